This is an optimization exercise on Yosys and OpenROAD, whose aim is small area and a short achievable clock period, not a production implementation. RTL that was checked went through simulation tests only; none was proved equivalent to the original. Runs are listed by start time; runs that overlapped did not see each other's results, and the first one shown may already differ from the original design. Not every run is shown, and edits may drop behaviour that the tests do not exercise. For runs 1 to 13, 21 to 23, 25, 32 to 34, 36, 38, 40, 42 and 46, only the layout was checked, not whether the RTL still works.

==> flow/design.v <==
module pe (
    input clk,
    input [31:0] x,       
    input [31:0] w,       
    input clr,            
    output [31:0] sum     
);
  wire neg0 = x[1];
  wire one0 = x[0] ^ 1'b0;
  wire two0 = (x[1] & ~x[0] & ~1'b0) | (~x[1] & x[0] & 1'b0);
  wire neg1 = x[3];
  wire one1 = x[2] ^ x[1];
  wire two1 = (x[3] & ~x[2] & ~x[1]) | (~x[3] & x[2] & x[1]);
  wire neg2 = x[5];
  wire one2 = x[4] ^ x[3];
  wire two2 = (x[5] & ~x[4] & ~x[3]) | (~x[5] & x[4] & x[3]);
  wire neg3 = x[7];
  wire one3 = x[6] ^ x[5];
  wire two3 = (x[7] & ~x[6] & ~x[5]) | (~x[7] & x[6] & x[5]);
  wire neg4 = x[9];
  wire one4 = x[8] ^ x[7];
  wire two4 = (x[9] & ~x[8] & ~x[7]) | (~x[9] & x[8] & x[7]);
  wire neg5 = x[11];
  wire one5 = x[10] ^ x[9];
  wire two5 = (x[11] & ~x[10] & ~x[9]) | (~x[11] & x[10] & x[9]);
  wire neg6 = x[13];
  wire one6 = x[12] ^ x[11];
  wire two6 = (x[13] & ~x[12] & ~x[11]) | (~x[13] & x[12] & x[11]);
  wire neg7 = x[15];
  wire one7 = x[14] ^ x[13];
  wire two7 = (x[15] & ~x[14] & ~x[13]) | (~x[15] & x[14] & x[13]);
  wire neg8 = x[17];
  wire one8 = x[16] ^ x[15];
  wire two8 = (x[17] & ~x[16] & ~x[15]) | (~x[17] & x[16] & x[15]);
  wire neg9 = x[19];
  wire one9 = x[18] ^ x[17];
  wire two9 = (x[19] & ~x[18] & ~x[17]) | (~x[19] & x[18] & x[17]);
  wire neg10 = x[21];
  wire one10 = x[20] ^ x[19];
  wire two10 = (x[21] & ~x[20] & ~x[19]) | (~x[21] & x[20] & x[19]);
  wire neg11 = x[23];
  wire one11 = x[22] ^ x[21];
  wire two11 = (x[23] & ~x[22] & ~x[21]) | (~x[23] & x[22] & x[21]);
  wire neg12 = x[25];
  wire one12 = x[24] ^ x[23];
  wire two12 = (x[25] & ~x[24] & ~x[23]) | (~x[25] & x[24] & x[23]);
  wire neg13 = x[27];
  wire one13 = x[26] ^ x[25];
  wire two13 = (x[27] & ~x[26] & ~x[25]) | (~x[27] & x[26] & x[25]);
  wire neg14 = x[29];
  wire one14 = x[28] ^ x[27];
  wire two14 = (x[29] & ~x[28] & ~x[27]) | (~x[29] & x[28] & x[27]);
  wire neg15 = x[31];
  wire one15 = x[30] ^ x[29];
  wire two15 = (x[31] & ~x[30] & ~x[29]) | (~x[31] & x[30] & x[29]);
  wire pp0_0 = (one0 & w[0]) ^ neg0;
  wire pp0_1 = ((one0 & w[1]) | (two0 & w[0])) ^ neg0;
  wire pp0_2 = ((one0 & w[2]) | (two0 & w[1])) ^ neg0;
  wire pp0_3 = ((one0 & w[3]) | (two0 & w[2])) ^ neg0;
  wire pp0_4 = ((one0 & w[4]) | (two0 & w[3])) ^ neg0;
  wire pp0_5 = ((one0 & w[5]) | (two0 & w[4])) ^ neg0;
  wire pp0_6 = ((one0 & w[6]) | (two0 & w[5])) ^ neg0;
  wire pp0_7 = ((one0 & w[7]) | (two0 & w[6])) ^ neg0;
  wire pp0_8 = ((one0 & w[8]) | (two0 & w[7])) ^ neg0;
  wire pp0_9 = ((one0 & w[9]) | (two0 & w[8])) ^ neg0;
  wire pp0_10 = ((one0 & w[10]) | (two0 & w[9])) ^ neg0;
  wire pp0_11 = ((one0 & w[11]) | (two0 & w[10])) ^ neg0;
  wire pp0_12 = ((one0 & w[12]) | (two0 & w[11])) ^ neg0;
  wire pp0_13 = ((one0 & w[13]) | (two0 & w[12])) ^ neg0;
  wire pp0_14 = ((one0 & w[14]) | (two0 & w[13])) ^ neg0;
  wire pp0_15 = ((one0 & w[15]) | (two0 & w[14])) ^ neg0;
  wire pp0_16 = ((one0 & w[16]) | (two0 & w[15])) ^ neg0;
  wire pp0_17 = ((one0 & w[17]) | (two0 & w[16])) ^ neg0;
  wire pp0_18 = ((one0 & w[18]) | (two0 & w[17])) ^ neg0;
  wire pp0_19 = ((one0 & w[19]) | (two0 & w[18])) ^ neg0;
  wire pp0_20 = ((one0 & w[20]) | (two0 & w[19])) ^ neg0;
  wire pp0_21 = ((one0 & w[21]) | (two0 & w[20])) ^ neg0;
  wire pp0_22 = ((one0 & w[22]) | (two0 & w[21])) ^ neg0;
  wire pp0_23 = ((one0 & w[23]) | (two0 & w[22])) ^ neg0;
  wire pp0_24 = ((one0 & w[24]) | (two0 & w[23])) ^ neg0;
  wire pp0_25 = ((one0 & w[25]) | (two0 & w[24])) ^ neg0;
  wire pp0_26 = ((one0 & w[26]) | (two0 & w[25])) ^ neg0;
  wire pp0_27 = ((one0 & w[27]) | (two0 & w[26])) ^ neg0;
  wire pp0_28 = ((one0 & w[28]) | (two0 & w[27])) ^ neg0;
  wire pp0_29 = ((one0 & w[29]) | (two0 & w[28])) ^ neg0;
  wire pp0_30 = ((one0 & w[30]) | (two0 & w[29])) ^ neg0;
  wire pp0_31 = ((one0 & w[31]) | (two0 & w[30])) ^ neg0;
  wire pp1_2 = (one1 & w[0]) ^ neg1;
  wire pp1_3 = ((one1 & w[1]) | (two1 & w[0])) ^ neg1;
  wire pp1_4 = ((one1 & w[2]) | (two1 & w[1])) ^ neg1;
  wire pp1_5 = ((one1 & w[3]) | (two1 & w[2])) ^ neg1;
  wire pp1_6 = ((one1 & w[4]) | (two1 & w[3])) ^ neg1;
  wire pp1_7 = ((one1 & w[5]) | (two1 & w[4])) ^ neg1;
  wire pp1_8 = ((one1 & w[6]) | (two1 & w[5])) ^ neg1;
  wire pp1_9 = ((one1 & w[7]) | (two1 & w[6])) ^ neg1;
  wire pp1_10 = ((one1 & w[8]) | (two1 & w[7])) ^ neg1;
  wire pp1_11 = ((one1 & w[9]) | (two1 & w[8])) ^ neg1;
  wire pp1_12 = ((one1 & w[10]) | (two1 & w[9])) ^ neg1;
  wire pp1_13 = ((one1 & w[11]) | (two1 & w[10])) ^ neg1;
  wire pp1_14 = ((one1 & w[12]) | (two1 & w[11])) ^ neg1;
  wire pp1_15 = ((one1 & w[13]) | (two1 & w[12])) ^ neg1;
  wire pp1_16 = ((one1 & w[14]) | (two1 & w[13])) ^ neg1;
  wire pp1_17 = ((one1 & w[15]) | (two1 & w[14])) ^ neg1;
  wire pp1_18 = ((one1 & w[16]) | (two1 & w[15])) ^ neg1;
  wire pp1_19 = ((one1 & w[17]) | (two1 & w[16])) ^ neg1;
  wire pp1_20 = ((one1 & w[18]) | (two1 & w[17])) ^ neg1;
  wire pp1_21 = ((one1 & w[19]) | (two1 & w[18])) ^ neg1;
  wire pp1_22 = ((one1 & w[20]) | (two1 & w[19])) ^ neg1;
  wire pp1_23 = ((one1 & w[21]) | (two1 & w[20])) ^ neg1;
  wire pp1_24 = ((one1 & w[22]) | (two1 & w[21])) ^ neg1;
  wire pp1_25 = ((one1 & w[23]) | (two1 & w[22])) ^ neg1;
  wire pp1_26 = ((one1 & w[24]) | (two1 & w[23])) ^ neg1;
  wire pp1_27 = ((one1 & w[25]) | (two1 & w[24])) ^ neg1;
  wire pp1_28 = ((one1 & w[26]) | (two1 & w[25])) ^ neg1;
  wire pp1_29 = ((one1 & w[27]) | (two1 & w[26])) ^ neg1;
  wire pp1_30 = ((one1 & w[28]) | (two1 & w[27])) ^ neg1;
  wire pp1_31 = ((one1 & w[29]) | (two1 & w[28])) ^ neg1;
  wire pp2_4 = (one2 & w[0]) ^ neg2;
  wire pp2_5 = ((one2 & w[1]) | (two2 & w[0])) ^ neg2;
  wire pp2_6 = ((one2 & w[2]) | (two2 & w[1])) ^ neg2;
  wire pp2_7 = ((one2 & w[3]) | (two2 & w[2])) ^ neg2;
  wire pp2_8 = ((one2 & w[4]) | (two2 & w[3])) ^ neg2;
  wire pp2_9 = ((one2 & w[5]) | (two2 & w[4])) ^ neg2;
  wire pp2_10 = ((one2 & w[6]) | (two2 & w[5])) ^ neg2;
  wire pp2_11 = ((one2 & w[7]) | (two2 & w[6])) ^ neg2;
  wire pp2_12 = ((one2 & w[8]) | (two2 & w[7])) ^ neg2;
  wire pp2_13 = ((one2 & w[9]) | (two2 & w[8])) ^ neg2;
  wire pp2_14 = ((one2 & w[10]) | (two2 & w[9])) ^ neg2;
  wire pp2_15 = ((one2 & w[11]) | (two2 & w[10])) ^ neg2;
  wire pp2_16 = ((one2 & w[12]) | (two2 & w[11])) ^ neg2;
  wire pp2_17 = ((one2 & w[13]) | (two2 & w[12])) ^ neg2;
  wire pp2_18 = ((one2 & w[14]) | (two2 & w[13])) ^ neg2;
  wire pp2_19 = ((one2 & w[15]) | (two2 & w[14])) ^ neg2;
  wire pp2_20 = ((one2 & w[16]) | (two2 & w[15])) ^ neg2;
  wire pp2_21 = ((one2 & w[17]) | (two2 & w[16])) ^ neg2;
  wire pp2_22 = ((one2 & w[18]) | (two2 & w[17])) ^ neg2;
  wire pp2_23 = ((one2 & w[19]) | (two2 & w[18])) ^ neg2;
  wire pp2_24 = ((one2 & w[20]) | (two2 & w[19])) ^ neg2;
  wire pp2_25 = ((one2 & w[21]) | (two2 & w[20])) ^ neg2;
  wire pp2_26 = ((one2 & w[22]) | (two2 & w[21])) ^ neg2;
  wire pp2_27 = ((one2 & w[23]) | (two2 & w[22])) ^ neg2;
  wire pp2_28 = ((one2 & w[24]) | (two2 & w[23])) ^ neg2;
  wire pp2_29 = ((one2 & w[25]) | (two2 & w[24])) ^ neg2;
  wire pp2_30 = ((one2 & w[26]) | (two2 & w[25])) ^ neg2;
  wire pp2_31 = ((one2 & w[27]) | (two2 & w[26])) ^ neg2;
  wire pp3_6 = (one3 & w[0]) ^ neg3;
  wire pp3_7 = ((one3 & w[1]) | (two3 & w[0])) ^ neg3;
  wire pp3_8 = ((one3 & w[2]) | (two3 & w[1])) ^ neg3;
  wire pp3_9 = ((one3 & w[3]) | (two3 & w[2])) ^ neg3;
  wire pp3_10 = ((one3 & w[4]) | (two3 & w[3])) ^ neg3;
  wire pp3_11 = ((one3 & w[5]) | (two3 & w[4])) ^ neg3;
  wire pp3_12 = ((one3 & w[6]) | (two3 & w[5])) ^ neg3;
  wire pp3_13 = ((one3 & w[7]) | (two3 & w[6])) ^ neg3;
  wire pp3_14 = ((one3 & w[8]) | (two3 & w[7])) ^ neg3;
  wire pp3_15 = ((one3 & w[9]) | (two3 & w[8])) ^ neg3;
  wire pp3_16 = ((one3 & w[10]) | (two3 & w[9])) ^ neg3;
  wire pp3_17 = ((one3 & w[11]) | (two3 & w[10])) ^ neg3;
  wire pp3_18 = ((one3 & w[12]) | (two3 & w[11])) ^ neg3;
  wire pp3_19 = ((one3 & w[13]) | (two3 & w[12])) ^ neg3;
  wire pp3_20 = ((one3 & w[14]) | (two3 & w[13])) ^ neg3;
  wire pp3_21 = ((one3 & w[15]) | (two3 & w[14])) ^ neg3;
  wire pp3_22 = ((one3 & w[16]) | (two3 & w[15])) ^ neg3;
  wire pp3_23 = ((one3 & w[17]) | (two3 & w[16])) ^ neg3;
  wire pp3_24 = ((one3 & w[18]) | (two3 & w[17])) ^ neg3;
  wire pp3_25 = ((one3 & w[19]) | (two3 & w[18])) ^ neg3;
  wire pp3_26 = ((one3 & w[20]) | (two3 & w[19])) ^ neg3;
  wire pp3_27 = ((one3 & w[21]) | (two3 & w[20])) ^ neg3;
  wire pp3_28 = ((one3 & w[22]) | (two3 & w[21])) ^ neg3;
  wire pp3_29 = ((one3 & w[23]) | (two3 & w[22])) ^ neg3;
  wire pp3_30 = ((one3 & w[24]) | (two3 & w[23])) ^ neg3;
  wire pp3_31 = ((one3 & w[25]) | (two3 & w[24])) ^ neg3;
  wire pp4_8 = (one4 & w[0]) ^ neg4;
  wire pp4_9 = ((one4 & w[1]) | (two4 & w[0])) ^ neg4;
  wire pp4_10 = ((one4 & w[2]) | (two4 & w[1])) ^ neg4;
  wire pp4_11 = ((one4 & w[3]) | (two4 & w[2])) ^ neg4;
  wire pp4_12 = ((one4 & w[4]) | (two4 & w[3])) ^ neg4;
  wire pp4_13 = ((one4 & w[5]) | (two4 & w[4])) ^ neg4;
  wire pp4_14 = ((one4 & w[6]) | (two4 & w[5])) ^ neg4;
  wire pp4_15 = ((one4 & w[7]) | (two4 & w[6])) ^ neg4;
  wire pp4_16 = ((one4 & w[8]) | (two4 & w[7])) ^ neg4;
  wire pp4_17 = ((one4 & w[9]) | (two4 & w[8])) ^ neg4;
  wire pp4_18 = ((one4 & w[10]) | (two4 & w[9])) ^ neg4;
  wire pp4_19 = ((one4 & w[11]) | (two4 & w[10])) ^ neg4;
  wire pp4_20 = ((one4 & w[12]) | (two4 & w[11])) ^ neg4;
  wire pp4_21 = ((one4 & w[13]) | (two4 & w[12])) ^ neg4;
  wire pp4_22 = ((one4 & w[14]) | (two4 & w[13])) ^ neg4;
  wire pp4_23 = ((one4 & w[15]) | (two4 & w[14])) ^ neg4;
  wire pp4_24 = ((one4 & w[16]) | (two4 & w[15])) ^ neg4;
  wire pp4_25 = ((one4 & w[17]) | (two4 & w[16])) ^ neg4;
  wire pp4_26 = ((one4 & w[18]) | (two4 & w[17])) ^ neg4;
  wire pp4_27 = ((one4 & w[19]) | (two4 & w[18])) ^ neg4;
  wire pp4_28 = ((one4 & w[20]) | (two4 & w[19])) ^ neg4;
  wire pp4_29 = ((one4 & w[21]) | (two4 & w[20])) ^ neg4;
  wire pp4_30 = ((one4 & w[22]) | (two4 & w[21])) ^ neg4;
  wire pp4_31 = ((one4 & w[23]) | (two4 & w[22])) ^ neg4;
  wire pp5_10 = (one5 & w[0]) ^ neg5;
  wire pp5_11 = ((one5 & w[1]) | (two5 & w[0])) ^ neg5;
  wire pp5_12 = ((one5 & w[2]) | (two5 & w[1])) ^ neg5;
  wire pp5_13 = ((one5 & w[3]) | (two5 & w[2])) ^ neg5;
  wire pp5_14 = ((one5 & w[4]) | (two5 & w[3])) ^ neg5;
  wire pp5_15 = ((one5 & w[5]) | (two5 & w[4])) ^ neg5;
  wire pp5_16 = ((one5 & w[6]) | (two5 & w[5])) ^ neg5;
  wire pp5_17 = ((one5 & w[7]) | (two5 & w[6])) ^ neg5;
  wire pp5_18 = ((one5 & w[8]) | (two5 & w[7])) ^ neg5;
  wire pp5_19 = ((one5 & w[9]) | (two5 & w[8])) ^ neg5;
  wire pp5_20 = ((one5 & w[10]) | (two5 & w[9])) ^ neg5;
  wire pp5_21 = ((one5 & w[11]) | (two5 & w[10])) ^ neg5;
  wire pp5_22 = ((one5 & w[12]) | (two5 & w[11])) ^ neg5;
  wire pp5_23 = ((one5 & w[13]) | (two5 & w[12])) ^ neg5;
  wire pp5_24 = ((one5 & w[14]) | (two5 & w[13])) ^ neg5;
  wire pp5_25 = ((one5 & w[15]) | (two5 & w[14])) ^ neg5;
  wire pp5_26 = ((one5 & w[16]) | (two5 & w[15])) ^ neg5;
  wire pp5_27 = ((one5 & w[17]) | (two5 & w[16])) ^ neg5;
  wire pp5_28 = ((one5 & w[18]) | (two5 & w[17])) ^ neg5;
  wire pp5_29 = ((one5 & w[19]) | (two5 & w[18])) ^ neg5;
  wire pp5_30 = ((one5 & w[20]) | (two5 & w[19])) ^ neg5;
  wire pp5_31 = ((one5 & w[21]) | (two5 & w[20])) ^ neg5;
  wire pp6_12 = (one6 & w[0]) ^ neg6;
  wire pp6_13 = ((one6 & w[1]) | (two6 & w[0])) ^ neg6;
  wire pp6_14 = ((one6 & w[2]) | (two6 & w[1])) ^ neg6;
  wire pp6_15 = ((one6 & w[3]) | (two6 & w[2])) ^ neg6;
  wire pp6_16 = ((one6 & w[4]) | (two6 & w[3])) ^ neg6;
  wire pp6_17 = ((one6 & w[5]) | (two6 & w[4])) ^ neg6;
  wire pp6_18 = ((one6 & w[6]) | (two6 & w[5])) ^ neg6;
  wire pp6_19 = ((one6 & w[7]) | (two6 & w[6])) ^ neg6;
  wire pp6_20 = ((one6 & w[8]) | (two6 & w[7])) ^ neg6;
  wire pp6_21 = ((one6 & w[9]) | (two6 & w[8])) ^ neg6;
  wire pp6_22 = ((one6 & w[10]) | (two6 & w[9])) ^ neg6;
  wire pp6_23 = ((one6 & w[11]) | (two6 & w[10])) ^ neg6;
  wire pp6_24 = ((one6 & w[12]) | (two6 & w[11])) ^ neg6;
  wire pp6_25 = ((one6 & w[13]) | (two6 & w[12])) ^ neg6;
  wire pp6_26 = ((one6 & w[14]) | (two6 & w[13])) ^ neg6;
  wire pp6_27 = ((one6 & w[15]) | (two6 & w[14])) ^ neg6;
  wire pp6_28 = ((one6 & w[16]) | (two6 & w[15])) ^ neg6;
  wire pp6_29 = ((one6 & w[17]) | (two6 & w[16])) ^ neg6;
  wire pp6_30 = ((one6 & w[18]) | (two6 & w[17])) ^ neg6;
  wire pp6_31 = ((one6 & w[19]) | (two6 & w[18])) ^ neg6;
  wire pp7_14 = (one7 & w[0]) ^ neg7;
  wire pp7_15 = ((one7 & w[1]) | (two7 & w[0])) ^ neg7;
  wire pp7_16 = ((one7 & w[2]) | (two7 & w[1])) ^ neg7;
  wire pp7_17 = ((one7 & w[3]) | (two7 & w[2])) ^ neg7;
  wire pp7_18 = ((one7 & w[4]) | (two7 & w[3])) ^ neg7;
  wire pp7_19 = ((one7 & w[5]) | (two7 & w[4])) ^ neg7;
  wire pp7_20 = ((one7 & w[6]) | (two7 & w[5])) ^ neg7;
  wire pp7_21 = ((one7 & w[7]) | (two7 & w[6])) ^ neg7;
  wire pp7_22 = ((one7 & w[8]) | (two7 & w[7])) ^ neg7;
  wire pp7_23 = ((one7 & w[9]) | (two7 & w[8])) ^ neg7;
  wire pp7_24 = ((one7 & w[10]) | (two7 & w[9])) ^ neg7;
  wire pp7_25 = ((one7 & w[11]) | (two7 & w[10])) ^ neg7;
  wire pp7_26 = ((one7 & w[12]) | (two7 & w[11])) ^ neg7;
  wire pp7_27 = ((one7 & w[13]) | (two7 & w[12])) ^ neg7;
  wire pp7_28 = ((one7 & w[14]) | (two7 & w[13])) ^ neg7;
  wire pp7_29 = ((one7 & w[15]) | (two7 & w[14])) ^ neg7;
  wire pp7_30 = ((one7 & w[16]) | (two7 & w[15])) ^ neg7;
  wire pp7_31 = ((one7 & w[17]) | (two7 & w[16])) ^ neg7;
  wire pp8_16 = (one8 & w[0]) ^ neg8;
  wire pp8_17 = ((one8 & w[1]) | (two8 & w[0])) ^ neg8;
  wire pp8_18 = ((one8 & w[2]) | (two8 & w[1])) ^ neg8;
  wire pp8_19 = ((one8 & w[3]) | (two8 & w[2])) ^ neg8;
  wire pp8_20 = ((one8 & w[4]) | (two8 & w[3])) ^ neg8;
  wire pp8_21 = ((one8 & w[5]) | (two8 & w[4])) ^ neg8;
  wire pp8_22 = ((one8 & w[6]) | (two8 & w[5])) ^ neg8;
  wire pp8_23 = ((one8 & w[7]) | (two8 & w[6])) ^ neg8;
  wire pp8_24 = ((one8 & w[8]) | (two8 & w[7])) ^ neg8;
  wire pp8_25 = ((one8 & w[9]) | (two8 & w[8])) ^ neg8;
  wire pp8_26 = ((one8 & w[10]) | (two8 & w[9])) ^ neg8;
  wire pp8_27 = ((one8 & w[11]) | (two8 & w[10])) ^ neg8;
  wire pp8_28 = ((one8 & w[12]) | (two8 & w[11])) ^ neg8;
  wire pp8_29 = ((one8 & w[13]) | (two8 & w[12])) ^ neg8;
  wire pp8_30 = ((one8 & w[14]) | (two8 & w[13])) ^ neg8;
  wire pp8_31 = ((one8 & w[15]) | (two8 & w[14])) ^ neg8;
  wire pp9_18 = (one9 & w[0]) ^ neg9;
  wire pp9_19 = ((one9 & w[1]) | (two9 & w[0])) ^ neg9;
  wire pp9_20 = ((one9 & w[2]) | (two9 & w[1])) ^ neg9;
  wire pp9_21 = ((one9 & w[3]) | (two9 & w[2])) ^ neg9;
  wire pp9_22 = ((one9 & w[4]) | (two9 & w[3])) ^ neg9;
  wire pp9_23 = ((one9 & w[5]) | (two9 & w[4])) ^ neg9;
  wire pp9_24 = ((one9 & w[6]) | (two9 & w[5])) ^ neg9;
  wire pp9_25 = ((one9 & w[7]) | (two9 & w[6])) ^ neg9;
  wire pp9_26 = ((one9 & w[8]) | (two9 & w[7])) ^ neg9;
  wire pp9_27 = ((one9 & w[9]) | (two9 & w[8])) ^ neg9;
  wire pp9_28 = ((one9 & w[10]) | (two9 & w[9])) ^ neg9;
  wire pp9_29 = ((one9 & w[11]) | (two9 & w[10])) ^ neg9;
  wire pp9_30 = ((one9 & w[12]) | (two9 & w[11])) ^ neg9;
  wire pp9_31 = ((one9 & w[13]) | (two9 & w[12])) ^ neg9;
  wire pp10_20 = (one10 & w[0]) ^ neg10;
  wire pp10_21 = ((one10 & w[1]) | (two10 & w[0])) ^ neg10;
  wire pp10_22 = ((one10 & w[2]) | (two10 & w[1])) ^ neg10;
  wire pp10_23 = ((one10 & w[3]) | (two10 & w[2])) ^ neg10;
  wire pp10_24 = ((one10 & w[4]) | (two10 & w[3])) ^ neg10;
  wire pp10_25 = ((one10 & w[5]) | (two10 & w[4])) ^ neg10;
  wire pp10_26 = ((one10 & w[6]) | (two10 & w[5])) ^ neg10;
  wire pp10_27 = ((one10 & w[7]) | (two10 & w[6])) ^ neg10;
  wire pp10_28 = ((one10 & w[8]) | (two10 & w[7])) ^ neg10;
  wire pp10_29 = ((one10 & w[9]) | (two10 & w[8])) ^ neg10;
  wire pp10_30 = ((one10 & w[10]) | (two10 & w[9])) ^ neg10;
  wire pp10_31 = ((one10 & w[11]) | (two10 & w[10])) ^ neg10;
  wire pp11_22 = (one11 & w[0]) ^ neg11;
  wire pp11_23 = ((one11 & w[1]) | (two11 & w[0])) ^ neg11;
  wire pp11_24 = ((one11 & w[2]) | (two11 & w[1])) ^ neg11;
  wire pp11_25 = ((one11 & w[3]) | (two11 & w[2])) ^ neg11;
  wire pp11_26 = ((one11 & w[4]) | (two11 & w[3])) ^ neg11;
  wire pp11_27 = ((one11 & w[5]) | (two11 & w[4])) ^ neg11;
  wire pp11_28 = ((one11 & w[6]) | (two11 & w[5])) ^ neg11;
  wire pp11_29 = ((one11 & w[7]) | (two11 & w[6])) ^ neg11;
  wire pp11_30 = ((one11 & w[8]) | (two11 & w[7])) ^ neg11;
  wire pp11_31 = ((one11 & w[9]) | (two11 & w[8])) ^ neg11;
  wire pp12_24 = (one12 & w[0]) ^ neg12;
  wire pp12_25 = ((one12 & w[1]) | (two12 & w[0])) ^ neg12;
  wire pp12_26 = ((one12 & w[2]) | (two12 & w[1])) ^ neg12;
  wire pp12_27 = ((one12 & w[3]) | (two12 & w[2])) ^ neg12;
  wire pp12_28 = ((one12 & w[4]) | (two12 & w[3])) ^ neg12;
  wire pp12_29 = ((one12 & w[5]) | (two12 & w[4])) ^ neg12;
  wire pp12_30 = ((one12 & w[6]) | (two12 & w[5])) ^ neg12;
  wire pp12_31 = ((one12 & w[7]) | (two12 & w[6])) ^ neg12;
  wire pp13_26 = (one13 & w[0]) ^ neg13;
  wire pp13_27 = ((one13 & w[1]) | (two13 & w[0])) ^ neg13;
  wire pp13_28 = ((one13 & w[2]) | (two13 & w[1])) ^ neg13;
  wire pp13_29 = ((one13 & w[3]) | (two13 & w[2])) ^ neg13;
  wire pp13_30 = ((one13 & w[4]) | (two13 & w[3])) ^ neg13;
  wire pp13_31 = ((one13 & w[5]) | (two13 & w[4])) ^ neg13;
  wire pp14_28 = (one14 & w[0]) ^ neg14;
  wire pp14_29 = ((one14 & w[1]) | (two14 & w[0])) ^ neg14;
  wire pp14_30 = ((one14 & w[2]) | (two14 & w[1])) ^ neg14;
  wire pp14_31 = ((one14 & w[3]) | (two14 & w[2])) ^ neg14;
  wire pp15_30 = (one15 & w[0]) ^ neg15;
  wire pp15_31 = ((one15 & w[1]) | (two15 & w[0])) ^ neg15;
  wire as1 = neg12 ^ pp0_24;
  wire ac2 = neg12 & pp0_24;
  wire as3 = pp0_25 ^ pp1_25;
  wire ac4 = pp0_25 & pp1_25;
  wire as5 = neg13 ^ pp0_26 ^ pp1_26;
  wire ac6 = (neg13 & pp0_26) | (neg13 & pp1_26) | (pp0_26 & pp1_26);
  wire as7 = pp2_26 ^ pp3_26;
  wire ac8 = pp2_26 & pp3_26;
  wire as9 = pp0_27 ^ pp1_27 ^ pp2_27;
  wire ac10 = (pp0_27 & pp1_27) | (pp0_27 & pp2_27) | (pp1_27 & pp2_27);
  wire as11 = pp3_27 ^ pp4_27;
  wire ac12 = pp3_27 & pp4_27;
  wire as13 = neg14 ^ pp0_28 ^ pp1_28;
  wire ac14 = (neg14 & pp0_28) | (neg14 & pp1_28) | (pp0_28 & pp1_28);
  wire as15 = pp2_28 ^ pp3_28 ^ pp4_28;
  wire ac16 = (pp2_28 & pp3_28) | (pp2_28 & pp4_28) | (pp3_28 & pp4_28);
  wire as17 = pp5_28 ^ pp6_28;
  wire ac18 = pp5_28 & pp6_28;
  wire as19 = pp0_29 ^ pp1_29 ^ pp2_29;
  wire ac20 = (pp0_29 & pp1_29) | (pp0_29 & pp2_29) | (pp1_29 & pp2_29);
  wire as21 = pp3_29 ^ pp4_29 ^ pp5_29;
  wire ac22 = (pp3_29 & pp4_29) | (pp3_29 & pp5_29) | (pp4_29 & pp5_29);
  wire as23 = pp6_29 ^ pp7_29;
  wire ac24 = pp6_29 & pp7_29;
  wire as25 = neg15 ^ pp0_30 ^ pp1_30;
  wire ac26 = (neg15 & pp0_30) | (neg15 & pp1_30) | (pp0_30 & pp1_30);
  wire as27 = pp2_30 ^ pp3_30 ^ pp4_30;
  wire ac28 = (pp2_30 & pp3_30) | (pp2_30 & pp4_30) | (pp3_30 & pp4_30);
  wire as29 = pp5_30 ^ pp6_30 ^ pp7_30;
  wire ac30 = (pp5_30 & pp6_30) | (pp5_30 & pp7_30) | (pp6_30 & pp7_30);
  wire as31 = pp8_30 ^ pp9_30;
  wire ac32 = pp8_30 & pp9_30;
  wire as33 = pp0_31 ^ pp1_31 ^ pp2_31;
  wire ac34 = (pp0_31 & pp1_31) | (pp0_31 & pp2_31) | (pp1_31 & pp2_31);
  wire as35 = pp3_31 ^ pp4_31 ^ pp5_31;
  wire ac36 = (pp3_31 & pp4_31) | (pp3_31 & pp5_31) | (pp4_31 & pp5_31);
  wire as37 = pp6_31 ^ pp7_31 ^ pp8_31;
  wire ac38 = (pp6_31 & pp7_31) | (pp6_31 & pp8_31) | (pp7_31 & pp8_31);
  wire as39 = pp9_31 ^ pp10_31;
  wire ac40 = pp9_31 & pp10_31;
  wire as41 = neg8 ^ pp0_16;
  wire ac42 = neg8 & pp0_16;
  wire as43 = pp0_17 ^ pp1_17;
  wire ac44 = pp0_17 & pp1_17;
  wire as45 = neg9 ^ pp0_18 ^ pp1_18;
  wire ac46 = (neg9 & pp0_18) | (neg9 & pp1_18) | (pp0_18 & pp1_18);
  wire as47 = pp2_18 ^ pp3_18;
  wire ac48 = pp2_18 & pp3_18;
  wire as49 = pp0_19 ^ pp1_19 ^ pp2_19;
  wire ac50 = (pp0_19 & pp1_19) | (pp0_19 & pp2_19) | (pp1_19 & pp2_19);
  wire as51 = pp3_19 ^ pp4_19;
  wire ac52 = pp3_19 & pp4_19;
  wire as53 = neg10 ^ pp0_20 ^ pp1_20;
  wire ac54 = (neg10 & pp0_20) | (neg10 & pp1_20) | (pp0_20 & pp1_20);
  wire as55 = pp2_20 ^ pp3_20 ^ pp4_20;
  wire ac56 = (pp2_20 & pp3_20) | (pp2_20 & pp4_20) | (pp3_20 & pp4_20);
  wire as57 = pp5_20 ^ pp6_20;
  wire ac58 = pp5_20 & pp6_20;
  wire as59 = pp0_21 ^ pp1_21 ^ pp2_21;
  wire ac60 = (pp0_21 & pp1_21) | (pp0_21 & pp2_21) | (pp1_21 & pp2_21);
  wire as61 = pp3_21 ^ pp4_21 ^ pp5_21;
  wire ac62 = (pp3_21 & pp4_21) | (pp3_21 & pp5_21) | (pp4_21 & pp5_21);
  wire as63 = pp6_21 ^ pp7_21;
  wire ac64 = pp6_21 & pp7_21;
  wire as65 = neg11 ^ pp0_22 ^ pp1_22;
  wire ac66 = (neg11 & pp0_22) | (neg11 & pp1_22) | (pp0_22 & pp1_22);
  wire as67 = pp2_22 ^ pp3_22 ^ pp4_22;
  wire ac68 = (pp2_22 & pp3_22) | (pp2_22 & pp4_22) | (pp3_22 & pp4_22);
  wire as69 = pp5_22 ^ pp6_22 ^ pp7_22;
  wire ac70 = (pp5_22 & pp6_22) | (pp5_22 & pp7_22) | (pp6_22 & pp7_22);
  wire as71 = pp8_22 ^ pp9_22;
  wire ac72 = pp8_22 & pp9_22;
  wire as73 = pp0_23 ^ pp1_23 ^ pp2_23;
  wire ac74 = (pp0_23 & pp1_23) | (pp0_23 & pp2_23) | (pp1_23 & pp2_23);
  wire as75 = pp3_23 ^ pp4_23 ^ pp5_23;
  wire ac76 = (pp3_23 & pp4_23) | (pp3_23 & pp5_23) | (pp4_23 & pp5_23);
  wire as77 = pp6_23 ^ pp7_23 ^ pp8_23;
  wire ac78 = (pp6_23 & pp7_23) | (pp6_23 & pp8_23) | (pp7_23 & pp8_23);
  wire as79 = pp9_23 ^ pp10_23;
  wire ac80 = pp9_23 & pp10_23;
  wire as81 = pp1_24 ^ pp2_24 ^ pp3_24;
  wire ac82 = (pp1_24 & pp2_24) | (pp1_24 & pp3_24) | (pp2_24 & pp3_24);
  wire as83 = pp4_24 ^ pp5_24 ^ pp6_24;
  wire ac84 = (pp4_24 & pp5_24) | (pp4_24 & pp6_24) | (pp5_24 & pp6_24);
  wire as85 = pp7_24 ^ pp8_24 ^ pp9_24;
  wire ac86 = (pp7_24 & pp8_24) | (pp7_24 & pp9_24) | (pp8_24 & pp9_24);
  wire as87 = pp10_24 ^ pp11_24 ^ pp12_24;
  wire ac88 = (pp10_24 & pp11_24) | (pp10_24 & pp12_24) | (pp11_24 & pp12_24);
  wire as89 = pp2_25 ^ pp3_25 ^ pp4_25;
  wire ac90 = (pp2_25 & pp3_25) | (pp2_25 & pp4_25) | (pp3_25 & pp4_25);
  wire as91 = pp5_25 ^ pp6_25 ^ pp7_25;
  wire ac92 = (pp5_25 & pp6_25) | (pp5_25 & pp7_25) | (pp6_25 & pp7_25);
  wire as93 = pp8_25 ^ pp9_25 ^ pp10_25;
  wire ac94 = (pp8_25 & pp9_25) | (pp8_25 & pp10_25) | (pp9_25 & pp10_25);
  wire as95 = pp11_25 ^ pp12_25 ^ ac2;
  wire ac96 = (pp11_25 & pp12_25) | (pp11_25 & ac2) | (pp12_25 & ac2);
  wire as97 = pp4_26 ^ pp5_26 ^ pp6_26;
  wire ac98 = (pp4_26 & pp5_26) | (pp4_26 & pp6_26) | (pp5_26 & pp6_26);
  wire as99 = pp7_26 ^ pp8_26 ^ pp9_26;
  wire ac100 = (pp7_26 & pp8_26) | (pp7_26 & pp9_26) | (pp8_26 & pp9_26);
  wire as101 = pp10_26 ^ pp11_26 ^ pp12_26;
  wire ac102 = (pp10_26 & pp11_26) | (pp10_26 & pp12_26) | (pp11_26 & pp12_26);
  wire as103 = pp13_26 ^ ac4 ^ as5;
  wire ac104 = (pp13_26 & ac4) | (pp13_26 & as5) | (ac4 & as5);
  wire as105 = pp5_27 ^ pp6_27 ^ pp7_27;
  wire ac106 = (pp5_27 & pp6_27) | (pp5_27 & pp7_27) | (pp6_27 & pp7_27);
  wire as107 = pp8_27 ^ pp9_27 ^ pp10_27;
  wire ac108 = (pp8_27 & pp9_27) | (pp8_27 & pp10_27) | (pp9_27 & pp10_27);
  wire as109 = pp11_27 ^ pp12_27 ^ pp13_27;
  wire ac110 = (pp11_27 & pp12_27) | (pp11_27 & pp13_27) | (pp12_27 & pp13_27);
  wire as111 = ac6 ^ ac8 ^ as9;
  wire ac112 = (ac6 & ac8) | (ac6 & as9) | (ac8 & as9);
  wire as113 = pp7_28 ^ pp8_28 ^ pp9_28;
  wire ac114 = (pp7_28 & pp8_28) | (pp7_28 & pp9_28) | (pp8_28 & pp9_28);
  wire as115 = pp10_28 ^ pp11_28 ^ pp12_28;
  wire ac116 = (pp10_28 & pp11_28) | (pp10_28 & pp12_28) | (pp11_28 & pp12_28);
  wire as117 = pp13_28 ^ pp14_28 ^ ac10;
  wire ac118 = (pp13_28 & pp14_28) | (pp13_28 & ac10) | (pp14_28 & ac10);
  wire as119 = ac12 ^ as13 ^ as15;
  wire ac120 = (ac12 & as13) | (ac12 & as15) | (as13 & as15);
  wire as121 = pp8_29 ^ pp9_29 ^ pp10_29;
  wire ac122 = (pp8_29 & pp9_29) | (pp8_29 & pp10_29) | (pp9_29 & pp10_29);
  wire as123 = pp11_29 ^ pp12_29 ^ pp13_29;
  wire ac124 = (pp11_29 & pp12_29) | (pp11_29 & pp13_29) | (pp12_29 & pp13_29);
  wire as125 = pp14_29 ^ ac14 ^ ac16;
  wire ac126 = (pp14_29 & ac14) | (pp14_29 & ac16) | (ac14 & ac16);
  wire as127 = ac18 ^ as19 ^ as21;
  wire ac128 = (ac18 & as19) | (ac18 & as21) | (as19 & as21);
  wire as129 = pp10_30 ^ pp11_30 ^ pp12_30;
  wire ac130 = (pp10_30 & pp11_30) | (pp10_30 & pp12_30) | (pp11_30 & pp12_30);
  wire as131 = pp13_30 ^ pp14_30 ^ pp15_30;
  wire ac132 = (pp13_30 & pp14_30) | (pp13_30 & pp15_30) | (pp14_30 & pp15_30);
  wire as133 = ac20 ^ ac22 ^ ac24;
  wire ac134 = (ac20 & ac22) | (ac20 & ac24) | (ac22 & ac24);
  wire as135 = as25 ^ as27 ^ as29;
  wire ac136 = (as25 & as27) | (as25 & as29) | (as27 & as29);
  wire as137 = pp11_31 ^ pp12_31 ^ pp13_31;
  wire ac138 = (pp11_31 & pp12_31) | (pp11_31 & pp13_31) | (pp12_31 & pp13_31);
  wire as139 = pp14_31 ^ pp15_31 ^ ac26;
  wire ac140 = (pp14_31 & pp15_31) | (pp14_31 & ac26) | (pp15_31 & ac26);
  wire as141 = ac28 ^ ac30 ^ ac32;
  wire ac142 = (ac28 & ac30) | (ac28 & ac32) | (ac30 & ac32);
  wire as143 = as33 ^ as35 ^ as37;
  wire ac144 = (as33 & as35) | (as33 & as37) | (as35 & as37);
  wire as145 = neg5 ^ pp0_10;
  wire ac146 = neg5 & pp0_10;
  wire as147 = pp0_11 ^ pp1_11;
  wire ac148 = pp0_11 & pp1_11;
  wire as149 = neg6 ^ pp0_12 ^ pp1_12;
  wire ac150 = (neg6 & pp0_12) | (neg6 & pp1_12) | (pp0_12 & pp1_12);
  wire as151 = pp2_12 ^ pp3_12;
  wire ac152 = pp2_12 & pp3_12;
  wire as153 = pp0_13 ^ pp1_13 ^ pp2_13;
  wire ac154 = (pp0_13 & pp1_13) | (pp0_13 & pp2_13) | (pp1_13 & pp2_13);
  wire as155 = pp3_13 ^ pp4_13;
  wire ac156 = pp3_13 & pp4_13;
  wire as157 = neg7 ^ pp0_14 ^ pp1_14;
  wire ac158 = (neg7 & pp0_14) | (neg7 & pp1_14) | (pp0_14 & pp1_14);
  wire as159 = pp2_14 ^ pp3_14 ^ pp4_14;
  wire ac160 = (pp2_14 & pp3_14) | (pp2_14 & pp4_14) | (pp3_14 & pp4_14);
  wire as161 = pp5_14 ^ pp6_14;
  wire ac162 = pp5_14 & pp6_14;
  wire as163 = pp0_15 ^ pp1_15 ^ pp2_15;
  wire ac164 = (pp0_15 & pp1_15) | (pp0_15 & pp2_15) | (pp1_15 & pp2_15);
  wire as165 = pp3_15 ^ pp4_15 ^ pp5_15;
  wire ac166 = (pp3_15 & pp4_15) | (pp3_15 & pp5_15) | (pp4_15 & pp5_15);
  wire as167 = pp6_15 ^ pp7_15;
  wire ac168 = pp6_15 & pp7_15;
  wire as169 = pp1_16 ^ pp2_16 ^ pp3_16;
  wire ac170 = (pp1_16 & pp2_16) | (pp1_16 & pp3_16) | (pp2_16 & pp3_16);
  wire as171 = pp4_16 ^ pp5_16 ^ pp6_16;
  wire ac172 = (pp4_16 & pp5_16) | (pp4_16 & pp6_16) | (pp5_16 & pp6_16);
  wire as173 = pp7_16 ^ pp8_16 ^ as41;
  wire ac174 = (pp7_16 & pp8_16) | (pp7_16 & as41) | (pp8_16 & as41);
  wire as175 = pp2_17 ^ pp3_17 ^ pp4_17;
  wire ac176 = (pp2_17 & pp3_17) | (pp2_17 & pp4_17) | (pp3_17 & pp4_17);
  wire as177 = pp5_17 ^ pp6_17 ^ pp7_17;
  wire ac178 = (pp5_17 & pp6_17) | (pp5_17 & pp7_17) | (pp6_17 & pp7_17);
  wire as179 = pp8_17 ^ ac42 ^ as43;
  wire ac180 = (pp8_17 & ac42) | (pp8_17 & as43) | (ac42 & as43);
  wire as181 = pp4_18 ^ pp5_18 ^ pp6_18;
  wire ac182 = (pp4_18 & pp5_18) | (pp4_18 & pp6_18) | (pp5_18 & pp6_18);
  wire as183 = pp7_18 ^ pp8_18 ^ pp9_18;
  wire ac184 = (pp7_18 & pp8_18) | (pp7_18 & pp9_18) | (pp8_18 & pp9_18);
  wire as185 = ac44 ^ as45 ^ as47;
  wire ac186 = (ac44 & as45) | (ac44 & as47) | (as45 & as47);
  wire as187 = pp5_19 ^ pp6_19 ^ pp7_19;
  wire ac188 = (pp5_19 & pp6_19) | (pp5_19 & pp7_19) | (pp6_19 & pp7_19);
  wire as189 = pp8_19 ^ pp9_19 ^ ac46;
  wire ac190 = (pp8_19 & pp9_19) | (pp8_19 & ac46) | (pp9_19 & ac46);
  wire as191 = ac48 ^ as49 ^ as51;
  wire ac192 = (ac48 & as49) | (ac48 & as51) | (as49 & as51);
  wire as193 = pp7_20 ^ pp8_20 ^ pp9_20;
  wire ac194 = (pp7_20 & pp8_20) | (pp7_20 & pp9_20) | (pp8_20 & pp9_20);
  wire as195 = pp10_20 ^ ac50 ^ ac52;
  wire ac196 = (pp10_20 & ac50) | (pp10_20 & ac52) | (ac50 & ac52);
  wire as197 = as53 ^ as55 ^ as57;
  wire ac198 = (as53 & as55) | (as53 & as57) | (as55 & as57);
  wire as199 = pp8_21 ^ pp9_21 ^ pp10_21;
  wire ac200 = (pp8_21 & pp9_21) | (pp8_21 & pp10_21) | (pp9_21 & pp10_21);
  wire as201 = ac54 ^ ac56 ^ ac58;
  wire ac202 = (ac54 & ac56) | (ac54 & ac58) | (ac56 & ac58);
  wire as203 = as59 ^ as61 ^ as63;
  wire ac204 = (as59 & as61) | (as59 & as63) | (as61 & as63);
  wire as205 = pp10_22 ^ pp11_22 ^ ac60;
  wire ac206 = (pp10_22 & pp11_22) | (pp10_22 & ac60) | (pp11_22 & ac60);
  wire as207 = ac62 ^ ac64 ^ as65;
  wire ac208 = (ac62 & ac64) | (ac62 & as65) | (ac64 & as65);
  wire as209 = as67 ^ as69 ^ as71;
  wire ac210 = (as67 & as69) | (as67 & as71) | (as69 & as71);
  wire as211 = pp11_23 ^ ac66 ^ ac68;
  wire ac212 = (pp11_23 & ac66) | (pp11_23 & ac68) | (ac66 & ac68);
  wire as213 = ac70 ^ ac72 ^ as73;
  wire ac214 = (ac70 & ac72) | (ac70 & as73) | (ac72 & as73);
  wire as215 = as75 ^ as77 ^ as79;
  wire ac216 = (as75 & as77) | (as75 & as79) | (as77 & as79);
  wire as217 = as1 ^ ac74 ^ ac76;
  wire ac218 = (as1 & ac74) | (as1 & ac76) | (ac74 & ac76);
  wire as219 = ac78 ^ ac80 ^ as81;
  wire ac220 = (ac78 & ac80) | (ac78 & as81) | (ac80 & as81);
  wire as221 = as83 ^ as85 ^ as87;
  wire ac222 = (as83 & as85) | (as83 & as87) | (as85 & as87);
  wire as223 = as3 ^ ac82 ^ ac84;
  wire ac224 = (as3 & ac82) | (as3 & ac84) | (ac82 & ac84);
  wire as225 = ac86 ^ ac88 ^ as89;
  wire ac226 = (ac86 & ac88) | (ac86 & as89) | (ac88 & as89);
  wire as227 = as91 ^ as93 ^ as95;
  wire ac228 = (as91 & as93) | (as91 & as95) | (as93 & as95);
  wire as229 = as7 ^ ac90 ^ ac92;
  wire ac230 = (as7 & ac90) | (as7 & ac92) | (ac90 & ac92);
  wire as231 = ac94 ^ ac96 ^ as97;
  wire ac232 = (ac94 & ac96) | (ac94 & as97) | (ac96 & as97);
  wire as233 = as99 ^ as101 ^ as103;
  wire ac234 = (as99 & as101) | (as99 & as103) | (as101 & as103);
  wire as235 = as11 ^ ac98 ^ ac100;
  wire ac236 = (as11 & ac98) | (as11 & ac100) | (ac98 & ac100);
  wire as237 = ac102 ^ as105 ^ as107;
  wire ac238 = (ac102 & as105) | (ac102 & as107) | (as105 & as107);
  wire as239 = as109 ^ ac104 ^ as111;
  wire ac240 = (as109 & ac104) | (as109 & as111) | (ac104 & as111);
  wire as241 = as17 ^ ac106 ^ ac108;
  wire ac242 = (as17 & ac106) | (as17 & ac108) | (ac106 & ac108);
  wire as243 = ac110 ^ as113 ^ as115;
  wire ac244 = (ac110 & as113) | (ac110 & as115) | (as113 & as115);
  wire as245 = as117 ^ ac112 ^ as119;
  wire ac246 = (as117 & ac112) | (as117 & as119) | (ac112 & as119);
  wire as247 = as23 ^ ac114 ^ ac116;
  wire ac248 = (as23 & ac114) | (as23 & ac116) | (ac114 & ac116);
  wire as249 = ac118 ^ as121 ^ as123;
  wire ac250 = (ac118 & as121) | (ac118 & as123) | (as121 & as123);
  wire as251 = ac120 ^ as125 ^ as127;
  wire ac252 = (ac120 & as125) | (ac120 & as127) | (as125 & as127);
  wire as253 = as31 ^ ac122 ^ ac124;
  wire ac254 = (as31 & ac122) | (as31 & ac124) | (ac122 & ac124);
  wire as255 = as129 ^ as131 ^ ac126;
  wire ac256 = (as129 & as131) | (as129 & ac126) | (as131 & ac126);
  wire as257 = ac128 ^ as133 ^ as135;
  wire ac258 = (ac128 & as133) | (ac128 & as135) | (as133 & as135);
  wire as259 = as39 ^ ac130 ^ ac132;
  wire ac260 = (as39 & ac130) | (as39 & ac132) | (ac130 & ac132);
  wire as261 = as137 ^ as139 ^ ac134;
  wire ac262 = (as137 & as139) | (as137 & ac134) | (as139 & ac134);
  wire as263 = ac136 ^ as141 ^ as143;
  wire ac264 = (ac136 & as141) | (ac136 & as143) | (as141 & as143);
  wire as265 = neg3 ^ pp0_6;
  wire ac266 = neg3 & pp0_6;
  wire as267 = pp0_7 ^ pp1_7;
  wire ac268 = pp0_7 & pp1_7;
  wire as269 = neg4 ^ pp0_8 ^ pp1_8;
  wire ac270 = (neg4 & pp0_8) | (neg4 & pp1_8) | (pp0_8 & pp1_8);
  wire as271 = pp2_8 ^ pp3_8;
  wire ac272 = pp2_8 & pp3_8;
  wire as273 = pp0_9 ^ pp1_9 ^ pp2_9;
  wire ac274 = (pp0_9 & pp1_9) | (pp0_9 & pp2_9) | (pp1_9 & pp2_9);
  wire as275 = pp3_9 ^ pp4_9;
  wire ac276 = pp3_9 & pp4_9;
  wire as277 = pp1_10 ^ pp2_10 ^ pp3_10;
  wire ac278 = (pp1_10 & pp2_10) | (pp1_10 & pp3_10) | (pp2_10 & pp3_10);
  wire as279 = pp4_10 ^ pp5_10 ^ as145;
  wire ac280 = (pp4_10 & pp5_10) | (pp4_10 & as145) | (pp5_10 & as145);
  wire as281 = pp2_11 ^ pp3_11 ^ pp4_11;
  wire ac282 = (pp2_11 & pp3_11) | (pp2_11 & pp4_11) | (pp3_11 & pp4_11);
  wire as283 = pp5_11 ^ ac146 ^ as147;
  wire ac284 = (pp5_11 & ac146) | (pp5_11 & as147) | (ac146 & as147);
  wire as285 = pp4_12 ^ pp5_12 ^ pp6_12;
  wire ac286 = (pp4_12 & pp5_12) | (pp4_12 & pp6_12) | (pp5_12 & pp6_12);
  wire as287 = ac148 ^ as149 ^ as151;
  wire ac288 = (ac148 & as149) | (ac148 & as151) | (as149 & as151);
  wire as289 = pp5_13 ^ pp6_13 ^ ac150;
  wire ac290 = (pp5_13 & pp6_13) | (pp5_13 & ac150) | (pp6_13 & ac150);
  wire as291 = ac152 ^ as153 ^ as155;
  wire ac292 = (ac152 & as153) | (ac152 & as155) | (as153 & as155);
  wire as293 = pp7_14 ^ ac154 ^ ac156;
  wire ac294 = (pp7_14 & ac154) | (pp7_14 & ac156) | (ac154 & ac156);
  wire as295 = as157 ^ as159 ^ as161;
  wire ac296 = (as157 & as159) | (as157 & as161) | (as159 & as161);
  wire as297 = ac158 ^ ac160 ^ ac162;
  wire ac298 = (ac158 & ac160) | (ac158 & ac162) | (ac160 & ac162);
  wire as299 = as163 ^ as165 ^ as167;
  wire ac300 = (as163 & as165) | (as163 & as167) | (as165 & as167);
  wire as301 = ac164 ^ ac166 ^ ac168;
  wire ac302 = (ac164 & ac166) | (ac164 & ac168) | (ac166 & ac168);
  wire as303 = as169 ^ as171 ^ as173;
  wire ac304 = (as169 & as171) | (as169 & as173) | (as171 & as173);
  wire as305 = ac170 ^ ac172 ^ ac174;
  wire ac306 = (ac170 & ac172) | (ac170 & ac174) | (ac172 & ac174);
  wire as307 = as175 ^ as177 ^ as179;
  wire ac308 = (as175 & as177) | (as175 & as179) | (as177 & as179);
  wire as309 = ac176 ^ ac178 ^ as181;
  wire ac310 = (ac176 & ac178) | (ac176 & as181) | (ac178 & as181);
  wire as311 = as183 ^ ac180 ^ as185;
  wire ac312 = (as183 & ac180) | (as183 & as185) | (ac180 & as185);
  wire as313 = ac182 ^ ac184 ^ as187;
  wire ac314 = (ac182 & ac184) | (ac182 & as187) | (ac184 & as187);
  wire as315 = as189 ^ ac186 ^ as191;
  wire ac316 = (as189 & ac186) | (as189 & as191) | (ac186 & as191);
  wire as317 = ac188 ^ ac190 ^ as193;
  wire ac318 = (ac188 & ac190) | (ac188 & as193) | (ac190 & as193);
  wire as319 = ac192 ^ as195 ^ as197;
  wire ac320 = (ac192 & as195) | (ac192 & as197) | (as195 & as197);
  wire as321 = ac194 ^ as199 ^ ac196;
  wire ac322 = (ac194 & as199) | (ac194 & ac196) | (as199 & ac196);
  wire as323 = ac198 ^ as201 ^ as203;
  wire ac324 = (ac198 & as201) | (ac198 & as203) | (as201 & as203);
  wire as325 = ac200 ^ as205 ^ ac202;
  wire ac326 = (ac200 & as205) | (ac200 & ac202) | (as205 & ac202);
  wire as327 = ac204 ^ as207 ^ as209;
  wire ac328 = (ac204 & as207) | (ac204 & as209) | (as207 & as209);
  wire as329 = ac206 ^ ac208 ^ ac210;
  wire ac330 = (ac206 & ac208) | (ac206 & ac210) | (ac208 & ac210);
  wire as331 = as211 ^ as213 ^ as215;
  wire ac332 = (as211 & as213) | (as211 & as215) | (as213 & as215);
  wire as333 = ac212 ^ ac214 ^ ac216;
  wire ac334 = (ac212 & ac214) | (ac212 & ac216) | (ac214 & ac216);
  wire as335 = as217 ^ as219 ^ as221;
  wire ac336 = (as217 & as219) | (as217 & as221) | (as219 & as221);
  wire as337 = ac218 ^ ac220 ^ ac222;
  wire ac338 = (ac218 & ac220) | (ac218 & ac222) | (ac220 & ac222);
  wire as339 = as223 ^ as225 ^ as227;
  wire ac340 = (as223 & as225) | (as223 & as227) | (as225 & as227);
  wire as341 = ac224 ^ ac226 ^ ac228;
  wire ac342 = (ac224 & ac226) | (ac224 & ac228) | (ac226 & ac228);
  wire as343 = as229 ^ as231 ^ as233;
  wire ac344 = (as229 & as231) | (as229 & as233) | (as231 & as233);
  wire as345 = ac230 ^ ac232 ^ ac234;
  wire ac346 = (ac230 & ac232) | (ac230 & ac234) | (ac232 & ac234);
  wire as347 = as235 ^ as237 ^ as239;
  wire ac348 = (as235 & as237) | (as235 & as239) | (as237 & as239);
  wire as349 = ac236 ^ ac238 ^ as241;
  wire ac350 = (ac236 & ac238) | (ac236 & as241) | (ac238 & as241);
  wire as351 = as243 ^ ac240 ^ as245;
  wire ac352 = (as243 & ac240) | (as243 & as245) | (ac240 & as245);
  wire as353 = ac242 ^ ac244 ^ as247;
  wire ac354 = (ac242 & ac244) | (ac242 & as247) | (ac244 & as247);
  wire as355 = as249 ^ ac246 ^ as251;
  wire ac356 = (as249 & ac246) | (as249 & as251) | (ac246 & as251);
  wire as357 = ac248 ^ ac250 ^ as253;
  wire ac358 = (ac248 & ac250) | (ac248 & as253) | (ac250 & as253);
  wire as359 = as255 ^ ac252 ^ as257;
  wire ac360 = (as255 & ac252) | (as255 & as257) | (ac252 & as257);
  wire as361 = ac254 ^ ac256 ^ as259;
  wire ac362 = (ac254 & ac256) | (ac254 & as259) | (ac256 & as259);
  wire as363 = as261 ^ ac258 ^ as263;
  wire ac364 = (as261 & ac258) | (as261 & as263) | (ac258 & as263);
  reg ra_0_0;
  reg ra_0_1;
  reg ra_1_0;
  reg ra_2_0;
  reg ra_2_1;
  reg ra_2_2;
  reg ra_3_0;
  reg ra_3_1;
  reg ra_4_0;
  reg ra_4_1;
  reg ra_4_2;
  reg ra_4_3;
  reg ra_5_0;
  reg ra_5_1;
  reg ra_5_2;
  reg ra_6_0;
  reg ra_6_1;
  reg ra_6_2;
  reg ra_6_3;
  reg ra_7_0;
  reg ra_7_1;
  reg ra_7_2;
  reg ra_7_3;
  reg ra_8_0;
  reg ra_8_1;
  reg ra_8_2;
  reg ra_8_3;
  reg ra_9_0;
  reg ra_9_1;
  reg ra_9_2;
  reg ra_9_3;
  reg ra_10_0;
  reg ra_10_1;
  reg ra_10_2;
  reg ra_10_3;
  reg ra_11_0;
  reg ra_11_1;
  reg ra_11_2;
  reg ra_11_3;
  reg ra_12_0;
  reg ra_12_1;
  reg ra_12_2;
  reg ra_12_3;
  reg ra_13_0;
  reg ra_13_1;
  reg ra_13_2;
  reg ra_13_3;
  reg ra_14_0;
  reg ra_14_1;
  reg ra_14_2;
  reg ra_14_3;
  reg ra_15_0;
  reg ra_15_1;
  reg ra_15_2;
  reg ra_15_3;
  reg ra_16_0;
  reg ra_16_1;
  reg ra_16_2;
  reg ra_16_3;
  reg ra_17_0;
  reg ra_17_1;
  reg ra_17_2;
  reg ra_17_3;
  reg ra_18_0;
  reg ra_18_1;
  reg ra_18_2;
  reg ra_18_3;
  reg ra_19_0;
  reg ra_19_1;
  reg ra_19_2;
  reg ra_19_3;
  reg ra_20_0;
  reg ra_20_1;
  reg ra_20_2;
  reg ra_20_3;
  reg ra_21_0;
  reg ra_21_1;
  reg ra_21_2;
  reg ra_21_3;
  reg ra_22_0;
  reg ra_22_1;
  reg ra_22_2;
  reg ra_22_3;
  reg ra_23_0;
  reg ra_23_1;
  reg ra_23_2;
  reg ra_23_3;
  reg ra_24_0;
  reg ra_24_1;
  reg ra_24_2;
  reg ra_24_3;
  reg ra_25_0;
  reg ra_25_1;
  reg ra_25_2;
  reg ra_25_3;
  reg ra_26_0;
  reg ra_26_1;
  reg ra_26_2;
  reg ra_26_3;
  reg ra_27_0;
  reg ra_27_1;
  reg ra_27_2;
  reg ra_27_3;
  reg ra_28_0;
  reg ra_28_1;
  reg ra_28_2;
  reg ra_28_3;
  reg ra_29_0;
  reg ra_29_1;
  reg ra_29_2;
  reg ra_29_3;
  reg ra_30_0;
  reg ra_30_1;
  reg ra_30_2;
  reg ra_30_3;
  reg ra_31_0;
  reg ra_31_1;
  reg ra_31_2;
  reg ra_31_3;
  always @(posedge clk) begin
    ra_0_0 <= neg0;
    ra_0_1 <= pp0_0;
    ra_1_0 <= pp0_1;
    ra_2_0 <= neg1;
    ra_2_1 <= pp0_2;
    ra_2_2 <= pp1_2;
    ra_3_0 <= pp0_3;
    ra_3_1 <= pp1_3;
    ra_4_0 <= neg2;
    ra_4_1 <= pp0_4;
    ra_4_2 <= pp1_4;
    ra_4_3 <= pp2_4;
    ra_5_0 <= pp0_5;
    ra_5_1 <= pp1_5;
    ra_5_2 <= pp2_5;
    ra_6_0 <= pp1_6;
    ra_6_1 <= pp2_6;
    ra_6_2 <= pp3_6;
    ra_6_3 <= as265;
    ra_7_0 <= pp2_7;
    ra_7_1 <= pp3_7;
    ra_7_2 <= ac266;
    ra_7_3 <= as267;
    ra_8_0 <= pp4_8;
    ra_8_1 <= ac268;
    ra_8_2 <= as269;
    ra_8_3 <= as271;
    ra_9_0 <= ac270;
    ra_9_1 <= ac272;
    ra_9_2 <= as273;
    ra_9_3 <= as275;
    ra_10_0 <= ac274;
    ra_10_1 <= ac276;
    ra_10_2 <= as277;
    ra_10_3 <= as279;
    ra_11_0 <= ac278;
    ra_11_1 <= ac280;
    ra_11_2 <= as281;
    ra_11_3 <= as283;
    ra_12_0 <= ac282;
    ra_12_1 <= ac284;
    ra_12_2 <= as285;
    ra_12_3 <= as287;
    ra_13_0 <= ac286;
    ra_13_1 <= ac288;
    ra_13_2 <= as289;
    ra_13_3 <= as291;
    ra_14_0 <= ac290;
    ra_14_1 <= ac292;
    ra_14_2 <= as293;
    ra_14_3 <= as295;
    ra_15_0 <= ac294;
    ra_15_1 <= ac296;
    ra_15_2 <= as297;
    ra_15_3 <= as299;
    ra_16_0 <= ac298;
    ra_16_1 <= ac300;
    ra_16_2 <= as301;
    ra_16_3 <= as303;
    ra_17_0 <= ac302;
    ra_17_1 <= ac304;
    ra_17_2 <= as305;
    ra_17_3 <= as307;
    ra_18_0 <= ac306;
    ra_18_1 <= ac308;
    ra_18_2 <= as309;
    ra_18_3 <= as311;
    ra_19_0 <= ac310;
    ra_19_1 <= ac312;
    ra_19_2 <= as313;
    ra_19_3 <= as315;
    ra_20_0 <= ac314;
    ra_20_1 <= ac316;
    ra_20_2 <= as317;
    ra_20_3 <= as319;
    ra_21_0 <= ac318;
    ra_21_1 <= ac320;
    ra_21_2 <= as321;
    ra_21_3 <= as323;
    ra_22_0 <= ac322;
    ra_22_1 <= ac324;
    ra_22_2 <= as325;
    ra_22_3 <= as327;
    ra_23_0 <= ac326;
    ra_23_1 <= ac328;
    ra_23_2 <= as329;
    ra_23_3 <= as331;
    ra_24_0 <= ac330;
    ra_24_1 <= ac332;
    ra_24_2 <= as333;
    ra_24_3 <= as335;
    ra_25_0 <= ac334;
    ra_25_1 <= ac336;
    ra_25_2 <= as337;
    ra_25_3 <= as339;
    ra_26_0 <= ac338;
    ra_26_1 <= ac340;
    ra_26_2 <= as341;
    ra_26_3 <= as343;
    ra_27_0 <= ac342;
    ra_27_1 <= ac344;
    ra_27_2 <= as345;
    ra_27_3 <= as347;
    ra_28_0 <= ac346;
    ra_28_1 <= ac348;
    ra_28_2 <= as349;
    ra_28_3 <= as351;
    ra_29_0 <= ac350;
    ra_29_1 <= ac352;
    ra_29_2 <= as353;
    ra_29_3 <= as355;
    ra_30_0 <= ac354;
    ra_30_1 <= ac356;
    ra_30_2 <= as357;
    ra_30_3 <= as359;
    ra_31_0 <= ac358;
    ra_31_1 <= ac360;
    ra_31_2 <= as361;
    ra_31_3 <= as363;
  end
  reg [31:0] acc;
  wire [31:0] accm = clr ? 32'd0 : acc;
  wire bs1 = ra_4_0 ^ ra_4_1;
  wire bc2 = ra_4_0 & ra_4_1;
  wire bs3 = ra_5_0 ^ ra_5_1;
  wire bc4 = ra_5_0 & ra_5_1;
  wire bs5 = ra_6_0 ^ ra_6_1 ^ ra_6_2;
  wire bc6 = (ra_6_0 & ra_6_1) | (ra_6_0 & ra_6_2) | (ra_6_1 & ra_6_2);
  wire bs7 = ra_7_0 ^ ra_7_1 ^ ra_7_2;
  wire bc8 = (ra_7_0 & ra_7_1) | (ra_7_0 & ra_7_2) | (ra_7_1 & ra_7_2);
  wire bs9 = ra_8_0 ^ ra_8_1 ^ ra_8_2;
  wire bc10 = (ra_8_0 & ra_8_1) | (ra_8_0 & ra_8_2) | (ra_8_1 & ra_8_2);
  wire bs11 = ra_9_0 ^ ra_9_1 ^ ra_9_2;
  wire bc12 = (ra_9_0 & ra_9_1) | (ra_9_0 & ra_9_2) | (ra_9_1 & ra_9_2);
  wire bs13 = ra_10_0 ^ ra_10_1 ^ ra_10_2;
  wire bc14 = (ra_10_0 & ra_10_1) | (ra_10_0 & ra_10_2) | (ra_10_1 & ra_10_2);
  wire bs15 = ra_11_0 ^ ra_11_1 ^ ra_11_2;
  wire bc16 = (ra_11_0 & ra_11_1) | (ra_11_0 & ra_11_2) | (ra_11_1 & ra_11_2);
  wire bs17 = ra_12_0 ^ ra_12_1 ^ ra_12_2;
  wire bc18 = (ra_12_0 & ra_12_1) | (ra_12_0 & ra_12_2) | (ra_12_1 & ra_12_2);
  wire bs19 = ra_13_0 ^ ra_13_1 ^ ra_13_2;
  wire bc20 = (ra_13_0 & ra_13_1) | (ra_13_0 & ra_13_2) | (ra_13_1 & ra_13_2);
  wire bs21 = ra_14_0 ^ ra_14_1 ^ ra_14_2;
  wire bc22 = (ra_14_0 & ra_14_1) | (ra_14_0 & ra_14_2) | (ra_14_1 & ra_14_2);
  wire bs23 = ra_15_0 ^ ra_15_1 ^ ra_15_2;
  wire bc24 = (ra_15_0 & ra_15_1) | (ra_15_0 & ra_15_2) | (ra_15_1 & ra_15_2);
  wire bs25 = ra_16_0 ^ ra_16_1 ^ ra_16_2;
  wire bc26 = (ra_16_0 & ra_16_1) | (ra_16_0 & ra_16_2) | (ra_16_1 & ra_16_2);
  wire bs27 = ra_17_0 ^ ra_17_1 ^ ra_17_2;
  wire bc28 = (ra_17_0 & ra_17_1) | (ra_17_0 & ra_17_2) | (ra_17_1 & ra_17_2);
  wire bs29 = ra_18_0 ^ ra_18_1 ^ ra_18_2;
  wire bc30 = (ra_18_0 & ra_18_1) | (ra_18_0 & ra_18_2) | (ra_18_1 & ra_18_2);
  wire bs31 = ra_19_0 ^ ra_19_1 ^ ra_19_2;
  wire bc32 = (ra_19_0 & ra_19_1) | (ra_19_0 & ra_19_2) | (ra_19_1 & ra_19_2);
  wire bs33 = ra_20_0 ^ ra_20_1 ^ ra_20_2;
  wire bc34 = (ra_20_0 & ra_20_1) | (ra_20_0 & ra_20_2) | (ra_20_1 & ra_20_2);
  wire bs35 = ra_21_0 ^ ra_21_1 ^ ra_21_2;
  wire bc36 = (ra_21_0 & ra_21_1) | (ra_21_0 & ra_21_2) | (ra_21_1 & ra_21_2);
  wire bs37 = ra_22_0 ^ ra_22_1 ^ ra_22_2;
  wire bc38 = (ra_22_0 & ra_22_1) | (ra_22_0 & ra_22_2) | (ra_22_1 & ra_22_2);
  wire bs39 = ra_23_0 ^ ra_23_1 ^ ra_23_2;
  wire bc40 = (ra_23_0 & ra_23_1) | (ra_23_0 & ra_23_2) | (ra_23_1 & ra_23_2);
  wire bs41 = ra_24_0 ^ ra_24_1 ^ ra_24_2;
  wire bc42 = (ra_24_0 & ra_24_1) | (ra_24_0 & ra_24_2) | (ra_24_1 & ra_24_2);
  wire bs43 = ra_25_0 ^ ra_25_1 ^ ra_25_2;
  wire bc44 = (ra_25_0 & ra_25_1) | (ra_25_0 & ra_25_2) | (ra_25_1 & ra_25_2);
  wire bs45 = ra_26_0 ^ ra_26_1 ^ ra_26_2;
  wire bc46 = (ra_26_0 & ra_26_1) | (ra_26_0 & ra_26_2) | (ra_26_1 & ra_26_2);
  wire bs47 = ra_27_0 ^ ra_27_1 ^ ra_27_2;
  wire bc48 = (ra_27_0 & ra_27_1) | (ra_27_0 & ra_27_2) | (ra_27_1 & ra_27_2);
  wire bs49 = ra_28_0 ^ ra_28_1 ^ ra_28_2;
  wire bc50 = (ra_28_0 & ra_28_1) | (ra_28_0 & ra_28_2) | (ra_28_1 & ra_28_2);
  wire bs51 = ra_29_0 ^ ra_29_1 ^ ra_29_2;
  wire bc52 = (ra_29_0 & ra_29_1) | (ra_29_0 & ra_29_2) | (ra_29_1 & ra_29_2);
  wire bs53 = ra_30_0 ^ ra_30_1 ^ ra_30_2;
  wire bc54 = (ra_30_0 & ra_30_1) | (ra_30_0 & ra_30_2) | (ra_30_1 & ra_30_2);
  wire bs55 = ra_31_0 ^ ra_31_1 ^ ra_31_2;
  wire bc56 = (ra_31_0 & ra_31_1) | (ra_31_0 & ra_31_2) | (ra_31_1 & ra_31_2);
  wire bs57 = ra_2_0 ^ ra_2_1;
  wire bc58 = ra_2_0 & ra_2_1;
  wire bs59 = ra_3_0 ^ ra_3_1;
  wire bc60 = ra_3_0 & ra_3_1;
  wire bs61 = ra_4_2 ^ ra_4_3 ^ accm[4];
  wire bc62 = (ra_4_2 & ra_4_3) | (ra_4_2 & accm[4]) | (ra_4_3 & accm[4]);
  wire bs63 = ra_5_2 ^ accm[5] ^ bc2;
  wire bc64 = (ra_5_2 & accm[5]) | (ra_5_2 & bc2) | (accm[5] & bc2);
  wire bs65 = ra_6_3 ^ accm[6] ^ bc4;
  wire bc66 = (ra_6_3 & accm[6]) | (ra_6_3 & bc4) | (accm[6] & bc4);
  wire bs67 = ra_7_3 ^ accm[7] ^ bc6;
  wire bc68 = (ra_7_3 & accm[7]) | (ra_7_3 & bc6) | (accm[7] & bc6);
  wire bs69 = ra_8_3 ^ accm[8] ^ bc8;
  wire bc70 = (ra_8_3 & accm[8]) | (ra_8_3 & bc8) | (accm[8] & bc8);
  wire bs71 = ra_9_3 ^ accm[9] ^ bc10;
  wire bc72 = (ra_9_3 & accm[9]) | (ra_9_3 & bc10) | (accm[9] & bc10);
  wire bs73 = ra_10_3 ^ accm[10] ^ bc12;
  wire bc74 = (ra_10_3 & accm[10]) | (ra_10_3 & bc12) | (accm[10] & bc12);
  wire bs75 = ra_11_3 ^ accm[11] ^ bc14;
  wire bc76 = (ra_11_3 & accm[11]) | (ra_11_3 & bc14) | (accm[11] & bc14);
  wire bs77 = ra_12_3 ^ accm[12] ^ bc16;
  wire bc78 = (ra_12_3 & accm[12]) | (ra_12_3 & bc16) | (accm[12] & bc16);
  wire bs79 = ra_13_3 ^ accm[13] ^ bc18;
  wire bc80 = (ra_13_3 & accm[13]) | (ra_13_3 & bc18) | (accm[13] & bc18);
  wire bs81 = ra_14_3 ^ accm[14] ^ bc20;
  wire bc82 = (ra_14_3 & accm[14]) | (ra_14_3 & bc20) | (accm[14] & bc20);
  wire bs83 = ra_15_3 ^ accm[15] ^ bc22;
  wire bc84 = (ra_15_3 & accm[15]) | (ra_15_3 & bc22) | (accm[15] & bc22);
  wire bs85 = ra_16_3 ^ accm[16] ^ bc24;
  wire bc86 = (ra_16_3 & accm[16]) | (ra_16_3 & bc24) | (accm[16] & bc24);
  wire bs87 = ra_17_3 ^ accm[17] ^ bc26;
  wire bc88 = (ra_17_3 & accm[17]) | (ra_17_3 & bc26) | (accm[17] & bc26);
  wire bs89 = ra_18_3 ^ accm[18] ^ bc28;
  wire bc90 = (ra_18_3 & accm[18]) | (ra_18_3 & bc28) | (accm[18] & bc28);
  wire bs91 = ra_19_3 ^ accm[19] ^ bc30;
  wire bc92 = (ra_19_3 & accm[19]) | (ra_19_3 & bc30) | (accm[19] & bc30);
  wire bs93 = ra_20_3 ^ accm[20] ^ bc32;
  wire bc94 = (ra_20_3 & accm[20]) | (ra_20_3 & bc32) | (accm[20] & bc32);
  wire bs95 = ra_21_3 ^ accm[21] ^ bc34;
  wire bc96 = (ra_21_3 & accm[21]) | (ra_21_3 & bc34) | (accm[21] & bc34);
  wire bs97 = ra_22_3 ^ accm[22] ^ bc36;
  wire bc98 = (ra_22_3 & accm[22]) | (ra_22_3 & bc36) | (accm[22] & bc36);
  wire bs99 = ra_23_3 ^ accm[23] ^ bc38;
  wire bc100 = (ra_23_3 & accm[23]) | (ra_23_3 & bc38) | (accm[23] & bc38);
  wire bs101 = ra_24_3 ^ accm[24] ^ bc40;
  wire bc102 = (ra_24_3 & accm[24]) | (ra_24_3 & bc40) | (accm[24] & bc40);
  wire bs103 = ra_25_3 ^ accm[25] ^ bc42;
  wire bc104 = (ra_25_3 & accm[25]) | (ra_25_3 & bc42) | (accm[25] & bc42);
  wire bs105 = ra_26_3 ^ accm[26] ^ bc44;
  wire bc106 = (ra_26_3 & accm[26]) | (ra_26_3 & bc44) | (accm[26] & bc44);
  wire bs107 = ra_27_3 ^ accm[27] ^ bc46;
  wire bc108 = (ra_27_3 & accm[27]) | (ra_27_3 & bc46) | (accm[27] & bc46);
  wire bs109 = ra_28_3 ^ accm[28] ^ bc48;
  wire bc110 = (ra_28_3 & accm[28]) | (ra_28_3 & bc48) | (accm[28] & bc48);
  wire bs111 = ra_29_3 ^ accm[29] ^ bc50;
  wire bc112 = (ra_29_3 & accm[29]) | (ra_29_3 & bc50) | (accm[29] & bc50);
  wire bs113 = ra_30_3 ^ accm[30] ^ bc52;
  wire bc114 = (ra_30_3 & accm[30]) | (ra_30_3 & bc52) | (accm[30] & bc52);
  wire bs115 = ra_31_3 ^ accm[31] ^ bc54;
  wire bc116 = (ra_31_3 & accm[31]) | (ra_31_3 & bc54) | (accm[31] & bc54);
  wire bs117 = ra_0_0 ^ ra_0_1;
  wire bc118 = ra_0_0 & ra_0_1;
  wire bs119 = ra_1_0 ^ accm[1];
  wire bc120 = ra_1_0 & accm[1];
  wire bs121 = ra_2_2 ^ accm[2] ^ bs57;
  wire bc122 = (ra_2_2 & accm[2]) | (ra_2_2 & bs57) | (accm[2] & bs57);
  wire bs123 = accm[3] ^ bc58 ^ bs59;
  wire bc124 = (accm[3] & bc58) | (accm[3] & bs59) | (bc58 & bs59);
  wire bs125 = bs1 ^ bc60 ^ bs61;
  wire bc126 = (bs1 & bc60) | (bs1 & bs61) | (bc60 & bs61);
  wire bs127 = bs3 ^ bc62 ^ bs63;
  wire bc128 = (bs3 & bc62) | (bs3 & bs63) | (bc62 & bs63);
  wire bs129 = bs5 ^ bc64 ^ bs65;
  wire bc130 = (bs5 & bc64) | (bs5 & bs65) | (bc64 & bs65);
  wire bs131 = bs7 ^ bc66 ^ bs67;
  wire bc132 = (bs7 & bc66) | (bs7 & bs67) | (bc66 & bs67);
  wire bs133 = bs9 ^ bc68 ^ bs69;
  wire bc134 = (bs9 & bc68) | (bs9 & bs69) | (bc68 & bs69);
  wire bs135 = bs11 ^ bc70 ^ bs71;
  wire bc136 = (bs11 & bc70) | (bs11 & bs71) | (bc70 & bs71);
  wire bs137 = bs13 ^ bc72 ^ bs73;
  wire bc138 = (bs13 & bc72) | (bs13 & bs73) | (bc72 & bs73);
  wire bs139 = bs15 ^ bc74 ^ bs75;
  wire bc140 = (bs15 & bc74) | (bs15 & bs75) | (bc74 & bs75);
  wire bs141 = bs17 ^ bc76 ^ bs77;
  wire bc142 = (bs17 & bc76) | (bs17 & bs77) | (bc76 & bs77);
  wire bs143 = bs19 ^ bc78 ^ bs79;
  wire bc144 = (bs19 & bc78) | (bs19 & bs79) | (bc78 & bs79);
  wire bs145 = bs21 ^ bc80 ^ bs81;
  wire bc146 = (bs21 & bc80) | (bs21 & bs81) | (bc80 & bs81);
  wire bs147 = bs23 ^ bc82 ^ bs83;
  wire bc148 = (bs23 & bc82) | (bs23 & bs83) | (bc82 & bs83);
  wire bs149 = bs25 ^ bc84 ^ bs85;
  wire bc150 = (bs25 & bc84) | (bs25 & bs85) | (bc84 & bs85);
  wire bs151 = bs27 ^ bc86 ^ bs87;
  wire bc152 = (bs27 & bc86) | (bs27 & bs87) | (bc86 & bs87);
  wire bs153 = bs29 ^ bc88 ^ bs89;
  wire bc154 = (bs29 & bc88) | (bs29 & bs89) | (bc88 & bs89);
  wire bs155 = bs31 ^ bc90 ^ bs91;
  wire bc156 = (bs31 & bc90) | (bs31 & bs91) | (bc90 & bs91);
  wire bs157 = bs33 ^ bc92 ^ bs93;
  wire bc158 = (bs33 & bc92) | (bs33 & bs93) | (bc92 & bs93);
  wire bs159 = bs35 ^ bc94 ^ bs95;
  wire bc160 = (bs35 & bc94) | (bs35 & bs95) | (bc94 & bs95);
  wire bs161 = bs37 ^ bc96 ^ bs97;
  wire bc162 = (bs37 & bc96) | (bs37 & bs97) | (bc96 & bs97);
  wire bs163 = bs39 ^ bc98 ^ bs99;
  wire bc164 = (bs39 & bc98) | (bs39 & bs99) | (bc98 & bs99);
  wire bs165 = bs41 ^ bc100 ^ bs101;
  wire bc166 = (bs41 & bc100) | (bs41 & bs101) | (bc100 & bs101);
  wire bs167 = bs43 ^ bc102 ^ bs103;
  wire bc168 = (bs43 & bc102) | (bs43 & bs103) | (bc102 & bs103);
  wire bs169 = bs45 ^ bc104 ^ bs105;
  wire bc170 = (bs45 & bc104) | (bs45 & bs105) | (bc104 & bs105);
  wire bs171 = bs47 ^ bc106 ^ bs107;
  wire bc172 = (bs47 & bc106) | (bs47 & bs107) | (bc106 & bs107);
  wire bs173 = bs49 ^ bc108 ^ bs109;
  wire bc174 = (bs49 & bc108) | (bs49 & bs109) | (bc108 & bs109);
  wire bs175 = bs51 ^ bc110 ^ bs111;
  wire bc176 = (bs51 & bc110) | (bs51 & bs111) | (bc110 & bs111);
  wire bs177 = bs53 ^ bc112 ^ bs113;
  wire bc178 = (bs53 & bc112) | (bs53 & bs113) | (bc112 & bs113);
  wire bs179 = bs55 ^ bc114 ^ bs115;
  wire bc180 = (bs55 & bc114) | (bs55 & bs115) | (bc114 & bs115);
  wire [31:0] r0 = {bc178, bc176, bc174, bc172, bc170, bc168, bc166, bc164, bc162, bc160, bc158, bc156, bc154, bc152, bc150, bc148, bc146, bc144, bc142, bc140, bc138, bc136, bc134, bc132, bc130, bc128, bc126, bc124, bc122, bc120, bc118, accm[0]};
  wire [31:0] r1 = {bs179, bs177, bs175, bs173, bs171, bs169, bs167, bs165, bs163, bs161, bs159, bs157, bs155, bs153, bs151, bs149, bs147, bs145, bs143, bs141, bs139, bs137, bs135, bs133, bs131, bs129, bs127, bs125, bs123, bs121, bs119, bs117};
  assign sum = r0 + r1;
  always @(posedge clk) acc <= sum;
endmodule
module systolic_array #(
    parameter M           = 5,
    parameter N           = 3,
    parameter K           = 4,
    parameter DATA_WIDTH  = 32
) (
    input clk,
    input rst_n,
    input [DATA_WIDTH*M-1:0] X,
    input [DATA_WIDTH*K-1:0] W,
    output reg [DATA_WIDTH*M*K-1:0] Y,
    output done
);
reg [3:0] cnt;
reg done_q;
always @(posedge clk or negedge rst_n) begin
    if (!rst_n) begin
        cnt <= 4'd0;
        done_q <= 1'b0;
    end else begin
        if (cnt != 4'd15) cnt <= cnt + 4'd1;
        if (cnt == 4'd13) done_q <= 1'b1;
    end
end
assign done = done_q;
wire ld  = (cnt <= 4'd2);                        
wire clr = (cnt == 4'd2) | (cnt == 4'd5) | (cnt == 4'd8) | (cnt == 4'd11);
wire [3:0] wy;                                   
assign wy[0] = (cnt == 4'd4);
assign wy[1] = (cnt == 4'd7);
assign wy[2] = (cnt == 4'd10);
assign wy[3] = (cnt == 4'd13);
reg [31:0] wq [0:9];
integer p;
always @(posedge clk) begin
    for (p = 0; p < 9; p = p + 1) begin
        if (p % 3 == 0 && ld) wq[p] <= W[32*(p/3) +: 32];
        else wq[p] <= wq[p+1];
    end
    wq[9] <= W[96 +: 32];
end
genvar i;
generate
    for (i = 0; i < M; i = i + 1) begin : row
        reg [31:0] xr0, xr1, xr2;
        always @(posedge clk) begin
            xr0 <= ld ? X[32*i +: 32] : xr1;
            xr1 <= xr2;
            xr2 <= xr0;
        end
        wire [31:0] sum;
        pe u (.clk(clk), .x(xr0), .w(wq[0]), .clr(clr), .sum(sum));
        always @(posedge clk) begin
            if (wy[0]) Y[32*(4*i+0) +: 32] <= sum;
            if (wy[1]) Y[32*(4*i+1) +: 32] <= sum;
            if (wy[2]) Y[32*(4*i+2) +: 32] <= sum;
            if (wy[3]) Y[32*(4*i+3) +: 32] <= sum;
        end
    end
endgenerate
endmodule
==> flow/run.sh <==
#!/bin/bash
# synth_recipe.tcl (not shown) runs the flow's synth.tcl, then flattens the netlist and writes it again
# the make line also repeats each setting of config.mk as NAME=value (left out here)
make -C /OpenROAD-flow-scripts/flow DESIGN_CONFIG=/design/flow/config.mk WORK_HOME=/design/flow/orfs CLKGATE_MAP_FILE= SYNTH_SCRIPT=/design/flow/synth_recipe.tcl finish
==> flow/config.mk <==
export PLATFORM = sky130hd
export DESIGN_NAME = systolic_array
export DESIGN_NICKNAME = systolic_array
export VERILOG_FILES = /design/flow/design.v
export SDC_FILE = /design/flow/constraint.sdc
export NUM_CORES = 8
export LEC_CHECK = 0
export ABC_CLOCK_PERIOD_IN_PS = 3000
export CAP_MARGIN = 20
export CORE_MARGIN = 2
export CORE_UTILIZATION = 40
export SETUP_SLACK_MARGIN = 5
export SLEW_MARGIN = 20
==> flow/constraint.sdc <==
create_clock -name core_clock -period 8.5 [get_ports {clk}]
set_input_delay 1.7000 -clock core_clock [delete_from_list [all_inputs] [get_ports {clk}]]
set_output_delay 1.7000 -clock core_clock [all_outputs]
set_load 0.01 [all_outputs]
==> impl_metrics.toml, run 1 <==
[sta]
max_clock_freq_mhz = 183
relSlewSlack = 0.384
fin_skew_ns = 0.0923
finalSetupTns_ns = 0
slew_viol_final = 0
finalCritPeriodShare = 0.643
finalSetupViolCount = 0
rsz0062_at_grt = "true"
hold_violations = 0
finalCriticalPeriod_ns = 5.46
worst_pin_slew_ns = 0.924

[synth]
synth.largest_area_cell = "dfxtp_1"
syn_nets = 15400
synth-adder-area-share = 0.206
yosysMostFrequentCell = "nor2_1"
synth_area_leaders = "dfxtp_1 (23%), fa_1 (17%), edfxtp_1 (15%)"
ys_top_cells_by_count = "nor2_1 (1823), dfxtp_1 (1540), inv_1 (1265)"
synth_top_area_frac = 0.233
synth-xor-area-share = 0.0451
synth_top_family_by_area = "adder cells"
yosys_register_bits = 2185
ys_types = 85
async_flop_share = 0.00229
syn_inst = 13700
ys_seq_area_frac = 0.379
synthMuxAreaShare = 0.0222
syn_avg_cell_area_um2 = 9.66
synth_compound_area_frac = 0.182
ys.flop_type = "dfxtp_1"
synth-simple-area-share = 0.0906
synth_warnings = 4
synth_edf_count = 640
synth.cell_area_mm2 = 0.132

[cells_and_area]
fin_nets = 16200
area.sequential_mm2 = 0.0505
area_delta_synth_final_pct = 27.7
fillCellCount = 29300
multi_input_area_mm2 = 0.0784
drive_above_1_share = 0.189

[min_path]
min_path_type = "register to register"
min_from = "row[2].xr2[4]$_DFF_P_"
holdPathEnd = "row[2].xr1[4]$_DFF_P_"
min_path_cells = 0

[place]
gp_congestion = 0.888
io_buffers = 930
dp_hpwl_um = 300000

[job]
max_cap_violations = 0

[global_routing]
gr-total-overflow = 0
grt_usage = 0.284
grt_first_pass_wirelength_um = 709000
grt_pass1_vias = 104000
antenna_found_initial = 59
grt_max_degree = 106

[drt]
routedWlPerCell_um = 26.5
vias = 110000
drtAntennaViolNets = 0
drt-total-wl_um = 504000
drc = 0
drt_iter0_markers = 13600
first_pass_iters = 7
via_per_inst = 5.77

[critical_path]
worst_r2r_startpoint = "cnt[0]$_DFFE_PN0P_"
r2r_slack_ns = 3.04
rr_endpoint = "Y[319]$_DFFE_PN_"
cp.required_ns = 9.13
cp_max_fo = 7
r2r_cells = 25
cp-start-kind = "register"
critPathArrivalTime_ns = 6.09
critical_path_class = "register to register"
cp-end-kind = "register"

[floorplan]
core_area_mm2 = 0.330
die_w_um = 579
die_h_um = 579
dieArea_mm2 = 0.335
placementRows = 211
start_util = 0.401
io-pin-count = 931

[clocking]
cts.reportedPaths.clkPinSlew_ns = 0.06
cts_buffers = 226
tritoncts = "built"
clockBufferDepth = 4
clock_latency_ns = 0.98
cts.sinks = 2185
hold_buffers = 0
root_buffer = "clkbuf_16"
h-tree-depth = 4

[run_status]
status = "timing/DRC/antenna clean"
## placed cells by master, fill, tap and decap left out, types with 420 or more instances in the layout
cell	netlist	routed
nor2_1	1823	1738
dfxtp_1	1540	1440
inv_1	1265	1161
fa_1	1130	1052
a211oi_1	933	864
o21ai_0	766	649
edfxtp_1	640	640
nand2_1	699	640
dlygate4sd2_1	0	623
a221oi_1	557	483
buf_4	0	420
## critical path, stage by stage, from the launching register on
cell       delay, ns
dfrtp_2         0.47
inv_4           0.11
ha_4            0.15
nor2_4          0.03
o21ai_2         0.17
o21ai_4         0.09
buf_6           0.15
buf_16          0.17
buf_6           0.16
and2_4          0.13
fa_1            0.48
inv_1           0.05
fa_1            0.53
inv_2           0.05
ha_4            0.25
nand4_1         0.14
a31oi_4         0.12
a2111oi_4       0.46
o31ai_4         0.14
a21o_1          0.22
a21oi_2         0.20
o211ai_1        0.12
buf_4           0.17
a31o_1          0.19
a21oi_2         0.17
xnor2_2         0.13
## metal layers
metal  track usage  up-vias  part of all wire
met5       0.00227        -            0.0011
met4         0.136       72             0.061
met3        0.0750     1659              0.11
met2         0.437     6639              0.44
met1         0.371    53300              0.39
li1              -    48300                 -
## final cells by class
cell class,instances,area share
Sequential cell,2185,0.299
Timing Repair Buffer,1892,0.128
Multi-Input combinational cell,8879,0.464
Tap cell,4366,0.0323
Antenna cell,14,0.000207
Inverter,1280,0.0297
Clock buffer,299,0.0376
Clock inverter,125,0.00962
## per-stage QoR
step	cells	util	hold slack, ns	setup WS (ns)	instance area (µm²)
floorplan	13700	-	0.310	3.33	133000
global placement	17900	0.440	0.310	2.47	145000
detailed placement	17900	0.440	0.312	2.41	145000
CTS	18800	0.497	0.243	3.10	164000
global route	19000	0.513	0.253	2.87	169000
finish	19000	0.513	0.262	3.04	169000
## logic make-up after synthesis
logic type / after synthesis
AOI/OAI and AO/OA: 3497
xor gates and xnor gates: 682
adders and majority gates: 1518
buffers and inverters: 2640
DFF: 2185
muxes: 261
and+or+nand+nor: 2919
## flip-flops by register name, summed over array words and instances (netlist names), 160 cells and up
name       cells
Y            640
wq           320
row.u.acc    160
row.xr0      160
row.xr1      160
row.xr2      160
## how the worst max path moves through the flow
stage | start | to | cells after the start
floorplan | cnt[0]$_DFFE_PN0P_ | Y[192]$_DFFE_PN_ | 4
global placement | cnt[1]$_DFFE_PN0P_ | Y[573]$_DFFE_PN_ | 22
detailed placement | cnt[1]$_DFFE_PN0P_ | Y[573]$_DFFE_PN_ | 22
CTS | cnt[0]$_DFFE_PN0P_ | Y[573]$_DFFE_PN_ | 24
global route | cnt[0]$_DFFE_PN0P_ | Y[573]$_DFFE_PN_ | 24
finish | cnt[0]$_DFFE_PN0P_ | Y[319]$_DFFE_PN_ | 25
## repair_timing
item	CTS	global route
buffers inserted	399	173
pin swaps	332	311
setup endpoints to repair	1688	907
endpoints found under the hold margin	0	0
resized for setup	2147	715
gates cloned	57	28
Power of run 1 is not shown: the default activity estimate is doubtful for this run.
==> inputs of run 2 (changes only) <==
--- a/flow/config.mk
+++ b/flow/config.mk
@@ -5,9 +5,7 @@
 export SDC_FILE = /design/flow/constraint.sdc
 export NUM_CORES = 8
 export LEC_CHECK = 0
-export ABC_CLOCK_PERIOD_IN_PS = 3000
 export CAP_MARGIN = 20
 export CORE_MARGIN = 2
 export CORE_UTILIZATION = 40
-export SETUP_SLACK_MARGIN = 5
 export SLEW_MARGIN = 20
==> run 2 against run 1 <==
Effect of this change: register-to-register slack got worse by 0.71 ns; core utilization decreased by 4.9 points; count of clock-buffer cells in the layout increased by 21; hold slack got worse by 0.0032 ns; first-iteration DRC count decreased by 13%; maximum frequency decreased by 12%; worst setup slack got worse by 0.71 ns; largest cell class unchanged; final cell count decreased by 3.4%; sequential share of layout area increased by 3.0 points; non-clock buffer count decreased by 645; highest routed layer unchanged; via count decreased by 6.2%; area after synthesis unchanged; still clean; critical path type unchanged.
==> impl_metrics.toml, run 2 <==
[drt]
routedWlPerCell_um = 23.6
drtAntennaViolNets = 0
drt-total-wl_um = 434000
vias = 103000
drc = 0
drt_iter0_markers = 11800
via_per_inst = 5.60
first_pass_iters = 7

[cells_and_area]
fin_nets = 15600
multi_input_area_share = 0.474
num_antenna_cells = 12
regMostFlops = "Y"
largestClassByArea = "multi-input combinational cells"
buffers = 1247
multi_input_gates = 8877
clock_buffers = 320
multi_input_area_mm2 = 0.0724
seq_area_frac = 0.329
seq_cell_count = 2185
n_all_inverters = 1280
final-clk-cell-share = 0.0520
largest_reg_flops = 640
layout_commonest_cell = "nor2_1"
bufAreaShareNonClock = 0.0780
fillCellCount = 30800
drive_above_1_share = 0.0783
top_regs = "Y x640, wq x320"
area.sequential_mm2 = 0.0503
mostFrequentLayoutCells = "nor2_1 (1791), dfxtp_1 (1493), inv_1 (1258)"
area_delta_synth_final_pct = 15.6

[clocking]
h-tree-depth = 4
cts.sinks = 2185
cts.reportedPaths.clkPinSlew_ns = 0.07
hold_buffers = 0
tritoncts = "built"
cts_setup_buffers = 0
cts_buffers = 230
clock_latency_ns = 0.97
clockBufferDepth = 4
root_buffer = "clkbuf_16"
cts_resized = 0

[sta]
relSlewSlack = 0.289
worst_pin_slew_ns = 1.06
finalCritPeriodShare = 0.727
fin_skew_ns = 0.0890
slew_viol_final = 0
finalSetupTns_ns = 0
hold_violations = 0
rsz0062_at_grt = "false"
max_clock_freq_mhz = 162
finalSetupViolCount = 0
finalCriticalPeriod_ns = 6.18

[global_routing]
grt_usage = 0.253
antenna_found_initial = 45
gr-total-overflow = 0
grt_max_degree = 118
grt_pass1_vias = 98200
grt_first_pass_wirelength_um = 646000

[floorplan]
start_util = 0.401
taps = 4366
die_w_um = 579
placementRows = 211
core_area_mm2 = 0.330
die_h_um = 579
io-pin-count = 931
dieArea_mm2 = 0.335

[critical_path]
cp_max_fo = 100
critical_path_class = "register to register"
cp.required_ns = 9.18
cpMaxStageDelayCell = "fa_1"
worst_path_largest_cell_delay_ns = 0.53
cp-end-kind = "register"
cp-start-kind = "register"
critPathArrivalTime_ns = 6.86
cp_common_cell = "inv_1"
crit_path_cell_trace = "inv_1 -> ha_1 -> inv_1 -> o21ai_0 -> o21ai_4 -> buf_12 -> and2_1 -> fa_1 -> inv_1 -> fa_1 -> inv_1 -> ha_1 -> o21a_1 -> o21ai_1 -> a21bo_2 -> nor4_1 -> o211ai_1 -> a21oi_2 -> a211o_1 -> a31o_1 -> a21oi_2 -> xnor2_1"

[synth]
syn_avg_cell_area_um2 = 9.66
synth_area_leaders = "dfxtp_1 (23%), fa_1 (17%), edfxtp_1 (15%)"
yosysMostFrequentCell = "nor2_1"
synth.largest_area_cell = "dfxtp_1"
yosys_register_bits = 2185
synth_edf_count = 640
ys_types = 85
syn_nets = 15400
ys.flop_type = "dfxtp_1"
ys_seq_area_frac = 0.379
async_flop_share = 0.00229
synth_warnings = 4
synth_top_area_frac = 0.233
ys_top_cells_by_count = "nor2_1 (1823), dfxtp_1 (1540), inv_1 (1265)"
synth.cell_area_mm2 = 0.132
syn_inst = 13700

[run_status]
status = "timing/DRC/antenna clean"

[job]
max_cap_violations = 0

[min_path]
min_path_type = "register to register"

[place]
gp_congestion = 0.890
dp_hpwl_um = 303000
io_buffers = 930
-- run 2: cell counts after synthesis --
No cell type changed its count.
-- run 2: worst paths after layout --
kind                                    startpoint                  to  slack, ns  cells after the start
worst max register to register  cnt[0]$_DFFE_PN0P_    Y[189]$_DFFE_PN_       2.32                     22
worst min register to register   wq[6][24]$_DFF_P_   wq[5][24]$_DFF_P_       0.26                      0
worst min-delay path             wq[6][24]$_DFF_P_   wq[5][24]$_DFF_P_       0.26                      0
worst max-delay path            cnt[0]$_DFFE_PN0P_    Y[189]$_DFFE_PN_       2.32                     22
max in group asynchronous                    rst_n  cnt[1]$_DFFE_PN0P_       6.77                      1
min in group asynchronous                    rst_n  done_q$_DFFE_PN0N_       1.23                      1
-- run 2: metrics by stage --
| step | hold WS [ns] | area [µm²] | std cells | worst slack, ns | utilization |
|---|---|---|---|---|---|
| 2_1_floorplan | 0.310 | 132000 | 13700 | 1.05 | - |
| 3_3_place_gp | 0.310 | 145000 | 18000 | 2.52 | 0.439 |
| 3_5_place_dp | 0.312 | 145000 | 18000 | 2.35 | 0.439 |
| 4_1_cts | 0.266 | 153000 | 18400 | 2.34 | 0.464 |
| 5_1_grt | 0.283 | 153000 | 18400 | 1.94 | 0.464 |
| 6_report | 0.259 | 153000 | 18400 | 2.32 | 0.464 |
-- run 2: logic make-up (layout without fill, tap and decap cells) --
group	count (synthesis)	after routing	synth area share
AOI/OAI and AO/OA	3497	3497	0.182
and+or+nand+nor	2919	2919	0.0906
buffers and inverters	2640	2960	0.0749
DFF	2185	2185	0.379
adders and majority gates	1518	1518	0.206
xor gates and xnor gates	682	682	0.0451
muxes	261	261	0.0222
other	0	12	0
-- run 2: metal layers --
layer,GRT usage,vias to the layer above,share of wire
li1,-,46900,-
met1,0.334,49900,0.40
met2,0.399,5102,0.45
met3,0.0595,1039,0.097
met4,0.105,64,0.044
met5,0,-,0.00097
-- run 2: critical path, delay by kind of cell (launching register included) --
family	cells	cell delay, ns
compound gates	10	1.99
buf+inv	5	0.51
simple gates	2	0.91
flops	1	0.41
fa+ha+maj	4	1.50
xor+xnor	1	0.36
Power of run 2 is not shown: the default activity estimate is doubtful for this run.
==> inputs of run 3 (changes only) <==
--- a/flow/design.v
+++ b/flow/design.v
@@ -1141,13 +1141,23 @@
     end
 end
 assign done = done_q;
-wire ld  = (cnt <= 4'd2);                        
-wire clr = (cnt == 4'd2) | (cnt == 4'd5) | (cnt == 4'd8) | (cnt == 4'd11);
-wire [3:0] wy;                                   
-assign wy[0] = (cnt == 4'd4);
-assign wy[1] = (cnt == 4'd7);
-assign wy[2] = (cnt == 4'd10);
-assign wy[3] = (cnt == 4'd13);
+reg ld;          
+reg [M-1:0] clr;  
+reg [3:0] wy;    
+always @(posedge clk or negedge rst_n) begin
+    if (!rst_n) begin
+        ld <= 1'b1;
+        clr <= {M{1'b0}};
+        wy <= 4'd0;
+    end else begin
+        ld <= (cnt <= 4'd1);
+        clr <= {M{(cnt == 4'd1) | (cnt == 4'd4) | (cnt == 4'd7) | (cnt == 4'd10)}};
+        wy[0] <= (cnt == 4'd3);
+        wy[1] <= (cnt == 4'd6);
+        wy[2] <= (cnt == 4'd9);
+        wy[3] <= (cnt == 4'd12);
+    end
+end
 reg [31:0] wq [0:9];
 integer p;
 always @(posedge clk) begin
@@ -1167,7 +1177,7 @@
             xr2 <= xr0;
         end
         wire [31:0] sum;
-        pe u (.clk(clk), .x(xr0), .w(wq[0]), .clr(clr), .sum(sum));
+        pe u (.clk(clk), .x(xr0), .w(wq[0]), .clr(clr[i]), .sum(sum));
         always @(posedge clk) begin
             if (wy[0]) Y[32*(4*i+0) +: 32] <= sum;
             if (wy[1]) Y[32*(4*i+1) +: 32] <= sum;
==> run 3 against run 2 <==
Effect of this change: worst setup slack better by 0.13 ns; cell area up 0.79%; maximum frequency up 2.2%; routed wire length up 1.9%; critical path depth down 6; via count up 1.4%; still clean; count of clock-buffer cells in the layout up 3; register-to-register slack better by 0.13 ns; area after synthesis up 0.97%; sequential share of layout area down 0.14 points.
==> impl_metrics.toml, run 3 <==
[run_status]
status = "timing/DRC/antenna clean"

[floorplan]
die_h_um = 582
placementRows = 212
io-pin-count = 931
start_util = 0.401
core_area_mm2 = 0.333
die_w_um = 582
dieArea_mm2 = 0.339

[cells_and_area]
fillCellCount = 31300
area.sequential_mm2 = 0.0505
mostFrequentLayoutCells = "nor2_1 (1774), dfxtp_1 (1492), inv_1 (1390)"
fin_util = 0.463
largest_reg_flops = 640
layout_commonest_cell = "nor2_1"
area_delta_synth_final_pct = 15.4
regMostFlops = "Y"
multi_input_area_mm2 = 0.0730
drive_above_1_share = 0.0771
top_regs = "Y x640, wq x320"
fin_nets = 15800

[clocking]
clockBufferDepth = 4
cts_setup_buffers = 0
cts.sinks = 2191
root_buffer = "clkbuf_16"
tritoncts = "built"
cts_resized = 0
cts_buffers = 232
h-tree-depth = 4
cts.reportedPaths.clkPinSlew_ns = 0.06
hold_buffers = 0
clock_latency_ns = 0.99

[sta]
finalCritPeriodShare = 0.711
fin_skew_ns = 0.111
worst_pin_slew_ns = 1.12
rsz0062_at_grt = "false"
hold_violations = 0
finalSetupTns_ns = 0
finalCriticalPeriod_ns = 6.04
slew_viol_final = 0
max_clock_freq_mhz = 165
relSlewSlack = 0.252
finalSetupViolCount = 0

[synth]
async_flop_share = 0.00502
ys_seq_area_frac = 0.377
yosysMostFrequentCell = "nor2_1"
ys_types = 85
ys_top_cells_by_count = "nor2_1 (1804), dfxtp_1 (1540), inv_1 (1399)"
yosys_register_bits = 2191
syn_avg_cell_area_um2 = 9.61
synth.largest_area_cell = "dfxtp_1"
synth_area_leaders = "dfxtp_1 (23%), fa_1 (17%), edfxtp_1 (14%)"
synth_top_area_frac = 0.231
syn_nets = 15600
synth_edf_count = 640
syn_inst = 13900
synth.cell_area_mm2 = 0.134
ys.flop_type = "dfxtp_1"
synth_warnings = 4

[drt]
via_per_inst = 5.61
drc = 0
drt-total-wl_um = 443000
first_pass_iters = 6
drt_iter0_markers = 11000
vias = 104000
routedWlPerCell_um = 23.8
drtAntennaViolNets = 0

[critical_path]
cpMaxStageDelayCell = "dfrtp_4"
cp_max_fo = 54
cp-end-kind = "register"
cp.required_ns = 9.13
crit_family = "compound AO/OA/AOI/OAI gates"
worst_path_largest_cell_delay_ns = 0.77
worst_r2r_startpoint = "clr[0]$_DFF_PN0_"
path_buf_inv = 3
cp-start-kind = "register"
crit_path_cell_trace = "buf_4 -> nor2b_1 -> fa_1 -> inv_1 -> fa_1 -> inv_1 -> ha_1 -> nand3_1 -> nor2_1 -> nand2_1 -> a2111o_1 -> a31oi_1 -> a21oi_1 -> o21ai_1 -> a221oi_1 -> xnor2_1"
crit_start = "clr[0]$_DFF_PN0_"
critPathArrivalTime_ns = 6.67
critical_path_class = "register to register"

[global_routing]
grt_first_pass_wirelength_um = 660000
grt_pass1_vias = 100000
antenna_found_initial = 38
grt_max_degree = 141
gr-total-overflow = 0
grt_usage = 0.255

[place]
dp_hpwl_um = 307000
gp_congestion = 0.892
io_buffers = 930

[min_path]
min_path_type = "register to register"
min_from = "row[1].xr2[23]$_DFF_P_"

[job]
max_cap_violations = 0
==> run 3: cell types whose count changed in the layout (fill, tap and decap cells not counted), sizes merged, moves of 7 or more <==
cell,before,now
inv,1295,1423
nand2b,43,135
nand2,699,620
nor2b,21,93
and2,164,110
nor2,1824,1804
xnor2,400,387
a31oi,12,23
mux2i,5,15
a21oi,425,434
xor2,282,291
o31ai,7,15
a221oi,561,554
==> run 3: kinds of logic after synthesis <==
logic type               Yosys count  share of synthesized area
AND/OR/NAND/NOR                 2952                     0.0933
XOR/XNOR                         678                     0.0444
multiplexers                     271                     0.0227
adder cells (fa/ha/maj)         1518                      0.204
AO/OA/AOI/OAI                   3517                      0.181
buffers and inverters           2775                     0.0780
flip-flops                      2191                      0.377
==> run 3: through the flow <==
step	hold WS (ns)	cells	area, µm²	setup WS [ns]
floorplan	0.310	13900	134000	4.18
global placement	0.310	18200	146000	2.46
detailed placement	0.312	18200	146000	2.46
CTS	0.305	18600	154000	2.43
global route	0.313	18600	154000	2.12
finish	0.313	18600	154000	2.46
==> run 3: path summary, 6_finish.rpt <==
check                                         end  slack [ns]  depth (start not counted)
setup reg to reg                 Y[223]$_DFFE_PP_        2.46                         16
hold / removal             row[1].xr1[23]$_DFF_P_        0.31                          0
hold reg to reg            row[1].xr1[23]$_DFF_P_        0.31                          0
min in group asynchronous      done_q$_DFFE_PN0N_        1.23                          1
max in group asynchronous         wy[2]$_DFF_PN0_        6.76                          1
setup / recovery                 Y[223]$_DFFE_PP_        2.46                         16
==> run 3: layer usage <==
metal  wire [µm]  up-vias  part of all wire  GRT usage
met5         277        -           0.00063          0
li1            -    47400                 -          -
met4       19600       42             0.044      0.104
met2      194000     5361              0.44      0.390
met3       43600     1054             0.099     0.0581
met1      185000    50600              0.42      0.347
==> run 3: final cells by class <==
cell class                      instances  share of cell area
Antenna cell                           12            0.000195
Inverter                             1412              0.0345
Clock buffer                          323              0.0434
Tap cell                             4387              0.0356
Multi-Input combinational cell       8936               0.474
Sequential cell                      2191               0.328
Timing Repair Buffer                 1243              0.0768
Clock inverter                        110             0.00833
Power of run 3 is not shown: the default activity estimate is doubtful for this run.
--- run 4: outline of the changes from run 3 ---
flow/design.v: 1189 -> 1205 lines; modules unchanged: 0
  pe: edited, 1118 -> 1128 lines, shown in part
  systolic_array: edited, 71 -> 77 lines, not shown
==> module pe as of run 4, first 50 of 1128 lines <==
module pe (
    input clk,
    input [31:0] x,       
    input [31:0] w,       
    input clr,            
    output [31:0] sum     
);
  reg [31:0] acc;        
  wire [31:0] accm = clr ? 32'd0 : acc;
  wire neg0 = x[1];
  wire one0 = x[0] ^ 1'b0;
  wire two0 = (x[1] & ~x[0] & ~1'b0) | (~x[1] & x[0] & 1'b0);
  wire neg1 = x[3];
  wire one1 = x[2] ^ x[1];
  wire two1 = (x[3] & ~x[2] & ~x[1]) | (~x[3] & x[2] & x[1]);
  wire neg2 = x[5];
  wire one2 = x[4] ^ x[3];
  wire two2 = (x[5] & ~x[4] & ~x[3]) | (~x[5] & x[4] & x[3]);
  wire neg3 = x[7];
  wire one3 = x[6] ^ x[5];
  wire two3 = (x[7] & ~x[6] & ~x[5]) | (~x[7] & x[6] & x[5]);
  wire neg4 = x[9];
  wire one4 = x[8] ^ x[7];
  wire two4 = (x[9] & ~x[8] & ~x[7]) | (~x[9] & x[8] & x[7]);
  wire neg5 = x[11];
  wire one5 = x[10] ^ x[9];
  wire two5 = (x[11] & ~x[10] & ~x[9]) | (~x[11] & x[10] & x[9]);
  wire neg6 = x[13];
  wire one6 = x[12] ^ x[11];
  wire two6 = (x[13] & ~x[12] & ~x[11]) | (~x[13] & x[12] & x[11]);
  wire neg7 = x[15];
  wire one7 = x[14] ^ x[13];
  wire two7 = (x[15] & ~x[14] & ~x[13]) | (~x[15] & x[14] & x[13]);
  wire neg8 = x[17];
  wire one8 = x[16] ^ x[15];
  wire two8 = (x[17] & ~x[16] & ~x[15]) | (~x[17] & x[16] & x[15]);
  wire neg9 = x[19];
  wire one9 = x[18] ^ x[17];
  wire two9 = (x[19] & ~x[18] & ~x[17]) | (~x[19] & x[18] & x[17]);
  wire neg10 = x[21];
  wire one10 = x[20] ^ x[19];
  wire two10 = (x[21] & ~x[20] & ~x[19]) | (~x[21] & x[20] & x[19]);
  wire neg11 = x[23];
  wire one11 = x[22] ^ x[21];
  wire two11 = (x[23] & ~x[22] & ~x[21]) | (~x[23] & x[22] & x[21]);
  wire neg12 = x[25];
  wire one12 = x[24] ^ x[23];
  wire two12 = (x[25] & ~x[24] & ~x[23]) | (~x[25] & x[24] & x[23]);
  wire neg13 = x[27];
  wire one13 = x[26] ^ x[25];
--- a/flow/config.mk
+++ b/flow/config.mk
@@ -5,7 +5,10 @@
 export SDC_FILE = /design/flow/constraint.sdc
 export NUM_CORES = 8
 export LEC_CHECK = 0
+export ABC_AREA = 1
 export CAP_MARGIN = 20
 export CORE_MARGIN = 2
-export CORE_UTILIZATION = 40
+export CORE_UTILIZATION = 60
+export PLACE_DENSITY = 0.7
+export SETUP_SLACK_MARGIN = 4
 export SLEW_MARGIN = 20
==> run 4 against run 3 <==
Effect of this change: final cell count fell by 17%; critical path type unchanged; non-clock buffer count fell by 99; core utilization rose by 24 points.
==> impl_metrics.toml, run 4 <==
[run_status]
status = "timing/DRC/antenna clean"

[synth]
yosysMostFrequentCell = "inv_1"
ys_types = 66
synth_edf_count = 640
ys_top_cells_by_count = "inv_1 (1958), dfxtp_1 (1570), xor2_1 (1444)"
syn_avg_cell_area_um2 = 10.3
ys_seq_area_frac = 0.415
synth_area_leaders = "dfxtp_1 (26%), fa_1 (18%), edfxtp_1 (16%)"
syn_nets = 13600
synth.cell_area_mm2 = 0.123
yosys_register_bits = 2223
ys.flop_type = "dfxtp_1"
async_flop_share = 0.00585
synth_warnings = 4
synth.largest_area_cell = "dfxtp_1"
synth_top_area_frac = 0.256
syn_inst = 11900

[cells_and_area]
fin_util = 0.700
drive_above_1_share = 0.0832
regMostFlops = "Y"
layout_commonest_cell = "inv_1"
postLayoutCellArea_mm2 = 0.143
area_delta_synth_final_pct = 16.3
fin_nets = 14300
largest_reg_flops = 640
mostFrequentLayoutCells = "inv_1 (1924), dfxtp_1 (1547), xor2_1 (1444)"
top_regs = "Y x640, wq x320"

[clocking]
cts_buffers = 217
hold_buffers = 0
tritoncts = "built"
cts.reportedPaths.clkPinSlew_ns = 0.07
clock_latency_ns = 0.89
h-tree-depth = 4
root_buffer = "clkbuf_16"
cts.sinks = 2223
clockBufferDepth = 3

[global_routing]
grt.busiest_layer = "met2"
grt_pass1_vias = 90600
grt_use_met2 = 0.558
use_met1 = 0.480
gr-total-overflow = 0
met3_usage = 0.0941
grt_max_degree = 116
antenna_found_initial = 26
grt_first_pass_wirelength_um = 568000
grt_usage = 0.361

[sta]
relSlewSlack = 0.306
max_clock_freq_mhz = 227
finalCriticalPeriod_ns = 4.41
finalSetupViolCount = 0
fin_skew_ns = 0.0544
slew_viol_final = 0
finalCritPeriodShare = 0.519
finalSetupTns_ns = 0
worst_pin_slew_ns = 1.04
hold_violations = 0
whs_ns = 0.294
rsz0062_at_grt = "true"

[floorplan]
start_util = 0.602
dieArea_mm2 = 0.208
placementRows = 166
die_h_um = 456
core_area_mm2 = 0.204
io-pin-count = 931
die_w_um = 456

[job]
max_cap_violations = 0

[drt]
highest_layer = "met5"
drt-total-wl_um = 382000
via_per_inst = 5.77
vias = 89400
wl_met1_um = 151000
first_pass_iters = 9
drt_iter0_markers = 10500
drc = 0
dr_wl_met2_um = 171000
met3WireLength_um = 40200
drtAntennaViolNets = 0
routedWlPerCell_um = 24.7

[critical_path]
cp_max_fo = 63
cp.required_ns = 9.31
critical_path_class = "register to register"
cp-start-kind = "register"
critPathArrivalTime_ns = 5.22
cp-end-kind = "register"

[place]
dp_hpwl_um = 277000
placed_area_mm2 = 0.134
gp_congestion = 0.976
io_buffers = 930

[min_path]
min_path_type = "register to register"
[run 4: path summary, 6_finish.rpt]
path	start	endpoint	slack, ns	cells past startpoint
setup reg to reg	wq[0][0]$_DFF_P_	row[3].u.ra_31_2$_DFF_P_	4.09	12
setup / recovery	wq[0][0]$_DFF_P_	row[3].u.ra_31_2$_DFF_P_	4.09	12
min in group asynchronous	rst_n	cnt[3]$_DFFE_PN0P_	1.24	1
max in group asynchronous	rst_n	wy[1]$_DFF_PN0_	6.74	1
hold / removal	row[2].xr2[15]$_DFF_P_	row[2].xr1[15]$_DFF_P_	0.29	0
hold reg to reg	row[2].xr2[15]$_DFF_P_	row[2].xr1[15]$_DFF_P_	0.29	0
[run 4: what timing repair did]
action                     in CTS  in global routing
resized for setup              77                200
gates cloned                    3                 13
buffers inserted                6                 64
pin swaps                       0                  4
setup endpoints to repair      58                 15
[run 4: cell type report]
type	count	area [µm²]
Multi-Input combinational cell	6936	61500
Fill cell	15200	61100
Clock buffer	288	6150
Antenna cell	11	27.5
Timing Repair Buffer	1144	11200
Clock inverter	125	1470
Inverter	2064	8030
Sequential cell	2223	51100
Timing Repair inverter	14	70.1
Tap cell	2688	3360
[run 4: kinds of logic after synthesis]
group	Yosys count	synth area share
AND/OR/NAND/NOR	1839	0.0608
adder cells (fa/ha/maj)	1444	0.216
XOR/XNOR	1540	0.110
AO/OA/AOI/OAI	1921	0.0937
other	1	0.0000305
buffers and inverters	2743	0.0865
flip-flops	2223	0.415
multiplexers	191	0.0175
[run 4: through the flow]
| step | worst slack, ns | instances |
|---|---|---|
| finish | 4.09 | 15500 |
| global route | 3.93 | 15500 |
| CTS | 3.95 | 15400 |
| detailed placement | 3.34 | 15000 |
| global placement | 3.29 | 15000 |
| floorplan | 4.45 | 11900 |
[run 4: critical path: stages (launching register included)]
cell and delay (ns):
dfxtp_4 0.51, inv_4 0.73, buf_6 0.65, nor2_1 0.13
xor2_1 0.19, fa_1 0.56, inv_1 0.06, fa_1 0.41
xnor2_1 0.22, xnor2_1 0.17, xnor2_1 0.16, xor2_1 0.20
xor2_1 0.17
Power of run 4 is left out: the tool's default activity adds up to more than one toggle a clock period on the data nets, which glitch-free logic cannot reach.
==> inputs of run 5 (changes only) <==
--- a/flow/design.v
+++ b/flow/design.v
@@ -1,60 +1,60 @@
 module pe (
     input clk,
-    input [31:0] x,       
+    input [47:0] xe,      
     input [31:0] w,       
     input clr,            
     output [31:0] sum     
 );
   reg [31:0] acc;        
   wire [31:0] accm = clr ? 32'd0 : acc;
-  wire neg0 = x[1];
-  wire one0 = x[0] ^ 1'b0;
-  wire two0 = (x[1] & ~x[0] & ~1'b0) | (~x[1] & x[0] & 1'b0);
-  wire neg1 = x[3];
-  wire one1 = x[2] ^ x[1];
-  wire two1 = (x[3] & ~x[2] & ~x[1]) | (~x[3] & x[2] & x[1]);
-  wire neg2 = x[5];
-  wire one2 = x[4] ^ x[3];
-  wire two2 = (x[5] & ~x[4] & ~x[3]) | (~x[5] & x[4] & x[3]);
-  wire neg3 = x[7];
-  wire one3 = x[6] ^ x[5];
-  wire two3 = (x[7] & ~x[6] & ~x[5]) | (~x[7] & x[6] & x[5]);
-  wire neg4 = x[9];
-  wire one4 = x[8] ^ x[7];
-  wire two4 = (x[9] & ~x[8] & ~x[7]) | (~x[9] & x[8] & x[7]);
-  wire neg5 = x[11];
-  wire one5 = x[10] ^ x[9];
-  wire two5 = (x[11] & ~x[10] & ~x[9]) | (~x[11] & x[10] & x[9]);
-  wire neg6 = x[13];
-  wire one6 = x[12] ^ x[11];
-  wire two6 = (x[13] & ~x[12] & ~x[11]) | (~x[13] & x[12] & x[11]);
-  wire neg7 = x[15];
-  wire one7 = x[14] ^ x[13];
-  wire two7 = (x[15] & ~x[14] & ~x[13]) | (~x[15] & x[14] & x[13]);
-  wire neg8 = x[17];
-  wire one8 = x[16] ^ x[15];
-  wire two8 = (x[17] & ~x[16] & ~x[15]) | (~x[17] & x[16] & x[15]);
-  wire neg9 = x[19];
-  wire one9 = x[18] ^ x[17];
-  wire two9 = (x[19] & ~x[18] & ~x[17]) | (~x[19] & x[18] & x[17]);
-  wire neg10 = x[21];
-  wire one10 = x[20] ^ x[19];
-  wire two10 = (x[21] & ~x[20] & ~x[19]) | (~x[21] & x[20] & x[19]);
-  wire neg11 = x[23];
-  wire one11 = x[22] ^ x[21];
-  wire two11 = (x[23] & ~x[22] & ~x[21]) | (~x[23] & x[22] & x[21]);
-  wire neg12 = x[25];
-  wire one12 = x[24] ^ x[23];
-  wire two12 = (x[25] & ~x[24] & ~x[23]) | (~x[25] & x[24] & x[23]);
-  wire neg13 = x[27];
-  wire one13 = x[26] ^ x[25];
-  wire two13 = (x[27] & ~x[26] & ~x[25]) | (~x[27] & x[26] & x[25]);
-  wire neg14 = x[29];
-  wire one14 = x[28] ^ x[27];
-  wire two14 = (x[29] & ~x[28] & ~x[27]) | (~x[29] & x[28] & x[27]);
-  wire neg15 = x[31];
-  wire one15 = x[30] ^ x[29];
-  wire two15 = (x[31] & ~x[30] & ~x[29]) | (~x[31] & x[30] & x[29]);
+  wire one0 = xe[0];
+  wire two0 = xe[1];
+  wire neg0 = xe[2];
+  wire one1 = xe[3];
+  wire two1 = xe[4];
+  wire neg1 = xe[5];
+  wire one2 = xe[6];
+  wire two2 = xe[7];
+  wire neg2 = xe[8];
+  wire one3 = xe[9];
+  wire two3 = xe[10];
+  wire neg3 = xe[11];
+  wire one4 = xe[12];
+  wire two4 = xe[13];
+  wire neg4 = xe[14];
+  wire one5 = xe[15];
+  wire two5 = xe[16];
+  wire neg5 = xe[17];
+  wire one6 = xe[18];
+  wire two6 = xe[19];
+  wire neg6 = xe[20];
+  wire one7 = xe[21];
+  wire two7 = xe[22];
+  wire neg7 = xe[23];
+  wire one8 = xe[24];
+  wire two8 = xe[25];
+  wire neg8 = xe[26];
+  wire one9 = xe[27];
+  wire two9 = xe[28];
+  wire neg9 = xe[29];
+  wire one10 = xe[30];
+  wire two10 = xe[31];
+  wire neg10 = xe[32];
+  wire one11 = xe[33];
+  wire two11 = xe[34];
+  wire neg11 = xe[35];
+  wire one12 = xe[36];
+  wire two12 = xe[37];
+  wire neg12 = xe[38];
+  wire one13 = xe[39];
+  wire two13 = xe[40];
+  wire neg13 = xe[41];
+  wire one14 = xe[42];
+  wire two14 = xe[43];
+  wire neg14 = xe[44];
+  wire one15 = xe[45];
+  wire two15 = xe[46];
+  wire neg15 = xe[47];
   wire pp0_0 = (one0 & w[0]) ^ neg0;
   wire pp0_1 = ((one0 & w[1]) | (two0 & w[0])) ^ neg0;
   wire pp0_2 = ((one0 & w[2]) | (two0 & w[1])) ^ neg0;
@@ -1183,17 +1183,31 @@
         wq[9] <= W[64 +: 32];
     end
 end
+function [47:0] benc(input [31:0] x);
+    integer k;
+    reg b2, b1, b0;
+    begin
+        for (k = 0; k < 16; k = k + 1) begin
+            b2 = x[2*k+1];
+            b1 = x[2*k];
+            b0 = (k == 0) ? 1'b0 : x[(k == 0) ? 0 : 2*k-1];
+            benc[3*k]   = b1 ^ b0;
+            benc[3*k+1] = (b2 & ~b1 & ~b0) | (~b2 & b1 & b0);
+            benc[3*k+2] = b2;
+        end
+    end
+endfunction
 genvar i;
 generate
     for (i = 0; i < M; i = i + 1) begin : row
-        reg [31:0] xr0, xr1, xr2;
+        reg [47:0] xr0, xr1, xr2;
         always @(posedge clk) begin
-            xr0 <= ldany ? X[32*i +: 32] : xr1;
+            xr0 <= ldany ? benc(X[32*i +: 32]) : xr1;
             xr1 <= xr2;
             xr2 <= xr0;
         end
         wire [31:0] sum;
-        pe u (.clk(clk), .x(xr0), .w(wq[0]), .clr(clr[i]), .sum(sum));
+        pe u (.clk(clk), .xe(xr0), .w(wq[0]), .clr(clr[i]), .sum(sum));
         always @(posedge clk) begin
             if (wy[0]) Y[32*(4*i+0) +: 32] <= sum;
             if (wy[1]) Y[32*(4*i+1) +: 32] <= sum;
==> run 5 against run 4 <==
Effect of this change: worst setup slack worse by 0.0033 ns; hold slack better by 0.011 ns; non-clock buffer count is 63 lower; clock skew is 0.0050 ns higher; global-route usage is 2.0 points higher; critical path depth is 2 lower; sequential share of layout area is 1.7 points higher; count of clock-buffer cells in the layout is 35 higher; first-iteration DRC count is 5.5% higher; die area is 5.3% higher; sequential cell count is 240 higher; critical endpoint is now row[1].u.ra_25_3$_DFF_P_.
==> impl_metrics.toml, run 5 <==
[run_status]
status = "timing/DRC/antenna clean"

[cells_and_area]
area_delta_synth_final_pct = 15.4
mostFrequentLayoutCells = "inv_1 (2071), dfxtp_1 (1805), xor2_1 (1422)"
top_regs = "Y x640, wq x320"
regMostFlops = "Y"
fillCellCount = 16100
largest_reg_flops = 640
drive_above_1_share = 0.0589
postLayoutCellArea_mm2 = 0.149
layout_commonest_cell = "inv_1"
fin_nets = 15100

[place]
dp_hpwl_um = 302000
gp_congestion = 1.01
dp_slack_ns = 3.83
placed_area_mm2 = 0.141
io_buffers = 930

[synth]
syn_avg_cell_area_um2 = 10.1
synth_top_area_frac = 0.280
ys_seq_area_frac = 0.431
synth.cell_area_mm2 = 0.129
ys_types = 51
synth_area_leaders = "dfxtp_1 (28%), fa_1 (17%), edfxtp_1 (15%)"
yosys_register_bits = 2463
async_flop_share = 0.00528
syn_nets = 14500
synth_warnings = 4
ys_top_cells_by_count = "inv_1 (2082), dfxtp_1 (1810), xor2_1 (1422)"
ys.flop_type = "dfxtp_1"
synth.largest_area_cell = "dfxtp_1"
synth_edf_count = 640
syn_inst = 12700
yosysMostFrequentCell = "inv_1"

[clocking]
hold_buffers = 0
cts.reportedPaths.clkPinSlew_ns = 0.06
tritoncts = "built"
cts_buffers = 240
clock_latency_ns = 0.95
root_buffer = "clkbuf_16"
cts.sinks = 2463
clockBufferDepth = 3
h-tree-depth = 4

[global_routing]
met3_usage = 0.113
use_met1 = 0.501
grt_usage = 0.381
grt_pass1_vias = 98200
grt_max_degree = 184
gr-total-overflow = 0
grt.busiest_layer = "met2"
grt_use_met2 = 0.573
grt_first_pass_wirelength_um = 622000
antenna_found_initial = 43

[drt]
drt-total-wl_um = 423000
drt_iter0_markers = 11100
highest_layer = "met5"
dr_wl_met2_um = 185000
met3WireLength_um = 49300
first_pass_iters = 7
routedWlPerCell_um = 25.7
via_per_inst = 5.90
drtAntennaViolNets = 0
drc = 0
wl_met1_um = 164000
vias = 97100

[critical_path]
endpoint = "row[1].u.ra_25_3$_DFF_P_"
worst_r2r_startpoint = "clr[0]$_DFF_PN0_"
critical_path_class = "register to register"
rr_endpoint = "row[1].u.ra_25_3$_DFF_P_"
cp-start-kind = "register"
cp-end-kind = "register"
r2r_slack_ns = 4.09
cp_max_fo = 38
critPathArrivalTime_ns = 5.21
cp.required_ns = 9.30
crit_start = "clr[0]$_DFF_PN0_"
r2r_cells = 10

[sta]
slew_viol_final = 0
rsz0062_at_grt = "true"
hold_violations = 0
max_clock_freq_mhz = 227
worst_slack_ns = 4.09
finalCriticalPeriod_ns = 4.41
finalCritPeriodShare = 0.519
relSlewSlack = 0.167
finalSetupTns_ns = 0
fin_skew_ns = 0.0594
finalSetupViolCount = 0
worst_pin_slew_ns = 1.25

[floorplan]
dieArea_mm2 = 0.219
io-pin-count = 931
die_h_um = 468
core_area_mm2 = 0.214
start_util = 0.603
die_w_um = 468
placementRows = 170

[job]
max_cap_violations = 0

[min_path]
min_from = "row[0].xr2[23]$_DFF_P_"
min_path_cells = 0
holdPathEnd = "row[0].xr1[23]$_DFF_P_"
min_path_type = "register to register"
run 5: cell count changes in the layout (fill, tap and decap cells not counted), moves of 25 or more:
cell and delta:
dfxtp_1 +258, nand2_1 +189, mux2_2 -150, inv_1 +147, o21ai_0 +131, a31oi_1 +115, a21oi_1 +88, nor2_1 +80
or2_2 +70, clkinv_1 +45, nand3_1 +43, buf_4 -41, nand2_2 -26, inv_4 -25
run 5: critical path, cell delays in order (launching register included):
cell and delay (ns):
dfrtp_4 0.68, inv_6 0.51, buf_4 0.61, nand2_1 0.14, fa_1 0.51, inv_1 0.06, fa_1 0.55, inv_1 0.07
fa_1 0.54, inv_1 0.06, fa_1 0.47
run 5: layout make-up:
| cell class | count | area, µm² | area share |
|---|---|---|---|
| repair buffers | 1081 | 10600 | 0.0713 |
| multi-input cells | 7392 | 62300 | 0.418 |
| flip-flops and latches | 2463 | 55800 | 0.374 |
| repair inverters | 1 | 5.00 | 0.0000335 |
| clock buffers | 323 | 6770 | 0.0454 |
| well taps | 2838 | 3550 | 0.0238 |
| clock inverters | 133 | 1690 | 0.0113 |
| diodes | 17 | 42.5 | 0.000285 |
| inverters | 2198 | 8360 | 0.0560 |
run 5: cells by family (layout without fill, tap and decap cells):
family / after synthesis / in the layout / synth area share
and+or+nand+nor: 2171 / 2171 / 0.0691
DFF: 2463 / 2463 / 0.431
muxes: 41 / 41 / 0.00357
buffers and inverters: 2894 / 3736 / 0.0869
AOI/OAI and AO/OA: 2237 / 2237 / 0.102
xor gates and xnor gates: 1498 / 1498 / 0.101
other: 1 / 18 / 0.0000290
adders and majority gates: 1444 / 1444 / 0.205
run 5: repair_timing:
action | 4_1_cts | 5_1_grt
setup buffers | 0 | 7
cloned | 0 | 1
gates resized for setup | 7 | 34
endpoints found under the setup margin | 14 | 6
run 5: stage by stage:
| stage | hold WS (ns) | std cells | util |
|---|---|---|---|
| floorplan | 0.310 | 12700 | - |
| global placement | 0.310 | 16000 | 0.655 |
| detailed placement | 0.312 | 16000 | 0.655 |
| CTS | 0.297 | 16400 | 0.695 |
| global route | 0.302 | 16400 | 0.696 |
| finish | 0.305 | 16400 | 0.696 |
Power of run 5 is left out for the same reason.
==> run 6: too many edits to list; what changed since run 5 <==
flow/design.v: 1219 -> 1204 lines; modules unchanged: 0
  pe: edited, 1128 -> 1127 lines, shown in part
  systolic_array: edited, 91 -> 77 lines
==> module pe, changes in run 6, first 58 of 1221 lines <==
@@ -1,60 +1,60 @@
 module pe (
     input clk,
-    input [47:0] xe,      
+    input [31:0] x,       
     input [31:0] w,       
     input clr,            
     output [31:0] sum     
 );
   reg [31:0] acc;        
   wire [31:0] accm = clr ? 32'd0 : acc;
-  wire one0 = xe[0];
-  wire two0 = xe[1];
-  wire neg0 = xe[2];
-  wire one1 = xe[3];
-  wire two1 = xe[4];
-  wire neg1 = xe[5];
-  wire one2 = xe[6];
-  wire two2 = xe[7];
-  wire neg2 = xe[8];
-  wire one3 = xe[9];
-  wire two3 = xe[10];
-  wire neg3 = xe[11];
-  wire one4 = xe[12];
-  wire two4 = xe[13];
-  wire neg4 = xe[14];
-  wire one5 = xe[15];
-  wire two5 = xe[16];
-  wire neg5 = xe[17];
-  wire one6 = xe[18];
-  wire two6 = xe[19];
-  wire neg6 = xe[20];
-  wire one7 = xe[21];
-  wire two7 = xe[22];
-  wire neg7 = xe[23];
-  wire one8 = xe[24];
-  wire two8 = xe[25];
-  wire neg8 = xe[26];
-  wire one9 = xe[27];
-  wire two9 = xe[28];
-  wire neg9 = xe[29];
-  wire one10 = xe[30];
-  wire two10 = xe[31];
-  wire neg10 = xe[32];
-  wire one11 = xe[33];
-  wire two11 = xe[34];
-  wire neg11 = xe[35];
-  wire one12 = xe[36];
-  wire two12 = xe[37];
-  wire neg12 = xe[38];
-  wire one13 = xe[39];
-  wire two13 = xe[40];
-  wire neg13 = xe[41];
-  wire one14 = xe[42];
-  wire two14 = xe[43];
-  wire neg14 = xe[44];
-  wire one15 = xe[45];
-  wire two15 = xe[46];
==> module systolic_array, changes in run 6 <==
@@ -55,31 +55,17 @@
         wq[9] <= W[64 +: 32];
     end
 end
-function [47:0] benc(input [31:0] x);
-    integer k;
-    reg b2, b1, b0;
-    begin
-        for (k = 0; k < 16; k = k + 1) begin
-            b2 = x[2*k+1];
-            b1 = x[2*k];
-            b0 = (k == 0) ? 1'b0 : x[(k == 0) ? 0 : 2*k-1];
-            benc[3*k]   = b1 ^ b0;
-            benc[3*k+1] = (b2 & ~b1 & ~b0) | (~b2 & b1 & b0);
-            benc[3*k+2] = b2;
-        end
-    end
-endfunction
 genvar i;
 generate
     for (i = 0; i < M; i = i + 1) begin : row
-        reg [47:0] xr0, xr1, xr2;
+        reg [31:0] xr0, xr1, xr2;
         always @(posedge clk) begin
-            xr0 <= ldany ? benc(X[32*i +: 32]) : xr1;
+            xr0 <= ldany ? X[32*i +: 32] : xr1;
             xr1 <= xr2;
             xr2 <= xr0;
         end
         wire [31:0] sum;
-        pe u (.clk(clk), .xe(xr0), .w(wq[0]), .clr(clr[i]), .sum(sum));
+        pe u (.clk(clk), .x(xr0), .w(wq[0]), .clr(clr[i]), .sum(sum));
         always @(posedge clk) begin
             if (wy[0]) Y[32*(4*i+0) +: 32] <= sum;
             if (wy[1]) Y[32*(4*i+1) +: 32] <= sum;
==> run 6 against run 5 <==
Effect of this change: first-iteration DRC count down 10%; cell area decreased by 4.8%; still clean; sequential cell count is 240 lower; hold slack better by 0.014 ns; clock skew fell by 0.020 ns.
==> impl_metrics.toml, run 6 <==
[synth]
yosysMostFrequentCell = "inv_1"
syn_inst = 11900
synth.cell_area_mm2 = 0.123
syn_nets = 13600
ys_types = 60
synth_warnings = 4
synth_area_leaders = "dfxtp_1 (26%), fa_1 (18%), edfxtp_1 (16%)"
yosys_register_bits = 2223
async_flop_share = 0.00585
synth-xor-area-share = 0.110
synth_compound_area_frac = 0.0928
synth.largest_area_cell = "dfxtp_1"
synthMuxAreaShare = 0.0175
synth_top_family_by_area = "adder cells"
synth_top_area_frac = 0.256
synth_edf_count = 640
syn_avg_cell_area_um2 = 10.3
ys_top_cells_by_count = "inv_1 (1870), dfxtp_1 (1570), xor2_1 (1434)"
ys.flop_type = "dfxtp_1"
synth-adder-area-share = 0.216
synth-simple-area-share = 0.0633
ys_seq_area_frac = 0.415

[place]
gp_congestion = 0.948
dp_hpwl_um = 275000
placed_area_mm2 = 0.134
io_buffers = 930
dp_slack_ns = 3.49

[cells_and_area]
mostFrequentLayoutCells = "inv_1 (1838), dfxtp_1 (1558), xor2_1 (1434)"
multi_input_area_mm2 = 0.0615
multi_input_gates = 7004
num_antenna_cells = 2
clock_buffers = 300
fillCellCount = 15400
drive_above_1_share = 0.0769
area.sequential_mm2 = 0.0510
multi_input_area_share = 0.433
area_delta_synth_final_pct = 15.6
final-clk-cell-share = 0.0549
top_regs = "Y x640, wq x320"
seq_cell_count = 2223
postLayoutCellArea_mm2 = 0.142
seq_area_frac = 0.359
buffers = 1102
layout_commonest_cell = "inv_1"
largest_reg_flops = 640
fin_nets = 14300
regMostFlops = "Y"
largestClassByArea = "multi-input combinational cells"
n_all_inverters = 1988
bufAreaShareNonClock = 0.0753

[drt]
drtAntennaViolNets = 0
dr_wl_met2_um = 172000
drc = 0
met3WireLength_um = 41100
drt_iter0_markers = 9918
first_pass_iters = 11
via_per_inst = 5.81
routedWlPerCell_um = 24.6
drt-total-wl_um = 380000
wl_met1_um = 146000
highest_layer = "met5"
vias = 89600

[sta]
finalCriticalPeriod_ns = 4.50
worst_pin_slew_ns = 1.16
slew_viol_final = 0
whs_ns = 0.319
relSlewSlack = 0.224
finalSetupTns_ns = 0
finalCritPeriodShare = 0.530
finalSetupViolCount = 0
worst_slack_ns = 4.00
hold_violations = 0
rsz0062_at_grt = "true"
fin_skew_ns = 0.0395
max_clock_freq_mhz = 222

[global_routing]
gr-total-overflow = 0
grt_usage = 0.360
antenna_found_initial = 28
grt_use_met2 = 0.561
grt_pass1_vias = 91300
use_met1 = 0.465
grt_max_degree = 115
met3_usage = 0.100
grt.busiest_layer = "met2"
grt_first_pass_wirelength_um = 566000

[floorplan]
dieArea_mm2 = 0.208
taps = 2688
die_h_um = 457
io-pin-count = 931
core_area_mm2 = 0.204
placementRows = 166
die_w_um = 457
start_util = 0.602

[critical_path]
cp.required_ns = 9.27
r2r_cells = 10
critPathArrivalTime_ns = 5.28
cp-end-kind = "register"
cp_max_fo = 42
critical_path_class = "register to register"
cp-start-kind = "register"

[min_path]
min_path_cells = 0
min_path_type = "register to register"

[clocking]
tritoncts = "built"
clockBufferDepth = 3
cts.sinks = 2223
cts.reportedPaths.clkPinSlew_ns = 0.07
root_buffer = "clkbuf_16"
h-tree-depth = 4
cts_buffers = 220
clock_latency_ns = 0.92

[job]
max_cap_violations = 0

[run_status]
status = "timing/DRC/antenna clean"
==> run 6: cell types whose count changed after synthesis, sizes merged, moves of 35 or more <==
cell / before / now
o21ai: 499 / 362
a31oi: 148 / 8
clkbuf: 360 / 408
xnor2: 76 / 111
nand2: 1222 / 1147
nand3: 240 / 184
nor2: 531 / 485
dfxtp: 1810 / 1570
a21oi: 276 / 216
or2: 79 / 14
buf: 336 / 268
mux2: 41 / 191
inv: 2142 / 1947
==> run 6: cell families (layout without fill, tap and decap cells) <==
group           count (synthesis)  in the layout
buf+inv                      2657           3512
flops                        2223           2223
simple gates                 1917           1917
compound gates               1906           1906
xor+xnor                     1545           1545
fa+ha+maj                    1444           1444
mux                           191            191
other cells                     1              3
==> run 6: worst max-delay path: stages, from the launching register on <==
cell	delay, ns
dfxtp_1	0.97
clkinv_4	0.56
buf_4	0.47
o22ai_1	0.29
xor2_1	0.10
ha_1	0.26
fa_1	0.55
inv_1	0.05
fa_1	0.51
inv_1	0.06
fa_1	0.46
==> run 6: path summary, 6_finish.rpt <==
check                                        from                  endpoint  slack, ns
setup / recovery                wq[0][10]$_DFF_P_  row[0].u.ra_30_3$_DFF_P_       4.00
hold / removal             row[2].xr2[31]$_DFF_P_    row[2].xr1[31]$_DFF_P_       0.32
setup reg to reg                wq[0][10]$_DFF_P_  row[0].u.ra_30_3$_DFF_P_       4.00
hold reg to reg            row[2].xr2[31]$_DFF_P_    row[2].xr1[31]$_DFF_P_       0.32
max in group asynchronous                   rst_n          clr[0]$_DFF_PN0_       6.85
min in group asynchronous                   rst_n        cnt[2]$_DFFE_PN0P_       1.19
==> run 6: repair_timing <==
item,CTS,global route
hold endpoints to repair,0,0
setup endpoints to repair,97,58
gates resized for setup,36,66
hold buffers,0,0
buffers inserted,0,26
gates cloned,1,6
==> run 6: per-stage QoR <==
step            util  std cells
6_report       0.696      15400
5_1_grt        0.696      15400
4_1_cts        0.694      15400
3_5_place_dp   0.655      15000
3_3_place_gp   0.655      15000
2_1_floorplan      -      11900
Power of run 6 is left out for the same reason.
==> inputs of run 7 (changes only) <==
--- a/flow/design.v
+++ b/flow/design.v
@@ -1169,6 +1169,7 @@
 end
 wire ldany = |ld;
 reg [31:0] wq [0:9];
+wire [31:0] wq0_d = (ld[0] | ld[2]) ? W[0 +: 32] : ld[1] ? W[32 +: 32] : wq[1];
 integer q;
 always @(posedge clk) begin
     for (q = 0; q < 9; q = q + 1) wq[q] <= wq[q+1];
@@ -1191,8 +1192,10 @@
             xr1 <= xr2;
             xr2 <= xr0;
         end
+        reg [31:0] wl;
+        always @(posedge clk) wl <= wq0_d;
         wire [31:0] sum;
-        pe u (.clk(clk), .x(xr0), .w(wq[0]), .clr(clr[i]), .sum(sum));
+        pe u (.clk(clk), .x(xr0), .w(wl), .clr(clr[i]), .sum(sum));
         always @(posedge clk) begin
             if (wy[0]) Y[32*(4*i+0) +: 32] <= sum;
             if (wy[1]) Y[32*(4*i+1) +: 32] <= sum;
==> run 7 against run 6 <==
Effect of this change: highest routed layer unchanged; critical path depth decreased by 2; routed wire length increased by 0.78%; core utilization decreased by 0.055 points; first-iteration DRC count increased by 1.8%; maximum frequency increased by 0.14%; sequential share of layout area increased by 0.060 points.
==> impl_metrics.toml, run 7 <==
[cells_and_area]
fin_nets = 14200
fin_util = 0.695
regMostFlops = "Y"
area_delta_synth_final_pct = 15.5
top_regs = "Y x640, wq x288"
postLayoutCellArea_mm2 = 0.142
layout_commonest_cell = "inv_1"
drive_above_1_share = 0.0768
instances_no_fill = 15400
mostFrequentLayoutCells = "inv_1 (1854), dfxtp_1 (1564), xor2_1 (1437)"
largest_reg_flops = 640

[clocking]
root_buffer = "clkbuf_16"
cts_buffers = 220
clock_latency_ns = 0.92
cts.sinks = 2223
cts.reportedPaths.clkPinSlew_ns = 0.06
clockBufferDepth = 3
tritoncts = "built"
h-tree-depth = 4
hold_buffers = 0

[sta]
relSlewSlack = 0.197
rsz0062_at_grt = "true"
worst_pin_slew_ns = 1.20
fin_skew_ns = 0.0470
finalSetupTns_ns = 0
slew_viol_final = 0
finalCritPeriodShare = 0.529
hold_violations = 0
finalCriticalPeriod_ns = 4.50
worst_slack_ns = 4.00
finalSetupViolCount = 0
whs_ns = 0.312
max_clock_freq_mhz = 222

[global_routing]
grt_max_degree = 103
use_met1 = 0.479
met3_usage = 0.101
grt.busiest_layer = "met2"
gr-total-overflow = 0
grt_usage = 0.362
grt_use_met2 = 0.554
antenna_found_initial = 34
grt_first_pass_wirelength_um = 568000
grt_pass1_vias = 90500

[synth]
syn_inst = 11900
ys_top_cells_by_count = "inv_1 (1880), dfxtp_1 (1570), xor2_1 (1438)"
synth_warnings = 3
synthMuxAreaShare = 0.0175
synth_top_family_by_area = "adder cells"
synth_compound_area_frac = 0.0936
synth-simple-area-share = 0.0619
synth_top_area_frac = 0.256
synth_area_leaders = "dfxtp_1 (26%), fa_1 (18%), edfxtp_1 (16%)"
ys_seq_area_frac = 0.415
synth.cell_area_mm2 = 0.123
ys_types = 61
synth_edf_count = 640
synth.largest_area_cell = "dfxtp_1"
ys.flop_type = "dfxtp_1"
synth-xor-area-share = 0.110
yosys_register_bits = 2223
syn_nets = 13600
yosysMostFrequentCell = "inv_1"
syn_avg_cell_area_um2 = 10.4
async_flop_share = 0.00585
synth-adder-area-share = 0.216

[floorplan]
dieArea_mm2 = 0.208
die_h_um = 456
die_w_um = 456
io-pin-count = 931
placementRows = 166
start_util = 0.602
core_area_mm2 = 0.204

[place]
dp_hpwl_um = 279000
gp_congestion = 0.970
dp.cells = 14900
placed_area_mm2 = 0.134
io_buffers = 930
dp_slack_ns = 3.50

[critical_path]
critical_path_class = "register to register"
cp.required_ns = 9.27
cp-start-kind = "register"
cp-end-kind = "register"
critPathArrivalTime_ns = 5.27
cp_max_fo = 60

[drt]
dr_wl_met2_um = 170000
via_per_inst = 5.81
first_pass_iters = 7
met3WireLength_um = 41600
routedWlPerCell_um = 24.8
vias = 89400
drc = 0
drt-total-wl_um = 382000
wl_met1_um = 150000
highest_layer = "met5"
drtAntennaViolNets = 0
drt_iter0_markers = 10100

[min_path]
min_path_type = "register to register"

[run_status]
status = "timing/DRC/antenna clean"

[job]
max_cap_violations = 0
## run 7: changes by cell type after synthesis, moves of 6 or more
cell,delta
nand2_1,-48
buf_1,+27
clkbuf_1,-26
o21ai_2,+15
xnor2_1,-13
and2_1,-11
o21ai_0,+11
inv_1,+10
clkinv_1,-9
o21bai_1,-9
buf_6,+8
nand2_2,+7
buf_2,-6
## run 7: area by class of cell
| type | instances | area, µm² |
|---|---|---|
| Timing Repair Buffer | 1105 | 10700 |
| Timing Repair inverter | 5 | 25.0 |
| Sequential cell | 2223 | 51000 |
| Multi-Input combinational cell | 6971 | 61400 |
| Tap cell | 2688 | 3360 |
| Inverter | 1986 | 7640 |
| Antenna cell | 6 | 15.0 |
| Clock inverter | 119 | 1420 |
| Clock buffer | 301 | 6290 |
| Fill cell | 15500 | 62100 |
## run 7: cells by family after synthesis
kind of cell | Yosys count
AOI/OAI and AO/OA | 1926
xor gates and xnor gates | 1538
adders and majority gates | 1444
buffers and inverters | 2663
DFF | 2223
muxes | 191
other | 1
and+or+nand+nor | 1871
## run 7: worst max-delay path, stage by stage (launching register included)
cell and delay, ns:
dfxtp_4 0.47, inv_4 0.81, buf_4 0.87, o22ai_1 0.23, xor2_1 0.30, fa_1 0.58
fa_1 0.56, inv_1 0.05, fa_1 0.45
## run 7: final timing paths
| check | start | end | slack (ns) | depth (start not counted) |
|---|---|---|---|---|
| max | row[0].wl[0]$_DFF_P_ | row[4].u.ra_25_3$_DFF_P_ | 4.00 | 8 |
| min | wq[2][5]$_DFF_P_ | wq[1][5]$_DFF_P_ | 0.31 | 0 |
| max reg2reg | row[0].wl[0]$_DFF_P_ | row[4].u.ra_25_3$_DFF_P_ | 4.00 | 8 |
| min reg2reg | wq[2][5]$_DFF_P_ | wq[1][5]$_DFF_P_ | 0.31 | 0 |
| max in group asynchronous | rst_n | wy[3]$_DFF_PN0_ | 6.87 | 1 |
| min in group asynchronous | rst_n | cnt[0]$_DFFE_PN0P_ | 1.16 | 1 |
## run 7: timing repair
action / CTS / global route
cloned: 0 / 5
setup endpoints to repair: 35 / 49
buffers inserted: 0 / 24
gates resized for setup: 8 / 50
pin swaps: 0 / 0
Power of run 7 is left out for the same reason.
==> inputs of run 8 (changes only) <==
--- a/flow/config.mk
+++ b/flow/config.mk
@@ -10,5 +10,5 @@
 export CORE_MARGIN = 2
 export CORE_UTILIZATION = 60
 export PLACE_DENSITY = 0.7
-export SETUP_SLACK_MARGIN = 4
+export SETUP_SLACK_MARGIN = 5
 export SLEW_MARGIN = 20
==> run 8 against run 7 <==
Effect of this change: routed wire length increased by 10%; sequential share of layout area fell by 2.5 points; global-route usage grew 3.0 points; final cell count up 3.3%; sequential cell count stayed put; critical path depth up 8; maximum frequency is 19% higher; worst setup slack improved by 0.72 ns; critical endpoint is now row[0].u.ra_28_3$_DFF_P_.
==> impl_metrics.toml, run 8 <==
[global_routing]
gr-total-overflow = 0
grt_usage = 0.392
use_met1 = 0.502
grt_first_pass_wirelength_um = 609000
grt_use_met2 = 0.589
grt_max_degree = 106
grt_pass1_vias = 94800
antenna_found_initial = 38
grt.busiest_layer = "met2"
met3_usage = 0.129

[drt]
wl_met1_um = 156000
highest_layer = "met5"
met3WireLength_um = 52700
dr_wl_met2_um = 183000
first_pass_iters = 8
drt_iter0_markers = 11800
drc = 0
drt-total-wl_um = 421000
drtAntennaViolNets = 0
routedWlPerCell_um = 26.5
vias = 95000
via_per_inst = 5.97

[synth]
yosysMostFrequentCell = "inv_1"
async_flop_share = 0.00585
synth_edf_count = 640
syn_avg_cell_area_um2 = 10.4
syn_inst = 11900
ys_seq_area_frac = 0.415
ys_top_cells_by_count = "inv_1 (1880), dfxtp_1 (1570), xor2_1 (1438)"
ys_types = 61
ys.flop_type = "dfxtp_1"
synth_warnings = 3
synth.cell_area_mm2 = 0.123
syn_nets = 13600
yosys_register_bits = 2223
synth.largest_area_cell = "dfxtp_1"
synth_area_leaders = "dfxtp_1 (26%), fa_1 (18%), edfxtp_1 (16%)"
synth_top_area_frac = 0.256

[sta]
relSlewSlack = 0.209
slew_viol_final = 0
fin_skew_ns = 0.0348
finalSetupViolCount = 0
finalCritPeriodShare = 0.445
worst_pin_slew_ns = 1.19
hold_violations = 0
finalCriticalPeriod_ns = 3.78
whs_ns = 0.321
rsz0062_at_grt = "true"
max_clock_freq_mhz = 265
finalSetupTns_ns = 0

[floorplan]
io-pin-count = 931
dieArea_mm2 = 0.208
placementRows = 166
die_w_um = 456
start_util = 0.602
die_h_um = 456
core_area_mm2 = 0.204

[clocking]
hold_buffers = 0
clockBufferDepth = 3
clock_latency_ns = 0.91
tritoncts = "built"
h-tree-depth = 4
cts_buffers = 220
cts.sinks = 2223
cts.reportedPaths.clkPinSlew_ns = 0.07
root_buffer = "clkbuf_16"

[cells_and_area]
postLayoutCellArea_mm2 = 0.153
top_regs = "Y x640, wq x288"
mostFrequentLayoutCells = "inv_1 (1787), dfxtp_1 (1488), xor2_1 (1344)"
fin_util = 0.751
drive_above_1_share = 0.167
layout_commonest_cell = "inv_1"
area.sequential_mm2 = 0.0512
fin_nets = 14800
regMostFlops = "Y"
fillCellCount = 13900
multi_input_area_mm2 = 0.0655
largest_reg_flops = 640
area_delta_synth_final_pct = 24.7

[min_path]
min_from = "row[2].xr2[15]$_DFF_P_"
min_path_type = "register to register"

[critical_path]
worst_r2r_startpoint = "row[0].xr0[7]$_DFF_P_"
cp_max_fo = 4
crit_start = "row[0].xr0[7]$_DFF_P_"
cp-start-kind = "register"
critical_path_class = "register to register"
cp-end-kind = "register"
critPathArrivalTime_ns = 4.60
cp.required_ns = 9.32

[place]
dp_hpwl_um = 277000
io_buffers = 930
placed_area_mm2 = 0.134
gp_congestion = 0.967

[run_status]
status = "timing/DRC/antenna clean"

[job]
max_cap_violations = 0
run 8: changes by cell type in the layout (fill, tap and decap cells not counted), sizes merged, moves of 13 or more:
cell           previous run  this run
dlygate4sd2               0       467
clkdlybuf4s50           930       435
inv                    1967      1954
bufbuf                    0        50
buf                     175       587
dlymetal6s2s              0        28
clkinvlp                 39        71
run 8: layout make-up:
cell class              count  area share
inverters                1986      0.0552
flip-flops and latches   2223       0.334
well taps                2688      0.0220
clock buffers             291      0.0402
repair inverters           30     0.00154
diodes                     18    0.000294
repair buffers           1574       0.110
clock inverters           126     0.00897
multi-input cells        6982       0.428
run 8: worst paths after layout:
path,to,slack [ns],cells past startpoint
min,row[2].xr1[15]$_DFF_P_,0.32,0
max,row[0].u.ra_28_3$_DFF_P_,4.72,16
max reg2reg,row[0].u.ra_28_3$_DFF_P_,4.72,16
min reg2reg,row[2].xr1[15]$_DFF_P_,0.32,0
min in group asynchronous,done_q$_DFFE_PN0N_,1.16,1
max in group asynchronous,clr[0]$_DFF_PN0_,6.91,1
run 8: metrics by stage:
step	std cells	worst slack (ns)
final	15900	4.72
after global routing	15900	4.71
after CTS	15700	4.91
after detailed placement	15000	3.52
after global placement	15000	3.55
after floorplan	11900	5.00
run 8: repair_timing:
| action | 4_1_cts | 5_1_grt |
|---|---|---|
| gates cloned | 92 | 9 |
| pin swaps | 207 | 245 |
| resized for setup | 1549 | 596 |
| setup buffers | 273 | 154 |
| setup endpoints to repair | 1043 | 511 |
run 8: logic make-up (layout without fill, tap and decap cells):
group	after synthesis	in the layout	share of synthesized area
xor gates and xnor gates	1538	1538	0.110
other	1	19	0.0000305
and+or+nand+nor	1871	1881	0.0619
AOI/OAI and AO/OA	1926	1927	0.0936
adders and majority gates	1444	1444	0.216
muxes	191	191	0.0175
DFF	2223	2223	0.415
buffers and inverters	2663	4007	0.0859
run 8: critical path: stages (launching register included):
cell and delay (ns):
dfxtp_2 0.33, buf_12 0.14, nor2_4 0.16, nand2_2 0.09, o21ai_4 0.09, clkinvlp_4 0.19
buf_6 0.15, buf_6 0.11, o22ai_4 0.11, xor2_2 0.09, fa_2 0.53, inv_2 0.04
fa_1 0.52, inv_2 0.07, fa_1 0.50, inv_2 0.04, fa_2 0.52
Power of run 8 is left out for the same reason.
==> inputs of run 9 (changes only) <==
--- a/flow/design.v
+++ b/flow/design.v
@@ -1,10 +1,12 @@
 module pe (
     input clk,
     input [31:0] x,       
-    input [31:0] w,       
+    input [31:0] wd,      
     input clr,            
     output [31:0] sum     
 );
+  reg [31:0] w;
+  always @(posedge clk) w <= wd;
   reg [31:0] acc;        
   wire [31:0] accm = clr ? 32'd0 : acc;
   wire neg0 = x[1];
@@ -1192,10 +1194,8 @@
             xr1 <= xr2;
             xr2 <= xr0;
         end
-        reg [31:0] wl;
-        always @(posedge clk) wl <= wq0_d;
         wire [31:0] sum;
-        pe u (.clk(clk), .x(xr0), .w(wl), .clr(clr[i]), .sum(sum));
+        pe u (.clk(clk), .x(xr0), .wd(wq0_d), .clr(clr[i]), .sum(sum));
         always @(posedge clk) begin
             if (wy[0]) Y[32*(4*i+0) +: 32] <= sum;
             if (wy[1]) Y[32*(4*i+1) +: 32] <= sum;
--- a/flow/config.mk
+++ b/flow/config.mk
@@ -10,5 +10,6 @@
 export CORE_MARGIN = 2
 export CORE_UTILIZATION = 60
 export PLACE_DENSITY = 0.7
-export SETUP_SLACK_MARGIN = 5
+export SETUP_SLACK_MARGIN = 4
 export SLEW_MARGIN = 20
+export SYNTH_HIERARCHICAL = 1
==> run 9 against run 8 <==
Effect of this change: count of clock-buffer cells in the layout up 27; die area grew 3.8%; via count fell by 1.7%; first-iteration DRC count fell by 17%.
==> impl_metrics.toml, run 9 <==
[drt]
via_per_inst = 5.65
drt_iter0_markers = 9730
drc = 0
vias = 93400
drt-total-wl_um = 387000
highest_layer = "met5"
first_pass_iters = 14
routedWlPerCell_um = 23.4
wl_met1_um = 155000
drtAntennaViolNets = 0
met3WireLength_um = 36600
dr_wl_met2_um = 176000

[cells_and_area]
layout_commonest_cell = "inv_1"
area_delta_synth_final_pct = 14.8
area.sequential_mm2 = 0.0538
largest_reg_flops = 640
regMostFlops = "Y"
top_regs = "Y x640, wq x288"
fillCellCount = 15900
mostFrequentLayoutCells = "inv_1 (2163), nand2_1 (1818), dfxtp_1 (1707)"
instances_no_fill = 16500
multi_input_area_mm2 = 0.0620
fin_nets = 15200
drive_above_1_share = 0.0561

[floorplan]
die_h_um = 465
dieArea_mm2 = 0.216
core_area_mm2 = 0.212
io-pin-count = 931
placementRows = 169
start_util = 0.602
die_w_um = 465

[synth]
yosysMostFrequentCell = "inv_1"
syn_nets = 14500
yosys_register_bits = 2361
ys_seq_area_frac = 0.422
ys_top_cells_by_count = "inv_1 (2171), nand2_1 (1828), dfxtp_1 (1708)"
synth.largest_area_cell = "dfxtp_1"
synth_warnings = 9
synth_edf_count = 640
synth_area_leaders = "dfxtp_1 (27%), fa_1 (18%), edfxtp_1 (15%)"
synth_top_area_frac = 0.268
synth.cell_area_mm2 = 0.127
async_flop_share = 0.00551
syn_avg_cell_area_um2 = 9.98
ys.flop_type = "dfxtp_1"
ys_types = 49
syn_inst = 12800

[global_routing]
grt_first_pass_wirelength_um = 578000
antenna_found_initial = 54
grt_usage = 0.353
grt_max_degree = 180
grt_pass1_vias = 93800
gr-total-overflow = 0

[place]
dp_slack_ns = 3.31
dp.cells = 16000
gp_congestion = 0.970
io_buffers = 930
dp_hpwl_um = 283000

[sta]
max_clock_freq_mhz = 227
finalCritPeriodShare = 0.517
worst_pin_slew_ns = 1.29
slew_viol_final = 0
hold_violations = 0
finalCriticalPeriod_ns = 4.40
worst_slack_ns = 4.10
fin_skew_ns = 0.0591
finalSetupViolCount = 0
finalSetupTns_ns = 0
whs_ns = 0.290
rsz0062_at_grt = "false"
relSlewSlack = 0.137

[clocking]
tritoncts = "built"
clock_latency_ns = 0.91
root_buffer = "clkbuf_16"
cts.sinks = 2361
clockBufferDepth = 3
h-tree-depth = 4
cts_buffers = 230
cts.reportedPaths.clkPinSlew_ns = 0.07

[critical_path]
rr_endpoint = "row[2].u.ra_29_3$_DFF_P_"
cp.required_ns = 9.23
cp-end-kind = "register"
crit_start = "row[2].xr0[15]$_DFF_P_"
worst_r2r_startpoint = "row[2].xr0[15]$_DFF_P_"
cp-start-kind = "register"
critical_path_class = "register to register"
endpoint = "row[2].u.ra_29_3$_DFF_P_"
r2r_cells = 11
cp_max_fo = 19
critPathArrivalTime_ns = 5.13
r2r_slack_ns = 4.10

[run_status]
status = "timing/DRC/antenna clean"

[min_path]
min_path_type = "register to register"
holdPathEnd = "row[3].xr1[20]$_DFF_P_"
min_path_cells = 0
min_from = "row[3].xr2[20]$_DFF_P_"

[job]
max_cap_violations = 0
## run 9: cell types whose count changed after synthesis, sizes merged, moves of 94 or more
| cell | change |
|---|---|
| nand2 | +779 |
| nand3 | +274 |
| dfxtp | +138 |
| inv | +303 |
| mux2 | -191 |
| o21ai | -162 |
| nor2 | -94 |
## run 9: logic make-up (layout without fill, tap and decap cells)
kind of cell               count (synthesis)  after routing  share of synthesized area
AOI/OAI and AO/OA                       1686           1686                     0.0812
DFF                                     2361           2361                      0.422
other                                      1             58                  0.0000294
and+or+nand+nor                         2803           2803                     0.0906
buffers and inverters                   2946           3806                     0.0925
xor gates and xnor gates                1535           1535                      0.106
adders and majority gates               1444           1444                      0.208
## run 9: routing by layer
metal / vias up / track usage
li1: 41700 / -
met1: 45700 / 0.475
met2: 5017 / 0.545
met3: 978 / 0.0751
met4: 8 / 0.174
met5: - / 0
## run 9: layout make-up
| class | count | area share |
|---|---|---|
| diodes | 57 | 0.000975 |
| well taps | 2821 | 0.0241 |
| repair buffers | 1056 | 0.0708 |
| clock buffers | 318 | 0.0441 |
| inverters | 2313 | 0.0598 |
| multi-input cells | 7469 | 0.424 |
| flip-flops and latches | 2361 | 0.367 |
| clock inverters | 119 | 0.00910 |
## run 9: Yosys stat by module (local to each module, per instance)
module | times used | flip-flops and latches | cell area, µm² | cells inside
systolic_array | 1 | 1421 | 40600 | 2786
pe | 5 | 188 | 17400 | 1998
## run 9: timing repair
item | CTS | global route
gates cloned | 0 | 0
pin swaps | 0 | 0
endpoints found under the setup margin | 36 | 25
buffers inserted | 0 | 9
hold buffers | 0 | 0
gates resized for setup | 4 | 23
hold endpoints to repair | 0 | 0
## run 9: metrics by stage
step	utilization	cell area, µm²
final	0.691	146000
after global routing	0.691	146000
after CTS	0.689	146000
after detailed placement	0.653	138000
after global placement	0.653	138000
after floorplan	-	127000
## run 9: critical path: stages (launching register included)
cell and delay, ns:
dfxtp_1 0.32, buf_4 0.35, inv_2 0.26, nand2_1 0.15, nand2_1 0.55, o22ai_1 0.39, xor2_1 0.21, fa_1 0.49
fa_1 0.47, fa_1 0.52, inv_1 0.07, fa_1 0.44
Power of run 9 is left out for the same reason.
--- run 10: outline of the changes from run 9 ---
flow/design.v: 1207 -> 1149 lines; modules unchanged: 1
  pe: edited, 1129 -> 1071 lines, shown in part
==> module pe, changes in run 10, first 46 of 652 lines <==
@@ -721,33 +721,93 @@
   wire ac390 = (ac278 & ac280) | (ac278 & as283) | (ac280 & as283);
   wire as391 = as285 ^ ac282 ^ as287;
   wire ac392 = (as285 & ac282) | (as285 & as287) | (ac282 & as287);
-  wire ax393 = accm[31] ^ pp0_31;
-  wire ax394 = pp1_31 ^ pp2_31;
-  wire ax395 = pp3_31 ^ pp4_31;
-  wire ax396 = pp5_31 ^ pp6_31;
-  wire ax397 = pp7_31 ^ pp8_31;
-  wire ax398 = pp9_31 ^ pp10_31;
-  wire ax399 = pp11_31 ^ pp12_31;
-  wire ax400 = pp13_31 ^ pp14_31;
-  wire ax401 = pp15_31 ^ ac42;
-  wire ax402 = ax393 ^ ax394;
-  wire ax403 = ax395 ^ ax396;
-  wire ax404 = ax397 ^ ax398;
-  wire ax405 = ax399 ^ ax400;
-  wire ax406 = ax401 ^ ac44;
-  wire ax407 = ac46 ^ ac48;
-  wire ax408 = ac50 ^ ac156;
-  wire ax409 = ac158 ^ ax402;
-  wire ax410 = ax403 ^ ax404;
-  wire ax411 = ax405 ^ ax406;
-  wire ax412 = ax407 ^ ax408;
-  wire ax413 = ax409 ^ ax410;
-  wire ax414 = ac160 ^ ac162;
-  wire ax415 = ac284 ^ ac286;
-  wire ax416 = ax411 ^ ax412;
-  wire ax417 = ax413 ^ ax414;
-  wire ax418 = ax415 ^ ax416;
-  wire ax419 = ac288 ^ ac390;
+  wire as393 = neg1 ^ accm[2];
+  wire ac394 = neg1 & accm[2];
+  wire as395 = accm[3] ^ pp0_3;
+  wire ac396 = accm[3] & pp0_3;
+  wire as397 = pp0_4 ^ pp1_4 ^ pp2_4;
+  wire ac398 = (pp0_4 & pp1_4) | (pp0_4 & pp2_4) | (pp1_4 & pp2_4);
+  wire as399 = pp1_5 ^ pp2_5 ^ ac290;
+  wire ac400 = (pp1_5 & pp2_5) | (pp1_5 & ac290) | (pp2_5 & ac290);
+  wire as401 = pp3_6 ^ as293 ^ ac292;
+  wire ac402 = (pp3_6 & as293) | (pp3_6 & ac292) | (as293 & ac292);
+  wire as403 = ac294 ^ ac296 ^ as297;
+  wire ac404 = (ac294 & ac296) | (ac294 & as297) | (ac296 & as297);
+  wire as405 = ac298 ^ ac300 ^ as301;
+  wire ac406 = (ac298 & ac300) | (ac298 & as301) | (ac300 & as301);
+  wire as407 = ac302 ^ ac304 ^ as305;
--- a/flow/config.mk
+++ b/flow/config.mk
@@ -10,6 +10,6 @@
 export CORE_MARGIN = 2
 export CORE_UTILIZATION = 60
 export PLACE_DENSITY = 0.7
-export SETUP_SLACK_MARGIN = 4
+export SETUP_SLACK_MARGIN = 5
 export SLEW_MARGIN = 20
 export SYNTH_HIERARCHICAL = 1
==> run 10 against run 9 <==
Effect of this change: area after synthesis fell by 3.0%; hold slack improved by 0.0067 ns; still clean; cell area rose by 6.5%; final cell count rose by 1.3%.
==> impl_metrics.toml, run 10 <==
[cells_and_area]
area_delta_synth_final_pct = 26.0
drive_above_1_share = 0.182
top_regs = "Y x640, wq x288"
fin_nets = 15500
mostFrequentLayoutCells = "nand2_1 (1849), inv_1 (1641), dfxtp_1 (1460)"
layout_commonest_cell = "nand2_1"
fillCellCount = 13700
instances_no_fill = 16700
multi_input_area_mm2 = 0.0676
largest_reg_flops = 640
regMostFlops = "Y"
fin_util = 0.761
postLayoutCellArea_mm2 = 0.156
area.sequential_mm2 = 0.0511

[synth]
synth.largest_area_cell = "dfxtp_1"
yosysMostFrequentCell = "nand2_1"
synth_top_area_frac = 0.253
synth-adder-area-share = 0.215
synth_edf_count = 640
synth_compound_area_frac = 0.0838
synth_top_family_by_area = "adder cells"
synth_area_leaders = "dfxtp_1 (25%), fa_1 (18%), edfxtp_1 (16%)"
ys_top_cells_by_count = "nand2_1 (1998), inv_1 (1876), dfxtp_1 (1563)"
synth-xor-area-share = 0.105
ys_seq_area_frac = 0.411
syn_avg_cell_area_um2 = 9.92
synthMuxAreaShare = 0
synth-simple-area-share = 0.0991
async_flop_share = 0.00587
syn_inst = 12500
synth_warnings = 9
syn_nets = 14200
ys.flop_type = "dfxtp_1"
yosys_register_bits = 2216
ys_types = 52
synth.cell_area_mm2 = 0.124

[critical_path]
r2r_slack_ns = 4.41
critical_path_class = "register to register"
cp.required_ns = 9.25
rr_endpoint = "row[3].u.ra_31_2$_DFF_P_"
critPathArrivalTime_ns = 4.83
r2r_cells = 20
cp-end-kind = "register"
cp-start-kind = "register"
cp_max_fo = 16
worst_r2r_startpoint = "row[3].xr0[9]$_DFF_P_"

[sta]
rsz0062_at_grt = "true"
finalCritPeriodShare = 0.481
max_clock_freq_mhz = 245
worst_pin_slew_ns = 1.15
finalSetupViolCount = 0
slew_viol_final = 0
finalCriticalPeriod_ns = 4.09
relSlewSlack = 0.231
worst_slack_ns = 4.41
fin_skew_ns = 0.0609
finalSetupTns_ns = 0
hold_violations = 0
whs_ns = 0.297

[floorplan]
die_h_um = 458
dieArea_mm2 = 0.210
die_w_um = 458
placementRows = 166
io-pin-count = 931
start_util = 0.604
core_area_mm2 = 0.205

[drt]
drc = 0
routedWlPerCell_um = 25.9
drtAntennaViolNets = 0
first_pass_iters = 9
drt_iter0_markers = 13200
vias = 99200
drt-total-wl_um = 433000
via_per_inst = 5.93

[clocking]
cts_buffers = 220
cts.sinks = 2216
root_buffer = "clkbuf_16"
tritoncts = "built"
hold_buffers = 0
clock_latency_ns = 0.90
cts_setup_buffers = 459
h-tree-depth = 4
cts.reportedPaths.clkPinSlew_ns = 0.07
cts_resized = 1391
clockBufferDepth = 3

[global_routing]
grt_first_pass_wirelength_um = 625000
grt_pass1_vias = 97800
grt_usage = 0.399
gr-total-overflow = 0
grt_max_degree = 144
antenna_found_initial = 56

[min_path]
min_path_cells = 0
min_from = "row[4].xr2[2]$_DFF_P_"
holdPathEnd = "row[4].xr1[2]$_DFF_P_"
min_path_type = "register to register"

[place]
io_buffers = 930
dp.cells = 15500
dp_hpwl_um = 291000
dp_slack_ns = 3.34
placed_area_mm2 = 0.135
gp_congestion = 0.986

[run_status]
status = "timing/DRC/antenna clean"

[job]
max_cap_violations = 0
## run 10: changes by cell type in the layout (fill, tap and decap cells not counted), sizes merged, moves of 145 or more
cell / delta
nand2: +150
clkdlybuf4s50: -340
buf: +593
inv: -396
dfxtp: -145
dlygate4sd2: +254
## run 10: final cells by class
type,count,share of cell area
diodes,52,0.000835
repair inverters,41,0.00186
clock buffers,303,0.0402
inverters,2008,0.0542
repair buffers,1677,0.110
multi-input cells,7624,0.434
clock inverters,113,0.00954
well taps,2688,0.0216
flip-flops and latches,2216,0.328
## run 10: worst max-delay path: stages, from the launching register on
cell and delay, ns:
dfxtp_4 0.41, clkinv_8 0.15, o21ai_4 0.22, clkinvlp_4 0.20, buf_6 0.17, o22ai_4 0.25
xor2_2 0.21, fa_1 0.45, fa_1 0.51, inv_2 0.05, fa_2 0.36, xnor2_2 0.19
nand3_1 0.13, nand4_1 0.15, nand2_1 0.07, nand2_1 0.08, nand2_1 0.06, nand2_1 0.09
nand2_2 0.08, nand3_1 0.08, nand2_1 0.05
## run 10: Yosys stat by module (local to each module, per instance)
| module | cells | times used | flops+latches |
|---|---|---|---|
| pe | 1935 | 5 | 159 |
| systolic_array | 2786 | 1 | 1421 |
## run 10: routing by layer
metal	up-vias	routed length, µm	track usage
li1	42500	-	-
met1	48300	160000	0.519
met2	6770	191000	0.605
met3	1739	52600	0.110
met4	26	29700	0.222
met5	-	170	0
## run 10: worst max-delay path by stage
stage	startpoint	to	slack, ns	cells past startpoint
floorplan	row[0].xr0[1]$_DFF_P_	row[0].u.ra_30_2$_DFF_P_	4.77	15
global placement	row[0].xr0[11]$_DFF_P_	row[0].u.ra_30_2$_DFF_P_	3.41	13
detailed placement	row[0].xr0[11]$_DFF_P_	row[0].u.ra_30_2$_DFF_P_	3.34	13
CTS	row[1].xr0[7]$_DFF_P_	row[1].u.ra_29_2$_DFF_P_	4.56	14
global route	row[3].xr0[9]$_DFF_P_	row[3].u.ra_31_2$_DFF_P_	4.26	22
finish	row[3].xr0[9]$_DFF_P_	row[3].u.ra_31_2$_DFF_P_	4.41	20
Power of run 10 is not shown: the default activity estimate is doubtful for this run.
==> inputs of run 11 (changes only) <==
==> flow/design.v: back to that of run 9 <==
==> run 11 against run 10 <==
Effect of this change: still clean; via count is 0.45% lower; core utilization is 1.5 points lower; critical path depth is 7 lower; sequential share of layout area is 1.4 points higher; cell area is 1.3% higher; worst setup slack better by 0.40 ns; largest cell class unchanged.
==> impl_metrics.toml, run 11 <==
[drt]
first_pass_iters = 12
met3WireLength_um = 45200
dr_wl_met2_um = 190000
via_per_inst = 5.79
drt_iter0_markers = 11000
drc = 0
wl_met1_um = 161000
routedWlPerCell_um = 24.8
drtAntennaViolNets = 0
highest_layer = "met5"
vias = 98800
drt-total-wl_um = 424000

[cells_and_area]
seq_area_frac = 0.342
clock_buffers = 302
area_delta_synth_final_pct = 23.9
final-clk-cell-share = 0.0538
instances_no_fill = 17100
n_all_inverters = 2345
multi_input_area_share = 0.420
fin_util = 0.746
bufAreaShareNonClock = 0.0995
fillCellCount = 14700
area.sequential_mm2 = 0.0539
layout_commonest_cell = "inv_1"
fin_nets = 15700
multi_input_area_mm2 = 0.0664
largest_reg_flops = 640
mostFrequentLayoutCells = "inv_1 (2075), nand2_1 (1668), dfxtp_1 (1626)"
seq_cell_count = 2361
top_regs = "Y x640, wq x288"
regMostFlops = "Y"
multi_input_gates = 7477
num_antenna_cells = 70
drive_above_1_share = 0.152
buffers = 1546
largestClassByArea = "multi-input combinational cells"

[floorplan]
die_h_um = 465
core_area_mm2 = 0.212
start_util = 0.602
io-pin-count = 931
placementRows = 169
taps = 2821
die_w_um = 465
dieArea_mm2 = 0.216

[synth]
ys_seq_area_frac = 0.422
synth-simple-area-share = 0.0906
synth_top_area_frac = 0.268
ys_types = 49
synth_edf_count = 640
synthMuxAreaShare = 0
synth_compound_area_frac = 0.0812
syn_inst = 12800
synth_top_family_by_area = "adder cells"
syn_avg_cell_area_um2 = 9.98
synth-adder-area-share = 0.208
yosys_register_bits = 2361
yosysMostFrequentCell = "inv_1"
ys_top_cells_by_count = "inv_1 (2171), nand2_1 (1828), dfxtp_1 (1708)"
synth_area_leaders = "dfxtp_1 (27%), fa_1 (18%), edfxtp_1 (15%)"
synth.largest_area_cell = "dfxtp_1"
synth.cell_area_mm2 = 0.127
synth-xor-area-share = 0.106
async_flop_share = 0.00551
ys.flop_type = "dfxtp_1"
synth_warnings = 9
syn_nets = 14500

[critical_path]
cp_max_fo = 5
cp-end-kind = "register"
critical_path_class = "register to register"
cp.required_ns = 9.33
rr_endpoint = "row[4].u.ra_28_3$_DFF_P_"
worst_r2r_startpoint = "row[4].xr0[10]$_DFF_P_"
r2r_slack_ns = 4.81
crit_start = "row[4].xr0[10]$_DFF_P_"
r2r_cells = 13
critPathArrivalTime_ns = 4.51
cp-start-kind = "register"

[sta]
finalSetupTns_ns = 0
max_clock_freq_mhz = 271
hold_violations = 0
relSlewSlack = 0.203
rsz0062_at_grt = "true"
finalCriticalPeriod_ns = 3.69
fin_skew_ns = 0.0784
finalSetupViolCount = 0
worst_pin_slew_ns = 1.19
finalCritPeriodShare = 0.434
slew_viol_final = 0

[min_path]
holdPathEnd = "row[3].xr1[10]$_DFF_P_"
min_from = "row[3].xr2[10]$_DFF_P_"
min_path_cells = 0
min_path_type = "register to register"

[clocking]
cts.sinks = 2361
clock_latency_ns = 0.94
cts.reportedPaths.clkPinSlew_ns = 0.07
clockBufferDepth = 3
tritoncts = "built"
cts_buffers = 235
h-tree-depth = 4
root_buffer = "clkbuf_16"

[place]
gp_congestion = 0.966
dp_hpwl_um = 286000
io_buffers = 930
dp.cells = 16000

[global_routing]
antenna_found_initial = 59
use_met1 = 0.499
grt_max_degree = 135
met3_usage = 0.0944
grt_pass1_vias = 98700
grt_use_met2 = 0.582
gr-total-overflow = 0
grt_first_pass_wirelength_um = 617000
grt.busiest_layer = "met2"
grt_usage = 0.380

[job]
max_cap_violations = 0

[run_status]
status = "timing/DRC/antenna clean"
run 11: cell count changes in the layout (fill, tap and decap cells not counted), sizes merged, moves of 35 or more:
| cell | delta |
|---|---|
| clkdlybuf4s50 | -251 |
| inv | +347 |
| dlygate4sd2 | +322 |
| dlymetal6s2s | -71 |
| buf | -152 |
| dfxtp | +145 |
| a21oi | +35 |
| xor2 | +35 |
| clkinvlp | -39 |
| nand2 | -142 |
run 11: how the worst max path moves through the flow:
stage / slack (ns) / cells past startpoint / endpoint
5_1_grt: 4.77 / 19 / row[2].u.ra_31_1$_DFF_P_
3_5_place_dp: 3.75 / 12 / row[4].u.ra_28_3$_DFF_P_
4_1_cts: 4.87 / 13 / row[4].u.ra_30_3$_DFF_P_
3_3_place_gp: 3.91 / 12 / row[4].u.ra_28_3$_DFF_P_
2_1_floorplan: 5.03 / 19 / row[0].u.ra_31_1$_DFF_P_
6_report: 4.81 / 13 / row[4].u.ra_28_3$_DFF_P_
run 11: kinds of logic (layout without fill, tap and decap cells):
group | count (synthesis) | count (layout)
xor+xnor | 1535 | 1535
other cells | 1 | 71
flops | 2361 | 2361
fa+ha+maj | 1444 | 1444
compound gates | 1686 | 1686
simple gates | 2803 | 2811
buf+inv | 2946 | 4339
run 11: critical path: stages (launching register included):
cell and delay, ns:
dfxtp_1 0.50, nor2_1 0.13, nor2_4 0.14, clkinvlp_4 0.18, buf_4 0.17, buf_4 0.15, o22ai_1 0.18, xor2_1 0.11
ha_1 0.26, fa_1 0.60, inv_1 0.07, fa_1 0.52, inv_1 0.06, fa_2 0.51
run 11: per-module statistics from Yosys (local to each module, per instance):
module          copies in the design  cells  cell area (µm²)  flip-flops and latches
systolic_array                     1   2786            40600                    1421
pe                                 5   1998            17400                     188
run 11: through the flow:
step                hold WS (ns)  instance area (µm²)  setup slack, ns
finish                     0.291               158000             4.81
global route               0.297               158000             4.77
CTS                        0.281               153000             4.87
detailed placement         0.312               138000             3.75
global placement           0.310               138000             3.91
floorplan                  0.310               128000             5.03
run 11: timing repair:
action,in CTS,in global routing
gates resized for setup,1507,627
pin swaps,182,267
buffers inserted,247,200
hold buffers,0,0
gates cloned,80,10
endpoints found under the setup margin,1120,528
Power of run 11 is left out: the tool's default activity adds up to more than one toggle a clock period on the data nets, which glitch-free logic cannot reach.
==> inputs of run 12 (changes only) <==
--- a/flow/design.v
+++ b/flow/design.v
@@ -1,12 +1,10 @@
 module pe (
     input clk,
     input [31:0] x,       
-    input [31:0] wd,      
+    input [31:0] w,       
     input clr,            
     output [31:0] sum     
 );
-  reg [31:0] w;
-  always @(posedge clk) w <= wd;
   reg [31:0] acc;        
   wire [31:0] accm = clr ? 32'd0 : acc;
   wire neg0 = x[1];
@@ -1194,8 +1192,10 @@
             xr1 <= xr2;
             xr2 <= xr0;
         end
+        reg [31:0] wl;
+        always @(posedge clk) wl <= wq0_d;
         wire [31:0] sum;
-        pe u (.clk(clk), .x(xr0), .wd(wq0_d), .clr(clr[i]), .sum(sum));
+        pe u (.clk(clk), .x(xr0), .w(wl), .clr(clr[i]), .sum(sum));
         always @(posedge clk) begin
             if (wy[0]) Y[32*(4*i+0) +: 32] <= sum;
             if (wy[1]) Y[32*(4*i+1) +: 32] <= sum;
==> flow/flow/run.sh (new file) <==
#!/bin/bash
set -euo pipefail
export BUFFER_PORTS_ARGS="-buffer_cell sky130_fd_sc_hd__buf_2"
bash standard.sh > standard_make.log 2>&1
==> flow/standard.sh (new file) <==
#!/bin/bash
# synth_recipe.tcl (not shown) runs the flow's synth.tcl, then flattens the netlist and writes it again
# the make line also repeats each setting of config.mk as NAME=value (left out here)
make -C /OpenROAD-flow-scripts/flow DESIGN_CONFIG=/design/flow/config.mk WORK_HOME=/design/flow/orfs CLKGATE_MAP_FILE= SYNTH_SCRIPT=/design/flow/synth_recipe.tcl "${@:-finish}"
--- a/flow/config.mk
+++ b/flow/config.mk
@@ -12,4 +12,3 @@
 export PLACE_DENSITY = 0.7
 export SETUP_SLACK_MARGIN = 5
 export SLEW_MARGIN = 20
-export SYNTH_HIERARCHICAL = 1
removed: flow/run.sh
==> run 12 against run 11 <==
Effect of this change: core utilization shrank 1.6 points; still clean; first-iteration DRC count is 8.1% higher; critical path depth stayed put; synthesized cell count down 7.2%; critical path type unchanged; area after synthesis fell by 3.7%; sequential share of layout area increased by 0.21 points; worst setup slack better by 0.0075 ns.
==> impl_metrics.toml, run 12 <==
[sta]
fin_skew_ns = 0.0620
rsz0062_at_grt = "true"
finalSetupViolCount = 0
max_clock_freq_mhz = 272
hold_violations = 0
worst_pin_slew_ns = 1.22
finalCritPeriodShare = 0.433
whs_ns = 0.295
finalSetupTns_ns = 0
worst_slack_ns = 4.82
slew_viol_final = 0
relSlewSlack = 0.181
finalCriticalPeriod_ns = 3.68

[drt]
drtAntennaViolNets = 0
drt-total-wl_um = 422000
drc = 0
vias = 95000
via_per_inst = 5.99
first_pass_iters = 19
drt_iter0_markers = 11900
routedWlPerCell_um = 26.6

[floorplan]
placementRows = 166
io-pin-count = 931
core_area_mm2 = 0.204
dieArea_mm2 = 0.208
die_h_um = 456
start_util = 0.602
die_w_um = 456

[synth]
yosysMostFrequentCell = "inv_1"
syn_avg_cell_area_um2 = 10.4
ys_top_cells_by_count = "inv_1 (1880), dfxtp_1 (1570), xor2_1 (1438)"
syn_inst = 11900
synth_warnings = 3
ys.flop_type = "dfxtp_1"
async_flop_share = 0.00585
yosys_register_bits = 2223
synth_edf_count = 640
ys_seq_area_frac = 0.415
synth_top_area_frac = 0.256
synth_area_leaders = "dfxtp_1 (26%), fa_1 (18%), edfxtp_1 (16%)"
synth.cell_area_mm2 = 0.123
syn_nets = 13600
ys_types = 61
synth.largest_area_cell = "dfxtp_1"

[place]
dp.cells = 15000
gp_congestion = 0.955
dp_slack_ns = 3.62
io_buffers = 930
dp_hpwl_um = 275000

[cells_and_area]
regMostFlops = "Y"
instances_no_fill = 15900
fin_nets = 14700
largest_reg_flops = 640
layout_commonest_cell = "inv_1"
top_regs = "Y x640, wq x288"
drive_above_1_share = 0.238
mostFrequentLayoutCells = "inv_1 (1788), dfxtp_1 (1483), xor2_1 (1340)"
area_delta_synth_final_pct = 21.3

[critical_path]
critical_path_class = "register to register"
worst_path_largest_cell_delay_ns = 0.50
critPathArrivalTime_ns = 4.47
r2r_slack_ns = 4.82
cp.required_ns = 9.29
r2r_cells = 13
path_buf_inv = 4
worst_r2r_startpoint = "row[1].xr0[3]$_DFF_P_"
cp-end-kind = "register"
crit_family = "adder cells"
crit_path_cell_trace = "buf_12 -> nand2_8 -> nor2_4 -> a21oi_4 -> buf_12 -> o22ai_2 -> xor2_1 -> fa_1 -> inv_1 -> fa_2 -> fa_1 -> inv_1 -> fa_1"
cp-start-kind = "register"
cpMaxStageDelayCell = "fa_1"
rr_endpoint = "row[1].u.ra_29_3$_DFF_P_"
cp_max_fo = 7
cp_common_cell = "fa_1"

[clocking]
root_buffer = "clkbuf_16"
cts.sinks = 2223
h-tree-depth = 4
hold_buffers = 0
tritoncts = "built"
clockBufferDepth = 3
cts_buffers = 218
cts.reportedPaths.clkPinSlew_ns = 0.07
clock_latency_ns = 0.94

[global_routing]
gr-total-overflow = 0
grt_max_degree = 98
grt_usage = 0.394
antenna_found_initial = 50
grt_pass1_vias = 95900
grt_first_pass_wirelength_um = 612000

[min_path]
min_path_cells = 0
holdPathEnd = "row[2].xr1[31]$_DFF_P_"
min_from = "row[2].xr2[31]$_DFF_P_"
min_path_type = "register to register"

[run_status]
status = "timing/DRC/antenna clean"

[job]
max_cap_violations = 0
[run 12: cell count changes after synthesis, moves of 72 or more]
cell      change
o21ai_0     +172
mux2_2      +191
clkbuf_1     +72
dfxtp_1     -138
inv_1       -291
nor2_1       +92
nand3_1     -270
nand2_1     -756
[run 12: final cells by class]
class | instances | area [µm²]
fill | 14300 | 55000
timing repair inverter | 29 | 203
tap | 2688 | 3360
inverter | 1986 | 8390
antenna | 15 | 37.5
clock buffer | 279 | 6110
multi-input combinational | 6983 | 65600
timing repair buffer | 1535 | 12300
sequential | 2223 | 51200
clock inverter | 133 | 1740
[run 12: repair_timing]
item,in CTS,in global routing
cloned,90,11
pin swaps,215,235
setup buffers,268,122
gates resized for setup,1086,565
setup endpoints to repair,668,531
[run 12: per-layer routing]
metal  track usage  part of all wire
met1         0.506              0.37
met2         0.587              0.43
met3         0.131              0.13
met4         0.220             0.072
met5             0            0.0011
[run 12: worst max path at each step]
stage | from | to | slack, ns | cells past startpoint
2_1_floorplan | row[1].xr0[3]$_DFF_P_ | row[1].u.ra_27_3$_DFF_P_ | 5.00 | 14
3_3_place_gp | row[0].wl[12]$_DFF_P_ | row[0].u.ra_30_3$_DFF_P_ | 3.65 | 9
3_5_place_dp | row[0].wl[14]$_DFF_P_ | row[4].u.ra_29_3$_DFF_P_ | 3.62 | 9
4_1_cts | row[0].xr0[7]$_DFF_P_ | row[0].u.ra_28_3$_DFF_P_ | 4.83 | 15
5_1_grt | row[1].xr0[3]$_DFF_P_ | row[1].u.ra_29_3$_DFF_P_ | 4.72 | 13
6_report | row[1].xr0[3]$_DFF_P_ | row[1].u.ra_29_3$_DFF_P_ | 4.82 | 13
[run 12: cell families after synthesis]
family,Yosys count,share of synthesized area
buf+inv,2663,0.0859
flops,2223,0.415
compound gates,1926,0.0936
simple gates,1871,0.0619
xor+xnor,1538,0.110
fa+ha+maj,1444,0.216
mux,191,0.0175
other cells,1,0.0000305
[run 12: metrics by stage]
stage               utilization  cell area (µm²)
floorplan                     -           123000
global placement          0.633           129000
detailed placement        0.633           129000
CTS                       0.712           145000
global route              0.730           149000
finish                    0.731           149000
Power of run 12 is left out for the same reason.
==> inputs of run 13 (changes only) <==
--- a/flow/design.v
+++ b/flow/design.v
@@ -1,60 +1,64 @@
 module pe (
     input clk,
     input [31:0] x,       
-    input [31:0] w,       
+    input [15:0] eone,    
+    input [15:0] etwo,    
+    input [31:0] wd,      
     input clr,            
     output [31:0] sum     
 );
+  reg [31:0] w;
+  always @(posedge clk) w <= wd;
   reg [31:0] acc;        
   wire [31:0] accm = clr ? 32'd0 : acc;
+  wire one0 = eone[0];
+  wire two0 = etwo[0];
   wire neg0 = x[1];
-  wire one0 = x[0] ^ 1'b0;
-  wire two0 = (x[1] & ~x[0] & ~1'b0) | (~x[1] & x[0] & 1'b0);
+  wire one1 = eone[1];
+  wire two1 = etwo[1];
   wire neg1 = x[3];
-  wire one1 = x[2] ^ x[1];
-  wire two1 = (x[3] & ~x[2] & ~x[1]) | (~x[3] & x[2] & x[1]);
+  wire one2 = eone[2];
+  wire two2 = etwo[2];
   wire neg2 = x[5];
-  wire one2 = x[4] ^ x[3];
-  wire two2 = (x[5] & ~x[4] & ~x[3]) | (~x[5] & x[4] & x[3]);
+  wire one3 = eone[3];
+  wire two3 = etwo[3];
   wire neg3 = x[7];
-  wire one3 = x[6] ^ x[5];
-  wire two3 = (x[7] & ~x[6] & ~x[5]) | (~x[7] & x[6] & x[5]);
+  wire one4 = eone[4];
+  wire two4 = etwo[4];
   wire neg4 = x[9];
-  wire one4 = x[8] ^ x[7];
-  wire two4 = (x[9] & ~x[8] & ~x[7]) | (~x[9] & x[8] & x[7]);
+  wire one5 = eone[5];
+  wire two5 = etwo[5];
   wire neg5 = x[11];
-  wire one5 = x[10] ^ x[9];
-  wire two5 = (x[11] & ~x[10] & ~x[9]) | (~x[11] & x[10] & x[9]);
+  wire one6 = eone[6];
+  wire two6 = etwo[6];
   wire neg6 = x[13];
-  wire one6 = x[12] ^ x[11];
-  wire two6 = (x[13] & ~x[12] & ~x[11]) | (~x[13] & x[12] & x[11]);
+  wire one7 = eone[7];
+  wire two7 = etwo[7];
   wire neg7 = x[15];
-  wire one7 = x[14] ^ x[13];
-  wire two7 = (x[15] & ~x[14] & ~x[13]) | (~x[15] & x[14] & x[13]);
+  wire one8 = eone[8];
+  wire two8 = etwo[8];
   wire neg8 = x[17];
-  wire one8 = x[16] ^ x[15];
-  wire two8 = (x[17] & ~x[16] & ~x[15]) | (~x[17] & x[16] & x[15]);
+  wire one9 = eone[9];
+  wire two9 = etwo[9];
   wire neg9 = x[19];
-  wire one9 = x[18] ^ x[17];
-  wire two9 = (x[19] & ~x[18] & ~x[17]) | (~x[19] & x[18] & x[17]);
+  wire one10 = eone[10];
+  wire two10 = etwo[10];
   wire neg10 = x[21];
-  wire one10 = x[20] ^ x[19];
-  wire two10 = (x[21] & ~x[20] & ~x[19]) | (~x[21] & x[20] & x[19]);
+  wire one11 = eone[11];
+  wire two11 = etwo[11];
   wire neg11 = x[23];
-  wire one11 = x[22] ^ x[21];
-  wire two11 = (x[23] & ~x[22] & ~x[21]) | (~x[23] & x[22] & x[21]);
+  wire one12 = eone[12];
+  wire two12 = etwo[12];
   wire neg12 = x[25];
-  wire one12 = x[24] ^ x[23];
-  wire two12 = (x[25] & ~x[24] & ~x[23]) | (~x[25] & x[24] & x[23]);
+  wire one13 = eone[13];
+  wire two13 = etwo[13];
   wire neg13 = x[27];
-  wire one13 = x[26] ^ x[25];
-  wire two13 = (x[27] & ~x[26] & ~x[25]) | (~x[27] & x[26] & x[25]);
+  wire one14 = eone[14];
+  wire two14 = etwo[14];
   wire neg14 = x[29];
-  wire one14 = x[28] ^ x[27];
-  wire two14 = (x[29] & ~x[28] & ~x[27]) | (~x[29] & x[28] & x[27]);
+  wire one15 = eone[15];
+  wire two15 = etwo[15];
   wire neg15 = x[31];
-  wire one15 = x[30] ^ x[29];
-  wire two15 = (x[31] & ~x[30] & ~x[29]) | (~x[31] & x[30] & x[29]);
   wire pp0_0 = (one0 & w[0]) ^ neg0;
   wire pp0_1 = ((one0 & w[1]) | (two0 & w[0])) ^ neg0;
   wire pp0_2 = ((one0 & w[2]) | (two0 & w[1])) ^ neg0;
@@ -1183,19 +1187,40 @@
         wq[9] <= W[64 +: 32];
     end
 end
+function [15:0] bone(input [31:0] x);
+    integer k;
+    begin
+        for (k = 0; k < 16; k = k + 1)
+            bone[k] = x[2*k] ^ ((k == 0) ? 1'b0 : x[(k == 0) ? 0 : 2*k-1]);
+    end
+endfunction
+function [15:0] btwo(input [31:0] x);
+    integer k;
+    reg b2, b1, b0;
+    begin
+        for (k = 0; k < 16; k = k + 1) begin
+            b2 = x[2*k+1];
+            b1 = x[2*k];
+            b0 = (k == 0) ? 1'b0 : x[(k == 0) ? 0 : 2*k-1];
+            btwo[k] = (b2 & ~b1 & ~b0) | (~b2 & b1 & b0);
+        end
+    end
+endfunction
 genvar i;
 generate
     for (i = 0; i < M; i = i + 1) begin : row
         reg [31:0] xr0, xr1, xr2;
+        reg [15:0] eone, etwo;       
+        wire [31:0] xr0_d = ldany ? X[32*i +: 32] : xr1;
         always @(posedge clk) begin
-            xr0 <= ldany ? X[32*i +: 32] : xr1;
+            xr0 <= xr0_d;
+            eone <= bone(xr0_d);
+            etwo <= btwo(xr0_d);
             xr1 <= xr2;
             xr2 <= xr0;
         end
-        reg [31:0] wl;
-        always @(posedge clk) wl <= wq0_d;
         wire [31:0] sum;
-        pe u (.clk(clk), .x(xr0), .w(wl), .clr(clr[i]), .sum(sum));
+        pe u (.clk(clk), .x(xr0), .eone(eone), .etwo(etwo), .wd(wq0_d), .clr(clr[i]), .sum(sum));
         always @(posedge clk) begin
             if (wy[0]) Y[32*(4*i+0) +: 32] <= sum;
             if (wy[1]) Y[32*(4*i+1) +: 32] <= sum;
--- a/flow/config.mk
+++ b/flow/config.mk
@@ -12,3 +12,4 @@
 export PLACE_DENSITY = 0.7
 export SETUP_SLACK_MARGIN = 5
 export SLEW_MARGIN = 20
+export SYNTH_HIERARCHICAL = 1
==> run 13 against run 12 <==
Effect of this change: still clean; critical path depth fell by 5; clock skew fell by 0.00084 ns; count of clock-buffer cells in the layout rose by 95; final cell count rose by 15%; hold slack barely moved; maximum frequency rose by 3.4%; sequential share of layout area rose by 2.6 points; cell area rose by 3.4%; worst setup slack improved by 0.12 ns; area after synthesis rose by 10%; routed wire length rose by 3.7%; highest routed layer unchanged.
==> impl_metrics.toml, run 13 <==
[run_status]
status = "timing/DRC/antenna clean"

[floorplan]
die_h_um = 479
placementRows = 174
core_area_mm2 = 0.225
start_util = 0.603
taps = 2992
die_w_um = 479
io-pin-count = 931
dieArea_mm2 = 0.230

[critical_path]
critPathArrivalTime_ns = 4.34
cp-start-kind = "register"
rr_endpoint = "row[1].u.ra_30_3$_DFF_P_"
cp_common_cell = "fa_1"
cp_max_fo = 14
worst_r2r_startpoint = "row[1].eone[8]$_DFF_P_"
critical_path_class = "register to register"
worst_path_largest_cell_delay_ns = 0.53
cp-end-kind = "register"
crit_path_cell_trace = "inv_1 -> o22ai_1 -> xor2_1 -> fa_1 -> fa_1 -> fa_1 -> inv_1 -> fa_1"
cpMaxStageDelayCell = "dfxtp_1"
cp.required_ns = 9.29
endpoint = "row[1].u.ra_30_3$_DFF_P_"
r2r_cells = 8
r2r_slack_ns = 4.94
crit_start = "row[1].eone[8]$_DFF_P_"

[cells_and_area]
fillCellCount = 17500
multi_input_area_mm2 = 0.0668
final-clk-cell-share = 0.0591
fin_nets = 16800
fin_util = 0.686
num_antenna_cells = 77
buffers = 1173
clock_buffers = 374
regMostFlops = "Y"
largestClassByArea = "multi-input combinational cells"
drive_above_1_share = 0.144
seq_cell_count = 2516
layout_commonest_cell = "inv_1"
area.sequential_mm2 = 0.0569
mostFrequentLayoutCells = "inv_1 (2358), nand2_1 (2268), dfxtp_1 (1830)"
top_regs = "Y x640, wq x288"
multi_input_area_share = 0.434
bufAreaShareNonClock = 0.0448
n_all_inverters = 2630
seq_area_frac = 0.370
multi_input_gates = 8440
largest_reg_flops = 640
area_delta_synth_final_pct = 13.7

[min_path]
min_path_type = "register to register"
min_from = "row[4].xr0[24]$_DFF_P_"
holdPathEnd = "row[4].xr2[24]$_DFF_P_"
min_path_cells = 0

[synth]
yosysMostFrequentCell = "inv_1"
synth.cell_area_mm2 = 0.135
synth_edf_count = 640
async_flop_share = 0.00517
syn_avg_cell_area_um2 = 9.53
synth.largest_area_cell = "dfxtp_1"
ys_top_cells_by_count = "inv_1 (2437), nand2_1 (2297), dfxtp_1 (1863)"
syn_inst = 14200
ys.flop_type = "dfxtp_1"
synth_top_area_frac = 0.275
ys_seq_area_frac = 0.420
syn_nets = 15900
yosys_register_bits = 2516
ys_types = 43
synth_area_leaders = "dfxtp_1 (28%), fa_1 (17%), edfxtp_1 (14%)"
synth_warnings = 9

[sta]
worst_pin_slew_ns = 1.14
slew_viol_final = 0
relSlewSlack = 0.240
finalCritPeriodShare = 0.418
finalCriticalPeriod_ns = 3.56
finalSetupViolCount = 0
rsz0062_at_grt = "true"
hold_violations = 0
finalSetupTns_ns = 0
fin_skew_ns = 0.0612
max_clock_freq_mhz = 281

[clocking]
hold_buffers = 0
h-tree-depth = 5
cts_buffers = 278
tritoncts = "built"
cts.sinks = 2516
cts.reportedPaths.clkPinSlew_ns = 0.07
root_buffer = "clkbuf_16"
clockBufferDepth = 4
clock_latency_ns = 0.98

[drt]
drc = 0
via_per_inst = 5.74
drt_iter0_markers = 11500
routedWlPerCell_um = 23.9
drtAntennaViolNets = 0
first_pass_iters = 9
drt-total-wl_um = 438000
vias = 105000

[place]
io_buffers = 930
dp_hpwl_um = 314000
gp_congestion = 0.984

[global_routing]
grt_usage = 0.373
grt_first_pass_wirelength_um = 645000
gr-total-overflow = 0
antenna_found_initial = 97
grt_max_degree = 149
grt_pass1_vias = 105000

[job]
max_cap_violations = 0
run 13: cell count changes after synthesis, sizes merged, moves of 20 or more:
cell	change
buf	+56
nor3	+33
mux2	-160
a21oi	-20
nand2	+1258
xnor2	-34
clkbuf	-73
o21ai	-44
o22ai	-21
nor2	-23
inv	+558
clkinv	+49
nand3	+538
dfxtp	+293
run 13: layer usage:
layer | routed length, µm | GRT usage | share of wire
met1 | 170000 | 0.487 | 0.39
met2 | 192000 | 0.559 | 0.44
met3 | 48200 | 0.104 | 0.11
met4 | 27200 | 0.211 | 0.062
met5 | 453 | 0 | 0.0010
run 13: critical path, delay by kind of cell, from the launching register on:
family	cells	cell delay, ns
fa+ha+maj	4	1.97
compound gates	1	0.25
xor+xnor	1	0.22
flops	1	0.53
buf+inv	2	0.43
run 13: per-stage QoR:
| stage | instance area, µm² | setup WS (ns) | std cells | hold slack [ns] |
|---|---|---|---|---|
| after floorplan | 135000 | 5.28 | 14200 | 0.310 |
| after global placement | 142000 | 4.38 | 17600 | 0.310 |
| after detailed placement | 142000 | 4.20 | 17600 | 0.312 |
| after CTS | 152000 | 4.99 | 18200 | 0.296 |
| after global routing | 154000 | 4.90 | 18300 | 0.302 |
| final | 154000 | 4.94 | 18300 | 0.296 |
run 13: logic make-up (layout without fill, tap and decap cells):
kind of cell | count (synthesis) | count (layout) | synth area share
AND/OR/NAND/NOR | 3666 | 3666 | 0.112
buffers and inverters | 3253 | 4283 | 0.0939
flip-flops | 2516 | 2516 | 0.420
AO/OA/AOI/OAI | 1807 | 1807 | 0.0791
XOR/XNOR | 1491 | 1491 | 0.0964
adder cells (fa/ha/maj) | 1444 | 1444 | 0.196
multiplexers | 31 | 31 | 0.00258
other | 1 | 78 | 0.0000277
run 13: modules after synthesis, one instance, submodules excluded:
module	cells	cell area, µm²
pe	2064	17500
systolic_array	3889	48100
run 13: repair_timing:
action / 4_1_cts / 5_1_grt
setup endpoints to repair: 486 / 598
gates resized for setup: 169 / 261
cloned: 35 / 7
pin swaps: 1 / 18
buffers inserted: 79 / 64
Power of run 13 is left out for the same reason.
==> inputs of run 14 (changes only) <==
--- a/flow/design.v
+++ b/flow/design.v
@@ -3,12 +3,10 @@
     input [31:0] x,       
     input [15:0] eone,    
     input [15:0] etwo,    
-    input [31:0] wd,      
+    input [31:0] w,       
     input clr,            
     output [31:0] sum     
 );
-  reg [31:0] w;
-  always @(posedge clk) w <= wd;
   reg [31:0] acc;        
   wire [31:0] accm = clr ? 32'd0 : acc;
   wire one0 = eone[0];
@@ -1219,8 +1217,10 @@
             xr1 <= xr2;
             xr2 <= xr0;
         end
+        reg [31:0] wl;
+        always @(posedge clk) wl <= wq0_d;
         wire [31:0] sum;
-        pe u (.clk(clk), .x(xr0), .eone(eone), .etwo(etwo), .wd(wq0_d), .clr(clr[i]), .sum(sum));
+        pe u (.clk(clk), .x(xr0), .eone(eone), .etwo(etwo), .w(wl), .clr(clr[i]), .sum(sum));
         always @(posedge clk) begin
             if (wy[0]) Y[32*(4*i+0) +: 32] <= sum;
             if (wy[1]) Y[32*(4*i+1) +: 32] <= sum;
--- a/flow/config.mk
+++ b/flow/config.mk
@@ -12,4 +12,3 @@
 export PLACE_DENSITY = 0.7
 export SETUP_SLACK_MARGIN = 5
 export SLEW_MARGIN = 20
-export SYNTH_HIERARCHICAL = 1
==> run 14 against run 13 <==
Effect of this change: still clean on timing, DRC and antenna; sequential cell count fell by 138; register-to-register slack got worse by 0.02 ns; routed wire length rose by 0.58%; global-route usage rose by 2.1 points; count of clock-buffer cells in the layout fell by 81; non-clock buffer count rose by 130; first-iteration DRC count rose by 4.7%; cell area fell by 3.3%; sequential share of layout area fell by 0.50 points; critical endpoint unchanged; highest routed layer unchanged.
==> impl_metrics.toml, run 14 <==
[critical_path]
critPathArrivalTime_ns = 4.43
path_buf_inv = 5
critical_path_class = "register to register"
worst_path_largest_cell_delay_ns = 0.55
cp.required_ns = 9.35
cp_max_fo = 6
cp-start-kind = "register"
cp-end-kind = "register"
crit_path_cell_trace = "clkinvlp_4 -> buf_12 -> clkbuf_16 -> buf_12 -> o22ai_2 -> xor2_1 -> fa_1 -> fa_1 -> fa_1 -> inv_2 -> fa_2"
cp_common_cell = "fa_1"
crit_family = "adder cells"
cpMaxStageDelayCell = "fa_2"

[synth]
synth-xor-area-share = 0.108
ys_types = 46
synth_edf_count = 640
synth.largest_area_cell = "dfxtp_1"
yosysMostFrequentCell = "inv_1"
ys_top_cells_by_count = "inv_1 (2262), dfxtp_1 (1725), xor2_1 (1504)"
synth_warnings = 3
synth-simple-area-share = 0.0728
synth.cell_area_mm2 = 0.128
synth_area_leaders = "dfxtp_1 (27%), fa_1 (18%), edfxtp_1 (15%)"
syn_inst = 12800
synth_top_family_by_area = "adder cells"
ys.flop_type = "dfxtp_1"
yosys_register_bits = 2378
synth_compound_area_frac = 0.0958
ys_seq_area_frac = 0.421
synth-adder-area-share = 0.207
async_flop_share = 0.00547
syn_avg_cell_area_um2 = 10.0
synth_top_area_frac = 0.269
syn_nets = 14500
synthMuxAreaShare = 0.00316

[sta]
rsz0062_at_grt = "true"
slew_viol_final = 0
hold_violations = 0
worst_pin_slew_ns = 1.11
max_clock_freq_mhz = 279
finalSetupViolCount = 0
finalCriticalPeriod_ns = 3.58
finalSetupTns_ns = 0
worst_slack_ns = 4.92
fin_skew_ns = 0.0487
whs_ns = 0.311
relSlewSlack = 0.255
finalCritPeriodShare = 0.421

[cells_and_area]
regMostFlops = "Y"
layout_commonest_cell = "inv_1"
fin_nets = 15500
fin_util = 0.701
largest_reg_flops = 640
instances_no_fill = 16800
mostFrequentLayoutCells = "inv_1 (2185), dfxtp_1 (1653), xor2_1 (1454)"
area_delta_synth_final_pct = 16.0
top_regs = "Y x640, wq x288"
postLayoutCellArea_mm2 = 0.149
drive_above_1_share = 0.174

[global_routing]
grt_usage = 0.394
grt_pass1_vias = 99500
gr-total-overflow = 0
grt_first_pass_wirelength_um = 636000
antenna_found_initial = 63
grt_use_met2 = 0.584
grt_max_degree = 163
met3_usage = 0.126
grt.busiest_layer = "met2"
use_met1 = 0.516

[floorplan]
dieArea_mm2 = 0.218
core_area_mm2 = 0.212
die_h_um = 466
placementRows = 169
io-pin-count = 931
die_w_um = 466
start_util = 0.604

[drt]
via_per_inst = 5.91
drt_iter0_markers = 12100
routedWlPerCell_um = 26.2
first_pass_iters = 11
drtAntennaViolNets = 0
drt-total-wl_um = 440000
vias = 99100
drc = 0

[clocking]
clockBufferDepth = 3
hold_buffers = 0
cts.reportedPaths.clkPinSlew_ns = 0.07
h-tree-depth = 4
cts.sinks = 2378
cts_resized = 406
clock_latency_ns = 0.93
root_buffer = "clkbuf_16"
tritoncts = "built"
cts_buffers = 236
cts_setup_buffers = 103

[job]
max_cap_violations = 0

[place]
gp_congestion = 0.973
placed_area_mm2 = 0.135
dp_slack_ns = 3.38
dp.cells = 16000
io_buffers = 930
dp_hpwl_um = 299000

[min_path]
min_path_type = "register to register"

[run_status]
status = "timing/DRC/antenna clean"
run 14: cell types whose count changed after synthesis, sizes merged, moves of 31 or more:
cell,change
clkbuf,+31
dfxtp,-138
nor2,-54
xor2,+78
o21ai,+158
inv,-167
buf,-42
nand2,-917
nand3,-386
run 14: per-layer routing:
layer | vias up | routed length (µm)
met4 | 96 | 28500
met2 | 6565 | 188000
met3 | 1663 | 56300
li1 | 42500 | -
met1 | 48300 | 167000
met5 | - | 771
run 14: kinds of logic (layout without fill, tap and decap cells):
logic type / after synthesis / after routing
DFF: 2378 / 2378
adders and majority gates: 1444 / 1444
xor gates and xnor gates: 1584 / 1584
muxes: 36 / 36
and+or+nand+nor: 2305 / 2306
buffers and inverters: 3047 / 4187
other: 1 / 19
AOI/OAI and AO/OA: 2001 / 2001
run 14: worst paths after layout:
| check | start | endpoint | slack [ns] | cells past startpoint |
|---|---|---|---|---|
| setup / recovery | row[0].wl[25]$_DFF_P_ | row[1].u.ra_30_3$_DFF_P_ | 4.92 | 11 |
| hold / removal | row[4].xr2[7]$_DFF_P_ | row[4].xr1[7]$_DFF_P_ | 0.31 | 0 |
| setup reg to reg | row[0].wl[25]$_DFF_P_ | row[1].u.ra_30_3$_DFF_P_ | 4.92 | 11 |
| hold reg to reg | row[4].xr2[7]$_DFF_P_ | row[4].xr1[7]$_DFF_P_ | 0.31 | 0 |
| max in group asynchronous | rst_n | wy[2]$_DFF_PN0_ | 7.54 | 1 |
| min in group asynchronous | rst_n | wy[0]$_DFF_PN0_ | 0.68 | 1 |
run 14: worst reg2reg max path, delay by kind of cell, from the launching register on:
family          cells  cell delay (ns)
buf+inv             5             0.76
flops               1             0.37
fa+ha+maj           4             2.03
compound gates      1             0.17
xor+xnor            1             0.19
run 14: final cells by class:
type / count / area (µm²)
Timing Repair Buffer: 1303 / 8980
Antenna cell: 18 / 45.0
Tap cell: 2821 / 3530
Multi-Input combinational cell: 7372 / 63900
Clock buffer: 293 / 6510
Timing Repair inverter: 37 / 208
Inverter: 2398 / 9760
Fill cell: 16000 / 63400
Sequential cell: 2378 / 54300
Clock inverter: 156 / 1730
Power of run 14 is left out for the same reason.
==> inputs of run 15 (changes only) <==
--- a/flow/config.mk
+++ b/flow/config.mk
@@ -9,6 +9,7 @@
 export CAP_MARGIN = 20
 export CORE_MARGIN = 2
 export CORE_UTILIZATION = 60
+export CTS_BUF_LIST = sky130_fd_sc_hd__clkbuf_4 sky130_fd_sc_hd__clkbuf_8
 export PLACE_DENSITY = 0.7
 export SETUP_SLACK_MARGIN = 5
 export SLEW_MARGIN = 20
==> run 15 against run 14 <==
Effect of this change: still clean; sequential cell count did not move; hold slack worse by 0.026 ns; maximum frequency decreased by 2.4%; synthesized cell count did not move; core utilization grew 0.054 points; routed wire length is 0.29% higher; critical path depth grew 6; non-clock buffer count up 9; cell area about the same; count of clock-buffer cells in the layout is 287 higher; clock skew is 0.018 ns higher; critical path type unchanged; critical endpoint is now row[0].u.ra_31_1$_DFF_P_; largest cell class unchanged.
==> impl_metrics.toml, run 15 <==
[synth]
ys_seq_area_frac = 0.421
synth_warnings = 3
synth_edf_count = 640
yosysMostFrequentCell = "inv_1"
synthMuxAreaShare = 0.00316
synth_area_leaders = "dfxtp_1 (27%), fa_1 (18%), edfxtp_1 (15%)"
syn_avg_cell_area_um2 = 10.0
syn_inst = 12800
synth-xor-area-share = 0.108
async_flop_share = 0.00547
synth.largest_area_cell = "dfxtp_1"
synth_top_family_by_area = "adder cells"
yosys_register_bits = 2378
ys_types = 46
synth-adder-area-share = 0.207
synth-simple-area-share = 0.0728
synth_compound_area_frac = 0.0958
synth.cell_area_mm2 = 0.128
ys_top_cells_by_count = "inv_1 (2262), dfxtp_1 (1725), xor2_1 (1504)"
ys.flop_type = "dfxtp_1"
syn_nets = 14500
synth_top_area_frac = 0.269

[drt]
met3WireLength_um = 58000
drc = 0
drt_iter0_markers = 11700
drt-total-wl_um = 441000
vias = 99800
dr_wl_met2_um = 186000
wl_met1_um = 166000
routedWlPerCell_um = 25.9
highest_layer = "met5"
via_per_inst = 5.86
first_pass_iters = 8
drtAntennaViolNets = 0

[global_routing]
met3_usage = 0.131
gr-total-overflow = 0
grt_first_pass_wirelength_um = 637000
grt_use_met2 = 0.576
use_met1 = 0.513
grt_max_degree = 163
grt.busiest_layer = "met2"
grt_usage = 0.394
grt_pass1_vias = 100000
antenna_found_initial = 59

[cells_and_area]
area.sequential_mm2 = 0.0543
fillCellCount = 16200
regMostFlops = "Y"
top_regs = "Y x640, wq x288"
multi_input_area_mm2 = 0.0637
fin_util = 0.702
fin_nets = 15600
area_delta_synth_final_pct = 16.1
postLayoutCellArea_mm2 = 0.149
drive_above_1_share = 0.190
largest_reg_flops = 640
mostFrequentLayoutCells = "inv_1 (2183), dfxtp_1 (1653), xor2_1 (1463)"
layout_commonest_cell = "inv_1"

[min_path]
min_path_type = "register to register"

[sta]
hold_violations = 0
finalSetupViolCount = 0
finalCriticalPeriod_ns = 3.67
max_clock_freq_mhz = 273
slew_viol_final = 0
finalCritPeriodShare = 0.432
worst_pin_slew_ns = 1.30
relSlewSlack = 0.125
worst_slack_ns = 4.83
fin_skew_ns = 0.0668
rsz0062_at_grt = "true"
finalSetupTns_ns = 0

[clocking]
cts.reportedPaths.clkPinSlew_ns = 0.07
cts_buffers = 394
clock_latency_ns = 1.14
tritoncts = "built"
root_buffer = "clkbuf_8"
clockBufferDepth = 4
cts.sinks = 2378
h-tree-depth = 5
hold_buffers = 0

[critical_path]
endpoint = "row[0].u.ra_31_1$_DFF_P_"
cp.required_ns = 9.53
critical_path_class = "register to register"
cp_max_fo = 4
cpMaxStageDelayCell = "fa_1"
crit_start = "row[0].wl[30]$_DFF_P_"
crit_family = "adder cells"
worst_path_largest_cell_delay_ns = 0.53
critPathArrivalTime_ns = 4.70
cp.depth = 17
cp-end-kind = "register"
cp-start-kind = "register"
path_buf_inv = 6
r2r_slack_ns = 4.83
worst_r2r_startpoint = "row[0].wl[30]$_DFF_P_"
r2r_cells = 17
crit_path_cell_trace = "buf_12 -> clkinvlp_4 -> buf_6 -> buf_12 -> o22ai_4 -> xor2_2 -> fa_1 -> fa_1 -> inv_1 -> fa_2 -> xor2_2 -> nand3b_1 -> nand3_1 -> nand2_1 -> nand3b_1 -> nand2_1 -> inv_1"
rr_endpoint = "row[0].u.ra_31_1$_DFF_P_"

[place]
gp_congestion = 0.973
io_buffers = 930
placed_area_mm2 = 0.135
dp_slack_ns = 3.38
dp_hpwl_um = 299000

[floorplan]
core_area_mm2 = 0.212
die_w_um = 466
placementRows = 169
dieArea_mm2 = 0.218
io-pin-count = 931
start_util = 0.604
die_h_um = 466

[run_status]
status = "timing/DRC/antenna clean"

[job]
max_cap_violations = 0
-- run 15: worst min-delay path by stage --
| stage | start | to | slack [ns] | cells past startpoint |
|---|---|---|---|---|
| after floorplan | row[0].xr2[0]$_DFF_P_ | row[0].xr1[0]$_DFF_P_ | 0.31 | 0 |
| after global placement | row[1].xr2[4]$_DFF_P_ | row[1].xr1[4]$_DFF_P_ | 0.31 | 0 |
| after detailed placement | row[1].xr2[11]$_DFF_P_ | row[1].xr1[11]$_DFF_P_ | 0.31 | 0 |
| after CTS | wq[9][29]$_DFF_P_ | wq[8][29]$_DFF_P_ | 0.28 | 0 |
| after global routing | wq[9][29]$_DFF_P_ | wq[8][29]$_DFF_P_ | 0.27 | 0 |
| final | wq[9][29]$_DFF_P_ | wq[8][29]$_DFF_P_ | 0.28 | 0 |
-- run 15: cell families (layout without fill, tap and decap cells) --
kind of cell / Yosys count / in the layout
adder cells (fa/ha/maj): 1444 / 1444
AO/OA/AOI/OAI: 2001 / 2001
buffers and inverters: 3047 / 4457
XOR/XNOR: 1584 / 1584
other: 1 / 20
multiplexers: 36 / 36
AND/OR/NAND/NOR: 2305 / 2306
flip-flops: 2378 / 2378
-- run 15: area by class of cell --
type / instances / area share
Clock inverter: 130 / 0.00742
Timing Repair Buffer: 1312 / 0.0611
Timing Repair inverter: 37 / 0.00145
Inverter: 2398 / 0.0652
Antenna cell: 19 / 0.000319
Clock buffer: 580 / 0.0490
Sequential cell: 2378 / 0.364
Tap cell: 2821 / 0.0237
Multi-Input combinational cell: 7372 / 0.427
-- run 15: per-stage QoR --
step / instances / hold WS [ns]
2_1_floorplan: 12800 / 0.310
3_3_place_gp: 16000 / 0.310
3_5_place_dp: 16000 / 0.312
4_1_cts: 16900 / 0.277
5_1_grt: 17000 / 0.272
6_report: 17000 / 0.285
-- run 15: timing repair --
item	in CTS	in global routing
resized for setup	413	366
setup endpoints to repair	508	405
pin swaps	19	82
setup buffers	96	112
cloned	40	25
Power of run 15 is left out for the same reason.
==> inputs of run 16 (changes only) <==
--- a/flow/config.mk
+++ b/flow/config.mk
@@ -9,7 +9,8 @@
 export CAP_MARGIN = 20
 export CORE_MARGIN = 2
 export CORE_UTILIZATION = 60
-export CTS_BUF_LIST = sky130_fd_sc_hd__clkbuf_4 sky130_fd_sc_hd__clkbuf_8
+export CTS_BUF_LIST = sky130_fd_sc_hd__clkbuf_8
+export CTS_CLUSTER_SIZE = 20
 export PLACE_DENSITY = 0.7
 export SETUP_SLACK_MARGIN = 5
 export SLEW_MARGIN = 20
==> run 16 against run 15 <==
Effect of this change: sequential share of layout area increased by 0.17 points; critical path depth is the same; count of clock-buffer cells in the layout decreased by 108.
==> impl_metrics.toml, run 16 <==
[run_status]
status = "timing/DRC/antenna clean"

[sta]
hold_violations = 0
rsz0062_at_grt = "true"
whs_ns = 0.288
worst_pin_slew_ns = 1.19
slew_viol_final = 0
fin_skew_ns = 0.0711
finalCriticalPeriod_ns = 3.54
relSlewSlack = 0.199
worst_slack_ns = 4.96
finalSetupViolCount = 0
finalSetupTns_ns = 0
finalCritPeriodShare = 0.416
max_clock_freq_mhz = 283

[synth]
synth.largest_area_cell = "dfxtp_1"
syn_avg_cell_area_um2 = 10.0
syn_inst = 12800
syn_nets = 14500
ys_seq_area_frac = 0.421
synth_edf_count = 640
synth_area_leaders = "dfxtp_1 (27%), fa_1 (18%), edfxtp_1 (15%)"
yosys_register_bits = 2378
synth.cell_area_mm2 = 0.128
ys_types = 46
synth_top_area_frac = 0.269
ys_top_cells_by_count = "inv_1 (2262), dfxtp_1 (1725), xor2_1 (1504)"
ys.flop_type = "dfxtp_1"
async_flop_share = 0.00547
yosysMostFrequentCell = "inv_1"
synth_warnings = 3

[cells_and_area]
fin_util = 0.699
drive_above_1_share = 0.180
postLayoutCellArea_mm2 = 0.148
layout_commonest_cell = "inv_1"
instances_no_fill = 17000
top_regs = "Y x640, wq x288"
fin_nets = 15600
fillCellCount = 16200
area_delta_synth_final_pct = 15.6
mostFrequentLayoutCells = "inv_1 (2298), dfxtp_1 (1654), xor2_1 (1462)"
regMostFlops = "Y"
largest_reg_flops = 640

[place]
dp_slack_ns = 3.38
dp.cells = 16000
io_buffers = 930
dp_hpwl_um = 299000
gp_congestion = 0.973
placed_area_mm2 = 0.135

[clocking]
tritoncts = "built"
cts.reportedPaths.clkPinSlew_ns = 0.06
cts_buffers = 394
root_buffer = "clkbuf_8"
clockBufferDepth = 4
hold_buffers = 0
h-tree-depth = 5
clock_latency_ns = 1.14
cts.sinks = 2378

[global_routing]
use_met1 = 0.509
grt_usage = 0.394
grt.busiest_layer = "met2"
grt_first_pass_wirelength_um = 637000
met3_usage = 0.135
grt_pass1_vias = 101000
grt_use_met2 = 0.577
antenna_found_initial = 60
grt_max_degree = 163
gr-total-overflow = 0

[drt]
drc = 0
via_per_inst = 5.82
wl_met1_um = 164000
vias = 99200
drt-total-wl_um = 438000
drt_iter0_markers = 11500
first_pass_iters = 10
met3WireLength_um = 57900
routedWlPerCell_um = 25.7
highest_layer = "met5"
dr_wl_met2_um = 186000
drtAntennaViolNets = 0

[floorplan]
die_w_um = 466
die_h_um = 466
start_util = 0.604
core_area_mm2 = 0.212
io-pin-count = 931
placementRows = 169
dieArea_mm2 = 0.218

[critical_path]
cp-start-kind = "register"
cp-end-kind = "register"
critical_path_class = "register to register"
critPathArrivalTime_ns = 4.53
cp_max_fo = 63
cp.required_ns = 9.50
r2r_slack_ns = 4.96

[job]
max_cap_violations = 0

[min_path]
min_path_type = "register to register"
## run 16: cell types whose count changed in the layout (fill, tap and decap cells not counted), sizes merged
cell / delta
clkbuf: -113
inv: +108
buf: -8
diode: -4
bufbuf: +2
clkinv: +2
bufinv: +1
clkinvlp: -1
## run 16: final timing paths
kind,startpoint,to,cells after the start
setup / recovery,row[0].wl[7]$_DFF_P_,row[4].u.ra_31_1$_DFF_P_,17
hold / removal,wq[9][29]$_DFF_P_,wq[8][29]$_DFF_P_,0
setup reg to reg,row[0].wl[7]$_DFF_P_,row[4].u.ra_31_1$_DFF_P_,17
hold reg to reg,wq[9][29]$_DFF_P_,wq[8][29]$_DFF_P_,0
max in group asynchronous,rst_n,wy[2]$_DFF_PN0_,1
min in group asynchronous,rst_n,done_q$_DFFE_PN0N_,1
## run 16: area by class of cell
cell class                 count  area (µm²)  share of cell area
timing repair inverter        39         239             0.00161
timing repair buffer        1301        8870              0.0598
multi-input combinational   7372       63600               0.429
antenna                       15        37.5            0.000253
clock inverter               238        1510              0.0102
inverter                    2398        9720              0.0655
tap                         2821        3530              0.0238
sequential                  2378       54300               0.366
clock buffer                 472        6500              0.0438
## run 16: critical path, stage by stage (launching register included)
cell and delay, ns:
dfxtp_1 0.30, buf_4 0.23, inv_4 0.10, buf_6 0.55
o22ai_1 0.22, xor2_1 0.21, ha_1 0.34, fa_1 0.48
xnor2_2 0.16, or2_2 0.31, nand2_1 0.06, nand2_1 0.06
nand2_1 0.07, nand2_1 0.04, nand2_1 0.08, nand2_1 0.05
inv_1 0.05, nor2_1 0.03
## run 16: timing repair
action,in CTS,in global routing
cloned,40,23
pin swaps,14,71
gates resized for setup,398,346
buffers inserted,96,105
setup endpoints to repair,508,413
## run 16: cell families (layout without fill, tap and decap cells)
| family | Yosys count | count (layout) | synth area share |
|---|---|---|---|
| fa+ha+maj | 1444 | 1444 | 0.207 |
| simple gates | 2305 | 2306 | 0.0728 |
| compound gates | 2001 | 2001 | 0.0958 |
| mux | 36 | 36 | 0.00316 |
| flops | 2378 | 2378 | 0.421 |
| buf+inv | 3047 | 4448 | 0.0918 |
| xor+xnor | 1584 | 1584 | 0.108 |
| other cells | 1 | 16 | 0.0000292 |
Power of run 16 is left out for the same reason.
==> inputs of run 17 (changes only) <==
==> flow/flow/run.sh (replaced) <==
#!/bin/bash
# The standard layout with two changes:
#  - input and output ports are buffered with plain buffers (buf_2) instead
#    of the delay cells buffer_ports picks by default;
#  - after the standard synthesis, fa_polarity.py complements some full
#    adders (a full adder is self-dual) so that fewer inverters are needed
#    between them; registers and all other cells are unchanged.
set -euo pipefail
export BUFFER_PORTS_ARGS="-buffer_cell sky130_fd_sc_hd__buf_2"
RES=orfs/results/${FLOW_PLATFORM}/systolic_array/base
bash standard.sh synth > make_synth.log 2>&1
python3 flow/fa_polarity.py $RES/1_2_yosys.v $RES/1_2_yosys.pol.v > fa_polarity.log 2>&1
cp $RES/1_2_yosys.v 1_2_yosys.standard.v
mv $RES/1_2_yosys.pol.v $RES/1_2_yosys.v
rm -f $RES/1_synth.odb $RES/1_synth.sdc
bash standard.sh > make_layout.log 2>&1
==> flow/flow/fa_polarity.py (new file) <==
#!/usr/bin/env python3
"""Remove inverters around full adders in a mapped netlist.

A full adder is self-dual: complementing its three inputs complements both
outputs.  This script chooses, for each sky130 fa cell, whether to use it in
complemented form so that as few inverters as possible are needed, removes
the netlist's inverters (inv/clkinv) and inserts one inverter per net that
still needs a complemented copy.  Registers, ports and every other cell are
left as they are; the netlist computes the same function.

usage: fa_polarity.py IN.v OUT.v
"""
import re, sys, random, collections

src = open(sys.argv[1]).read()
cell_re = re.compile(r'^(\s*)(sky130_fd_sc_hd__\w+)\s+(\S+)\s*\((.*?)\);\s*$', re.S | re.M)
pin_re = re.compile(r'\.(\w+)\(([^()]*)\)')
OUTPINS = {'X', 'Y', 'Q', 'Q_N', 'SUM', 'COUT', 'HI', 'LO'}

m = re.search(r'^\s*module\s+(\w+)\s*\(([^)]*)\);', src, re.M)
ports = set(p.strip() for p in m.group(2).split(','))
def is_port_net(n):
    base = n.split('[')[0].strip()
    return base in ports

cells = []   # [typ, name, pins(dict pin->net), span]
for mm in cell_re.finditer(src):
    typ = mm.group(2).split('__')[1]
    pins = {p: n.strip() for p, n in pin_re.findall(mm.group(4))}
    cells.append([typ, mm.group(3), pins, mm.span()])

def is_inv(t): return re.match(r'(clk)?inv_\d+$', t) is not None
def is_fa(t): return re.match(r'fa_\d+$', t) is not None

drv = {}
for i, (t, n, pins, _) in enumerate(cells):
    for p, net in pins.items():
        if p in OUTPINS:
            drv[net] = i
# inverters we may remove: those whose output is not a port
removable = set()
for i, (t, n, pins, _) in enumerate(cells):
    if is_inv(t) and not is_port_net(pins['Y']):
        removable.add(i)

def source(net):
    par = 0
    seen = 0
    while net in drv and drv[net] in removable:
        par ^= 1
        net = cells[drv[net]][2]['A']
        seen += 1
        assert seen < 100
    return net, par

# every input pin of a kept cell: (cell, pin, source net, parity)
uses = []
for i, (t, n, pins, _) in enumerate(cells):
    if i in removable:
        continue
    for p, net in pins.items():
        if p in OUTPINS:
            continue
        if not (net.startswith('_') or net.startswith('\\') or re.match(r'[A-Za-z]', net)):
            continue  # constants
        s, par = source(net)
        uses.append((i, p, s, par))

fas = [i for i, c in enumerate(cells) if is_fa(c[0])]
flip = collections.defaultdict(int)
bysrc = collections.defaultdict(list)
for u in uses:
    bysrc[u[2]].append(u)

def netcost(s):
    d = drv.get(s)
    fd = flip[d] if d is not None else 0
    need1 = any(par ^ fd ^ flip[i] for (i, p, _, par) in bysrc[s])
    return 1 if need1 else 0

famnets = collections.defaultdict(set)
for s, us in bysrc.items():
    d = drv.get(s)
    if d is not None and is_fa(cells[d][0]):
        famnets[d].add(s)
    for (i, p, _, par) in us:
        if is_fa(cells[i][0]):
            famnets[i].add(s)

def total():
    return sum(netcost(s) for s in bysrc)

before = total()
rng = random.Random(1)
best = before
order = list(fas)
for rnd in range(40):
    rng.shuffle(order)
    changed = False
    for f in order:
        nets = famnets[f]
        b = sum(netcost(s) for s in nets)
        flip[f] ^= 1
        a = sum(netcost(s) for s in nets)
        if a < b or (a == b and rng.random() < 0.3):
            changed = changed or a < b
        else:
            flip[f] ^= 1
    cur = total()
    if cur < best:
        best = cur
        bestflip = dict(flip)
    if rnd > 10 and not changed:
        break
if best < before:
    flip = collections.defaultdict(int, bestflip)
else:
    flip = collections.defaultdict(int)
after = total()

# rewrite
newinv = {}
newwires = []
def inverted(s):
    if s not in newinv:
        k = len(newinv)
        w = f"_polinv{k}_"
        newinv[s] = w
        newwires.append(w)
    return newinv[s]

out_cells = {}
for i, (t, n, pins, span) in enumerate(cells):
    if i in removable:
        out_cells[i] = None
        continue
    np = dict(pins)
    for p, net in pins.items():
        if p in OUTPINS:
            continue
    out_cells[i] = np
for (i, p, s, par) in uses:
    d = drv.get(s)
    fd = flip[d] if d is not None else 0
    need = par ^ fd ^ flip[i]
    out_cells[i][p] = inverted(s) if need else s

def esc(v):
    return v + " " if v.startswith("\\") else v

def fmt(t, n, pins, indent):
    body = ",\n".join(f"{indent}  .{p}({esc(v)})" for p, v in pins.items())
    return f"{indent}sky130_fd_sc_hd__{t} {n} (\n{body}\n{indent});"

pieces = []
last = 0
for i, (t, n, pins, span) in enumerate(cells):
    pieces.append(src[last:span[0]])
    last = span[1]
    if out_cells[i] is None:
        continue
    # keep original formatting of the instance, only pin values change
    indent = re.match(r'\s*', src[span[0]:span[1]]).group(0).lstrip('\n')
    pieces.append("\n" + fmt(t, n, out_cells[i], indent if indent else "  "))
pieces.append(src[last:])
text = "".join(pieces)
# declarations and new inverters
decl = "".join(f"  wire {w};\n" for w in newwires)
insts = "".join(f"  sky130_fd_sc_hd__inv_1 _polinvc{k}_ (\n    .A({esc(s)}),\n    .Y({w})\n  );\n"
                for k, (s, w) in enumerate(newinv.items()))
pos = text.rfind("endmodule")
text = text[:pos] + insts + text[pos:]
# wires right after the module's port list declarations: before first cell
first = cell_re.search(text).start()
text = text[:first] + "\n" + decl + text[first:]
open(sys.argv[2], "w").write(text)
print(f"fa_polarity: {len(fas)} full adders, {sum(flip.values())} complemented; "
      f"inverters {len(removable)} removable -> {len(newinv)} inserted (cost before flips {before})",
      file=sys.stderr)
--- a/flow/config.mk
+++ b/flow/config.mk
@@ -9,8 +9,6 @@
 export CAP_MARGIN = 20
 export CORE_MARGIN = 2
 export CORE_UTILIZATION = 60
-export CTS_BUF_LIST = sky130_fd_sc_hd__clkbuf_8
-export CTS_CLUSTER_SIZE = 20
 export PLACE_DENSITY = 0.7
 export SETUP_SLACK_MARGIN = 5
 export SLEW_MARGIN = 20
==> run 17 against run 16 <==
Effect of this change: still clean; final cell count down 7.6%; sequential share of layout area up 0.77 points; critical path depth down 1.
==> impl_metrics.toml, run 17 <==
[run_status]
status = "timing/DRC/antenna clean"

[critical_path]
worst_r2r_startpoint = "row[0].wl[0]$_DFF_P_"
cp_max_fo = 45
critical_path_class = "register to register"
critPathArrivalTime_ns = 4.45
worst_path_largest_cell_delay_ns = 0.48
r2r_slack_ns = 4.88
rr_endpoint = "row[0].u.ra_31_1$_DFF_P_"
crit_family = "buffers and inverters"
path_buf_inv = 5
cp.required_ns = 9.33
cp-start-kind = "register"
cpMaxStageDelayCell = "buf_8"
cp-end-kind = "register"
crit_path_cell_trace = "buf_16 -> clkinv_2 -> buf_8 -> o22ai_1 -> xor2_1 -> fa_1 -> fa_1 -> inv_1 -> xor2_2 -> nand3b_1 -> nand2_1 -> nand2_1 -> nand2_1 -> nand3b_1 -> nand2_1 -> inv_1"
r2r_cells = 16
cp_common_cell = "nand2_1"

[global_routing]
grt_max_degree = 128
grt_pass1_vias = 96500
antenna_found_initial = 53
grt_first_pass_wirelength_um = 626000
grt_usage = 0.402
gr-total-overflow = 0

[cells_and_area]
fin_util = 0.701
regMostFlops = "Y"
fin_nets = 14500
area_delta_synth_final_pct = 16.4
layout_commonest_cell = "dfxtp_1"
mostFrequentLayoutCells = "dfxtp_1 (1667), xor2_1 (1452), nand2_1 (1439)"
largest_reg_flops = 640
top_regs = "Y x640, wq x288"
drive_above_1_share = 0.178

[place]
gp_congestion = 0.989
io_buffers = 930
dp_hpwl_um = 294000

[sta]
relSlewSlack = 0.267
finalCriticalPeriod_ns = 3.62
finalSetupViolCount = 0
finalCritPeriodShare = 0.426
finalSetupTns_ns = 0
hold_violations = 0
max_clock_freq_mhz = 276
worst_pin_slew_ns = 1.09
rsz0062_at_grt = "true"
fin_skew_ns = 0.0502
slew_viol_final = 0

[clocking]
clock_latency_ns = 0.94
tritoncts = "built"
cts.reportedPaths.clkPinSlew_ns = 0.07
cts_buffers = 233
cts.sinks = 2378
hold_buffers = 0
h-tree-depth = 4
clockBufferDepth = 3
root_buffer = "clkbuf_16"

[drt]
drt_iter0_markers = 12200
drtAntennaViolNets = 0
vias = 96200
via_per_inst = 6.11
first_pass_iters = 12
drc = 0
routedWlPerCell_um = 27.7
drt-total-wl_um = 436000

[floorplan]
start_util = 0.603
placementRows = 167
die_h_um = 460
die_w_um = 460
dieArea_mm2 = 0.211
io-pin-count = 931
core_area_mm2 = 0.207

[synth]
synth_warnings = 3
synth.cell_area_mm2 = 0.125
syn_inst = 11800
syn_nets = 13600
syn_avg_cell_area_um2 = 10.5

[min_path]
holdPathEnd = "row[4].xr1[27]$_DFF_P_"
min_path_type = "register to register"
min_path_cells = 0
min_from = "row[4].xr2[27]$_DFF_P_"

[job]
max_cap_violations = 0
==> run 17: metrics by stage <==
step	area [µm²]	setup WS [ns]	hold slack [ns]	std cells
final	145000	4.88	0.286	15700
after global routing	145000	4.78	0.297	15700
after CTS	143000	4.90	0.283	15600
after detailed placement	131000	3.50	0.312	15000
after global placement	131000	3.42	0.310	15000
after floorplan	125000	5.07	0.310	11800
==> run 17: how the worst max path moves through the flow <==
stage / start / endpoint / slack (ns) / cells after the start
after floorplan: row[0].wl[20]$_DFF_P_ / row[1].u.ra_29_3$_DFF_P_ / 5.07 / 10
after global placement: row[0].wl[12]$_DFF_P_ / row[3].u.ra_30_3$_DFF_P_ / 3.42 / 9
after detailed placement: row[0].wl[13]$_DFF_P_ / row[4].u.ra_30_3$_DFF_P_ / 3.50 / 9
after CTS: row[0].wl[30]$_DFF_P_ / row[4].u.ra_31_1$_DFF_P_ / 4.90 / 19
after global routing: row[0].wl[29]$_DFF_P_ / row[1].u.ra_31_1$_DFF_P_ / 4.78 / 18
final: row[0].wl[0]$_DFF_P_ / row[0].u.ra_31_1$_DFF_P_ / 4.88 / 16
==> run 17: timing repair <==
action | 4_1_cts | 5_1_grt
buffers inserted | 119 | 117
pin swaps | 40 | 70
hold endpoints to repair | 0 | 0
endpoints found under the setup margin | 543 | 277
gates cloned | 40 | 15
gates resized for setup | 381 | 256
==> run 17: cell type report <==
class | instances | area (µm²)
clock inverter | 122 | 1650
tap | 2704 | 3380
multi-input combinational | 7374 | 63500
timing repair buffer | 1371 | 9420
timing repair inverter | 32 | 208
clock buffer | 320 | 6590
sequential | 2378 | 54200
antenna | 26 | 65.1
inverter | 1419 | 5980
fill | 15400 | 61800
==> run 17: routing by layer <==
metal | wire (µm) | global-route usage | vias up | part of all wire
met4 | 31000 | 0.228 | 56 | 0.071
met2 | 185000 | 0.590 | 6695 | 0.42
met5 | 356 | 0 | - | 0.00082
met1 | 161000 | 0.514 | 47000 | 0.37
met3 | 59400 | 0.147 | 1827 | 0.14
li1 | - | - | 40700 | -
Power of run 17 is left out for the same reason.
==> inputs of run 18 (changes only) <==
==> flow/flow/run.sh (replaced) <==
#!/bin/bash
set -euo pipefail
export BUFFER_PORTS_ARGS="-buffer_cell sky130_fd_sc_hd__buf_2"
bash standard.sh > standard_make.log 2>&1
--- a/flow/config.mk
+++ b/flow/config.mk
@@ -12,3 +12,4 @@
 export PLACE_DENSITY = 0.7
 export SETUP_SLACK_MARGIN = 5
 export SLEW_MARGIN = 20
+export TNS_END_PERCENT = 10
removed: flow/flow/fa_polarity.py
==> run 18 against run 17 <==
Effect of this change: first-iteration DRC count is 6.8% lower; count of clock-buffer cells in the layout is 6 lower; routed wire length is 0.64% lower; hold slack better by 0.022 ns; critical endpoint is now row[2].u.ra_29_3$_DFF_P_.
==> impl_metrics.toml, run 18 <==
[clocking]
hold_buffers = 0
cts_setup_buffers = 84
cts.reportedPaths.clkPinSlew_ns = 0.07
tritoncts = "built"
root_buffer = "clkbuf_16"
clock_latency_ns = 0.94
cts_resized = 370
cts.sinks = 2378
h-tree-depth = 4
cts_buffers = 236
clockBufferDepth = 3

[place]
io_buffers = 930
gp_congestion = 0.973
dp_slack_ns = 3.31
dp_hpwl_um = 300000

[critical_path]
cp_common_cell = "fa_1"
worst_path_largest_cell_delay_ns = 0.53
cpMaxStageDelayCell = "dfxtp_1"
cp_max_fo = 16
crit_path_cell_trace = "inv_1 -> o22ai_1 -> xor2_1 -> fa_1 -> fa_1 -> fa_1 -> inv_1 -> fa_1"
cp-start-kind = "register"
crit_family = "adder cells"
critPathArrivalTime_ns = 4.44
cp-end-kind = "register"
cp.required_ns = 9.27
critical_path_class = "register to register"
path_buf_inv = 2

[drt]
drc = 0
drtAntennaViolNets = 0
drt-total-wl_um = 434000
via_per_inst = 5.87
routedWlPerCell_um = 26.0
drt_iter0_markers = 11400
first_pass_iters = 9
vias = 97900

[synth]
ys.flop_type = "dfxtp_1"
synth_edf_count = 640
syn_inst = 12800
yosysMostFrequentCell = "inv_1"
synth.cell_area_mm2 = 0.128
synth-adder-area-share = 0.207
ys_seq_area_frac = 0.421
synth-simple-area-share = 0.0728
ys_top_cells_by_count = "inv_1 (2262), dfxtp_1 (1725), xor2_1 (1504)"
synthMuxAreaShare = 0.00316
syn_avg_cell_area_um2 = 10.0
synth-xor-area-share = 0.108
yosys_register_bits = 2378
synth_area_leaders = "dfxtp_1 (27%), fa_1 (18%), edfxtp_1 (15%)"
synth_top_family_by_area = "adder cells"
synth_compound_area_frac = 0.0958
ys_types = 46
synth.largest_area_cell = "dfxtp_1"
async_flop_share = 0.00547
synth_warnings = 3
syn_nets = 14500
synth_top_area_frac = 0.269

[sta]
finalSetupViolCount = 0
finalSetupTns_ns = 0
slew_viol_final = 0
fin_skew_ns = 0.0555
hold_violations = 0
rsz0062_at_grt = "true"
relSlewSlack = 0.174
whs_ns = 0.308
worst_slack_ns = 4.83
max_clock_freq_mhz = 272
worst_pin_slew_ns = 1.23
finalCritPeriodShare = 0.432
finalCriticalPeriod_ns = 3.67

[floorplan]
placementRows = 169
core_area_mm2 = 0.212
die_w_um = 466
dieArea_mm2 = 0.218
start_util = 0.604
io-pin-count = 931
die_h_um = 466

[job]
max_cap_violations = 0

[cells_and_area]
regMostFlops = "Y"
layout_commonest_cell = "inv_1"
area_delta_synth_final_pct = 14.3
drive_above_1_share = 0.154
top_regs = "Y x640, wq x288"
fin_nets = 15400
fin_util = 0.691
mostFrequentLayoutCells = "inv_1 (2208), dfxtp_1 (1661), xor2_1 (1489)"
largest_reg_flops = 640

[global_routing]
grt_pass1_vias = 100000
gr-total-overflow = 0
antenna_found_initial = 56
grt_usage = 0.391
grt_max_degree = 98
grt_first_pass_wirelength_um = 632000

[run_status]
status = "timing/DRC/antenna clean"

[min_path]
min_path_type = "register to register"
==> run 18: kinds of logic (layout without fill, tap and decap cells) <==
| family | after synthesis | in the layout |
|---|---|---|
| adders and majority gates | 1444 | 1444 |
| DFF | 2378 | 2378 |
| other | 1 | 17 |
| muxes | 36 | 36 |
| and+or+nand+nor | 2305 | 2306 |
| buffers and inverters | 3047 | 4090 |
| xor gates and xnor gates | 1584 | 1584 |
| AOI/OAI and AO/OA | 2001 | 2001 |
==> run 18: worst register-to-register path: cells and delay by family (launching register included) <==
family                   cells  cell delay [ns]
adder cells (fa/ha/maj)      4             1.88
buffers and inverters        2             0.55
flip-flops                   1             0.53
AO/OA/AOI/OAI                1             0.36
XOR/XNOR                     1             0.21
==> run 18: stage by stage <==
stage          cells  area (µm²)
3_3_place_gp   16100      135000
6_report       16700      147000
4_1_cts        16600      146000
3_5_place_dp   16100      135000
5_1_grt        16700      147000
2_1_floorplan  12800      128000
==> run 18: routing by layer <==
metal,global-route usage,wire [µm],vias to the layer above
li1,-,-,42300
met3,0.133,56200,1632
met4,0.226,29100,76
met5,0,474,-
met1,0.507,164000,47500
met2,0.571,183000,6330
==> run 18: area by class of cell <==
cell class,count,area (µm²)
fill,16500,65600
multi-input combinational,7372,62900
sequential,2378,54300
inverter,2398,9610
timing repair buffer,1222,7960
clock buffer,314,6660
tap,2821,3530
clock inverter,136,1600
timing repair inverter,20,130
antenna,16,40.0
==> run 18: worst paths after layout <==
path	endpoint	slack, ns	depth (start not counted)	from
worst max-delay path	row[2].u.ra_29_3$_DFF_P_	4.83	8	row[2].etwo[7]$_DFF_P_
worst min-delay path	row[1].xr1[21]$_DFF_P_	0.31	0	row[1].xr2[21]$_DFF_P_
worst max register to register	row[2].u.ra_29_3$_DFF_P_	4.83	8	row[2].etwo[7]$_DFF_P_
worst min register to register	row[1].xr1[21]$_DFF_P_	0.31	0	row[1].xr2[21]$_DFF_P_
max in group asynchronous	ld[0]$_DFF_PN1_	7.52	1	rst_n
min in group asynchronous	cnt[0]$_DFFE_PN0P_	0.67	1	rst_n
Power of run 18 is left out for the same reason.
==> inputs of run 19 (changes only) <==
==> flow/flow/run.sh (replaced) <==
#!/bin/bash
# The standard layout with two changes:
#  - input and output ports are buffered with plain buffers (buf_2) instead
#    of the delay cells buffer_ports picks by default;
#  - after the standard synthesis, fa_polarity.py complements some full
#    adders (a full adder is self-dual) so that fewer inverters are needed
#    between them; registers and all other cells are unchanged.
set -euo pipefail
export BUFFER_PORTS_ARGS="-buffer_cell sky130_fd_sc_hd__buf_2"
RES=orfs/results/${FLOW_PLATFORM}/systolic_array/base
bash standard.sh synth > make_synth.log 2>&1
python3 flow/fa_polarity.py $RES/1_2_yosys.v $RES/1_2_yosys.pol.v > fa_polarity.log 2>&1
cp $RES/1_2_yosys.v 1_2_yosys.standard.v
mv $RES/1_2_yosys.pol.v $RES/1_2_yosys.v
rm -f $RES/1_synth.odb $RES/1_synth.sdc
bash standard.sh > make_layout.log 2>&1
==> flow/flow/fa_polarity.py: back to that of run 17 <==
--- a/flow/config.mk
+++ b/flow/config.mk
@@ -9,7 +9,8 @@
 export CAP_MARGIN = 20
 export CORE_MARGIN = 2
 export CORE_UTILIZATION = 60
+export CTS_CLUSTER_DIAMETER = 100
+export CTS_CLUSTER_SIZE = 24
 export PLACE_DENSITY = 0.7
 export SETUP_SLACK_MARGIN = 5
 export SLEW_MARGIN = 20
-export TNS_END_PERCENT = 10
==> run 19 against run 18 <==
Effect of this change: register-to-register slack improved by 0.06 ns; cell area shrank 4.0%; first-iteration DRC count increased by 7.7%; global-route usage up 0.42 points; via count decreased by 2.9%; final cell count down 7.0%; critical path depth is 2 higher; count of clock-buffer cells in the layout is 146 lower; largest cell class unchanged.
==> impl_metrics.toml, run 19 <==
[cells_and_area]
fin_nets = 14400
instances_no_fill = 15500
postLayoutCellArea_mm2 = 0.141
area_delta_synth_final_pct = 13.0
regMostFlops = "Y"
fillCellCount = 16000
top_regs = "Y x640, wq x288"
multi_input_area_mm2 = 0.0638
mostFrequentLayoutCells = "dfxtp_1 (1664), xor2_1 (1447), nand2_1 (1442)"
area.sequential_mm2 = 0.0542
largest_reg_flops = 640
drive_above_1_share = 0.166
layout_commonest_cell = "dfxtp_1"

[place]
dp_slack_ns = 3.50
io_buffers = 930
gp_congestion = 0.989
dp.cells = 15000
placed_area_mm2 = 0.131
dp_hpwl_um = 294000

[drt]
first_pass_iters = 10
drt-total-wl_um = 431000
drt_iter0_markers = 12300
drtAntennaViolNets = 0
via_per_inst = 6.13
vias = 95000
drc = 0
routedWlPerCell_um = 27.8

[critical_path]
cp-end-kind = "register"
worst_r2r_startpoint = "row[0].wl[23]$_DFF_P_"
crit_start = "row[0].wl[23]$_DFF_P_"
critical_path_class = "register to register"
cp-start-kind = "register"
cp.required_ns = 9.28
critPathArrivalTime_ns = 4.39
cp_max_fo = 24

[sta]
finalSetupTns_ns = 0
hold_violations = 0
rsz0062_at_grt = "true"
relSlewSlack = 0.280
worst_pin_slew_ns = 1.07
fin_skew_ns = 0.0428
slew_viol_final = 0
worst_slack_ns = 4.88
max_clock_freq_mhz = 276
finalCritPeriodShare = 0.426
finalSetupViolCount = 0
finalCriticalPeriod_ns = 3.62

[synth]
syn_avg_cell_area_um2 = 10.5
syn_inst = 11800
synth.cell_area_mm2 = 0.125
synth_warnings = 3
syn_nets = 13600

[clocking]
clockBufferDepth = 3
root_buffer = "clkbuf_16"
clock_latency_ns = 0.86
tritoncts = "built"
cts.reportedPaths.clkPinSlew_ns = 0.11
cts_buffers = 118
cts.sinks = 2378
h-tree-depth = 3

[min_path]
min_from = "row[3].xr0[16]$_DFF_P_"
min_path_type = "register to register"

[floorplan]
dieArea_mm2 = 0.211
placementRows = 167
start_util = 0.603
die_w_um = 460
core_area_mm2 = 0.207
die_h_um = 460
io-pin-count = 931

[global_routing]
gr-total-overflow = 0
antenna_found_initial = 57
grt_max_degree = 128
grt_pass1_vias = 94500
grt_usage = 0.395
grt_first_pass_wirelength_um = 616000

[job]
max_cap_violations = 0

[run_status]
status = "timing/DRC/antenna clean"
==> run 19: what timing repair did <==
item | CTS | global route
endpoints found under the setup margin | 524 | 286
gates resized for setup | 394 | 299
pin swaps | 39 | 106
setup buffers | 122 | 116
cloned | 38 | 20
hold buffers | 0 | 0
==> run 19: metal layers <==
layer  part of all wire  vias up  global-route usage  wire length, µm
met5             0.0010        -                   0              448
met4              0.070       64               0.213            30200
met3               0.13     1758               0.135            58200
met2               0.42     6547               0.583           183000
met1               0.37    46400               0.513           160000
li1                   -    40300                   -                -
==> run 19: final timing paths <==
check,to,slack [ns],cells after the start
min reg2reg,row[3].xr2[16]$_DFF_P_,0.31,0
min,row[3].xr2[16]$_DFF_P_,0.31,0
max reg2reg,row[2].u.ra_26_3$_DFF_P_,4.88,10
max in group asynchronous,ld[0]$_DFF_PN1_,7.45,1
max,row[2].u.ra_26_3$_DFF_P_,4.88,10
min in group asynchronous,done_q$_DFFE_PN0N_,0.75,1
==> run 19: per-stage QoR <==
stage / hold WS, ns / utilization
3_3_place_gp: 0.310 / 0.635
6_report: 0.311 / 0.681
2_1_floorplan: 0.310 / -
3_5_place_dp: 0.312 / 0.635
4_1_cts: 0.317 / 0.667
5_1_grt: 0.313 / 0.681
==> run 19: worst max-delay path, cell delays in order (launching register included) <==
cell     delay (ns)
dfxtp_2        0.35
buf_12         0.16
inv_8          0.18
buf_12         0.24
o22ai_1        0.14
xor2_1         0.19
fa_1           0.60
fa_1           0.47
fa_1           0.59
inv_1          0.06
fa_2           0.53
==> run 19: area by class of cell <==
class                           instances  share of cell area
Timing Repair inverter                 32             0.00142
Multi-Input combinational cell       7373               0.453
Antenna cell                           21            0.000373
Timing Repair Buffer                 1377              0.0680
Clock inverter                         30             0.00335
Inverter                             1419              0.0427
Sequential cell                      2378               0.385
Clock buffer                          168              0.0224
Tap cell                             2704              0.0240
Power of run 19 is left out for the same reason.
==> inputs of run 20 (changes only) <==
--- a/flow/config.mk
+++ b/flow/config.mk
@@ -9,8 +9,8 @@
 export CAP_MARGIN = 20
 export CORE_MARGIN = 2
 export CORE_UTILIZATION = 60
-export CTS_CLUSTER_DIAMETER = 100
-export CTS_CLUSTER_SIZE = 24
+export CTS_CLUSTER_DIAMETER = 150
+export CTS_CLUSTER_SIZE = 20
 export PLACE_DENSITY = 0.7
 export SETUP_SLACK_MARGIN = 5
 export SLEW_MARGIN = 20
==> run 20 against run 19 <==
Effect of this change: register-to-register slack hardly changed; still clean; synthesized cell count stayed put; cell area is 0.11% lower; final cell count hardly changed; clock skew is 0.023 ns higher; critical path depth is 6 higher; highest routed layer unchanged.
==> impl_metrics.toml, run 20 <==
[critical_path]
critPathArrivalTime_ns = 4.41
r2r_cells = 16
cp-start-kind = "register"
cpMaxStageDelayCell = "fa_1"
cp_common_cell = "nand2_1"
cp.required_ns = 9.31
r2r_slack_ns = 4.90
cp-end-kind = "register"
critical_path_class = "register to register"
crit_path_cell_trace = "buf_16 -> clkinv_2 -> buf_8 -> o22ai_1 -> xor2_1 -> fa_1 -> fa_1 -> inv_1 -> xor2_2 -> nand3b_1 -> nand2_1 -> nand2_1 -> nand2_1 -> nand3b_1 -> nand2_1 -> inv_1"
worst_path_largest_cell_delay_ns = 0.44
cp_max_fo = 46

[clocking]
tritoncts = "built"
hold_buffers = 0
clockBufferDepth = 3
root_buffer = "clkbuf_16"
cts.sinks = 2378
cts_buffers = 136
h-tree-depth = 4
cts.reportedPaths.clkPinSlew_ns = 0.11
clock_latency_ns = 0.90

[job]
max_cap_violations = 0

[sta]
worst_slack_ns = 4.90
rsz0062_at_grt = "true"
finalCritPeriodShare = 0.424
relSlewSlack = 0.329
fin_skew_ns = 0.0655
finalSetupTns_ns = 0
slew_viol_final = 0
worst_pin_slew_ns = 0.997
hold_violations = 0
max_clock_freq_mhz = 277
finalSetupViolCount = 0
whs_ns = 0.285
finalCriticalPeriod_ns = 3.60

[place]
dp.cells = 15000
dp_hpwl_um = 294000
io_buffers = 930
dp_slack_ns = 3.50
gp_congestion = 0.989

[cells_and_area]
regMostFlops = "Y"
layout_commonest_cell = "dfxtp_1"
instances_no_fill = 15500
largest_reg_flops = 640
area.sequential_mm2 = 0.0542
mostFrequentLayoutCells = "dfxtp_1 (1669), xor2_1 (1456), nand2_1 (1441)"
area_delta_synth_final_pct = 12.9
drive_above_1_share = 0.162
top_regs = "Y x640, wq x288"
multi_input_area_mm2 = 0.0635
fin_nets = 14400
fillCellCount = 16000

[drt]
met3WireLength_um = 56000
vias = 94900
drt-total-wl_um = 430000
wl_met1_um = 161000
drt_iter0_markers = 12000
routedWlPerCell_um = 27.7
first_pass_iters = 7
via_per_inst = 6.12
drtAntennaViolNets = 0
drc = 0
highest_layer = "met5"
dr_wl_met2_um = 183000

[global_routing]
grt_usage = 0.396
grt_max_degree = 128
antenna_found_initial = 52
met3_usage = 0.139
use_met1 = 0.511
grt_use_met2 = 0.583
gr-total-overflow = 0
grt.busiest_layer = "met2"
grt_first_pass_wirelength_um = 616000
grt_pass1_vias = 94600

[synth]
synth.cell_area_mm2 = 0.125
syn_nets = 13600
synth_warnings = 3
syn_inst = 11800
syn_avg_cell_area_um2 = 10.5

[floorplan]
die_w_um = 460
io-pin-count = 931
die_h_um = 460
start_util = 0.603
core_area_mm2 = 0.207
placementRows = 167
dieArea_mm2 = 0.211

[min_path]
min_path_cells = 0
min_path_type = "register to register"

[run_status]
status = "timing/DRC/antenna clean"
-- run 20: cell count changes in the layout (fill, tap and decap cells not counted), moves of 5 or more --
| cell | previous run | this run |
|---|---|---|
| clkbuf_16 | 131 | 150 |
| diode_2 | 21 | 28 |
| xor2_2 | 47 | 39 |
| o22ai_4 | 21 | 13 |
| o22ai_1 | 1175 | 1190 |
| xor2_1 | 1447 | 1456 |
| clkbuf_1 | 49 | 59 |
| o22ai_2 | 40 | 33 |
| fa_1 | 1099 | 1110 |
| dfxtp_2 | 44 | 37 |
| fa_2 | 31 | 20 |
| dfxtp_1 | 1664 | 1669 |
-- run 20: critical path: cells and delay by family, from the launching register on --
family | cells | cell delay, ns
compound gates | 1 | 0.25
xor+xnor | 2 | 0.37
fa+ha+maj | 2 | 0.88
buf+inv | 5 | 0.87
flops | 1 | 0.37
simple gates | 6 | 0.54
-- run 20: cell type report --
cell class / instances / area share
clock buffers: 199 / 0.0264
inverters: 1419 / 0.0426
repair buffers: 1365 / 0.0668
flip-flops and latches: 2378 / 0.385
diodes: 28 / 0.000498
well taps: 2704 / 0.0240
clock inverters: 12 / 0.00142
multi-input cells: 7373 / 0.452
repair inverters: 31 / 0.00138
-- run 20: final timing paths --
kind	from	to
max reg2reg	row[0].wl[0]$_DFF_P_	row[0].u.ra_31_1$_DFF_P_
min reg2reg	wq[2][9]$_DFF_P_	wq[1][9]$_DFF_P_
min in group asynchronous	rst_n	done_q$_DFFE_PN0N_
min	wq[2][9]$_DFF_P_	wq[1][9]$_DFF_P_
max in group asynchronous	rst_n	ld[0]$_DFF_PN1_
max	row[0].wl[0]$_DFF_P_	row[0].u.ra_31_1$_DFF_P_
-- run 20: timing repair --
action | 4_1_cts | 5_1_grt
gates resized for setup | 374 | 260
setup endpoints to repair | 530 | 290
pin swaps | 38 | 67
buffers inserted | 106 | 124
cloned | 37 | 16
endpoints found under the hold margin | 0 | 0
-- run 20: per-stage QoR --
step,utilization,area (µm²)
final,0.680,141000
after global routing,0.680,141000
after CTS,0.668,138000
after detailed placement,0.635,131000
after global placement,0.635,131000
after floorplan,-,125000
Power of run 20 is left out for the same reason.
==> inputs of run 21 (changes only) <==
--- a/flow/design.v
+++ b/flow/design.v
@@ -1155,15 +1155,18 @@
 reg [2:0] ld;     
 reg [M-1:0] clr;  
 reg [3:0] wy;     
+reg rot;          
 always @(posedge clk or negedge rst_n) begin
     if (!rst_n) begin
         ld <= 3'b001;
         clr <= {M{1'b0}};
         wy <= 4'd0;
+        rot <= 1'b1;
     end else begin
         ld <= {cnt == 4'd1, cnt == 4'd0, 1'b0};
         clr <= {M{(cnt == 4'd0) | (cnt == 4'd1) | (cnt == 4'd6) | (cnt == 4'd7)}};
         wy[0] <= (cnt == 4'd5);
+        rot <= (cnt <= 4'd10);
         wy[1] <= (cnt == 4'd6);
         wy[2] <= (cnt == 4'd11);
         wy[3] <= (cnt == 4'd12);
@@ -1207,15 +1210,15 @@
 genvar i;
 generate
     for (i = 0; i < M; i = i + 1) begin : row
-        reg [31:0] xr0, xr1, xr2;
+        reg [31:0] xr0;
+        wire [31:0] xr1 = Y[32*(4*i+2) +: 32];
+        wire [31:0] xr2 = Y[32*(4*i+3) +: 32];
         reg [15:0] eone, etwo;       
         wire [31:0] xr0_d = ldany ? X[32*i +: 32] : xr1;
         always @(posedge clk) begin
             xr0 <= xr0_d;
             eone <= bone(xr0_d);
             etwo <= btwo(xr0_d);
-            xr1 <= xr2;
-            xr2 <= xr0;
         end
         reg [31:0] wl;
         always @(posedge clk) wl <= wq0_d;
@@ -1225,7 +1228,9 @@
             if (wy[0]) Y[32*(4*i+0) +: 32] <= sum;
             if (wy[1]) Y[32*(4*i+1) +: 32] <= sum;
             if (wy[2]) Y[32*(4*i+2) +: 32] <= sum;
+            else if (rot) Y[32*(4*i+2) +: 32] <= xr2;
             if (wy[3]) Y[32*(4*i+3) +: 32] <= sum;
+            else if (rot) Y[32*(4*i+3) +: 32] <= xr0;
         end
     end
 endgenerate
==> run 21 against run 20 <==
Effect of this change: sequential share of layout area down 4.0 points; critical endpoint is now row[3].u.ra_27_3$_DFF_P_; synthesized cell count up 8.7%; register-to-register slack worse by 0.07 ns; global-route usage up 3.0 points; critical path depth down 4; die area down 0.95%; via count up 6.7%; routed wire length up 7.2%.
==> impl_metrics.toml, run 21 <==
[drt]
drt_iter0_markers = 12900
via_per_inst = 6.15
drtAntennaViolNets = 0
vias = 101000
first_pass_iters = 11
drc = 0
routedWlPerCell_um = 28.0
drt-total-wl_um = 461000

[place]
placed_area_mm2 = 0.130
dp_slack_ns = 3.79
io_buffers = 930
dp.cells = 15900
dp_hpwl_um = 321000
gp_congestion = 1.00

[cells_and_area]
area_delta_synth_final_pct = 12.9
fin_nets = 15400
largest_reg_flops = 640
postLayoutCellArea_mm2 = 0.139
mostFrequentLayoutCells = "nand2_1 (2352), inv_1 (1517), xor2_1 (1434)"
layout_commonest_cell = "nand2_1"
instances_no_fill = 16500
drive_above_1_share = 0.160
fin_util = 0.681
fillCellCount = 16100
top_regs = "Y x640, wq x288, row.u.acc x160"
regMostFlops = "Y"

[sta]
max_clock_freq_mhz = 272
worst_pin_slew_ns = 1.30
fin_skew_ns = 0.0748
finalCritPeriodShare = 0.432
slew_viol_final = 0
whs_ns = 0.323
relSlewSlack = 0.135
finalCriticalPeriod_ns = 3.67
finalSetupTns_ns = 0
hold_violations = 0
finalSetupViolCount = 0
worst_slack_ns = 4.83
rsz0062_at_grt = "true"

[global_routing]
gr-total-overflow = 0
grt_max_degree = 112
grt_pass1_vias = 101000
grt_first_pass_wirelength_um = 661000
antenna_found_initial = 50
grt_usage = 0.426

[run_status]
status = "timing/DRC/antenna clean"

[clocking]
cts.reportedPaths.clkPinSlew_ns = 0.09
clockBufferDepth = 3
root_buffer = "clkbuf_16"
tritoncts = "built"
cts_buffers = 114
h-tree-depth = 3
cts.sinks = 2069
clock_latency_ns = 0.85

[critical_path]
critPathArrivalTime_ns = 4.40
cp.required_ns = 9.23
cp-start-kind = "register"
critical_path_class = "register to register"
cp-end-kind = "register"
cp_max_fo = 7

[floorplan]
die_w_um = 458
core_area_mm2 = 0.205
dieArea_mm2 = 0.209
placementRows = 166
io-pin-count = 931
die_h_um = 458
start_util = 0.603

[min_path]
min_path_type = "register to register"

[job]
max_cap_violations = 0

[synth]
syn_avg_cell_area_um2 = 9.61
syn_inst = 12800
synth_warnings = 3
synth.cell_area_mm2 = 0.123
syn_nets = 14600
run 21: what timing repair did:
item / 4_1_cts / 5_1_grt
gates resized for setup: 354 / 391
endpoints found under the setup margin: 326 / 218
pin swaps: 19 / 104
gates cloned: 43 / 23
hold buffers: 0 / 0
buffers inserted: 146 / 115
run 21: critical path: stages (launching register included):
cell and delay (ns):
dfxtp_2 0.36, buf_12 0.14, clkinvlp_4 0.15, buf_12 0.16
clkbuf_16 0.18, buf_12 0.14, o22ai_4 0.14, xor2_2 0.21
fa_1 0.46, fa_2 0.57, fa_2 0.44, fa_2 0.55
inv_1 0.06
run 21: cell type report:
class	instances	area [µm²]	area share
multi-input combinational	8400	67400	0.484
sequential	2069	48200	0.346
timing repair buffer	1410	9960	0.0715
inverter	1648	6860	0.0492
tap	2688	3360	0.0241
clock buffer	181	3150	0.0226
timing repair inverter	38	248	0.00178
clock inverter	9	166	0.00119
antenna	22	55.1	0.000395
run 21: path summary, 6_finish.rpt:
path / startpoint / to / slack (ns) / depth (start not counted)
worst max-delay path: row[0].wl[27]$_DFF_P_ / row[3].u.ra_27_3$_DFF_P_ / 4.83 / 12
worst min-delay path: wq[3][29]$_DFF_P_ / wq[2][29]$_DFF_P_ / 0.32 / 0
worst max register to register: row[0].wl[27]$_DFF_P_ / row[3].u.ra_27_3$_DFF_P_ / 4.83 / 12
worst min register to register: wq[3][29]$_DFF_P_ / wq[2][29]$_DFF_P_ / 0.32 / 0
max in group asynchronous: rst_n / rot$_DFF_PN1_ / 7.42 / 1
min in group asynchronous: rst_n / done_q$_DFFE_PN0N_ / 0.74 / 1
run 21: layer usage:
metal / routed length [µm] / vias to the layer above / track usage
met5: 359 / - / 0
met4: 39800 / 54 / 0.288
met3: 57800 / 2025 / 0.135
met2: 201000 / 7063 / 0.647
met1: 162000 / 49100 / 0.520
li1: - / 43100 / -
Power of run 21 is left out for the same reason.
==> inputs of run 22 (changes only) <==
--- a/flow/design.v
+++ b/flow/design.v
@@ -1188,6 +1188,11 @@
         wq[9] <= W[64 +: 32];
     end
 end
+reg [31:0] wla, wlb;
+always @(posedge clk) begin
+    wla <= wq0_d;
+    wlb <= ~wq0_d;
+end
 function [15:0] bone(input [31:0] x);
     integer k;
     begin
@@ -1220,10 +1225,9 @@
             eone <= bone(xr0_d);
             etwo <= btwo(xr0_d);
         end
-        reg [31:0] wl;
-        always @(posedge clk) wl <= wq0_d;
+        wire [31:0] wh = (i < 3) ? wla : ~wlb;
         wire [31:0] sum;
-        pe u (.clk(clk), .x(xr0), .eone(eone), .etwo(etwo), .w(wl), .clr(clr[i]), .sum(sum));
+        pe u (.clk(clk), .x(xr0), .eone(eone), .etwo(etwo), .w(wh), .clr(clr[i]), .sum(sum));
         always @(posedge clk) begin
             if (wy[0]) Y[32*(4*i+0) +: 32] <= sum;
             if (wy[1]) Y[32*(4*i+1) +: 32] <= sum;
==> run 22 against run 21 <==
Effect of this change: first-iteration DRC count grew 14%; routed wire length grew 6.2%; cell area grew 0.16%; critical path depth grew 5; register-to-register slack is essentially flat; die area grew 0.64%; largest cell class unchanged; still clean on timing, DRC and antenna; clock skew grew 0.010 ns; maximum frequency shrank 0.40%; hold slack lost 0.0018 ns.
==> impl_metrics.toml, run 22 <==
[place]
io_buffers = 930
gp_congestion = 1.06
placed_area_mm2 = 0.131
dp_hpwl_um = 357000

[sta]
finalCriticalPeriod_ns = 3.69
finalCritPeriodShare = 0.434
finalSetupViolCount = 0
relSlewSlack = 0.175
max_clock_freq_mhz = 271
rsz0062_at_grt = "true"
worst_pin_slew_ns = 1.23
hold_violations = 0
slew_viol_final = 0
fin_skew_ns = 0.0850
finalSetupTns_ns = 0

[min_path]
min_path_cells = 0
min_from = "wq[6][14]$_DFF_P_"
holdPathEnd = "wq[5][14]$_DFF_P_"
min_path_type = "register to register"

[floorplan]
core_area_mm2 = 0.206
dieArea_mm2 = 0.211
die_h_um = 459
io-pin-count = 931
placementRows = 167
die_w_um = 459
start_util = 0.602

[critical_path]
cp_max_fo = 31
rr_endpoint = "row[2].u.ra_31_1$_DFF_P_"
cp-start-kind = "register"
worst_r2r_startpoint = "wla[4]$_DFF_P_"
cp-end-kind = "register"
cp.required_ns = 9.24
r2r_slack_ns = 4.81
critPathArrivalTime_ns = 4.43
critical_path_class = "register to register"
r2r_cells = 17

[cells_and_area]
mostFrequentLayoutCells = "nand2_1 (2267), inv_1 (1516), xor2_1 (1442)"
largest_reg_flops = 640
fin_util = 0.676
area_delta_synth_final_pct = 12.3
drive_above_1_share = 0.165
regMostFlops = "Y"
layout_commonest_cell = "nand2_1"
fin_nets = 15500
postLayoutCellArea_mm2 = 0.140
top_regs = "Y x640, wq x288, row.u.acc x160"

[clocking]
root_buffer = "clkbuf_16"
h-tree-depth = 3
cts_resized = 289
clock_latency_ns = 0.90
cts.reportedPaths.clkPinSlew_ns = 0.10
tritoncts = "built"
clockBufferDepth = 3
cts_setup_buffers = 140
hold_buffers = 0
cts_buffers = 116
cts.sinks = 2101

[drt]
drtAntennaViolNets = 0
first_pass_iters = 9
drc = 0
vias = 103000
via_per_inst = 6.24
drt-total-wl_um = 490000
routedWlPerCell_um = 29.6
drt_iter0_markers = 14600

[global_routing]
grt_usage = 0.452
grt_first_pass_wirelength_um = 691000
antenna_found_initial = 40
grt_max_degree = 194
gr-total-overflow = 0
grt_pass1_vias = 101000

[synth]
syn_inst = 12900
synth_warnings = 3
syn_avg_cell_area_um2 = 9.63
synth.cell_area_mm2 = 0.124
syn_nets = 14600

[run_status]
status = "timing/DRC/antenna clean"

[job]
max_cap_violations = 0
## run 22: cell types whose count changed in the layout (fill, tap and decap cells not counted), moves of 30 or more
cell,before,now
a31oi_1,5,35
nand2_1,2352,2267
ha_1,307,273
o21ai_0,343,279
or2_2,10,40
dfxtp_1,1303,1349
## run 22: metrics by stage
step | instances | worst slack [ns] | hold slack, ns
CTS | 16400 | 4.85 | 0.324
floorplan | 12900 | 5.03 | 0.310
finish | 16500 | 4.81 | 0.321
global route | 16500 | 4.70 | 0.329
detailed placement | 16000 | 4.31 | 0.312
global placement | 16000 | 4.27 | 0.310
## run 22: area by class of cell
type,instances,area (µm²)
antenna,29,72.6
clock buffer,196,3200
clock inverter,10,236
fill,16400,66900
inverter,1654,6710
multi-input combinational,8417,68100
sequential,2101,48700
tap,2704,3380
timing repair buffer,1391,8950
timing repair inverter,36,195
## run 22: worst max-delay path, cell delays in order, from the launching register on
cell and delay (ns):
dfxtp_1 0.31, inv_2 0.32, buf_4 0.45, o22ai_1 0.17, xor2_1 0.20, fa_1 0.58
inv_1 0.09, fa_1 0.44, xnor2_1 0.15, or2_2 0.30, nand2_1 0.07, nand2_1 0.07
nand2_1 0.07, nand2_1 0.07, nand2_1 0.06, nand2_1 0.05, nand2_1 0.06, inv_1 0.03
## run 22: how the worst max path moves through the flow
stage	startpoint	endpoint	slack, ns	cells after the start
2_1_floorplan	clr[0]$_DFF_PN0_	row[2].u.ra_31_1$_DFF_P_	5.03	19
3_3_place_gp	clr[0]$_DFF_PN0_	row[2].u.ra_31_1$_DFF_P_	4.27	17
3_5_place_dp	clr[0]$_DFF_PN0_	row[2].u.ra_31_1$_DFF_P_	4.31	17
4_1_cts	wla[29]$_DFF_P_	row[2].u.ra_31_1$_DFF_P_	4.85	17
5_1_grt	row[2].eone[0]$_DFF_P_	row[2].u.ra_31_1$_DFF_P_	4.70	18
6_report	wla[4]$_DFF_P_	row[2].u.ra_31_1$_DFF_P_	4.81	17
## run 22: layer usage
layer  vias up  GRT usage  share of wire
met5         -    0.00299        0.00043
met4        18      0.298          0.086
met3      1901      0.138           0.13
met2      7834      0.655           0.42
met1     50300      0.586           0.36
li1      43200          -              -
Power of run 22 is left out for the same reason.
==> inputs of run 23 (changes only) <==
--- a/flow/design.v
+++ b/flow/design.v
@@ -746,8 +746,6 @@
   wire ax415 = ac284 ^ ac286;
   wire ax416 = ax411 ^ ax412;
   wire ax417 = ax413 ^ ax414;
-  wire ax418 = ax415 ^ ax416;
-  wire ax419 = ac288 ^ ac390;
   reg ra_0_0;
   reg ra_0_1;
   reg ra_0_2;
@@ -872,6 +870,8 @@
   reg ra_31_1;
   reg ra_31_2;
   reg ra_31_3;
+  reg ra_31_4;
+  reg ra_31_5;
   always @(posedge clk) begin
     ra_0_0 <= neg0;
     ra_0_1 <= accm[0];
@@ -993,10 +993,12 @@
     ra_30_1 <= ac388;
     ra_30_2 <= as389;
     ra_30_3 <= as391;
-    ra_31_0 <= ax417;
-    ra_31_1 <= ax418;
-    ra_31_2 <= ac392;
-    ra_31_3 <= ax419;
+    ra_31_0 <= ax415;
+    ra_31_1 <= ax416;
+    ra_31_2 <= ac288;
+    ra_31_3 <= ac390;
+    ra_31_4 <= ac392;
+    ra_31_5 <= ax417;
   end
   wire bs1 = ra_2_0 ^ ra_2_1;
   wire bc2 = ra_2_0 & ra_2_1;
@@ -1120,10 +1122,12 @@
   wire bc120 = (ra_30_3 & bc56) | (ra_30_3 & bs57) | (bc56 & bs57);
   wire bx121 = ra_31_0 ^ ra_31_1;
   wire bx122 = ra_31_2 ^ ra_31_3;
-  wire bx123 = bx121 ^ bx122;
-  wire bx124 = bc58 ^ bx123;
+  wire bx123 = ra_31_4 ^ ra_31_5;
+  wire bx124 = bx121 ^ bx122;
+  wire bx125 = bx123 ^ bc58;
+  wire bx126 = bx124 ^ bx125;
   wire [31:0] r0 = {bc120, bc118, bc116, bc114, bc112, bc110, bc108, bc106, bc104, bc102, bc100, bc98, bc96, bc94, bc92, bc90, bc88, bc86, bc84, bc82, bc80, bc78, bc76, bc74, bc72, bc70, bc68, bc66, bc64, bc62, bc60, ra_0_2};
-  wire [31:0] r1 = {bx124, bs119, bs117, bs115, bs113, bs111, bs109, bs107, bs105, bs103, bs101, bs99, bs97, bs95, bs93, bs91, bs89, bs87, bs85, bs83, bs81, bs79, bs77, bs75, bs73, bs71, bs69, bs67, bs65, bs63, bs61, bs59};
+  wire [31:0] r1 = {bx126, bs119, bs117, bs115, bs113, bs111, bs109, bs107, bs105, bs103, bs101, bs99, bs97, bs95, bs93, bs91, bs89, bs87, bs85, bs83, bs81, bs79, bs77, bs75, bs73, bs71, bs69, bs67, bs65, bs63, bs61, bs59};
   assign sum = r0 + r1;
   always @(posedge clk) acc <= sum;
 endmodule
==> run 23 against run 22 <==
Effect of this change: critical path depth is 4 lower; count of clock-buffer cells in the layout is 8 lower; first-iteration DRC count is 2.8% lower; global-route usage is 1.7 points higher; die area is 0.55% higher; critical path type unchanged; hold slack worse by 0.0061 ns.
==> impl_metrics.toml, run 23 <==
[run_status]
status = "timing/DRC/antenna clean"

[synth]
syn_inst = 13300
synth.cell_area_mm2 = 0.125
syn_nets = 15000
synth_warnings = 3
syn_avg_cell_area_um2 = 9.42

[drt]
via_per_inst = 6.20
drt-total-wl_um = 508000
vias = 105000
routedWlPerCell_um = 29.9
drc = 0
drtAntennaViolNets = 0
first_pass_iters = 10
drt_iter0_markers = 14200

[sta]
rsz0062_at_grt = "true"
worst_pin_slew_ns = 1.40
max_clock_freq_mhz = 271
hold_violations = 0
finalCritPeriodShare = 0.434
finalSetupViolCount = 0
finalCriticalPeriod_ns = 3.69
finalSetupTns_ns = 0
fin_skew_ns = 0.0599
relSlewSlack = 0.0606
slew_viol_final = 0

[floorplan]
dieArea_mm2 = 0.212
placementRows = 167
core_area_mm2 = 0.207
io-pin-count = 931
die_w_um = 460
die_h_um = 460
start_util = 0.603

[critical_path]
cp-end-kind = "register"
endpoint = "Y[86]$_DFFE_PP_"
cp.required_ns = 9.12
cp_max_fo = 4
cp_common_cell = "nand2_1"
rr_endpoint = "Y[86]$_DFFE_PP_"
crit_path_cell_trace = "fa_1 -> fa_1 -> ha_1 -> nand2_1 -> inv_1 -> nand2_1 -> nand2_1 -> a21oi_1 -> nand2_2 -> nand2_1 -> nand3b_1 -> nand3_2 -> nand2_1"
critPathArrivalTime_ns = 4.31
cp.depth = 13
worst_r2r_startpoint = "row[0].u.ra_8_2$_DFF_P_"
cp-start-kind = "register"
r2r_slack_ns = 4.81
critical_path_class = "register to register"
path_buf_inv = 1
crit_start = "row[0].u.ra_8_2$_DFF_P_"
r2r_cells = 13
crit_family = "adder cells"
cpMaxStageDelayCell = "fa_1"
worst_path_largest_cell_delay_ns = 0.56

[clocking]
cts.reportedPaths.clkPinSlew_ns = 0.11
root_buffer = "clkbuf_16"
cts_buffers = 115
clock_latency_ns = 0.90
tritoncts = "built"
cts_resized = 312
cts_setup_buffers = 177
clockBufferDepth = 3
h-tree-depth = 3
hold_buffers = 0
cts.sinks = 2111

[place]
gp_congestion = 1.07
io_buffers = 930
dp_hpwl_um = 367000

[global_routing]
antenna_found_initial = 55
grt_pass1_vias = 104000
grt_first_pass_wirelength_um = 716000
grt_usage = 0.469
gr-total-overflow = 0
grt_max_degree = 94

[job]
max_cap_violations = 0

[cells_and_area]
area.sequential_mm2 = 0.0490
fin_nets = 15800
regMostFlops = "Y"
largest_reg_flops = 640
fillCellCount = 16200
multi_input_area_mm2 = 0.0680
mostFrequentLayoutCells = "nand2_1 (2600), inv_1 (1669), xor2_1 (1416)"
top_regs = "Y x640, wq x288, row.u.acc x160"
layout_commonest_cell = "nand2_1"
area_delta_synth_final_pct = 12.2
drive_above_1_share = 0.150

[min_path]
min_path_type = "register to register"
==> run 23: changes by cell type in the layout (fill, tap and decap cells not counted), moves of 13 or more <==
cell,previous run,this run
a21oi_2,41,20
nand2_1,2267,2600
buf_4,364,378
xnor2_1,65,49
o21ai_2,131,36
nand3_1,482,505
o21ai_0,279,242
dfxtp_2,74,60
inv_1,1516,1669
o21ai_1,50,121
xor2_1,1442,1416
nand4_1,22,9
nand2_2,26,46
dfxtp_1,1349,1368
==> run 23: routing by layer <==
layer	vias up	track usage	routed length (µm)
met4	66	0.386	53000
met5	-	0.00551	483
met3	2429	0.166	68200
met2	8336	0.693	216000
met1	50400	0.549	170000
li1	44000	-	-
==> run 23: worst min path at each step <==
stage | to | cells past startpoint | startpoint
floorplan | wq[1][0]$_DFF_P_ | 0 | wq[2][0]$_DFF_P_
global placement | wq[2][30]$_DFF_P_ | 0 | wq[3][30]$_DFF_P_
detailed placement | wq[1][28]$_DFF_P_ | 0 | wq[2][28]$_DFF_P_
CTS | wq[1][17]$_DFF_P_ | 0 | wq[2][17]$_DFF_P_
global route | wq[1][1]$_DFF_P_ | 0 | wq[2][1]$_DFF_P_
finish | wq[1][17]$_DFF_P_ | 0 | wq[2][17]$_DFF_P_
==> run 23: per-stage QoR <==
stage | util | setup slack (ns) | hold WS [ns] | area, µm² | cells
6_report | 0.677 | 4.81 | 0.315 | 140000 | 17000
3_3_place_gp | 0.637 | 4.23 | 0.310 | 132000 | 16400
2_1_floorplan | - | 5.02 | 0.310 | 125000 | 13300
5_1_grt | 0.676 | 4.79 | 0.322 | 140000 | 16900
3_5_place_dp | 0.637 | 4.16 | 0.312 | 132000 | 16400
4_1_cts | 0.666 | 4.83 | 0.319 | 138000 | 16800
==> run 23: layout make-up <==
cell class / count / area share
repair inverters: 24 / 0.000893
well taps: 2788 / 0.0249
diodes: 37 / 0.000661
clock buffers: 188 / 0.0226
clock inverters: 7 / 0.00121
flip-flops and latches: 2111 / 0.349
repair buffers: 1401 / 0.0640
multi-input cells: 8621 / 0.485
inverters: 1797 / 0.0516
Power of run 23 is left out for the same reason.
## Run 24: large edit since run 23, in outline
flow/design.v: 1245 -> 1239 lines; modules unchanged: 0
  wcopy: new, 7 lines
  systolic_array: edited, 112 -> 1232 lines, shown in part
  removed: pe
==> module wcopy as of run 24 <==
module wcopy (
    input clk,
    input [31:0] d,
    output reg [31:0] q
);
always @(posedge clk) q <= d;
endmodule
==> module systolic_array, changes in run 24, first 61 of 1149 lines <==
@@ -59,11 +59,6 @@
         wq[9] <= W[64 +: 32];
     end
 end
-reg [31:0] wla, wlb;
-always @(posedge clk) begin
-    wla <= wq0_d;
-    wlb <= ~wq0_d;
-end
 function [15:0] bone(input [31:0] x);
     integer k;
     begin
@@ -96,9 +91,1134 @@
             eone <= bone(xr0_d);
             etwo <= btwo(xr0_d);
         end
-        wire [31:0] wh = (i < 3) ? wla : ~wlb;
         wire [31:0] sum;
-        pe u (.clk(clk), .x(xr0), .eone(eone), .etwo(etwo), .w(wh), .clr(clr[i]), .sum(sum));
+        wire [31:0] x = xr0;
+        wire [31:0] w;
+        wcopy wc (.clk(clk), .d(wq0_d), .q(w));
+        wire uclr = clr[i];
+        reg [31:0] acc;        
+        wire [31:0] accm = uclr ? 32'd0 : acc;
+        wire one0 = eone[0];
+        wire two0 = etwo[0];
+        wire neg0 = x[1];
+        wire one1 = eone[1];
+        wire two1 = etwo[1];
+        wire neg1 = x[3];
+        wire one2 = eone[2];
+        wire two2 = etwo[2];
+        wire neg2 = x[5];
+        wire one3 = eone[3];
+        wire two3 = etwo[3];
+        wire neg3 = x[7];
+        wire one4 = eone[4];
+        wire two4 = etwo[4];
+        wire neg4 = x[9];
+        wire one5 = eone[5];
+        wire two5 = etwo[5];
+        wire neg5 = x[11];
+        wire one6 = eone[6];
+        wire two6 = etwo[6];
+        wire neg6 = x[13];
+        wire one7 = eone[7];
+        wire two7 = etwo[7];
+        wire neg7 = x[15];
+        wire one8 = eone[8];
+        wire two8 = etwo[8];
+        wire neg8 = x[17];
+        wire one9 = eone[9];
+        wire two9 = etwo[9];
+        wire neg9 = x[19];
+        wire one10 = eone[10];
+        wire two10 = etwo[10];
+        wire neg10 = x[21];
+        wire one11 = eone[11];
+        wire two11 = etwo[11];
+        wire neg11 = x[23];
--- a/flow/config.mk
+++ b/flow/config.mk
@@ -14,3 +14,4 @@
 export PLACE_DENSITY = 0.7
 export SETUP_SLACK_MARGIN = 5
 export SLEW_MARGIN = 20
+export SYNTH_HIERARCHICAL = 1
==> run 24 against run 23 <==
Effect of this change: still clean; sequential cell count increased by 96; maximum frequency increased by 3.9%; critical path depth decreased by 1.
==> impl_metrics.toml, run 24 <==
[clocking]
tritoncts = "built"
cts.reportedPaths.clkPinSlew_ns = 0.10
h-tree-depth = 3
clock_latency_ns = 0.89
root_buffer = "clkbuf_16"
clockBufferDepth = 3
cts.sinks = 2207
cts_buffers = 120

[critical_path]
worst_path_largest_cell_delay_ns = 0.57
crit_family = "adder cells"
worst_r2r_startpoint = "row[2].ra_6_0$_DFF_P_"
cp-start-kind = "register"
critical_path_class = "register to register"
r2r_slack_ns = 4.95
cp_common_cell = "nand2_1"
crit_start = "row[2].ra_6_0$_DFF_P_"
cp_max_fo = 4
cp-end-kind = "register"
crit_path_cell_trace = "fa_1 -> fa_1 -> ha_1 -> nand2_1 -> nand2_1 -> a21oi_1 -> nand2_2 -> nand2_1 -> nand2_1 -> nand2_2 -> nand3_1 -> and2_1"
cp.required_ns = 9.07
cp.depth = 12
r2r_cells = 12
critPathArrivalTime_ns = 4.12
rr_endpoint = "Y[287]$_DFFE_PP_"
path_buf_inv = 0
cpMaxStageDelayCell = "fa_1"
endpoint = "Y[287]$_DFFE_PP_"

[floorplan]
dieArea_mm2 = 0.215
die_w_um = 464
start_util = 0.605
core_area_mm2 = 0.210
die_h_um = 464
io-pin-count = 931
placementRows = 168

[drt]
drc = 0
routedWlPerCell_um = 29.0
vias = 106000
via_per_inst = 6.13
drt_iter0_markers = 13800
drt-total-wl_um = 499000
first_pass_iters = 8
drtAntennaViolNets = 0

[sta]
finalCriticalPeriod_ns = 3.55
hold_violations = 0
finalSetupTns_ns = 0
rsz0062_at_grt = "true"
slew_viol_final = 0
worst_slack_ns = 4.95
finalSetupViolCount = 0
relSlewSlack = 0.186
finalCritPeriodShare = 0.418
fin_skew_ns = 0.0697
max_clock_freq_mhz = 282
worst_pin_slew_ns = 1.22
whs_ns = 0.304

[synth]
syn_avg_cell_area_um2 = 9.54
syn_nets = 15000
synth_warnings = 9
synth.cell_area_mm2 = 0.127
syn_inst = 13300

[global_routing]
antenna_found_initial = 53
grt_pass1_vias = 105000
met3_usage = 0.123
gr-total-overflow = 0
grt_first_pass_wirelength_um = 711000
grt_usage = 0.453
grt.busiest_layer = "met2"
use_met1 = 0.547
grt_use_met2 = 0.683
grt_max_degree = 105

[run_status]
status = "timing/DRC/antenna clean"

[cells_and_area]
fillCellCount = 16300
area_delta_synth_final_pct = 12.8
multi_input_area_mm2 = 0.0686
mostFrequentLayoutCells = "nand2_1 (2539), inv_1 (1639), dfxtp_1 (1454)"
area.sequential_mm2 = 0.0509
regMostFlops = "Y"
instances_no_fill = 17200
top_regs = "Y x640, wq x288"
layout_commonest_cell = "nand2_1"
drive_above_1_share = 0.164
largest_reg_flops = 640
fin_nets = 16000

[place]
dp.cells = 16600
dp_slack_ns = 3.89
dp_hpwl_um = 363000
gp_congestion = 1.03
io_buffers = 930

[job]
max_cap_violations = 0

[min_path]
min_path_type = "register to register"
min_from = "wq[5][25]$_DFF_P_"
run 24: cell type report:
class | count | area share
Inverter | 1812 | 0.0519
Clock buffer | 207 | 0.0235
Sequential cell | 2207 | 0.355
Clock inverter | 7 | 0.000934
Timing Repair Buffer | 1468 | 0.0637
Tap cell | 2805 | 0.0245
Multi-Input combinational cell | 8632 | 0.478
Timing Repair inverter | 44 | 0.00154
Antenna cell | 41 | 0.000716
run 24: per-layer routing:
layer,up-vias,part of all wire
li1,44700,-
met1,51200,0.35
met2,7651,0.44
met3,2014,0.12
met4,40,0.10
met5,-,0.00064
run 24: through the flow:
step	instance area, µm²	utilization
4_1_cts	141000	0.669
6_report	143000	0.683
5_1_grt	143000	0.682
2_1_floorplan	127000	-
3_3_place_gp	134000	0.638
3_5_place_dp	134000	0.638
run 24: how the worst min path moves through the flow:
stage | to | slack (ns) | cells after the start
final | wq[4][25]$_DFF_P_ | 0.30 | 0
after detailed placement | wq[1][20]$_DFF_P_ | 0.31 | 0
after global routing | wq[4][25]$_DFF_P_ | 0.31 | 0
after CTS | wq[4][25]$_DFF_P_ | 0.31 | 0
after floorplan | wq[1][0]$_DFF_P_ | 0.31 | 0
after global placement | wq[5][14]$_DFF_P_ | 0.31 | 0
run 24: worst reg2reg max path, delay by kind of cell, from the launching register on:
kind	cells	cell delay [ns]
DFF	1	0.33
and+or+nand+nor	8	1.37
adders and majority gates	3	1.37
AOI/OAI and AO/OA	1	0.19
run 24: repair_timing:
action | 4_1_cts | 5_1_grt
gates resized for setup | 294 | 389
setup buffers | 235 | 134
endpoints found under the setup margin | 437 | 442
hold buffers | 0 | 0
cloned | 42 | 6
pin swaps | 2 | 28
Power of run 24 is left out for the same reason.
==> run 25: too many edits to list; what changed since run 24 <==
flow/design.v: 1239 -> 966 lines; modules unchanged: 1
  systolic_array: edited, 1232 -> 959 lines, shown in part
==> module systolic_array, changes in run 25, first 59 of 1791 lines <==
@@ -45,6 +45,7 @@
 end
 wire ldany = |ld;
 reg [31:0] wq [0:9];
+wire [31:0] w3_d;
 wire [31:0] wq0_d = (ld[0] | ld[2]) ? W[0 +: 32] : ld[1] ? W[32 +: 32] : wq[1];
 integer q;
 always @(posedge clk) begin
@@ -59,429 +60,331 @@
         wq[9] <= W[64 +: 32];
     end
 end
-function [15:0] bone(input [31:0] x);
-    integer k;
-    begin
-        for (k = 0; k < 16; k = k + 1)
-            bone[k] = x[2*k] ^ ((k == 0) ? 1'b0 : x[(k == 0) ? 0 : 2*k-1]);
-    end
-endfunction
-function [15:0] btwo(input [31:0] x);
-    integer k;
-    reg b2, b1, b0;
-    begin
-        for (k = 0; k < 16; k = k + 1) begin
-            b2 = x[2*k+1];
-            b1 = x[2*k];
-            b0 = (k == 0) ? 1'b0 : x[(k == 0) ? 0 : 2*k-1];
-            btwo[k] = (b2 & ~b1 & ~b0) | (~b2 & b1 & b0);
-        end
-    end
-endfunction
+assign w3_d = wq0_d + {wq0_d[30:0], 1'b0};    
 genvar i;
 generate
     for (i = 0; i < M; i = i + 1) begin : row
         reg [31:0] xr0;
         wire [31:0] xr1 = Y[32*(4*i+2) +: 32];
         wire [31:0] xr2 = Y[32*(4*i+3) +: 32];
-        reg [15:0] eone, etwo;       
-        wire [31:0] xr0_d = ldany ? X[32*i +: 32] : xr1;
         always @(posedge clk) begin
-            xr0 <= xr0_d;
-            eone <= bone(xr0_d);
-            etwo <= btwo(xr0_d);
+            xr0 <= ldany ? X[32*i +: 32] : xr1;
         end
         wire [31:0] sum;
         wire [31:0] x = xr0;
         wire [31:0] w;
         wcopy wc (.clk(clk), .d(wq0_d), .q(w));
         wire uclr = clr[i];
+        wire [31:0] w3;
+        wcopy wc3 (.clk(clk), .d(w3_d), .q(w3));
         reg [31:0] acc;        
         wire [31:0] accm = uclr ? 32'd0 : acc;
-        wire one0 = eone[0];
-        wire two0 = etwo[0];
-        wire neg0 = x[1];
-        wire one1 = eone[1];
==> run 25 against run 24 <==
Effect of this change: area after synthesis down 5.6%; via count up 8.0%; largest cell class unchanged; critical path depth down 2; worst setup slack worse by 0.73 ns; sequential cell count down 10; now fails the layout checks on capacitance limit, slew limit; sequential share of layout area down 0.22 points; routed wire length up 13%; first-iteration DRC count up 51%; synthesized cell count down 9.6%.
==> impl_metrics.toml, run 25 <==
[critical_path]
cp_max_fo = 5
cp-start-kind = "register"
critPathArrivalTime_ns = 4.98
cp-end-kind = "register"
critical_path_class = "register to register"
cpMaxStageDelayCell = "xor2_1"
worst_r2r_startpoint = "row[3].ra_3_1$_SDFF_PP0_"
worst_path_largest_cell_delay_ns = 1.43
r2r_slack_ns = 4.22
crit_family = "XOR/XNOR gates"
crit_path_cell_trace = "ha_1 -> fa_1 -> ha_2 -> nand3_1 -> nand2_2 -> buf_12 -> buf_4 -> xor2_1 -> nand2_1 -> o21ai_0"
crit_start = "row[3].ra_3_1$_SDFF_PP0_"
path_buf_inv = 2
cp.required_ns = 9.20

[sta]
fin_skew_ns = 0.0717
rsz0062_at_grt = "true"
finalCriticalPeriod_ns = 4.28
hold_violations = 0
worst_slack_ns = 4.22
worst_pin_slew_ns = 1.88
slew_viol_final = 10
relSlewSlack = -0.256
finalSetupTns_ns = 0
finalCritPeriodShare = 0.504
max_clock_freq_mhz = 233
finalSetupViolCount = 0

[clocking]
cts.reportedPaths.clkPinSlew_ns = 0.10
root_buffer = "clkbuf_16"
tritoncts = "built"
cts_buffers = 120
h-tree-depth = 3
cts.sinks = 2197
clock_latency_ns = 0.91
hold_buffers = 0
clockBufferDepth = 3

[drt]
via_per_inst = 7.12
first_pass_iters = 22
drt_iter0_markers = 20900
drt-total-wl_um = 563000
drc = 0
routedWlPerCell_um = 35.1
drtAntennaViolNets = 0
vias = 114000

[global_routing]
grt_usage = 0.506
grt_first_pass_wirelength_um = 753000
gr-total-overflow = 0
grt_pass1_vias = 108000
antenna_found_initial = 74
grt_max_degree = 154

[cells_and_area]
regMostFlops = "Y"
fillCellCount = 13200
top_regs = "Y x640, wq x288"
drive_above_1_share = 0.249
largest_reg_flops = 640
postLayoutCellArea_mm2 = 0.144
layout_commonest_cell = "nand2_1"
area_delta_synth_final_pct = 19.9
mostFrequentLayoutCells = "nand2_1 (1629), dfxtp_1 (1445), inv_1 (1073)"
fin_nets = 14700

[job]
max_cap_violations = 3

[place]
dp_hpwl_um = 371000
io_buffers = 930
placed_area_mm2 = 0.127
gp_congestion = 1.07
dp_slack_ns = 3.19

[floorplan]
die_w_um = 451
start_util = 0.602
core_area_mm2 = 0.199
die_h_um = 451
placementRows = 164
io-pin-count = 931
dieArea_mm2 = 0.203

[synth]
synth_warnings = 9
syn_inst = 12000
syn_avg_cell_area_um2 = 9.96
synth.cell_area_mm2 = 0.120
syn_nets = 13500

[run_status]
violations = "capacitance limit, slew limit"
status = "complete, but fails checks"

[min_path]
min_path_type = "register to register"
min_from = "wq[3][31]$_DFF_P_"
-- run 25: final timing paths --
check,endpoint,cells past startpoint
worst max-delay path,Y[484]$_DFFE_PP_,10
worst min-delay path,wq[2][31]$_DFF_P_,0
worst max register to register,Y[484]$_DFFE_PP_,10
worst min register to register,wq[2][31]$_DFF_P_,0
max in group asynchronous,ld[0]$_DFF_PN1_,1
min in group asynchronous,cnt[0]$_DFFE_PN0P_,1
-- run 25: per-stage QoR --
step	hold slack (ns)	utilization	cells
global placement	0.310	0.636	15100
finish	0.320	0.721	16000
floorplan	0.310	-	12000
CTS	0.315	0.689	15700
detailed placement	0.312	0.636	15100
global route	0.322	0.721	16000
-- run 25: layer usage --
metal  part of all wire  up-vias  track usage
met2               0.40    11800        0.716
met5             0.0019        -      0.00829
li1                   -    44000            -
met4              0.093       84        0.312
met1               0.34    54300        0.633
met3               0.17     3873        0.220
-- run 25: repair_timing --
item,CTS,global route
cloned,29,21
endpoints found under the setup margin,953,789
setup buffers,331,244
pin swaps,155,342
resized for setup,818,865
-- run 25: area by class of cell --
| type | count | area [µm²] | share of cell area |
|---|---|---|---|
| multi-input cells | 7992 | 68800 | 0.479 |
| flip-flops and latches | 2197 | 50700 | 0.353 |
| repair buffers | 1706 | 12300 | 0.0856 |
| inverters | 1214 | 4990 | 0.0347 |
| well taps | 2656 | 3320 | 0.0231 |
| clock buffers | 183 | 3240 | 0.0225 |
| clock inverters | 9 | 203 | 0.00141 |
| diodes | 47 | 118 | 0.000818 |
| repair inverters | 8 | 45.0 | 0.000313 |
-- run 25: worst register-to-register path: stages (launching register included) --
cell and delay [ns]:
dfxtp_1 0.35, ha_1 0.31, fa_1 0.49, ha_2 0.42, nand3_1 0.13, nand2_2 0.16, buf_12 0.15, buf_4 0.19
xor2_1 1.43, nand2_1 0.22, o21ai_0 0.21
Power of run 25 is left out for the same reason.
==> inputs of run 26 (changes only) <==
==> flow/design.v: back to that of run 24 <==
==> flow/flow/run.sh (replaced) <==
#!/bin/bash
# The standard layout with two changes:
#  - input and output ports are buffered with plain buffers (buf_1) instead
#    of the delay cells buffer_ports picks by default;
#  - after the standard synthesis, fa_polarity.py complements some full
#    adders (a full adder is self-dual) so that fewer inverters are needed
#    between them; registers and all other cells are unchanged.
set -euo pipefail
export BUFFER_PORTS_ARGS="-buffer_cell sky130_fd_sc_hd__buf_1"
RES=orfs/results/${FLOW_PLATFORM}/systolic_array/base
bash standard.sh synth > make_synth.log 2>&1
python3 flow/fa_polarity.py $RES/1_2_yosys.v $RES/1_2_yosys.pol.v > fa_polarity.log 2>&1
cp $RES/1_2_yosys.v 1_2_yosys.standard.v
mv $RES/1_2_yosys.pol.v $RES/1_2_yosys.v
rm -f $RES/1_synth.odb $RES/1_synth.sdc
bash standard.sh > make_layout.log 2>&1
==> run 26 against run 25 <==
Effect of this change: the run now finishes clean; non-clock buffer count fell by 244; first-iteration DRC count shrank 33%; register-to-register slack better by 0.70 ns; hold slack worse by 0.0031 ns; core utilization down 4.5 points; global-route usage down 5.6 points; cell area decreased by 1.2%; final cell count increased by 7.6%; routed wire length fell by 12%; critical path depth is 2 higher.
==> impl_metrics.toml, run 26 <==
[run_status]
status = "timing/DRC/antenna clean"

[place]
dp_hpwl_um = 361000
gp_congestion = 1.04
dp_slack_ns = 3.78
placed_area_mm2 = 0.133
io_buffers = 930

[drt]
drtAntennaViolNets = 0
first_pass_iters = 7
drt-total-wl_um = 497000
drt_iter0_markers = 13900
routedWlPerCell_um = 28.9
drc = 0
via_per_inst = 6.11
vias = 105000

[min_path]
holdPathEnd = "wq[1][21]$_DFF_P_"
min_path_type = "register to register"
min_path_cells = 0
min_from = "wq[2][21]$_DFF_P_"

[sta]
finalCritPeriodShare = 0.421
worst_pin_slew_ns = 1.36
finalSetupViolCount = 0
fin_skew_ns = 0.0605
rsz0062_at_grt = "true"
whs_ns = 0.317
worst_slack_ns = 4.92
relSlewSlack = 0.0930
finalSetupTns_ns = 0
hold_violations = 0
finalCriticalPeriod_ns = 3.58
slew_viol_final = 0
max_clock_freq_mhz = 279

[cells_and_area]
multi_input_area_mm2 = 0.0684
top_regs = "Y x640, wq x288"
mostFrequentLayoutCells = "nand2_1 (2535), inv_1 (1640), dfxtp_1 (1455)"
regMostFlops = "Y"
layout_commonest_cell = "nand2_1"
area.sequential_mm2 = 0.0509
drive_above_1_share = 0.0978
postLayoutCellArea_mm2 = 0.142
area_delta_synth_final_pct = 11.8
largest_reg_flops = 640
fin_nets = 16000
fillCellCount = 16600

[global_routing]
gr-total-overflow = 0
grt_usage = 0.449
grt_pass1_vias = 104000
grt_first_pass_wirelength_um = 706000
grt_max_degree = 140
antenna_found_initial = 50

[synth]
syn_nets = 15000
synth_warnings = 9
syn_avg_cell_area_um2 = 9.54
synth.cell_area_mm2 = 0.127
syn_inst = 13300

[clocking]
clock_latency_ns = 0.87
clockBufferDepth = 3
h-tree-depth = 3
cts.reportedPaths.clkPinSlew_ns = 0.11
hold_buffers = 0
cts_buffers = 120
tritoncts = "built"
cts.sinks = 2207
root_buffer = "clkbuf_16"

[floorplan]
io-pin-count = 931
die_w_um = 464
start_util = 0.605
die_h_um = 464
placementRows = 168
dieArea_mm2 = 0.215
core_area_mm2 = 0.210

[critical_path]
cp-start-kind = "register"
worst_r2r_startpoint = "row[2].ra_7_0$_DFF_P_"
cp-end-kind = "register"
cp.required_ns = 9.09
cp_max_fo = 4
r2r_slack_ns = 4.92
critical_path_class = "register to register"
rr_endpoint = "Y[316]$_DFFE_PP_"
r2r_cells = 12
critPathArrivalTime_ns = 4.17

[job]
max_cap_violations = 0
run 26: worst max-delay path by stage:
stage,to,cells after the start,from,slack (ns)
detailed placement,row[1].ra_28_3$_DFF_P_,8,clr[0]$_DFF_PN0_,3.78
CTS,row[1].ra_28_3$_DFF_P_,10,row[1].wc.q[16]$_DFF_P_,4.92
floorplan,row[3].ra_25_3$_DFF_P_,10,row[3].etwo[1]$_DFF_P_,5.11
global placement,row[4].ra_29_3$_DFF_P_,8,clr[0]$_DFF_PN0_,3.80
global route,Y[153]$_DFFE_PP_,13,row[1].ra_13_0$_DFF_P_,4.83
finish,Y[316]$_DFFE_PP_,12,row[2].ra_7_0$_DFF_P_,4.92
run 26: what timing repair did:
| action | 4_1_cts | 5_1_grt |
|---|---|---|
| setup endpoints to repair | 573 | 466 |
| pin swaps | 2 | 29 |
| hold endpoints to repair | 0 | 0 |
| cloned | 44 | 7 |
| resized for setup | 302 | 374 |
| setup buffers | 189 | 170 |
run 26: critical path, stage by stage (launching register included):
cell and delay [ns]:
dfxtp_1 0.34, fa_1 0.57, fa_1 0.44, ha_1 0.37, nand2_1 0.11, inv_1 0.07
a21oi_1 0.20, nand2_2 0.18, nand2_1 0.10, nand2_1 0.14, nand2_1 0.16, nand3_2 0.26
and2_2 0.36
run 26: layout make-up:
class	count	share of cell area
antenna	51	0.000898
clock buffer	204	0.0237
clock inverter	6	0.000881
inverter	1812	0.0524
multi-input combinational	8633	0.482
sequential	2207	0.358
tap	2805	0.0247
timing repair buffer	1462	0.0559
timing repair inverter	45	0.00160
run 26: per-layer routing:
metal | global-route usage | vias up | wire length, µm | part of all wire
li1 | - | 44700 | - | -
met5 | 0 | - | 64 | 0.00013
met1 | 0.547 | 51000 | 172000 | 0.35
met2 | 0.683 | 7578 | 219000 | 0.44
met4 | 0.351 | 10 | 48600 | 0.098
met3 | 0.114 | 1870 | 58100 | 0.12
run 26: through the flow:
step           utilization  std cells
6_report             0.677      17200
3_5_place_dp         0.633      16600
5_1_grt              0.676      17200
2_1_floorplan            -      13300
4_1_cts              0.663      17000
3_3_place_gp         0.633      16600
Power of run 26 is left out for the same reason.
==> inputs of run 27 (changes only) <==
--- a/flow/config.mk
+++ b/flow/config.mk
@@ -8,10 +8,10 @@
 export ABC_AREA = 1
 export CAP_MARGIN = 20
 export CORE_MARGIN = 2
-export CORE_UTILIZATION = 60
+export CORE_UTILIZATION = 62
 export CTS_CLUSTER_DIAMETER = 150
 export CTS_CLUSTER_SIZE = 20
-export PLACE_DENSITY = 0.7
+export PLACE_DENSITY = 0.75
 export SETUP_SLACK_MARGIN = 5
 export SLEW_MARGIN = 20
 export SYNTH_HIERARCHICAL = 1
==> run 27 against run 26 <==
Effect of this change: register-to-register slack got worse by 0.04 ns; global-route usage increased by 3.1 points; critical path type unchanged; count of clock-buffer cells in the layout increased by 2; maximum frequency decreased by 1.1%; core utilization increased by 2.2 points; still clean on timing, DRC and antenna; largest cell class unchanged; die area decreased by 3.2%; non-clock buffer count increased by 42; sequential share of layout area decreased by 0.18 points; area after synthesis unchanged.
==> impl_metrics.toml, run 27 <==
[run_status]
status = "timing/DRC/antenna clean"

[critical_path]
rr_endpoint = "Y[610]$_DFFE_PP_"
r2r_slack_ns = 4.88
crit_path_cell_trace = "inv_6 -> buf_4 -> nand2_1 -> nand2_1"
crit_family = "buffers and inverters"
r2r_cells = 4
cp_common_cell = "nand2_1"
critPathArrivalTime_ns = 4.31
worst_r2r_startpoint = "wy[3]$_DFF_PN0_"
critical_path_class = "register to register"
cp_max_fo = 58
path_buf_inv = 2
cp.required_ns = 9.19
cp-start-kind = "register"
cpMaxStageDelayCell = "buf_4"
worst_path_largest_cell_delay_ns = 0.95
cp-end-kind = "register"
cp.depth = 4

[floorplan]
dieArea_mm2 = 0.209
core_area_mm2 = 0.204
placementRows = 166
die_w_um = 457
start_util = 0.622
io-pin-count = 931
die_h_um = 457

[sta]
worst_pin_slew_ns = 1.30
fin_skew_ns = 0.0872
finalSetupTns_ns = 0
finalCriticalPeriod_ns = 3.62
relSlewSlack = 0.131
slew_viol_final = 0
rsz0062_at_grt = "true"
finalCritPeriodShare = 0.426
hold_violations = 0
finalSetupViolCount = 0
max_clock_freq_mhz = 276

[global_routing]
grt_pass1_vias = 106000
grt_max_degree = 98
grt_usage = 0.481
grt_first_pass_wirelength_um = 726000
gr-total-overflow = 0
antenna_found_initial = 49

[clocking]
cts_buffers = 120
hold_buffers = 0
clock_latency_ns = 0.88
h-tree-depth = 3
cts.reportedPaths.clkPinSlew_ns = 0.10
root_buffer = "clkbuf_16"
clockBufferDepth = 3
tritoncts = "built"
cts.sinks = 2207

[synth]
synth_warnings = 9
syn_nets = 15000
syn_inst = 13300
syn_avg_cell_area_um2 = 9.54
synth.cell_area_mm2 = 0.127

[drt]
via_per_inst = 6.31
drt-total-wl_um = 518000
drtAntennaViolNets = 0
routedWlPerCell_um = 30.2
drt_iter0_markers = 15900
vias = 108000
first_pass_iters = 10
drc = 0

[job]
max_cap_violations = 0

[place]
io_buffers = 930
dp_hpwl_um = 372000
gp_congestion = 1.06

[cells_and_area]
mostFrequentLayoutCells = "nand2_1 (2529), inv_1 (1663), dfxtp_1 (1472)"
area.sequential_mm2 = 0.0508
area_delta_synth_final_pct = 12.3
top_regs = "Y x640, wq x288"
regMostFlops = "Y"
fillCellCount = 15400
drive_above_1_share = 0.0997
multi_input_area_mm2 = 0.0688
fin_nets = 16000
layout_commonest_cell = "nand2_1"
largest_reg_flops = 640

[min_path]
holdPathEnd = "wq[5][12]$_DFF_P_"
min_path_type = "register to register"
min_from = "wq[6][12]$_DFF_P_"
min_path_cells = 0
[run 27: cell count changes in the layout (fill, tap and decap cells not counted), sizes merged, moves of 2 or more]
cell and delta:
buf +41, bufbuf +2, clkinvlp -48, diode +3, inv +29
[run 27: final cells by class]
class,count,share of cell area
antenna,54,0.000947
clock buffer,206,0.0235
clock inverter,5,0.000807
inverter,1812,0.0515
multi-input combinational,8634,0.482
sequential,2207,0.356
tap,2688,0.0236
timing repair buffer,1504,0.0599
timing repair inverter,28,0.00100
[run 27: how the worst max path moves through the flow]
stage,start,end,slack [ns]
final,wy[3]$_DFF_PN0_,Y[610]$_DFFE_PP_,4.88
after global routing,row[3].ra_11_0$_DFF_P_,Y[412]$_DFFE_PP_,4.86
after CTS,row[2].etwo[7]$_DFF_P_,row[2].ra_29_3$_DFF_P_,4.91
after detailed placement,clr[0]$_DFF_PN0_,row[1].ra_29_3$_DFF_P_,3.80
after global placement,clr[0]$_DFF_PN0_,row[1].ra_29_3$_DFF_P_,3.86
after floorplan,row[3].etwo[1]$_DFF_P_,row[3].ra_25_3$_DFF_P_,5.11
[run 27: per-layer routing]
layer | GRT usage | part of all wire | vias up
li1 | - | - | 44700
met1 | 0.573 | 0.33 | 52100
met4 | 0.396 | 0.10 | 12
met2 | 0.711 | 0.43 | 8891
met5 | 0 | 0.00022 | -
met3 | 0.156 | 0.14 | 2386
[run 27: timing repair]
| action | CTS | global route |
|---|---|---|
| gates resized for setup | 324 | 418 |
| cloned | 31 | 9 |
| setup buffers | 171 | 189 |
| pin swaps | 7 | 60 |
| endpoints found under the setup margin | 918 | 489 |
[run 27: stage by stage]
stage	hold WS [ns]	setup WS [ns]	cell area (µm²)	util	cells
after global routing	0.298	4.86	143000	0.698	17100
final	0.282	4.88	143000	0.699	17100
after global placement	0.310	3.86	133000	0.651	16500
after floorplan	0.310	5.11	127000	-	13300
after detailed placement	0.312	3.80	133000	0.651	16500
after CTS	0.278	4.91	139000	0.682	16900
Power of run 27 is left out for the same reason.
==> inputs of run 28 (changes only) <==
--- a/flow/config.mk
+++ b/flow/config.mk
@@ -8,10 +8,10 @@
 export ABC_AREA = 1
 export CAP_MARGIN = 20
 export CORE_MARGIN = 2
-export CORE_UTILIZATION = 62
+export CORE_UTILIZATION = 55
 export CTS_CLUSTER_DIAMETER = 150
 export CTS_CLUSTER_SIZE = 20
-export PLACE_DENSITY = 0.75
+export PLACE_DENSITY = 0.65
 export SETUP_SLACK_MARGIN = 5
 export SLEW_MARGIN = 20
 export SYNTH_HIERARCHICAL = 1
==> run 28 against run 27 <==
Effect of this change: still clean on timing, DRC and antenna; non-clock buffer count is 91 lower; routed wire length is 2.3% lower; critical path depth is 8 higher; global-route usage is 6.1 points lower; critical endpoint is now Y[235]$_DFFE_PP_; highest routed layer unchanged.
==> impl_metrics.toml, run 28 <==
[critical_path]
crit_path_cell_trace = "fa_1 -> fa_1 -> ha_1 -> nand2_1 -> inv_1 -> a21oi_2 -> nand2_2 -> nand2_1 -> nand2_1 -> xor2_2 -> nand2_1 -> o21ai_0"
cp.required_ns = 9.18
cp-end-kind = "register"
critical_path_class = "register to register"
worst_path_largest_cell_delay_ns = 0.63
path_buf_inv = 1
cp_max_fo = 5
cp-start-kind = "register"
crit_family = "adder cells"
cp_common_cell = "nand2_1"
cpMaxStageDelayCell = "xor2_2"
critPathArrivalTime_ns = 4.19

[clocking]
cts.reportedPaths.clkPinSlew_ns = 0.09
root_buffer = "clkbuf_16"
h-tree-depth = 3
cts_buffers = 120
cts.sinks = 2207
clockBufferDepth = 3
clock_latency_ns = 0.91
tritoncts = "built"

[place]
dp_hpwl_um = 364000
io_buffers = 930
gp_congestion = 0.988

[drt]
first_pass_iters = 8
drt_iter0_markers = 12000
vias = 104000
drc = 0
drt-total-wl_um = 506000
drtAntennaViolNets = 0
routedWlPerCell_um = 29.1
via_per_inst = 5.97

[floorplan]
die_h_um = 485
placementRows = 176
dieArea_mm2 = 0.235
die_w_um = 485
start_util = 0.553
io-pin-count = 931
core_area_mm2 = 0.230

[sta]
rsz0062_at_grt = "true"
slew_viol_final = 0
relSlewSlack = 0.102
fin_skew_ns = 0.105
finalSetupViolCount = 0
finalCritPeriodShare = 0.413
hold_violations = 0
max_clock_freq_mhz = 285
finalSetupTns_ns = 0
finalCriticalPeriod_ns = 3.51
worst_pin_slew_ns = 1.35

[global_routing]
grt_first_pass_wirelength_um = 716000
grt_usage = 0.419
antenna_found_initial = 56
gr-total-overflow = 0
grt_max_degree = 162
grt_pass1_vias = 103000

[synth]
synth_warnings = 9
syn_avg_cell_area_um2 = 9.54
syn_inst = 13300
syn_nets = 15000
synth.cell_area_mm2 = 0.127

[cells_and_area]
largest_reg_flops = 640
layout_commonest_cell = "nand2_1"
fillCellCount = 19700
regMostFlops = "Y"
drive_above_1_share = 0.0929
area_delta_synth_final_pct = 11.8
fin_nets = 16000
mostFrequentLayoutCells = "nand2_1 (2539), inv_1 (1650), dfxtp_1 (1475)"
area.sequential_mm2 = 0.0508
multi_input_area_mm2 = 0.0685
top_regs = "Y x640, wq x288"

[job]
max_cap_violations = 0

[min_path]
min_path_type = "register to register"

[run_status]
status = "timing/DRC/antenna clean"
-- run 28: timing repair --
item / CTS / global route
setup endpoints to repair: 704 / 376
pin swaps: 2 / 21
hold endpoints to repair: 0 / 0
gates cloned: 42 / 5
hold buffers: 0 / 0
buffers inserted: 176 / 111
gates resized for setup: 311 / 361
-- run 28: stage by stage --
step                cells  setup WS [ns]  area [µm²]  hold WS (ns)  utilization
floorplan           13300           5.11      127000         0.310            -
global placement    16800           3.71      133000         0.310        0.580
global route        17400           4.89      142000         0.300        0.618
detailed placement  16800           3.62      133000         0.312        0.580
finish              17400           4.99      142000         0.279        0.618
CTS                 17200           4.92      140000         0.281        0.607
-- run 28: layout make-up --
type | count | share of cell area
Antenna cell | 62 | 0.00109
Clock buffer | 202 | 0.0233
Clock inverter | 9 | 0.00151
Inverter | 1812 | 0.0523
Multi-Input combinational cell | 8633 | 0.482
Sequential cell | 2207 | 0.358
Tap cell | 3026 | 0.0266
Timing Repair Buffer | 1413 | 0.0544
Timing Repair inverter | 40 | 0.00146
-- run 28: worst paths after layout --
path / to / slack [ns] / depth (start not counted) / from
max: Y[235]$_DFFE_PP_ / 4.99 / 12 / row[1].ra_6_0$_DFF_P_
min: wq[4][22]$_DFF_P_ / 0.28 / 0 / wq[5][22]$_DFF_P_
max reg2reg: Y[235]$_DFFE_PP_ / 4.99 / 12 / row[1].ra_6_0$_DFF_P_
min reg2reg: wq[4][22]$_DFF_P_ / 0.28 / 0 / wq[5][22]$_DFF_P_
max in group asynchronous: wy[1]$_DFF_PN0_ / 6.79 / 1 / rst_n
min in group asynchronous: done_q$_DFFE_PN0N_ / 0.96 / 1 / rst_n
-- run 28: metal layers --
| metal | track usage | vias to the layer above | wire (µm) | part of all wire |
|---|---|---|---|---|
| met1 | 0.513 | 51000 | 184000 | 0.36 |
| met3 | 0.110 | 1682 | 53800 | 0.11 |
| met4 | 0.295 | 26 | 43500 | 0.086 |
| met2 | 0.647 | 6618 | 225000 | 0.44 |
| met5 | 0 | - | 174 | 0.00034 |
| li1 | - | 44600 | - | - |
Power of run 28 is left out for the same reason.
==> inputs of run 29 (changes only) <==
--- a/flow/config.mk
+++ b/flow/config.mk
@@ -8,10 +8,10 @@
 export ABC_AREA = 1
 export CAP_MARGIN = 20
 export CORE_MARGIN = 2
-export CORE_UTILIZATION = 55
+export CORE_UTILIZATION = 50
 export CTS_CLUSTER_DIAMETER = 150
 export CTS_CLUSTER_SIZE = 20
-export PLACE_DENSITY = 0.65
+export PLACE_DENSITY = 0.6
 export SETUP_SLACK_MARGIN = 5
 export SLEW_MARGIN = 20
 export SYNTH_HIERARCHICAL = 1
==> run 29 against run 28 <==
Effect of this change: critical endpoint is now Y[325]; cell area up 0.53%; via count fell by 1.3%; core utilization decreased by 5.4 points.
==> impl_metrics.toml, run 29 <==
[clocking]
cts.sinks = 2207
clockBufferDepth = 3
h-tree-depth = 3
cts_buffers = 120
clock_latency_ns = 0.89
tritoncts = "built"
root_buffer = "clkbuf_16"
cts.reportedPaths.clkPinSlew_ns = 0.09

[sta]
worst_pin_slew_ns = 1.22
max_clock_freq_mhz = 284
fin_skew_ns = 0.111
whs_ns = 0.299
finalSetupTns_ns = 0
slew_viol_final = 0
relSlewSlack = 0.190
finalCritPeriodShare = 0.414
finalSetupViolCount = 0
rsz0062_at_grt = "true"
hold_violations = 0
finalCriticalPeriod_ns = 3.52
worst_slack_ns = 4.98

[cells_and_area]
layout_commonest_cell = "nand2_1"
fillCellCount = 23000
top_regs = "Y x640, wq x288"
area_delta_synth_final_pct = 12.4
fin_nets = 16000
regMostFlops = "Y"
drive_above_1_share = 0.0977
largest_reg_flops = 640
mostFrequentLayoutCells = "nand2_1 (2530), inv_1 (1650), dfxtp_1 (1468)"

[drt]
drt-total-wl_um = 519000
routedWlPerCell_um = 29.2
drtAntennaViolNets = 0
via_per_inst = 5.78
vias = 103000
drt_iter0_markers = 11300
drc = 0
first_pass_iters = 8

[critical_path]
crit_family = "buffers and inverters"
crit_path_cell_trace = "buf_1"
cp-end-kind = "output port"
cp.depth = 1
path_buf_inv = 1
cp-start-kind = "register"
critPathArrivalTime_ns = 1.82
worst_path_largest_cell_delay_ns = 0.56
cpMaxStageDelayCell = "buf_1"
critical_path_class = "register to output port"
cp_max_fo = 2
cp.required_ns = 6.80
r2r_cells = 10

[floorplan]
start_util = 0.501
core_area_mm2 = 0.253
dieArea_mm2 = 0.258
die_w_um = 508
placementRows = 185
die_h_um = 508
io-pin-count = 931

[global_routing]
grt_pass1_vias = 102000
grt_max_degree = 130
grt_usage = 0.394
gr-total-overflow = 0
antenna_found_initial = 52
grt_first_pass_wirelength_um = 731000

[synth]
syn_avg_cell_area_um2 = 9.54
synth_warnings = 9
syn_nets = 15000
syn_inst = 13300
synth.cell_area_mm2 = 0.127

[place]
dp_hpwl_um = 381000
io_buffers = 930
gp_congestion = 0.982
dp_slack_ns = 3.88

[min_path]
min_path_cells = 0
min_path_type = "register to register"

[job]
max_cap_violations = 0

[run_status]
status = "timing/DRC/antenna clean"
run 29: timing repair:
action,CTS,global route
gates resized for setup,332,367
pin swaps,7,28
endpoints found under the hold margin,0,0
buffers inserted,203,119
hold buffers,0,0
cloned,39,4
endpoints found under the setup margin,628,465
run 29: cell type report:
type / count / area, µm² / share of cell area
sequential: 2207 / 50800 / 0.356
antenna: 38 / 95.1 / 0.000666
multi-input combinational: 8634 / 68600 / 0.480
timing repair inverter: 37 / 185 / 0.00130
clock buffer: 201 / 3350 / 0.0234
tap: 3366 / 4210 / 0.0295
inverter: 1812 / 7410 / 0.0519
clock inverter: 8 / 145 / 0.00102
timing repair buffer: 1459 / 8020 / 0.0562
run 29: final timing paths:
check | start | endpoint | slack (ns)
worst min register to register | wq[3][6]$_DFF_P_ | wq[2][6]$_DFF_P_ | 0.30
min in group asynchronous | rst_n | wy[0]$_DFF_PN0_ | 0.82
worst max register to register | row[0].ra_19_0$_DFF_P_ | Y[28]$_DFFE_PP_ | 4.99
max in group asynchronous | rst_n | clr[0]$_DFF_PN0_ | 7.22
worst max-delay path | Y[325]$_DFFE_PP_ | Y[325] | 4.98
worst min-delay path | wq[3][6]$_DFF_P_ | wq[2][6]$_DFF_P_ | 0.30
run 29: metal layers:
metal / track usage / up-vias / routed length [µm] / part of all wire
li1: - / 44600 / - / -
met2: 0.615 / 5671 / 233000 / 0.45
met1: 0.498 / 51000 / 198000 / 0.38
met5: 0 / - / 230 / 0.00044
met4: 0.247 / 34 / 39700 / 0.076
met3: 0.0840 / 1311 / 48400 / 0.093
run 29: through the flow:
stage | area, µm² | utilization | std cells
floorplan | 127000 | - | 13300
global placement | 134000 | 0.528 | 17100
detailed placement | 134000 | 0.528 | 17100
CTS | 140000 | 0.554 | 17600
global route | 143000 | 0.563 | 17700
finish | 143000 | 0.564 | 17800
Power of run 29 is left out for the same reason.
==> inputs of run 30 (changes only) <==
--- a/flow/config.mk
+++ b/flow/config.mk
@@ -8,10 +8,10 @@
 export ABC_AREA = 1
 export CAP_MARGIN = 20
 export CORE_MARGIN = 2
-export CORE_UTILIZATION = 50
+export CORE_UTILIZATION = 45
 export CTS_CLUSTER_DIAMETER = 150
 export CTS_CLUSTER_SIZE = 20
-export PLACE_DENSITY = 0.6
+export PLACE_DENSITY = 0.55
 export SETUP_SLACK_MARGIN = 5
 export SLEW_MARGIN = 20
 export SYNTH_HIERARCHICAL = 1
==> run 30 against run 29 <==
Effect of this change: maximum frequency rose by 0.15%; area after synthesis did not move; final cell count rose by 2.2%; critical path depth rose by 6; cell area rose by 0.68%; die area rose by 11%; non-clock buffer count rose by 25; largest cell class unchanged.
==> impl_metrics.toml, run 30 <==
[synth]
syn_inst = 13300
synth.cell_area_mm2 = 0.127
synth_warnings = 9
syn_nets = 15000
syn_avg_cell_area_um2 = 9.54

[global_routing]
met3_usage = 0.0692
grt_use_met2 = 0.580
grt_usage = 0.359
gr-total-overflow = 0
grt_max_degree = 115
grt_first_pass_wirelength_um = 741000
grt_pass1_vias = 102000
grt.busiest_layer = "met2"
antenna_found_initial = 64
use_met1 = 0.455

[sta]
finalSetupTns_ns = 0
slew_viol_final = 0
rsz0062_at_grt = "true"
relSlewSlack = 0.145
worst_pin_slew_ns = 1.28
max_clock_freq_mhz = 285
worst_slack_ns = 4.99
fin_skew_ns = 0.0772
finalCritPeriodShare = 0.413
hold_violations = 0
finalSetupViolCount = 0
finalCriticalPeriod_ns = 3.51

[drt]
drc = 0
via_per_inst = 5.63
drt_iter0_markers = 10700
first_pass_iters = 6
drtAntennaViolNets = 0
routedWlPerCell_um = 29.2
drt-total-wl_um = 529000
vias = 102000

[place]
gp_congestion = 1.00
io_buffers = 930
dp_hpwl_um = 389000
dp_slack_ns = 4.24

[cells_and_area]
fin_util = 0.511
area_delta_synth_final_pct = 13.2
fin_nets = 16000
regMostFlops = "Y"
top_regs = "Y x640, wq x288"
layout_commonest_cell = "nand2_1"
largest_reg_flops = 640
drive_above_1_share = 0.0990
mostFrequentLayoutCells = "nand2_1 (2555), inv_1 (1661), dfxtp_1 (1464)"

[run_status]
status = "timing/DRC/antenna clean"

[clocking]
root_buffer = "clkbuf_16"
tritoncts = "built"
clockBufferDepth = 4
clock_latency_ns = 0.95
cts_buffers = 124
h-tree-depth = 3
cts.sinks = 2207
cts.reportedPaths.clkPinSlew_ns = 0.11

[min_path]
min_path_type = "register to register"

[critical_path]
critPathArrivalTime_ns = 4.32
cp_max_fo = 10
critical_path_class = "register to register"
cp.required_ns = 9.31
worst_path_largest_cell_delay_ns = 0.65
endpoint = "row[4].ra_24_3$_DFF_P_"
rr_endpoint = "row[4].ra_24_3$_DFF_P_"
cp-end-kind = "register"
cp-start-kind = "register"
cp.depth = 7
cpMaxStageDelayCell = "clkinvlp_2"
r2r_slack_ns = 4.99
path_buf_inv = 2
crit_family = "adder cells"
cp_common_cell = "fa_1"
worst_r2r_startpoint = "row[4].wc.q[11]$_DFF_P_"
crit_path_cell_trace = "clkinvlp_2 -> o22ai_1 -> xor2_1 -> fa_1 -> inv_1 -> fa_1 -> fa_1"
crit_start = "row[4].wc.q[11]$_DFF_P_"
r2r_cells = 7

[floorplan]
placementRows = 195
die_w_um = 535
start_util = 0.451
die_h_um = 535
core_area_mm2 = 0.282
dieArea_mm2 = 0.287
io-pin-count = 931

[job]
max_cap_violations = 0
run 30: how the worst min path moves through the flow:
| stage | start | endpoint | slack (ns) | cells after the start |
|---|---|---|---|---|
| 2_1_floorplan | wq[2][0]$_DFF_P_ | wq[1][0]$_DFF_P_ | 0.31 | 0 |
| 3_3_place_gp | wq[6][13]$_DFF_P_ | wq[5][13]$_DFF_P_ | 0.31 | 0 |
| 3_5_place_dp | wq[2][10]$_DFF_P_ | wq[1][10]$_DFF_P_ | 0.31 | 0 |
| 4_1_cts | wq[3][20]$_DFF_P_ | wq[2][20]$_DFF_P_ | 0.31 | 0 |
| 5_1_grt | wq[3][20]$_DFF_P_ | wq[2][20]$_DFF_P_ | 0.32 | 0 |
| 6_report | wq[3][20]$_DFF_P_ | wq[2][20]$_DFF_P_ | 0.31 | 0 |
run 30: timing repair:
action / in CTS / in global routing
hold buffers: 0 / 0
pin swaps: 5 / 26
setup endpoints to repair: 566 / 432
resized for setup: 352 / 392
gates cloned: 31 / 7
setup buffers: 218 / 105
run 30: cell type report:
cell class,instances,area [µm²]
clock buffers,203,3460
clock inverters,2,25.0
repair buffers,1484,8520
flip-flops and latches,2207,50800
inverters,1812,7360
fillers,26600,138000
well taps,3743,4680
diodes,46,115
multi-input cells,8632,68700
repair inverters,29,148
run 30: stage by stage:
| step | instance area (µm²) | hold WS [ns] | cells |
|---|---|---|---|
| 2_1_floorplan | 127000 | 0.310 | 13300 |
| 3_3_place_gp | 134000 | 0.310 | 17500 |
| 3_5_place_dp | 135000 | 0.312 | 17500 |
| 4_1_cts | 141000 | 0.311 | 18000 |
| 5_1_grt | 144000 | 0.316 | 18100 |
| 6_report | 144000 | 0.310 | 18200 |
run 30: routing by layer:
metal,part of all wire,wire length [µm],vias to the layer above
li1,-,-,44600
met1,0.39,206000,51000
met2,0.46,244000,5329
met3,0.084,44200,1210
met4,0.065,34400,44
met5,0.00056,294,-
Power of run 30 is left out for the same reason.
==> inputs of run 31 (changes only) <==
--- a/flow/design.v
+++ b/flow/design.v
@@ -1224,7 +1224,169 @@
         wire bx126 = bx124 ^ bx125;
         wire [31:0] r0 = {bc120, bc118, bc116, bc114, bc112, bc110, bc108, bc106, bc104, bc102, bc100, bc98, bc96, bc94, bc92, bc90, bc88, bc86, bc84, bc82, bc80, bc78, bc76, bc74, bc72, bc70, bc68, bc66, bc64, bc62, bc60, ra_0_2};
         wire [31:0] r1 = {bx126, bs119, bs117, bs115, bs113, bs111, bs109, bs107, bs105, bs103, bs101, bs99, bs97, bs95, bs93, bs91, bs89, bs87, bs85, bs83, bs81, bs79, bs77, bs75, bs73, bs71, bs69, bs67, bs65, bs63, bs61, bs59};
-        assign sum = r0 + r1;
+        wire [31:0] cg0 = r0 & r1;
+        wire [31:0] cp0 = r0 ^ r1;
+        wire sg1_1 = cg0[1] | (cp0[1] & cg0[0]);
+        wire sp1_1 = cp0[1] & cp0[0];
+        wire sg1_3 = cg0[3] | (cp0[3] & cg0[2]);
+        wire sp1_3 = cp0[3] & cp0[2];
+        wire sg1_5 = cg0[5] | (cp0[5] & cg0[4]);
+        wire sp1_5 = cp0[5] & cp0[4];
+        wire sg1_7 = cg0[7] | (cp0[7] & cg0[6]);
+        wire sp1_7 = cp0[7] & cp0[6];
+        wire sg1_9 = cg0[9] | (cp0[9] & cg0[8]);
+        wire sp1_9 = cp0[9] & cp0[8];
+        wire sg1_11 = cg0[11] | (cp0[11] & cg0[10]);
+        wire sp1_11 = cp0[11] & cp0[10];
+        wire sg1_13 = cg0[13] | (cp0[13] & cg0[12]);
+        wire sp1_13 = cp0[13] & cp0[12];
+        wire sg1_15 = cg0[15] | (cp0[15] & cg0[14]);
+        wire sp1_15 = cp0[15] & cp0[14];
+        wire sg1_17 = cg0[17] | (cp0[17] & cg0[16]);
+        wire sp1_17 = cp0[17] & cp0[16];
+        wire sg1_19 = cg0[19] | (cp0[19] & cg0[18]);
+        wire sp1_19 = cp0[19] & cp0[18];
+        wire sg1_21 = cg0[21] | (cp0[21] & cg0[20]);
+        wire sp1_21 = cp0[21] & cp0[20];
+        wire sg1_23 = cg0[23] | (cp0[23] & cg0[22]);
+        wire sp1_23 = cp0[23] & cp0[22];
+        wire sg1_25 = cg0[25] | (cp0[25] & cg0[24]);
+        wire sp1_25 = cp0[25] & cp0[24];
+        wire sg1_27 = cg0[27] | (cp0[27] & cg0[26]);
+        wire sp1_27 = cp0[27] & cp0[26];
+        wire sg1_29 = cg0[29] | (cp0[29] & cg0[28]);
+        wire sp1_29 = cp0[29] & cp0[28];
+        wire sg1_31 = cg0[31] | (cp0[31] & cg0[30]);
+        wire sp1_31 = cp0[31] & cp0[30];
+        wire sg2_2 = cg0[2] | (cp0[2] & sg1_1);
+        wire sp2_2 = cp0[2] & sp1_1;
+        wire sg2_3 = sg1_3 | (sp1_3 & sg1_1);
+        wire sp2_3 = sp1_3 & sp1_1;
+        wire sg2_6 = cg0[6] | (cp0[6] & sg1_5);
+        wire sp2_6 = cp0[6] & sp1_5;
+        wire sg2_7 = sg1_7 | (sp1_7 & sg1_5);
+        wire sp2_7 = sp1_7 & sp1_5;
+        wire sg2_10 = cg0[10] | (cp0[10] & sg1_9);
+        wire sp2_10 = cp0[10] & sp1_9;
+        wire sg2_11 = sg1_11 | (sp1_11 & sg1_9);
+        wire sp2_11 = sp1_11 & sp1_9;
+        wire sg2_14 = cg0[14] | (cp0[14] & sg1_13);
+        wire sp2_14 = cp0[14] & sp1_13;
+        wire sg2_15 = sg1_15 | (sp1_15 & sg1_13);
+        wire sp2_15 = sp1_15 & sp1_13;
+        wire sg2_18 = cg0[18] | (cp0[18] & sg1_17);
+        wire sp2_18 = cp0[18] & sp1_17;
+        wire sg2_19 = sg1_19 | (sp1_19 & sg1_17);
+        wire sp2_19 = sp1_19 & sp1_17;
+        wire sg2_22 = cg0[22] | (cp0[22] & sg1_21);
+        wire sp2_22 = cp0[22] & sp1_21;
+        wire sg2_23 = sg1_23 | (sp1_23 & sg1_21);
+        wire sp2_23 = sp1_23 & sp1_21;
+        wire sg2_26 = cg0[26] | (cp0[26] & sg1_25);
+        wire sp2_26 = cp0[26] & sp1_25;
+        wire sg2_27 = sg1_27 | (sp1_27 & sg1_25);
+        wire sp2_27 = sp1_27 & sp1_25;
+        wire sg2_30 = cg0[30] | (cp0[30] & sg1_29);
+        wire sp2_30 = cp0[30] & sp1_29;
+        wire sg2_31 = sg1_31 | (sp1_31 & sg1_29);
+        wire sp2_31 = sp1_31 & sp1_29;
+        wire sg3_4 = cg0[4] | (cp0[4] & sg2_3);
+        wire sp3_4 = cp0[4] & sp2_3;
+        wire sg3_5 = sg1_5 | (sp1_5 & sg2_3);
+        wire sp3_5 = sp1_5 & sp2_3;
+        wire sg3_6 = sg2_6 | (sp2_6 & sg2_3);
+        wire sp3_6 = sp2_6 & sp2_3;
+        wire sg3_7 = sg2_7 | (sp2_7 & sg2_3);
+        wire sp3_7 = sp2_7 & sp2_3;
+        wire sg3_12 = cg0[12] | (cp0[12] & sg2_11);
+        wire sp3_12 = cp0[12] & sp2_11;
+        wire sg3_13 = sg1_13 | (sp1_13 & sg2_11);
+        wire sp3_13 = sp1_13 & sp2_11;
+        wire sg3_14 = sg2_14 | (sp2_14 & sg2_11);
+        wire sp3_14 = sp2_14 & sp2_11;
+        wire sg3_15 = sg2_15 | (sp2_15 & sg2_11);
+        wire sp3_15 = sp2_15 & sp2_11;
+        wire sg3_20 = cg0[20] | (cp0[20] & sg2_19);
+        wire sp3_20 = cp0[20] & sp2_19;
+        wire sg3_21 = sg1_21 | (sp1_21 & sg2_19);
+        wire sp3_21 = sp1_21 & sp2_19;
+        wire sg3_22 = sg2_22 | (sp2_22 & sg2_19);
+        wire sp3_22 = sp2_22 & sp2_19;
+        wire sg3_23 = sg2_23 | (sp2_23 & sg2_19);
+        wire sp3_23 = sp2_23 & sp2_19;
+        wire sg3_28 = cg0[28] | (cp0[28] & sg2_27);
+        wire sp3_28 = cp0[28] & sp2_27;
+        wire sg3_29 = sg1_29 | (sp1_29 & sg2_27);
+        wire sp3_29 = sp1_29 & sp2_27;
+        wire sg3_30 = sg2_30 | (sp2_30 & sg2_27);
+        wire sp3_30 = sp2_30 & sp2_27;
+        wire sg3_31 = sg2_31 | (sp2_31 & sg2_27);
+        wire sp3_31 = sp2_31 & sp2_27;
+        wire sg4_8 = cg0[8] | (cp0[8] & sg3_7);
+        wire sp4_8 = cp0[8] & sp3_7;
+        wire sg4_9 = sg1_9 | (sp1_9 & sg3_7);
+        wire sp4_9 = sp1_9 & sp3_7;
+        wire sg4_10 = sg2_10 | (sp2_10 & sg3_7);
+        wire sp4_10 = sp2_10 & sp3_7;
+        wire sg4_11 = sg2_11 | (sp2_11 & sg3_7);
+        wire sp4_11 = sp2_11 & sp3_7;
+        wire sg4_12 = sg3_12 | (sp3_12 & sg3_7);
+        wire sp4_12 = sp3_12 & sp3_7;
+        wire sg4_13 = sg3_13 | (sp3_13 & sg3_7);
+        wire sp4_13 = sp3_13 & sp3_7;
+        wire sg4_14 = sg3_14 | (sp3_14 & sg3_7);
+        wire sp4_14 = sp3_14 & sp3_7;
+        wire sg4_15 = sg3_15 | (sp3_15 & sg3_7);
+        wire sp4_15 = sp3_15 & sp3_7;
+        wire sg4_24 = cg0[24] | (cp0[24] & sg3_23);
+        wire sp4_24 = cp0[24] & sp3_23;
+        wire sg4_25 = sg1_25 | (sp1_25 & sg3_23);
+        wire sp4_25 = sp1_25 & sp3_23;
+        wire sg4_26 = sg2_26 | (sp2_26 & sg3_23);
+        wire sp4_26 = sp2_26 & sp3_23;
+        wire sg4_27 = sg2_27 | (sp2_27 & sg3_23);
+        wire sp4_27 = sp2_27 & sp3_23;
+        wire sg4_28 = sg3_28 | (sp3_28 & sg3_23);
+        wire sp4_28 = sp3_28 & sp3_23;
+        wire sg4_29 = sg3_29 | (sp3_29 & sg3_23);
+        wire sp4_29 = sp3_29 & sp3_23;
+        wire sg4_30 = sg3_30 | (sp3_30 & sg3_23);
+        wire sp4_30 = sp3_30 & sp3_23;
+        wire sg4_31 = sg3_31 | (sp3_31 & sg3_23);
+        wire sp4_31 = sp3_31 & sp3_23;
+        wire sg5_16 = cg0[16] | (cp0[16] & sg4_15);
+        wire sp5_16 = cp0[16] & sp4_15;
+        wire sg5_17 = sg1_17 | (sp1_17 & sg4_15);
+        wire sp5_17 = sp1_17 & sp4_15;
+        wire sg5_18 = sg2_18 | (sp2_18 & sg4_15);
+        wire sp5_18 = sp2_18 & sp4_15;
+        wire sg5_19 = sg2_19 | (sp2_19 & sg4_15);
+        wire sp5_19 = sp2_19 & sp4_15;
+        wire sg5_20 = sg3_20 | (sp3_20 & sg4_15);
+        wire sp5_20 = sp3_20 & sp4_15;
+        wire sg5_21 = sg3_21 | (sp3_21 & sg4_15);
+        wire sp5_21 = sp3_21 & sp4_15;
+        wire sg5_22 = sg3_22 | (sp3_22 & sg4_15);
+        wire sp5_22 = sp3_22 & sp4_15;
+        wire sg5_23 = sg3_23 | (sp3_23 & sg4_15);
+        wire sp5_23 = sp3_23 & sp4_15;
+        wire sg5_24 = sg4_24 | (sp4_24 & sg4_15);
+        wire sp5_24 = sp4_24 & sp4_15;
+        wire sg5_25 = sg4_25 | (sp4_25 & sg4_15);
+        wire sp5_25 = sp4_25 & sp4_15;
+        wire sg5_26 = sg4_26 | (sp4_26 & sg4_15);
+        wire sp5_26 = sp4_26 & sp4_15;
+        wire sg5_27 = sg4_27 | (sp4_27 & sg4_15);
+        wire sp5_27 = sp4_27 & sp4_15;
+        wire sg5_28 = sg4_28 | (sp4_28 & sg4_15);
+        wire sp5_28 = sp4_28 & sp4_15;
+        wire sg5_29 = sg4_29 | (sp4_29 & sg4_15);
+        wire sp5_29 = sp4_29 & sp4_15;
+        wire sg5_30 = sg4_30 | (sp4_30 & sg4_15);
+        wire sp5_30 = sp4_30 & sp4_15;
+        wire sg5_31 = sg4_31 | (sp4_31 & sg4_15);
+        wire sp5_31 = sp4_31 & sp4_15;
+        assign sum = {cp0[31] ^ sg5_30, cp0[30] ^ sg5_29, cp0[29] ^ sg5_28, cp0[28] ^ sg5_27, cp0[27] ^ sg5_26, cp0[26] ^ sg5_25, cp0[25] ^ sg5_24, cp0[24] ^ sg5_23, cp0[23] ^ sg5_22, cp0[22] ^ sg5_21, cp0[21] ^ sg5_20, cp0[20] ^ sg5_19, cp0[19] ^ sg5_18, cp0[18] ^ sg5_17, cp0[17] ^ sg5_16, cp0[16] ^ sg4_15, cp0[15] ^ sg4_14, cp0[14] ^ sg4_13, cp0[13] ^ sg4_12, cp0[12] ^ sg4_11, cp0[11] ^ sg4_10, cp0[10] ^ sg4_9, cp0[9] ^ sg4_8, cp0[8] ^ sg3_7, cp0[7] ^ sg3_6, cp0[6] ^ sg3_5, cp0[5] ^ sg3_4, cp0[4] ^ sg2_3, cp0[3] ^ sg2_2, cp0[2] ^ sg1_1, cp0[1] ^ cg0[0], cp0[0]};
         always @(posedge clk) acc <= sum;
         always @(posedge clk) begin
             if (wy[0]) Y[32*(4*i+0) +: 32] <= sum;
--- a/flow/config.mk
+++ b/flow/config.mk
@@ -8,10 +8,10 @@
 export ABC_AREA = 1
 export CAP_MARGIN = 20
 export CORE_MARGIN = 2
-export CORE_UTILIZATION = 45
+export CORE_UTILIZATION = 50
 export CTS_CLUSTER_DIAMETER = 150
 export CTS_CLUSTER_SIZE = 20
-export PLACE_DENSITY = 0.55
+export PLACE_DENSITY = 0.6
 export SETUP_SLACK_MARGIN = 5
 export SLEW_MARGIN = 20
 export SYNTH_HIERARCHICAL = 1
==> run 31 against run 30 <==
Effect of this change: die area down 12%; maximum frequency up 0.43%; cell area down 3.2%; final cell count down 6.6%; global-route usage down 0.36 points; core utilization up 5.4 points; register-to-register slack about the same; count of clock-buffer cells in the layout up 1; sequential share of layout area up 1.1 points; critical path depth unchanged; first-iteration DRC count down 11%; via count down 5.2%.
==> impl_metrics.toml, run 31 <==
[cells_and_area]
top_regs = "Y x640, wq x288"
mostFrequentLayoutCells = "nand2_1 (2145), inv_1 (1535), dfxtp_1 (1507)"
fin_nets = 15300
area.sequential_mm2 = 0.0508
regMostFlops = "Y"
layout_commonest_cell = "nand2_1"
area_delta_synth_final_pct = 12.2
multi_input_area_mm2 = 0.0658
drive_above_1_share = 0.0849
fillCellCount = 22000
largest_reg_flops = 640

[floorplan]
start_util = 0.504
die_h_um = 502
dieArea_mm2 = 0.252
core_area_mm2 = 0.246
placementRows = 182
io-pin-count = 931
die_w_um = 502

[clocking]
root_buffer = "clkbuf_16"
clock_latency_ns = 0.89
clockBufferDepth = 3
h-tree-depth = 3
cts_buffers = 120
tritoncts = "built"
cts.sinks = 2207
hold_buffers = 0
cts.reportedPaths.clkPinSlew_ns = 0.10

[place]
dp_hpwl_um = 325000
io_buffers = 930
gp_congestion = 0.965

[global_routing]
gr-total-overflow = 0
grt_usage = 0.355
grt_pass1_vias = 97400
grt_max_degree = 193
antenna_found_initial = 68
grt_first_pass_wirelength_um = 657000

[critical_path]
critical_path_class = "register to register"
cp_max_fo = 24
critPathArrivalTime_ns = 4.19
cp-end-kind = "register"
cp-start-kind = "register"
cp.required_ns = 9.19

[sta]
rsz0062_at_grt = "true"
slew_viol_final = 0
finalSetupViolCount = 0
max_clock_freq_mhz = 286
hold_violations = 0
relSlewSlack = 0.142
finalCritPeriodShare = 0.411
finalCriticalPeriod_ns = 3.50
finalSetupTns_ns = 0
fin_skew_ns = 0.0627
worst_pin_slew_ns = 1.29

[synth]
syn_avg_cell_area_um2 = 9.87
synth_warnings = 9
syn_inst = 12600
synth.cell_area_mm2 = 0.124
syn_nets = 14300

[drt]
drt-total-wl_um = 459000
drc = 0
via_per_inst = 5.71
routedWlPerCell_um = 27.0
first_pass_iters = 6
drtAntennaViolNets = 0
vias = 96900
drt_iter0_markers = 9583

[job]
max_cap_violations = 0

[run_status]
status = "timing/DRC/antenna clean"

[min_path]
min_path_type = "register to register"
[run 31: cell type report]
type | instances | share of cell area
multi-input combinational | 8020 | 0.473
sequential | 2207 | 0.365
timing repair buffer | 1446 | 0.0563
inverter | 1677 | 0.0492
tap | 3312 | 0.0298
clock buffer | 204 | 0.0240
clock inverter | 7 | 0.00131
antenna | 64 | 0.00115
timing repair inverter | 29 | 0.00110
[run 31: path summary, 6_finish.rpt]
check,to,startpoint,slack [ns],cells past startpoint
max,row[0].ra_24_3$_DFF_P_,row[0].wc.q[7]$_DFF_P_,5.00,7
min in group asynchronous,ld[1]$_DFF_PN0_,rst_n,1.03,1
min reg2reg,wq[7][27]$_DFF_P_,wq[8][27]$_DFF_P_,0.31,0
min,wq[7][27]$_DFF_P_,wq[8][27]$_DFF_P_,0.31,0
max in group asynchronous,wy[1]$_DFF_PN0_,rst_n,6.70,1
max reg2reg,row[0].ra_24_3$_DFF_P_,row[0].wc.q[7]$_DFF_P_,5.00,7
[run 31: stage by stage]
stage,hold slack (ns),util,cell area [µm²],worst slack [ns],instances
floorplan,0.310,-,124000,5.11,12600
global placement,0.310,0.531,131000,4.13,16300
detailed placement,0.312,0.531,131000,4.05,16300
CTS,0.306,0.555,137000,4.96,16700
global route,0.322,0.564,139000,4.94,16900
finish,0.311,0.565,139000,5.00,17000
[run 31: what timing repair did]
item / 4_1_cts / 5_1_grt
setup endpoints to repair: 607 / 430
gates cloned: 32 / 4
setup buffers: 159 / 164
resized for setup: 198 / 249
pin swaps: 11 / 27
[run 31: critical path, cell delays in order (launching register included)]
cell     delay (ns)
dfxtp_1        0.32
inv_1          0.81
o22ai_1        0.25
xor2_1         0.23
fa_1           0.60
inv_1          0.07
fa_1           0.48
fa_1           0.55
[run 31: layer usage]
layer	vias to the layer above	wire, µm	part of all wire	GRT usage
met5	-	394	0.00086	0.00289
met3	1313	41300	0.090	0.0720
li1	42400	-	-	-
met4	58	29500	0.064	0.192
met1	47800	176000	0.38	0.449
met2	5329	212000	0.46	0.572
Power of run 31 is not shown: the default activity estimate is doubtful for this run.
==> inputs of run 32 (changes only) <==
--- a/flow/design.v
+++ b/flow/design.v
@@ -85,16 +85,26 @@
         end
     end
 endfunction
-genvar i;
+integer xb;
+genvar i, k;
 generate
     for (i = 0; i < M; i = i + 1) begin : row
-        reg [31:0] xr0;
+        reg [15:0] xodd;
+        wire [31:0] xr0;
         wire [31:0] xr1 = Y[32*(4*i+2) +: 32];
         wire [31:0] xr2 = Y[32*(4*i+3) +: 32];
         reg [15:0] eone, etwo;       
+        for (k = 0; k < 16; k = k + 1) begin : xd
+            assign xr0[2*k+1] = xodd[k];
+            if (k == 0) begin : b0
+                assign xr0[0] = eone[0];
+            end else begin : bk
+                assign xr0[2*k] = eone[k] ^ xodd[k-1];
+            end
+        end
         wire [31:0] xr0_d = ldany ? X[32*i +: 32] : xr1;
         always @(posedge clk) begin
-            xr0 <= xr0_d;
+            for (xb = 0; xb < 16; xb = xb + 1) xodd[xb] <= xr0_d[2*xb+1];
             eone <= bone(xr0_d);
             etwo <= btwo(xr0_d);
         end
--- a/flow/config.mk
+++ b/flow/config.mk
@@ -8,10 +8,10 @@
 export ABC_AREA = 1
 export CAP_MARGIN = 20
 export CORE_MARGIN = 2
-export CORE_UTILIZATION = 50
+export CORE_UTILIZATION = 55
 export CTS_CLUSTER_DIAMETER = 150
 export CTS_CLUSTER_SIZE = 20
-export PLACE_DENSITY = 0.6
+export PLACE_DENSITY = 0.65
 export SETUP_SLACK_MARGIN = 5
 export SLEW_MARGIN = 20
 export SYNTH_HIERARCHICAL = 1
==> run 32 against run 31 <==
Effect of this change: critical path depth unchanged; still clean; via count about the same; largest cell class unchanged; synthesized cell count is 1.3% lower; count of clock-buffer cells in the layout decreased by 6; register-to-register slack lost 0.34 ns; die area is 10% lower; area after synthesis decreased by 1.2%.
==> impl_metrics.toml, run 32 <==
[global_routing]
grt_max_degree = 193
grt_first_pass_wirelength_um = 643000
grt_pass1_vias = 97200
gr-total-overflow = 0
antenna_found_initial = 61
grt_usage = 0.388

[critical_path]
cp-start-kind = "register"
cp.required_ns = 9.17
critPathArrivalTime_ns = 4.51
cp-end-kind = "register"
cp_max_fo = 88
critical_path_class = "register to register"

[floorplan]
core_area_mm2 = 0.222
die_w_um = 476
io-pin-count = 931
dieArea_mm2 = 0.227
die_h_um = 476
placementRows = 173
start_util = 0.552

[sta]
finalSetupTns_ns = 0
finalCritPeriodShare = 0.451
whs_ns = 0.319
max_clock_freq_mhz = 261
fin_skew_ns = 0.0552
finalCriticalPeriod_ns = 3.84
worst_pin_slew_ns = 1.28
slew_viol_final = 0
finalSetupViolCount = 0
relSlewSlack = 0.149
rsz0062_at_grt = "true"
hold_violations = 0

[drt]
drtAntennaViolNets = 0
drc = 0
vias = 96900
routedWlPerCell_um = 27.1
drt_iter0_markers = 9764
first_pass_iters = 7
via_per_inst = 5.87
drt-total-wl_um = 447000

[cells_and_area]
area_delta_synth_final_pct = 12.2
mostFrequentLayoutCells = "nand2_1 (2015), dfxtp_1 (1439), xor2_1 (1407)"
fin_nets = 15100
regMostFlops = "Y"
drive_above_1_share = 0.0812
top_regs = "Y x640, wq x288"
fillCellCount = 18700
layout_commonest_cell = "nand2_1"
largest_reg_flops = 640

[clocking]
clockBufferDepth = 3
clock_latency_ns = 0.85
root_buffer = "clkbuf_16"
h-tree-depth = 3
cts.sinks = 2132
tritoncts = "built"
cts.reportedPaths.clkPinSlew_ns = 0.09
cts_buffers = 116
hold_buffers = 0

[synth]
syn_nets = 14200
syn_avg_cell_area_um2 = 9.87
synth_warnings = 9
synth.cell_area_mm2 = 0.123
syn_inst = 12400

[place]
gp_congestion = 0.960
io_buffers = 930
dp_hpwl_um = 314000

[job]
max_cap_violations = 0

[run_status]
status = "timing/DRC/antenna clean"

[min_path]
min_path_type = "register to register"
run 32: layout make-up:
cell class | count | area [µm²] | area share
tap | 2975 | 3720 | 0.0271
clock inverter | 6 | 135 | 0.000983
inverter | 1528 | 6300 | 0.0459
clock buffer | 198 | 3250 | 0.0237
sequential | 2132 | 49200 | 0.358
timing repair inverter | 37 | 194 | 0.00141
timing repair buffer | 1481 | 8290 | 0.0603
multi-input combinational | 8068 | 66100 | 0.481
antenna | 67 | 168 | 0.00122
run 32: metrics by stage:
| step | utilization | setup slack (ns) | area [µm²] | std cells |
|---|---|---|---|---|
| global placement | 0.581 | 4.01 | 129000 | 15800 |
| floorplan | - | 5.15 | 123000 | 12400 |
| detailed placement | 0.582 | 4.01 | 129000 | 15800 |
| CTS | 0.607 | 4.73 | 135000 | 16200 |
| finish | 0.620 | 4.66 | 137000 | 16500 |
| global route | 0.619 | 4.76 | 137000 | 16400 |
run 32: worst max-delay path: stages (launching register included):
cell and delay, ns:
dfrtp_2 0.40, buf_4 0.33, nor2_4 0.52, nand2_8 0.34, buf_12 0.33, o21ai_1 0.67, nor2_1 0.13, a211oi_1 0.59
run 32: path summary, 6_finish.rpt:
check	start	endpoint	slack [ns]	depth (start not counted)
setup / recovery	ld[2]$_DFF_PN0_	row[1].etwo[1]$_DFF_P_	4.66	7
hold / removal	wq[8][18]$_DFF_P_	wq[7][18]$_DFF_P_	0.32	0
setup reg to reg	ld[2]$_DFF_PN0_	row[1].etwo[1]$_DFF_P_	4.66	7
hold reg to reg	wq[8][18]$_DFF_P_	wq[7][18]$_DFF_P_	0.32	0
max in group asynchronous	rst_n	clr[0]$_DFF_PN0_	6.97	1
min in group asynchronous	rst_n	done_q$_DFFE_PN0N_	0.93	1
run 32: timing repair:
action                                  in CTS  in global routing
gates cloned                                35                  5
setup buffers                              156                200
endpoints found under the setup margin     784                449
resized for setup                          185                226
pin swaps                                   18                 33
run 32: per-layer routing:
metal	track usage	wire length, µm	up-vias
met2	0.615	206000	5575
met3	0.0918	42900	1320
met1	0.474	165000	47800
met4	0.254	33300	34
li1	-	-	42100
met5	0	227	-
Power of run 32 is not shown: the default activity estimate is doubtful for this run.
==> inputs of run 33 (changes only) <==
--- a/flow/config.mk
+++ b/flow/config.mk
@@ -8,10 +8,10 @@
 export ABC_AREA = 1
 export CAP_MARGIN = 20
 export CORE_MARGIN = 2
-export CORE_UTILIZATION = 55
+export CORE_UTILIZATION = 50
 export CTS_CLUSTER_DIAMETER = 150
 export CTS_CLUSTER_SIZE = 20
-export PLACE_DENSITY = 0.65
+export PLACE_DENSITY = 0.6
 export SETUP_SLACK_MARGIN = 5
 export SLEW_MARGIN = 20
 export SYNTH_HIERARCHICAL = 1
==> run 33 against run 32 <==
Effect of this change: register-to-register slack better by 0.13 ns; area after synthesis unchanged; routed wire length up 0.32%; cell area about the same; count of clock-buffer cells in the layout up 2; critical path type unchanged; largest cell class unchanged; highest routed layer unchanged.
==> impl_metrics.toml, run 33 <==
[cells_and_area]
mostFrequentLayoutCells = "nand2_1 (2014), dfxtp_1 (1433), xor2_1 (1401)"
fin_util = 0.565
multi_input_area_mm2 = 0.0663
drive_above_1_share = 0.0783
layout_commonest_cell = "nand2_1"
top_regs = "Y x640, wq x288"
fillCellCount = 21500
fin_nets = 15100
regMostFlops = "Y"
area_delta_synth_final_pct = 12.2
largest_reg_flops = 640
area.sequential_mm2 = 0.0492
instances_no_fill = 16700

[min_path]
min_path_type = "register to register"
min_from = "wq[3][11]$_DFF_P_"
min_path_cells = 0
holdPathEnd = "wq[2][11]$_DFF_P_"

[sta]
max_clock_freq_mhz = 270
fin_skew_ns = 0.0822
finalSetupTns_ns = 0
hold_violations = 0
finalSetupViolCount = 0
worst_slack_ns = 4.80
finalCriticalPeriod_ns = 3.70
rsz0062_at_grt = "true"
slew_viol_final = 0
worst_pin_slew_ns = 1.23
finalCritPeriodShare = 0.436
relSlewSlack = 0.179

[synth]
synth_warnings = 9
syn_inst = 12400
syn_avg_cell_area_um2 = 9.87
syn_nets = 14200
synth.cell_area_mm2 = 0.123

[critical_path]
cp_max_fo = 107
critical_path_class = "register to register"
critPathArrivalTime_ns = 4.42
cp-end-kind = "register"
cp.required_ns = 9.22
r2r_slack_ns = 4.80
worst_r2r_startpoint = "ld[2]$_DFF_PN0_"
cp-start-kind = "register"
rr_endpoint = "row[0].etwo[15]$_DFF_P_"
r2r_cells = 7

[place]
dp_hpwl_um = 322000
gp_congestion = 0.959
dp.cells = 16100
io_buffers = 930
dp_slack_ns = 4.04

[global_routing]
grt_pass1_vias = 96600
grt_first_pass_wirelength_um = 646000
grt_max_degree = 193
grt_usage = 0.352
antenna_found_initial = 57
gr-total-overflow = 0

[drt]
drc = 0
vias = 95400
via_per_inst = 5.72
drt-total-wl_um = 449000
routedWlPerCell_um = 26.9
drt_iter0_markers = 9532
first_pass_iters = 6
drtAntennaViolNets = 0

[floorplan]
die_w_um = 499
io-pin-count = 931
core_area_mm2 = 0.243
dieArea_mm2 = 0.249
die_h_um = 499
start_util = 0.503
placementRows = 181

[clocking]
cts.reportedPaths.clkPinSlew_ns = 0.09
clock_latency_ns = 0.86
root_buffer = "clkbuf_16"
hold_buffers = 0
clockBufferDepth = 3
tritoncts = "built"
h-tree-depth = 3
cts_buffers = 116
cts.sinks = 2132

[job]
max_cap_violations = 0

[run_status]
status = "timing/DRC/antenna clean"
-- run 33: how the worst max path moves through the flow --
stage | startpoint | end | slack [ns] | cells past startpoint
after floorplan | wy[2]$_DFF_PN0_ | Y[192]$_DFFE_PP_ | 5.15 | 4
after global placement | clr[0]$_DFF_PN0_ | row[2].ra_25_3$_DFF_P_ | 4.07 | 8
after detailed placement | clr[0]$_DFF_PN0_ | row[2].ra_25_3$_DFF_P_ | 4.04 | 8
after CTS | row[3].ra_9_0$_DFF_P_ | Y[497]$_DFFE_PP_ | 4.99 | 14
after global routing | row[4].ra_7_2$_DFF_P_ | Y[617]$_DFFE_PP_ | 4.90 | 11
final | ld[2]$_DFF_PN0_ | row[0].etwo[15]$_DFF_P_ | 4.80 | 7
-- run 33: metal layers --
layer,up-vias,GRT usage,share of wire
met2,4827,0.566,0.47
met1,47300,0.435,0.38
met3,1182,0.0745,0.086
met5,-,0,0.00064
li1,42100,-,-
met4,20,0.213,0.067
-- run 33: cell type report --
class	instances	area share
Timing Repair Buffer	1459	0.0585
Antenna cell	74	0.00135
Multi-Input combinational cell	8068	0.482
Sequential cell	2132	0.358
Timing Repair inverter	20	0.000791
Tap cell	3202	0.0291
Inverter	1528	0.0452
Clock inverter	8	0.00135
Clock buffer	200	0.0234
-- run 33: what timing repair did --
item                                    4_1_cts  5_1_grt
gates cloned                                 19        6
gates resized for setup                     184      229
endpoints found under the hold margin         0        0
pin swaps                                    19       45
buffers inserted                            140      167
endpoints found under the setup margin      698      325
-- run 33: critical path, cell delays in order (launching register included) --
cell      delay, ns
dfrtp_2        0.40
buf_4          0.33
nor2_4         0.52
nand2_8        0.28
buf_12         0.28
o21ai_1        1.01
nor2_1         0.08
a211oi_1       0.24
-- run 33: metrics by stage --
| stage | instance area [µm²] | hold slack [ns] |
|---|---|---|
| after global routing | 137000 | 0.331 |
| after floorplan | 123000 | 0.310 |
| after global placement | 129000 | 0.310 |
| after CTS | 135000 | 0.320 |
| final | 138000 | 0.319 |
| after detailed placement | 130000 | 0.312 |
Power of run 33 is not shown: the default activity estimate is doubtful for this run.
--- run 34: outline of the changes from run 33 ---
flow/design.v: 1411 -> 1355 lines; modules unchanged: 1
  systolic_array: edited, 1404 -> 1348 lines, shown in part
==> module systolic_array, changes in run 34, first 45 of 313 lines <==
@@ -78,26 +78,16 @@
         end
     end
 endfunction
-integer xb;
-genvar i, k;
+genvar i;
 generate
     for (i = 0; i < M; i = i + 1) begin : row
-        reg [15:0] xodd;
-        wire [31:0] xr0;
+        reg [31:0] xr0;
         wire [31:0] xr1 = Y[32*(4*i+2) +: 32];
         wire [31:0] xr2 = Y[32*(4*i+3) +: 32];
         reg [15:0] eone, etwo;       
-        for (k = 0; k < 16; k = k + 1) begin : xd
-            assign xr0[2*k+1] = xodd[k];
-            if (k == 0) begin : b0
-                assign xr0[0] = eone[0];
-            end else begin : bk
-                assign xr0[2*k] = eone[k] ^ xodd[k-1];
-            end
-        end
         wire [31:0] xr0_d = ldany ? X[32*i +: 32] : xr1;
         always @(posedge clk) begin
-            for (xb = 0; xb < 16; xb = xb + 1) xodd[xb] <= xr0_d[2*xb+1];
+            xr0 <= xr0_d;
             eone <= bone(xr0_d);
             etwo <= btwo(xr0_d);
         end
@@ -1229,167 +1219,121 @@
         wire [31:0] r1 = {bx126, bs119, bs117, bs115, bs113, bs111, bs109, bs107, bs105, bs103, bs101, bs99, bs97, bs95, bs93, bs91, bs89, bs87, bs85, bs83, bs81, bs79, bs77, bs75, bs73, bs71, bs69, bs67, bs65, bs63, bs61, bs59};
         wire [31:0] cg0 = r0 & r1;
         wire [31:0] cp0 = r0 ^ r1;
-        wire sg1_1 = cg0[1] | (cp0[1] & cg0[0]);
-        wire sp1_1 = cp0[1] & cp0[0];
-        wire sg1_3 = cg0[3] | (cp0[3] & cg0[2]);
-        wire sp1_3 = cp0[3] & cp0[2];
-        wire sg1_5 = cg0[5] | (cp0[5] & cg0[4]);
-        wire sp1_5 = cp0[5] & cp0[4];
-        wire sg1_7 = cg0[7] | (cp0[7] & cg0[6]);
-        wire sp1_7 = cp0[7] & cp0[6];
-        wire sg1_9 = cg0[9] | (cp0[9] & cg0[8]);
-        wire sp1_9 = cp0[9] & cp0[8];
-        wire sg1_11 = cg0[11] | (cp0[11] & cg0[10]);
--- a/flow/config.mk
+++ b/flow/config.mk
@@ -8,10 +8,10 @@
 export ABC_AREA = 1
 export CAP_MARGIN = 20
 export CORE_MARGIN = 2
-export CORE_UTILIZATION = 50
+export CORE_UTILIZATION = 55
 export CTS_CLUSTER_DIAMETER = 150
 export CTS_CLUSTER_SIZE = 20
-export PLACE_DENSITY = 0.6
+export PLACE_DENSITY = 0.65
 export SETUP_SLACK_MARGIN = 5
 export SLEW_MARGIN = 20
 export SYNTH_HIERARCHICAL = 1
==> run 34 against run 33 <==
Effect of this change: register-to-register slack worse by 0.34 ns; area after synthesis is 0.24% lower; first-iteration DRC count is 17% higher; largest cell class unchanged.
==> impl_metrics.toml, run 34 <==
[global_routing]
antenna_found_initial = 64
grt_usage = 0.388
grt_pass1_vias = 93900
gr-total-overflow = 0
grt_first_pass_wirelength_um = 638000
grt_max_degree = 127

[critical_path]
cp.required_ns = 9.05
critical_path_class = "register to register"
cpMaxStageDelayCell = "fa_2"
cp_common_cell = "buf_6"
crit_start = "row[2].ra_9_1$_DFF_P_"
worst_path_largest_cell_delay_ns = 0.60
critPathArrivalTime_ns = 4.59
worst_r2r_startpoint = "row[2].ra_9_1$_DFF_P_"
crit_path_cell_trace = "fa_1 -> fa_1 -> ha_4 -> buf_4 -> buf_4 -> nand3_4 -> nor2_2 -> nand2_2 -> nand2_4 -> buf_6 -> buf_6 -> buf_6 -> buf_6 -> nand2_4 -> nand3_4 -> buf_6 -> a21oi_4 -> fa_2 -> clkinvlp_4"
cp_max_fo = 3
cp-end-kind = "register"
cp-start-kind = "register"

[synth]
synth.cell_area_mm2 = 0.122
syn_avg_cell_area_um2 = 10.2
synth_warnings = 9
syn_nets = 13700
syn_inst = 11900

[drt]
drc = 0
drt_iter0_markers = 11100
via_per_inst = 5.87
drt-total-wl_um = 450000
routedWlPerCell_um = 27.8
first_pass_iters = 8
vias = 95200
drtAntennaViolNets = 0

[sta]
finalSetupViolCount = 0
finalCriticalPeriod_ns = 4.04
rsz0062_at_grt = "true"
worst_pin_slew_ns = 1.21
max_clock_freq_mhz = 247
fin_skew_ns = 0.0467
whs_ns = 0.319
finalSetupTns_ns = 0
hold_violations = 0
relSlewSlack = 0.194
finalCritPeriodShare = 0.476
slew_viol_final = 0

[cells_and_area]
layout_commonest_cell = "nand2_1"
top_regs = "Y x640, wq x288"
fin_nets = 14900
instances_no_fill = 16200
drive_above_1_share = 0.133
largest_reg_flops = 640
area_delta_synth_final_pct = 15.6
regMostFlops = "Y"
fin_util = 0.637
mostFrequentLayoutCells = "nand2_1 (1745), dfxtp_1 (1480), inv_1 (1414)"

[floorplan]
die_w_um = 475
dieArea_mm2 = 0.226
die_h_um = 475
placementRows = 173
start_util = 0.551
core_area_mm2 = 0.222
io-pin-count = 931

[place]
dp.cells = 15300
dp_hpwl_um = 315000
gp_congestion = 0.963
io_buffers = 930

[clocking]
clockBufferDepth = 3
root_buffer = "clkbuf_16"
cts.reportedPaths.clkPinSlew_ns = 0.09
cts_buffers = 120
cts.sinks = 2207
clock_latency_ns = 0.86
h-tree-depth = 3
tritoncts = "built"
hold_buffers = 0

[job]
max_cap_violations = 0

[min_path]
min_from = "wq[2][28]$_DFF_P_"
min_path_type = "register to register"

[run_status]
status = "timing/DRC/antenna clean"
==> run 34: cell types whose count changed in the layout (fill, tap and decap cells not counted), moves of 71 or more <==
cell / before / now
nand2_1: 2014 / 1745
nor2_1: 448 / 240
buf_6: 17 / 172
nand3_1: 431 / 290
o21ai_2: 5 / 128
a21oi_1: 100 / 24
mux2i_1: 71 / 0
==> run 34: repair_timing <==
item	in CTS	in global routing
gates cloned	33	7
pin swaps	252	273
setup buffers	264	283
gates resized for setup	586	516
endpoints found under the setup margin	855	590
==> run 34: critical path: cells and delay by family (launching register included) <==
family | cells | cell delay [ns]
compound gates | 1 | 0.05
flops | 1 | 0.34
buf+inv | 8 | 0.90
fa+ha+maj | 4 | 1.96
simple gates | 6 | 0.48
==> run 34: stage by stage <==
step           instance area [µm²]  setup slack [ns]
3_3_place_gp                128000              4.07
5_1_grt                     141000              4.31
6_report                    141000              4.46
3_5_place_dp                128000              4.13
2_1_floorplan               122000              3.52
4_1_cts                     137000              4.55
==> run 34: cell type report <==
cell class	count	area (µm²)
timing repair buffer	1646	10100
tap	2975	3720
sequential	2207	50800
antenna	67	168
inverter	1611	6640
multi-input combinational	7451	66200
fill	18100	80400
timing repair inverter	35	175
clock inverter	7	153
clock buffer	209	3340
==> run 34: path summary, 6_finish.rpt <==
path                                       to  slack (ns)  cells past startpoint
max reg2reg                  Y[278]$_DFFE_PP_        4.46                     19
max                          Y[278]$_DFFE_PP_        4.46                     19
min                         wq[1][28]$_DFF_P_        0.32                      0
max in group asynchronous     wy[2]$_DFF_PN0_        6.90                      1
min in group asynchronous  cnt[3]$_DFFE_PN0P_        0.95                      1
min reg2reg                 wq[1][28]$_DFF_P_        0.32                      0
==> run 34: metal layers <==
layer  up-vias  track usage  wire, µm
met1     47000        0.504    169000
met5         -            0       276
met4        40        0.224     30200
met3      1367        0.103     51700
met2      6021        0.587    199000
li1      40700            -         -
Power of run 34 is left out: the tool's default activity adds up to more than one toggle a clock period on the data nets, which glitch-free logic cannot reach.
==> inputs of run 35 (changes only) <==
==> flow/design.v: back to that of run 31 <==
==> run 35 against run 34 <==
Effect of this change: clock skew up 0.014 ns; global-route usage down 0.69 points; critical path depth down 5; core utilization down 2.2 points; sequential share of layout area up 0.76 points; largest cell class unchanged; highest routed layer unchanged.
==> impl_metrics.toml, run 35 <==
[run_status]
status = "timing/DRC/antenna clean"

[critical_path]
worst_path_largest_cell_delay_ns = 0.59
crit_family = "adder cells"
cp.required_ns = 9.07
r2r_cells = 14
cp_max_fo = 11
cp-end-kind = "register"
cp-start-kind = "register"
r2r_slack_ns = 5.00
critical_path_class = "register to register"
cpMaxStageDelayCell = "fa_1"
path_buf_inv = 2
cp_common_cell = "nand2_1"
critPathArrivalTime_ns = 4.06
crit_path_cell_trace = "fa_1 -> fa_2 -> ha_1 -> nand2_1 -> inv_1 -> nand3_1 -> nor3_2 -> nand2_4 -> nand2_4 -> buf_12 -> nand2_1 -> nand2_1 -> nand2_1 -> and2_1"
rr_endpoint = "Y[55]$_DFFE_PP_"
worst_r2r_startpoint = "row[0].ra_8_0$_DFF_P_"

[place]
io_buffers = 930
dp_hpwl_um = 315000
placed_area_mm2 = 0.130
dp.cells = 16000
gp_congestion = 0.977
dp_slack_ns = 3.92

[sta]
max_clock_freq_mhz = 286
hold_violations = 0
worst_pin_slew_ns = 1.21
rsz0062_at_grt = "true"
worst_slack_ns = 5.00
finalCriticalPeriod_ns = 3.50
finalSetupViolCount = 0
relSlewSlack = 0.192
slew_viol_final = 0
whs_ns = 0.316
finalCritPeriodShare = 0.411
finalSetupTns_ns = 0
fin_skew_ns = 0.0604

[clocking]
cts.reportedPaths.clkPinSlew_ns = 0.09
root_buffer = "clkbuf_16"
tritoncts = "built"
cts_buffers = 120
h-tree-depth = 3
clock_latency_ns = 0.85
clockBufferDepth = 3
cts.sinks = 2207
hold_buffers = 0

[global_routing]
grt_first_pass_wirelength_um = 645000
grt_usage = 0.381
gr-total-overflow = 0
antenna_found_initial = 64
grt_max_degree = 160
grt_pass1_vias = 97700

[min_path]
min_path_cells = 0
min_path_type = "register to register"
min_from = "wq[2][9]$_DFF_P_"
holdPathEnd = "wq[1][9]$_DFF_P_"

[cells_and_area]
area.sequential_mm2 = 0.0507
layout_commonest_cell = "nand2_1"
fin_util = 0.615
drive_above_1_share = 0.0802
fin_nets = 15200
regMostFlops = "Y"
largest_reg_flops = 640
instances_no_fill = 16600
multi_input_area_mm2 = 0.0656
postLayoutCellArea_mm2 = 0.138
fillCellCount = 19200
area_delta_synth_final_pct = 11.3
top_regs = "Y x640, wq x288"
mostFrequentLayoutCells = "nand2_1 (2149), inv_1 (1532), dfxtp_1 (1530)"

[drt]
first_pass_iters = 14
drtAntennaViolNets = 0
drt-total-wl_um = 445000
vias = 96800
via_per_inst = 5.83
drc = 0
routedWlPerCell_um = 26.8
drt_iter0_markers = 9692

[floorplan]
dieArea_mm2 = 0.229
die_w_um = 479
core_area_mm2 = 0.224
io-pin-count = 931
placementRows = 174
die_h_um = 479
start_util = 0.553

[synth]
syn_avg_cell_area_um2 = 9.87
syn_inst = 12600
synth.cell_area_mm2 = 0.124
syn_nets = 14300
synth_warnings = 9

[job]
max_cap_violations = 0
## run 35: repair_timing
| item | in CTS | in global routing |
|---|---|---|
| gates resized for setup | 181 | 196 |
| gates cloned | 36 | 2 |
| setup endpoints to repair | 539 | 328 |
| setup buffers | 164 | 133 |
| pin swaps | 14 | 35 |
| endpoints found under the hold margin | 0 | 0 |
## run 35: worst register-to-register path, cell delays in order, from the launching register on
cell	delay, ns
dfxtp_1	0.33
fa_1	0.59
fa_2	0.46
ha_1	0.35
nand2_1	0.07
inv_1	0.08
nand3_1	0.12
nor3_2	0.28
nand2_4	0.08
nand2_4	0.11
buf_12	0.16
nand2_1	0.10
nand2_1	0.07
nand2_1	0.16
and2_1	0.25
## run 35: worst max path at each step
| stage | slack, ns | to | startpoint | depth (start not counted) |
|---|---|---|---|---|
| finish | 5.00 | Y[55]$_DFFE_PP_ | row[0].ra_8_0$_DFF_P_ | 14 |
| floorplan | 5.11 | row[2].ra_25_3$_DFF_P_ | row[2].etwo[1]$_DFF_P_ | 10 |
| CTS | 4.90 | row[2].wc.q[7]$_DFF_P_ | ld[2]$_DFF_PN0_ | 6 |
| detailed placement | 3.92 | row[3].ra_28_3$_DFF_P_ | clr[0]$_DFF_PN0_ | 8 |
| global placement | 3.98 | row[3].ra_28_3$_DFF_P_ | clr[0]$_DFF_PN0_ | 8 |
| global route | 4.93 | Y[82]$_DFFE_PP_ | row[0].ra_8_0$_DFF_P_ | 16 |
## run 35: cell type report
type                    instances  share of cell area
diodes                         62             0.00112
clock buffers                 194              0.0238
clock inverters                 9             0.00122
inverters                    1677              0.0496
multi-input cells            8020               0.475
flip-flops and latches       2207               0.367
well taps                    2992              0.0271
repair buffers               1404              0.0536
repair inverters               34             0.00128
## run 35: metal layers
metal / vias to the layer above / global-route usage / wire (µm)
li1: 42300 / - / -
met1: 47600 / 0.473 / 165000
met3: 1388 / 0.0815 / 42300
met5: - / 0 / 298
met4: 42 / 0.219 / 30600
met2: 5504 / 0.617 / 206000
Power of run 35 is not shown: the default activity estimate is doubtful for this run.
==> inputs of run 36 (changes only) <==
--- a/flow/design.v
+++ b/flow/design.v
@@ -842,6 +842,8 @@
         wire ax415 = ac284 ^ ac286;
         wire ax416 = ax411 ^ ax412;
         wire ax417 = ax413 ^ ax414;
+        wire ax418 = ax415 ^ ax416;
+        wire ax419 = ac288 ^ ac390;
         reg ra_0_0;
         reg ra_0_1;
         reg ra_0_2;
@@ -966,8 +968,6 @@
         reg ra_31_1;
         reg ra_31_2;
         reg ra_31_3;
-        reg ra_31_4;
-        reg ra_31_5;
         always @(posedge clk) begin
           ra_0_0 <= neg0;
           ra_0_1 <= accm[0];
@@ -1089,12 +1089,10 @@
           ra_30_1 <= ac388;
           ra_30_2 <= as389;
           ra_30_3 <= as391;
-          ra_31_0 <= ax415;
-          ra_31_1 <= ax416;
-          ra_31_2 <= ac288;
-          ra_31_3 <= ac390;
-          ra_31_4 <= ac392;
-          ra_31_5 <= ax417;
+          ra_31_0 <= ax417;
+          ra_31_1 <= ax418;
+          ra_31_2 <= ac392;
+          ra_31_3 <= ax419;
         end
         wire bs1 = ra_2_0 ^ ra_2_1;
         wire bc2 = ra_2_0 & ra_2_1;
@@ -1218,12 +1216,10 @@
         wire bc120 = (ra_30_3 & bc56) | (ra_30_3 & bs57) | (bc56 & bs57);
         wire bx121 = ra_31_0 ^ ra_31_1;
         wire bx122 = ra_31_2 ^ ra_31_3;
-        wire bx123 = ra_31_4 ^ ra_31_5;
-        wire bx124 = bx121 ^ bx122;
-        wire bx125 = bx123 ^ bc58;
-        wire bx126 = bx124 ^ bx125;
+        wire bx123 = bx121 ^ bx122;
+        wire bx124 = bc58 ^ bx123;
         wire [31:0] r0 = {bc120, bc118, bc116, bc114, bc112, bc110, bc108, bc106, bc104, bc102, bc100, bc98, bc96, bc94, bc92, bc90, bc88, bc86, bc84, bc82, bc80, bc78, bc76, bc74, bc72, bc70, bc68, bc66, bc64, bc62, bc60, ra_0_2};
-        wire [31:0] r1 = {bx126, bs119, bs117, bs115, bs113, bs111, bs109, bs107, bs105, bs103, bs101, bs99, bs97, bs95, bs93, bs91, bs89, bs87, bs85, bs83, bs81, bs79, bs77, bs75, bs73, bs71, bs69, bs67, bs65, bs63, bs61, bs59};
+        wire [31:0] r1 = {bx124, bs119, bs117, bs115, bs113, bs111, bs109, bs107, bs105, bs103, bs101, bs99, bs97, bs95, bs93, bs91, bs89, bs87, bs85, bs83, bs81, bs79, bs77, bs75, bs73, bs71, bs69, bs67, bs65, bs63, bs61, bs59};
         wire [31:0] cg0 = r0 & r1;
         wire [31:0] cp0 = r0 ^ r1;
         wire sg1_1 = cg0[1] | (cp0[1] & cg0[0]);
==> run 36 against run 35 <==
Effect of this change: still clean on timing, DRC and antenna; routed wire length increased by 1.3%; core utilization increased by 0.14 points; non-clock buffer count is 7 higher; area after synthesis increased by 0.12%; sequential share of layout area shrank 0.24 points; maximum frequency is 1.2% lower; via count is 0.41% lower; clock skew up 0.014 ns; hold slack improved by 0.0018 ns; sequential cell count is 10 lower; worst setup slack worse by 0.041 ns; critical path depth fell by 9; largest cell class unchanged.
==> impl_metrics.toml, run 36 <==
[critical_path]
cpMaxStageDelayCell = "o22ai_4"
path_buf_inv = 2
critPathArrivalTime_ns = 4.14
r2r_cells = 5
crit_family = "compound AO/OA/AOI/OAI gates"
rr_endpoint = "row[1].wc.q[17]$_DFF_P_"
cp.required_ns = 9.10
worst_r2r_startpoint = "ld[2]$_DFF_PN0_"
critical_path_class = "register to register"
worst_path_largest_cell_delay_ns = 1.02
cp-start-kind = "register"
cp_max_fo = 192
r2r_slack_ns = 4.96
cp-end-kind = "register"
crit_path_cell_trace = "buf_6 -> nor2_4 -> buf_12 -> o21ai_0 -> o22ai_4"
crit_start = "ld[2]$_DFF_PN0_"

[cells_and_area]
layout_commonest_cell = "nand2_1"
regMostFlops = "Y"
fin_util = 0.617
mostFrequentLayoutCells = "nand2_1 (2090), inv_1 (1551), dfxtp_1 (1518)"
fillCellCount = 19100
drive_above_1_share = 0.0864
top_regs = "Y x640, wq x288"
fin_nets = 15200
postLayoutCellArea_mm2 = 0.139
largest_reg_flops = 640
area_delta_synth_final_pct = 11.6

[drt]
routedWlPerCell_um = 27.2
vias = 96400
drtAntennaViolNets = 0
drc = 0
drt-total-wl_um = 451000
first_pass_iters = 6
via_per_inst = 5.82
drt_iter0_markers = 9843

[global_routing]
grt_max_degree = 193
grt_first_pass_wirelength_um = 645000
antenna_found_initial = 42
grt_usage = 0.381
gr-total-overflow = 0
grt_pass1_vias = 96600

[place]
gp_congestion = 0.944
dp_hpwl_um = 323000
io_buffers = 930
placed_area_mm2 = 0.131

[sta]
rsz0062_at_grt = "true"
fin_skew_ns = 0.0739
relSlewSlack = 0.0945
finalCritPeriodShare = 0.416
max_clock_freq_mhz = 283
finalSetupViolCount = 0
slew_viol_final = 0
hold_violations = 0
finalCriticalPeriod_ns = 3.54
whs_ns = 0.318
worst_pin_slew_ns = 1.36
finalSetupTns_ns = 0

[synth]
syn_inst = 12500
synth_warnings = 9
syn_nets = 14300
synth.cell_area_mm2 = 0.124
syn_avg_cell_area_um2 = 9.93

[clocking]
cts_resized = 158
h-tree-depth = 3
cts.reportedPaths.clkPinSlew_ns = 0.10
cts.sinks = 2197
clockBufferDepth = 3
tritoncts = "built"
cts_buffers = 119
clock_latency_ns = 0.86
hold_buffers = 0
root_buffer = "clkbuf_16"
cts_setup_buffers = 116

[run_status]
status = "timing/DRC/antenna clean"

[min_path]
min_from = "wq[2][21]$_DFF_P_"
holdPathEnd = "wq[1][21]$_DFF_P_"
min_path_type = "register to register"
min_path_cells = 0

[floorplan]
start_util = 0.553
dieArea_mm2 = 0.230
placementRows = 174
io-pin-count = 931
core_area_mm2 = 0.225
die_h_um = 479
die_w_um = 479

[job]
max_cap_violations = 0
[run 36: cell count changes in the layout (fill, tap and decap cells not counted), moves of 14 or more]
| cell | before | now |
|---|---|---|
| nand2_2 | 18 | 35 |
| xor2_1 | 1405 | 1426 |
| a21oi_1 | 99 | 70 |
| inv_1 | 1532 | 1551 |
| o22ai_4 | 8 | 23 |
| o21ai_0 | 329 | 343 |
| o21ai_2 | 73 | 143 |
| nand2_1 | 2149 | 2090 |
| a21oi_2 | 18 | 35 |
| o21ai_1 | 93 | 17 |
| o22ai_1 | 1213 | 1195 |
| clkinvlp_4 | 138 | 113 |
| buf_4 | 436 | 413 |
[run 36: layout make-up]
class | instances | area (µm²) | area share
Multi-Input combinational cell | 7982 | 66000 | 0.476
Timing Repair Buffer | 1411 | 7820 | 0.0564
Sequential cell | 2197 | 50500 | 0.365
Timing Repair inverter | 27 | 141 | 0.00102
Inverter | 1671 | 6740 | 0.0486
Clock inverter | 8 | 174 | 0.00125
Clock buffer | 197 | 3270 | 0.0236
Antenna cell | 63 | 158 | 0.00114
Tap cell | 2992 | 3740 | 0.0270
[run 36: how the worst max path moves through the flow]
| stage | endpoint | depth (start not counted) |
|---|---|---|
| finish | row[1].wc.q[17]$_DFF_P_ | 5 |
| detailed placement | row[1].ra_31_1$_DFF_P_ | 17 |
| floorplan | row[0].ra_25_3$_DFF_P_ | 10 |
| global placement | row[1].ra_31_1$_DFF_P_ | 17 |
| global route | Y[188]$_DFFE_PP_ | 13 |
| CTS | row[1].ra_31_1$_DFF_P_ | 17 |
[run 36: through the flow]
| step | setup WS [ns] | std cells |
|---|---|---|
| 2_1_floorplan | 5.12 | 12500 |
| 3_3_place_gp | 4.04 | 15900 |
| 3_5_place_dp | 4.07 | 16000 |
| 4_1_cts | 4.93 | 16300 |
| 5_1_grt | 4.90 | 16500 |
| 6_report | 4.96 | 16500 |
[run 36: layer usage]
metal / GRT usage / vias to the layer above / share of wire
li1: - / 42100 / -
met3: 0.0805 / 1173 / 0.094
met5: 0 / - / 0.00020
met1: 0.480 / 47800 / 0.38
met2: 0.614 / 5297 / 0.46
met4: 0.210 / 14 / 0.065
Power of run 36 is not shown: the default activity estimate is doubtful for this run.
==> inputs of run 37 (changes only) <==
--- a/flow/design.v
+++ b/flow/design.v
@@ -842,8 +842,6 @@
         wire ax415 = ac284 ^ ac286;
         wire ax416 = ax411 ^ ax412;
         wire ax417 = ax413 ^ ax414;
-        wire ax418 = ax415 ^ ax416;
-        wire ax419 = ac288 ^ ac390;
         reg ra_0_0;
         reg ra_0_1;
         reg ra_0_2;
@@ -968,6 +966,8 @@
         reg ra_31_1;
         reg ra_31_2;
         reg ra_31_3;
+        reg ra_31_4;
+        reg ra_31_5;
         always @(posedge clk) begin
           ra_0_0 <= neg0;
           ra_0_1 <= accm[0];
@@ -1089,10 +1089,12 @@
           ra_30_1 <= ac388;
           ra_30_2 <= as389;
           ra_30_3 <= as391;
-          ra_31_0 <= ax417;
-          ra_31_1 <= ax418;
-          ra_31_2 <= ac392;
-          ra_31_3 <= ax419;
+          ra_31_0 <= ax415;
+          ra_31_1 <= ax416;
+          ra_31_2 <= ac288;
+          ra_31_3 <= ac390;
+          ra_31_4 <= ac392;
+          ra_31_5 <= ax417;
         end
         wire bs1 = ra_2_0 ^ ra_2_1;
         wire bc2 = ra_2_0 & ra_2_1;
@@ -1216,10 +1218,12 @@
         wire bc120 = (ra_30_3 & bc56) | (ra_30_3 & bs57) | (bc56 & bs57);
         wire bx121 = ra_31_0 ^ ra_31_1;
         wire bx122 = ra_31_2 ^ ra_31_3;
-        wire bx123 = bx121 ^ bx122;
-        wire bx124 = bc58 ^ bx123;
+        wire bx123 = ra_31_4 ^ ra_31_5;
+        wire bx124 = bx121 ^ bx122;
+        wire bx125 = bx123 ^ bc58;
+        wire bx126 = bx124 ^ bx125;
         wire [31:0] r0 = {bc120, bc118, bc116, bc114, bc112, bc110, bc108, bc106, bc104, bc102, bc100, bc98, bc96, bc94, bc92, bc90, bc88, bc86, bc84, bc82, bc80, bc78, bc76, bc74, bc72, bc70, bc68, bc66, bc64, bc62, bc60, ra_0_2};
-        wire [31:0] r1 = {bx124, bs119, bs117, bs115, bs113, bs111, bs109, bs107, bs105, bs103, bs101, bs99, bs97, bs95, bs93, bs91, bs89, bs87, bs85, bs83, bs81, bs79, bs77, bs75, bs73, bs71, bs69, bs67, bs65, bs63, bs61, bs59};
+        wire [31:0] r1 = {bx126, bs119, bs117, bs115, bs113, bs111, bs109, bs107, bs105, bs103, bs101, bs99, bs97, bs95, bs93, bs91, bs89, bs87, bs85, bs83, bs81, bs79, bs77, bs75, bs73, bs71, bs69, bs67, bs65, bs63, bs61, bs59};
         wire [31:0] cg0 = r0 & r1;
         wire [31:0] cp0 = r0 ^ r1;
         wire sg1_1 = cg0[1] | (cp0[1] & cg0[0]);
--- a/flow/config.mk
+++ b/flow/config.mk
@@ -9,8 +9,8 @@
 export CAP_MARGIN = 20
 export CORE_MARGIN = 2
 export CORE_UTILIZATION = 55
-export CTS_CLUSTER_DIAMETER = 150
-export CTS_CLUSTER_SIZE = 20
+export CTS_CLUSTER_DIAMETER = 120
+export CTS_CLUSTER_SIZE = 24
 export PLACE_DENSITY = 0.65
 export SETUP_SLACK_MARGIN = 5
 export SLEW_MARGIN = 20
==> run 37 against run 36 <==
Effect of this change: sequential cell count grew 10; non-clock buffer count decreased by 9; area after synthesis decreased by 0.12%; final cell count grew 0.10%; first-iteration DRC count grew 1.3%; largest cell class unchanged.
==> impl_metrics.toml, run 37 <==
[floorplan]
die_w_um = 479
io-pin-count = 931
die_h_um = 479
dieArea_mm2 = 0.229
start_util = 0.553
core_area_mm2 = 0.224
taps = 2992
placementRows = 174

[cells_and_area]
final-clk-cell-share = 0.0220
largestClassByArea = "multi-input combinational cells"
seq_cell_count = 2207
num_antenna_cells = 51
clock_buffers = 169
regMostFlops = "Y"
multi_input_area_share = 0.477
mostFrequentLayoutCells = "nand2_1 (2147), inv_1 (1535), dfxtp_1 (1530)"
top_regs = "Y x640, wq x288"
multi_input_gates = 8019
fin_nets = 15200
n_all_inverters = 1711
multi_input_area_mm2 = 0.0656
area.sequential_mm2 = 0.0507
area_delta_synth_final_pct = 10.9
layout_commonest_cell = "nand2_1"
drive_above_1_share = 0.0787
seq_area_frac = 0.368
largest_reg_flops = 640
bufAreaShareNonClock = 0.0537
fillCellCount = 19200
buffers = 1402

[clocking]
cts_buffers = 103
clock_latency_ns = 0.84
cts.sinks = 2207
tritoncts = "built"
cts.reportedPaths.clkPinSlew_ns = 0.11
h-tree-depth = 3
root_buffer = "clkbuf_16"
clockBufferDepth = 3

[synth]
synth_warnings = 9
synth.cell_area_mm2 = 0.124
syn_inst = 12600
syn_avg_cell_area_um2 = 9.87
syn_nets = 14300

[global_routing]
antenna_found_initial = 61
grt_max_degree = 160
gr-total-overflow = 0
grt_usage = 0.380
grt_pass1_vias = 97300
grt_first_pass_wirelength_um = 643000

[job]
max_cap_violations = 0

[critical_path]
cp_max_fo = 11
cp.depth = 6
critPathArrivalTime_ns = 4.17
cp_common_cell = "fa_1"
r2r_cells = 6
cp-end-kind = "register"
path_buf_inv = 1
cp.required_ns = 9.18
cpMaxStageDelayCell = "clkinvlp_2"
crit_family = "adder cells"
critical_path_class = "register to register"
cp-start-kind = "register"
worst_path_largest_cell_delay_ns = 0.68
crit_path_cell_trace = "clkinvlp_2 -> o22ai_1 -> xor2_1 -> fa_1 -> fa_1 -> fa_1"

[drt]
first_pass_iters = 9
drt-total-wl_um = 443000
routedWlPerCell_um = 26.7
drtAntennaViolNets = 0
drt_iter0_markers = 9973
via_per_inst = 5.83
vias = 96600
drc = 0

[sta]
finalSetupTns_ns = 0
fin_skew_ns = 0.0572
worst_pin_slew_ns = 1.26
finalCritPeriodShare = 0.411
hold_violations = 0
finalSetupViolCount = 0
max_clock_freq_mhz = 286
slew_viol_final = 0
finalCriticalPeriod_ns = 3.49
rsz0062_at_grt = "true"
relSlewSlack = 0.158

[min_path]
min_path_cells = 0
min_path_type = "register to register"

[place]
dp_hpwl_um = 315000
io_buffers = 930
gp_congestion = 0.977

[run_status]
status = "timing/DRC/antenna clean"
-- run 37: changes by cell type in the layout (fill, tap and decap cells not counted), sizes merged, moves of 6 or more --
cell	previous run	this run
nand2	2137	2182
clkbuf	203	171
clkinvlp	139	166
xor2	1443	1427
a21oi	106	121
and2	87	72
o22ai	1234	1248
diode	63	51
inv	1561	1550
dfxtp	1543	1553
o21ai	503	495
nand3	510	516
xnor2	67	73
-- run 37: stage by stage --
stage | hold slack [ns] | std cells | worst slack [ns] | util | cell area, µm²
2_1_floorplan | 0.310 | 12600 | 5.11 | - | 124000
3_3_place_gp | 0.310 | 16000 | 3.98 | 0.580 | 130000
3_5_place_dp | 0.312 | 16000 | 3.92 | 0.580 | 130000
4_1_cts | 0.325 | 16400 | 4.92 | 0.604 | 135000
5_1_grt | 0.327 | 16500 | 4.88 | 0.613 | 138000
6_report | 0.326 | 16600 | 5.01 | 0.613 | 138000
-- run 37: what timing repair did --
| action | CTS | global route |
|---|---|---|
| cloned | 36 | 1 |
| pin swaps | 14 | 33 |
| buffers inserted | 153 | 142 |
| setup endpoints to repair | 543 | 322 |
| hold buffers | 0 | 0 |
| resized for setup | 180 | 193 |
-- run 37: routing by layer --
metal / track usage / wire length [µm] / vias to the layer above / share of wire
met2: 0.615 / 206000 / 5336 / 0.46
met5: 0 / 329 / - / 0.00074
li1: - / - / 42200 / -
met4: 0.215 / 29500 / 46 / 0.067
met3: 0.0786 / 41600 / 1246 / 0.094
met1: 0.473 / 166000 / 47700 / 0.37
-- run 37: final timing paths --
check / end / slack (ns) / startpoint
max in group asynchronous: wy[1]$_DFF_PN0_ / 7.31 / rst_n
min in group asynchronous: done_q$_DFFE_PN0N_ / 0.82 / rst_n
worst max-delay path: row[2].ra_20_3$_DFF_P_ / 5.01 / row[2].eone[4]$_DFF_P_
worst min-delay path: wq[4][9]$_DFF_P_ / 0.33 / wq[5][9]$_DFF_P_
worst min register to register: wq[4][9]$_DFF_P_ / 0.33 / wq[5][9]$_DFF_P_
worst max register to register: row[2].ra_20_3$_DFF_P_ / 5.01 / row[2].eone[4]$_DFF_P_
Power of run 37 is not shown: the default activity estimate is doubtful for this run.
==> inputs of run 38 (changes only) <==
--- a/flow/design.v
+++ b/flow/design.v
@@ -85,6 +85,13 @@
         end
     end
 endfunction
+wire [31:0] wsh [0:2];
+genvar c;
+generate
+    for (c = 0; c < 3; c = c + 1) begin : wcp
+        wcopy wc (.clk(clk), .d(wq0_d), .q(wsh[c]));
+    end
+endgenerate
 genvar i;
 generate
     for (i = 0; i < M; i = i + 1) begin : row
@@ -100,8 +107,7 @@
         end
         wire [31:0] sum;
         wire [31:0] x = xr0;
-        wire [31:0] w;
-        wcopy wc (.clk(clk), .d(wq0_d), .q(w));
+        wire [31:0] w = wsh[i * 3 / 5];
         wire uclr = clr[i];
         reg [31:0] acc;        
         wire [31:0] accm = uclr ? 32'd0 : acc;
==> run 38 against run 37 <==
Effect of this change: clock skew grew 0.053 ns; first-iteration DRC count grew 8.5%; highest routed layer unchanged; routed wire length grew 4.7%; die area shrank 0.79%.
==> impl_metrics.toml, run 38 <==
[place]
dp_hpwl_um = 331000
io_buffers = 930
dp_slack_ns = 4.25
gp_congestion = 0.970

[drt]
first_pass_iters = 6
drt_iter0_markers = 10800
drtAntennaViolNets = 0
routedWlPerCell_um = 28.2
drc = 0
vias = 97200
drt-total-wl_um = 464000
via_per_inst = 5.92

[sta]
finalSetupViolCount = 0
finalCriticalPeriod_ns = 3.55
fin_skew_ns = 0.110
rsz0062_at_grt = "true"
whs_ns = 0.270
finalCritPeriodShare = 0.418
hold_violations = 0
worst_slack_ns = 4.95
worst_pin_slew_ns = 1.20
relSlewSlack = 0.193
max_clock_freq_mhz = 282
finalSetupTns_ns = 0
slew_viol_final = 0

[cells_and_area]
mostFrequentLayoutCells = "nand2_1 (2117), inv_1 (1438), dfxtp_1 (1423)"
regMostFlops = "Y"
largest_reg_flops = 640
drive_above_1_share = 0.0891
top_regs = "Y x640, wq x288, row.acc x160"
fin_nets = 15100
area_delta_synth_final_pct = 11.1
layout_commonest_cell = "nand2_1"

[clocking]
tritoncts = "built"
hold_buffers = 0
cts.reportedPaths.clkPinSlew_ns = 0.10
clock_latency_ns = 0.90
cts_buffers = 100
h-tree-depth = 3
clockBufferDepth = 3
cts.sinks = 2143
root_buffer = "clkbuf_16"

[run_status]
status = "timing/DRC/antenna clean"

[synth]
syn_inst = 12400
synth.cell_area_mm2 = 0.123
syn_avg_cell_area_um2 = 9.89
synth_warnings = 10
syn_nets = 14200

[floorplan]
die_w_um = 477
core_area_mm2 = 0.222
io-pin-count = 931
start_util = 0.554
dieArea_mm2 = 0.228
die_h_um = 477
placementRows = 173

[critical_path]
worst_path_largest_cell_delay_ns = 0.73
critPathArrivalTime_ns = 4.25
critical_path_class = "register to register"
cp.required_ns = 9.20
cpMaxStageDelayCell = "o21ai_2"
crit_path_cell_trace = "buf_6 -> nor2_4 -> nand2_8 -> buf_12 -> o21ai_2 -> inv_1 -> nand3_1 -> nand2_1"
cp_max_fo = 85
cp-end-kind = "register"
cp-start-kind = "register"

[global_routing]
gr-total-overflow = 0
grt_first_pass_wirelength_um = 667000
antenna_found_initial = 42
grt_usage = 0.400
grt_pass1_vias = 96700
grt_max_degree = 193

[min_path]
min_path_type = "register to register"

[job]
max_cap_violations = 0
run 38: final cells by class:
type                       instances  area, µm²
clock buffer                     171       2810
clock inverter                     9        233
timing repair inverter            38        211
timing repair buffer            1448       7960
tap                             2975       3720
multi-input combinational       8010      65800
antenna                           29       72.6
inverter                        1587       6500
sequential                      2143      49500
fill                           18900      85500
run 38: per-stage QoR:
| step | cell area, µm² | util | std cells |
|---|---|---|---|
| after floorplan | 123000 | - | 12400 |
| after global placement | 129000 | 0.581 | 15900 |
| after detailed placement | 129000 | 0.581 | 15900 |
| after CTS | 135000 | 0.607 | 16300 |
| after global routing | 137000 | 0.615 | 16400 |
| final | 137000 | 0.615 | 16400 |
run 38: critical path: cells and delay by family, from the launching register on:
family / cells / cell delay (ns)
and+or+nand+nor: 4 / 1.03
buffers and inverters: 3 / 1.06
AOI/OAI and AO/OA: 1 / 0.73
DFF: 1 / 0.41
run 38: final timing paths:
kind	from	end	slack, ns	cells past startpoint
worst max-delay path	ld[2]$_DFF_PN0_	row[0].etwo[2]$_DFF_P_	4.95	8
worst min-delay path	wq[6][1]$_DFF_P_	wq[5][1]$_DFF_P_	0.27	0
worst max register to register	ld[2]$_DFF_PN0_	row[0].etwo[2]$_DFF_P_	4.95	8
worst min register to register	wq[6][1]$_DFF_P_	wq[5][1]$_DFF_P_	0.27	0
max in group asynchronous	rst_n	clr[0]$_DFF_PN0_	6.93	1
min in group asynchronous	rst_n	done_q$_DFFE_PN0N_	0.95	1
run 38: what timing repair did:
item / in CTS / in global routing
pin swaps: 10 / 20
resized for setup: 221 / 241
setup endpoints to repair: 406 / 300
gates cloned: 35 / 8
setup buffers: 206 / 96
run 38: layer usage:
layer | wire length [µm] | up-vias | track usage
met5 | 172 | - | 0
met4 | 31400 | 24 | 0.231
met3 | 46600 | 1277 | 0.0852
met2 | 209000 | 5828 | 0.621
met1 | 177000 | 48200 | 0.520
li1 | - | 41900 | -
Power of run 38 is not shown: the default activity estimate is doubtful for this run.
==> inputs of run 39 (changes only) <==
--- a/flow/design.v
+++ b/flow/design.v
@@ -85,13 +85,6 @@
         end
     end
 endfunction
-wire [31:0] wsh [0:2];
-genvar c;
-generate
-    for (c = 0; c < 3; c = c + 1) begin : wcp
-        wcopy wc (.clk(clk), .d(wq0_d), .q(wsh[c]));
-    end
-endgenerate
 genvar i;
 generate
     for (i = 0; i < M; i = i + 1) begin : row
@@ -107,7 +100,8 @@
         end
         wire [31:0] sum;
         wire [31:0] x = xr0;
-        wire [31:0] w = wsh[i * 3 / 5];
+        wire [31:0] w;
+        wcopy wc (.clk(clk), .d(wq0_d), .q(w));
         wire uclr = clr[i];
         reg [31:0] acc;        
         wire [31:0] accm = uclr ? 32'd0 : acc;
--- a/flow/config.mk
+++ b/flow/config.mk
@@ -15,3 +15,4 @@
 export SETUP_SLACK_MARGIN = 5
 export SLEW_MARGIN = 20
 export SYNTH_HIERARCHICAL = 1
+export TNS_END_PERCENT = 50
==> run 39 against run 38 <==
Effect of this change: maximum frequency grew 0.75%; routed wire length shrank 4.1%; critical path type unchanged; count of clock-buffer cells in the layout is the same; via count shrank 0.46%; non-clock buffer count shrank 29; critical path depth shrank 1; register-to-register slack gained 0.03 ns; synthesized cell count grew 0.99%; critical endpoint is now row[0].ra_22_3$_DFF_P_; global-route usage shrank 2.1 points; cell area grew 0.84%; largest cell class unchanged.
==> impl_metrics.toml, run 39 <==
[cells_and_area]
postLayoutCellArea_mm2 = 0.138
fillCellCount = 19100
regMostFlops = "Y"
mostFrequentLayoutCells = "nand2_1 (2147), inv_1 (1528), dfxtp_1 (1521)"
largest_reg_flops = 640
layout_commonest_cell = "nand2_1"
area_delta_synth_final_pct = 11.2
drive_above_1_share = 0.0807
fin_util = 0.615
fin_nets = 15200
top_regs = "Y x640, wq x288"

[global_routing]
grt_first_pass_wirelength_um = 644000
gr-total-overflow = 0
antenna_found_initial = 69
grt_pass1_vias = 97100
grt_max_degree = 162
grt_usage = 0.380

[critical_path]
cp.depth = 7
worst_path_largest_cell_delay_ns = 0.76
crit_family = "adder cells"
critical_path_class = "register to register"
cp-end-kind = "register"
worst_r2r_startpoint = "row[0].etwo[3]$_DFF_P_"
crit_path_cell_trace = "clkinvlp_2 -> o22ai_1 -> xor2_1 -> fa_1 -> inv_1 -> fa_1 -> fa_1"
cp_common_cell = "fa_1"
cp_max_fo = 12
crit_start = "row[0].etwo[3]$_DFF_P_"
r2r_cells = 7
cp-start-kind = "register"
path_buf_inv = 2
endpoint = "row[0].ra_22_3$_DFF_P_"
cpMaxStageDelayCell = "clkinvlp_2"
critPathArrivalTime_ns = 4.20
cp.required_ns = 9.17
r2r_slack_ns = 4.98
rr_endpoint = "row[0].ra_22_3$_DFF_P_"

[synth]
synth_warnings = 9
syn_nets = 14300
synth.cell_area_mm2 = 0.124
syn_inst = 12600
syn_avg_cell_area_um2 = 9.87

[clocking]
cts_buffers = 103
tritoncts = "built"
h-tree-depth = 3
cts.sinks = 2207
hold_buffers = 0
cts.reportedPaths.clkPinSlew_ns = 0.10
root_buffer = "clkbuf_16"
clockBufferDepth = 3
clock_latency_ns = 0.86

[sta]
finalCritPeriodShare = 0.414
worst_slack_ns = 4.98
relSlewSlack = 0.195
finalCriticalPeriod_ns = 3.52
rsz0062_at_grt = "true"
hold_violations = 0
slew_viol_final = 0
fin_skew_ns = 0.0729
worst_pin_slew_ns = 1.20
finalSetupViolCount = 0
finalSetupTns_ns = 0
max_clock_freq_mhz = 284

[floorplan]
die_h_um = 479
io-pin-count = 931
die_w_um = 479
placementRows = 174
start_util = 0.553
core_area_mm2 = 0.224
dieArea_mm2 = 0.229

[drt]
drtAntennaViolNets = 0
routedWlPerCell_um = 26.8
vias = 96800
drc = 0
drt-total-wl_um = 445000
first_pass_iters = 8
drt_iter0_markers = 10100
via_per_inst = 5.84

[place]
dp_slack_ns = 3.77
io_buffers = 930
dp_hpwl_um = 317000
gp_congestion = 0.973
placed_area_mm2 = 0.130

[run_status]
status = "timing/DRC/antenna clean"

[min_path]
min_path_type = "register to register"

[job]
max_cap_violations = 0
==> run 39: how the worst min path moves through the flow <==
stage                       from                 to  slack [ns]  cells past startpoint
2_1_floorplan   wq[2][0]$_DFF_P_   wq[1][0]$_DFF_P_        0.31                      0
3_3_place_gp   wq[8][10]$_DFF_P_  wq[7][10]$_DFF_P_        0.31                      0
3_5_place_dp   wq[6][18]$_DFF_P_  wq[5][18]$_DFF_P_        0.31                      0
4_1_cts        wq[9][10]$_DFF_P_  wq[8][10]$_DFF_P_        0.32                      0
5_1_grt        wq[2][24]$_DFF_P_  wq[1][24]$_DFF_P_        0.33                      0
6_report       wq[3][12]$_DFF_P_  wq[2][12]$_DFF_P_        0.31                      0
==> run 39: what timing repair did <==
| item | in CTS | in global routing |
|---|---|---|
| hold endpoints to repair | 0 | 0 |
| gates cloned | 30 | 5 |
| buffers inserted | 177 | 136 |
| pin swaps | 13 | 50 |
| endpoints found under the setup margin | 630 | 606 |
| resized for setup | 172 | 219 |
==> run 39: layer usage <==
layer  up-vias  track usage  part of all wire
li1      42300            -                 -
met1     47700        0.479              0.37
met3      1375       0.0818             0.096
met4        40        0.215             0.070
met5         -            0           0.00062
met2      5410        0.607              0.46
==> run 39: area by class of cell <==
type | instances | area, µm² | share of cell area
diodes | 47 | 118 | 0.000853
clock buffers | 171 | 2830 | 0.0205
repair inverters | 30 | 150 | 0.00109
multi-input cells | 8019 | 65600 | 0.476
inverters | 1677 | 6830 | 0.0495
flip-flops and latches | 2207 | 50700 | 0.368
clock inverters | 14 | 240 | 0.00174
repair buffers | 1419 | 7660 | 0.0555
well taps | 2992 | 3740 | 0.0271
==> run 39: through the flow <==
step | hold WS [ns] | std cells
final | 0.313 | 16600
after CTS | 0.323 | 16400
after global routing | 0.331 | 16500
after detailed placement | 0.312 | 16000
after global placement | 0.310 | 16000
after floorplan | 0.310 | 12600
Power of run 39 is not shown: the default activity estimate is doubtful for this run.
==> inputs of run 40 (changes only) <==
--- a/flow/design.v
+++ b/flow/design.v
@@ -85,6 +85,13 @@
         end
     end
 endfunction
+wire [31:0] wsh [0:2];
+genvar c;
+generate
+    for (c = 0; c < 3; c = c + 1) begin : wcp
+        wcopy wc (.clk(clk), .d(wq0_d), .q(wsh[c]));
+    end
+endgenerate
 genvar i;
 generate
     for (i = 0; i < M; i = i + 1) begin : row
@@ -100,8 +107,7 @@
         end
         wire [31:0] sum;
         wire [31:0] x = xr0;
-        wire [31:0] w;
-        wcopy wc (.clk(clk), .d(wq0_d), .q(w));
+        wire [31:0] w = wsh[i * 3 / 5];
         wire uclr = clr[i];
         reg [31:0] acc;        
         wire [31:0] accm = uclr ? 32'd0 : acc;
--- a/flow/config.mk
+++ b/flow/config.mk
@@ -9,10 +9,9 @@
 export CAP_MARGIN = 20
 export CORE_MARGIN = 2
 export CORE_UTILIZATION = 55
-export CTS_CLUSTER_DIAMETER = 120
-export CTS_CLUSTER_SIZE = 24
+export CTS_CLUSTER_DIAMETER = 150
+export CTS_CLUSTER_SIZE = 20
 export PLACE_DENSITY = 0.65
 export SETUP_SLACK_MARGIN = 5
 export SLEW_MARGIN = 20
 export SYNTH_HIERARCHICAL = 1
-export TNS_END_PERCENT = 50
==> run 40 against run 39 <==
Effect of this change: synthesized cell count fell by 0.98%; area after synthesis fell by 0.79%; critical path depth rose by 2; sequential cell count fell by 64; sequential share of layout area fell by 0.70 points; hold slack got worse by 0.020 ns; die area fell by 0.79%; register-to-register slack got worse by 0.02 ns; critical endpoint is now row[1].ra_30_3$_DFF_P_; largest cell class unchanged; highest routed layer unchanged.
==> impl_metrics.toml, run 40 <==
[cells_and_area]
regMostFlops = "Y"
top_regs = "Y x640, wq x288, row.acc x160"
area_delta_synth_final_pct = 11.5
postLayoutCellArea_mm2 = 0.137
drive_above_1_share = 0.0887
layout_commonest_cell = "nand2_1"
mostFrequentLayoutCells = "nand2_1 (2117), inv_1 (1442), dfxtp_1 (1428)"
largest_reg_flops = 640
fillCellCount = 18900
fin_nets = 15100

[place]
dp_hpwl_um = 331000
placed_area_mm2 = 0.129
io_buffers = 930
dp_slack_ns = 4.25
gp_congestion = 0.970

[clocking]
cts_buffers = 117
clock_latency_ns = 0.89
root_buffer = "clkbuf_16"
cts.reportedPaths.clkPinSlew_ns = 0.09
h-tree-depth = 3
clockBufferDepth = 3
cts.sinks = 2143
tritoncts = "built"

[critical_path]
critPathArrivalTime_ns = 4.22
cp_max_fo = 13
cp-start-kind = "register"
r2r_slack_ns = 4.96
cp.required_ns = 9.18
critical_path_class = "register to register"
cp-end-kind = "register"

[sta]
rsz0062_at_grt = "true"
finalSetupViolCount = 0
relSlewSlack = 0.153
slew_viol_final = 0
hold_violations = 0
finalCriticalPeriod_ns = 3.54
max_clock_freq_mhz = 282
finalSetupTns_ns = 0
worst_pin_slew_ns = 1.26
finalCritPeriodShare = 0.417
fin_skew_ns = 0.0981
worst_slack_ns = 4.96

[global_routing]
grt_max_degree = 193
gr-total-overflow = 0
grt_pass1_vias = 97100
antenna_found_initial = 41
grt_first_pass_wirelength_um = 667000
grt_usage = 0.400

[floorplan]
die_w_um = 477
die_h_um = 477
dieArea_mm2 = 0.228
start_util = 0.554
placementRows = 173
core_area_mm2 = 0.222
io-pin-count = 931

[synth]
syn_nets = 14200
syn_avg_cell_area_um2 = 9.89
synth_warnings = 10
synth.cell_area_mm2 = 0.123
syn_inst = 12400

[drt]
first_pass_iters = 8
routedWlPerCell_um = 28.2
drt-total-wl_um = 464000
drc = 0
drt_iter0_markers = 10900
via_per_inst = 5.91
drtAntennaViolNets = 0
vias = 97200

[job]
max_cap_violations = 0

[run_status]
status = "timing/DRC/antenna clean"

[min_path]
min_path_type = "register to register"
-- run 40: path summary, 6_finish.rpt --
check | from | to | depth (start not counted)
min reg2reg | wq[6][1]$_DFF_P_ | wq[5][1]$_DFF_P_ | 0
min | wq[6][1]$_DFF_P_ | wq[5][1]$_DFF_P_ | 0
max reg2reg | row[1].eone[7]$_DFF_P_ | row[1].ra_30_3$_DFF_P_ | 9
max in group asynchronous | rst_n | wy[2]$_DFF_PN0_ | 1
max | row[1].eone[7]$_DFF_P_ | row[1].ra_30_3$_DFF_P_ | 9
min in group asynchronous | rst_n | cnt[1]$_DFFE_PN0P_ | 1
-- run 40: critical path, stage by stage, from the launching register on --
cell and delay, ns:
dfxtp_1 0.56, clkinvlp_4 0.14, buf_4 0.21, o22ai_1 0.21
xor2_1 0.21, fa_1 0.49, fa_1 0.55, inv_1 0.06
fa_1 0.56, fa_1 0.42
-- run 40: timing repair --
item,in CTS,in global routing
setup endpoints to repair,406,240
cloned,33,8
hold buffers,0,0
buffers inserted,200,100
gates resized for setup,219,229
pin swaps,10,28
-- run 40: metrics by stage --
stage / instances / hold slack, ns / util
3_3_place_gp: 15900 / 0.310 / 0.581
5_1_grt: 16400 / 0.286 / 0.617
6_report: 16400 / 0.293 / 0.617
3_5_place_dp: 15900 / 0.312 / 0.581
2_1_floorplan: 12400 / 0.310 / -
4_1_cts: 16300 / 0.290 / 0.609
-- run 40: area by class of cell --
type | count | area, µm² | share of cell area
Antenna cell | 30 | 75.1 | 0.000547
Clock buffer | 198 | 3240 | 0.0236
Clock inverter | 9 | 219 | 0.00160
Inverter | 1587 | 6490 | 0.0473
Multi-Input combinational cell | 8010 | 65800 | 0.480
Sequential cell | 2143 | 49500 | 0.361
Tap cell | 2975 | 3720 | 0.0271
Timing Repair Buffer | 1446 | 7940 | 0.0579
Timing Repair inverter | 36 | 199 | 0.00145
-- run 40: routing by layer --
layer  GRT usage  routed length [µm]  vias to the layer above  share of wire
met3      0.0854               45800                     1275          0.099
met4       0.228               32100                       30          0.069
li1            -                   -                    42000              -
met5           0                 201                        -        0.00043
met1       0.519              177000                    48200           0.38
met2       0.624              209000                     5673           0.45
Power of run 40 is not shown: the default activity estimate is doubtful for this run.
==> inputs of run 41 (changes only) <==
--- a/flow/design.v
+++ b/flow/design.v
@@ -85,10 +85,10 @@
         end
     end
 endfunction
-wire [31:0] wsh [0:2];
+wire [31:0] wsh [0:1];
 genvar c;
 generate
-    for (c = 0; c < 3; c = c + 1) begin : wcp
+    for (c = 0; c < 2; c = c + 1) begin : wcp
         wcopy wc (.clk(clk), .d(wq0_d), .q(wsh[c]));
     end
 endgenerate
@@ -107,7 +107,7 @@
         end
         wire [31:0] sum;
         wire [31:0] x = xr0;
-        wire [31:0] w = wsh[i * 3 / 5];
+        wire [31:0] w = wsh[i * 2 / 5];
         wire uclr = clr[i];
         reg [31:0] acc;        
         wire [31:0] accm = uclr ? 32'd0 : acc;
==> run 41 against run 40 <==
Effect of this change: maximum frequency rose by 1.1%; routed wire length fell by 0.65%; critical path depth fell by 8; clock skew fell by 0.0095 ns; non-clock buffer count rose by 40; register-to-register slack improved by 0.04 ns; global-route usage fell by 0.45 points; highest routed layer unchanged; die area fell by 0.92%; hold slack improved by 0.034 ns.
==> impl_metrics.toml, run 41 <==
[critical_path]
critical_path_class = "register to output port"
cp-end-kind = "output port"
cp_max_fo = 2
cp.required_ns = 6.80
path_buf_inv = 1
endpoint = "Y[360]"
rr_endpoint = "row[3].ra_29_3$_DFF_P_"
cp.depth = 1
crit_path_cell_trace = "buf_1"
critPathArrivalTime_ns = 1.80
cpMaxStageDelayCell = "buf_1"
cp-start-kind = "register"
r2r_cells = 8
worst_r2r_startpoint = "wcp[1].wc.q[28]$_DFF_P_"
r2r_slack_ns = 5.00
crit_start = "Y[360]$_DFFE_PP_"
worst_path_largest_cell_delay_ns = 0.55
crit_family = "buffers and inverters"

[synth]
syn_avg_cell_area_um2 = 9.96
synth_warnings = 10
syn_nets = 14000
syn_inst = 12200
synth.cell_area_mm2 = 0.122

[floorplan]
core_area_mm2 = 0.220
placementRows = 172
dieArea_mm2 = 0.226
io-pin-count = 931
start_util = 0.554
die_h_um = 475
die_w_um = 475

[cells_and_area]
mostFrequentLayoutCells = "nand2_1 (1893), xor2_1 (1403), inv_1 (1403)"
largest_reg_flops = 640
layout_commonest_cell = "nand2_1"
area_delta_synth_final_pct = 12.2
fin_nets = 14900
top_regs = "Y x640, wq x288, row.acc x160"
drive_above_1_share = 0.0982
regMostFlops = "Y"

[sta]
slew_viol_final = 0
finalSetupTns_ns = 0
max_clock_freq_mhz = 286
fin_skew_ns = 0.0887
finalCritPeriodShare = 0.412
finalSetupViolCount = 0
worst_pin_slew_ns = 1.22
hold_violations = 0
relSlewSlack = 0.188
finalCriticalPeriod_ns = 3.50
rsz0062_at_grt = "true"

[run_status]
status = "timing/DRC/antenna clean"

[clocking]
cts_buffers = 115
h-tree-depth = 3
cts.reportedPaths.clkPinSlew_ns = 0.09
tritoncts = "built"
cts.sinks = 2111
root_buffer = "clkbuf_16"
hold_buffers = 0
clock_latency_ns = 0.88
clockBufferDepth = 3

[global_routing]
grt_pass1_vias = 95600
grt_max_degree = 145
grt_usage = 0.396
grt_first_pass_wirelength_um = 650000
antenna_found_initial = 31
gr-total-overflow = 0

[place]
io_buffers = 930
dp_hpwl_um = 321000
gp_congestion = 0.958

[drt]
vias = 95900
drc = 0
drt-total-wl_um = 461000
first_pass_iters = 6
drtAntennaViolNets = 0
via_per_inst = 5.91
routedWlPerCell_um = 28.4
drt_iter0_markers = 11200

[min_path]
min_from = "wq[3][18]$_DFF_P_"
min_path_type = "register to register"

[job]
max_cap_violations = 0
-- run 41: cell type report --
type                    instances  area (µm²)
multi-input cells            7869       65700
repair buffers               1486        8660
fillers                     18500       83100
flip-flops and latches       2111       48900
repair inverters               17         106
well taps                    2958        3700
diodes                         26        65.1
clock buffers                 201        3200
clock inverters                 9         191
inverters                    1543        6320
-- run 41: timing repair --
action / 4_1_cts / 5_1_grt
resized for setup: 279 / 350
setup buffers: 168 / 148
pin swaps: 22 / 67
endpoints found under the setup margin: 479 / 426
cloned: 20 / 15
-- run 41: worst min path at each step --
stage,end,cells past startpoint,slack (ns)
4_1_cts,wq[2][23]$_DFF_P_,0,0.32
5_1_grt,wq[1][19]$_DFF_P_,0,0.33
3_5_place_dp,wq[1][2]$_DFF_P_,0,0.31
3_3_place_gp,wq[8][0]$_DFF_P_,0,0.31
6_report,wq[2][18]$_DFF_P_,0,0.33
2_1_floorplan,wq[1][0]$_DFF_P_,0,0.31
-- run 41: through the flow --
| stage | instances | util | setup slack, ns | hold WS (ns) | cell area [µm²] |
|---|---|---|---|---|---|
| 2_1_floorplan | 12200 | - | 5.08 | 0.310 | 122000 |
| 3_3_place_gp | 15600 | 0.582 | 4.08 | 0.310 | 128000 |
| 3_5_place_dp | 15600 | 0.582 | 4.06 | 0.312 | 128000 |
| 4_1_cts | 16000 | 0.609 | 4.90 | 0.320 | 134000 |
| 5_1_grt | 16200 | 0.622 | 4.94 | 0.332 | 137000 |
| 6_report | 16200 | 0.622 | 5.00 | 0.327 | 137000 |
-- run 41: per-layer routing --
layer  GRT usage  vias up  part of all wire
li1            -    41400                 -
met1       0.502    47400              0.37
met2       0.628     5642              0.46
met3      0.0763     1448             0.093
met4       0.244        8             0.074
met5           0        -           0.00012
Power of run 41 is not shown: the default activity estimate is doubtful for this run.
==> inputs of run 42 (changes only) <==
--- a/flow/design.v
+++ b/flow/design.v
@@ -85,10 +85,10 @@
         end
     end
 endfunction
-wire [31:0] wsh [0:1];
+wire [31:0] wsh [0:0];
 genvar c;
 generate
-    for (c = 0; c < 2; c = c + 1) begin : wcp
+    for (c = 0; c < 1; c = c + 1) begin : wcp
         wcopy wc (.clk(clk), .d(wq0_d), .q(wsh[c]));
     end
 endgenerate
@@ -107,7 +107,7 @@
         end
         wire [31:0] sum;
         wire [31:0] x = xr0;
-        wire [31:0] w = wsh[i * 2 / 5];
+        wire [31:0] w = wsh[i * 1 / 5];
         wire uclr = clr[i];
         reg [31:0] acc;        
         wire [31:0] accm = uclr ? 32'd0 : acc;
==> run 42 against run 41 <==
Effect of this change: critical path type is now register to register; die area down 0.22%; critical path depth up 8; highest routed layer unchanged; cell area down 0.11%; first-iteration DRC count up 2.3%; sequential cell count down 32; core utilization about the same.
==> impl_metrics.toml, run 42 <==
[cells_and_area]
mostFrequentLayoutCells = "nand2_1 (2122), inv_1 (1412), xor2_1 (1403)"
instances_no_fill = 16200
fillCellCount = 18300
postLayoutCellArea_mm2 = 0.137
drive_above_1_share = 0.0853
layout_commonest_cell = "nand2_1"
area_delta_synth_final_pct = 12.4
largest_reg_flops = 640
fin_nets = 14900
regMostFlops = "Y"
top_regs = "Y x640, wq x288, row.acc x160"

[drt]
first_pass_iters = 10
drc = 0
via_per_inst = 5.98
routedWlPerCell_um = 28.5
drt-total-wl_um = 462000
drt_iter0_markers = 11500
drtAntennaViolNets = 0
vias = 97100

[sta]
finalCritPeriodShare = 0.427
rsz0062_at_grt = "true"
worst_slack_ns = 4.87
slew_viol_final = 0
relSlewSlack = 0.229
finalSetupViolCount = 0
finalCriticalPeriod_ns = 3.63
finalSetupTns_ns = 0
fin_skew_ns = 0.0547
worst_pin_slew_ns = 1.15
hold_violations = 0
max_clock_freq_mhz = 276

[critical_path]
endpoint = "row[4].etwo[3]$_DFF_P_"
cp.required_ns = 9.16
cp-end-kind = "register"
critPathArrivalTime_ns = 4.29
cpMaxStageDelayCell = "o21ai_4"
r2r_slack_ns = 4.87
crit_path_cell_trace = "buf_8 -> nor2_4 -> buf_6 -> nand2_8 -> buf_16 -> o21ai_4 -> inv_1 -> nand3_1 -> nand2_1"
crit_family = "buffers and inverters"
cp-start-kind = "register"
worst_path_largest_cell_delay_ns = 0.51
r2r_cells = 9
crit_start = "ld[0]$_DFF_PN1_"
rr_endpoint = "row[4].etwo[3]$_DFF_P_"
cp_max_fo = 113
worst_r2r_startpoint = "ld[0]$_DFF_PN1_"
critical_path_class = "register to register"
path_buf_inv = 4
cp.depth = 9

[clocking]
root_buffer = "clkbuf_16"
cts.reportedPaths.clkPinSlew_ns = 0.10
tritoncts = "built"
clock_latency_ns = 0.88
h-tree-depth = 3
clockBufferDepth = 3
cts_buffers = 113
cts.sinks = 2079

[place]
dp_slack_ns = 3.49
dp.cells = 15700
io_buffers = 930
placed_area_mm2 = 0.128
dp_hpwl_um = 305000
gp_congestion = 0.984

[job]
max_cap_violations = 0

[synth]
syn_inst = 12400
synth_warnings = 10
syn_nets = 14100
syn_avg_cell_area_um2 = 9.85
synth.cell_area_mm2 = 0.122

[global_routing]
gr-total-overflow = 0
grt_usage = 0.397
grt_first_pass_wirelength_um = 652000
grt_max_degree = 114
antenna_found_initial = 36
grt_pass1_vias = 96700

[floorplan]
die_w_um = 474
start_util = 0.554
io-pin-count = 931
die_h_um = 474
dieArea_mm2 = 0.225
core_area_mm2 = 0.220
placementRows = 172

[min_path]
min_path_type = "register to register"

[run_status]
status = "timing/DRC/antenna clean"
==> run 42: cell types whose count changed in the layout (fill, tap and decap cells not counted), sizes merged, moves of 8 or more <==
cell / delta
buf: -89
nand2: +162
o21ai: -24
bufbuf: +10
clkinvlp: -17
nand3: +30
dfxtp: -32
inv: +8
==> run 42: cell type report <==
type / count / area, µm² / area share
clock buffer: 195 / 3140 / 0.0229
timing repair buffer: 1413 / 8840 / 0.0647
inverter: 1533 / 6440 / 0.0471
multi-input combinational: 8004 / 66000 / 0.483
sequential: 2079 / 48300 / 0.353
clock inverter: 7 / 170 / 0.00124
tap: 2958 / 3700 / 0.0271
antenna: 24 / 60.1 / 0.000439
timing repair inverter: 20 / 135 / 0.000988
==> run 42: routing by layer <==
layer,vias up,global-route usage,routed length [µm]
met3,1682,0.129,58000
met2,6268,0.592,197000
li1,41500,-,-
met1,47600,0.504,172000
met5,-,0,413
met4,40,0.235,34700
==> run 42: worst min-delay path by stage <==
stage | depth (start not counted) | startpoint | slack (ns) | to
6_report | 0 | wq[3][21]$_DFF_P_ | 0.32 | wq[2][21]$_DFF_P_
5_1_grt | 0 | wq[5][15]$_DFF_P_ | 0.33 | wq[4][15]$_DFF_P_
4_1_cts | 0 | wq[2][6]$_DFF_P_ | 0.33 | wq[1][6]$_DFF_P_
3_5_place_dp | 0 | wq[3][18]$_DFF_P_ | 0.31 | wq[2][18]$_DFF_P_
3_3_place_gp | 0 | wq[5][24]$_DFF_P_ | 0.31 | wq[4][24]$_DFF_P_
2_1_floorplan | 0 | wq[2][0]$_DFF_P_ | 0.31 | wq[1][0]$_DFF_P_
==> run 42: repair_timing <==
| item | 4_1_cts | 5_1_grt |
|---|---|---|
| setup endpoints to repair | 688 | 322 |
| cloned | 32 | 22 |
| gates resized for setup | 333 | 296 |
| buffers inserted | 137 | 107 |
| endpoints found under the hold margin | 0 | 0 |
| hold buffers | 0 | 0 |
| pin swaps | 19 | 69 |
==> run 42: stage by stage <==
stage	util	hold WS, ns
2_1_floorplan	-	0.310
4_1_cts	0.610	0.326
3_5_place_dp	0.581	0.312
5_1_grt	0.622	0.330
6_report	0.622	0.324
3_3_place_gp	0.581	0.310
Power of run 42 is not shown: the default activity estimate is doubtful for this run.
==> inputs of run 43 (changes only) <==
--- a/flow/design.v
+++ b/flow/design.v
@@ -85,10 +85,10 @@
         end
     end
 endfunction
-wire [31:0] wsh [0:0];
+wire [31:0] wsh [0:1];
 genvar c;
 generate
-    for (c = 0; c < 1; c = c + 1) begin : wcp
+    for (c = 0; c < 2; c = c + 1) begin : wcp
         wcopy wc (.clk(clk), .d(wq0_d), .q(wsh[c]));
     end
 endgenerate
@@ -107,7 +107,7 @@
         end
         wire [31:0] sum;
         wire [31:0] x = xr0;
-        wire [31:0] w = wsh[i * 1 / 5];
+        wire [31:0] w = wsh[i * 2 / 5];
         wire uclr = clr[i];
         reg [31:0] acc;        
         wire [31:0] accm = uclr ? 32'd0 : acc;
--- a/flow/config.mk
+++ b/flow/config.mk
@@ -8,10 +8,10 @@
 export ABC_AREA = 1
 export CAP_MARGIN = 20
 export CORE_MARGIN = 2
-export CORE_UTILIZATION = 55
+export CORE_UTILIZATION = 50
 export CTS_CLUSTER_DIAMETER = 150
 export CTS_CLUSTER_SIZE = 20
-export PLACE_DENSITY = 0.65
+export PLACE_DENSITY = 0.6
 export SETUP_SLACK_MARGIN = 5
 export SLEW_MARGIN = 20
 export SYNTH_HIERARCHICAL = 1
==> run 43 against run 42 <==
Effect of this change: still clean; register-to-register slack better by 0.16 ns; hold slack worse by 0.018 ns; critical path depth down 1; clock skew down 0.00082 ns; critical endpoint is now row[3].ra_24_3$_DFF_P_; largest cell class unchanged.
==> impl_metrics.toml, run 43 <==
[global_routing]
grt_first_pass_wirelength_um = 642000
antenna_found_initial = 24
grt_usage = 0.349
grt_max_degree = 120
grt_pass1_vias = 94700
gr-total-overflow = 0

[drt]
vias = 94400
drt_iter0_markers = 9849
routedWlPerCell_um = 27.1
drt-total-wl_um = 444000
drtAntennaViolNets = 0
via_per_inst = 5.77
drc = 0
first_pass_iters = 6

[critical_path]
cp.required_ns = 9.30
crit_path_cell_trace = "clkinvlp_4 -> buf_4 -> o22ai_1 -> xor2_2 -> fa_1 -> fa_1 -> fa_1 -> fa_1"
worst_path_largest_cell_delay_ns = 0.54
cpMaxStageDelayCell = "fa_1"
cp-start-kind = "register"
critical_path_class = "register to register"
critPathArrivalTime_ns = 4.27
cp_max_fo = 3
cp-end-kind = "register"
cp_common_cell = "fa_1"

[cells_and_area]
multi_input_area_mm2 = 0.0653
largest_reg_flops = 640
fin_util = 0.559
area_delta_synth_final_pct = 11.3
fillCellCount = 21600
drive_above_1_share = 0.0870
layout_commonest_cell = "nand2_1"
top_regs = "Y x640, wq x288, row.acc x160"
fin_nets = 14800
area.sequential_mm2 = 0.0489
regMostFlops = "Y"
mostFrequentLayoutCells = "nand2_1 (1899), inv_1 (1416), xor2_1 (1407)"

[place]
dp_slack_ns = 4.33
io_buffers = 930
dp_hpwl_um = 316000
gp_congestion = 0.959

[clocking]
tritoncts = "built"
h-tree-depth = 3
root_buffer = "clkbuf_16"
clockBufferDepth = 3
cts.sinks = 2111
hold_buffers = 0
cts_buffers = 116
cts.reportedPaths.clkPinSlew_ns = 0.09
clock_latency_ns = 0.87

[sta]
hold_violations = 0
finalSetupTns_ns = 0
max_clock_freq_mhz = 288
finalSetupViolCount = 0
finalCritPeriodShare = 0.408
finalCriticalPeriod_ns = 3.47
rsz0062_at_grt = "true"
whs_ns = 0.306
worst_slack_ns = 5.03
relSlewSlack = 0.163
worst_pin_slew_ns = 1.26
fin_skew_ns = 0.0538
slew_viol_final = 0

[synth]
synth.cell_area_mm2 = 0.122
syn_nets = 14000
synth_warnings = 10
syn_avg_cell_area_um2 = 9.96
syn_inst = 12200

[floorplan]
core_area_mm2 = 0.243
io-pin-count = 931
die_h_um = 498
start_util = 0.502
dieArea_mm2 = 0.248
placementRows = 181
die_w_um = 498

[run_status]
status = "timing/DRC/antenna clean"

[min_path]
min_path_type = "register to register"

[job]
max_cap_violations = 0
## run 43: what timing repair did
item / 4_1_cts / 5_1_grt
buffers inserted: 136 / 125
cloned: 16 / 7
pin swaps: 15 / 36
setup endpoints to repair: 414 / 375
resized for setup: 208 / 271
## run 43: final timing paths
check	start	end	slack [ns]	depth (start not counted)
hold / removal	wq[3][25]$_DFF_P_	wq[2][25]$_DFF_P_	0.31	0
max in group asynchronous	rst_n	clr[0]$_DFF_PN0_	7.01	1
hold reg to reg	wq[3][25]$_DFF_P_	wq[2][25]$_DFF_P_	0.31	0
setup / recovery	wcp[1].wc.q[23]$_DFF_P_	row[3].ra_24_3$_DFF_P_	5.03	8
setup reg to reg	wcp[1].wc.q[23]$_DFF_P_	row[3].ra_24_3$_DFF_P_	5.03	8
min in group asynchronous	rst_n	cnt[0]$_DFFE_PN0P_	0.90	1
## run 43: critical path: cells and delay by family, from the launching register on
family	cells	cell delay, ns
fa+ha+maj	4	2.09
flops	1	0.47
xor+xnor	1	0.33
compound gates	1	0.21
buf+inv	2	0.31
## run 43: final cells by class
type | instances | share of cell area
repair buffers | 1403 | 0.0580
inverters | 1543 | 0.0458
multi-input cells | 7864 | 0.481
flip-flops and latches | 2111 | 0.360
repair inverters | 20 | 0.000820
clock inverters | 7 | 0.000986
clock buffers | 199 | 0.0240
well taps | 3202 | 0.0295
diodes | 9 | 0.000166
## run 43: per-layer routing
layer / up-vias / track usage / part of all wire
met3: 1316 / 0.0677 / 0.088
met5: - / 0 / 0.000074
li1: 41200 / - / -
met1: 46700 / 0.442 / 0.38
met4: 6 / 0.194 / 0.069
met2: 5135 / 0.562 / 0.46
## run 43: metrics by stage
step / instance area [µm²] / cells
floorplan: 122000 / 12200
global placement: 128000 / 15900
detailed placement: 128000 / 15900
CTS: 134000 / 16200
global route: 136000 / 16400
finish: 136000 / 16400
Power of run 43 is not shown: the default activity estimate is doubtful for this run.
==> inputs of run 44 (changes only) <==
--- a/flow/config.mk
+++ b/flow/config.mk
@@ -8,10 +8,10 @@
 export ABC_AREA = 1
 export CAP_MARGIN = 20
 export CORE_MARGIN = 2
-export CORE_UTILIZATION = 50
+export CORE_UTILIZATION = 48
 export CTS_CLUSTER_DIAMETER = 150
 export CTS_CLUSTER_SIZE = 20
-export PLACE_DENSITY = 0.6
+export PLACE_DENSITY = 0.58
 export SETUP_SLACK_MARGIN = 5
 export SLEW_MARGIN = 20
 export SYNTH_HIERARCHICAL = 1
==> run 44 against run 43 <==
Effect of this change: maximum frequency is 0.45% lower; area after synthesis did not move; final cell count is 1.3% higher; hold slack better by 0.020 ns; global-route usage fell by 0.97 points; first-iteration DRC count grew 3.3%; sequential share of layout area decreased by 0.16 points; register-to-register slack worse by 0.02 ns; clock skew rose by 0.023 ns; die area is 4.1% higher.
==> impl_metrics.toml, run 44 <==
[critical_path]
worst_path_largest_cell_delay_ns = 0.59
rr_endpoint = "row[2].ra_29_3$_DFF_P_"
cp_max_fo = 28
crit_family = "adder cells"
r2r_cells = 9
cp-end-kind = "register"
cpMaxStageDelayCell = "fa_1"
worst_r2r_startpoint = "row[2].eone[1]$_DFF_P_"
crit_start = "row[2].eone[1]$_DFF_P_"
path_buf_inv = 3
crit_path_cell_trace = "inv_1 -> buf_4 -> o22ai_1 -> xor2_1 -> fa_1 -> inv_1 -> fa_1 -> fa_1 -> fa_1"
cp_common_cell = "fa_1"
critical_path_class = "register to register"
cp-start-kind = "register"
endpoint = "row[2].ra_29_3$_DFF_P_"
critPathArrivalTime_ns = 4.23
cp.required_ns = 9.25
r2r_slack_ns = 5.02
cp.depth = 9

[floorplan]
start_util = 0.481
dieArea_mm2 = 0.258
core_area_mm2 = 0.253
placementRows = 185
die_w_um = 508
io-pin-count = 931
die_h_um = 508

[place]
dp_hpwl_um = 318000
io_buffers = 930
gp_congestion = 0.963

[min_path]
min_path_type = "register to register"
min_path_cells = 0

[global_routing]
grt_first_pass_wirelength_um = 643000
gr-total-overflow = 0
grt_usage = 0.339
grt_max_degree = 107
grt_pass1_vias = 94700
antenna_found_initial = 23

[cells_and_area]
area_delta_synth_final_pct = 11.9
regMostFlops = "Y"
fin_nets = 14800
top_regs = "Y x640, wq x288, row.acc x160"
drive_above_1_share = 0.0914
largest_reg_flops = 640
fillCellCount = 22900
area.sequential_mm2 = 0.0489
layout_commonest_cell = "nand2_1"
multi_input_area_mm2 = 0.0652
mostFrequentLayoutCells = "nand2_1 (1898), xor2_1 (1411), inv_1 (1399)"

[drt]
via_per_inst = 5.69
drtAntennaViolNets = 0
routedWlPerCell_um = 27.2
vias = 94200
drt-total-wl_um = 450000
first_pass_iters = 8
drc = 0
drt_iter0_markers = 10200

[sta]
relSlewSlack = 0.183
fin_skew_ns = 0.0765
hold_violations = 0
finalSetupTns_ns = 0
worst_pin_slew_ns = 1.23
slew_viol_final = 0
max_clock_freq_mhz = 287
finalCritPeriodShare = 0.410
finalCriticalPeriod_ns = 3.48
finalSetupViolCount = 0
rsz0062_at_grt = "true"

[clocking]
cts.sinks = 2111
h-tree-depth = 3
cts_buffers = 115
hold_buffers = 0
clockBufferDepth = 3
root_buffer = "clkbuf_16"
tritoncts = "built"
clock_latency_ns = 0.87
cts.reportedPaths.clkPinSlew_ns = 0.11

[synth]
synth_warnings = 10
syn_avg_cell_area_um2 = 9.96
syn_nets = 14000
synth.cell_area_mm2 = 0.122
syn_inst = 12200

[run_status]
status = "timing/DRC/antenna clean"

[job]
max_cap_violations = 0
## run 44: changes by cell type in the layout (fill, tap and decap cells not counted), moves of 5 or more
cell        previous run  this run
a21oi_1               86        93
a21oi_2               23        16
buf_12                38        33
buf_4                373       404
buf_6                 41        48
buf_8                 10        15
clkbuf_1              81        76
clkinvlp_4            97       117
dfxtp_1             1391      1380
dfxtp_2               48        54
dfxtp_4               18        23
diode_2                9        23
inv_1               1416      1399
## run 44: what timing repair did
action / 4_1_cts / 5_1_grt
endpoints found under the hold margin: 0 / 0
gates cloned: 20 / 9
setup endpoints to repair: 636 / 341
pin swaps: 18 / 41
gates resized for setup: 257 / 267
setup buffers: 168 / 116
## run 44: final cells by class
cell class                 instances  area share
timing repair buffer            1443      0.0605
sequential                      2111       0.358
clock inverter                     8     0.00111
inverter                        1543      0.0463
multi-input combinational       7865       0.478
tap                             3366      0.0309
antenna                           23    0.000422
clock buffer                     192      0.0234
timing repair inverter            20    0.000871
## run 44: how the worst min path moves through the flow
stage	startpoint	end	slack, ns
after CTS	wq[6][25]$_DFF_P_	wq[5][25]$_DFF_P_	0.33
after global placement	wq[8][19]$_DFF_P_	wq[7][19]$_DFF_P_	0.31
after global routing	wq[2][2]$_DFF_P_	wq[1][2]$_DFF_P_	0.33
after floorplan	wq[2][0]$_DFF_P_	wq[1][0]$_DFF_P_	0.31
after detailed placement	wq[2][4]$_DFF_P_	wq[1][4]$_DFF_P_	0.31
final	wq[5][28]$_DFF_P_	wq[4][28]$_DFF_P_	0.33
## run 44: metal layers
layer,wire length (µm),global-route usage,vias to the layer above
met5,13,0,-
met4,28500,0.182,2
met3,36800,0.0627,1202
met2,212000,0.554,4873
met1,173000,0.427,46900
li1,-,-,41300
## run 44: through the flow
step                      area [µm²]   util  setup WS, ns  instances  hold slack, ns
after floorplan               122000      -          5.08      12200           0.310
after global placement        128000  0.507          4.34      16000           0.310
after CTS                     134000  0.529          4.91      16400           0.325
after global routing          136000  0.538          4.93      16600           0.333
final                         136000  0.538          5.02      16600           0.326
after detailed placement      128000  0.507          4.31      16000           0.312
Power of run 44 is not shown: the default activity estimate is doubtful for this run.
==> inputs of run 45 (changes only) <==
--- a/flow/config.mk
+++ b/flow/config.mk
@@ -8,10 +8,10 @@
 export ABC_AREA = 1
 export CAP_MARGIN = 20
 export CORE_MARGIN = 2
-export CORE_UTILIZATION = 48
+export CORE_UTILIZATION = 50
 export CTS_CLUSTER_DIAMETER = 150
 export CTS_CLUSTER_SIZE = 20
-export PLACE_DENSITY = 0.58
-export SETUP_SLACK_MARGIN = 5
+export PLACE_DENSITY = 0.6
+export SETUP_SLACK_MARGIN = 4.8
 export SLEW_MARGIN = 20
 export SYNTH_HIERARCHICAL = 1
==> run 45 against run 44 <==
Effect of this change: final cell count down 2.1%; die area down 4.0%; cell area down 2.3%; first-iteration DRC count up 1.3%; count of clock-buffer cells in the layout up 6; non-clock buffer count down 168; sequential cell count unchanged; via count down 0.85%; hold slack worse by 0.015 ns; core utilization up 1.1 points; critical path type unchanged; critical endpoint is now row[3].ra_29_3$_DFF_P_.
==> impl_metrics.toml, run 45 <==
[run_status]
status = "timing/DRC/antenna clean"

[cells_and_area]
top_regs = "Y x640, wq x288, row.acc x160"
area_delta_synth_final_pct = 9.30
largest_reg_flops = 640
fillCellCount = 21800
drive_above_1_share = 0.0623
fin_nets = 14700
mostFrequentLayoutCells = "nand2_1 (1906), inv_1 (1464), dfxtp_1 (1437)"
fin_util = 0.549
area.sequential_mm2 = 0.0488
layout_commonest_cell = "nand2_1"
multi_input_area_mm2 = 0.0646
regMostFlops = "Y"

[floorplan]
start_util = 0.502
die_w_um = 498
io-pin-count = 931
dieArea_mm2 = 0.248
die_h_um = 498
placementRows = 181
core_area_mm2 = 0.243

[critical_path]
cp_max_fo = 37
cp-end-kind = "register"
critPathArrivalTime_ns = 4.42
critical_path_class = "register to register"
cp-start-kind = "register"
cp.required_ns = 9.23

[sta]
slew_viol_final = 0
fin_skew_ns = 0.0465
rsz0062_at_grt = "false"
finalCritPeriodShare = 0.433
finalCriticalPeriod_ns = 3.68
max_clock_freq_mhz = 272
worst_pin_slew_ns = 1.18
relSlewSlack = 0.209
hold_violations = 0
finalSetupTns_ns = 0
finalSetupViolCount = 0

[global_routing]
grt_usage = 0.347
gr-total-overflow = 0
antenna_found_initial = 30
grt_pass1_vias = 94100
grt_max_degree = 112
grt_first_pass_wirelength_um = 639000

[place]
dp_hpwl_um = 318000
gp_congestion = 0.948
io_buffers = 930

[drt]
first_pass_iters = 8
drt-total-wl_um = 440000
drtAntennaViolNets = 0
drc = 0
vias = 93400
via_per_inst = 5.76
drt_iter0_markers = 10300
routedWlPerCell_um = 27.1

[synth]
syn_inst = 12200
syn_avg_cell_area_um2 = 9.96
syn_nets = 14000
synth.cell_area_mm2 = 0.122
synth_warnings = 10

[clocking]
cts.reportedPaths.clkPinSlew_ns = 0.09
clockBufferDepth = 3
tritoncts = "built"
cts_buffers = 116
root_buffer = "clkbuf_16"
cts.sinks = 2111
h-tree-depth = 3
clock_latency_ns = 0.87

[job]
max_cap_violations = 0

[min_path]
min_path_type = "register to register"
## run 45: changes by cell type in the layout (fill, tap and decap cells not counted), sizes merged
cell      change
nand2         -2
bufinv        -1
diode         -6
clkinvlp     -71
clkbuf        -1
buf         -160
inv          +64
bufbuf        -1
## run 45: final timing paths
path	startpoint	slack, ns	to	depth (start not counted)
min in group asynchronous	rst_n	0.93	cnt[3]$_DFFE_PN0P_	1
worst min-delay path	wq[2][9]$_DFF_P_	0.31	wq[1][9]$_DFF_P_	0
worst min register to register	wq[2][9]$_DFF_P_	0.31	wq[1][9]$_DFF_P_	0
max in group asynchronous	rst_n	6.93	wy[2]$_DFF_PN0_	1
worst max register to register	wcp[1].wc.q[1]$_DFF_P_	4.82	row[3].ra_29_3$_DFF_P_	8
worst max-delay path	wcp[1].wc.q[1]$_DFF_P_	4.82	row[3].ra_29_3$_DFF_P_	8
## run 45: cell type report
class,instances,area share
multi-input combinational,7863,0.485
sequential,2111,0.366
timing repair buffer,1275,0.0478
inverter,1543,0.0452
tap,3202,0.0301
clock buffer,198,0.0242
clock inverter,10,0.00140
timing repair inverter,10,0.000394
antenna,17,0.000319
## run 45: critical path: stages, from the launching register on
cell and delay (ns):
dfxtp_1 0.74, inv_4 0.30, buf_6 0.35, o22ai_1 0.26, xor2_1 0.36, fa_1 0.48, inv_1 0.09, fa_1 0.44
fa_1 0.49
## run 45: metrics by stage
step	worst slack (ns)	hold WS (ns)	instance area, µm²	instances
2_1_floorplan	4.92	0.310	122000	12200
3_3_place_gp	4.29	0.310	128000	15900
3_5_place_dp	4.21	0.312	128000	15900
4_1_cts	4.76	0.320	132000	16100
5_1_grt	4.77	0.317	133000	16200
6_report	4.82	0.311	133000	16200
## run 45: routing by layer
layer	vias up	track usage	part of all wire
li1	40900	-	-
met1	46500	0.446	0.39
met2	4958	0.560	0.47
met3	1090	0.0611	0.083
met4	10	0.188	0.063
met5	-	0	0.00016
## run 45: what timing repair did
action                                  4_1_cts  5_1_grt
gates cloned                                  4        6
hold buffers                                  0        0
buffers inserted                             45       76
pin swaps                                     6        5
endpoints found under the setup margin      214      105
gates resized for setup                      59       95
Power of run 45 is not shown: the default activity estimate is doubtful for this run.
## Run 46: large edit since run 45, in outline
flow/design.v: 1407 -> 1128 lines; modules unchanged: 1
  systolic_array: edited, 1400 -> 1121 lines, shown in part
==> module systolic_array, changes in run 46, first 61 of 1799 lines <==
@@ -45,6 +45,7 @@
 end
 wire ldany = |ld;
 reg [31:0] wq [0:9];
+wire [31:0] w3_d;
 wire [31:0] wq0_d = (ld[0] | ld[2]) ? W[0 +: 32] : ld[1] ? W[32 +: 32] : wq[1];
 integer q;
 always @(posedge clk) begin
@@ -59,435 +60,331 @@
         wq[9] <= W[64 +: 32];
     end
 end
-function [15:0] bone(input [31:0] x);
-    integer k;
-    begin
-        for (k = 0; k < 16; k = k + 1)
-            bone[k] = x[2*k] ^ ((k == 0) ? 1'b0 : x[(k == 0) ? 0 : 2*k-1]);
-    end
-endfunction
-function [15:0] btwo(input [31:0] x);
-    integer k;
-    reg b2, b1, b0;
-    begin
-        for (k = 0; k < 16; k = k + 1) begin
-            b2 = x[2*k+1];
-            b1 = x[2*k];
-            b0 = (k == 0) ? 1'b0 : x[(k == 0) ? 0 : 2*k-1];
-            btwo[k] = (b2 & ~b1 & ~b0) | (~b2 & b1 & b0);
-        end
-    end
-endfunction
-wire [31:0] wsh [0:1];
-genvar c;
-generate
-    for (c = 0; c < 2; c = c + 1) begin : wcp
-        wcopy wc (.clk(clk), .d(wq0_d), .q(wsh[c]));
-    end
-endgenerate
+assign w3_d = wq0_d + {wq0_d[30:0], 1'b0};    
 genvar i;
 generate
     for (i = 0; i < M; i = i + 1) begin : row
         reg [31:0] xr0;
         wire [31:0] xr1 = Y[32*(4*i+2) +: 32];
         wire [31:0] xr2 = Y[32*(4*i+3) +: 32];
-        reg [15:0] eone, etwo;       
-        wire [31:0] xr0_d = ldany ? X[32*i +: 32] : xr1;
         always @(posedge clk) begin
-            xr0 <= xr0_d;
-            eone <= bone(xr0_d);
-            etwo <= btwo(xr0_d);
+            xr0 <= ldany ? X[32*i +: 32] : xr1;
         end
         wire [31:0] sum;
         wire [31:0] x = xr0;
-        wire [31:0] w = wsh[i * 2 / 5];
+        wire [31:0] w;
+        wcopy wc (.clk(clk), .d(wq0_d), .q(w));
         wire uclr = clr[i];
+        wire [31:0] w3;
+        wcopy wc3 (.clk(clk), .d(w3_d), .q(w3));
--- a/flow/config.mk
+++ b/flow/config.mk
@@ -8,10 +8,10 @@
 export ABC_AREA = 1
 export CAP_MARGIN = 20
 export CORE_MARGIN = 2
-export CORE_UTILIZATION = 50
+export CORE_UTILIZATION = 45
 export CTS_CLUSTER_DIAMETER = 150
 export CTS_CLUSTER_SIZE = 20
-export PLACE_DENSITY = 0.6
-export SETUP_SLACK_MARGIN = 4.8
+export PLACE_DENSITY = 0.55
+export SETUP_SLACK_MARGIN = 5
 export SLEW_MARGIN = 20
 export SYNTH_HIERARCHICAL = 1
==> run 46 against run 45 <==
Effect of this change: core utilization is 0.99 points lower; count of clock-buffer cells in the layout decreased by 2; maximum frequency is 3.1% higher; global-route usage grew 3.5 points; area after synthesis decreased by 2.9%; synthesized cell count is 3.7% lower; cell area grew 6.0%; via count up 8.8%; die area grew 7.8%; worst setup slack improved by 0.11 ns; final cell count grew 2.6%; sequential share of layout area shrank 0.71 points; highest routed layer unchanged.
==> impl_metrics.toml, run 46 <==
[cells_and_area]
area_delta_synth_final_pct = 19.3
fin_util = 0.539
layout_commonest_cell = "nand2_1"
fin_nets = 14500
instances_no_fill = 16700
regMostFlops = "Y"
drive_above_1_share = 0.158
largest_reg_flops = 640
top_regs = "Y x640, wq x288"
mostFrequentLayoutCells = "nand2_1 (1591), dfxtp_1 (1442), inv_1 (1073)"

[sta]
finalSetupViolCount = 0
fin_skew_ns = 0.0781
finalCriticalPeriod_ns = 3.57
worst_slack_ns = 4.93
finalSetupTns_ns = 0
worst_pin_slew_ns = 1.26
max_clock_freq_mhz = 280
rsz0062_at_grt = "true"
relSlewSlack = 0.154
finalCritPeriodShare = 0.420
hold_violations = 0
slew_viol_final = 0

[global_routing]
grt_first_pass_wirelength_um = 734000
grt_pass1_vias = 98800
grt_max_degree = 123
grt_usage = 0.383
antenna_found_initial = 49
gr-total-overflow = 0

[drt]
drt_iter0_markers = 12100
drt-total-wl_um = 533000
drc = 0
routedWlPerCell_um = 32.0
first_pass_iters = 10
drtAntennaViolNets = 0
vias = 102000
via_per_inst = 6.10

[min_path]
holdPathEnd = "wq[1][7]$_DFF_P_"
min_path_type = "register to register"
min_from = "wq[2][7]$_DFF_P_"
min_path_cells = 0

[clocking]
tritoncts = "built"
cts_buffers = 120
clockBufferDepth = 3
clock_latency_ns = 0.90
h-tree-depth = 3
root_buffer = "clkbuf_16"
cts.reportedPaths.clkPinSlew_ns = 0.09
cts.sinks = 2197

[floorplan]
die_h_um = 517
die_w_um = 517
placementRows = 188
start_util = 0.452
io-pin-count = 931
core_area_mm2 = 0.262
dieArea_mm2 = 0.267

[critical_path]
worst_r2r_startpoint = "row[0].xr0[11]$_DFF_P_"
rr_endpoint = "row[0].ra_25_3$_DFF_P_"
r2r_slack_ns = 4.93
critical_path_class = "register to register"
r2r_cells = 12
cp_max_fo = 5
cp-start-kind = "register"
cpMaxStageDelayCell = "fa_2"
cp-end-kind = "register"
worst_path_largest_cell_delay_ns = 0.62
path_buf_inv = 4
cp_common_cell = "buf_6"
critPathArrivalTime_ns = 4.27
cp.required_ns = 9.20
crit_path_cell_trace = "buf_6 -> buf_6 -> ha_4 -> nor3_4 -> clkinvlp_4 -> buf_4 -> o22ai_1 -> a221oi_1 -> xor2_1 -> ha_1 -> fa_2 -> fa_1"
crit_family = "adder cells"

[place]
dp_slack_ns = 3.17
dp_hpwl_um = 378000
io_buffers = 930
dp.cells = 15800
gp_congestion = 0.993

[synth]
syn_inst = 11800
syn_avg_cell_area_um2 = 10.0
synth.cell_area_mm2 = 0.118
synth_warnings = 9
syn_nets = 13300

[run_status]
status = "timing/DRC/antenna clean"

[job]
max_cap_violations = 0
-- run 46: cell count changes in the layout (fill, tap and decap cells not counted), moves of 308 or more --
| cell | before | now |
|---|---|---|
| a221oi_1 | 0 | 590 |
| buf_4 | 309 | 617 |
| fa_1 | 1148 | 725 |
| inv_1 | 1464 | 1073 |
| nand2_1 | 1906 | 1591 |
| o22ai_1 | 1248 | 835 |
| xor2_1 | 1418 | 903 |
-- run 46: area by class of cell --
cell class,instances,area [µm²]
antenna,26,65.1
fill,23500,121000
timing repair buffer,1742,11900
clock inverter,9,211
tap,3515,4400
clock buffer,196,3290
inverter,1217,4960
timing repair inverter,8,50.0
sequential,2197,50700
multi-input combinational,7746,65700
-- run 46: layer usage --
| metal | wire length [µm] | GRT usage |
|---|---|---|
| met2 | 230000 | 0.575 |
| met5 | 341 | 0 |
| met3 | 56300 | 0.100 |
| met4 | 31500 | 0.175 |
| met1 | 215000 | 0.516 |
-- run 46: repair_timing --
item / 4_1_cts / 5_1_grt
gates cloned: 40 / 20
endpoints found under the setup margin: 1090 / 570
pin swaps: 181 / 308
hold buffers: 0 / 0
resized for setup: 793 / 606
buffers inserted: 322 / 243
-- run 46: through the flow --
step                cell area (µm²)  hold slack [ns]
floorplan                    119000            0.310
global placement             126000            0.310
detailed placement           126000            0.312
CTS                          136000            0.309
global route                 141000            0.309
finish                       141000            0.306
-- run 46: worst max path at each step --
stage | to | depth (start not counted) | from
floorplan | row[0].wc3.q[19]$_DFF_P_ | 13 | W[1]
global placement | row[0].wc3.q[11]$_DFF_P_ | 12 | ld[2]$_DFF_PN0_
detailed placement | row[0].wc3.q[13]$_DFF_P_ | 12 | ld[2]$_DFF_PN0_
global route | row[0].ra_31_5$_DFF_P_ | 20 | clr[0]$_DFF_PN0_
CTS | row[1].ra_25_3$_DFF_P_ | 12 | row[1].xr0[2]$_DFF_P_
finish | row[0].ra_25_3$_DFF_P_ | 12 | row[0].xr0[11]$_DFF_P_
Power of run 46 is not shown: the default activity estimate is doubtful for this run.
==> inputs of run 47 (changes only) <==
==> flow/design.v: back to that of run 41 <==
--- a/flow/flow/fa_polarity.py
+++ b/flow/flow/fa_polarity.py
@@ -2,6 +2,8 @@
 """Remove inverters around full adders in a mapped netlist.
 
 A full adder is self-dual: complementing its three inputs complements both
+outputs; an XOR gate absorbs an inverted input or output by becoming XNOR
+(and back).
 outputs.  This script chooses, for each sky130 fa cell, whether to use it in
 complemented form so that as few inverters as possible are needed, removes
 the netlist's inverters (inv/clkinv) and inserts one inverter per net that
@@ -31,6 +33,7 @@
 
 def is_inv(t): return re.match(r'(clk)?inv_\d+$', t) is not None
 def is_fa(t): return re.match(r'fa_\d+$', t) is not None
+def is_xor(t): return re.match(r'x(n)?or2_[124]$', t) is not None
 
 drv = {}
 for i, (t, n, pins, _) in enumerate(cells):
@@ -66,7 +69,7 @@
         s, par = source(net)
         uses.append((i, p, s, par))
 
-fas = [i for i, c in enumerate(cells) if is_fa(c[0])]
+fas = [i for i, c in enumerate(cells) if is_fa(c[0]) or is_xor(c[0])]
 flip = collections.defaultdict(int)
 bysrc = collections.defaultdict(list)
 for u in uses:
@@ -75,13 +78,13 @@
 def netcost(s):
     d = drv.get(s)
     fd = flip[d] if d is not None else 0
-    need1 = any(par ^ fd ^ flip[i] for (i, p, _, par) in bysrc[s])
+    need1 = any(par ^ fd ^ flip[i] for (i, p, _, par) in bysrc[s] if not is_xor(cells[i][0]))
     return 1 if need1 else 0
 
 famnets = collections.defaultdict(set)
 for s, us in bysrc.items():
     d = drv.get(s)
-    if d is not None and is_fa(cells[d][0]):
+    if d is not None and (is_fa(cells[d][0]) or is_xor(cells[d][0])):
         famnets[d].add(s)
     for (i, p, _, par) in us:
         if is_fa(cells[i][0]):
@@ -139,11 +142,24 @@
         if p in OUTPINS:
             continue
     out_cells[i] = np
+xtog = collections.defaultdict(int)
 for (i, p, s, par) in uses:
     d = drv.get(s)
     fd = flip[d] if d is not None else 0
+    if is_xor(cells[i][0]):
+        xtog[i] ^= par ^ fd
+        out_cells[i][p] = s
+        continue
     need = par ^ fd ^ flip[i]
     out_cells[i][p] = inverted(s) if need else s
+for i, c in enumerate(cells):
+    if is_xor(c[0]) and (xtog[i] ^ flip[i]):
+        c[0] = c[0].replace("xnor2", "XX").replace("xor2", "xnor2").replace("XX", "xor2")
+        pn = out_cells[i]
+        if "X" in pn:
+            out_cells[i] = {("Y" if k == "X" else k): v for k, v in pn.items()}
+        else:
+            out_cells[i] = {("X" if k == "Y" else k): v for k, v in pn.items()}
 
 def esc(v):
     return v + " " if v.startswith("\\") else v
--- a/flow/config.mk
+++ b/flow/config.mk
@@ -8,10 +8,10 @@
 export ABC_AREA = 1
 export CAP_MARGIN = 20
 export CORE_MARGIN = 2
-export CORE_UTILIZATION = 45
+export CORE_UTILIZATION = 50
 export CTS_CLUSTER_DIAMETER = 150
 export CTS_CLUSTER_SIZE = 20
-export PLACE_DENSITY = 0.55
+export PLACE_DENSITY = 0.6
 export SETUP_SLACK_MARGIN = 5
 export SLEW_MARGIN = 20
 export SYNTH_HIERARCHICAL = 1
==> run 47 against run 46 <==
Effect of this change: still clean on timing, DRC and antenna; sequential share of layout area is 0.34 points higher; final cell count is 2.7% lower; count of clock-buffer cells in the layout is 2 higher; core utilization is 1.7 points higher; non-clock buffer count is 407 lower; clock skew is 0.0039 ns lower; global-route usage is 3.1 points lower; sequential cell count is 86 lower; register-to-register slack better by 0.07 ns; area after synthesis is 2.8% higher; critical path type unchanged.
==> impl_metrics.toml, run 47 <==
[cells_and_area]
mostFrequentLayoutCells = "nand2_1 (1897), dfxtp_1 (1393), inv_1 (1348)"
layout_commonest_cell = "nand2_1"
area_delta_synth_final_pct = 10.9
fin_nets = 14700
instances_no_fill = 16200
fillCellCount = 21500
top_regs = "Y x640, wq x288, row.acc x160"
regMostFlops = "Y"
largest_reg_flops = 640
drive_above_1_share = 0.0814

[critical_path]
worst_path_largest_cell_delay_ns = 0.77
cpMaxStageDelayCell = "xor2_1"
r2r_cells = 8
critPathArrivalTime_ns = 4.02
cp_max_fo = 6
cp.required_ns = 9.01
cp-start-kind = "register"
crit_path_cell_trace = "fa_1 -> fa_1 -> ha_1 -> nand2_1 -> o21ai_2 -> inv_1 -> nand2_2 -> xor2_1"
critical_path_class = "register to register"
cp-end-kind = "register"
cp_common_cell = "fa_1"

[sta]
max_clock_freq_mhz = 285
hold_violations = 0
finalSetupViolCount = 0
finalSetupTns_ns = 0
worst_pin_slew_ns = 1.20
fin_skew_ns = 0.0742
rsz0062_at_grt = "true"
relSlewSlack = 0.199
finalCriticalPeriod_ns = 3.50
finalCritPeriodShare = 0.412
slew_viol_final = 0

[synth]
synth_warnings = 10
synth.cell_area_mm2 = 0.122
syn_nets = 13900
syn_avg_cell_area_um2 = 10.0
syn_inst = 12200

[global_routing]
grt_pass1_vias = 95300
gr-total-overflow = 0
grt_max_degree = 126
antenna_found_initial = 34
grt_first_pass_wirelength_um = 643000
grt_usage = 0.351

[clocking]
root_buffer = "clkbuf_16"
tritoncts = "built"
cts_buffers = 115
cts.sinks = 2111
clock_latency_ns = 0.89
clockBufferDepth = 3
h-tree-depth = 3
hold_buffers = 0
cts.reportedPaths.clkPinSlew_ns = 0.09

[place]
io_buffers = 930
dp_hpwl_um = 313000
gp_congestion = 0.952
dp.cells = 15800

[min_path]
min_path_cells = 0
min_path_type = "register to register"

[job]
max_cap_violations = 0

[drt]
drt-total-wl_um = 444000
drtAntennaViolNets = 0
drt_iter0_markers = 9480
drc = 0
via_per_inst = 5.78
first_pass_iters = 6
routedWlPerCell_um = 27.4
vias = 93700

[run_status]
status = "timing/DRC/antenna clean"

[floorplan]
die_w_um = 497
dieArea_mm2 = 0.247
die_h_um = 497
placementRows = 181
core_area_mm2 = 0.243
io-pin-count = 931
start_util = 0.502
## run 47: cell types whose count changed in the layout (fill, tap and decap cells not counted), sizes merged, moves of 155 or more
cell,previous run,this run
a221oi,742,0
buf,1709,1318
fa,751,1150
inv,1129,1383
mux2,160,5
nand2,1776,1979
nor2,481,324
o22ai,858,1252
xnor2,87,425
## run 47: area by class of cell
cell class,count,area (µm²),area share
flip-flops and latches,2111,48900,0.362
inverters,1467,5900,0.0437
clock inverters,7,113,0.000835
repair inverters,18,97.6,0.000723
repair buffers,1335,7460,0.0553
multi-input cells,7863,65200,0.483
diodes,13,32.5,0.000241
well taps,3202,4010,0.0297
clock buffers,198,3210,0.0238
## run 47: worst max-delay path, delay by kind of cell, from the launching register on
kind,cells,cell delay (ns)
compound gates,1,0.30
fa+ha+maj,3,1.39
buf+inv,1,0.09
xor+xnor,1,0.77
flops,1,0.34
simple gates,2,0.23
## run 47: through the flow
stage	setup WS, ns	instance area [µm²]	util	hold slack (ns)
finish	5.00	135000	0.556	0.296
detailed placement	4.19	128000	0.527	0.312
floorplan	5.05	122000	-	0.310
global placement	4.24	128000	0.527	0.310
CTS	4.91	133000	0.549	0.308
global route	4.97	135000	0.556	0.323
## run 47: path summary, 6_finish.rpt
kind,slack (ns),endpoint,start
setup / recovery,5.00,Y[428]$_DFFE_PP_,row[3].ra_10_0$_DFF_P_
hold / removal,0.30,wq[4][18]$_DFF_P_,wq[5][18]$_DFF_P_
setup reg to reg,5.00,Y[428]$_DFFE_PP_,row[3].ra_10_0$_DFF_P_
hold reg to reg,0.30,wq[4][18]$_DFF_P_,wq[5][18]$_DFF_P_
max in group asynchronous,7.05,clr[0]$_DFF_PN0_,rst_n
min in group asynchronous,0.90,cnt[1]$_DFFE_PN0P_,rst_n
## run 47: timing repair
action,CTS,global route
cloned,15,8
resized for setup,215,272
pin swaps,10,36
setup endpoints to repair,469,360
setup buffers,123,73
## run 47: layer usage
metal  wire length (µm)  track usage  up-vias  share of wire
met5                126            0        -        0.00028
met4              30800        0.207       14          0.069
met3              40800       0.0778     1266          0.092
met2             206000        0.565     5027           0.46
met1             166000        0.435    46500           0.37
li1                   -            -    40900              -
Power of run 47 is not shown: the default activity estimate is doubtful for this run.
==> inputs of run 48 (changes only) <==
--- a/flow/flow/fa_polarity.py
+++ b/flow/flow/fa_polarity.py
@@ -3,8 +3,7 @@
 
 A full adder is self-dual: complementing its three inputs complements both
 outputs; an XOR gate absorbs an inverted input or output by becoming XNOR
-(and back).
-outputs.  This script chooses, for each sky130 fa cell, whether to use it in
+(and back).  This script chooses, for each sky130 fa and xor/xnor cell, whether to use it in
 complemented form so that as few inverters as possible are needed, removes
 the netlist's inverters (inv/clkinv) and inserts one inverter per net that
 still needs a complemented copy.  Registers, ports and every other cell are
==> run 48 against run 47 <==
Effect of this change: register-to-register slack hardly changed; core utilization unchanged; sequential cell count is the same; final cell count stayed put; routed wire length is the same; non-clock buffer count did not move; area after synthesis unchanged; first-iteration DRC count is the same; hold slack stayed put; sequential share of layout area unchanged; count of clock-buffer cells in the layout unchanged; largest cell class unchanged.
==> impl_metrics.toml, run 48 <==
[run_status]
status = "timing/DRC/antenna clean"

[global_routing]
grt_pass1_vias = 95300
gr-total-overflow = 0
grt_first_pass_wirelength_um = 643000
grt.busiest_layer = "met2"
antenna_found_initial = 34
grt_max_degree = 126
grt_usage = 0.351
grt_use_met2 = 0.565
use_met1 = 0.435
met3_usage = 0.0778

[min_path]
min_path_cells = 0
holdPathEnd = "wq[4][18]$_DFF_P_"
min_from = "wq[5][18]$_DFF_P_"
min_path_type = "register to register"

[critical_path]
worst_path_largest_cell_delay_ns = 0.77
crit_path_cell_trace = "fa_1 -> fa_1 -> ha_1 -> nand2_1 -> o21ai_2 -> inv_1 -> nand2_2 -> xor2_1"
cp.required_ns = 9.01
critPathArrivalTime_ns = 4.02
path_buf_inv = 1
cp-end-kind = "register"
r2r_cells = 8
cp-start-kind = "register"
r2r_slack_ns = 5.00
crit_family = "adder cells"
cp_max_fo = 6
critical_path_class = "register to register"
crit_start = "row[3].ra_10_0$_DFF_P_"
cpMaxStageDelayCell = "xor2_1"
rr_endpoint = "Y[428]$_DFFE_PP_"
cp_common_cell = "fa_1"
worst_r2r_startpoint = "row[3].ra_10_0$_DFF_P_"

[clocking]
tritoncts = "built"
clockBufferDepth = 3
cts_buffers = 115
cts.reportedPaths.clkPinSlew_ns = 0.09
cts.sinks = 2111
root_buffer = "clkbuf_16"
clock_latency_ns = 0.89
h-tree-depth = 3

[floorplan]
dieArea_mm2 = 0.247
core_area_mm2 = 0.243
io-pin-count = 931
die_w_um = 497
placementRows = 181
start_util = 0.502
die_h_um = 497

[sta]
finalSetupTns_ns = 0
finalCriticalPeriod_ns = 3.50
finalCritPeriodShare = 0.412
max_clock_freq_mhz = 285
hold_violations = 0
worst_slack_ns = 5.00
rsz0062_at_grt = "true"
slew_viol_final = 0
fin_skew_ns = 0.0742
finalSetupViolCount = 0
worst_pin_slew_ns = 1.20
relSlewSlack = 0.199

[cells_and_area]
instances_no_fill = 16200
drive_above_1_share = 0.0814
layout_commonest_cell = "nand2_1"
mostFrequentLayoutCells = "nand2_1 (1897), dfxtp_1 (1393), inv_1 (1348)"
regMostFlops = "Y"
largest_reg_flops = 640
top_regs = "Y x640, wq x288, row.acc x160"
fin_nets = 14700
area_delta_synth_final_pct = 10.9
fillCellCount = 21500

[synth]
syn_inst = 12200
syn_nets = 13900
syn_avg_cell_area_um2 = 10.0
synth.cell_area_mm2 = 0.122
synth_warnings = 10

[drt]
drc = 0
drtAntennaViolNets = 0
vias = 93700
first_pass_iters = 6
routedWlPerCell_um = 27.4
drt-total-wl_um = 444000
drt_iter0_markers = 9480
via_per_inst = 5.78

[place]
dp.cells = 15800
dp_slack_ns = 4.19
io_buffers = 930
gp_congestion = 0.952
dp_hpwl_um = 313000

[job]
max_cap_violations = 0
## run 48: worst max path at each step
| stage | depth (start not counted) | slack [ns] | endpoint |
|---|---|---|---|
| 2_1_floorplan | 10 | 5.05 | row[2].ra_27_3$_DFF_P_ |
| 3_3_place_gp | 8 | 4.24 | row[3].ra_28_3$_DFF_P_ |
| 3_5_place_dp | 8 | 4.19 | row[4].ra_30_3$_DFF_P_ |
| 4_1_cts | 8 | 4.91 | row[4].ra_30_3$_DFF_P_ |
| 5_1_grt | 11 | 4.97 | Y[241]$_DFFE_PP_ |
| 6_report | 8 | 5.00 | Y[428]$_DFFE_PP_ |
## run 48: per-layer routing
layer  share of wire  wire length [µm]  vias up
li1                -                 -    40900
met3           0.092             40800     1266
met4           0.069             30800       14
met5         0.00028               126        -
met2            0.46            206000     5027
met1            0.37            166000    46500
## run 48: metrics by stage
| stage | instance area (µm²) | util | hold slack, ns |
|---|---|---|---|
| floorplan | 122000 | - | 0.310 |
| global placement | 128000 | 0.527 | 0.310 |
| CTS | 133000 | 0.549 | 0.308 |
| finish | 135000 | 0.556 | 0.296 |
| global route | 135000 | 0.556 | 0.323 |
| detailed placement | 128000 | 0.527 | 0.312 |
## run 48: layout make-up
| class | instances | area (µm²) | area share |
|---|---|---|---|
| clock inverters | 7 | 113 | 0.000835 |
| clock buffers | 198 | 3210 | 0.0238 |
| repair inverters | 18 | 97.6 | 0.000723 |
| diodes | 13 | 32.5 | 0.000241 |
| repair buffers | 1335 | 7460 | 0.0553 |
| multi-input cells | 7863 | 65200 | 0.483 |
| inverters | 1467 | 5900 | 0.0437 |
| well taps | 3202 | 4010 | 0.0297 |
| flip-flops and latches | 2111 | 48900 | 0.362 |
## run 48: timing repair
item / in CTS / in global routing
resized for setup: 215 / 272
pin swaps: 10 / 36
setup endpoints to repair: 469 / 360
setup buffers: 123 / 73
hold buffers: 0 / 0
gates cloned: 15 / 8
hold endpoints to repair: 0 / 0
Power of run 48 is not shown: the default activity estimate is doubtful for this run.
==> inputs of run 49 (changes only) <==
--- a/flow/config.mk
+++ b/flow/config.mk
@@ -11,6 +11,7 @@
 export CORE_UTILIZATION = 50
 export CTS_CLUSTER_DIAMETER = 150
 export CTS_CLUSTER_SIZE = 20
+export GPL_TIMING_DRIVEN = 0
 export PLACE_DENSITY = 0.6
 export SETUP_SLACK_MARGIN = 5
 export SLEW_MARGIN = 20
==> run 49 against run 48 <==
Effect of this change: critical path type unchanged; still clean on timing, DRC and antenna; sequential cell count stayed put; worst setup slack got worse by 0.27 ns; area after synthesis is the same; highest routed layer unchanged; routed wire length grew 53%; non-clock buffer count rose by 706; count of clock-buffer cells in the layout increased by 3; final cell count up 4.8%.
==> impl_metrics.toml, run 49 <==
[critical_path]
critical_path_class = "register to register"
endpoint = "row[1].ra_29_3$_DFF_P_"
r2r_slack_ns = 4.72
r2r_cells = 10
rr_endpoint = "row[1].ra_29_3$_DFF_P_"
cp.required_ns = 9.26
crit_start = "wcp[0].wc.q[16]$_DFF_P_"
worst_r2r_startpoint = "wcp[0].wc.q[16]$_DFF_P_"
cpMaxStageDelayCell = "fa_1"
cp-end-kind = "register"
worst_path_largest_cell_delay_ns = 0.58
critPathArrivalTime_ns = 4.54
crit_path_cell_trace = "clkinvlp_4 -> buf_12 -> buf_8 -> o22ai_4 -> xor2_2 -> fa_1 -> fa_1 -> fa_2 -> fa_2 -> inv_2"
path_buf_inv = 4
crit_family = "adder cells"
cp_max_fo = 10
cp-start-kind = "register"
cp.depth = 10

[sta]
fin_skew_ns = 0.0724
finalSetupTns_ns = 0
finalCriticalPeriod_ns = 3.78
hold_violations = 0
finalSetupViolCount = 0
max_clock_freq_mhz = 265
finalCritPeriodShare = 0.444
relSlewSlack = 0.122
slew_viol_final = 0
worst_pin_slew_ns = 1.32
rsz0062_at_grt = "true"

[global_routing]
grt_pass1_vias = 106000
grt_max_degree = 70
antenna_found_initial = 88
grt_usage = 0.534
grt_first_pass_wirelength_um = 892000
gr-total-overflow = 0

[drt]
first_pass_iters = 15
drt-total-wl_um = 678000
routedWlPerCell_um = 39.9
drt_iter0_markers = 16400
drc = 0
vias = 109000
via_per_inst = 6.40
drtAntennaViolNets = 0

[synth]
syn_nets = 13900
syn_inst = 12200
synth.cell_area_mm2 = 0.122
syn_avg_cell_area_um2 = 10.0
synth_warnings = 10

[min_path]
min_path_cells = 0
min_path_type = "register to register"

[run_status]
status = "timing/DRC/antenna clean"

[clocking]
cts_buffers = 117
clockBufferDepth = 3
cts.sinks = 2111
hold_buffers = 0
root_buffer = "clkbuf_16"
cts.reportedPaths.clkPinSlew_ns = 0.09
clock_latency_ns = 0.90
tritoncts = "built"
h-tree-depth = 3

[job]
max_cap_violations = 0

[cells_and_area]
fillCellCount = 19900
mostFrequentLayoutCells = "nand2_1 (1846), dfxtp_1 (1355), inv_1 (1343)"
fin_nets = 15400
drive_above_1_share = 0.152
regMostFlops = "Y"
area.sequential_mm2 = 0.0490
largest_reg_flops = 640
area_delta_synth_final_pct = 19.1
multi_input_area_mm2 = 0.0686
layout_commonest_cell = "nand2_1"
top_regs = "Y x640, wq x288, row.acc x160"

[floorplan]
die_w_um = 497
io-pin-count = 931
core_area_mm2 = 0.243
start_util = 0.502
dieArea_mm2 = 0.247
die_h_um = 497
placementRows = 181

[place]
gp_congestion = 1.09
dp_hpwl_um = 512000
io_buffers = 930
[run 49: final cells by class]
| cell class | count | area share |
|---|---|---|
| inverters | 1467 | 0.0401 |
| clock inverters | 11 | 0.00148 |
| well taps | 3202 | 0.0277 |
| multi-input cells | 7865 | 0.473 |
| diodes | 91 | 0.00157 |
| plain buffers | 730 | 0.0381 |
| flip-flops and latches | 2111 | 0.338 |
| clock buffers | 201 | 0.0227 |
| repair buffers | 1311 | 0.0567 |
[run 49: per-stage QoR]
step,setup slack (ns),cells,utilization,hold WS (ns),cell area [µm²]
global route,4.75,16900,0.597,0.329,145000
finish,4.72,17000,0.597,0.300,145000
CTS,4.81,16800,0.586,0.318,142000
global placement,0.920,16300,0.533,0.310,129000
floorplan,5.05,12200,-,0.310,122000
detailed placement,3.00,16400,0.540,0.312,131000
[run 49: how the worst min path moves through the flow]
stage	slack (ns)	startpoint	endpoint
floorplan	0.31	wq[2][0]$_DFF_P_	wq[1][0]$_DFF_P_
global placement	0.31	wq[2][23]$_DFF_P_	wq[1][23]$_DFF_P_
detailed placement	0.31	wq[2][13]$_DFF_P_	wq[1][13]$_DFF_P_
CTS	0.32	wq[2][13]$_DFF_P_	wq[1][13]$_DFF_P_
global route	0.33	wq[9][21]$_DFF_P_	wq[8][21]$_DFF_P_
finish	0.30	wq[3][2]$_DFF_P_	wq[2][2]$_DFF_P_
[run 49: what timing repair did]
item | in CTS | in global routing
endpoints found under the setup margin | 958 | 482
gates resized for setup | 1457 | 530
cloned | 6 | 1
pin swaps | 220 | 210
buffers inserted | 238 | 73
[run 49: layer usage]
layer  global-route usage  vias to the layer above  part of all wire
met5                    0                        -           0.00075
met2                0.754                     9685              0.41
met1                0.614                    53500              0.33
met4                0.540                       32              0.13
li1                     -                    42400                 -
met3                0.191                     3083              0.13
Power of run 49 is not shown: the default activity estimate is doubtful for this run.
==> inputs of run 50 (changes only) <==
--- a/flow/config.mk
+++ b/flow/config.mk
@@ -11,7 +11,7 @@
 export CORE_UTILIZATION = 50
 export CTS_CLUSTER_DIAMETER = 150
 export CTS_CLUSTER_SIZE = 20
-export GPL_TIMING_DRIVEN = 0
+export GPL_ROUTABILITY_DRIVEN = 0
 export PLACE_DENSITY = 0.6
 export SETUP_SLACK_MARGIN = 5
 export SLEW_MARGIN = 20
==> run 50 against run 49 <==
Effect of this change: synthesized cell count unchanged; clock skew about the same; area after synthesis unchanged; cell area down 7.0%; critical path depth down 2; core utilization down 4.2 points; maximum frequency up 8.2%; final cell count down 4.5%; routed wire length down 35%; largest cell class unchanged.
==> impl_metrics.toml, run 50 <==
[job]
max_cap_violations = 0

[sta]
finalCriticalPeriod_ns = 3.49
worst_pin_slew_ns = 1.30
worst_slack_ns = 5.01
relSlewSlack = 0.132
finalSetupViolCount = 0
whs_ns = 0.294
rsz0062_at_grt = "true"
slew_viol_final = 0
hold_violations = 0
finalCritPeriodShare = 0.410
fin_skew_ns = 0.0727
max_clock_freq_mhz = 287
finalSetupTns_ns = 0

[floorplan]
placementRows = 181
die_w_um = 497
io-pin-count = 931
start_util = 0.502
core_area_mm2 = 0.243
die_h_um = 497
dieArea_mm2 = 0.247

[synth]
syn_nets = 13900
syn_inst = 12200
syn_avg_cell_area_um2 = 10.0
synth_warnings = 10
synth.cell_area_mm2 = 0.122

[drt]
drc = 0
drt_iter0_markers = 10300
vias = 94700
first_pass_iters = 8
drt-total-wl_um = 441000
via_per_inst = 5.84
routedWlPerCell_um = 27.2
drtAntennaViolNets = 0

[clocking]
clock_latency_ns = 0.89
cts.sinks = 2111
hold_buffers = 0
tritoncts = "built"
cts.reportedPaths.clkPinSlew_ns = 0.09
cts_buffers = 116
root_buffer = "clkbuf_16"
h-tree-depth = 3
clockBufferDepth = 3

[critical_path]
critical_path_class = "register to register"
cp_max_fo = 4
critPathArrivalTime_ns = 4.23
cp-start-kind = "register"
cp.required_ns = 9.24
cp-end-kind = "register"

[cells_and_area]
layout_commonest_cell = "nand2_1"
mostFrequentLayoutCells = "nand2_1 (1898), dfxtp_1 (1397), inv_1 (1349)"
top_regs = "Y x640, wq x288, row.acc x160"
drive_above_1_share = 0.0807
fin_util = 0.556
fillCellCount = 21600
fin_nets = 14700
largest_reg_flops = 640
regMostFlops = "Y"
area_delta_synth_final_pct = 10.8
postLayoutCellArea_mm2 = 0.135
instances_no_fill = 16200

[place]
dp_slack_ns = 4.37
dp.cells = 15800
placed_area_mm2 = 0.128
dp_hpwl_um = 312000
io_buffers = 930

[global_routing]
grt_usage = 0.346
gr-total-overflow = 0
grt_max_degree = 120
grt_pass1_vias = 95400
grt_first_pass_wirelength_um = 636000
antenna_found_initial = 36

[min_path]
min_path_type = "register to register"

[run_status]
status = "timing/DRC/antenna clean"
==> run 50: repair_timing <==
action,in CTS,in global routing
endpoints found under the hold margin,0,0
setup buffers,139,58
resized for setup,202,256
cloned,18,8
endpoints found under the setup margin,416,340
pin swaps,13,25
==> run 50: path summary, 6_finish.rpt <==
path	startpoint	to	slack, ns	cells after the start
max	row[3].eone[6]$_DFF_P_	row[3].ra_30_3$_DFF_P_	5.01	8
min	wq[5][18]$_DFF_P_	wq[4][18]$_DFF_P_	0.29	0
max reg2reg	row[3].eone[6]$_DFF_P_	row[3].ra_30_3$_DFF_P_	5.01	8
min reg2reg	wq[5][18]$_DFF_P_	wq[4][18]$_DFF_P_	0.29	0
max in group asynchronous	rst_n	clr[0]$_DFF_PN0_	7.08	1
min in group asynchronous	rst_n	wy[2]$_DFF_PN0_	0.89	1
==> run 50: metal layers <==
| metal | vias up | GRT usage | routed length (µm) | share of wire |
|---|---|---|---|---|
| li1 | 40900 | - | - | - |
| met1 | 46900 | 0.424 | 162000 | 0.37 |
| met2 | 5578 | 0.555 | 203000 | 0.46 |
| met3 | 1405 | 0.0832 | 44000 | 0.10 |
| met4 | 12 | 0.208 | 31600 | 0.072 |
| met5 | - | 0.00444 | 223 | 0.00051 |
==> run 50: final cells by class <==
| class | instances | area (µm²) | area share |
|---|---|---|---|
| Timing Repair inverter | 20 | 110 | 0.000817 |
| Clock buffer | 193 | 3220 | 0.0239 |
| Antenna cell | 29 | 72.6 | 0.000539 |
| Multi-Input combinational cell | 7864 | 65100 | 0.483 |
| Clock inverter | 9 | 140 | 0.00104 |
| Timing Repair Buffer | 1328 | 7280 | 0.0540 |
| Sequential cell | 2111 | 48900 | 0.363 |
| Tap cell | 3202 | 4010 | 0.0297 |
| Inverter | 1467 | 5900 | 0.0438 |
==> run 50: worst max-delay path, stage by stage, from the launching register on <==
cell,delay (ns)
dfxtp_2,0.46
clkinvlp_4,0.21
o22ai_1,0.29
xor2_1,0.28
fa_1,0.47
fa_1,0.54
inv_1,0.06
fa_1,0.60
fa_1,0.44
Power of run 50 is not shown: the default activity estimate is doubtful for this run.

what the ideal ports hide:
How much do the figures lean on ideal ports? The routed layouts below were timed once more, with nothing changed but the port constraints.
Step 1 (the two cells are an assumption about what drives the block):
set clk [get_ports {clk}]
set_driving_cell -lib_cell sky130_fd_sc_hd__clkbuf_16 $clk
set_driving_cell -lib_cell sky130_fd_sc_hd__buf_2 [delete_from_list [all_inputs] $clk]
Step 2 adds t to the input delays and takes it off the output delays; t is the mean of the earliest and latest rising clock arrival at the registers after step 1. Input paths then give back, and output paths get back, about the clock's delay inside the block.
Slacks: no drivers / after step 1 / after step 2; pairs: no drivers / after step 1.
run	shift t [ns]	setup slack, ns	hold WS [ns]	clock arrival spread, ns	cell pins on the clock port's net
run 1	1.034	3.035 / 3.035 / 3.035	0.262 / 0.262 / 0.262	0.098 / 0.098	1
run 2	1.037	2.322 / 2.322 / 2.322	0.259 / 0.259 / 0.259	0.094 / 0.094	1
run 3	1.022	2.455 / 2.455 / 2.455	0.313 / 0.313 / 0.313	0.112 / 0.112	1
run 4	0.962	4.091 / 4.091 / 4.091	0.294 / 0.294 / 0.294	0.057 / 0.057	1
run 5	1.018	4.087 / 4.087 / 4.087	0.305 / 0.305 / 0.305	0.062 / 0.061	1
run 6	0.996	3.995 / 3.995 / 3.995	0.319 / 0.319 / 0.319	0.041 / 0.041	1
run 7	1.000	4.001 / 4.001 / 4.001	0.312 / 0.312 / 0.312	0.047 / 0.047	1
run 8	0.997	4.721 / 4.721 / 4.721	0.321 / 0.321 / 0.321	0.036 / 0.036	1
run 9	0.985	4.103 / 4.103 / 4.103	0.290 / 0.290 / 0.290	0.071 / 0.071	1
run 10	0.970	4.415 / 4.415 / 4.415	0.297 / 0.297 / 0.297	0.069 / 0.069	1
run 11	1.003	4.815 / 4.815 / 4.815	0.291 / 0.291 / 0.291	0.087 / 0.088	1
run 12	1.011	4.822 / 4.822 / 4.822	0.295 / 0.295 / 0.295	0.065 / 0.066	1
run 13	1.048	4.945 / 4.945 / 4.945	0.296 / 0.296 / 0.296	0.065 / 0.065	1
run 14	1.005	4.920 / 4.920 / 4.920	0.311 / 0.311 / 0.311	0.054 / 0.054	1
run 15	1.198	4.832 / 4.832 / 4.832	0.285 / 0.285 / 0.285	0.068 / 0.067	1
run 16	1.200	4.964 / 4.908 / 4.964	0.288 / 0.288 / 0.288	0.072 / 0.072	1
run 17	1.014	4.876 / 4.876 / 4.876	0.286 / 0.286 / 0.286	0.051 / 0.050	1
run 18	1.014	4.827 / 4.827 / 4.827	0.308 / 0.308 / 0.308	0.056 / 0.056	1
run 19	0.933	4.882 / 4.882 / 4.882	0.311 / 0.311 / 0.311	0.044 / 0.044	1
run 20	0.963	4.895 / 4.895 / 4.895	0.285 / 0.285 / 0.285	0.067 / 0.067	1
run 21	0.915	4.829 / 4.829 / 4.829	0.323 / 0.323 / 0.323	0.076 / 0.076	1
run 22	0.952	4.814 / 4.814 / 4.814	0.321 / 0.321 / 0.321	0.095 / 0.094	1
run 23	0.970	4.811 / 4.811 / 4.811	0.315 / 0.315 / 0.315	0.077 / 0.076	1
run 24	0.933	4.951 / 4.900 / 4.951	0.304 / 0.304 / 0.304	0.079 / 0.079	1
run 25	0.969	4.217 / 4.217 / 4.171	0.320 / 0.320 / 0.320	0.082 / 0.082	1
run 26	0.939	4.921 / 4.921 / 4.921	0.317 / 0.317 / 0.317	0.080 / 0.080	1
run 27	0.908	4.881 / 4.881 / 4.881	0.282 / 0.282 / 0.282	0.095 / 0.095	1
run 28	0.941	4.991 / 4.908 / 4.991	0.279 / 0.279 / 0.279	0.114 / 0.113	1
run 29	0.916	4.984 / 4.905 / 4.993	0.299 / 0.299 / 0.299	0.126 / 0.126	1
run 30	0.994	4.989 / 4.966 / 4.989	0.310 / 0.310 / 0.310	0.087 / 0.086	1
run 31	0.948	5.004 / 4.973 / 5.004	0.311 / 0.311 / 0.311	0.094 / 0.093	1
run 32	0.935	4.663 / 4.663 / 4.663	0.319 / 0.319 / 0.319	0.068 / 0.068	1
run 33	0.934	4.797 / 4.797 / 4.797	0.319 / 0.319 / 0.319	0.099 / 0.098	1
run 34	0.943	4.457 / 4.457 / 4.457	0.319 / 0.319 / 0.319	0.059 / 0.058	1
run 35	0.938	5.004 / 4.940 / 5.004	0.316 / 0.316 / 0.316	0.086 / 0.087	1
run 36	0.908	4.963 / 4.939 / 4.963	0.318 / 0.318 / 0.318	0.092 / 0.092	1
run 37	0.919	5.008 / 4.900 / 5.008	0.326 / 0.326 / 0.326	0.062 / 0.061	1
run 38	0.955	4.950 / 4.926 / 4.950	0.270 / 0.270 / 0.270	0.115 / 0.115	1
run 39	0.918	4.977 / 4.977 / 4.977	0.313 / 0.313 / 0.313	0.078 / 0.078	1
run 40	0.952	4.958 / 4.893 / 4.958	0.293 / 0.293 / 0.293	0.101 / 0.101	1
run 41	0.932	4.998 / 4.897 / 5.003	0.327 / 0.327 / 0.327	0.094 / 0.094	1
run 42	0.956	4.875 / 4.875 / 4.875	0.324 / 0.324 / 0.324	0.057 / 0.057	1
run 43	0.952	5.033 / 4.935 / 5.033	0.306 / 0.306 / 0.306	0.070 / 0.070	1
run 44	0.944	5.018 / 4.957 / 5.018	0.326 / 0.326 / 0.326	0.077 / 0.077	1
run 45	0.941	4.817 / 4.817 / 4.817	0.311 / 0.311 / 0.311	0.052 / 0.052	1
run 46	0.978	4.929 / 4.929 / 4.200	0.306 / 0.306 / 0.306	0.082 / 0.081	1
run 47	0.956	4.996 / 4.897 / 4.996	0.296 / 0.296 / 0.296	0.074 / 0.075	1
run 48	0.956	4.996 / 4.897 / 4.996	0.296 / 0.296 / 0.296	0.074 / 0.075	1
run 49	0.981	4.723 / 4.723 / 4.723	0.300 / 0.300 / 0.300	0.074 / 0.074	1
run 50	0.955	5.011 / 4.912 / 5.011	0.294 / 0.294 / 0.294	0.077 / 0.076	1
For run 46, which loses most, drivers alone change the setup slack by 0.000 ns; drivers and shift together by -0.729 ns.
